This is an optimization exercise on Yosys and OpenROAD, whose aim is small area, a short achievable clock period and few clock cycles per item, not a production implementation.
RTL that was checked went through simulation tests only; none was proved equivalent to the original.
Runs are listed by start time; runs that overlapped did not see each other's results, and the first one shown may already differ from the original design.
Some runs may be left out. An edit can pass the tests and still lose a function that they never use.
The RTL of runs 2, 9, 10 and 14 was laid out without a check of its function.

--- constraint.sdc ---
create_clock -name core_clock -period 130.0 [get_ports {clk}]
set_input_delay 26.0000 -clock core_clock [delete_from_list [all_inputs] [get_ports {clk}]]
set_output_delay 26.0000 -clock core_clock [all_outputs]
set_load 0.01 [all_outputs]
--- design.v ---
module isEvenNumber(
	output reg result,
	output reg[1:0] stuckState,
	input wire clock,
	input wire reset,
	input wire go_i,
	input wire[31:0] number
);
localparam STATE_Initial = 2'd0,
			  STATE_1 = 2'd1,
			  STATE_2 = 2'd2,
			  STATE_3 = 2'd3;
reg[1:0] currentState;
reg[1:0] nextState;
reg[31:0] number_reg;
always @ (posedge clock) begin
	if (reset)
		currentState <= STATE_Initial;
	else
		currentState <= nextState;
end
always @ (posedge clock) begin
	if (currentState == STATE_Initial && go_i)
		number_reg <= number;
end
always @ (*) begin
	nextState = currentState;
	stuckState = currentState;
	result = 1'b0;
	case (currentState)
		STATE_Initial: begin
			if (go_i)
				nextState = STATE_1;
		end
		STATE_1: begin
			if (number_reg % 2 == 0) 
				nextState = STATE_2;
			else
				nextState = STATE_3;
		end
		STATE_2: begin
			result = 1'b1;
			nextState = STATE_Initial;
		end
		STATE_3: begin
			result = 1'b0;
			nextState = STATE_Initial;
		end
	endcase
end
endmodule
module isFibonacci(
	output reg result,
	output reg[3:0] stuckState,
	input wire clock,
	input wire reset,
	input wire go_i,
	input wire[31:0] number
);
localparam STATE_Initial = 4'd0,
			  STATE_1 = 4'd1,
			  STATE_2 = 4'd2,
			  STATE_3 = 4'd3,
			  STATE_4 = 4'd4,
			  STATE_5 = 4'd5,
			  STATE_6 = 4'd6,
			  STATE_7 = 4'd7,
			  STATE_8 = 4'd8;
reg[3:0] currentState;
reg[3:0] nextState;
reg[32:0] fib1;
reg[32:0] fib2;
reg[32:0] res;
reg[31:0] number_reg;
always @ (posedge clock) begin
	if (reset)
		currentState <= STATE_Initial;
	else
		currentState <= nextState;
end
always @ (posedge clock) begin
	case (currentState)
		STATE_Initial: begin
			if (go_i)
				number_reg <= number;
		end
		STATE_1: begin
			fib1 <= {33{1'b1}};
			fib2 <= 33'd1;
			res <= 33'd0;
		end
		STATE_3: begin
			res <= fib1 + fib2;
		end
		STATE_4: begin
			fib1 <= fib2;
		end
		STATE_5: begin
			fib2 <= res;
		end
		default: ;
	endcase
end
always @ (*) begin
	nextState = currentState;
	stuckState = currentState;
	result = 1'b0;
	case (currentState)
		STATE_Initial: begin
			if (go_i)
				nextState = STATE_1;
		end
		STATE_1: begin
			nextState = STATE_2;
		end
		STATE_2: begin
			nextState = STATE_3;
		end
		STATE_3: begin
			nextState = STATE_4;
		end
		STATE_4: begin
			nextState = STATE_5;
		end
		STATE_5: begin
			nextState = STATE_6;
		end
		STATE_6: begin
			if (res == {1'b0, number_reg})
				nextState = STATE_7;
			else if (res > {1'b0, number_reg})
				nextState = STATE_8;
			else
				nextState = STATE_2;
		end
		STATE_7: begin
			result = 1'b1;
			nextState = STATE_Initial;
		end
		STATE_8: begin
			result = 1'b0;
			nextState = STATE_Initial;
		end
		default: ;
	endcase
end
endmodule
module isPalindrome(
	output reg result,
	output reg[3:0] stuckState,
	input wire clock,
	input wire reset,
	input wire go_i,
	input wire[31:0] number
);
localparam STATE_Initial = 4'd0,
			  STATE_1 = 4'd1,
			  STATE_2 = 4'd2,
			  STATE_3 = 4'd3,
			  STATE_4 = 4'd4,
			  STATE_5 = 4'd5,
			  STATE_6 = 4'd6,
			  STATE_7 = 4'd7,
			  STATE_8 = 4'd8,	
			  STATE_9 = 4'd9;
reg[3:0] currentState;
reg[3:0] nextState;
reg[31:0] divisor;
wire[31:0] leading;
wire[31:0] trailing;
reg[31:0] number_reg;
assign leading = number_reg / divisor;
assign trailing = number_reg % 10;
always @ (posedge clock) begin
	if (reset)
		currentState <= STATE_Initial;
	else
		currentState <= nextState;
end
always @ (posedge clock) begin
	case (currentState)
		STATE_Initial: begin
			if (go_i)
				number_reg <= number;
		end
		STATE_1: begin
			divisor <= 1;
		end
		STATE_3: begin
			divisor <= divisor * 10;
		end
		STATE_7: begin
			number_reg <= (number_reg % divisor) / 10;
		end
		STATE_8: begin
			divisor <= divisor / 100;
		end
		default: ;
	endcase
end
always @ (*) begin
	nextState = currentState;
	stuckState = currentState;
	result = 1'b0;
	case (currentState)
		STATE_Initial: begin
			if (go_i)
				nextState = STATE_1;
		end
		STATE_1: begin
			nextState = STATE_2;
		end
		STATE_2: begin
			if (leading >= 10)
				nextState = STATE_3;
			else
				nextState = STATE_4;
		end
		STATE_3: begin
			nextState = STATE_2;
		end
		STATE_4: begin
			if (number_reg != 0)
				nextState = STATE_5;
			else
				nextState = STATE_9;
		end
		STATE_5: begin
			if (leading != trailing)
				nextState = STATE_6;
			else
				nextState = STATE_7;
		end
		STATE_6: begin
			result = 0;
			nextState = STATE_Initial;
		end
		STATE_7: begin
			nextState = STATE_8;
		end
		STATE_8: begin
			nextState = STATE_4;
		end
		STATE_9: begin
			result = 1;
			nextState = STATE_Initial;
		end
		default: ;
	endcase
end
endmodule
module numberAnalyzer(isEven, isFibonacci, isPalindrome, stuckStateEven, stuckStateFibonacci, stuckStatePalindrome, inp, reset, go_i, clk);
	output isEven;
	output isFibonacci;
	output isPalindrome;
	output[1:0] stuckStateEven;
	output[3:0] stuckStateFibonacci;
	output[3:0] stuckStatePalindrome;
	input[31:0] inp;
	input reset;
	input go_i;
	input clk;
	wire[1:0] stuckStateEven;
	wire[3:0] stuckStateFibonacci;
	wire[3:0] stuckStatePalindrome;
	isEvenNumber ien(isEven, stuckStateEven, clk, reset, go_i, inp);
	isFibonacci  ifn(isFibonacci, stuckStateFibonacci, clk, reset, go_i, inp);
	isPalindrome ipn(isPalindrome, stuckStatePalindrome, clk, reset, go_i, inp);
endmodule
--- config.mk ---
export PLATFORM = sky130hd
export DESIGN_NAME = numberAnalyzer
export DESIGN_NICKNAME = numberAnalyzer
export VERILOG_FILES = /design/flow/design.v
export SDC_FILE = /design/flow/constraint.sdc
export NUM_CORES = 4
export LEC_CHECK = 0
export CAP_MARGIN = 20
export CORE_MARGIN = 2
export CORE_UTILIZATION = 40
export PLACE_DENSITY = 0.6
export SLEW_MARGIN = 20
--- run.sh ---
#!/bin/bash
# synth_recipe.tcl (not shown) runs the flow's synth.tcl, then flattens the netlist and writes it again
# the make line also repeats each setting of config.mk as NAME=value (left out here)
make -C /OpenROAD-flow-scripts/flow DESIGN_CONFIG=/design/flow/config.mk WORK_HOME=/design/flow/orfs CLKGATE_MAP_FILE= SYNTH_SCRIPT=/design/flow/synth_recipe.tcl finish
==> impl_metrics.csv, run 1 <==
group,metric,value,unit
cts,ctsHoldBuffers,0,
worst_setup_path,timing.critical_path.slowest_cell_delay,0.92,ns
worst_setup_path,rr_startpoint,"ipn.divisor[20]",
worst_setup_path,worst_setup_path_start_kind,"flop",
synthesis,synth.lib_cells_used.distinct,188,
drt,firstDrtPassIters,6,
floorplan,dieWidth,374,um
worst_setup_path,critPathMaxFanout,48,
synthesis,ffs_latches_synth,206,
drt,detailedRoute.firstIterationViolations,5466,
sta,timing_hold_violations_final,0,
global_route,global_route.overflow_total,0,
sta,final_min_period_over_clock_period,0.799,
drt,aggregate_routed_wire_length,193000,um
cells_and_area,final_layout_size_suffix_gt1_frac,0.0914,
synthesis,synthesized_nets,8024,
synthesis,synth-edff-count,196,
synthesis,ys_top_cells_by_count,"sky130_fd_sc_hd__nor2_1 (676), sky130_fd_sc_hd__nand2_1 (656), sky130_fd_sc_hd__ha_1 (652)",
global_route,number_of_global_route_vias_before_repair,52623,
global_route,largest_net_degree_at_the_start_of_global_routing,65,
hold_path,holdCritPathClass,"reg2reg",
sta,max-slew-margin-rel,0.204,
synthesis,synthTopCellsByArea,"sky130_fd_sc_hd__ha_1 (15%), sky130_fd_sc_hd__edfxtp_1 (11%), sky130_fd_sc_hd__a21oi_1 (4.9%), sky130_fd_sc_hd__nor2_1 (4.6%), sky130_fd_sc_hd__nand2_1 (4.5%)",
sta,fin_skew,0.0256,ns
drt,wl_per_cell,21.5,um
hold_path,whs_endpoint,"ien.currentState[1]",
outcome,status,"complete, no violations",
synthesis,post_synth.cell_area_avg,7.45,um2
sta,period_minus_slack,103.83,ns
floorplan,placement_rows,135,
synthesis,most_frequent_cell_after_synthesis,"sky130_fd_sc_hd__nor2_1",
cells_and_area,reg_top3,"ifn.fib1: 33 flops, ifn.fib2: 33 flops, ifn.res: 33 flops",
placement,numPortBuffers,47,
hold_path,hold_path_startpoint,"ien.currentState[1]",
sta,final_max_slew_viol_count,0,
worst_setup_path,worst-r2r-cell-count,404,
cts,root_cell_of_the_clock_tree,"sky130_fd_sc_hd__clkbuf_16",
cts,num_cts_buffers,25,
cts,clock_tree_from_tritoncts,"built",
synthesis,synth_top_flop_cell,"sky130_fd_sc_hd__edfxtp_1",
job,max_cap_violations,0,
synthesis,ys_seq_area_frac,0.111,
synthesis,share_of_the_synthesized_area_in_the_top_cell_type,0.149,
drt,vias,56920,
sta,fmax_achieved,9.63,MHz
hold_path,min_path_cells,1,
worst_setup_path,end_kind,"flop",
cells_and_area,post_layout_net_count,7875,
worst_setup_path,regToRegSetupSlack,26.17,ns
sta,fin_tns_setup,0,ns
drt,antenna_left,0,
floorplan,chipHeight,374,um
sta,rsz0062_at_grt,"no",
sta,worst_pin_slew,1.16,ns
cts,numClockSinks,206,
floorplan,initial_core_util,0.403,
cts,cts_repair_resize_count,0,
sta,setup-violations-final,0,
worst_setup_path,cp.arrival,104.18,ns
placement,routabilityCongestion,0.975,
drt,remaining_drc_errors,0,
global_route,globalRouteTotalUtil,0.264,
worst_setup_path,criticalPathCategory,"reg2reg",
worst_setup_path,cp_data_required_time,130.35,ns
cts,worst_skew_pair.late_latency,0.61,ns
worst_setup_path,reg2reg_to,"ipn.number_reg[0]",
cells_and_area,area_growth,4.69,%
cts,cts_setup_buffers,0,
synthesis,async_flop_share,0,
synthesis,netlist_area,54600,um2
synthesis,yosysTopAreaCell,"sky130_fd_sc_hd__ha_1",
placement,hpwlAfterDp,151000,um
floorplan,die_area,140000,um2
synthesis,synthesized_instance_count,7334,
drt,detail_route.vias_per_cell,6.34,
synthesis,yosysWarnings,3,
worst_setup_path,critical-path-slowest-cell,"sky130_fd_sc_hd__a41o_1",
worst_setup_path,crit_path_frequent_cell,"sky130_fd_sc_hd__o21a_1",
cts,cts_max_path_buffers,3,
cells_and_area,final_core_utilization,0.422,
global_route,grt_antenna_before_repair,5,
cts,cts.clk_slew.worst_paths,0.07,ns
floorplan,core,135000,um2
cts,cts-htree-levels,1,
global_route,grt_pass1_wl,300000,um
floorplan,io_pins,48,
## final cells by class
type	count	area [um2]
fillers	13835	78300
multi-input cells	6504	45700
clock inverters	15	156
clock buffers	28	637
repair buffers	150	1240
flip-flops and latches	206	6090
well taps	1781	2230
inverters	298	1120
diodes	2	5.00
## per-layer routing
layer | wire, um | global-route usage | vias to the layer above | share of wire
met1 | 86300 | 0.363 | 26854 | 0.45
met5 | 14 | 0 | - | 0.000072
met2 | 85400 | 0.422 | 2116 | 0.44
met3 | 13400 | 0.0281 | 393 | 0.069
met4 | 8240 | 0.101 | 2 | 0.043
li1 | - | - | 27555 | -
## through the flow
| step | setup WS, ns | instances | cell area [um2] | hold WS, ns |
|---|---|---|---|---|
| after floorplan | 35.86 | 7334 | 54600 | 0.504 |
| after global placement | 30.88 | 8936 | 56300 | 0.493 |
| after detailed placement | 28.43 | 8937 | 56400 | 0.503 |
| after CTS | 28.03 | 8980 | 57200 | 0.512 |
| after global routing | 17.23 | 8982 | 57200 | 0.538 |
| final | 26.17 | 8984 | 57200 | 0.513 |
## worst max-delay path by stage
stage,start,end,slack (ns),cells after the start
after floorplan,ipn.divisor[29],ipn.number_reg[0],35.86,442
after global placement,ipn.divisor[14],ipn.number_reg[0],30.88,401
after detailed placement,ipn.divisor[20],ipn.number_reg[0],28.43,400
after CTS,ipn.divisor[20],ipn.number_reg[0],28.03,400
after global routing,ipn.divisor[20],ipn.number_reg[0],17.23,401
final,ipn.divisor[20],ipn.number_reg[0],26.17,404
## kinds of logic (layout without fill, tap and decap cells)
group,count (synthesis),count (layout),synth area share
DFF,206,206,0.111
AOI/OAI and AO/OA,2617,2617,0.342
and+or+nand+nor,2661,2661,0.241
buffers and inverters,624,491,0.0550
muxes,179,179,0.0357
adders and majority gates,669,669,0.153
other,0,2,0
xor gates and xnor gates,378,378,0.0618
## worst max-delay path, delay by kind of cell (launching register included)
family          cells  cell delay, ns
simple gates       60           15.15
flops               1            0.69
xor+xnor            1            0.22
buf+inv            17            4.51
fa+ha+maj          32            9.32
compound gates    281           69.07
mux                13            4.34
## cells in the final DEF, fill, tap and decap left out, types with 24 or more instances in the layout
cell type,count
sky130_fd_sc_hd__o21a_1,261
sky130_fd_sc_hd__a221oi_1,29
sky130_fd_sc_hd__o31ai_1,98
sky130_fd_sc_hd__a21o_1,206
sky130_fd_sc_hd__o21ai_1,52
sky130_fd_sc_hd__o22ai_1,44
sky130_fd_sc_hd__o21ai_0,438
sky130_fd_sc_hd__and2_1,68
sky130_fd_sc_hd__o2111ai_1,28
sky130_fd_sc_hd__o21bai_1,71
sky130_fd_sc_hd__nor2b_1,77
sky130_fd_sc_hd__edfxtp_1,196
sky130_fd_sc_hd__o211ai_1,77
sky130_fd_sc_hd__nand4_1,91
sky130_fd_sc_hd__o211a_1,24
sky130_fd_sc_hd__nand2b_1,109
sky130_fd_sc_hd__inv_1,281
sky130_fd_sc_hd__nor2_1,670
sky130_fd_sc_hd__xor2_1,117
sky130_fd_sc_hd__nor4_1,55
sky130_fd_sc_hd__nand3_1,193
sky130_fd_sc_hd__nor3_1,302
sky130_fd_sc_hd__or2_2,48
sky130_fd_sc_hd__buf_4,100
sky130_fd_sc_hd__nand2_1,655
sky130_fd_sc_hd__a21boi_0,35
sky130_fd_sc_hd__a211o_1,25
sky130_fd_sc_hd__clkbuf_16,25
sky130_fd_sc_hd__or3_1,82
sky130_fd_sc_hd__mux2_2,88
sky130_fd_sc_hd__ha_1,652
sky130_fd_sc_hd__clkdlybuf4s50_1,47
sky130_fd_sc_hd__and3_1,91
sky130_fd_sc_hd__a211oi_1,71
sky130_fd_sc_hd__a31oi_1,99
sky130_fd_sc_hd__a21oi_1,538
sky130_fd_sc_hd__xnor2_1,252
sky130_fd_sc_hd__mux2i_1,81
Testbench counts, summed over its fixed seeds: cycles 254,525, items 2,400.
Power of run 1 is not shown: default switching activity piles up to over one toggle a cycle in this logic, so the estimate is an artifact.
==> run 2, diff against run 1 <==
==> design.v (replaced) <==
module isEvenNumber(
	output wire result,
	input wire[31:0] number
);
assign result = ~number[0];
endmodule
module isFibonacci(
	output wire result,
	input wire[31:0] number
);
function fib_member(input [31:0] n);
	reg [33:0] a, b, t;
	integer i;
	begin
		fib_member = 1'b0;
		a = 34'd0;
		b = 34'd1;
		for (i = 0; i < 48; i = i + 1) begin
			if ({2'b00, n} == a)
				fib_member = 1'b1;
			t = a + b;
			a = b;
			b = t;
		end
	end
endfunction
assign result = fib_member(number);
endmodule
module isPalindrome(
	output wire result,
	input wire[31:0] number
);
function pal(input [31:0] n);
	reg [71:0] s;
	reg [39:0] d;
	reg sym;
	integer i, j, k;
	begin
		s = {40'd0, n};
		for (i = 0; i < 32; i = i + 1) begin
			for (j = 0; j < 10; j = j + 1)
				if (s[32 + 4 * j +: 4] >= 4'd5)
					s[32 + 4 * j +: 4] = s[32 + 4 * j +: 4] + 4'd3;
			s = s << 1;
		end
		d = s[71:32];
		pal = 1'b1;  
		for (k = 2; k <= 10; k = k + 1) begin
			sym = 1'b1;
			for (i = 0; i < k / 2; i = i + 1)
				if (d[4 * i +: 4] != d[4 * (k - 1 - i) +: 4])
					sym = 1'b0;
			if (d[4 * (k - 1) +: 4] != 4'd0)
				pal = sym;
		end
	end
endfunction
assign result = pal(number);
endmodule
module numberAnalyzer(isEven, isFibonacci, isPalindrome, stuckStateEven, stuckStateFibonacci, stuckStatePalindrome, inp, reset, go_i, clk);
	output isEven;
	output isFibonacci;
	output isPalindrome;
	output[1:0] stuckStateEven;
	output[3:0] stuckStateFibonacci;
	output[3:0] stuckStatePalindrome;
	input[31:0] inp;
	input reset;
	input go_i;
	input clk;
	wire even_w, fib_w, pal_w;
	isEvenNumber ien(even_w, inp);
	isFibonacci  ifn(fib_w, inp);
	isPalindrome ipn(pal_w, inp);
	reg done;
	reg even_r, fib_r, pal_r;
	always @(posedge clk) begin
		done <= ~reset & ~done & go_i;
		even_r <= even_w;
		fib_r <= fib_w;
		pal_r <= pal_w;
	end
	assign isEven = done & even_r;
	assign isFibonacci = done & fib_r;
	assign isPalindrome = done & pal_r;
	assign stuckStateEven = {done, done & ~even_r};
	assign stuckStateFibonacci = {done & ~fib_r, {3{done & fib_r}}};
	assign stuckStatePalindrome = {done & pal_r, {2{done & ~pal_r}}, done & pal_r};
endmodule
==> impl_metrics.csv, run 2 <==
group,metric,value,unit
outcome,status,"complete, no violations",
drt,detail_route.vias_per_cell,6.20,
drt,met2_length,34800,um
cells_and_area,area_growth,4.33,%
floorplan,io_pins,48,
synthesis,yosysWarnings,3,
worst_setup_path,cp_data_required_time,130.16,ns
worst_setup_path,crit_path_frequent_cell,"sky130_fd_sc_hd__ha_1",
worst_setup_path,critPathMaxFanout,12,
floorplan,placement_rows,95,
drt,wl_per_cell,16.5,um
synthesis,post_synth.cell_area_avg,6.83,um2
cells_and_area,final_layout_size_suffix_gt1_frac,0.0916,
cts,cts_setup_buffers,0,
synthesis,ys_top_cells_by_count,"sky130_fd_sc_hd__nor2_1 (382), sky130_fd_sc_hd__nand2_1 (280), sky130_fd_sc_hd__inv_1 (269)",
sta,timing_hold_violations_final,0,
cts,cts.clk_slew.worst_paths,0.04,ns
drt,detailedRoute.firstIterationViolations,2348,
synthesis,synth-edff-count,0,
synthesis,synth_xor_area_frac,0.0653,
floorplan,initial_core_util,0.403,
sta,final_critical_path_setup_slack,66.71,ns
cts,cts_max_path_buffers,2,
hold_path,holdCritPathClass,"reg2reg",
cells_and_area,final_common_cell,"sky130_fd_sc_hd__nor2_1",
cts,clock_tree_from_tritoncts,"built",
floorplan,die_area,69700,um2
sta,setup-violations-final,0,
sta,period_minus_slack,63.29,ns
sta,fin_tns_setup,0,ns
synthesis,compound_cell_area_share_of_the_yosys_netlist,0.367,
sta,rsz0062_at_grt,"no",
worst_setup_path,critical-path-slowest-cell,"sky130_fd_sc_hd__a311oi_1",
cts,root_cell_of_the_clock_tree,"sky130_fd_sc_hd__clkbuf_16",
floorplan,core,67000,um2
sta,fin_skew,0,ns
global_route,global_route.overflow_total,0,
global_route,number_of_global_route_vias_before_repair,26866,
placement,dpl_worst_slack,66.91,ns
sta,minimum_hold_slack,0.530,ns
synthesis,synth.lib_cells_used.distinct,154,
global_route,globalRouteTotalUtil,0.217,
worst_setup_path,worst_setup_path_start_kind,"input port",
synthesis,synthesized_nets,4221,
cts,numClockSinks,4,
cts,ctsHoldBuffers,0,
sta,final_min_period_over_clock_period,0.487,
synthesis,netlist_area,27000,um2
global_route,grt_antenna_before_repair,5,
worst_setup_path,end_kind,"flop",
synthesis,post_synth_fa_ha_maj_area_fraction,0.105,
job,max_cap_violations,0,
cells_and_area,layout_common_cells,"sky130_fd_sc_hd__nor2_1 (382), sky130_fd_sc_hd__nand2_1 (280), sky130_fd_sc_hd__inv_1 (269)",
synthesis,yosysTopAreaCell,"sky130_fd_sc_hd__ha_1",
drt,aggregate_routed_wire_length,79000,um
synthesis,yosys.area_share.simple,0.297,
cells_and_area,post_layout_net_count,4162,
synthesis,async_flop_share,0,
sta,final_max_slew_viol_count,0,
drt,remaining_drc_errors,0,
cts,cts-htree-levels,1,
placement,routabilityCongestion,0.948,
synthesis,synth_top_flop_cell,"sky130_fd_sc_hd__dfxtp_1",
floorplan,dieWidth,264,um
sta,fmax_achieved,15.8,MHz
drt,vias,29608,
synthesis,synth_mux_area_frac,0.0935,
drt,wl_met1,39000,um
global_route,grt_pass1_wl,133000,um
synthesis,synthTopCellsByArea,"sky130_fd_sc_hd__ha_1 (11%), sky130_fd_sc_hd__nor2_1 (5.3%), sky130_fd_sc_hd__mux2i_1 (4.6%), sky130_fd_sc_hd__a21oi_1 (4.0%), sky130_fd_sc_hd__nand2_1 (3.9%)",
worst_setup_path,timing.critical_path.slowest_cell_delay,0.80,ns
synthesis,synth_top_family_by_area,"compound AO/OA/AOI/OAI gates",
synthesis,ffs_latches_synth,4,
worst_setup_path,criticalPathCategory,"in2reg",
cts,cts_repair_resize_count,0,
cts,num_cts_buffers,3,
worst_setup_path,cp.arrival,63.45,ns
sta,worst_pin_slew,0.993,ns
synthesis,share_of_the_synthesized_area_in_the_top_cell_type,0.105,
drt,firstDrtPassIters,7,
drt,met3_wl_post_dr,4470,um
drt,routed.top_layer,"met5",
sta,max-slew-margin-rel,0.319,
floorplan,chipHeight,264,um
drt,antenna_left,0,
placement,numPortBuffers,47,
global_route,largest_net_degree_at_the_start_of_global_routing,30,
synthesis,synthesized_instance_count,3958,
cts,worst_skew_pair.late_latency,0.23,ns
synthesis,most_frequent_cell_after_synthesis,"sky130_fd_sc_hd__nor2_1",
placement,hpwlAfterDp,63700,um
cells_and_area,final_core_utilization,0.421,
synthesis,ys_seq_area_frac,0.00296,
## run 2: cell type report
type                    instances  area [um2]
fillers                      7191       38800
multi-input cells            3511       25100
inverters                     306        1150
well taps                     873        1090
repair buffers                 73         666
flip-flops and latches          4        80.1
clock buffers                   3        75.1
diodes                          4        10.0
## run 2: per-layer routing
metal,up-vias,track usage
met5,-,0
met4,2,0.0197
met3,84,0.0232
met2,789,0.360
met1,13730,0.311
li1,15003,-
## run 2: cell families (layout without fill, tap and decap cells)
family | count (synthesis) | count (layout)
AO/OA/AOI/OAI | 1318 | 1318
XOR/XNOR | 173 | 173
multiplexers | 227 | 227
adder cells (fa/ha/maj) | 228 | 228
AND/OR/NAND/NOR | 1565 | 1565
other | 0 | 4
flip-flops | 4 | 4
buffers and inverters | 443 | 382
## run 2: critical path, delay by kind of cell
kind	cells	cell delay, ns
AOI/OAI and AO/OA	37	10.36
xor gates and xnor gates	16	4.47
adders and majority gates	27	5.85
buffers and inverters	27	3.15
muxes	2	1.03
and+or+nand+nor	63	12.54
## run 2: worst paths after layout
path | cells past startpoint | start | endpoint | slack, ns
worst min register to register | 1 | done | done | 0.53
worst max-delay path | 172 | inp[30] | pal_r | 66.71
worst min-delay path | 1 | done | done | 0.53
worst max register to register | 1 | done | done | 129.39
## run 2: metrics by stage
step / instances / instance area (um2)
after CTS: 4770 / 28200
after global placement: 4767 / 28100
after global routing: 4770 / 28200
after detailed placement: 4767 / 28100
final: 4774 / 28200
after floorplan: 3958 / 27000
Power of run 2 is left out for the same reason.
==> run 3, diff against run 2 <==
==> design.v (replaced) <==
module isEvenNumber(
	output wire result,
	input wire lsb
);
	assign result = ~lsb;
endmodule
module isFibonacci(
	output wire result,
	input wire [31:0] number
);
	function fib_member(input [31:0] n);
		reg [33:0] a, b, t;
		integer i;
		begin
			fib_member = 1'b0;
			a = 34'd0;
			b = 34'd1;
			for (i = 0; i < 48; i = i + 1) begin
				if ({2'b00, n} == a)
					fib_member = 1'b1;
				t = a + b;
				a = b;
				b = t;
			end
		end
	endfunction
	assign result = fib_member(number);
endmodule
module add3(input wire [3:0] a, output wire [3:0] o);
	wire g = a[3] | a[2] & (a[1] | a[0]);
	assign o[3] = g;
	assign o[2] = ~g & a[2] | a[3] & a[0];
	assign o[1] = a[1] ^ (g & ~a[0]);
	assign o[0] = a[0] ^ g;
endmodule
module palFront(
	output wire [36:0] state,
	input wire [31:0] number
);
	wire [3:0] f1_v;
	add3 f1_u(.a({1'b0, number[31], number[30], number[29]}), .o(f1_v));
	wire [3:0] f5_v;
	add3 f5_u(.a({f1_v[2], f1_v[1], f1_v[0], number[28]}), .o(f5_v));
	wire [3:0] f9_v;
	add3 f9_u(.a({f5_v[2], f5_v[1], f5_v[0], number[27]}), .o(f9_v));
	wire [3:0] f13_v;
	add3 f13_u(.a({f9_v[2], f9_v[1], f9_v[0], number[26]}), .o(f13_v));
	wire [3:0] f17_v;
	add3 f17_u(.a({1'b0, f1_v[3], f5_v[3], f9_v[3]}), .o(f17_v));
	wire [3:0] f21_v;
	add3 f21_u(.a({f13_v[2], f13_v[1], f13_v[0], number[25]}), .o(f21_v));
	wire [3:0] f25_v;
	add3 f25_u(.a({f17_v[2], f17_v[1], f17_v[0], f13_v[3]}), .o(f25_v));
	wire [3:0] f29_v;
	add3 f29_u(.a({f21_v[2], f21_v[1], f21_v[0], number[24]}), .o(f29_v));
	wire [3:0] f33_v;
	add3 f33_u(.a({f25_v[2], f25_v[1], f25_v[0], f21_v[3]}), .o(f33_v));
	wire [3:0] f37_v;
	add3 f37_u(.a({f29_v[2], f29_v[1], f29_v[0], number[23]}), .o(f37_v));
	wire [3:0] f41_v;
	add3 f41_u(.a({f33_v[2], f33_v[1], f33_v[0], f29_v[3]}), .o(f41_v));
	wire [3:0] f45_v;
	add3 f45_u(.a({1'b0, f17_v[3], f25_v[3], f33_v[3]}), .o(f45_v));
	wire [3:0] f49_v;
	add3 f49_u(.a({f37_v[2], f37_v[1], f37_v[0], number[22]}), .o(f49_v));
	wire [3:0] f53_v;
	add3 f53_u(.a({f41_v[2], f41_v[1], f41_v[0], f37_v[3]}), .o(f53_v));
	wire [3:0] f57_v;
	add3 f57_u(.a({f45_v[2], f45_v[1], f45_v[0], f41_v[3]}), .o(f57_v));
	wire [3:0] f61_v;
	add3 f61_u(.a({f49_v[2], f49_v[1], f49_v[0], number[21]}), .o(f61_v));
	wire [3:0] f65_v;
	add3 f65_u(.a({f53_v[2], f53_v[1], f53_v[0], f49_v[3]}), .o(f65_v));
	wire [3:0] f69_v;
	add3 f69_u(.a({f57_v[2], f57_v[1], f57_v[0], f53_v[3]}), .o(f69_v));
	wire [3:0] f73_v;
	add3 f73_u(.a({f61_v[2], f61_v[1], f61_v[0], number[20]}), .o(f73_v));
	wire [3:0] f77_v;
	add3 f77_u(.a({f65_v[2], f65_v[1], f65_v[0], f61_v[3]}), .o(f77_v));
	wire [3:0] f81_v;
	add3 f81_u(.a({f69_v[2], f69_v[1], f69_v[0], f65_v[3]}), .o(f81_v));
	wire [3:0] f85_v;
	add3 f85_u(.a({f73_v[2], f73_v[1], f73_v[0], number[19]}), .o(f85_v));
	wire [3:0] f89_v;
	add3 f89_u(.a({f77_v[2], f77_v[1], f77_v[0], f73_v[3]}), .o(f89_v));
	wire [3:0] f93_v;
	add3 f93_u(.a({f81_v[2], f81_v[1], f81_v[0], f77_v[3]}), .o(f93_v));
	wire [3:0] f97_v;
	add3 f97_u(.a({f45_v[3], f57_v[3], f69_v[3], f81_v[3]}), .o(f97_v));
	wire [3:0] f101_v;
	add3 f101_u(.a({f85_v[2], f85_v[1], f85_v[0], number[18]}), .o(f101_v));
	wire [3:0] f105_v;
	add3 f105_u(.a({f89_v[2], f89_v[1], f89_v[0], f85_v[3]}), .o(f105_v));
	wire [3:0] f109_v;
	add3 f109_u(.a({f93_v[2], f93_v[1], f93_v[0], f89_v[3]}), .o(f109_v));
	wire [3:0] f113_v;
	add3 f113_u(.a({f97_v[2], f97_v[1], f97_v[0], f93_v[3]}), .o(f113_v));
	wire [3:0] f117_v;
	add3 f117_u(.a({f101_v[2], f101_v[1], f101_v[0], number[17]}), .o(f117_v));
	wire [3:0] f121_v;
	add3 f121_u(.a({f105_v[2], f105_v[1], f105_v[0], f101_v[3]}), .o(f121_v));
	wire [3:0] f125_v;
	add3 f125_u(.a({f109_v[2], f109_v[1], f109_v[0], f105_v[3]}), .o(f125_v));
	wire [3:0] f129_v;
	add3 f129_u(.a({f113_v[2], f113_v[1], f113_v[0], f109_v[3]}), .o(f129_v));
	wire [3:0] f133_v;
	add3 f133_u(.a({f117_v[2], f117_v[1], f117_v[0], number[16]}), .o(f133_v));
	wire [3:0] f137_v;
	add3 f137_u(.a({f121_v[2], f121_v[1], f121_v[0], f117_v[3]}), .o(f137_v));
	wire [3:0] f141_v;
	add3 f141_u(.a({f125_v[2], f125_v[1], f125_v[0], f121_v[3]}), .o(f141_v));
	wire [3:0] f145_v;
	add3 f145_u(.a({f129_v[2], f129_v[1], f129_v[0], f125_v[3]}), .o(f145_v));
	wire [3:0] f149_v;
	add3 f149_u(.a({1'b0, f97_v[3], f113_v[3], f129_v[3]}), .o(f149_v));
	wire [3:0] f153_v;
	add3 f153_u(.a({f133_v[2], f133_v[1], f133_v[0], number[15]}), .o(f153_v));
	wire [3:0] f157_v;
	add3 f157_u(.a({f137_v[2], f137_v[1], f137_v[0], f133_v[3]}), .o(f157_v));
	wire [3:0] f161_v;
	add3 f161_u(.a({f141_v[2], f141_v[1], f141_v[0], f137_v[3]}), .o(f161_v));
	wire [3:0] f165_v;
	add3 f165_u(.a({f145_v[2], f145_v[1], f145_v[0], f141_v[3]}), .o(f165_v));
	wire [3:0] f169_v;
	add3 f169_u(.a({f149_v[2], f149_v[1], f149_v[0], f145_v[3]}), .o(f169_v));
	wire [3:0] f173_v;
	add3 f173_u(.a({f153_v[2], f153_v[1], f153_v[0], number[14]}), .o(f173_v));
	wire [3:0] f177_v;
	add3 f177_u(.a({f157_v[2], f157_v[1], f157_v[0], f153_v[3]}), .o(f177_v));
	wire [3:0] f181_v;
	add3 f181_u(.a({f161_v[2], f161_v[1], f161_v[0], f157_v[3]}), .o(f181_v));
	wire [3:0] f185_v;
	add3 f185_u(.a({f165_v[2], f165_v[1], f165_v[0], f161_v[3]}), .o(f185_v));
	wire [3:0] f189_v;
	add3 f189_u(.a({f169_v[2], f169_v[1], f169_v[0], f165_v[3]}), .o(f189_v));
	wire [3:0] f193_v;
	add3 f193_u(.a({f173_v[2], f173_v[1], f173_v[0], number[13]}), .o(f193_v));
	wire [3:0] f197_v;
	add3 f197_u(.a({f177_v[2], f177_v[1], f177_v[0], f173_v[3]}), .o(f197_v));
	wire [3:0] f201_v;
	add3 f201_u(.a({f181_v[2], f181_v[1], f181_v[0], f177_v[3]}), .o(f201_v));
	wire [3:0] f205_v;
	add3 f205_u(.a({f185_v[2], f185_v[1], f185_v[0], f181_v[3]}), .o(f205_v));
	wire [3:0] f209_v;
	add3 f209_u(.a({f189_v[2], f189_v[1], f189_v[0], f185_v[3]}), .o(f209_v));
	wire [3:0] f213_v;
	add3 f213_u(.a({1'b0, f149_v[3], f169_v[3], f189_v[3]}), .o(f213_v));
	assign state = {f213_v[3], f213_v[2], f213_v[1], f213_v[0], f209_v[3], f209_v[2], f209_v[1], f209_v[0], f205_v[3], f205_v[2], f205_v[1], f205_v[0], f201_v[3], f201_v[2], f201_v[1], f201_v[0], f197_v[3], f197_v[2], f197_v[1], f197_v[0], f193_v[3], f193_v[2], f193_v[1], f193_v[0], number[12], number[11], number[10], number[9], number[8], number[7], number[6], number[5], number[4], number[3], number[2], number[1], number[0]};
endmodule
module palBack(
	output wire result,
	input wire [36:0] state
);
	wire [39:0] d;
	wire [3:0] b1_v;
	add3 b1_u(.a({state[15], state[14], state[13], state[12]}), .o(b1_v));
	wire [3:0] b5_v;
	add3 b5_u(.a({state[19], state[18], state[17], state[16]}), .o(b5_v));
	wire [3:0] b9_v;
	add3 b9_u(.a({state[23], state[22], state[21], state[20]}), .o(b9_v));
	wire [3:0] b13_v;
	add3 b13_u(.a({state[27], state[26], state[25], state[24]}), .o(b13_v));
	wire [3:0] b17_v;
	add3 b17_u(.a({state[31], state[30], state[29], state[28]}), .o(b17_v));
	wire [3:0] b21_v;
	add3 b21_u(.a({state[35], state[34], state[33], state[32]}), .o(b21_v));
	wire [3:0] b25_v;
	add3 b25_u(.a({b1_v[2], b1_v[1], b1_v[0], state[11]}), .o(b25_v));
	wire [3:0] b29_v;
	add3 b29_u(.a({b5_v[2], b5_v[1], b5_v[0], b1_v[3]}), .o(b29_v));
	wire [3:0] b33_v;
	add3 b33_u(.a({b9_v[2], b9_v[1], b9_v[0], b5_v[3]}), .o(b33_v));
	wire [3:0] b37_v;
	add3 b37_u(.a({b13_v[2], b13_v[1], b13_v[0], b9_v[3]}), .o(b37_v));
	wire [3:0] b41_v;
	add3 b41_u(.a({b17_v[2], b17_v[1], b17_v[0], b13_v[3]}), .o(b41_v));
	wire [3:0] b45_v;
	add3 b45_u(.a({b21_v[2], b21_v[1], b21_v[0], b17_v[3]}), .o(b45_v));
	wire [3:0] b49_v;
	add3 b49_u(.a({b25_v[2], b25_v[1], b25_v[0], state[10]}), .o(b49_v));
	wire [3:0] b53_v;
	add3 b53_u(.a({b29_v[2], b29_v[1], b29_v[0], b25_v[3]}), .o(b53_v));
	wire [3:0] b57_v;
	add3 b57_u(.a({b33_v[2], b33_v[1], b33_v[0], b29_v[3]}), .o(b57_v));
	wire [3:0] b61_v;
	add3 b61_u(.a({b37_v[2], b37_v[1], b37_v[0], b33_v[3]}), .o(b61_v));
	wire [3:0] b65_v;
	add3 b65_u(.a({b41_v[2], b41_v[1], b41_v[0], b37_v[3]}), .o(b65_v));
	wire [3:0] b69_v;
	add3 b69_u(.a({b45_v[2], b45_v[1], b45_v[0], b41_v[3]}), .o(b69_v));
	wire [3:0] b73_v;
	add3 b73_u(.a({b49_v[2], b49_v[1], b49_v[0], state[9]}), .o(b73_v));
	wire [3:0] b77_v;
	add3 b77_u(.a({b53_v[2], b53_v[1], b53_v[0], b49_v[3]}), .o(b77_v));
	wire [3:0] b81_v;
	add3 b81_u(.a({b57_v[2], b57_v[1], b57_v[0], b53_v[3]}), .o(b81_v));
	wire [3:0] b85_v;
	add3 b85_u(.a({b61_v[2], b61_v[1], b61_v[0], b57_v[3]}), .o(b85_v));
	wire [3:0] b89_v;
	add3 b89_u(.a({b65_v[2], b65_v[1], b65_v[0], b61_v[3]}), .o(b89_v));
	wire [3:0] b93_v;
	add3 b93_u(.a({b69_v[2], b69_v[1], b69_v[0], b65_v[3]}), .o(b93_v));
	wire [3:0] b97_v;
	add3 b97_u(.a({state[36], b21_v[3], b45_v[3], b69_v[3]}), .o(b97_v));
	wire [3:0] b101_v;
	add3 b101_u(.a({b73_v[2], b73_v[1], b73_v[0], state[8]}), .o(b101_v));
	wire [3:0] b105_v;
	add3 b105_u(.a({b77_v[2], b77_v[1], b77_v[0], b73_v[3]}), .o(b105_v));
	wire [3:0] b109_v;
	add3 b109_u(.a({b81_v[2], b81_v[1], b81_v[0], b77_v[3]}), .o(b109_v));
	wire [3:0] b113_v;
	add3 b113_u(.a({b85_v[2], b85_v[1], b85_v[0], b81_v[3]}), .o(b113_v));
	wire [3:0] b117_v;
	add3 b117_u(.a({b89_v[2], b89_v[1], b89_v[0], b85_v[3]}), .o(b117_v));
	wire [3:0] b121_v;
	add3 b121_u(.a({b93_v[2], b93_v[1], b93_v[0], b89_v[3]}), .o(b121_v));
	wire [3:0] b125_v;
	add3 b125_u(.a({b97_v[2], b97_v[1], b97_v[0], b93_v[3]}), .o(b125_v));
	wire [3:0] b129_v;
	add3 b129_u(.a({b101_v[2], b101_v[1], b101_v[0], state[7]}), .o(b129_v));
	wire [3:0] b133_v;
	add3 b133_u(.a({b105_v[2], b105_v[1], b105_v[0], b101_v[3]}), .o(b133_v));
	wire [3:0] b137_v;
	add3 b137_u(.a({b109_v[2], b109_v[1], b109_v[0], b105_v[3]}), .o(b137_v));
	wire [3:0] b141_v;
	add3 b141_u(.a({b113_v[2], b113_v[1], b113_v[0], b109_v[3]}), .o(b141_v));
	wire [3:0] b145_v;
	add3 b145_u(.a({b117_v[2], b117_v[1], b117_v[0], b113_v[3]}), .o(b145_v));
	wire [3:0] b149_v;
	add3 b149_u(.a({b121_v[2], b121_v[1], b121_v[0], b117_v[3]}), .o(b149_v));
	wire [3:0] b153_v;
	add3 b153_u(.a({b125_v[2], b125_v[1], b125_v[0], b121_v[3]}), .o(b153_v));
	wire [3:0] b157_v;
	add3 b157_u(.a({b129_v[2], b129_v[1], b129_v[0], state[6]}), .o(b157_v));
	wire [3:0] b161_v;
	add3 b161_u(.a({b133_v[2], b133_v[1], b133_v[0], b129_v[3]}), .o(b161_v));
	wire [3:0] b165_v;
	add3 b165_u(.a({b137_v[2], b137_v[1], b137_v[0], b133_v[3]}), .o(b165_v));
	wire [3:0] b169_v;
	add3 b169_u(.a({b141_v[2], b141_v[1], b141_v[0], b137_v[3]}), .o(b169_v));
	wire [3:0] b173_v;
	add3 b173_u(.a({b145_v[2], b145_v[1], b145_v[0], b141_v[3]}), .o(b173_v));
	wire [3:0] b177_v;
	add3 b177_u(.a({b149_v[2], b149_v[1], b149_v[0], b145_v[3]}), .o(b177_v));
	wire [3:0] b181_v;
	add3 b181_u(.a({b153_v[2], b153_v[1], b153_v[0], b149_v[3]}), .o(b181_v));
	wire [3:0] b185_v;
	add3 b185_u(.a({1'b0, b97_v[3], b125_v[3], b153_v[3]}), .o(b185_v));
	wire [3:0] b189_v;
	add3 b189_u(.a({b157_v[2], b157_v[1], b157_v[0], state[5]}), .o(b189_v));
	wire [3:0] b193_v;
	add3 b193_u(.a({b161_v[2], b161_v[1], b161_v[0], b157_v[3]}), .o(b193_v));
	wire [3:0] b197_v;
	add3 b197_u(.a({b165_v[2], b165_v[1], b165_v[0], b161_v[3]}), .o(b197_v));
	wire [3:0] b201_v;
	add3 b201_u(.a({b169_v[2], b169_v[1], b169_v[0], b165_v[3]}), .o(b201_v));
	wire [3:0] b205_v;
	add3 b205_u(.a({b173_v[2], b173_v[1], b173_v[0], b169_v[3]}), .o(b205_v));
	wire [3:0] b209_v;
	add3 b209_u(.a({b177_v[2], b177_v[1], b177_v[0], b173_v[3]}), .o(b209_v));
	wire [3:0] b213_v;
	add3 b213_u(.a({b181_v[2], b181_v[1], b181_v[0], b177_v[3]}), .o(b213_v));
	wire [3:0] b217_v;
	add3 b217_u(.a({b185_v[2], b185_v[1], b185_v[0], b181_v[3]}), .o(b217_v));
	wire [3:0] b221_v;
	add3 b221_u(.a({b189_v[2], b189_v[1], b189_v[0], state[4]}), .o(b221_v));
	wire [3:0] b225_v;
	add3 b225_u(.a({b193_v[2], b193_v[1], b193_v[0], b189_v[3]}), .o(b225_v));
	wire [3:0] b229_v;
	add3 b229_u(.a({b197_v[2], b197_v[1], b197_v[0], b193_v[3]}), .o(b229_v));
	wire [3:0] b233_v;
	add3 b233_u(.a({b201_v[2], b201_v[1], b201_v[0], b197_v[3]}), .o(b233_v));
	wire [3:0] b237_v;
	add3 b237_u(.a({b205_v[2], b205_v[1], b205_v[0], b201_v[3]}), .o(b237_v));
	wire [3:0] b241_v;
	add3 b241_u(.a({b209_v[2], b209_v[1], b209_v[0], b205_v[3]}), .o(b241_v));
	wire [3:0] b245_v;
	add3 b245_u(.a({b213_v[2], b213_v[1], b213_v[0], b209_v[3]}), .o(b245_v));
	wire [3:0] b249_v;
	add3 b249_u(.a({b217_v[2], b217_v[1], b217_v[0], b213_v[3]}), .o(b249_v));
	wire [3:0] b253_v;
	add3 b253_u(.a({b221_v[2], b221_v[1], b221_v[0], state[3]}), .o(b253_v));
	wire [3:0] b257_v;
	add3 b257_u(.a({b225_v[2], b225_v[1], b225_v[0], b221_v[3]}), .o(b257_v));
	wire [3:0] b261_v;
	add3 b261_u(.a({b229_v[2], b229_v[1], b229_v[0], b225_v[3]}), .o(b261_v));
	wire [3:0] b265_v;
	add3 b265_u(.a({b233_v[2], b233_v[1], b233_v[0], b229_v[3]}), .o(b265_v));
	wire [3:0] b269_v;
	add3 b269_u(.a({b237_v[2], b237_v[1], b237_v[0], b233_v[3]}), .o(b269_v));
	wire [3:0] b273_v;
	add3 b273_u(.a({b241_v[2], b241_v[1], b241_v[0], b237_v[3]}), .o(b273_v));
	wire [3:0] b277_v;
	add3 b277_u(.a({b245_v[2], b245_v[1], b245_v[0], b241_v[3]}), .o(b277_v));
	wire [3:0] b281_v;
	add3 b281_u(.a({b249_v[2], b249_v[1], b249_v[0], b245_v[3]}), .o(b281_v));
	wire [3:0] b285_v;
	add3 b285_u(.a({1'b0, b185_v[3], b217_v[3], b249_v[3]}), .o(b285_v));
	wire [3:0] b289_v;
	add3 b289_u(.a({b253_v[2], b253_v[1], b253_v[0], state[2]}), .o(b289_v));
	wire [3:0] b293_v;
	add3 b293_u(.a({b257_v[2], b257_v[1], b257_v[0], b253_v[3]}), .o(b293_v));
	wire [3:0] b297_v;
	add3 b297_u(.a({b261_v[2], b261_v[1], b261_v[0], b257_v[3]}), .o(b297_v));
	wire [3:0] b301_v;
	add3 b301_u(.a({b265_v[2], b265_v[1], b265_v[0], b261_v[3]}), .o(b301_v));
	wire [3:0] b305_v;
	add3 b305_u(.a({b269_v[2], b269_v[1], b269_v[0], b265_v[3]}), .o(b305_v));
	wire [3:0] b309_v;
	add3 b309_u(.a({b273_v[2], b273_v[1], b273_v[0], b269_v[3]}), .o(b309_v));
	wire [3:0] b313_v;
	add3 b313_u(.a({b277_v[2], b277_v[1], b277_v[0], b273_v[3]}), .o(b313_v));
	wire [3:0] b317_v;
	add3 b317_u(.a({b281_v[2], b281_v[1], b281_v[0], b277_v[3]}), .o(b317_v));
	wire [3:0] b321_v;
	add3 b321_u(.a({b285_v[2], b285_v[1], b285_v[0], b281_v[3]}), .o(b321_v));
	wire [3:0] b325_v;
	add3 b325_u(.a({b289_v[2], b289_v[1], b289_v[0], state[1]}), .o(b325_v));
	wire [3:0] b329_v;
	add3 b329_u(.a({b293_v[2], b293_v[1], b293_v[0], b289_v[3]}), .o(b329_v));
	wire [3:0] b333_v;
	add3 b333_u(.a({b297_v[2], b297_v[1], b297_v[0], b293_v[3]}), .o(b333_v));
	wire [3:0] b337_v;
	add3 b337_u(.a({b301_v[2], b301_v[1], b301_v[0], b297_v[3]}), .o(b337_v));
	wire [3:0] b341_v;
	add3 b341_u(.a({b305_v[2], b305_v[1], b305_v[0], b301_v[3]}), .o(b341_v));
	wire [3:0] b345_v;
	add3 b345_u(.a({b309_v[2], b309_v[1], b309_v[0], b305_v[3]}), .o(b345_v));
	wire [3:0] b349_v;
	add3 b349_u(.a({b313_v[2], b313_v[1], b313_v[0], b309_v[3]}), .o(b349_v));
	wire [3:0] b353_v;
	add3 b353_u(.a({b317_v[2], b317_v[1], b317_v[0], b313_v[3]}), .o(b353_v));
	wire [3:0] b357_v;
	add3 b357_u(.a({b321_v[2], b321_v[1], b321_v[0], b317_v[3]}), .o(b357_v));
	assign d = {1'b0, b285_v[3], b321_v[3], b357_v[3], b357_v[2], b357_v[1], b357_v[0], b353_v[3], b353_v[2], b353_v[1], b353_v[0], b349_v[3], b349_v[2], b349_v[1], b349_v[0], b345_v[3], b345_v[2], b345_v[1], b345_v[0], b341_v[3], b341_v[2], b341_v[1], b341_v[0], b337_v[3], b337_v[2], b337_v[1], b337_v[0], b333_v[3], b333_v[2], b333_v[1], b333_v[0], b329_v[3], b329_v[2], b329_v[1], b329_v[0], b325_v[3], b325_v[2], b325_v[1], b325_v[0], state[0]};
	function pal(input [39:0] d);
		reg sym;
		integer i, k;
		begin
			pal = 1'b1;
			for (k = 2; k <= 10; k = k + 1) begin
				sym = 1'b1;
				for (i = 0; i < k / 2; i = i + 1)
					if (d[4 * i +: 4] != d[4 * (k - 1 - i) +: 4])
						sym = 1'b0;
				if (d[4 * (k - 1) +: 4] != 4'd0)
					pal = sym;
			end
		end
	endfunction
	assign result = pal(d);
endmodule
module numberAnalyzer(isEven, isFibonacci, isPalindrome, stuckStateEven, stuckStateFibonacci, stuckStatePalindrome, inp, reset, go_i, clk);
	output isEven;
	output isFibonacci;
	output isPalindrome;
	output[1:0] stuckStateEven;
	output[3:0] stuckStateFibonacci;
	output[3:0] stuckStatePalindrome;
	input[31:0] inp;
	input reset;
	input go_i;
	input clk;
	wire fib_w;
	wire [36:0] pal_w;
	isFibonacci ifn(fib_w, inp);
	palFront pf(pal_w, inp);
	reg done;
	reg fib_r;
	reg [36:0] pal_s;
	always @(posedge clk) begin
		done <= ~reset & ~done & go_i;
		fib_r <= fib_w;
		pal_s <= pal_w;
	end
	wire even_r, pal_r;
	isEvenNumber ien(even_r, pal_s[0]);
	palBack pb(pal_r, pal_s);
	assign isEven = done & even_r;
	assign isFibonacci = done & fib_r;
	assign isPalindrome = done & pal_r;
	assign stuckStateEven = {done, done & ~even_r};
	assign stuckStateFibonacci = {done & ~fib_r, {3{done & fib_r}}};
	assign stuckStatePalindrome = {done & pal_r, {2{done & ~pal_r}}, done & pal_r};
endmodule
==> flow/run.sh (new file) <==
#!/bin/bash
# Own layout flow: the standard synthesis, then the combinational logic is
# mapped again with an area-oriented ABC script (flip-flops are kept as the
# standard synthesis made them: same instances, names and cells), then the standard flow's
# standard layout from that netlist.  Each tool's output goes to a log here.
set -euo pipefail
W=$PWD
F=$W/flow
P=${FLOW_PLATFORM:-sky130hd}
R=$W/orfs/results/$P/numberAnalyzer/base
LOGS=$W/orfs/logs/$P/numberAnalyzer/base
YOSYS=${YOSYS_EXE:-$FLOW_HOME/../tools/install/yosys/bin/yosys}
[[ -x $YOSYS ]] || YOSYS=yosys

# 1. standard synthesis
bash standard.sh synth > $W/flow_synth.log 2>&1

# 2. re-map the combinational logic
cp $R/1_2_yosys.v $W/standard_1_2_yosys.v
printf 'set_driving_cell sky130_fd_sc_hd__buf_1\nset_load 5\n' > $W/remap.constr
export REMAP_IN=$W/standard_1_2_yosys.v
export REMAP_OUT=$W/remap_1_2_yosys.v
export REMAP_LIB=$FLOW_HOME/platforms/$P/lib/sky130_fd_sc_hd__tt_025C_1v80.lib
export REMAP_ABC=$F/area.abc
export REMAP_CONSTR=$W/remap.constr
export REMAP_TOP=$FLOW_TOP
export REMAP_DONTUSE="$(grep -o -- '-dont_use [^ ]*' $LOGS/1_2_yosys.log | sed 's/-dont_use //' | sort -u | tr '\n' ' ')"
$YOSYS -c $F/remap.tcl > $W/flow_remap.log 2>&1
cp $REMAP_OUT $R/1_2_yosys.v
rm -f $R/1_synth.odb $R/1_synth.sdc

# 3. standard layout from the re-mapped netlist
bash standard.sh > $W/flow_layout.log 2>&1
==> flow/area.abc (new file) <==
strash
dch -f
map -a
mfs -a
strash
dch -f
map -a
topo
stime -c
==> flow/remap.tcl (new file) <==
# Re-map the combinational logic of a synthesized netlist with an area-oriented ABC script.
# Flip-flop instances are kept as they are (same names and cell types).
# env: REMAP_IN, REMAP_OUT, REMAP_LIB, REMAP_ABC (script), REMAP_DONTUSE (list), REMAP_TOP
yosys -import
set lib $::env(REMAP_LIB)
read_liberty -ignore_miss_func $lib
# sequential cells stay as instances
read_verilog -defer $::env(REMAP_IN)
hierarchy -top $::env(REMAP_TOP)
setattr -mod -set keep_hierarchy 1 {=t:$_*FF*} %m
flatten
opt_clean -purge
set du {}
foreach c $::env(REMAP_DONTUSE) { lappend du -dont_use $c }
abc -script $::env(REMAP_ABC) -liberty $lib {*}$du -constr $::env(REMAP_CONSTR)
opt_clean -purge
setundef -zero
splitnets
opt_clean -purge
# nets named after the flattened cells' pins
yosys rename -hide w:*.*
hilomap -singleton -hicell sky130_fd_sc_hd__conb_1 HI -locell sky130_fd_sc_hd__conb_1 LO
insbuf -buf sky130_fd_sc_hd__buf_4 A X
opt_clean -purge
select -module $::env(REMAP_TOP)
tee -o $::env(REMAP_OUT).stat stat -liberty $lib
write_verilog -noattr -nohex -nodec -selected $::env(REMAP_OUT)
==> standard.sh (new file) <==
#!/bin/bash
# synth_recipe.tcl (not shown) runs the flow's synth.tcl, then flattens the netlist and writes it again
# the make line also repeats each setting of config.mk as NAME=value (left out here)
make -C /OpenROAD-flow-scripts/flow DESIGN_CONFIG=/design/flow/config.mk WORK_HOME=/design/flow/orfs CLKGATE_MAP_FILE= SYNTH_SCRIPT=/design/flow/synth_recipe.tcl "${@:-finish}"
removed: run.sh
==> impl_metrics.csv, run 3 <==
group,metric,value,unit
outcome,status,"complete, no violations",
cts,cts_setup_buffers,0,
sta,worst_pin_slew,0.874,ns
global_route,global_route.overflow_total,0,
synthesis,yosysWarnings,3,
floorplan,initial_core_util,0.406,
cells_and_area,top_register_by_number_of_flip_flops,"pal_s",
cells_and_area,reg_top3,"pal_s: 37 flops, done: 1 flops, fib_r: 1 flops",
cts,numClockSinks,39,
worst_setup_path,criticalPathCategory,"reg2out",
worst_setup_path,critPathMaxFanout,9,
sta,setup-violations-final,0,
sta,fin_skew,0,ns
synthesis,netlist_area,10200,um2
floorplan,dieWidth,164,um
sta,fin_tns_setup,0,ns
sta,final_max_slew_viol_count,0,
cts,worst_skew_pair.late_latency,0.28,ns
drt,detail_route.vias_per_cell,5.31,
placement,routabilityCongestion,0.963,
cts,root_cell_of_the_clock_tree,"sky130_fd_sc_hd__clkbuf_16",
cells_and_area,layout_common_cells,"sky130_fd_sc_hd__nor2_1 (471), sky130_fd_sc_hd__clkinv_1 (430), sky130_fd_sc_hd__nand2_1 (389)",
cells_and_area,final_layout_size_suffix_gt1_frac,0.0186,
cts,clock_tree_from_tritoncts,"built",
floorplan,core,25100,um2
drt,wl_per_cell,13.0,um
cts,cts.clk_slew.worst_paths,0.06,ns
placement,hpwlAfterDp,26800,um
sta,final_critical_path_setup_slack,90.97,ns
worst_setup_path,cp_data_required_time,104.00,ns
cts,cts_max_path_buffers,2,
cells_and_area,n_antenna_cell,0,
worst_setup_path,timing.critical_path.slowest_cell_delay,0.67,ns
worst_setup_path,end_kind,"output pin",
cells_and_area,post_layout_net_count,2135,
global_route,globalRouteTotalUtil,0.236,
global_route,number_of_global_route_vias_before_repair,11712,
drt,vias,12903,
floorplan,die_area,26800,um2
floorplan,io_pins,48,
hold_path,holdCritPathClass,"reg2reg",
global_route,grt_pass1_wl,53100,um
worst_setup_path,critical-path-slowest-cell,"sky130_fd_sc_hd__nor2_1",
cells_and_area,area_growth,10.1,%
synthesis,post_synth.cell_area_avg,4.98,um2
cts,cts_repair_resize_count,0,
synthesis,synthesized_instance_count,2049,
worst_setup_path,cp.arrival,13.03,ns
sta,max-slew-margin-rel,0.415,
job,max_cap_violations,0,
cts,cts-htree-levels,2,
cells_and_area,final_core_utilization,0.448,
cells_and_area,final_common_cell,"sky130_fd_sc_hd__nor2_1",
drt,antenna_left,0,
sta,timing_hold_violations_final,0,
sta,final_min_period_over_clock_period,0.300,
cells_and_area,largest_register_ff_count,37,
floorplan,chipHeight,164,um
drt,remaining_drc_errors,0,
sta,rsz0062_at_grt,"no",
global_route,largest_net_degree_at_the_start_of_global_routing,15,
drt,detailedRoute.firstIterationViolations,798,
floorplan,placement_rows,58,
placement,numPortBuffers,47,
sta,period_minus_slack,39.03,ns
sta,fmax_achieved,25.6,MHz
global_route,grt_antenna_before_repair,0,
synthesis,synthesized_nets,2084,
cts,num_cts_buffers,5,
drt,firstDrtPassIters,6,
worst_setup_path,worst_setup_path_start_kind,"flop",
placement,dpl_worst_slack,90.78,ns
cts,ctsHoldBuffers,0,
drt,aggregate_routed_wire_length,31700,um
==> run 3: final cells by class <==
cell class	count	area, um2
sequential	39	781
fill	2854	13900
timing repair buffer	51	500
inverter	430	1610
clock inverter	3	46.3
clock buffer	5	125
multi-input combinational	1573	7760
tap	330	413
==> run 3: through the flow <==
step                      hold slack (ns)  cell area, um2  cells
final                               0.616           11200   2431
after CTS                           0.626           11200   2431
after global placement              0.599           11100   2423
after global routing                0.673           11200   2431
after floorplan                     0.534           10200   2049
after detailed placement            0.608           11100   2423
==> run 3: path summary, 6_finish.rpt <==
path	start	end	slack, ns	cells after the start
setup / recovery	pal_s[13]	stuckStatePalindrome[2]	90.97	82
hold / removal	done	done	0.62	3
setup reg to reg	done	done	129.22	3
hold reg to reg	done	done	0.62	3
==> run 3: metal layers <==
| layer | GRT usage | share of wire |
|---|---|---|
| met4 | 0.113 | 0.047 |
| met5 | 0 | 0 |
| met1 | 0.281 | 0.45 |
| met2 | 0.427 | 0.47 |
| met3 | 0.0164 | 0.039 |
==> run 3: critical path: cells and delay by family (launching register included) <==
family | cells | cell delay [ns]
XOR/XNOR | 2 | 0.44
flip-flops | 1 | 0.34
AO/OA/AOI/OAI | 19 | 3.92
buffers and inverters | 21 | 3.07
AND/OR/NAND/NOR | 40 | 4.96
Testbench counts for the RTL of run 3, summed over its fixed seeds: cycles 4,800, items 2,400.
Power of run 3 is left out for the same reason.
==> run 4, diff against run 3 <==
--- a/flow/run.sh
+++ b/flow/run.sh
@@ -30,4 +30,4 @@
 rm -f $R/1_synth.odb $R/1_synth.sdc
 
 # 3. standard layout from the re-mapped netlist
-bash standard.sh > $W/flow_layout.log 2>&1
+bash standard.sh BUFFER_PORTS_ARGS="-buffer_cell sky130_fd_sc_hd__buf_1" > $W/flow_layout.log 2>&1
==> flow/area.abc (replaced) <==
strash
dc2
dch -f
amap -m
topo
stime -c
--- a/config.mk
+++ b/config.mk
@@ -7,6 +7,6 @@
 export LEC_CHECK = 0
 export CAP_MARGIN = 20
 export CORE_MARGIN = 2
-export CORE_UTILIZATION = 40
-export PLACE_DENSITY = 0.6
+export CORE_UTILIZATION = 60
+export PLACE_DENSITY = 0.75
 export SLEW_MARGIN = 20
==> impl_metrics.csv, run 4 <==
group,metric,value,unit
cells_and_area,area_growth,6.08,%
synthesis,post_synth.cell_area_avg,5.21,um2
cts,clock_tree_from_tritoncts,"built",
worst_setup_path,cp_data_required_time,104.00,ns
global_route,number_of_global_route_vias_before_repair,10924,
synthesis,yosysWarnings,3,
cts,cts.clk_slew.worst_paths,0.07,ns
floorplan,initial_core_util,0.605,
synthesis,synthesized_instance_count,1745,
sta,final_max_slew_viol_count,0,
hold_path,holdCritPathClass,"reg2reg",
drt,antenna_left,0,
worst_setup_path,timing.critical_path.slowest_cell_delay,0.74,ns
worst_setup_path,crit_path_frequent_cell,"sky130_fd_sc_hd__nor2_1",
sta,final_critical_path_setup_slack,87.90,ns
floorplan,io_pins,48,
global_route,largest_net_degree_at_the_start_of_global_routing,15,
worst_setup_path,critPathMaxFanout,7,
cells_and_area,top_register_by_number_of_flip_flops,"pal_s",
placement,numPortBuffers,47,
sta,setup-violations-final,0,
placement,dpl_worst_slack,88.59,ns
global_route,grt_antenna_before_repair,0,
cells_and_area,final_common_cell,"sky130_fd_sc_hd__nor2_1",
sta,worst_pin_slew,1.15,ns
synthesis,synthesized_nets,1780,
worst_setup_path,cp.arrival,16.10,ns
sta,fin_skew,0,ns
cts,root_cell_of_the_clock_tree,"sky130_fd_sc_hd__clkbuf_16",
drt,detailedRoute.firstIterationViolations,1463,
outcome,status,"complete, no violations",
sta,fin_tns_setup,0,ns
worst_setup_path,critical-path-slowest-cell,"sky130_fd_sc_hd__a21oi_1",
placement,routabilityCongestion,1.11,
cells_and_area,n_antenna_cell,0,
cells_and_area,post-route-cell-area,9650,um2
cells_and_area,layout_common_cells,"sky130_fd_sc_hd__nor2_1 (385), sky130_fd_sc_hd__clkinv_1 (275), sky130_fd_sc_hd__o21ai_0 (219)",
cells_and_area,largest_register_ff_count,37,
sta,period_minus_slack,42.10,ns
cts,ctsHoldBuffers,0,
cts,num_cts_buffers,5,
floorplan,placement_rows,45,
placement,placedInstanceArea,9500,um2
floorplan,chipHeight,127,um
placement,placed_cells,1979,
cells_and_area,final_layout_size_suffix_gt1_frac,0.00778,
worst_setup_path,worst_setup_path_start_kind,"flop",
cts,cts-htree-levels,2,
job,max_cap_violations,0,
worst_setup_path,criticalPathCategory,"reg2out",
cts,cts_setup_buffers,0,
worst_setup_path,end_kind,"output pin",
floorplan,die_area,16200,um2
cts,cts_repair_resize_count,0,
drt,aggregate_routed_wire_length,30300,um
cts,cts_max_path_buffers,2,
sta,final_min_period_over_clock_period,0.324,
cts,worst_skew_pair.late_latency,0.30,ns
synthesis,netlist_area,9100,um2
drt,vias,12765,
floorplan,core,15000,um2
cells_and_area,post_layout_net_count,1833,
drt,firstDrtPassIters,6,
cells_and_area,reg_top3,"pal_s: 37 flops, done: 1 flops, fib_r: 1 flops",
sta,timing_hold_violations_final,0,
hold_path,min_path_cells,3,
floorplan,dieWidth,127,um
placement,hpwlAfterDp,24400,um
sta,rsz0062_at_grt,"no",
cts,numClockSinks,39,
global_route,globalRouteTotalUtil,0.357,
sta,max-slew-margin-rel,0.233,
global_route,grt_pass1_wl,49200,um
sta,fmax_achieved,23.8,MHz
drt,wl_per_cell,15.3,um
worst_setup_path,worst-r2r-cell-count,3,
global_route,global_route.overflow_total,0,
drt,remaining_drc_errors,0,
cells_and_area,post_layout_instance_count_excluding_filler_cells,1987,
drt,detail_route.vias_per_cell,6.42,
[run 4: path summary, 6_finish.rpt]
kind | to | from | slack [ns]
worst max-delay path | stuckStatePalindrome[3] | pal_s[25] | 87.90
worst min-delay path | done | done | 0.76
worst max register to register | done | done | 128.96
worst min register to register | done | done | 0.76
[run 4: critical path, delay by kind of cell (launching register included)]
family                 cells  cell delay, ns
AOI/OAI and AO/OA         26            7.84
buffers and inverters     14            2.90
DFF                        1            0.34
and+or+nand+nor           35            4.71
[run 4: final cells by class]
class                   instances  area (um2)
well taps                     188         235
clock buffers                   5         125
fillers                      1426        5380
multi-input cells            1424        7230
flip-flops and latches         39         781
repair buffers                 53         221
inverters                     275        1030
clock inverters                 3        23.8
[run 4: layer usage]
| layer | wire, um | global-route usage |
|---|---|---|
| met4 | 832 | 0.111 |
| met5 | 0 | 0 |
| met2 | 13500 | 0.600 |
| met3 | 2760 | 0.0791 |
| met1 | 13200 | 0.456 |
[run 4: stage by stage]
stage,hold WS [ns],util
after CTS,0.769,0.642
final,0.762,0.642
after detailed placement,0.754,0.632
after floorplan,0.534,-
after global placement,0.749,0.632
after global routing,0.820,0.642
Power of run 4 is left out for the same reason.
==> run 5, diff against run 4 <==
--- a/design.v
+++ b/design.v
@@ -145,7 +145,19 @@
 	add3 f209_u(.a({f189_v[2], f189_v[1], f189_v[0], f185_v[3]}), .o(f209_v));
 	wire [3:0] f213_v;
 	add3 f213_u(.a({1'b0, f149_v[3], f169_v[3], f189_v[3]}), .o(f213_v));
-	assign state = {f213_v[3], f213_v[2], f213_v[1], f213_v[0], f209_v[3], f209_v[2], f209_v[1], f209_v[0], f205_v[3], f205_v[2], f205_v[1], f205_v[0], f201_v[3], f201_v[2], f201_v[1], f201_v[0], f197_v[3], f197_v[2], f197_v[1], f197_v[0], f193_v[3], f193_v[2], f193_v[1], f193_v[0], number[12], number[11], number[10], number[9], number[8], number[7], number[6], number[5], number[4], number[3], number[2], number[1], number[0]};
+	wire [3:0] f217_v;
+	add3 f217_u(.a({f193_v[2], f193_v[1], f193_v[0], number[12]}), .o(f217_v));
+	wire [3:0] f221_v;
+	add3 f221_u(.a({f197_v[2], f197_v[1], f197_v[0], f193_v[3]}), .o(f221_v));
+	wire [3:0] f225_v;
+	add3 f225_u(.a({f201_v[2], f201_v[1], f201_v[0], f197_v[3]}), .o(f225_v));
+	wire [3:0] f229_v;
+	add3 f229_u(.a({f205_v[2], f205_v[1], f205_v[0], f201_v[3]}), .o(f229_v));
+	wire [3:0] f233_v;
+	add3 f233_u(.a({f209_v[2], f209_v[1], f209_v[0], f205_v[3]}), .o(f233_v));
+	wire [3:0] f237_v;
+	add3 f237_u(.a({f213_v[2], f213_v[1], f213_v[0], f209_v[3]}), .o(f237_v));
+	assign state = {f213_v[3], f237_v[3], f237_v[2], f237_v[1], f237_v[0], f233_v[3], f233_v[2], f233_v[1], f233_v[0], f229_v[3], f229_v[2], f229_v[1], f229_v[0], f225_v[3], f225_v[2], f225_v[1], f225_v[0], f221_v[3], f221_v[2], f221_v[1], f221_v[0], f217_v[3], f217_v[2], f217_v[1], f217_v[0], number[11], number[10], number[9], number[8], number[7], number[6], number[5], number[4], number[3], number[2], number[1], number[0]};
 endmodule
 module palBack(
 	output wire result,
@@ -153,19 +165,19 @@
 );
 	wire [39:0] d;
 	wire [3:0] b1_v;
-	add3 b1_u(.a({state[15], state[14], state[13], state[12]}), .o(b1_v));
+	add3 b1_u(.a({state[14], state[13], state[12], state[11]}), .o(b1_v));
 	wire [3:0] b5_v;
-	add3 b5_u(.a({state[19], state[18], state[17], state[16]}), .o(b5_v));
+	add3 b5_u(.a({state[18], state[17], state[16], state[15]}), .o(b5_v));
 	wire [3:0] b9_v;
-	add3 b9_u(.a({state[23], state[22], state[21], state[20]}), .o(b9_v));
+	add3 b9_u(.a({state[22], state[21], state[20], state[19]}), .o(b9_v));
 	wire [3:0] b13_v;
-	add3 b13_u(.a({state[27], state[26], state[25], state[24]}), .o(b13_v));
+	add3 b13_u(.a({state[26], state[25], state[24], state[23]}), .o(b13_v));
 	wire [3:0] b17_v;
-	add3 b17_u(.a({state[31], state[30], state[29], state[28]}), .o(b17_v));
+	add3 b17_u(.a({state[30], state[29], state[28], state[27]}), .o(b17_v));
 	wire [3:0] b21_v;
-	add3 b21_u(.a({state[35], state[34], state[33], state[32]}), .o(b21_v));
+	add3 b21_u(.a({state[34], state[33], state[32], state[31]}), .o(b21_v));
 	wire [3:0] b25_v;
-	add3 b25_u(.a({b1_v[2], b1_v[1], b1_v[0], state[11]}), .o(b25_v));
+	add3 b25_u(.a({b1_v[2], b1_v[1], b1_v[0], state[10]}), .o(b25_v));
 	wire [3:0] b29_v;
 	add3 b29_u(.a({b5_v[2], b5_v[1], b5_v[0], b1_v[3]}), .o(b29_v));
 	wire [3:0] b33_v;
@@ -177,7 +189,7 @@
 	wire [3:0] b45_v;
 	add3 b45_u(.a({b21_v[2], b21_v[1], b21_v[0], b17_v[3]}), .o(b45_v));
 	wire [3:0] b49_v;
-	add3 b49_u(.a({b25_v[2], b25_v[1], b25_v[0], state[10]}), .o(b49_v));
+	add3 b49_u(.a({b25_v[2], b25_v[1], b25_v[0], state[9]}), .o(b49_v));
 	wire [3:0] b53_v;
 	add3 b53_u(.a({b29_v[2], b29_v[1], b29_v[0], b25_v[3]}), .o(b53_v));
 	wire [3:0] b57_v;
@@ -189,23 +201,23 @@
 	wire [3:0] b69_v;
 	add3 b69_u(.a({b45_v[2], b45_v[1], b45_v[0], b41_v[3]}), .o(b69_v));
 	wire [3:0] b73_v;
-	add3 b73_u(.a({b49_v[2], b49_v[1], b49_v[0], state[9]}), .o(b73_v));
+	add3 b73_u(.a({state[36], state[35], b21_v[3], b45_v[3]}), .o(b73_v));
 	wire [3:0] b77_v;
-	add3 b77_u(.a({b53_v[2], b53_v[1], b53_v[0], b49_v[3]}), .o(b77_v));
+	add3 b77_u(.a({b49_v[2], b49_v[1], b49_v[0], state[8]}), .o(b77_v));
 	wire [3:0] b81_v;
-	add3 b81_u(.a({b57_v[2], b57_v[1], b57_v[0], b53_v[3]}), .o(b81_v));
+	add3 b81_u(.a({b53_v[2], b53_v[1], b53_v[0], b49_v[3]}), .o(b81_v));
 	wire [3:0] b85_v;
-	add3 b85_u(.a({b61_v[2], b61_v[1], b61_v[0], b57_v[3]}), .o(b85_v));
+	add3 b85_u(.a({b57_v[2], b57_v[1], b57_v[0], b53_v[3]}), .o(b85_v));
 	wire [3:0] b89_v;
-	add3 b89_u(.a({b65_v[2], b65_v[1], b65_v[0], b61_v[3]}), .o(b89_v));
+	add3 b89_u(.a({b61_v[2], b61_v[1], b61_v[0], b57_v[3]}), .o(b89_v));
 	wire [3:0] b93_v;
-	add3 b93_u(.a({b69_v[2], b69_v[1], b69_v[0], b65_v[3]}), .o(b93_v));
+	add3 b93_u(.a({b65_v[2], b65_v[1], b65_v[0], b61_v[3]}), .o(b93_v));
 	wire [3:0] b97_v;
-	add3 b97_u(.a({state[36], b21_v[3], b45_v[3], b69_v[3]}), .o(b97_v));
+	add3 b97_u(.a({b69_v[2], b69_v[1], b69_v[0], b65_v[3]}), .o(b97_v));
 	wire [3:0] b101_v;
-	add3 b101_u(.a({b73_v[2], b73_v[1], b73_v[0], state[8]}), .o(b101_v));
+	add3 b101_u(.a({b73_v[2], b73_v[1], b73_v[0], b69_v[3]}), .o(b101_v));
 	wire [3:0] b105_v;
-	add3 b105_u(.a({b77_v[2], b77_v[1], b77_v[0], b73_v[3]}), .o(b105_v));
+	add3 b105_u(.a({b77_v[2], b77_v[1], b77_v[0], state[7]}), .o(b105_v));
 	wire [3:0] b109_v;
 	add3 b109_u(.a({b81_v[2], b81_v[1], b81_v[0], b77_v[3]}), .o(b109_v));
 	wire [3:0] b113_v;
@@ -217,9 +229,9 @@
 	wire [3:0] b125_v;
 	add3 b125_u(.a({b97_v[2], b97_v[1], b97_v[0], b93_v[3]}), .o(b125_v));
 	wire [3:0] b129_v;
-	add3 b129_u(.a({b101_v[2], b101_v[1], b101_v[0], state[7]}), .o(b129_v));
+	add3 b129_u(.a({b101_v[2], b101_v[1], b101_v[0], b97_v[3]}), .o(b129_v));
 	wire [3:0] b133_v;
-	add3 b133_u(.a({b105_v[2], b105_v[1], b105_v[0], b101_v[3]}), .o(b133_v));
+	add3 b133_u(.a({b105_v[2], b105_v[1], b105_v[0], state[6]}), .o(b133_v));
 	wire [3:0] b137_v;
 	add3 b137_u(.a({b109_v[2], b109_v[1], b109_v[0], b105_v[3]}), .o(b137_v));
 	wire [3:0] b141_v;
@@ -231,27 +243,27 @@
 	wire [3:0] b153_v;
 	add3 b153_u(.a({b125_v[2], b125_v[1], b125_v[0], b121_v[3]}), .o(b153_v));
 	wire [3:0] b157_v;
-	add3 b157_u(.a({b129_v[2], b129_v[1], b129_v[0], state[6]}), .o(b157_v));
+	add3 b157_u(.a({b129_v[2], b129_v[1], b129_v[0], b125_v[3]}), .o(b157_v));
 	wire [3:0] b161_v;
-	add3 b161_u(.a({b133_v[2], b133_v[1], b133_v[0], b129_v[3]}), .o(b161_v));
+	add3 b161_u(.a({1'b0, b73_v[3], b101_v[3], b129_v[3]}), .o(b161_v));
 	wire [3:0] b165_v;
-	add3 b165_u(.a({b137_v[2], b137_v[1], b137_v[0], b133_v[3]}), .o(b165_v));
+	add3 b165_u(.a({b133_v[2], b133_v[1], b133_v[0], state[5]}), .o(b165_v));
 	wire [3:0] b169_v;
-	add3 b169_u(.a({b141_v[2], b141_v[1], b141_v[0], b137_v[3]}), .o(b169_v));
+	add3 b169_u(.a({b137_v[2], b137_v[1], b137_v[0], b133_v[3]}), .o(b169_v));
 	wire [3:0] b173_v;
-	add3 b173_u(.a({b145_v[2], b145_v[1], b145_v[0], b141_v[3]}), .o(b173_v));
+	add3 b173_u(.a({b141_v[2], b141_v[1], b141_v[0], b137_v[3]}), .o(b173_v));
 	wire [3:0] b177_v;
-	add3 b177_u(.a({b149_v[2], b149_v[1], b149_v[0], b145_v[3]}), .o(b177_v));
+	add3 b177_u(.a({b145_v[2], b145_v[1], b145_v[0], b141_v[3]}), .o(b177_v));
 	wire [3:0] b181_v;
-	add3 b181_u(.a({b153_v[2], b153_v[1], b153_v[0], b149_v[3]}), .o(b181_v));
+	add3 b181_u(.a({b149_v[2], b149_v[1], b149_v[0], b145_v[3]}), .o(b181_v));
 	wire [3:0] b185_v;
-	add3 b185_u(.a({1'b0, b97_v[3], b125_v[3], b153_v[3]}), .o(b185_v));
+	add3 b185_u(.a({b153_v[2], b153_v[1], b153_v[0], b149_v[3]}), .o(b185_v));
 	wire [3:0] b189_v;
-	add3 b189_u(.a({b157_v[2], b157_v[1], b157_v[0], state[5]}), .o(b189_v));
+	add3 b189_u(.a({b157_v[2], b157_v[1], b157_v[0], b153_v[3]}), .o(b189_v));
 	wire [3:0] b193_v;
 	add3 b193_u(.a({b161_v[2], b161_v[1], b161_v[0], b157_v[3]}), .o(b193_v));
 	wire [3:0] b197_v;
-	add3 b197_u(.a({b165_v[2], b165_v[1], b165_v[0], b161_v[3]}), .o(b197_v));
+	add3 b197_u(.a({b165_v[2], b165_v[1], b165_v[0], state[4]}), .o(b197_v));
 	wire [3:0] b201_v;
 	add3 b201_u(.a({b169_v[2], b169_v[1], b169_v[0], b165_v[3]}), .o(b201_v));
 	wire [3:0] b205_v;
@@ -263,11 +275,11 @@
 	wire [3:0] b217_v;
 	add3 b217_u(.a({b185_v[2], b185_v[1], b185_v[0], b181_v[3]}), .o(b217_v));
 	wire [3:0] b221_v;
-	add3 b221_u(.a({b189_v[2], b189_v[1], b189_v[0], state[4]}), .o(b221_v));
+	add3 b221_u(.a({b189_v[2], b189_v[1], b189_v[0], b185_v[3]}), .o(b221_v));
 	wire [3:0] b225_v;
 	add3 b225_u(.a({b193_v[2], b193_v[1], b193_v[0], b189_v[3]}), .o(b225_v));
 	wire [3:0] b229_v;
-	add3 b229_u(.a({b197_v[2], b197_v[1], b197_v[0], b193_v[3]}), .o(b229_v));
+	add3 b229_u(.a({b197_v[2], b197_v[1], b197_v[0], state[3]}), .o(b229_v));
 	wire [3:0] b233_v;
 	add3 b233_u(.a({b201_v[2], b201_v[1], b201_v[0], b197_v[3]}), .o(b233_v));
 	wire [3:0] b237_v;
@@ -279,31 +291,31 @@
 	wire [3:0] b249_v;
 	add3 b249_u(.a({b217_v[2], b217_v[1], b217_v[0], b213_v[3]}), .o(b249_v));
 	wire [3:0] b253_v;
-	add3 b253_u(.a({b221_v[2], b221_v[1], b221_v[0], state[3]}), .o(b253_v));
+	add3 b253_u(.a({b221_v[2], b221_v[1], b221_v[0], b217_v[3]}), .o(b253_v));
 	wire [3:0] b257_v;
 	add3 b257_u(.a({b225_v[2], b225_v[1], b225_v[0], b221_v[3]}), .o(b257_v));
 	wire [3:0] b261_v;
-	add3 b261_u(.a({b229_v[2], b229_v[1], b229_v[0], b225_v[3]}), .o(b261_v));
+	add3 b261_u(.a({1'b0, b161_v[3], b193_v[3], b225_v[3]}), .o(b261_v));
 	wire [3:0] b265_v;
-	add3 b265_u(.a({b233_v[2], b233_v[1], b233_v[0], b229_v[3]}), .o(b265_v));
+	add3 b265_u(.a({b229_v[2], b229_v[1], b229_v[0], state[2]}), .o(b265_v));
 	wire [3:0] b269_v;
-	add3 b269_u(.a({b237_v[2], b237_v[1], b237_v[0], b233_v[3]}), .o(b269_v));
+	add3 b269_u(.a({b233_v[2], b233_v[1], b233_v[0], b229_v[3]}), .o(b269_v));
 	wire [3:0] b273_v;
-	add3 b273_u(.a({b241_v[2], b241_v[1], b241_v[0], b237_v[3]}), .o(b273_v));
+	add3 b273_u(.a({b237_v[2], b237_v[1], b237_v[0], b233_v[3]}), .o(b273_v));
 	wire [3:0] b277_v;
-	add3 b277_u(.a({b245_v[2], b245_v[1], b245_v[0], b241_v[3]}), .o(b277_v));
+	add3 b277_u(.a({b241_v[2], b241_v[1], b241_v[0], b237_v[3]}), .o(b277_v));
 	wire [3:0] b281_v;
-	add3 b281_u(.a({b249_v[2], b249_v[1], b249_v[0], b245_v[3]}), .o(b281_v));
+	add3 b281_u(.a({b245_v[2], b245_v[1], b245_v[0], b241_v[3]}), .o(b281_v));
 	wire [3:0] b285_v;
-	add3 b285_u(.a({1'b0, b185_v[3], b217_v[3], b249_v[3]}), .o(b285_v));
+	add3 b285_u(.a({b249_v[2], b249_v[1], b249_v[0], b245_v[3]}), .o(b285_v));
 	wire [3:0] b289_v;
-	add3 b289_u(.a({b253_v[2], b253_v[1], b253_v[0], state[2]}), .o(b289_v));
+	add3 b289_u(.a({b253_v[2], b253_v[1], b253_v[0], b249_v[3]}), .o(b289_v));
 	wire [3:0] b293_v;
 	add3 b293_u(.a({b257_v[2], b257_v[1], b257_v[0], b253_v[3]}), .o(b293_v));
 	wire [3:0] b297_v;
 	add3 b297_u(.a({b261_v[2], b261_v[1], b261_v[0], b257_v[3]}), .o(b297_v));
 	wire [3:0] b301_v;
-	add3 b301_u(.a({b265_v[2], b265_v[1], b265_v[0], b261_v[3]}), .o(b301_v));
+	add3 b301_u(.a({b265_v[2], b265_v[1], b265_v[0], state[1]}), .o(b301_v));
 	wire [3:0] b305_v;
 	add3 b305_u(.a({b269_v[2], b269_v[1], b269_v[0], b265_v[3]}), .o(b305_v));
 	wire [3:0] b309_v;
@@ -315,24 +327,12 @@
 	wire [3:0] b321_v;
 	add3 b321_u(.a({b285_v[2], b285_v[1], b285_v[0], b281_v[3]}), .o(b321_v));
 	wire [3:0] b325_v;
-	add3 b325_u(.a({b289_v[2], b289_v[1], b289_v[0], state[1]}), .o(b325_v));
+	add3 b325_u(.a({b289_v[2], b289_v[1], b289_v[0], b285_v[3]}), .o(b325_v));
 	wire [3:0] b329_v;
 	add3 b329_u(.a({b293_v[2], b293_v[1], b293_v[0], b289_v[3]}), .o(b329_v));
 	wire [3:0] b333_v;
 	add3 b333_u(.a({b297_v[2], b297_v[1], b297_v[0], b293_v[3]}), .o(b333_v));
-	wire [3:0] b337_v;
-	add3 b337_u(.a({b301_v[2], b301_v[1], b301_v[0], b297_v[3]}), .o(b337_v));
-	wire [3:0] b341_v;
-	add3 b341_u(.a({b305_v[2], b305_v[1], b305_v[0], b301_v[3]}), .o(b341_v));
-	wire [3:0] b345_v;
-	add3 b345_u(.a({b309_v[2], b309_v[1], b309_v[0], b305_v[3]}), .o(b345_v));
-	wire [3:0] b349_v;
-	add3 b349_u(.a({b313_v[2], b313_v[1], b313_v[0], b309_v[3]}), .o(b349_v));
-	wire [3:0] b353_v;
-	add3 b353_u(.a({b317_v[2], b317_v[1], b317_v[0], b313_v[3]}), .o(b353_v));
-	wire [3:0] b357_v;
-	add3 b357_u(.a({b321_v[2], b321_v[1], b321_v[0], b317_v[3]}), .o(b357_v));
-	assign d = {1'b0, b285_v[3], b321_v[3], b357_v[3], b357_v[2], b357_v[1], b357_v[0], b353_v[3], b353_v[2], b353_v[1], b353_v[0], b349_v[3], b349_v[2], b349_v[1], b349_v[0], b345_v[3], b345_v[2], b345_v[1], b345_v[0], b341_v[3], b341_v[2], b341_v[1], b341_v[0], b337_v[3], b337_v[2], b337_v[1], b337_v[0], b333_v[3], b333_v[2], b333_v[1], b333_v[0], b329_v[3], b329_v[2], b329_v[1], b329_v[0], b325_v[3], b325_v[2], b325_v[1], b325_v[0], state[0]};
+	assign d = {1'b0, b261_v[3], b297_v[3], b333_v[3], b333_v[2], b333_v[1], b333_v[0], b329_v[3], b329_v[2], b329_v[1], b329_v[0], b325_v[3], b325_v[2], b325_v[1], b325_v[0], b321_v[3], b321_v[2], b321_v[1], b321_v[0], b317_v[3], b317_v[2], b317_v[1], b317_v[0], b313_v[3], b313_v[2], b313_v[1], b313_v[0], b309_v[3], b309_v[2], b309_v[1], b309_v[0], b305_v[3], b305_v[2], b305_v[1], b305_v[0], b301_v[3], b301_v[2], b301_v[1], b301_v[0], state[0]};
 	function pal(input [39:0] d);
 		reg sym;
 		integer i, k;
--- a/flow/run.sh
+++ b/flow/run.sh
@@ -30,4 +30,4 @@
 rm -f $R/1_synth.odb $R/1_synth.sdc
 
 # 3. standard layout from the re-mapped netlist
-bash standard.sh BUFFER_PORTS_ARGS="-buffer_cell sky130_fd_sc_hd__buf_1" > $W/flow_layout.log 2>&1
+bash standard.sh BUFFER_PORTS_ARGS="-buffer_cell sky130_fd_sc_hd__buf_1" SETUP_SLACK_MARGIN=91.5 > $W/flow_layout.log 2>&1
--- a/config.mk
+++ b/config.mk
@@ -7,6 +7,7 @@
 export LEC_CHECK = 0
 export CAP_MARGIN = 20
 export CORE_MARGIN = 2
-export CORE_UTILIZATION = 60
-export PLACE_DENSITY = 0.75
+export CORE_UTILIZATION = 70
+export CTS_BUF_LIST = sky130_fd_sc_hd__clkbuf_4
+export PLACE_DENSITY = 0.8
 export SLEW_MARGIN = 20
==> impl_metrics.csv, run 5 <==
group,metric,value,unit
outcome,status,"stopped before the end",
outcome,stop_stage,"5_1_grt",
outcome,error,"[ERROR GRT-0232] Routing congestion too high. Check the congestion heatmap in the GUI.",
sta,worst_path_end_type,"register data pin",
floorplan,dieWidth,118,um
cts,root_cell_of_the_clock_tree,"sky130_fd_sc_hd__clkbuf_4",
sta,grt-worst-endpoint,"pal_s[21]$_DFF_P_/D",
floorplan,placement_rows,41,
placement,hpwlAfterDp,23700,um
synthesis,netlist_area,9150,um2
synthesis,synthesized_nets,1802,
placement,numPortBuffers,47,
floorplan,initial_core_util,0.722,
cts,num_cts_buffers,5,
placement,routabilityCongestion,1.09,
floorplan,chipHeight,118,um
global_route,global_route.overflow_total,76,
floorplan,io_pins,48,
synthesis,post_synth.cell_area_avg,5.18,um2
synthesis,synthesized_instance_count,1767,
global_route,largest_net_degree_at_the_start_of_global_routing,15,
placement,dpl_worst_slack,88.70,ns
cts,cts_max_path_buffers,2,
synthesis,yosysWarnings,3,
global_route,globalRouteTotalUtil,0.725,
cts,cts-htree-levels,2,
-- run 5: how the worst min path moves through the flow --
stage           end  depth (start not counted)  slack [ns]
2_1_floorplan  done                          3        0.53
3_3_place_gp   done                          3        0.63
3_5_place_dp   done                          3        0.66
4_1_cts        done                          3        0.69
-- run 5: timing repair --
item | in CTS
pin swaps | 3
endpoints found under the setup margin | 29
hold endpoints to repair | 0
cloned | 0
gates resized for setup | 167
buffers inserted | 6
hold buffers | 0
-- run 5: stage by stage --
| step | area, um2 | std cells |
|---|---|---|
| 2_1_floorplan | 9150 | 1767 |
| 3_3_place_gp | 9570 | 1989 |
| 3_5_place_dp | 9570 | 1989 |
| 4_1_cts | 9990 | 2003 |
-- run 5: layer usage --
layer,GRT overflow,global-route usage
met4,26,0.766
met2,47,0.941
met5,0,0.0993
met3,1,0.525
met1,2,0.705
Testbench counts for the RTL of run 5, summed over its fixed seeds: cycles 4,800, items 2,400.
==> run 6, diff against run 5 <==
--- a/flow/run.sh
+++ b/flow/run.sh
@@ -30,4 +30,4 @@
 rm -f $R/1_synth.odb $R/1_synth.sdc
 
 # 3. standard layout from the re-mapped netlist
-bash standard.sh BUFFER_PORTS_ARGS="-buffer_cell sky130_fd_sc_hd__buf_1" SETUP_SLACK_MARGIN=91.5 > $W/flow_layout.log 2>&1
+bash standard.sh BUFFER_PORTS_ARGS="-buffer_cell sky130_fd_sc_hd__buf_1" SETUP_SLACK_MARGIN=90 > $W/flow_layout.log 2>&1
==> flow/area.abc (replaced) <==
strash
&get -n
&deepsyn -J 10 -T 600
&put
dch -f
amap -m
topo
stime -c
--- a/config.mk
+++ b/config.mk
@@ -7,7 +7,7 @@
 export LEC_CHECK = 0
 export CAP_MARGIN = 20
 export CORE_MARGIN = 2
-export CORE_UTILIZATION = 70
-export CTS_BUF_LIST = sky130_fd_sc_hd__clkbuf_4
-export PLACE_DENSITY = 0.8
+export CORE_UTILIZATION = 60
+export CTS_BUF_LIST = sky130_fd_sc_hd__clkbuf_8
+export PLACE_DENSITY = 0.75
 export SLEW_MARGIN = 20
==> impl_metrics.csv, run 6 <==
group,metric,value,unit
hold_path,holdCritPathClass,"reg2reg",
cells_and_area,area_growth,14.7,%
cts,clock_tree_from_tritoncts,"built",
cells_and_area,top_register_by_number_of_flip_flops,"pal_s",
cells_and_area,fillCellCount,1161,
worst_setup_path,cp_data_required_time,130.26,ns
sta,fmax_achieved,24.7,MHz
job,max_cap_violations,0,
drt,remaining_drc_errors,0,
cts,num_cts_buffers,5,
cts,cts.clk_slew.worst_paths,0.09,ns
cells_and_area,largest_register_ff_count,37,
global_route,grt_antenna_before_repair,0,
drt,wl_per_cell,19.0,um
outcome,status,"complete, no violations",
placement,numPortBuffers,47,
cts,numClockSinks,39,
sta,final_max_slew_viol_count,0,
cts,cts-htree-levels,2,
cts,cts_max_path_buffers,2,
sta,worst_pin_slew,1.12,ns
floorplan,chipHeight,125,um
sta,fin_skew,0,ns
worst_setup_path,timing.critical_path.slowest_cell_delay,0.36,ns
cells_and_area,final_layout_size_suffix_gt1_frac,0.0969,
synthesis,post_synth.cell_area_avg,5.37,um2
cells_and_area,post_layout_net_count,1758,
drt,detailedRoute.firstIterationViolations,2315,
sta,setup-violations-final,0,
synthesis,synthesized_nets,1682,
floorplan,die_area,15700,um2
floorplan,placement_rows,44,
cells_and_area,layout_common_cells,"sky130_fd_sc_hd__nor2_1 (299), sky130_fd_sc_hd__clkinv_1 (268), sky130_fd_sc_hd__nand2_1 (149)",
drt,antenna_left,0,
global_route,number_of_global_route_vias_before_repair,11217,
drt,aggregate_routed_wire_length,36300,um
worst_setup_path,worst_setup_path_start_kind,"input port",
placement,hpwlAfterDp,25100,um
global_route,globalRouteTotalUtil,0.389,
global_route,grt_pass1_wl,52500,um
sta,fin_tns_setup,0,ns
placement,routabilityCongestion,1.03,
floorplan,core,14500,um2
worst_setup_path,cp.arrival,40.71,ns
cts,worst_skew_pair.late_latency,0.33,ns
cells_and_area,n_antenna_cell,0,
worst_setup_path,end_kind,"flop",
synthesis,yosysWarnings,3,
cells_and_area,reg_top3,"pal_s: 37 flops, done: 1 flops, fib_r: 1 flops",
drt,firstDrtPassIters,9,
cells_and_area,final_common_cell,"sky130_fd_sc_hd__nor2_1",
sta,timing_hold_violations_final,0,
synthesis,netlist_area,8850,um2
cts,root_cell_of_the_clock_tree,"sky130_fd_sc_hd__clkbuf_8",
worst_setup_path,crit_path_frequent_cell,"sky130_fd_sc_hd__nor2_1",
sta,max-slew-margin-rel,0.244,
drt,detail_route.vias_per_cell,7.13,
cells_and_area,final_core_utilization,0.701,
global_route,global_route.overflow_total,0,
sta,period_minus_slack,40.45,ns
worst_setup_path,critical-path-slowest-cell,"sky130_fd_sc_hd__or3_1",
worst_setup_path,criticalPathCategory,"in2reg",
synthesis,synthesized_instance_count,1647,
sta,final_min_period_over_clock_period,0.311,
floorplan,dieWidth,125,um
global_route,largest_net_degree_at_the_start_of_global_routing,14,
sta,rsz0062_at_grt,"yes",
floorplan,initial_core_util,0.611,
drt,vias,13595,
floorplan,io_pins,48,
worst_setup_path,critPathMaxFanout,7,
run 6: layout make-up:
| type | instances | area [um2] | share of cell area |
|---|---|---|---|
| tap | 184 | 230 | 0.0227 |
| timing repair buffer | 76 | 399 | 0.0393 |
| sequential | 39 | 781 | 0.0769 |
| clock inverter | 3 | 43.8 | 0.00431 |
| inverter | 288 | 1100 | 0.109 |
| multi-input combinational | 1313 | 7520 | 0.741 |
| clock buffer | 5 | 68.8 | 0.00678 |
run 6: what timing repair did:
action / CTS / global route
gates resized for setup: 53 / 171
pin swaps: 0 / 12
setup buffers: 0 / 16
hold buffers: 0 / 0
hold endpoints to repair: 0 / 0
setup endpoints to repair: 29 / 29
run 6: stage by stage:
stage                     hold WS, ns  worst slack, ns  area [um2]  cells
after global routing            0.702            88.64       10200   1908
final                           0.610            89.55       10200   1908
after floorplan                 0.534            90.71        8850   1647
after CTS                       0.608            89.93        9490   1892
after global placement          0.570            87.95        9300   1884
after detailed placement        0.588            87.18        9300   1884
run 6: path summary, 6_finish.rpt:
kind | from | to | slack [ns] | depth (start not counted)
hold reg to reg | done | done | 0.61 | 3
hold / removal | done | done | 0.61 | 3
setup / recovery | inp[28] | pal_s[16] | 89.55 | 87
setup reg to reg | done | done | 129.24 | 3
run 6: critical path: cells and delay by family:
kind,cells,cell delay [ns]
AO/OA/AOI/OAI,33,6.25
AND/OR/NAND/NOR,36,5.92
buffers and inverters,18,2.51
run 6: layer usage:
metal | GRT usage | vias up | share of wire
met5 | 0 | - | 0
met4 | 0.142 | 0 | 0.057
li1 | - | 6207 | -
met1 | 0.512 | 5983 | 0.39
met3 | 0.0736 | 294 | 0.12
met2 | 0.635 | 1111 | 0.44
Power of run 6 is left out for the same reason.
==> run 7, diff against run 6 <==
--- a/flow/run.sh
+++ b/flow/run.sh
@@ -30,4 +30,4 @@
 rm -f $R/1_synth.odb $R/1_synth.sdc
 
 # 3. standard layout from the re-mapped netlist
-bash standard.sh BUFFER_PORTS_ARGS="-buffer_cell sky130_fd_sc_hd__buf_1" SETUP_SLACK_MARGIN=90 > $W/flow_layout.log 2>&1
+bash standard.sh BUFFER_PORTS_ARGS="-buffer_cell sky130_fd_sc_hd__buf_1" SETUP_SLACK_MARGIN=89 > $W/flow_layout.log 2>&1
--- a/config.mk
+++ b/config.mk
@@ -8,6 +8,5 @@
 export CAP_MARGIN = 20
 export CORE_MARGIN = 2
 export CORE_UTILIZATION = 60
-export CTS_BUF_LIST = sky130_fd_sc_hd__clkbuf_8
 export PLACE_DENSITY = 0.75
 export SLEW_MARGIN = 20
==> impl_metrics.csv, run 7 <==
group,metric,value,unit
outcome,status,"complete, no violations",
placement,numPortBuffers,47,
cts,clock_tree_from_tritoncts,"built",
drt,antenna_left,0,
worst_setup_path,end_kind,"flop",
worst_setup_path,reg2reg_to,"done",
worst_setup_path,timing.critical_path.slowest_cell_delay,0.32,ns
drt,aggregate_routed_wire_length,34300,um
cts,worst_skew_pair.late_latency,0.30,ns
cells_and_area,post_layout_instance_count_excluding_filler_cells,1897,
worst_setup_path,worst-r2r-cell-count,3,
drt,wl_per_cell,18.1,um
cells_and_area,n_antenna_cell,0,
hold_path,min_path_cells,3,
cts,root_cell_of_the_clock_tree,"sky130_fd_sc_hd__clkbuf_16",
placement,placed_cells,1884,
cells_and_area,area_growth,11.3,%
worst_setup_path,cp.arrival,40.78,ns
global_route,largest_net_degree_at_the_start_of_global_routing,14,
drt,detail_route.vias_per_cell,6.98,
cts,cts.clk_slew.worst_paths,0.06,ns
cts,numClockSinks,39,
floorplan,io_pins,48,
sta,worst_pin_slew,1.12,ns
cells_and_area,final_layout_size_suffix_gt1_frac,0.0595,
sta,setup-violations-final,0,
global_route,number_of_global_route_vias_before_repair,11228,
global_route,grt_antenna_before_repair,0,
synthesis,post_synth.cell_area_avg,5.37,um2
cts,ctsHoldBuffers,0,
placement,routabilityCongestion,1.03,
global_route,global_route.overflow_total,0,
job,max_cap_violations,0,
sta,fin_skew,0,ns
worst_setup_path,regToRegSetupSlack,129.24,ns
floorplan,die_area,15700,um2
floorplan,initial_core_util,0.611,
hold_path,whs_endpoint,"done",
floorplan,dieWidth,125,um
global_route,grt_pass1_wl,52300,um
synthesis,synthesized_instance_count,1647,
worst_setup_path,rr_startpoint,"done",
worst_setup_path,critPathMaxFanout,8,
sta,final_min_period_over_clock_period,0.312,
floorplan,core,14500,um2
drt,vias,13243,
drt,remaining_drc_errors,0,
synthesis,yosysWarnings,3,
worst_setup_path,crit_path_frequent_cell,"sky130_fd_sc_hd__nor2_1",
synthesis,synthesized_nets,1682,
cts,cts_max_path_buffers,2,
drt,firstDrtPassIters,8,
hold_path,holdCritPathClass,"reg2reg",
sta,max-slew-margin-rel,0.248,
sta,timing_hold_violations_final,0,
floorplan,placement_rows,44,
floorplan,chipHeight,125,um
synthesis,netlist_area,8850,um2
global_route,globalRouteTotalUtil,0.390,
worst_setup_path,cp_data_required_time,130.16,ns
cells_and_area,final_common_cell,"sky130_fd_sc_hd__nor2_1",
worst_setup_path,worst_setup_path_start_kind,"input port",
cells_and_area,fillCellCount,1227,
cells_and_area,reg_top3,"pal_s: 37 flops, done: 1 flops, fib_r: 1 flops",
worst_setup_path,criticalPathCategory,"in2reg",
sta,final_max_slew_viol_count,0,
sta,rsz0062_at_grt,"no",
cells_and_area,largest_register_ff_count,37,
sta,fin_tns_setup,0,ns
worst_setup_path,critical-path-slowest-cell,"sky130_fd_sc_hd__a21oi_1",
sta,period_minus_slack,40.62,ns
sta,fmax_achieved,24.6,MHz
cts,cts-htree-levels,2,
cells_and_area,post_layout_net_count,1747,
cells_and_area,top_register_by_number_of_flip_flops,"pal_s",
cts,num_cts_buffers,5,
placement,hpwlAfterDp,25100,um
drt,detailedRoute.firstIterationViolations,2012,
hold_path,hold_path_startpoint,"done",
cells_and_area,layout_common_cells,"sky130_fd_sc_hd__nor2_1 (302), sky130_fd_sc_hd__clkinv_1 (277), sky130_fd_sc_hd__nand2_1 (150)",
-- run 7: cell count changes in the layout (fill, tap and decap cells not counted), sizes merged --
| cell | change |
|---|---|
| buf | -9 |
| clkinv | +9 |
| inv | -8 |
| clkbuf | -2 |
| clkinvlp | -1 |
-- run 7: how the worst max path moves through the flow --
stage,to,startpoint
after floorplan,pal_s[16],inp[31]
after global placement,pal_s[16],inp[28]
after detailed placement,pal_s[16],inp[28]
after CTS,pal_s[16],inp[31]
after global routing,pal_s[21],inp[31]
final,pal_s[21],inp[31]
-- run 7: worst max-delay path, delay by kind of cell --
family | cells | cell delay, ns
AND/OR/NAND/NOR | 37 | 5.40
AO/OA/AOI/OAI | 33 | 6.33
buffers and inverters | 20 | 3.03
-- run 7: area by class of cell --
cell class	count	area (um2)	area share
tap	184	230	0.0234
inverter	288	1100	0.111
sequential	39	781	0.0792
clock buffer	5	125	0.0127
timing repair buffer	65	314	0.0319
clock inverter	3	43.8	0.00445
multi-input combinational	1313	7260	0.737
-- run 7: stage by stage --
stage | hold slack (ns) | instance area (um2) | worst slack [ns] | utilization
after floorplan | 0.534 | 8850 | 90.71 | -
after global placement | 0.570 | 9300 | 87.95 | 0.642
after detailed placement | 0.588 | 9300 | 87.18 | 0.642
after CTS | 0.602 | 9480 | 89.04 | 0.655
after global routing | 0.695 | 9850 | 88.22 | 0.680
final | 0.605 | 9850 | 89.38 | 0.680
-- run 7: repair_timing --
action | in CTS | in global routing
setup endpoints to repair | 20 | 29
gates resized for setup | 21 | 111
buffers inserted | 0 | 5
pin swaps | 0 | 5
-- run 7: metal layers --
layer | vias up | GRT usage | share of wire
li1 | 6178 | - | -
met1 | 5854 | 0.510 | 0.40
met2 | 976 | 0.628 | 0.44
met3 | 235 | 0.0749 | 0.11
met4 | 0 | 0.162 | 0.047
met5 | - | 0 | 0
Power of run 7 is left out for the same reason.
==> run 8, diff against run 7 <==
--- a/flow/run.sh
+++ b/flow/run.sh
@@ -30,4 +30,4 @@
 rm -f $R/1_synth.odb $R/1_synth.sdc
 
 # 3. standard layout from the re-mapped netlist
-bash standard.sh BUFFER_PORTS_ARGS="-buffer_cell sky130_fd_sc_hd__buf_1" SETUP_SLACK_MARGIN=89 > $W/flow_layout.log 2>&1
+bash standard.sh BUFFER_PORTS_ARGS="-buffer_cell sky130_fd_sc_hd__buf_1" SETUP_SLACK_MARGIN=90 > $W/flow_layout.log 2>&1
==> flow/area.abc (replaced) <==
strash
dc2
dch -f
amap -m
topo
stime -c
==> impl_metrics.csv, run 8 <==
group,metric,value,unit
global_route,number_of_global_route_vias_before_repair,11078,
sta,worst_pin_slew,0.943,ns
worst_setup_path,timing.critical_path.slowest_cell_delay,0.53,ns
synthesis,synthesized_nets,1802,
job,max_cap_violations,0,
cts,worst_skew_pair.late_latency,0.29,ns
drt,wl_per_cell,14.9,um
global_route,largest_net_degree_at_the_start_of_global_routing,14,
worst_setup_path,cp_data_required_time,104.00,ns
sta,max-slew-margin-rel,0.365,
sta,timing_hold_violations_final,0,
global_route,global_route.overflow_total,0,
worst_setup_path,critical-path-slowest-cell,"sky130_fd_sc_hd__a22oi_2",
floorplan,chipHeight,128,um
cts,cts_max_path_buffers,2,
worst_setup_path,critPathMaxFanout,10,
cts,root_cell_of_the_clock_tree,"sky130_fd_sc_hd__clkbuf_16",
floorplan,dieWidth,128,um
worst_setup_path,criticalPathCategory,"reg2out",
cts,num_cts_buffers,5,
placement,dpl_worst_slack,88.35,ns
cells_and_area,post_layout_net_count,1866,
sta,rsz0062_at_grt,"no",
synthesis,post_synth.cell_area_avg,5.18,um2
sta,fin_tns_setup,0,ns
cells_and_area,final_layout_size_suffix_gt1_frac,0.0633,
cts,numClockSinks,39,
cells_and_area,top_register_by_number_of_flip_flops,"pal_s",
worst_setup_path,path_delay_family,"compound AO/OA/AOI/OAI gates",
global_route,grt_antenna_before_repair,0,
cts,cts-htree-levels,2,
cells_and_area,reg_top3,"pal_s: 37 flops, done: 1 flops, fib_r: 1 flops",
drt,vias,12939,
drt,firstDrtPassIters,8,
floorplan,die_area,16300,um2
drt,detailedRoute.firstIterationViolations,1264,
drt,detail_route.vias_per_cell,6.41,
worst_setup_path,end_kind,"output pin",
placement,placed_cells,2006,
floorplan,initial_core_util,0.609,
cells_and_area,post_layout_instance_count_excluding_filler_cells,2020,
cts,clock_tree_from_tritoncts,"built",
drt,remaining_drc_errors,0,
sta,period_minus_slack,38.64,ns
synthesis,netlist_area,9150,um2
sta,final_max_slew_viol_count,0,
floorplan,core,15000,um2
global_route,grt_pass1_wl,49300,um
outcome,status,"complete, no violations",
worst_setup_path,cp.arrival,12.64,ns
sta,setup-violations-final,0,
worst_setup_path,crit_path_frequent_cell,"sky130_fd_sc_hd__nor2_1",
placement,numPortBuffers,47,
global_route,globalRouteTotalUtil,0.354,
cells_and_area,final_common_cell,"sky130_fd_sc_hd__nor2_1",
cells_and_area,largest_register_ff_count,37,
placement,routabilityCongestion,1.08,
placement,hpwlAfterDp,23400,um
worst_setup_path,worst_setup_path_start_kind,"flop",
drt,antenna_left,0,
floorplan,placement_rows,45,
cells_and_area,layout_common_cells,"sky130_fd_sc_hd__nor2_1 (393), sky130_fd_sc_hd__clkinv_1 (267), sky130_fd_sc_hd__nand2_1 (190)",
cells_and_area,n_antenna_cell,0,
sta,final_critical_path_setup_slack,91.36,ns
sta,minimum_hold_slack,0.713,ns
sta,fmax_achieved,25.9,MHz
hold_path,holdCritPathClass,"reg2reg",
synthesis,synthesized_instance_count,1767,
cts,cts.clk_slew.worst_paths,0.06,ns
worst_setup_path,crit_buf_inv,19,
cells_and_area,area_growth,11.3,%
floorplan,io_pins,48,
sta,final_min_period_over_clock_period,0.297,
synthesis,yosysWarnings,3,
cells_and_area,fillCellCount,1457,
drt,aggregate_routed_wire_length,30000,um
sta,fin_skew,0,ns
run 8: tightest hold or removal path, cell delays in order, from the launching register on:
cell	delay, ns
sky130_fd_sc_hd__dfxtp_1	0.32
sky130_fd_sc_hd__clkinv_1	0.18
sky130_fd_sc_hd__nand2_1	0.07
sky130_fd_sc_hd__nor2_1	0.10
run 8: worst paths after layout:
check             from                       to  slack, ns  cells after the start
max reg2reg       done                     done     129.10                      3
min reg2reg       done                     done       0.71                      3
max          pal_s[15]  stuckStatePalindrome[3]      91.36                     76
min               done                     done       0.71                      3
run 8: timing repair:
action                     in CTS  in global routing
setup endpoints to repair      26                 29
gates resized for setup        34                159
hold buffers                    0                  0
setup buffers                   0                  6
pin swaps                       0                  4
run 8: metrics by stage:
stage	cell area, um2	utilization
global placement	9590	0.638
detailed placement	9590	0.638
CTS	9790	0.651
global route	10200	0.677
floorplan	9150	-
finish	10200	0.677
run 8: layer usage:
metal | GRT usage | vias up | routed length [um] | part of all wire
met3 | 0.0574 | 127 | 2260 | 0.075
met2 | 0.609 | 577 | 13900 | 0.46
met1 | 0.447 | 5691 | 12700 | 0.42
met4 | 0.125 | 0 | 1090 | 0.036
li1 | - | 6544 | - | -
met5 | 0 | - | 0 | 0
run 8: layout make-up:
class                   instances  area (um2)  share of cell area
clock buffers                   5         125              0.0123
clock inverters                 3        43.8             0.00430
inverters                     278        1060               0.104
multi-input cells            1443        7630               0.750
flip-flops and latches         39         781              0.0767
well taps                     188         235              0.0231
repair buffers                 64         304              0.0299
Power of run 8 is left out for the same reason.
==> run 9, diff against run 8 <==
==> design.v (replaced) <==
module isEvenNumber(
	output wire result,
	input wire lsb
);
	assign result = ~lsb;
endmodule
module isFibonacci(
	output wire result,
	input wire [31:0] number
);
	function fib_member(input [31:0] n);
		reg [33:0] a, b, t;
		integer i;
		begin
			fib_member = 1'b0;
			a = 34'd0;
			b = 34'd1;
			for (i = 0; i < 48; i = i + 1) begin
				if ({2'b00, n} == a)
					fib_member = 1'b1;
				t = a + b;
				a = b;
				b = t;
			end
		end
	endfunction
	assign result = fib_member(number);
endmodule
module qstep(input wire p, input wire [4:0] q, output wire [4:0] m, output wire c);
	assign m[0] = q[0] & ~p | q[2] & p;
	assign m[1] = q[0] & p | q[3] & ~p;
	assign m[2] = q[1] & ~p | q[3] & p;
	assign m[3] = q[1] & p | q[4] & ~p;
	assign m[4] = q[2] & ~p | q[4] & p;
	assign c = q[3] | q[4] | q[2] & p;
endmodule
module palFront(
	output wire [44:0] state,
	input wire [31:0] number
);
	wire [4:0] f1_m;
	wire f1_c;
	qstep f1(.p(1'b0), .q({1'b0, 1'b0, 1'b0, 1'b0, 1'b1}), .m(f1_m), .c(f1_c));
	wire [4:0] f2_m;
	wire f2_c;
	qstep f2(.p(number[31]), .q({1'b0, 1'b0, 1'b0, 1'b0, f1_m[0]}), .m(f2_m), .c(f2_c));
	wire [4:0] f3_m;
	wire f3_c;
	qstep f3(.p(number[30]), .q({1'b0, 1'b0, 1'b0, f2_m[1], f2_m[0]}), .m(f3_m), .c(f3_c));
	wire [4:0] f4_m;
	wire f4_c;
	qstep f4(.p(number[29]), .q({1'b0, f3_m[3], f3_m[2], f3_m[1], f3_m[0]}), .m(f4_m), .c(f4_c));
	wire [4:0] f5_m;
	wire f5_c;
	qstep f5(.p(1'b0), .q({1'b0, 1'b0, 1'b0, 1'b0, 1'b1}), .m(f5_m), .c(f5_c));
	wire [4:0] f6_m;
	wire f6_c;
	qstep f6(.p(number[28]), .q({f4_m[4], f4_m[3], f4_m[2], f4_m[1], f4_m[0]}), .m(f6_m), .c(f6_c));
	wire [4:0] f7_m;
	wire f7_c;
	qstep f7(.p(f4_c), .q({1'b0, 1'b0, 1'b0, 1'b0, f5_m[0]}), .m(f7_m), .c(f7_c));
	wire [4:0] f8_m;
	wire f8_c;
	qstep f8(.p(number[27]), .q({f6_m[4], f6_m[3], f6_m[2], f6_m[1], f6_m[0]}), .m(f8_m), .c(f8_c));
	wire [4:0] f9_m;
	wire f9_c;
	qstep f9(.p(f6_c), .q({1'b0, 1'b0, 1'b0, f7_m[1], f7_m[0]}), .m(f9_m), .c(f9_c));
	wire [4:0] f10_m;
	wire f10_c;
	qstep f10(.p(number[26]), .q({f8_m[4], f8_m[3], f8_m[2], f8_m[1], f8_m[0]}), .m(f10_m), .c(f10_c));
	wire [4:0] f11_m;
	wire f11_c;
	qstep f11(.p(f8_c), .q({1'b0, f9_m[3], f9_m[2], f9_m[1], f9_m[0]}), .m(f11_m), .c(f11_c));
	wire [4:0] f12_m;
	wire f12_c;
	qstep f12(.p(1'b0), .q({1'b0, 1'b0, 1'b0, 1'b0, 1'b1}), .m(f12_m), .c(f12_c));
	wire [4:0] f13_m;
	wire f13_c;
	qstep f13(.p(number[25]), .q({f10_m[4], f10_m[3], f10_m[2], f10_m[1], f10_m[0]}), .m(f13_m), .c(f13_c));
	wire [4:0] f14_m;
	wire f14_c;
	qstep f14(.p(f10_c), .q({f11_m[4], f11_m[3], f11_m[2], f11_m[1], f11_m[0]}), .m(f14_m), .c(f14_c));
	wire [4:0] f15_m;
	wire f15_c;
	qstep f15(.p(f11_c), .q({1'b0, 1'b0, 1'b0, 1'b0, f12_m[0]}), .m(f15_m), .c(f15_c));
	wire [4:0] f16_m;
	wire f16_c;
	qstep f16(.p(number[24]), .q({f13_m[4], f13_m[3], f13_m[2], f13_m[1], f13_m[0]}), .m(f16_m), .c(f16_c));
	wire [4:0] f17_m;
	wire f17_c;
	qstep f17(.p(f13_c), .q({f14_m[4], f14_m[3], f14_m[2], f14_m[1], f14_m[0]}), .m(f17_m), .c(f17_c));
	wire [4:0] f18_m;
	wire f18_c;
	qstep f18(.p(f14_c), .q({1'b0, 1'b0, 1'b0, f15_m[1], f15_m[0]}), .m(f18_m), .c(f18_c));
	wire [4:0] f19_m;
	wire f19_c;
	qstep f19(.p(number[23]), .q({f16_m[4], f16_m[3], f16_m[2], f16_m[1], f16_m[0]}), .m(f19_m), .c(f19_c));
	wire [4:0] f20_m;
	wire f20_c;
	qstep f20(.p(f16_c), .q({f17_m[4], f17_m[3], f17_m[2], f17_m[1], f17_m[0]}), .m(f20_m), .c(f20_c));
	wire [4:0] f21_m;
	wire f21_c;
	qstep f21(.p(f17_c), .q({1'b0, 1'b0, f18_m[2], f18_m[1], f18_m[0]}), .m(f21_m), .c(f21_c));
	wire [4:0] f22_m;
	wire f22_c;
	qstep f22(.p(1'b0), .q({1'b0, 1'b0, 1'b0, 1'b0, 1'b1}), .m(f22_m), .c(f22_c));
	wire [4:0] f23_m;
	wire f23_c;
	qstep f23(.p(number[22]), .q({f19_m[4], f19_m[3], f19_m[2], f19_m[1], f19_m[0]}), .m(f23_m), .c(f23_c));
	wire [4:0] f24_m;
	wire f24_c;
	qstep f24(.p(f19_c), .q({f20_m[4], f20_m[3], f20_m[2], f20_m[1], f20_m[0]}), .m(f24_m), .c(f24_c));
	wire [4:0] f25_m;
	wire f25_c;
	qstep f25(.p(f20_c), .q({f21_m[4], f21_m[3], f21_m[2], f21_m[1], f21_m[0]}), .m(f25_m), .c(f25_c));
	wire [4:0] f26_m;
	wire f26_c;
	qstep f26(.p(f21_c), .q({1'b0, 1'b0, 1'b0, 1'b0, f22_m[0]}), .m(f26_m), .c(f26_c));
	wire [4:0] f27_m;
	wire f27_c;
	qstep f27(.p(number[21]), .q({f23_m[4], f23_m[3], f23_m[2], f23_m[1], f23_m[0]}), .m(f27_m), .c(f27_c));
	wire [4:0] f28_m;
	wire f28_c;
	qstep f28(.p(f23_c), .q({f24_m[4], f24_m[3], f24_m[2], f24_m[1], f24_m[0]}), .m(f28_m), .c(f28_c));
	wire [4:0] f29_m;
	wire f29_c;
	qstep f29(.p(f24_c), .q({f25_m[4], f25_m[3], f25_m[2], f25_m[1], f25_m[0]}), .m(f29_m), .c(f29_c));
	wire [4:0] f30_m;
	wire f30_c;
	qstep f30(.p(f25_c), .q({1'b0, 1'b0, 1'b0, f26_m[1], f26_m[0]}), .m(f30_m), .c(f30_c));
	wire [4:0] f31_m;
	wire f31_c;
	qstep f31(.p(number[20]), .q({f27_m[4], f27_m[3], f27_m[2], f27_m[1], f27_m[0]}), .m(f31_m), .c(f31_c));
	wire [4:0] f32_m;
	wire f32_c;
	qstep f32(.p(f27_c), .q({f28_m[4], f28_m[3], f28_m[2], f28_m[1], f28_m[0]}), .m(f32_m), .c(f32_c));
	wire [4:0] f33_m;
	wire f33_c;
	qstep f33(.p(f28_c), .q({f29_m[4], f29_m[3], f29_m[2], f29_m[1], f29_m[0]}), .m(f33_m), .c(f33_c));
	wire [4:0] f34_m;
	wire f34_c;
	qstep f34(.p(f29_c), .q({1'b0, 1'b0, f30_m[2], f30_m[1], f30_m[0]}), .m(f34_m), .c(f34_c));
	wire [4:0] f35_m;
	wire f35_c;
	qstep f35(.p(number[19]), .q({f31_m[4], f31_m[3], f31_m[2], f31_m[1], f31_m[0]}), .m(f35_m), .c(f35_c));
	wire [4:0] f36_m;
	wire f36_c;
	qstep f36(.p(f31_c), .q({f32_m[4], f32_m[3], f32_m[2], f32_m[1], f32_m[0]}), .m(f36_m), .c(f36_c));
	wire [4:0] f37_m;
	wire f37_c;
	qstep f37(.p(f32_c), .q({f33_m[4], f33_m[3], f33_m[2], f33_m[1], f33_m[0]}), .m(f37_m), .c(f37_c));
	wire [4:0] f38_m;
	wire f38_c;
	qstep f38(.p(f33_c), .q({f34_m[4], f34_m[3], f34_m[2], f34_m[1], f34_m[0]}), .m(f38_m), .c(f38_c));
	wire [4:0] f39_m;
	wire f39_c;
	qstep f39(.p(1'b0), .q({1'b0, 1'b0, 1'b0, 1'b0, 1'b1}), .m(f39_m), .c(f39_c));
	wire [4:0] f40_m;
	wire f40_c;
	qstep f40(.p(number[18]), .q({f35_m[4], f35_m[3], f35_m[2], f35_m[1], f35_m[0]}), .m(f40_m), .c(f40_c));
	wire [4:0] f41_m;
	wire f41_c;
	qstep f41(.p(f35_c), .q({f36_m[4], f36_m[3], f36_m[2], f36_m[1], f36_m[0]}), .m(f41_m), .c(f41_c));
	wire [4:0] f42_m;
	wire f42_c;
	qstep f42(.p(f36_c), .q({f37_m[4], f37_m[3], f37_m[2], f37_m[1], f37_m[0]}), .m(f42_m), .c(f42_c));
	wire [4:0] f43_m;
	wire f43_c;
	qstep f43(.p(f37_c), .q({f38_m[4], f38_m[3], f38_m[2], f38_m[1], f38_m[0]}), .m(f43_m), .c(f43_c));
	wire [4:0] f44_m;
	wire f44_c;
	qstep f44(.p(f38_c), .q({1'b0, 1'b0, 1'b0, 1'b0, f39_m[0]}), .m(f44_m), .c(f44_c));
	wire [4:0] f45_m;
	wire f45_c;
	qstep f45(.p(number[17]), .q({f40_m[4], f40_m[3], f40_m[2], f40_m[1], f40_m[0]}), .m(f45_m), .c(f45_c));
	wire [4:0] f46_m;
	wire f46_c;
	qstep f46(.p(f40_c), .q({f41_m[4], f41_m[3], f41_m[2], f41_m[1], f41_m[0]}), .m(f46_m), .c(f46_c));
	wire [4:0] f47_m;
	wire f47_c;
	qstep f47(.p(f41_c), .q({f42_m[4], f42_m[3], f42_m[2], f42_m[1], f42_m[0]}), .m(f47_m), .c(f47_c));
	wire [4:0] f48_m;
	wire f48_c;
	qstep f48(.p(f42_c), .q({f43_m[4], f43_m[3], f43_m[2], f43_m[1], f43_m[0]}), .m(f48_m), .c(f48_c));
	wire [4:0] f49_m;
	wire f49_c;
	qstep f49(.p(f43_c), .q({1'b0, 1'b0, 1'b0, f44_m[1], f44_m[0]}), .m(f49_m), .c(f49_c));
	assign state = {f49_m[3], f49_m[2], f49_m[1], f49_m[0], f48_c, f48_m[4], f48_m[3], f48_m[2], f48_m[1], f48_m[0], f47_c, f47_m[4], f47_m[3], f47_m[2], f47_m[1], f47_m[0], f46_c, f46_m[4], f46_m[3], f46_m[2], f46_m[1], f46_m[0], f45_c, f45_m[4], f45_m[3], f45_m[2], f45_m[1], f45_m[0], number[16], number[15], number[14], number[13], number[12], number[11], number[10], number[9], number[8], number[7], number[6], number[5], number[4], number[3], number[2], number[1], number[0]};
endmodule
module palBack(
	output wire result,
	input wire [44:0] state
);
	wire [4:0] b1_m;
	wire b1_c;
	qstep b1(.p(state[16]), .q({state[21], state[20], state[19], state[18], state[17]}), .m(b1_m), .c(b1_c));
	wire [4:0] b2_m;
	wire b2_c;
	qstep b2(.p(state[22]), .q({state[27], state[26], state[25], state[24], state[23]}), .m(b2_m), .c(b2_c));
	wire [4:0] b3_m;
	wire b3_c;
	qstep b3(.p(state[28]), .q({state[33], state[32], state[31], state[30], state[29]}), .m(b3_m), .c(b3_c));
	wire [4:0] b4_m;
	wire b4_c;
	qstep b4(.p(state[34]), .q({state[39], state[38], state[37], state[36], state[35]}), .m(b4_m), .c(b4_c));
	wire [4:0] b5_m;
	wire b5_c;
	qstep b5(.p(state[40]), .q({1'b0, state[44], state[43], state[42], state[41]}), .m(b5_m), .c(b5_c));
	wire [4:0] b6_m;
	wire b6_c;
	qstep b6(.p(1'b0), .q({1'b0, 1'b0, 1'b0, 1'b0, 1'b1}), .m(b6_m), .c(b6_c));
	wire [4:0] b7_m;
	wire b7_c;
	qstep b7(.p(state[15]), .q({b1_m[4], b1_m[3], b1_m[2], b1_m[1], b1_m[0]}), .m(b7_m), .c(b7_c));
	wire [4:0] b8_m;
	wire b8_c;
	qstep b8(.p(b1_c), .q({b2_m[4], b2_m[3], b2_m[2], b2_m[1], b2_m[0]}), .m(b8_m), .c(b8_c));
	wire [4:0] b9_m;
	wire b9_c;
	qstep b9(.p(b2_c), .q({b3_m[4], b3_m[3], b3_m[2], b3_m[1], b3_m[0]}), .m(b9_m), .c(b9_c));
	wire [4:0] b10_m;
	wire b10_c;
	qstep b10(.p(b3_c), .q({b4_m[4], b4_m[3], b4_m[2], b4_m[1], b4_m[0]}), .m(b10_m), .c(b10_c));
	wire [4:0] b11_m;
	wire b11_c;
	qstep b11(.p(b4_c), .q({b5_m[4], b5_m[3], b5_m[2], b5_m[1], b5_m[0]}), .m(b11_m), .c(b11_c));
	wire [4:0] b12_m;
	wire b12_c;
	qstep b12(.p(b5_c), .q({1'b0, 1'b0, 1'b0, 1'b0, b6_m[0]}), .m(b12_m), .c(b12_c));
	wire [4:0] b13_m;
	wire b13_c;
	qstep b13(.p(state[14]), .q({b7_m[4], b7_m[3], b7_m[2], b7_m[1], b7_m[0]}), .m(b13_m), .c(b13_c));
	wire [4:0] b14_m;
	wire b14_c;
	qstep b14(.p(b7_c), .q({b8_m[4], b8_m[3], b8_m[2], b8_m[1], b8_m[0]}), .m(b14_m), .c(b14_c));
	wire [4:0] b15_m;
	wire b15_c;
	qstep b15(.p(b8_c), .q({b9_m[4], b9_m[3], b9_m[2], b9_m[1], b9_m[0]}), .m(b15_m), .c(b15_c));
	wire [4:0] b16_m;
	wire b16_c;
	qstep b16(.p(b9_c), .q({b10_m[4], b10_m[3], b10_m[2], b10_m[1], b10_m[0]}), .m(b16_m), .c(b16_c));
	wire [4:0] b17_m;
	wire b17_c;
	qstep b17(.p(b10_c), .q({b11_m[4], b11_m[3], b11_m[2], b11_m[1], b11_m[0]}), .m(b17_m), .c(b17_c));
	wire [4:0] b18_m;
	wire b18_c;
	qstep b18(.p(b11_c), .q({1'b0, 1'b0, 1'b0, b12_m[1], b12_m[0]}), .m(b18_m), .c(b18_c));
	wire [4:0] b19_m;
	wire b19_c;
	qstep b19(.p(state[13]), .q({b13_m[4], b13_m[3], b13_m[2], b13_m[1], b13_m[0]}), .m(b19_m), .c(b19_c));
	wire [4:0] b20_m;
	wire b20_c;
	qstep b20(.p(b13_c), .q({b14_m[4], b14_m[3], b14_m[2], b14_m[1], b14_m[0]}), .m(b20_m), .c(b20_c));
	wire [4:0] b21_m;
	wire b21_c;
	qstep b21(.p(b14_c), .q({b15_m[4], b15_m[3], b15_m[2], b15_m[1], b15_m[0]}), .m(b21_m), .c(b21_c));
	wire [4:0] b22_m;
	wire b22_c;
	qstep b22(.p(b15_c), .q({b16_m[4], b16_m[3], b16_m[2], b16_m[1], b16_m[0]}), .m(b22_m), .c(b22_c));
	wire [4:0] b23_m;
	wire b23_c;
	qstep b23(.p(b16_c), .q({b17_m[4], b17_m[3], b17_m[2], b17_m[1], b17_m[0]}), .m(b23_m), .c(b23_c));
	wire [4:0] b24_m;
	wire b24_c;
	qstep b24(.p(b17_c), .q({1'b0, 1'b0, b18_m[2], b18_m[1], b18_m[0]}), .m(b24_m), .c(b24_c));
	wire [4:0] b25_m;
	wire b25_c;
	qstep b25(.p(1'b0), .q({1'b0, 1'b0, 1'b0, 1'b0, 1'b1}), .m(b25_m), .c(b25_c));
	wire [4:0] b26_m;
	wire b26_c;
	qstep b26(.p(state[12]), .q({b19_m[4], b19_m[3], b19_m[2], b19_m[1], b19_m[0]}), .m(b26_m), .c(b26_c));
	wire [4:0] b27_m;
	wire b27_c;
	qstep b27(.p(b19_c), .q({b20_m[4], b20_m[3], b20_m[2], b20_m[1], b20_m[0]}), .m(b27_m), .c(b27_c));
	wire [4:0] b28_m;
	wire b28_c;
	qstep b28(.p(b20_c), .q({b21_m[4], b21_m[3], b21_m[2], b21_m[1], b21_m[0]}), .m(b28_m), .c(b28_c));
	wire [4:0] b29_m;
	wire b29_c;
	qstep b29(.p(b21_c), .q({b22_m[4], b22_m[3], b22_m[2], b22_m[1], b22_m[0]}), .m(b29_m), .c(b29_c));
	wire [4:0] b30_m;
	wire b30_c;
	qstep b30(.p(b22_c), .q({b23_m[4], b23_m[3], b23_m[2], b23_m[1], b23_m[0]}), .m(b30_m), .c(b30_c));
	wire [4:0] b31_m;
	wire b31_c;
	qstep b31(.p(b23_c), .q({b24_m[4], b24_m[3], b24_m[2], b24_m[1], b24_m[0]}), .m(b31_m), .c(b31_c));
	wire [4:0] b32_m;
	wire b32_c;
	qstep b32(.p(b24_c), .q({1'b0, 1'b0, 1'b0, 1'b0, b25_m[0]}), .m(b32_m), .c(b32_c));
	wire [4:0] b33_m;
	wire b33_c;
	qstep b33(.p(state[11]), .q({b26_m[4], b26_m[3], b26_m[2], b26_m[1], b26_m[0]}), .m(b33_m), .c(b33_c));
	wire [4:0] b34_m;
	wire b34_c;
	qstep b34(.p(b26_c), .q({b27_m[4], b27_m[3], b27_m[2], b27_m[1], b27_m[0]}), .m(b34_m), .c(b34_c));
	wire [4:0] b35_m;
	wire b35_c;
	qstep b35(.p(b27_c), .q({b28_m[4], b28_m[3], b28_m[2], b28_m[1], b28_m[0]}), .m(b35_m), .c(b35_c));
	wire [4:0] b36_m;
	wire b36_c;
	qstep b36(.p(b28_c), .q({b29_m[4], b29_m[3], b29_m[2], b29_m[1], b29_m[0]}), .m(b36_m), .c(b36_c));
	wire [4:0] b37_m;
	wire b37_c;
	qstep b37(.p(b29_c), .q({b30_m[4], b30_m[3], b30_m[2], b30_m[1], b30_m[0]}), .m(b37_m), .c(b37_c));
	wire [4:0] b38_m;
	wire b38_c;
	qstep b38(.p(b30_c), .q({b31_m[4], b31_m[3], b31_m[2], b31_m[1], b31_m[0]}), .m(b38_m), .c(b38_c));
	wire [4:0] b39_m;
	wire b39_c;
	qstep b39(.p(b31_c), .q({1'b0, 1'b0, 1'b0, b32_m[1], b32_m[0]}), .m(b39_m), .c(b39_c));
	wire [4:0] b40_m;
	wire b40_c;
	qstep b40(.p(state[10]), .q({b33_m[4], b33_m[3], b33_m[2], b33_m[1], b33_m[0]}), .m(b40_m), .c(b40_c));
	wire [4:0] b41_m;
	wire b41_c;
	qstep b41(.p(b33_c), .q({b34_m[4], b34_m[3], b34_m[2], b34_m[1], b34_m[0]}), .m(b41_m), .c(b41_c));
	wire [4:0] b42_m;
	wire b42_c;
	qstep b42(.p(b34_c), .q({b35_m[4], b35_m[3], b35_m[2], b35_m[1], b35_m[0]}), .m(b42_m), .c(b42_c));
	wire [4:0] b43_m;
	wire b43_c;
	qstep b43(.p(b35_c), .q({b36_m[4], b36_m[3], b36_m[2], b36_m[1], b36_m[0]}), .m(b43_m), .c(b43_c));
	wire [4:0] b44_m;
	wire b44_c;
	qstep b44(.p(b36_c), .q({b37_m[4], b37_m[3], b37_m[2], b37_m[1], b37_m[0]}), .m(b44_m), .c(b44_c));
	wire [4:0] b45_m;
	wire b45_c;
	qstep b45(.p(b37_c), .q({b38_m[4], b38_m[3], b38_m[2], b38_m[1], b38_m[0]}), .m(b45_m), .c(b45_c));
	wire [4:0] b46_m;
	wire b46_c;
	qstep b46(.p(b38_c), .q({1'b0, 1'b0, b39_m[2], b39_m[1], b39_m[0]}), .m(b46_m), .c(b46_c));
	wire [4:0] b47_m;
	wire b47_c;
	qstep b47(.p(state[9]), .q({b40_m[4], b40_m[3], b40_m[2], b40_m[1], b40_m[0]}), .m(b47_m), .c(b47_c));
	wire [4:0] b48_m;
	wire b48_c;
	qstep b48(.p(b40_c), .q({b41_m[4], b41_m[3], b41_m[2], b41_m[1], b41_m[0]}), .m(b48_m), .c(b48_c));
	wire [4:0] b49_m;
	wire b49_c;
	qstep b49(.p(b41_c), .q({b42_m[4], b42_m[3], b42_m[2], b42_m[1], b42_m[0]}), .m(b49_m), .c(b49_c));
	wire [4:0] b50_m;
	wire b50_c;
	qstep b50(.p(b42_c), .q({b43_m[4], b43_m[3], b43_m[2], b43_m[1], b43_m[0]}), .m(b50_m), .c(b50_c));
	wire [4:0] b51_m;
	wire b51_c;
	qstep b51(.p(b43_c), .q({b44_m[4], b44_m[3], b44_m[2], b44_m[1], b44_m[0]}), .m(b51_m), .c(b51_c));
	wire [4:0] b52_m;
	wire b52_c;
	qstep b52(.p(b44_c), .q({b45_m[4], b45_m[3], b45_m[2], b45_m[1], b45_m[0]}), .m(b52_m), .c(b52_c));
	wire [4:0] b53_m;
	wire b53_c;
	qstep b53(.p(b45_c), .q({b46_m[4], b46_m[3], b46_m[2], b46_m[1], b46_m[0]}), .m(b53_m), .c(b53_c));
	wire [4:0] b54_m;
	wire b54_c;
	qstep b54(.p(1'b0), .q({1'b0, 1'b0, 1'b0, 1'b0, 1'b1}), .m(b54_m), .c(b54_c));
	wire [4:0] b55_m;
	wire b55_c;
	qstep b55(.p(state[8]), .q({b47_m[4], b47_m[3], b47_m[2], b47_m[1], b47_m[0]}), .m(b55_m), .c(b55_c));
	wire [4:0] b56_m;
	wire b56_c;
	qstep b56(.p(b47_c), .q({b48_m[4], b48_m[3], b48_m[2], b48_m[1], b48_m[0]}), .m(b56_m), .c(b56_c));
	wire [4:0] b57_m;
	wire b57_c;
	qstep b57(.p(b48_c), .q({b49_m[4], b49_m[3], b49_m[2], b49_m[1], b49_m[0]}), .m(b57_m), .c(b57_c));
	wire [4:0] b58_m;
	wire b58_c;
	qstep b58(.p(b49_c), .q({b50_m[4], b50_m[3], b50_m[2], b50_m[1], b50_m[0]}), .m(b58_m), .c(b58_c));
	wire [4:0] b59_m;
	wire b59_c;
	qstep b59(.p(b50_c), .q({b51_m[4], b51_m[3], b51_m[2], b51_m[1], b51_m[0]}), .m(b59_m), .c(b59_c));
	wire [4:0] b60_m;
	wire b60_c;
	qstep b60(.p(b51_c), .q({b52_m[4], b52_m[3], b52_m[2], b52_m[1], b52_m[0]}), .m(b60_m), .c(b60_c));
	wire [4:0] b61_m;
	wire b61_c;
	qstep b61(.p(b52_c), .q({b53_m[4], b53_m[3], b53_m[2], b53_m[1], b53_m[0]}), .m(b61_m), .c(b61_c));
	wire [4:0] b62_m;
	wire b62_c;
	qstep b62(.p(b53_c), .q({1'b0, 1'b0, 1'b0, 1'b0, b54_m[0]}), .m(b62_m), .c(b62_c));
	wire [4:0] b63_m;
	wire b63_c;
	qstep b63(.p(state[7]), .q({b55_m[4], b55_m[3], b55_m[2], b55_m[1], b55_m[0]}), .m(b63_m), .c(b63_c));
	wire [4:0] b64_m;
	wire b64_c;
	qstep b64(.p(b55_c), .q({b56_m[4], b56_m[3], b56_m[2], b56_m[1], b56_m[0]}), .m(b64_m), .c(b64_c));
	wire [4:0] b65_m;
	wire b65_c;
	qstep b65(.p(b56_c), .q({b57_m[4], b57_m[3], b57_m[2], b57_m[1], b57_m[0]}), .m(b65_m), .c(b65_c));
	wire [4:0] b66_m;
	wire b66_c;
	qstep b66(.p(b57_c), .q({b58_m[4], b58_m[3], b58_m[2], b58_m[1], b58_m[0]}), .m(b66_m), .c(b66_c));
	wire [4:0] b67_m;
	wire b67_c;
	qstep b67(.p(b58_c), .q({b59_m[4], b59_m[3], b59_m[2], b59_m[1], b59_m[0]}), .m(b67_m), .c(b67_c));
	wire [4:0] b68_m;
	wire b68_c;
	qstep b68(.p(b59_c), .q({b60_m[4], b60_m[3], b60_m[2], b60_m[1], b60_m[0]}), .m(b68_m), .c(b68_c));
	wire [4:0] b69_m;
	wire b69_c;
	qstep b69(.p(b60_c), .q({b61_m[4], b61_m[3], b61_m[2], b61_m[1], b61_m[0]}), .m(b69_m), .c(b69_c));
	wire [4:0] b70_m;
	wire b70_c;
	qstep b70(.p(b61_c), .q({1'b0, 1'b0, 1'b0, b62_m[1], b62_m[0]}), .m(b70_m), .c(b70_c));
	wire [4:0] b71_m;
	wire b71_c;
	qstep b71(.p(state[6]), .q({b63_m[4], b63_m[3], b63_m[2], b63_m[1], b63_m[0]}), .m(b71_m), .c(b71_c));
	wire [4:0] b72_m;
	wire b72_c;
	qstep b72(.p(b63_c), .q({b64_m[4], b64_m[3], b64_m[2], b64_m[1], b64_m[0]}), .m(b72_m), .c(b72_c));
	wire [4:0] b73_m;
	wire b73_c;
	qstep b73(.p(b64_c), .q({b65_m[4], b65_m[3], b65_m[2], b65_m[1], b65_m[0]}), .m(b73_m), .c(b73_c));
	wire [4:0] b74_m;
	wire b74_c;
	qstep b74(.p(b65_c), .q({b66_m[4], b66_m[3], b66_m[2], b66_m[1], b66_m[0]}), .m(b74_m), .c(b74_c));
	wire [4:0] b75_m;
	wire b75_c;
	qstep b75(.p(b66_c), .q({b67_m[4], b67_m[3], b67_m[2], b67_m[1], b67_m[0]}), .m(b75_m), .c(b75_c));
	wire [4:0] b76_m;
	wire b76_c;
	qstep b76(.p(b67_c), .q({b68_m[4], b68_m[3], b68_m[2], b68_m[1], b68_m[0]}), .m(b76_m), .c(b76_c));
	wire [4:0] b77_m;
	wire b77_c;
	qstep b77(.p(b68_c), .q({b69_m[4], b69_m[3], b69_m[2], b69_m[1], b69_m[0]}), .m(b77_m), .c(b77_c));
	wire [4:0] b78_m;
	wire b78_c;
	qstep b78(.p(b69_c), .q({1'b0, b70_m[3], b70_m[2], b70_m[1], b70_m[0]}), .m(b78_m), .c(b78_c));
	wire [4:0] b79_m;
	wire b79_c;
	qstep b79(.p(1'b0), .q({1'b0, 1'b0, 1'b0, 1'b0, 1'b1}), .m(b79_m), .c(b79_c));
	wire [4:0] b80_m;
	wire b80_c;
	qstep b80(.p(state[5]), .q({b71_m[4], b71_m[3], b71_m[2], b71_m[1], b71_m[0]}), .m(b80_m), .c(b80_c));
	wire [4:0] b81_m;
	wire b81_c;
	qstep b81(.p(b71_c), .q({b72_m[4], b72_m[3], b72_m[2], b72_m[1], b72_m[0]}), .m(b81_m), .c(b81_c));
	wire [4:0] b82_m;
	wire b82_c;
	qstep b82(.p(b72_c), .q({b73_m[4], b73_m[3], b73_m[2], b73_m[1], b73_m[0]}), .m(b82_m), .c(b82_c));
	wire [4:0] b83_m;
	wire b83_c;
	qstep b83(.p(b73_c), .q({b74_m[4], b74_m[3], b74_m[2], b74_m[1], b74_m[0]}), .m(b83_m), .c(b83_c));
	wire [4:0] b84_m;
	wire b84_c;
	qstep b84(.p(b74_c), .q({b75_m[4], b75_m[3], b75_m[2], b75_m[1], b75_m[0]}), .m(b84_m), .c(b84_c));
	wire [4:0] b85_m;
	wire b85_c;
	qstep b85(.p(b75_c), .q({b76_m[4], b76_m[3], b76_m[2], b76_m[1], b76_m[0]}), .m(b85_m), .c(b85_c));
	wire [4:0] b86_m;
	wire b86_c;
	qstep b86(.p(b76_c), .q({b77_m[4], b77_m[3], b77_m[2], b77_m[1], b77_m[0]}), .m(b86_m), .c(b86_c));
	wire [4:0] b87_m;
	wire b87_c;
	qstep b87(.p(b77_c), .q({b78_m[4], b78_m[3], b78_m[2], b78_m[1], b78_m[0]}), .m(b87_m), .c(b87_c));
	wire [4:0] b88_m;
	wire b88_c;
	qstep b88(.p(b78_c), .q({1'b0, 1'b0, 1'b0, 1'b0, b79_m[0]}), .m(b88_m), .c(b88_c));
	wire [4:0] b89_m;
	wire b89_c;
	qstep b89(.p(state[4]), .q({b80_m[4], b80_m[3], b80_m[2], b80_m[1], b80_m[0]}), .m(b89_m), .c(b89_c));
	wire [4:0] b90_m;
	wire b90_c;
	qstep b90(.p(b80_c), .q({b81_m[4], b81_m[3], b81_m[2], b81_m[1], b81_m[0]}), .m(b90_m), .c(b90_c));
	wire [4:0] b91_m;
	wire b91_c;
	qstep b91(.p(b81_c), .q({b82_m[4], b82_m[3], b82_m[2], b82_m[1], b82_m[0]}), .m(b91_m), .c(b91_c));
	wire [4:0] b92_m;
	wire b92_c;
	qstep b92(.p(b82_c), .q({b83_m[4], b83_m[3], b83_m[2], b83_m[1], b83_m[0]}), .m(b92_m), .c(b92_c));
	wire [4:0] b93_m;
	wire b93_c;
	qstep b93(.p(b83_c), .q({b84_m[4], b84_m[3], b84_m[2], b84_m[1], b84_m[0]}), .m(b93_m), .c(b93_c));
	wire [4:0] b94_m;
	wire b94_c;
	qstep b94(.p(b84_c), .q({b85_m[4], b85_m[3], b85_m[2], b85_m[1], b85_m[0]}), .m(b94_m), .c(b94_c));
	wire [4:0] b95_m;
	wire b95_c;
	qstep b95(.p(b85_c), .q({b86_m[4], b86_m[3], b86_m[2], b86_m[1], b86_m[0]}), .m(b95_m), .c(b95_c));
	wire [4:0] b96_m;
	wire b96_c;
	qstep b96(.p(b86_c), .q({b87_m[4], b87_m[3], b87_m[2], b87_m[1], b87_m[0]}), .m(b96_m), .c(b96_c));
	wire [4:0] b97_m;
	wire b97_c;
	qstep b97(.p(b87_c), .q({1'b0, 1'b0, 1'b0, b88_m[1], b88_m[0]}), .m(b97_m), .c(b97_c));
	wire [4:0] b98_m;
	wire b98_c;
	qstep b98(.p(state[3]), .q({b89_m[4], b89_m[3], b89_m[2], b89_m[1], b89_m[0]}), .m(b98_m), .c(b98_c));
	wire [4:0] b99_m;
	wire b99_c;
	qstep b99(.p(b89_c), .q({b90_m[4], b90_m[3], b90_m[2], b90_m[1], b90_m[0]}), .m(b99_m), .c(b99_c));
	wire [4:0] b100_m;
	wire b100_c;
	qstep b100(.p(b90_c), .q({b91_m[4], b91_m[3], b91_m[2], b91_m[1], b91_m[0]}), .m(b100_m), .c(b100_c));
	wire [4:0] b101_m;
	wire b101_c;
	qstep b101(.p(b91_c), .q({b92_m[4], b92_m[3], b92_m[2], b92_m[1], b92_m[0]}), .m(b101_m), .c(b101_c));
	wire [4:0] b102_m;
	wire b102_c;
	qstep b102(.p(b92_c), .q({b93_m[4], b93_m[3], b93_m[2], b93_m[1], b93_m[0]}), .m(b102_m), .c(b102_c));
	wire [4:0] b103_m;
	wire b103_c;
	qstep b103(.p(b93_c), .q({b94_m[4], b94_m[3], b94_m[2], b94_m[1], b94_m[0]}), .m(b103_m), .c(b103_c));
	wire [4:0] b104_m;
	wire b104_c;
	qstep b104(.p(b94_c), .q({b95_m[4], b95_m[3], b95_m[2], b95_m[1], b95_m[0]}), .m(b104_m), .c(b104_c));
	wire [4:0] b105_m;
	wire b105_c;
	qstep b105(.p(b95_c), .q({b96_m[4], b96_m[3], b96_m[2], b96_m[1], b96_m[0]}), .m(b105_m), .c(b105_c));
	wire [4:0] b106_m;
	wire b106_c;
	qstep b106(.p(b96_c), .q({1'b0, 1'b0, b97_m[2], b97_m[1], b97_m[0]}), .m(b106_m), .c(b106_c));
	wire [4:0] b107_m;
	wire b107_c;
	qstep b107(.p(1'b0), .q({1'b0, 1'b0, 1'b0, 1'b0, 1'b1}), .m(b107_m), .c(b107_c));
	wire [4:0] b108_m;
	wire b108_c;
	qstep b108(.p(state[2]), .q({b98_m[4], b98_m[3], b98_m[2], b98_m[1], b98_m[0]}), .m(b108_m), .c(b108_c));
	wire [4:0] b109_m;
	wire b109_c;
	qstep b109(.p(b98_c), .q({b99_m[4], b99_m[3], b99_m[2], b99_m[1], b99_m[0]}), .m(b109_m), .c(b109_c));
	wire [4:0] b110_m;
	wire b110_c;
	qstep b110(.p(b99_c), .q({b100_m[4], b100_m[3], b100_m[2], b100_m[1], b100_m[0]}), .m(b110_m), .c(b110_c));
	wire [4:0] b111_m;
	wire b111_c;
	qstep b111(.p(b100_c), .q({b101_m[4], b101_m[3], b101_m[2], b101_m[1], b101_m[0]}), .m(b111_m), .c(b111_c));
	wire [4:0] b112_m;
	wire b112_c;
	qstep b112(.p(b101_c), .q({b102_m[4], b102_m[3], b102_m[2], b102_m[1], b102_m[0]}), .m(b112_m), .c(b112_c));
	wire [4:0] b113_m;
	wire b113_c;
	qstep b113(.p(b102_c), .q({b103_m[4], b103_m[3], b103_m[2], b103_m[1], b103_m[0]}), .m(b113_m), .c(b113_c));
	wire [4:0] b114_m;
	wire b114_c;
	qstep b114(.p(b103_c), .q({b104_m[4], b104_m[3], b104_m[2], b104_m[1], b104_m[0]}), .m(b114_m), .c(b114_c));
	wire [4:0] b115_m;
	wire b115_c;
	qstep b115(.p(b104_c), .q({b105_m[4], b105_m[3], b105_m[2], b105_m[1], b105_m[0]}), .m(b115_m), .c(b115_c));
	wire [4:0] b116_m;
	wire b116_c;
	qstep b116(.p(b105_c), .q({b106_m[4], b106_m[3], b106_m[2], b106_m[1], b106_m[0]}), .m(b116_m), .c(b116_c));
	wire [4:0] b117_m;
	wire b117_c;
	qstep b117(.p(b106_c), .q({1'b0, 1'b0, 1'b0, 1'b0, b107_m[0]}), .m(b117_m), .c(b117_c));
	wire [4:0] b118_m;
	wire b118_c;
	qstep b118(.p(state[1]), .q({b108_m[4], b108_m[3], b108_m[2], b108_m[1], b108_m[0]}), .m(b118_m), .c(b118_c));
	wire [4:0] b119_m;
	wire b119_c;
	qstep b119(.p(b108_c), .q({b109_m[4], b109_m[3], b109_m[2], b109_m[1], b109_m[0]}), .m(b119_m), .c(b119_c));
	wire [4:0] b120_m;
	wire b120_c;
	qstep b120(.p(b109_c), .q({b110_m[4], b110_m[3], b110_m[2], b110_m[1], b110_m[0]}), .m(b120_m), .c(b120_c));
	wire [4:0] b121_m;
	wire b121_c;
	qstep b121(.p(b110_c), .q({b111_m[4], b111_m[3], b111_m[2], b111_m[1], b111_m[0]}), .m(b121_m), .c(b121_c));
	wire [4:0] b122_m;
	wire b122_c;
	qstep b122(.p(b111_c), .q({b112_m[4], b112_m[3], b112_m[2], b112_m[1], b112_m[0]}), .m(b122_m), .c(b122_c));
	wire [4:0] b123_m;
	wire b123_c;
	qstep b123(.p(b112_c), .q({b113_m[4], b113_m[3], b113_m[2], b113_m[1], b113_m[0]}), .m(b123_m), .c(b123_c));
	wire [4:0] b124_m;
	wire b124_c;
	qstep b124(.p(b113_c), .q({b114_m[4], b114_m[3], b114_m[2], b114_m[1], b114_m[0]}), .m(b124_m), .c(b124_c));
	wire [4:0] b125_m;
	wire b125_c;
	qstep b125(.p(b114_c), .q({b115_m[4], b115_m[3], b115_m[2], b115_m[1], b115_m[0]}), .m(b125_m), .c(b125_c));
	wire [4:0] b126_m;
	wire b126_c;
	qstep b126(.p(b115_c), .q({b116_m[4], b116_m[3], b116_m[2], b116_m[1], b116_m[0]}), .m(b126_m), .c(b126_c));
	wire [4:0] b127_m;
	wire b127_c;
	qstep b127(.p(b116_c), .q({1'b0, 1'b0, 1'b0, b117_m[1], b117_m[0]}), .m(b127_m), .c(b127_c));
	wire [9:0] z;
	assign z[0] = ~state[0] & b118_m[0];
	assign z[1] = ~b118_c & b119_m[0];
	assign z[2] = ~b119_c & b120_m[0];
	assign z[3] = ~b120_c & b121_m[0];
	assign z[4] = ~b121_c & b122_m[0];
	assign z[5] = ~b122_c & b123_m[0];
	assign z[6] = ~b123_c & b124_m[0];
	assign z[7] = ~b124_c & b125_m[0];
	assign z[8] = ~b125_c & b126_m[0];
	assign z[9] = ~b126_c & b127_m[0];
	wire [10:2] s;
	assign s[2] = ((state[0] ~^ b118_c) & (b118_m[0] & b119_m[0] | b118_m[1] & b119_m[1] | b118_m[2] & b119_m[2] | b118_m[3] & b119_m[3] | b118_m[4] & b119_m[4]));
	assign s[3] = ((state[0] ~^ b119_c) & (b118_m[0] & b120_m[0] | b118_m[1] & b120_m[1] | b118_m[2] & b120_m[2] | b118_m[3] & b120_m[3] | b118_m[4] & b120_m[4]));
	assign s[4] = ((state[0] ~^ b120_c) & (b118_m[0] & b121_m[0] | b118_m[1] & b121_m[1] | b118_m[2] & b121_m[2] | b118_m[3] & b121_m[3] | b118_m[4] & b121_m[4])) & ((b118_c ~^ b119_c) & (b119_m[0] & b120_m[0] | b119_m[1] & b120_m[1] | b119_m[2] & b120_m[2] | b119_m[3] & b120_m[3] | b119_m[4] & b120_m[4]));
	assign s[5] = ((state[0] ~^ b121_c) & (b118_m[0] & b122_m[0] | b118_m[1] & b122_m[1] | b118_m[2] & b122_m[2] | b118_m[3] & b122_m[3] | b118_m[4] & b122_m[4])) & ((b118_c ~^ b120_c) & (b119_m[0] & b121_m[0] | b119_m[1] & b121_m[1] | b119_m[2] & b121_m[2] | b119_m[3] & b121_m[3] | b119_m[4] & b121_m[4]));
	assign s[6] = ((state[0] ~^ b122_c) & (b118_m[0] & b123_m[0] | b118_m[1] & b123_m[1] | b118_m[2] & b123_m[2] | b118_m[3] & b123_m[3] | b118_m[4] & b123_m[4])) & ((b118_c ~^ b121_c) & (b119_m[0] & b122_m[0] | b119_m[1] & b122_m[1] | b119_m[2] & b122_m[2] | b119_m[3] & b122_m[3] | b119_m[4] & b122_m[4])) & ((b119_c ~^ b120_c) & (b120_m[0] & b121_m[0] | b120_m[1] & b121_m[1] | b120_m[2] & b121_m[2] | b120_m[3] & b121_m[3] | b120_m[4] & b121_m[4]));
	assign s[7] = ((state[0] ~^ b123_c) & (b118_m[0] & b124_m[0] | b118_m[1] & b124_m[1] | b118_m[2] & b124_m[2] | b118_m[3] & b124_m[3] | b118_m[4] & b124_m[4])) & ((b118_c ~^ b122_c) & (b119_m[0] & b123_m[0] | b119_m[1] & b123_m[1] | b119_m[2] & b123_m[2] | b119_m[3] & b123_m[3] | b119_m[4] & b123_m[4])) & ((b119_c ~^ b121_c) & (b120_m[0] & b122_m[0] | b120_m[1] & b122_m[1] | b120_m[2] & b122_m[2] | b120_m[3] & b122_m[3] | b120_m[4] & b122_m[4]));
	assign s[8] = ((state[0] ~^ b124_c) & (b118_m[0] & b125_m[0] | b118_m[1] & b125_m[1] | b118_m[2] & b125_m[2] | b118_m[3] & b125_m[3] | b118_m[4] & b125_m[4])) & ((b118_c ~^ b123_c) & (b119_m[0] & b124_m[0] | b119_m[1] & b124_m[1] | b119_m[2] & b124_m[2] | b119_m[3] & b124_m[3] | b119_m[4] & b124_m[4])) & ((b119_c ~^ b122_c) & (b120_m[0] & b123_m[0] | b120_m[1] & b123_m[1] | b120_m[2] & b123_m[2] | b120_m[3] & b123_m[3] | b120_m[4] & b123_m[4])) & ((b120_c ~^ b121_c) & (b121_m[0] & b122_m[0] | b121_m[1] & b122_m[1] | b121_m[2] & b122_m[2] | b121_m[3] & b122_m[3] | b121_m[4] & b122_m[4]));
	assign s[9] = ((state[0] ~^ b125_c) & (b118_m[0] & b126_m[0] | b118_m[1] & b126_m[1] | b118_m[2] & b126_m[2] | b118_m[3] & b126_m[3] | b118_m[4] & b126_m[4])) & ((b118_c ~^ b124_c) & (b119_m[0] & b125_m[0] | b119_m[1] & b125_m[1] | b119_m[2] & b125_m[2] | b119_m[3] & b125_m[3] | b119_m[4] & b125_m[4])) & ((b119_c ~^ b123_c) & (b120_m[0] & b124_m[0] | b120_m[1] & b124_m[1] | b120_m[2] & b124_m[2] | b120_m[3] & b124_m[3] | b120_m[4] & b124_m[4])) & ((b120_c ~^ b122_c) & (b121_m[0] & b123_m[0] | b121_m[1] & b123_m[1] | b121_m[2] & b123_m[2] | b121_m[3] & b123_m[3] | b121_m[4] & b123_m[4]));
	assign s[10] = ((state[0] ~^ b126_c) & (b118_m[0] & b127_m[0] | b118_m[1] & b127_m[1] | b118_m[2] & b127_m[2])) & ((b118_c ~^ b125_c) & (b119_m[0] & b126_m[0] | b119_m[1] & b126_m[1] | b119_m[2] & b126_m[2] | b119_m[3] & b126_m[3] | b119_m[4] & b126_m[4])) & ((b119_c ~^ b124_c) & (b120_m[0] & b125_m[0] | b120_m[1] & b125_m[1] | b120_m[2] & b125_m[2] | b120_m[3] & b125_m[3] | b120_m[4] & b125_m[4])) & ((b120_c ~^ b123_c) & (b121_m[0] & b124_m[0] | b121_m[1] & b124_m[1] | b121_m[2] & b124_m[2] | b121_m[3] & b124_m[3] | b121_m[4] & b124_m[4])) & ((b121_c ~^ b122_c) & (b122_m[0] & b123_m[0] | b122_m[1] & b123_m[1] | b122_m[2] & b123_m[2] | b122_m[3] & b123_m[3] | b122_m[4] & b123_m[4]));
	function pal(input [9:0] z, input [10:2] s);
		integer k;
		begin
			pal = 1'b1;
			for (k = 2; k <= 10; k = k + 1)
				if (!z[k - 1])
					pal = s[k];
		end
	endfunction
	assign result = pal(z, s);
endmodule
module numberAnalyzer(isEven, isFibonacci, isPalindrome, stuckStateEven, stuckStateFibonacci, stuckStatePalindrome, inp, reset, go_i, clk);
	output isEven;
	output isFibonacci;
	output isPalindrome;
	output[1:0] stuckStateEven;
	output[3:0] stuckStateFibonacci;
	output[3:0] stuckStatePalindrome;
	input[31:0] inp;
	input reset;
	input go_i;
	input clk;
	wire fib_w;
	wire [44:0] pal_w;
	isFibonacci ifn(fib_w, inp);
	palFront pf(pal_w, inp);
	reg done;
	reg fib_r;
	reg [44:0] pal_s;
	always @(posedge clk) begin
		done <= ~reset & ~done & go_i;
		fib_r <= fib_w;
		pal_s <= pal_w;
	end
	wire even_r, pal_r;
	isEvenNumber ien(even_r, pal_s[0]);
	palBack pb(pal_r, pal_s);
	assign isEven = done & even_r;
	assign isFibonacci = done & fib_r;
	assign isPalindrome = done & pal_r;
	assign stuckStateEven = {done, done & ~even_r};
	assign stuckStateFibonacci = {done & ~fib_r, {3{done & fib_r}}};
	assign stuckStatePalindrome = {done & pal_r, {2{done & ~pal_r}}, done & pal_r};
endmodule
==> impl_metrics.csv, run 9 <==
group,metric,value,unit
global_route,globalRouteTotalUtil,0.378,
cts,clock_tree_from_tritoncts,"built",
worst_setup_path,timing.critical_path.slowest_cell_delay,0.81,ns
global_route,global_route.overflow_total,0,
floorplan,core,21100,um2
sta,final_min_period_over_clock_period,0.295,
worst_setup_path,regToRegSetupSlack,129.06,ns
hold_path,whs_endpoint,"done",
sta,fmax_achieved,26.0,MHz
cells_and_area,post_layout_net_count,2427,
placement,placed_cells,2660,
cts,num_cts_buffers,5,
placement,hpwlAfterDp,35000,um
cells_and_area,post_layout_instance_count_excluding_filler_cells,2668,
sta,final_max_slew_viol_count,0,
cells_and_area,final_common_cell,"sky130_fd_sc_hd__nor2_1",
floorplan,die_area,22800,um2
outcome,status,"complete, no violations",
drt,remaining_drc_errors,0,
cells_and_area,n_antenna_cell,0,
worst_setup_path,rr_startpoint,"done",
synthesis,synthesized_instance_count,2332,
cells_and_area,final_layout_size_suffix_gt1_frac,0.0130,
job,max_cap_violations,0,
cells_and_area,layout_common_cells,"sky130_fd_sc_hd__nor2_1 (493), sky130_fd_sc_hd__o22ai_1 (400), sky130_fd_sc_hd__clkinv_1 (315)",
cells_and_area,fillCellCount,1971,
cells_and_area,area_of_the_multi_input_gates,10800,um2
global_route,grt_pass1_wl,73900,um
worst_setup_path,critical-path-slowest-cell,"sky130_fd_sc_hd__a211oi_1",
synthesis,synthesized_nets,2367,
sta,fin_tns_setup,0,ns
sta,rsz0062_at_grt,"no",
cts,cts.clk_slew.worst_paths,0.07,ns
global_route,grt_util_met3,0.0684,
cts,numClockSinks,47,
drt,antenna_left,0,
global_route,grt_antenna_before_repair,0,
drt,vias,19040,
cells_and_area,top_register_by_number_of_flip_flops,"pal_s",
cells_and_area,reg_top3,"pal_s: 45 flops, done: 1 flops, fib_r: 1 flops",
worst_setup_path,end_kind,"output pin",
worst_setup_path,crit_path_frequent_cell,"sky130_fd_sc_hd__nor2_1",
drt,detail_route.vias_per_cell,7.14,
global_route,number_of_global_route_vias_before_repair,15890,
cts,root_cell_of_the_clock_tree,"sky130_fd_sc_hd__clkbuf_16",
drt,aggregate_routed_wire_length,45100,um
worst_setup_path,worst_setup_path_start_kind,"flop",
worst_setup_path,cp_data_required_time,104.00,ns
placement,routabilityCongestion,1.08,
drt,wl_per_cell,16.9,um
hold_path,min_path_cells,3,
global_route,grt_busiest_layer,"met2",
floorplan,placement_rows,53,
placement,numPortBuffers,47,
cells_and_area,largest_register_ff_count,45,
sta,worst_pin_slew,1.11,ns
sta,period_minus_slack,38.39,ns
worst_setup_path,worst-r2r-cell-count,3,
worst_setup_path,critPathMaxFanout,11,
cts,cts_max_path_buffers,2,
synthesis,netlist_area,13000,um2
cts,worst_skew_pair.late_latency,0.29,ns
sta,max-slew-margin-rel,0.259,
hold_path,holdCritPathClass,"reg2reg",
worst_setup_path,reg2reg_to,"done",
floorplan,chipHeight,151,um
worst_setup_path,criticalPathCategory,"reg2out",
hold_path,hold_path_startpoint,"done",
drt,firstDrtPassIters,9,
floorplan,io_pins,48,
worst_setup_path,cp.arrival,12.39,ns
global_route,largest_net_degree_at_the_start_of_global_routing,16,
global_route,global_routing_usage_on_met2,0.615,
cells_and_area,area_growth,6.09,%
cells_and_area,seqCellArea,941,um2
sta,setup-violations-final,0,
drt,detailedRoute.firstIterationViolations,2621,
synthesis,post_synth.cell_area_avg,5.55,um2
synthesis,yosysWarnings,3,
cts,cts-htree-levels,2,
cts,cts_setup_buffers,0,
worst_setup_path,timing.critical_path.from,"pal_s[13]",
sta,timing_hold_violations_final,0,
floorplan,initial_core_util,0.614,
global_route,met1_usage,0.506,
floorplan,dieWidth,151,um
sta,fin_skew,0,ns
-- run 9: through the flow --
step	utilization	cell area, um2	hold slack [ns]	worst slack (ns)
2_1_floorplan	-	13000	0.538	92.46
3_3_place_gp	0.641	13500	0.668	92.03
3_5_place_dp	0.641	13500	0.688	91.27
4_1_cts	0.649	13700	0.704	90.87
5_1_grt	0.652	13700	0.720	90.00
6_report	0.652	13700	0.702	91.61
-- run 9: how the worst max path moves through the flow --
stage / endpoint / cells past startpoint
finish: stuckStatePalindrome[0] / 44
global route: stuckStatePalindrome[0] / 49
CTS: stuckStatePalindrome[2] / 49
detailed placement: stuckStatePalindrome[2] / 49
global placement: stuckStatePalindrome[1] / 49
floorplan: stuckStatePalindrome[0] / 44
-- run 9: what timing repair did --
item | 4_1_cts | 5_1_grt
setup endpoints to repair | 0 | 5
hold buffers | 0 | 0
resized for setup | 0 | 6
-- run 9: area by class of cell --
class | count | share of cell area
multi-input combinational | 1963 | 0.788
inverter | 315 | 0.0861
sequential | 47 | 0.0685
tap | 275 | 0.0250
timing repair buffer | 60 | 0.0199
clock buffer | 5 | 0.00911
clock inverter | 3 | 0.00319
-- run 9: per-layer routing --
metal  vias to the layer above  routed length [um]  share of wire
met1                      8408               18800           0.42
met2                      1269               20100           0.45
met5                         -                   0              0
met3                       179                4620           0.10
met4                         0                1590          0.035
li1                       9184                   -              -
-- run 9: worst max-delay path, delay by kind of cell (launching register included) --
kind | cells | cell delay [ns]
compound gates | 16 | 5.32
simple gates | 20 | 4.08
buf+inv | 8 | 2.27
flops | 1 | 0.41
Power of run 9 is left out for the same reason.
==> run 10, diff against run 9 <==
==> flow/run.sh (replaced) <==
#!/bin/bash
# Own layout flow: the standard synthesis with an area-oriented ABC script
# (a copy of ORFS's scripts whose ABC script is flow/area.abc; every other
# synthesis step, and so every register and its name, is as standard), then the
# combinational logic is mapped once more with the same script (flip-flops kept
# as they are: same instances, names and cells), then the standard layout
# from that netlist with 1x port buffers and a setup repair margin.  Each tool's
# output goes to a log of its own here.
set -euo pipefail
W=$PWD
F=$W/flow
P=${FLOW_PLATFORM:-sky130hd}
R=$W/orfs/results/$P/numberAnalyzer/base
LOGS=$W/orfs/logs/$P/numberAnalyzer/base
YOSYS=${YOSYS_EXE:-$FLOW_HOME/../tools/install/yosys/bin/yosys}
[[ -x $YOSYS ]] || YOSYS=yosys

# 1. standard synthesis, ABC script replaced
rm -rf $W/scripts_area
cp -r $FLOW_HOME/scripts $W/scripts_area
cp $F/area.abc $W/scripts_area/abc_speed.script
cp $F/area.abc $W/scripts_area/abc_area.script
bash standard.sh SCRIPTS_DIR=$W/scripts_area synth > $W/flow_synth.log 2>&1

# 2. re-map the combinational logic
cp $R/1_2_yosys.v $W/synth_1_2_yosys.v
printf 'set_driving_cell sky130_fd_sc_hd__buf_1\nset_load 5\n' > $W/remap.constr
export REMAP_IN=$W/synth_1_2_yosys.v
export REMAP_OUT=$W/remap_1_2_yosys.v
export REMAP_LIB=$FLOW_HOME/platforms/$P/lib/sky130_fd_sc_hd__tt_025C_1v80.lib
export REMAP_ABC=$F/area.abc
export REMAP_CONSTR=$W/remap.constr
export REMAP_TOP=$FLOW_TOP
export REMAP_DONTUSE="$(grep -o -- '-dont_use [^ ]*' $LOGS/1_2_yosys.log | sed 's/-dont_use //' | sort -u | tr '\n' ' ')"
$YOSYS -c $F/remap.tcl > $W/flow_remap.log 2>&1
cp $REMAP_OUT $R/1_2_yosys.v
rm -f $R/1_synth.odb $R/1_synth.sdc

# 3. standard layout from the re-mapped netlist
bash standard.sh BUFFER_PORTS_ARGS="-buffer_cell sky130_fd_sc_hd__buf_1" SETUP_SLACK_MARGIN=90 > $W/flow_layout.log 2>&1
==> impl_metrics.csv, run 10 <==
group,metric,value,unit
sta,max-slew-margin-rel,0.200,
cts,cts-htree-levels,2,
sta,final_critical_path_setup_slack,93.24,ns
sta,final_min_period_over_clock_period,0.283,
cells_and_area,post_layout_net_count,2047,
sta,worst_pin_slew,1.19,ns
sta,rsz0062_at_grt,"no",
synthesis,synthesized_nets,1999,
sta,final_max_slew_viol_count,0,
cts,clock_tree_from_tritoncts,"built",
cells_and_area,largest_register_ff_count,45,
floorplan,core,17200,um2
sta,timing_hold_violations_final,0,
cts,cts_repair_resize_count,0,
job,max_cap_violations,0,
cells_and_area,final_layout_size_suffix_gt1_frac,0.00497,
placement,numPortBuffers,47,
drt,vias,14876,
worst_setup_path,crit_path_frequent_cell,"sky130_fd_sc_hd__clkinv_1",
global_route,number_of_global_route_vias_before_repair,12808,
worst_setup_path,criticalPathCategory,"reg2out",
drt,firstDrtPassIters,9,
floorplan,dieWidth,136,um
hold_path,holdCritPathClass,"reg2reg",
cts,cts_setup_buffers,0,
worst_setup_path,critPathMaxFanout,7,
drt,antenna_left,0,
cells_and_area,layout_common_cells,"sky130_fd_sc_hd__nor2_1 (474), sky130_fd_sc_hd__o22ai_1 (393), sky130_fd_sc_hd__clkinv_1 (258)",
cells_and_area,n_antenna_cell,0,
drt,detail_route.vias_per_cell,6.65,
placement,hpwlAfterDp,26800,um
hold_path,hold_path_startpoint,"done",
worst_setup_path,worst_setup_path_start_kind,"flop",
worst_setup_path,crit_cells,36,
global_route,largest_net_degree_at_the_start_of_global_routing,18,
synthesis,yosysWarnings,3,
cells_and_area,top_register_by_number_of_flip_flops,"pal_s",
worst_setup_path,critical-path-slowest-cell,"sky130_fd_sc_hd__nor3_1",
floorplan,placement_rows,48,
synthesis,synthesized_instance_count,1964,
global_route,global_route.overflow_total,0,
cells_and_area,area_growth,5.43,%
sta,fmax_achieved,27.2,MHz
cells_and_area,reg_top3,"pal_s: 45 flops, done: 1 flops, fib_r: 1 flops",
worst_setup_path,timing.critical_path.slowest_cell_delay,0.58,ns
worst_setup_path,timing.critical_path.from,"pal_s[16]",
cts,ctsHoldBuffers,0,
sta,fin_tns_setup,0,ns
cts,root_cell_of_the_clock_tree,"sky130_fd_sc_hd__clkbuf_16",
drt,detailedRoute.firstIterationViolations,1269,
drt,aggregate_routed_wire_length,33000,um
worst_setup_path,cp_data_required_time,104.00,ns
placement,dpl_worst_slack,93.88,ns
cts,cts_max_path_buffers,2,
worst_setup_path,end_kind,"output pin",
synthesis,netlist_area,10500,um2
sta,fin_skew,0,ns
cells_and_area,fillCellCount,1657,
drt,wl_per_cell,14.8,um
worst_setup_path,rr_startpoint,"done",
worst_setup_path,crit_buf_inv,10,
sta,setup-violations-final,0,
cells_and_area,final_common_cell,"sky130_fd_sc_hd__nor2_1",
placement,routabilityCongestion,1.05,
cts,worst_skew_pair.late_latency,0.30,ns
worst_setup_path,cp.arrival,10.76,ns
global_route,grt_antenna_before_repair,0,
global_route,globalRouteTotalUtil,0.344,
cts,cts.clk_slew.worst_paths,0.06,ns
floorplan,initial_core_util,0.611,
cts,numClockSinks,47,
outcome,status,"complete, no violations",
floorplan,chipHeight,136,um
drt,remaining_drc_errors,0,
worst_setup_path,path_delay_family,"simple AND/OR/NAND/NOR gates",
global_route,grt_pass1_wl,54300,um
synthesis,post_synth.cell_area_avg,5.35,um2
worst_setup_path,worst-r2r-cell-count,3,
floorplan,die_area,18600,um2
hold_path,min_path_cells,3,
sta,period_minus_slack,36.76,ns
cts,num_cts_buffers,5,
floorplan,io_pins,48,
## run 10: area by class of cell
cell class / instances / area [um2] / area share
well taps: 225 / 282 / 0.0254
multi-input cells: 1652 / 8540 / 0.772
clock buffers: 5 / 125 / 0.0113
clock inverters: 3 / 27.5 / 0.00249
inverters: 258 / 968 / 0.0875
flip-flops and latches: 47 / 941 / 0.0850
repair buffers: 48 / 184 / 0.0166
## run 10: worst paths after layout
check             slack (ns)      endpoint
setup / recovery       93.24  isPalindrome
hold / removal          0.67          done
setup reg to reg      129.12          done
hold reg to reg         0.67          done
## run 10: worst register-to-register path, cell delays in order (launching register included)
cell,delay [ns]
sky130_fd_sc_hd__dfxtp_1,0.33
sky130_fd_sc_hd__clkinv_1,0.26
sky130_fd_sc_hd__nand2_1,0.16
sky130_fd_sc_hd__nor2_1,0.04
## run 10: through the flow
step	cell area [um2]	util	hold slack, ns	cells
6_report	11100	0.644	0.670	2238
5_1_grt	11100	0.644	0.722	2238
4_1_cts	11100	0.644	0.660	2238
3_5_place_dp	10900	0.635	0.642	2230
3_3_place_gp	10900	0.635	0.618	2230
2_1_floorplan	10500	-	0.539	1964
## run 10: routing by layer
metal  wire length, um  GRT usage
met3              2150     0.0354
met5                 0          0
met2             15700      0.633
met1             13900      0.407
met4              1230      0.131
Power of run 10 is left out for the same reason.
==> run 11, diff against run 10 <==
==> design.v (replaced) <==
module isEvenNumber(
	output wire result,
	input wire lsb
);
	assign result = ~lsb;
endmodule
module isFibonacci(
	output wire result,
	input wire [31:0] number
);
	function fib_member(input [31:0] n);
		reg [33:0] a, b, t;
		integer i;
		begin
			fib_member = 1'b0;
			a = 34'd0;
			b = 34'd1;
			for (i = 0; i < 48; i = i + 1) begin
				if ({2'b00, n} == a)
					fib_member = 1'b1;
				t = a + b;
				a = b;
				b = t;
			end
		end
	endfunction
	assign result = fib_member(number);
endmodule
module qstep(input wire p, input wire [4:0] q, output wire [4:0] m, output wire c);
	assign m[0] = q[0] & ~p | q[2] & p;
	assign m[1] = q[0] & p | q[3] & ~p;
	assign m[2] = q[1] & ~p | q[3] & p;
	assign m[3] = q[1] & p | q[4] & ~p;
	assign m[4] = q[2] & ~p | q[4] & p;
	assign c = q[3] | q[4] | q[2] & p;
endmodule
module palFront(
	output wire [49:0] state,
	input wire [31:0] number
);
	wire [4:0] f1_m;
	wire f1_c;
	qstep f1(.p(1'b0), .q({1'b0, 1'b0, 1'b0, 1'b0, 1'b1}), .m(f1_m), .c(f1_c));
	wire [4:0] f2_m;
	wire f2_c;
	qstep f2(.p(number[31]), .q({1'b0, 1'b0, 1'b0, 1'b0, f1_m[0]}), .m(f2_m), .c(f2_c));
	wire [4:0] f3_m;
	wire f3_c;
	qstep f3(.p(number[30]), .q({1'b0, 1'b0, 1'b0, f2_m[1], f2_m[0]}), .m(f3_m), .c(f3_c));
	wire [4:0] f4_m;
	wire f4_c;
	qstep f4(.p(number[29]), .q({1'b0, f3_m[3], f3_m[2], f3_m[1], f3_m[0]}), .m(f4_m), .c(f4_c));
	wire [4:0] f5_m;
	wire f5_c;
	qstep f5(.p(1'b0), .q({1'b0, 1'b0, 1'b0, 1'b0, 1'b1}), .m(f5_m), .c(f5_c));
	wire [4:0] f6_m;
	wire f6_c;
	qstep f6(.p(number[28]), .q({f4_m[4], f4_m[3], f4_m[2], f4_m[1], f4_m[0]}), .m(f6_m), .c(f6_c));
	wire [4:0] f7_m;
	wire f7_c;
	qstep f7(.p(f4_c), .q({1'b0, 1'b0, 1'b0, 1'b0, f5_m[0]}), .m(f7_m), .c(f7_c));
	wire [4:0] f8_m;
	wire f8_c;
	qstep f8(.p(number[27]), .q({f6_m[4], f6_m[3], f6_m[2], f6_m[1], f6_m[0]}), .m(f8_m), .c(f8_c));
	wire [4:0] f9_m;
	wire f9_c;
	qstep f9(.p(f6_c), .q({1'b0, 1'b0, 1'b0, f7_m[1], f7_m[0]}), .m(f9_m), .c(f9_c));
	wire [4:0] f10_m;
	wire f10_c;
	qstep f10(.p(number[26]), .q({f8_m[4], f8_m[3], f8_m[2], f8_m[1], f8_m[0]}), .m(f10_m), .c(f10_c));
	wire [4:0] f11_m;
	wire f11_c;
	qstep f11(.p(f8_c), .q({1'b0, f9_m[3], f9_m[2], f9_m[1], f9_m[0]}), .m(f11_m), .c(f11_c));
	wire [4:0] f12_m;
	wire f12_c;
	qstep f12(.p(1'b0), .q({1'b0, 1'b0, 1'b0, 1'b0, 1'b1}), .m(f12_m), .c(f12_c));
	wire [4:0] f13_m;
	wire f13_c;
	qstep f13(.p(number[25]), .q({f10_m[4], f10_m[3], f10_m[2], f10_m[1], f10_m[0]}), .m(f13_m), .c(f13_c));
	wire [4:0] f14_m;
	wire f14_c;
	qstep f14(.p(f10_c), .q({f11_m[4], f11_m[3], f11_m[2], f11_m[1], f11_m[0]}), .m(f14_m), .c(f14_c));
	wire [4:0] f15_m;
	wire f15_c;
	qstep f15(.p(f11_c), .q({1'b0, 1'b0, 1'b0, 1'b0, f12_m[0]}), .m(f15_m), .c(f15_c));
	wire [4:0] f16_m;
	wire f16_c;
	qstep f16(.p(number[24]), .q({f13_m[4], f13_m[3], f13_m[2], f13_m[1], f13_m[0]}), .m(f16_m), .c(f16_c));
	wire [4:0] f17_m;
	wire f17_c;
	qstep f17(.p(f13_c), .q({f14_m[4], f14_m[3], f14_m[2], f14_m[1], f14_m[0]}), .m(f17_m), .c(f17_c));
	wire [4:0] f18_m;
	wire f18_c;
	qstep f18(.p(f14_c), .q({1'b0, 1'b0, 1'b0, f15_m[1], f15_m[0]}), .m(f18_m), .c(f18_c));
	wire [4:0] f19_m;
	wire f19_c;
	qstep f19(.p(number[23]), .q({f16_m[4], f16_m[3], f16_m[2], f16_m[1], f16_m[0]}), .m(f19_m), .c(f19_c));
	wire [4:0] f20_m;
	wire f20_c;
	qstep f20(.p(f16_c), .q({f17_m[4], f17_m[3], f17_m[2], f17_m[1], f17_m[0]}), .m(f20_m), .c(f20_c));
	wire [4:0] f21_m;
	wire f21_c;
	qstep f21(.p(f17_c), .q({1'b0, 1'b0, f18_m[2], f18_m[1], f18_m[0]}), .m(f21_m), .c(f21_c));
	wire [4:0] f22_m;
	wire f22_c;
	qstep f22(.p(1'b0), .q({1'b0, 1'b0, 1'b0, 1'b0, 1'b1}), .m(f22_m), .c(f22_c));
	wire [4:0] f23_m;
	wire f23_c;
	qstep f23(.p(number[22]), .q({f19_m[4], f19_m[3], f19_m[2], f19_m[1], f19_m[0]}), .m(f23_m), .c(f23_c));
	wire [4:0] f24_m;
	wire f24_c;
	qstep f24(.p(f19_c), .q({f20_m[4], f20_m[3], f20_m[2], f20_m[1], f20_m[0]}), .m(f24_m), .c(f24_c));
	wire [4:0] f25_m;
	wire f25_c;
	qstep f25(.p(f20_c), .q({f21_m[4], f21_m[3], f21_m[2], f21_m[1], f21_m[0]}), .m(f25_m), .c(f25_c));
	wire [4:0] f26_m;
	wire f26_c;
	qstep f26(.p(f21_c), .q({1'b0, 1'b0, 1'b0, 1'b0, f22_m[0]}), .m(f26_m), .c(f26_c));
	wire [4:0] f27_m;
	wire f27_c;
	qstep f27(.p(number[21]), .q({f23_m[4], f23_m[3], f23_m[2], f23_m[1], f23_m[0]}), .m(f27_m), .c(f27_c));
	wire [4:0] f28_m;
	wire f28_c;
	qstep f28(.p(f23_c), .q({f24_m[4], f24_m[3], f24_m[2], f24_m[1], f24_m[0]}), .m(f28_m), .c(f28_c));
	wire [4:0] f29_m;
	wire f29_c;
	qstep f29(.p(f24_c), .q({f25_m[4], f25_m[3], f25_m[2], f25_m[1], f25_m[0]}), .m(f29_m), .c(f29_c));
	wire [4:0] f30_m;
	wire f30_c;
	qstep f30(.p(f25_c), .q({1'b0, 1'b0, 1'b0, f26_m[1], f26_m[0]}), .m(f30_m), .c(f30_c));
	wire [4:0] f31_m;
	wire f31_c;
	qstep f31(.p(number[20]), .q({f27_m[4], f27_m[3], f27_m[2], f27_m[1], f27_m[0]}), .m(f31_m), .c(f31_c));
	wire [4:0] f32_m;
	wire f32_c;
	qstep f32(.p(f27_c), .q({f28_m[4], f28_m[3], f28_m[2], f28_m[1], f28_m[0]}), .m(f32_m), .c(f32_c));
	wire [4:0] f33_m;
	wire f33_c;
	qstep f33(.p(f28_c), .q({f29_m[4], f29_m[3], f29_m[2], f29_m[1], f29_m[0]}), .m(f33_m), .c(f33_c));
	wire [4:0] f34_m;
	wire f34_c;
	qstep f34(.p(f29_c), .q({1'b0, 1'b0, f30_m[2], f30_m[1], f30_m[0]}), .m(f34_m), .c(f34_c));
	wire [4:0] f35_m;
	wire f35_c;
	qstep f35(.p(number[19]), .q({f31_m[4], f31_m[3], f31_m[2], f31_m[1], f31_m[0]}), .m(f35_m), .c(f35_c));
	wire [4:0] f36_m;
	wire f36_c;
	qstep f36(.p(f31_c), .q({f32_m[4], f32_m[3], f32_m[2], f32_m[1], f32_m[0]}), .m(f36_m), .c(f36_c));
	wire [4:0] f37_m;
	wire f37_c;
	qstep f37(.p(f32_c), .q({f33_m[4], f33_m[3], f33_m[2], f33_m[1], f33_m[0]}), .m(f37_m), .c(f37_c));
	wire [4:0] f38_m;
	wire f38_c;
	qstep f38(.p(f33_c), .q({f34_m[4], f34_m[3], f34_m[2], f34_m[1], f34_m[0]}), .m(f38_m), .c(f38_c));
	wire [4:0] f39_m;
	wire f39_c;
	qstep f39(.p(1'b0), .q({1'b0, 1'b0, 1'b0, 1'b0, 1'b1}), .m(f39_m), .c(f39_c));
	wire [4:0] f40_m;
	wire f40_c;
	qstep f40(.p(number[18]), .q({f35_m[4], f35_m[3], f35_m[2], f35_m[1], f35_m[0]}), .m(f40_m), .c(f40_c));
	wire [4:0] f41_m;
	wire f41_c;
	qstep f41(.p(f35_c), .q({f36_m[4], f36_m[3], f36_m[2], f36_m[1], f36_m[0]}), .m(f41_m), .c(f41_c));
	wire [4:0] f42_m;
	wire f42_c;
	qstep f42(.p(f36_c), .q({f37_m[4], f37_m[3], f37_m[2], f37_m[1], f37_m[0]}), .m(f42_m), .c(f42_c));
	wire [4:0] f43_m;
	wire f43_c;
	qstep f43(.p(f37_c), .q({f38_m[4], f38_m[3], f38_m[2], f38_m[1], f38_m[0]}), .m(f43_m), .c(f43_c));
	wire [4:0] f44_m;
	wire f44_c;
	qstep f44(.p(f38_c), .q({1'b0, 1'b0, 1'b0, 1'b0, f39_m[0]}), .m(f44_m), .c(f44_c));
	wire [4:0] f45_m;
	wire f45_c;
	qstep f45(.p(number[17]), .q({f40_m[4], f40_m[3], f40_m[2], f40_m[1], f40_m[0]}), .m(f45_m), .c(f45_c));
	wire [4:0] f46_m;
	wire f46_c;
	qstep f46(.p(f40_c), .q({f41_m[4], f41_m[3], f41_m[2], f41_m[1], f41_m[0]}), .m(f46_m), .c(f46_c));
	wire [4:0] f47_m;
	wire f47_c;
	qstep f47(.p(f41_c), .q({f42_m[4], f42_m[3], f42_m[2], f42_m[1], f42_m[0]}), .m(f47_m), .c(f47_c));
	wire [4:0] f48_m;
	wire f48_c;
	qstep f48(.p(f42_c), .q({f43_m[4], f43_m[3], f43_m[2], f43_m[1], f43_m[0]}), .m(f48_m), .c(f48_c));
	wire [4:0] f49_m;
	wire f49_c;
	qstep f49(.p(f43_c), .q({1'b0, 1'b0, 1'b0, f44_m[1], f44_m[0]}), .m(f49_m), .c(f49_c));
	wire [4:0] f50_m;
	wire f50_c;
	qstep f50(.p(number[16]), .q({f45_m[4], f45_m[3], f45_m[2], f45_m[1], f45_m[0]}), .m(f50_m), .c(f50_c));
	wire [4:0] f51_m;
	wire f51_c;
	qstep f51(.p(f45_c), .q({f46_m[4], f46_m[3], f46_m[2], f46_m[1], f46_m[0]}), .m(f51_m), .c(f51_c));
	wire [4:0] f52_m;
	wire f52_c;
	qstep f52(.p(f46_c), .q({f47_m[4], f47_m[3], f47_m[2], f47_m[1], f47_m[0]}), .m(f52_m), .c(f52_c));
	wire [4:0] f53_m;
	wire f53_c;
	qstep f53(.p(f47_c), .q({f48_m[4], f48_m[3], f48_m[2], f48_m[1], f48_m[0]}), .m(f53_m), .c(f53_c));
	wire [4:0] f54_m;
	wire f54_c;
	qstep f54(.p(f48_c), .q({1'b0, f49_m[3], f49_m[2], f49_m[1], f49_m[0]}), .m(f54_m), .c(f54_c));
	wire [4:0] f55_m;
	wire f55_c;
	qstep f55(.p(1'b0), .q({1'b0, 1'b0, 1'b0, 1'b0, 1'b1}), .m(f55_m), .c(f55_c));
	wire [4:0] f56_m;
	wire f56_c;
	qstep f56(.p(number[15]), .q({f50_m[4], f50_m[3], f50_m[2], f50_m[1], f50_m[0]}), .m(f56_m), .c(f56_c));
	wire [4:0] f57_m;
	wire f57_c;
	qstep f57(.p(f50_c), .q({f51_m[4], f51_m[3], f51_m[2], f51_m[1], f51_m[0]}), .m(f57_m), .c(f57_c));
	wire [4:0] f58_m;
	wire f58_c;
	qstep f58(.p(f51_c), .q({f52_m[4], f52_m[3], f52_m[2], f52_m[1], f52_m[0]}), .m(f58_m), .c(f58_c));
	wire [4:0] f59_m;
	wire f59_c;
	qstep f59(.p(f52_c), .q({f53_m[4], f53_m[3], f53_m[2], f53_m[1], f53_m[0]}), .m(f59_m), .c(f59_c));
	wire [4:0] f60_m;
	wire f60_c;
	qstep f60(.p(f53_c), .q({f54_m[4], f54_m[3], f54_m[2], f54_m[1], f54_m[0]}), .m(f60_m), .c(f60_c));
	wire [4:0] f61_m;
	wire f61_c;
	qstep f61(.p(f54_c), .q({1'b0, 1'b0, 1'b0, 1'b0, f55_m[0]}), .m(f61_m), .c(f61_c));
	wire [4:0] f62_m;
	wire f62_c;
	qstep f62(.p(number[14]), .q({f56_m[4], f56_m[3], f56_m[2], f56_m[1], f56_m[0]}), .m(f62_m), .c(f62_c));
	wire [4:0] f63_m;
	wire f63_c;
	qstep f63(.p(f56_c), .q({f57_m[4], f57_m[3], f57_m[2], f57_m[1], f57_m[0]}), .m(f63_m), .c(f63_c));
	wire [4:0] f64_m;
	wire f64_c;
	qstep f64(.p(f57_c), .q({f58_m[4], f58_m[3], f58_m[2], f58_m[1], f58_m[0]}), .m(f64_m), .c(f64_c));
	wire [4:0] f65_m;
	wire f65_c;
	qstep f65(.p(f58_c), .q({f59_m[4], f59_m[3], f59_m[2], f59_m[1], f59_m[0]}), .m(f65_m), .c(f65_c));
	wire [4:0] f66_m;
	wire f66_c;
	qstep f66(.p(f59_c), .q({f60_m[4], f60_m[3], f60_m[2], f60_m[1], f60_m[0]}), .m(f66_m), .c(f66_c));
	wire [4:0] f67_m;
	wire f67_c;
	qstep f67(.p(f60_c), .q({1'b0, 1'b0, 1'b0, f61_m[1], f61_m[0]}), .m(f67_m), .c(f67_c));
	wire [4:0] f68_m;
	wire f68_c;
	qstep f68(.p(number[13]), .q({f62_m[4], f62_m[3], f62_m[2], f62_m[1], f62_m[0]}), .m(f68_m), .c(f68_c));
	wire [4:0] f69_m;
	wire f69_c;
	qstep f69(.p(f62_c), .q({f63_m[4], f63_m[3], f63_m[2], f63_m[1], f63_m[0]}), .m(f69_m), .c(f69_c));
	wire [4:0] f70_m;
	wire f70_c;
	qstep f70(.p(f63_c), .q({f64_m[4], f64_m[3], f64_m[2], f64_m[1], f64_m[0]}), .m(f70_m), .c(f70_c));
	wire [4:0] f71_m;
	wire f71_c;
	qstep f71(.p(f64_c), .q({f65_m[4], f65_m[3], f65_m[2], f65_m[1], f65_m[0]}), .m(f71_m), .c(f71_c));
	wire [4:0] f72_m;
	wire f72_c;
	qstep f72(.p(f65_c), .q({f66_m[4], f66_m[3], f66_m[2], f66_m[1], f66_m[0]}), .m(f72_m), .c(f72_c));
	wire [4:0] f73_m;
	wire f73_c;
	qstep f73(.p(f66_c), .q({1'b0, 1'b0, f67_m[2], f67_m[1], f67_m[0]}), .m(f73_m), .c(f73_c));
	wire [4:0] f74_m;
	wire f74_c;
	qstep f74(.p(1'b0), .q({1'b0, 1'b0, 1'b0, 1'b0, 1'b1}), .m(f74_m), .c(f74_c));
	wire [4:0] f75_m;
	wire f75_c;
	qstep f75(.p(number[12]), .q({f68_m[4], f68_m[3], f68_m[2], f68_m[1], f68_m[0]}), .m(f75_m), .c(f75_c));
	wire [4:0] f76_m;
	wire f76_c;
	qstep f76(.p(f68_c), .q({f69_m[4], f69_m[3], f69_m[2], f69_m[1], f69_m[0]}), .m(f76_m), .c(f76_c));
	wire [4:0] f77_m;
	wire f77_c;
	qstep f77(.p(f69_c), .q({f70_m[4], f70_m[3], f70_m[2], f70_m[1], f70_m[0]}), .m(f77_m), .c(f77_c));
	wire [4:0] f78_m;
	wire f78_c;
	qstep f78(.p(f70_c), .q({f71_m[4], f71_m[3], f71_m[2], f71_m[1], f71_m[0]}), .m(f78_m), .c(f78_c));
	wire [4:0] f79_m;
	wire f79_c;
	qstep f79(.p(f71_c), .q({f72_m[4], f72_m[3], f72_m[2], f72_m[1], f72_m[0]}), .m(f79_m), .c(f79_c));
	wire [4:0] f80_m;
	wire f80_c;
	qstep f80(.p(f72_c), .q({f73_m[4], f73_m[3], f73_m[2], f73_m[1], f73_m[0]}), .m(f80_m), .c(f80_c));
	wire [4:0] f81_m;
	wire f81_c;
	qstep f81(.p(f73_c), .q({1'b0, 1'b0, 1'b0, 1'b0, f74_m[0]}), .m(f81_m), .c(f81_c));
	assign state = {f81_m[1], f81_m[0], f80_c, f80_m[4], f80_m[3], f80_m[2], f80_m[1], f80_m[0], f79_c, f79_m[4], f79_m[3], f79_m[2], f79_m[1], f79_m[0], f78_c, f78_m[4], f78_m[3], f78_m[2], f78_m[1], f78_m[0], f77_c, f77_m[4], f77_m[3], f77_m[2], f77_m[1], f77_m[0], f76_c, f76_m[4], f76_m[3], f76_m[2], f76_m[1], f76_m[0], f75_c, f75_m[4], f75_m[3], f75_m[2], f75_m[1], f75_m[0], number[11], number[10], number[9], number[8], number[7], number[6], number[5], number[4], number[3], number[2], number[1], number[0]};
endmodule
module palBack(
	output wire result,
	input wire [49:0] state
);
	wire [4:0] b1_m;
	wire b1_c;
	qstep b1(.p(state[11]), .q({state[16], state[15], state[14], state[13], state[12]}), .m(b1_m), .c(b1_c));
	wire [4:0] b2_m;
	wire b2_c;
	qstep b2(.p(state[17]), .q({state[22], state[21], state[20], state[19], state[18]}), .m(b2_m), .c(b2_c));
	wire [4:0] b3_m;
	wire b3_c;
	qstep b3(.p(state[23]), .q({state[28], state[27], state[26], state[25], state[24]}), .m(b3_m), .c(b3_c));
	wire [4:0] b4_m;
	wire b4_c;
	qstep b4(.p(state[29]), .q({state[34], state[33], state[32], state[31], state[30]}), .m(b4_m), .c(b4_c));
	wire [4:0] b5_m;
	wire b5_c;
	qstep b5(.p(state[35]), .q({state[40], state[39], state[38], state[37], state[36]}), .m(b5_m), .c(b5_c));
	wire [4:0] b6_m;
	wire b6_c;
	qstep b6(.p(state[41]), .q({state[46], state[45], state[44], state[43], state[42]}), .m(b6_m), .c(b6_c));
	wire [4:0] b7_m;
	wire b7_c;
	qstep b7(.p(state[47]), .q({1'b0, 1'b0, 1'b0, state[49], state[48]}), .m(b7_m), .c(b7_c));
	wire [4:0] b8_m;
	wire b8_c;
	qstep b8(.p(state[10]), .q({b1_m[4], b1_m[3], b1_m[2], b1_m[1], b1_m[0]}), .m(b8_m), .c(b8_c));
	wire [4:0] b9_m;
	wire b9_c;
	qstep b9(.p(b1_c), .q({b2_m[4], b2_m[3], b2_m[2], b2_m[1], b2_m[0]}), .m(b9_m), .c(b9_c));
	wire [4:0] b10_m;
	wire b10_c;
	qstep b10(.p(b2_c), .q({b3_m[4], b3_m[3], b3_m[2], b3_m[1], b3_m[0]}), .m(b10_m), .c(b10_c));
	wire [4:0] b11_m;
	wire b11_c;
	qstep b11(.p(b3_c), .q({b4_m[4], b4_m[3], b4_m[2], b4_m[1], b4_m[0]}), .m(b11_m), .c(b11_c));
	wire [4:0] b12_m;
	wire b12_c;
	qstep b12(.p(b4_c), .q({b5_m[4], b5_m[3], b5_m[2], b5_m[1], b5_m[0]}), .m(b12_m), .c(b12_c));
	wire [4:0] b13_m;
	wire b13_c;
	qstep b13(.p(b5_c), .q({b6_m[4], b6_m[3], b6_m[2], b6_m[1], b6_m[0]}), .m(b13_m), .c(b13_c));
	wire [4:0] b14_m;
	wire b14_c;
	qstep b14(.p(b6_c), .q({1'b0, 1'b0, b7_m[2], b7_m[1], b7_m[0]}), .m(b14_m), .c(b14_c));
	wire [4:0] b15_m;
	wire b15_c;
	qstep b15(.p(state[9]), .q({b8_m[4], b8_m[3], b8_m[2], b8_m[1], b8_m[0]}), .m(b15_m), .c(b15_c));
	wire [4:0] b16_m;
	wire b16_c;
	qstep b16(.p(b8_c), .q({b9_m[4], b9_m[3], b9_m[2], b9_m[1], b9_m[0]}), .m(b16_m), .c(b16_c));
	wire [4:0] b17_m;
	wire b17_c;
	qstep b17(.p(b9_c), .q({b10_m[4], b10_m[3], b10_m[2], b10_m[1], b10_m[0]}), .m(b17_m), .c(b17_c));
	wire [4:0] b18_m;
	wire b18_c;
	qstep b18(.p(b10_c), .q({b11_m[4], b11_m[3], b11_m[2], b11_m[1], b11_m[0]}), .m(b18_m), .c(b18_c));
	wire [4:0] b19_m;
	wire b19_c;
	qstep b19(.p(b11_c), .q({b12_m[4], b12_m[3], b12_m[2], b12_m[1], b12_m[0]}), .m(b19_m), .c(b19_c));
	wire [4:0] b20_m;
	wire b20_c;
	qstep b20(.p(b12_c), .q({b13_m[4], b13_m[3], b13_m[2], b13_m[1], b13_m[0]}), .m(b20_m), .c(b20_c));
	wire [4:0] b21_m;
	wire b21_c;
	qstep b21(.p(b13_c), .q({b14_m[4], b14_m[3], b14_m[2], b14_m[1], b14_m[0]}), .m(b21_m), .c(b21_c));
	wire [4:0] b22_m;
	wire b22_c;
	qstep b22(.p(1'b0), .q({1'b0, 1'b0, 1'b0, 1'b0, 1'b1}), .m(b22_m), .c(b22_c));
	wire [4:0] b23_m;
	wire b23_c;
	qstep b23(.p(state[8]), .q({b15_m[4], b15_m[3], b15_m[2], b15_m[1], b15_m[0]}), .m(b23_m), .c(b23_c));
	wire [4:0] b24_m;
	wire b24_c;
	qstep b24(.p(b15_c), .q({b16_m[4], b16_m[3], b16_m[2], b16_m[1], b16_m[0]}), .m(b24_m), .c(b24_c));
	wire [4:0] b25_m;
	wire b25_c;
	qstep b25(.p(b16_c), .q({b17_m[4], b17_m[3], b17_m[2], b17_m[1], b17_m[0]}), .m(b25_m), .c(b25_c));
	wire [4:0] b26_m;
	wire b26_c;
	qstep b26(.p(b17_c), .q({b18_m[4], b18_m[3], b18_m[2], b18_m[1], b18_m[0]}), .m(b26_m), .c(b26_c));
	wire [4:0] b27_m;
	wire b27_c;
	qstep b27(.p(b18_c), .q({b19_m[4], b19_m[3], b19_m[2], b19_m[1], b19_m[0]}), .m(b27_m), .c(b27_c));
	wire [4:0] b28_m;
	wire b28_c;
	qstep b28(.p(b19_c), .q({b20_m[4], b20_m[3], b20_m[2], b20_m[1], b20_m[0]}), .m(b28_m), .c(b28_c));
	wire [4:0] b29_m;
	wire b29_c;
	qstep b29(.p(b20_c), .q({b21_m[4], b21_m[3], b21_m[2], b21_m[1], b21_m[0]}), .m(b29_m), .c(b29_c));
	wire [4:0] b30_m;
	wire b30_c;
	qstep b30(.p(b21_c), .q({1'b0, 1'b0, 1'b0, 1'b0, b22_m[0]}), .m(b30_m), .c(b30_c));
	wire [4:0] b31_m;
	wire b31_c;
	qstep b31(.p(state[7]), .q({b23_m[4], b23_m[3], b23_m[2], b23_m[1], b23_m[0]}), .m(b31_m), .c(b31_c));
	wire [4:0] b32_m;
	wire b32_c;
	qstep b32(.p(b23_c), .q({b24_m[4], b24_m[3], b24_m[2], b24_m[1], b24_m[0]}), .m(b32_m), .c(b32_c));
	wire [4:0] b33_m;
	wire b33_c;
	qstep b33(.p(b24_c), .q({b25_m[4], b25_m[3], b25_m[2], b25_m[1], b25_m[0]}), .m(b33_m), .c(b33_c));
	wire [4:0] b34_m;
	wire b34_c;
	qstep b34(.p(b25_c), .q({b26_m[4], b26_m[3], b26_m[2], b26_m[1], b26_m[0]}), .m(b34_m), .c(b34_c));
	wire [4:0] b35_m;
	wire b35_c;
	qstep b35(.p(b26_c), .q({b27_m[4], b27_m[3], b27_m[2], b27_m[1], b27_m[0]}), .m(b35_m), .c(b35_c));
	wire [4:0] b36_m;
	wire b36_c;
	qstep b36(.p(b27_c), .q({b28_m[4], b28_m[3], b28_m[2], b28_m[1], b28_m[0]}), .m(b36_m), .c(b36_c));
	wire [4:0] b37_m;
	wire b37_c;
	qstep b37(.p(b28_c), .q({b29_m[4], b29_m[3], b29_m[2], b29_m[1], b29_m[0]}), .m(b37_m), .c(b37_c));
	wire [4:0] b38_m;
	wire b38_c;
	qstep b38(.p(b29_c), .q({1'b0, 1'b0, 1'b0, b30_m[1], b30_m[0]}), .m(b38_m), .c(b38_c));
	wire [4:0] b39_m;
	wire b39_c;
	qstep b39(.p(state[6]), .q({b31_m[4], b31_m[3], b31_m[2], b31_m[1], b31_m[0]}), .m(b39_m), .c(b39_c));
	wire [4:0] b40_m;
	wire b40_c;
	qstep b40(.p(b31_c), .q({b32_m[4], b32_m[3], b32_m[2], b32_m[1], b32_m[0]}), .m(b40_m), .c(b40_c));
	wire [4:0] b41_m;
	wire b41_c;
	qstep b41(.p(b32_c), .q({b33_m[4], b33_m[3], b33_m[2], b33_m[1], b33_m[0]}), .m(b41_m), .c(b41_c));
	wire [4:0] b42_m;
	wire b42_c;
	qstep b42(.p(b33_c), .q({b34_m[4], b34_m[3], b34_m[2], b34_m[1], b34_m[0]}), .m(b42_m), .c(b42_c));
	wire [4:0] b43_m;
	wire b43_c;
	qstep b43(.p(b34_c), .q({b35_m[4], b35_m[3], b35_m[2], b35_m[1], b35_m[0]}), .m(b43_m), .c(b43_c));
	wire [4:0] b44_m;
	wire b44_c;
	qstep b44(.p(b35_c), .q({b36_m[4], b36_m[3], b36_m[2], b36_m[1], b36_m[0]}), .m(b44_m), .c(b44_c));
	wire [4:0] b45_m;
	wire b45_c;
	qstep b45(.p(b36_c), .q({b37_m[4], b37_m[3], b37_m[2], b37_m[1], b37_m[0]}), .m(b45_m), .c(b45_c));
	wire [4:0] b46_m;
	wire b46_c;
	qstep b46(.p(b37_c), .q({1'b0, b38_m[3], b38_m[2], b38_m[1], b38_m[0]}), .m(b46_m), .c(b46_c));
	wire [4:0] b47_m;
	wire b47_c;
	qstep b47(.p(1'b0), .q({1'b0, 1'b0, 1'b0, 1'b0, 1'b1}), .m(b47_m), .c(b47_c));
	wire [4:0] b48_m;
	wire b48_c;
	qstep b48(.p(state[5]), .q({b39_m[4], b39_m[3], b39_m[2], b39_m[1], b39_m[0]}), .m(b48_m), .c(b48_c));
	wire [4:0] b49_m;
	wire b49_c;
	qstep b49(.p(b39_c), .q({b40_m[4], b40_m[3], b40_m[2], b40_m[1], b40_m[0]}), .m(b49_m), .c(b49_c));
	wire [4:0] b50_m;
	wire b50_c;
	qstep b50(.p(b40_c), .q({b41_m[4], b41_m[3], b41_m[2], b41_m[1], b41_m[0]}), .m(b50_m), .c(b50_c));
	wire [4:0] b51_m;
	wire b51_c;
	qstep b51(.p(b41_c), .q({b42_m[4], b42_m[3], b42_m[2], b42_m[1], b42_m[0]}), .m(b51_m), .c(b51_c));
	wire [4:0] b52_m;
	wire b52_c;
	qstep b52(.p(b42_c), .q({b43_m[4], b43_m[3], b43_m[2], b43_m[1], b43_m[0]}), .m(b52_m), .c(b52_c));
	wire [4:0] b53_m;
	wire b53_c;
	qstep b53(.p(b43_c), .q({b44_m[4], b44_m[3], b44_m[2], b44_m[1], b44_m[0]}), .m(b53_m), .c(b53_c));
	wire [4:0] b54_m;
	wire b54_c;
	qstep b54(.p(b44_c), .q({b45_m[4], b45_m[3], b45_m[2], b45_m[1], b45_m[0]}), .m(b54_m), .c(b54_c));
	wire [4:0] b55_m;
	wire b55_c;
	qstep b55(.p(b45_c), .q({b46_m[4], b46_m[3], b46_m[2], b46_m[1], b46_m[0]}), .m(b55_m), .c(b55_c));
	wire [4:0] b56_m;
	wire b56_c;
	qstep b56(.p(b46_c), .q({1'b0, 1'b0, 1'b0, 1'b0, b47_m[0]}), .m(b56_m), .c(b56_c));
	wire [4:0] b57_m;
	wire b57_c;
	qstep b57(.p(state[4]), .q({b48_m[4], b48_m[3], b48_m[2], b48_m[1], b48_m[0]}), .m(b57_m), .c(b57_c));
	wire [4:0] b58_m;
	wire b58_c;
	qstep b58(.p(b48_c), .q({b49_m[4], b49_m[3], b49_m[2], b49_m[1], b49_m[0]}), .m(b58_m), .c(b58_c));
	wire [4:0] b59_m;
	wire b59_c;
	qstep b59(.p(b49_c), .q({b50_m[4], b50_m[3], b50_m[2], b50_m[1], b50_m[0]}), .m(b59_m), .c(b59_c));
	wire [4:0] b60_m;
	wire b60_c;
	qstep b60(.p(b50_c), .q({b51_m[4], b51_m[3], b51_m[2], b51_m[1], b51_m[0]}), .m(b60_m), .c(b60_c));
	wire [4:0] b61_m;
	wire b61_c;
	qstep b61(.p(b51_c), .q({b52_m[4], b52_m[3], b52_m[2], b52_m[1], b52_m[0]}), .m(b61_m), .c(b61_c));
	wire [4:0] b62_m;
	wire b62_c;
	qstep b62(.p(b52_c), .q({b53_m[4], b53_m[3], b53_m[2], b53_m[1], b53_m[0]}), .m(b62_m), .c(b62_c));
	wire [4:0] b63_m;
	wire b63_c;
	qstep b63(.p(b53_c), .q({b54_m[4], b54_m[3], b54_m[2], b54_m[1], b54_m[0]}), .m(b63_m), .c(b63_c));
	wire [4:0] b64_m;
	wire b64_c;
	qstep b64(.p(b54_c), .q({b55_m[4], b55_m[3], b55_m[2], b55_m[1], b55_m[0]}), .m(b64_m), .c(b64_c));
	wire [4:0] b65_m;
	wire b65_c;
	qstep b65(.p(b55_c), .q({1'b0, 1'b0, 1'b0, b56_m[1], b56_m[0]}), .m(b65_m), .c(b65_c));
	wire [4:0] b66_m;
	wire b66_c;
	qstep b66(.p(state[3]), .q({b57_m[4], b57_m[3], b57_m[2], b57_m[1], b57_m[0]}), .m(b66_m), .c(b66_c));
	wire [4:0] b67_m;
	wire b67_c;
	qstep b67(.p(b57_c), .q({b58_m[4], b58_m[3], b58_m[2], b58_m[1], b58_m[0]}), .m(b67_m), .c(b67_c));
	wire [4:0] b68_m;
	wire b68_c;
	qstep b68(.p(b58_c), .q({b59_m[4], b59_m[3], b59_m[2], b59_m[1], b59_m[0]}), .m(b68_m), .c(b68_c));
	wire [4:0] b69_m;
	wire b69_c;
	qstep b69(.p(b59_c), .q({b60_m[4], b60_m[3], b60_m[2], b60_m[1], b60_m[0]}), .m(b69_m), .c(b69_c));
	wire [4:0] b70_m;
	wire b70_c;
	qstep b70(.p(b60_c), .q({b61_m[4], b61_m[3], b61_m[2], b61_m[1], b61_m[0]}), .m(b70_m), .c(b70_c));
	wire [4:0] b71_m;
	wire b71_c;
	qstep b71(.p(b61_c), .q({b62_m[4], b62_m[3], b62_m[2], b62_m[1], b62_m[0]}), .m(b71_m), .c(b71_c));
	wire [4:0] b72_m;
	wire b72_c;
	qstep b72(.p(b62_c), .q({b63_m[4], b63_m[3], b63_m[2], b63_m[1], b63_m[0]}), .m(b72_m), .c(b72_c));
	wire [4:0] b73_m;
	wire b73_c;
	qstep b73(.p(b63_c), .q({b64_m[4], b64_m[3], b64_m[2], b64_m[1], b64_m[0]}), .m(b73_m), .c(b73_c));
	wire [4:0] b74_m;
	wire b74_c;
	qstep b74(.p(b64_c), .q({1'b0, 1'b0, b65_m[2], b65_m[1], b65_m[0]}), .m(b74_m), .c(b74_c));
	wire [4:0] b75_m;
	wire b75_c;
	qstep b75(.p(1'b0), .q({1'b0, 1'b0, 1'b0, 1'b0, 1'b1}), .m(b75_m), .c(b75_c));
	wire [4:0] b76_m;
	wire b76_c;
	qstep b76(.p(state[2]), .q({b66_m[4], b66_m[3], b66_m[2], b66_m[1], b66_m[0]}), .m(b76_m), .c(b76_c));
	wire [4:0] b77_m;
	wire b77_c;
	qstep b77(.p(b66_c), .q({b67_m[4], b67_m[3], b67_m[2], b67_m[1], b67_m[0]}), .m(b77_m), .c(b77_c));
	wire [4:0] b78_m;
	wire b78_c;
	qstep b78(.p(b67_c), .q({b68_m[4], b68_m[3], b68_m[2], b68_m[1], b68_m[0]}), .m(b78_m), .c(b78_c));
	wire [4:0] b79_m;
	wire b79_c;
	qstep b79(.p(b68_c), .q({b69_m[4], b69_m[3], b69_m[2], b69_m[1], b69_m[0]}), .m(b79_m), .c(b79_c));
	wire [4:0] b80_m;
	wire b80_c;
	qstep b80(.p(b69_c), .q({b70_m[4], b70_m[3], b70_m[2], b70_m[1], b70_m[0]}), .m(b80_m), .c(b80_c));
	wire [4:0] b81_m;
	wire b81_c;
	qstep b81(.p(b70_c), .q({b71_m[4], b71_m[3], b71_m[2], b71_m[1], b71_m[0]}), .m(b81_m), .c(b81_c));
	wire [4:0] b82_m;
	wire b82_c;
	qstep b82(.p(b71_c), .q({b72_m[4], b72_m[3], b72_m[2], b72_m[1], b72_m[0]}), .m(b82_m), .c(b82_c));
	wire [4:0] b83_m;
	wire b83_c;
	qstep b83(.p(b72_c), .q({b73_m[4], b73_m[3], b73_m[2], b73_m[1], b73_m[0]}), .m(b83_m), .c(b83_c));
	wire [4:0] b84_m;
	wire b84_c;
	qstep b84(.p(b73_c), .q({b74_m[4], b74_m[3], b74_m[2], b74_m[1], b74_m[0]}), .m(b84_m), .c(b84_c));
	wire [4:0] b85_m;
	wire b85_c;
	qstep b85(.p(b74_c), .q({1'b0, 1'b0, 1'b0, 1'b0, b75_m[0]}), .m(b85_m), .c(b85_c));
	wire [4:0] b86_m;
	wire b86_c;
	qstep b86(.p(state[1]), .q({b76_m[4], b76_m[3], b76_m[2], b76_m[1], b76_m[0]}), .m(b86_m), .c(b86_c));
	wire [4:0] b87_m;
	wire b87_c;
	qstep b87(.p(b76_c), .q({b77_m[4], b77_m[3], b77_m[2], b77_m[1], b77_m[0]}), .m(b87_m), .c(b87_c));
	wire [4:0] b88_m;
	wire b88_c;
	qstep b88(.p(b77_c), .q({b78_m[4], b78_m[3], b78_m[2], b78_m[1], b78_m[0]}), .m(b88_m), .c(b88_c));
	wire [4:0] b89_m;
	wire b89_c;
	qstep b89(.p(b78_c), .q({b79_m[4], b79_m[3], b79_m[2], b79_m[1], b79_m[0]}), .m(b89_m), .c(b89_c));
	wire [4:0] b90_m;
	wire b90_c;
	qstep b90(.p(b79_c), .q({b80_m[4], b80_m[3], b80_m[2], b80_m[1], b80_m[0]}), .m(b90_m), .c(b90_c));
	wire [4:0] b91_m;
	wire b91_c;
	qstep b91(.p(b80_c), .q({b81_m[4], b81_m[3], b81_m[2], b81_m[1], b81_m[0]}), .m(b91_m), .c(b91_c));
	wire [4:0] b92_m;
	wire b92_c;
	qstep b92(.p(b81_c), .q({b82_m[4], b82_m[3], b82_m[2], b82_m[1], b82_m[0]}), .m(b92_m), .c(b92_c));
	wire [4:0] b93_m;
	wire b93_c;
	qstep b93(.p(b82_c), .q({b83_m[4], b83_m[3], b83_m[2], b83_m[1], b83_m[0]}), .m(b93_m), .c(b93_c));
	wire [4:0] b94_m;
	wire b94_c;
	qstep b94(.p(b83_c), .q({b84_m[4], b84_m[3], b84_m[2], b84_m[1], b84_m[0]}), .m(b94_m), .c(b94_c));
	wire [4:0] b95_m;
	wire b95_c;
	qstep b95(.p(b84_c), .q({1'b0, 1'b0, 1'b0, b85_m[1], b85_m[0]}), .m(b95_m), .c(b95_c));
	wire [9:0] z;
	assign z[0] = ~state[0] & b86_m[0];
	assign z[1] = ~b86_c & b87_m[0];
	assign z[2] = ~b87_c & b88_m[0];
	assign z[3] = ~b88_c & b89_m[0];
	assign z[4] = ~b89_c & b90_m[0];
	assign z[5] = ~b90_c & b91_m[0];
	assign z[6] = ~b91_c & b92_m[0];
	assign z[7] = ~b92_c & b93_m[0];
	assign z[8] = ~b93_c & b94_m[0];
	assign z[9] = ~b94_c & b95_m[0];
	wire [10:2] s;
	assign s[2] = ((state[0] ~^ b86_c) & (b86_m[0] & b87_m[0] | b86_m[1] & b87_m[1] | b86_m[2] & b87_m[2] | b86_m[3] & b87_m[3] | b86_m[4] & b87_m[4]));
	assign s[3] = ((state[0] ~^ b87_c) & (b86_m[0] & b88_m[0] | b86_m[1] & b88_m[1] | b86_m[2] & b88_m[2] | b86_m[3] & b88_m[3] | b86_m[4] & b88_m[4]));
	assign s[4] = ((state[0] ~^ b88_c) & (b86_m[0] & b89_m[0] | b86_m[1] & b89_m[1] | b86_m[2] & b89_m[2] | b86_m[3] & b89_m[3] | b86_m[4] & b89_m[4])) & ((b86_c ~^ b87_c) & (b87_m[0] & b88_m[0] | b87_m[1] & b88_m[1] | b87_m[2] & b88_m[2] | b87_m[3] & b88_m[3] | b87_m[4] & b88_m[4]));
	assign s[5] = ((state[0] ~^ b89_c) & (b86_m[0] & b90_m[0] | b86_m[1] & b90_m[1] | b86_m[2] & b90_m[2] | b86_m[3] & b90_m[3] | b86_m[4] & b90_m[4])) & ((b86_c ~^ b88_c) & (b87_m[0] & b89_m[0] | b87_m[1] & b89_m[1] | b87_m[2] & b89_m[2] | b87_m[3] & b89_m[3] | b87_m[4] & b89_m[4]));
	assign s[6] = ((state[0] ~^ b90_c) & (b86_m[0] & b91_m[0] | b86_m[1] & b91_m[1] | b86_m[2] & b91_m[2] | b86_m[3] & b91_m[3] | b86_m[4] & b91_m[4])) & ((b86_c ~^ b89_c) & (b87_m[0] & b90_m[0] | b87_m[1] & b90_m[1] | b87_m[2] & b90_m[2] | b87_m[3] & b90_m[3] | b87_m[4] & b90_m[4])) & ((b87_c ~^ b88_c) & (b88_m[0] & b89_m[0] | b88_m[1] & b89_m[1] | b88_m[2] & b89_m[2] | b88_m[3] & b89_m[3] | b88_m[4] & b89_m[4]));
	assign s[7] = ((state[0] ~^ b91_c) & (b86_m[0] & b92_m[0] | b86_m[1] & b92_m[1] | b86_m[2] & b92_m[2] | b86_m[3] & b92_m[3] | b86_m[4] & b92_m[4])) & ((b86_c ~^ b90_c) & (b87_m[0] & b91_m[0] | b87_m[1] & b91_m[1] | b87_m[2] & b91_m[2] | b87_m[3] & b91_m[3] | b87_m[4] & b91_m[4])) & ((b87_c ~^ b89_c) & (b88_m[0] & b90_m[0] | b88_m[1] & b90_m[1] | b88_m[2] & b90_m[2] | b88_m[3] & b90_m[3] | b88_m[4] & b90_m[4]));
	assign s[8] = ((state[0] ~^ b92_c) & (b86_m[0] & b93_m[0] | b86_m[1] & b93_m[1] | b86_m[2] & b93_m[2] | b86_m[3] & b93_m[3] | b86_m[4] & b93_m[4])) & ((b86_c ~^ b91_c) & (b87_m[0] & b92_m[0] | b87_m[1] & b92_m[1] | b87_m[2] & b92_m[2] | b87_m[3] & b92_m[3] | b87_m[4] & b92_m[4])) & ((b87_c ~^ b90_c) & (b88_m[0] & b91_m[0] | b88_m[1] & b91_m[1] | b88_m[2] & b91_m[2] | b88_m[3] & b91_m[3] | b88_m[4] & b91_m[4])) & ((b88_c ~^ b89_c) & (b89_m[0] & b90_m[0] | b89_m[1] & b90_m[1] | b89_m[2] & b90_m[2] | b89_m[3] & b90_m[3] | b89_m[4] & b90_m[4]));
	assign s[9] = ((state[0] ~^ b93_c) & (b86_m[0] & b94_m[0] | b86_m[1] & b94_m[1] | b86_m[2] & b94_m[2] | b86_m[3] & b94_m[3] | b86_m[4] & b94_m[4])) & ((b86_c ~^ b92_c) & (b87_m[0] & b93_m[0] | b87_m[1] & b93_m[1] | b87_m[2] & b93_m[2] | b87_m[3] & b93_m[3] | b87_m[4] & b93_m[4])) & ((b87_c ~^ b91_c) & (b88_m[0] & b92_m[0] | b88_m[1] & b92_m[1] | b88_m[2] & b92_m[2] | b88_m[3] & b92_m[3] | b88_m[4] & b92_m[4])) & ((b88_c ~^ b90_c) & (b89_m[0] & b91_m[0] | b89_m[1] & b91_m[1] | b89_m[2] & b91_m[2] | b89_m[3] & b91_m[3] | b89_m[4] & b91_m[4]));
	assign s[10] = ((state[0] ~^ b94_c) & (b86_m[0] & b95_m[0] | b86_m[1] & b95_m[1] | b86_m[2] & b95_m[2])) & ((b86_c ~^ b93_c) & (b87_m[0] & b94_m[0] | b87_m[1] & b94_m[1] | b87_m[2] & b94_m[2] | b87_m[3] & b94_m[3] | b87_m[4] & b94_m[4])) & ((b87_c ~^ b92_c) & (b88_m[0] & b93_m[0] | b88_m[1] & b93_m[1] | b88_m[2] & b93_m[2] | b88_m[3] & b93_m[3] | b88_m[4] & b93_m[4])) & ((b88_c ~^ b91_c) & (b89_m[0] & b92_m[0] | b89_m[1] & b92_m[1] | b89_m[2] & b92_m[2] | b89_m[3] & b92_m[3] | b89_m[4] & b92_m[4])) & ((b89_c ~^ b90_c) & (b90_m[0] & b91_m[0] | b90_m[1] & b91_m[1] | b90_m[2] & b91_m[2] | b90_m[3] & b91_m[3] | b90_m[4] & b91_m[4]));
	function pal(input [9:0] z, input [10:2] s);
		integer k;
		begin
			pal = 1'b1;
			for (k = 2; k <= 10; k = k + 1)
				if (!z[k - 1])
					pal = s[k];
		end
	endfunction
	assign result = pal(z, s);
endmodule
module numberAnalyzer(isEven, isFibonacci, isPalindrome, stuckStateEven, stuckStateFibonacci, stuckStatePalindrome, inp, reset, go_i, clk);
	output isEven;
	output isFibonacci;
	output isPalindrome;
	output[1:0] stuckStateEven;
	output[3:0] stuckStateFibonacci;
	output[3:0] stuckStatePalindrome;
	input[31:0] inp;
	input reset;
	input go_i;
	input clk;
	wire fib_w;
	wire [49:0] pal_w;
	isFibonacci ifn(fib_w, inp);
	palFront pf(pal_w, inp);
	reg done;
	reg fib_r;
	reg [49:0] pal_s;
	always @(posedge clk) begin
		done <= ~reset & ~done & go_i;
		fib_r <= fib_w;
		pal_s <= pal_w;
	end
	wire even_r, pal_r;
	isEvenNumber ien(even_r, pal_s[0]);
	palBack pb(pal_r, pal_s);
	assign isEven = done & even_r;
	assign isFibonacci = done & fib_r;
	assign isPalindrome = done & pal_r;
	assign stuckStateEven = {done, done & ~even_r};
	assign stuckStateFibonacci = {done & ~fib_r, {3{done & fib_r}}};
	assign stuckStatePalindrome = {done & pal_r, {2{done & ~pal_r}}, done & pal_r};
endmodule
==> impl_metrics.csv, run 11 <==
group,metric,value,unit
sta,rsz0062_at_grt,"no",
cts,clock_tree_from_tritoncts,"built",
sta,final_min_period_over_clock_period,0.269,
cells_and_area,layout_common_cells,"sky130_fd_sc_hd__nor2_1 (459), sky130_fd_sc_hd__o22ai_1 (401), sky130_fd_sc_hd__clkinv_1 (260)",
placement,numPortBuffers,47,
worst_setup_path,reg2reg_to,"done",
hold_path,hold_path_startpoint,"done",
cells_and_area,area_growth,5.73,%
cells_and_area,post_layout_net_count,2039,
floorplan,placement_rows,48,
worst_setup_path,crit_path_frequent_cell,"sky130_fd_sc_hd__nor2_1",
hold_path,whs_endpoint,"done",
cts,cts_max_path_buffers,2,
drt,detailedRoute.firstIterationViolations,1363,
global_route,globalRouteTotalUtil,0.361,
sta,fin_tns_setup,0,ns
sta,final_max_slew_viol_count,0,
outcome,status,"complete, no violations",
cts,ctsHoldBuffers,0,
drt,antenna_left,0,
sta,setup-violations-final,0,
worst_setup_path,end_kind,"output pin",
cells_and_area,reg_top3,"pal_s: 50 flops, done: 1 flops, fib_r: 1 flops",
floorplan,dieWidth,137,um
global_route,global_route.overflow_total,0,
cts,worst_skew_pair.late_latency,0.29,ns
drt,vias,14958,
cells_and_area,post_layout_instance_count_excluding_filler_cells,2230,
worst_setup_path,rr_startpoint,"done",
drt,aggregate_routed_wire_length,34800,um
cells_and_area,post-route-cell-area,11200,um2
drt,detail_route.vias_per_cell,6.71,
job,max_cap_violations,0,
worst_setup_path,timing.critical_path.slowest_cell_delay,0.64,ns
synthesis,yosysWarnings,3,
cells_and_area,fillCellCount,1640,
floorplan,io_pins,48,
worst_setup_path,critPathMaxFanout,7,
cts,root_cell_of_the_clock_tree,"sky130_fd_sc_hd__clkbuf_16",
worst_setup_path,criticalPathCategory,"reg2out",
placement,placed_cells,2221,
drt,remaining_drc_errors,0,
synthesis,synthesized_nets,1989,
worst_setup_path,worst-r2r-cell-count,3,
worst_setup_path,regToRegSetupSlack,129.05,ns
cts,num_cts_buffers,5,
floorplan,initial_core_util,0.613,
worst_setup_path,cp_data_required_time,104.00,ns
hold_path,holdCritPathClass,"reg2reg",
global_route,largest_net_degree_at_the_start_of_global_routing,18,
floorplan,die_area,18700,um2
sta,fin_skew,0,ns
cells_and_area,largest_register_ff_count,50,
worst_setup_path,worst_setup_path_start_kind,"flop",
hold_path,min_path_cells,3,
sta,worst_pin_slew,1.18,ns
worst_setup_path,critical-path-slowest-cell,"sky130_fd_sc_hd__a211oi_1",
global_route,grt_antenna_before_repair,0,
floorplan,core,17200,um2
placement,hpwlAfterDp,27200,um
cts,cts.clk_slew.worst_paths,0.07,ns
drt,firstDrtPassIters,9,
cts,cts-htree-levels,2,
cts,cts_setup_buffers,0,
cells_and_area,final_common_cell,"sky130_fd_sc_hd__nor2_1",
sta,fmax_achieved,28.6,MHz
cts,numClockSinks,52,
global_route,grt_pass1_wl,57100,um
worst_setup_path,cp.arrival,8.96,ns
synthesis,netlist_area,10600,um2
global_route,number_of_global_route_vias_before_repair,12987,
cells_and_area,final_layout_size_suffix_gt1_frac,0.00599,
floorplan,chipHeight,137,um
sta,max-slew-margin-rel,0.215,
sta,timing_hold_violations_final,0,
cells_and_area,top_register_by_number_of_flip_flops,"pal_s",
placement,routabilityCongestion,1.11,
cells_and_area,n_antenna_cell,0,
synthesis,post_synth.cell_area_avg,5.41,um2
sta,period_minus_slack,34.96,ns
synthesis,synthesized_instance_count,1954,
cts,cts_repair_resize_count,0,
placement,placedInstanceArea,11000,um2
drt,wl_per_cell,15.6,um
## run 11: how the worst max path moves through the flow
stage          startpoint                       to  slack, ns  depth (start not counted)
2_1_floorplan   pal_s[11]  stuckStatePalindrome[0]      96.67                         31
3_3_place_gp    pal_s[11]             isPalindrome      95.83                         30
3_5_place_dp    pal_s[11]  stuckStatePalindrome[0]      95.52                         30
4_1_cts         pal_s[11]  stuckStatePalindrome[0]      95.16                         30
5_1_grt         pal_s[11]             isPalindrome      93.89                         30
6_report        pal_s[11]  stuckStatePalindrome[0]      95.04                         30
## run 11: worst max-delay path, delay by kind of cell, from the launching register on
kind / cells / cell delay, ns
AO/OA/AOI/OAI: 10 / 2.85
buffers and inverters: 5 / 1.29
flip-flops: 1 / 0.37
AND/OR/NAND/NOR: 15 / 4.15
## run 11: stage by stage
stage          hold WS, ns  setup slack, ns   util
2_1_floorplan        0.538            96.67      -
6_report             0.714            95.04  0.648
3_3_place_gp         0.702            95.83  0.637
5_1_grt              0.760            93.89  0.648
4_1_cts              0.728            95.16  0.647
3_5_place_dp         0.712            95.52  0.637
## run 11: area by class of cell
type,instances,area (um2),area share
inverter,260,976,0.0874
timing repair buffer,50,199,0.0178
multi-input combinational,1635,8500,0.761
tap,225,282,0.0252
clock buffer,5,125,0.0112
sequential,52,1040,0.0932
clock inverter,3,46.3,0.00415
## run 11: routing by layer
layer	global-route usage	routed length, um	up-vias
met4	0.178	1710	0
met3	0.0507	2480	163
met5	0	0	-
met1	0.417	14100	6606
li1	-	-	7487
met2	0.648	16400	702
Testbench counts for the RTL of run 11, summed over its fixed seeds: cycles 4,800, items 2,400.
Power of run 11 is left out for the same reason.
==> run 12, diff against run 11 <==
--- a/flow/run.sh
+++ b/flow/run.sh
@@ -37,4 +37,4 @@
 rm -f $R/1_synth.odb $R/1_synth.sdc
 
 # 3. standard layout from the re-mapped netlist
-bash standard.sh BUFFER_PORTS_ARGS="-buffer_cell sky130_fd_sc_hd__buf_1" SETUP_SLACK_MARGIN=90 > $W/flow_layout.log 2>&1
+bash standard.sh BUFFER_PORTS_ARGS="-buffer_cell sky130_fd_sc_hd__buf_1" SETUP_SLACK_MARGIN=96 > $W/flow_layout.log 2>&1
==> impl_metrics.csv, run 12 <==
group,metric,value,unit
outcome,status,"complete, no violations",
sta,worst_pin_slew,1.25,ns
placement,placed_cells,2221,
hold_path,hold_path_startpoint,"done",
worst_setup_path,crit_path_frequent_cell,"sky130_fd_sc_hd__clkinv_1",
global_route,number_of_global_route_vias_before_repair,13087,
sta,final_min_period_over_clock_period,0.258,
floorplan,chipHeight,137,um
global_route,grt_antenna_before_repair,0,
cells_and_area,n_antenna_cell,0,
placement,numPortBuffers,47,
cells_and_area,post_layout_net_count,2049,
sta,final_max_slew_viol_count,0,
worst_setup_path,critical-path-slowest-cell,"sky130_fd_sc_hd__dfxtp_1",
worst_setup_path,crit_buf_inv,9,
hold_path,holdCritPathClass,"reg2reg",
sta,timing_hold_violations_final,0,
synthesis,post_synth.cell_area_avg,5.41,um2
floorplan,initial_core_util,0.613,
drt,detail_route.vias_per_cell,6.81,
worst_setup_path,cp.arrival,7.54,ns
worst_setup_path,critPathMaxFanout,6,
synthesis,yosysWarnings,3,
sta,setup-violations-final,0,
sta,fin_tns_setup,0,ns
sta,rsz0062_at_grt,"yes",
drt,antenna_left,0,
worst_setup_path,timing.critical_path.slowest_cell_delay,0.43,ns
sta,max-slew-margin-rel,0.167,
cells_and_area,final_common_cell,"sky130_fd_sc_hd__nor2_1",
cts,cts_max_path_buffers,2,
drt,detailedRoute.firstIterationViolations,1548,
global_route,grt_util_met3,0.0544,
global_route,grt_pass1_wl,57600,um
cells_and_area,final_layout_size_suffix_gt1_frac,0.0630,
worst_setup_path,worst_setup_path_start_kind,"flop",
global_route,global_routing_usage_on_met2,0.654,
synthesis,synthesized_nets,1989,
worst_setup_path,path_delay_family,"compound AO/OA/AOI/OAI gates",
sta,fmax_achieved,29.8,MHz
cells_and_area,top_register_by_number_of_flip_flops,"pal_s",
synthesis,netlist_area,10600,um2
drt,aggregate_routed_wire_length,36200,um
cts,numClockSinks,52,
worst_setup_path,end_kind,"output pin",
placement,hpwlAfterDp,27200,um
placement,routabilityCongestion,1.11,
cts,cts.clk_slew.worst_paths,0.07,ns
cts,root_cell_of_the_clock_tree,"sky130_fd_sc_hd__clkbuf_16",
sta,period_minus_slack,33.54,ns
cells_and_area,fillCellCount,1527,
global_route,met1_usage,0.420,
cells_and_area,layout_common_cells,"sky130_fd_sc_hd__nor2_1 (455), sky130_fd_sc_hd__o22ai_1 (386), sky130_fd_sc_hd__clkinv_1 (249)",
floorplan,dieWidth,137,um
drt,vias,15249,
global_route,globalRouteTotalUtil,0.365,
worst_setup_path,rr_startpoint,"done",
sta,fin_skew,0,ns
cells_and_area,post_layout_instance_count_excluding_filler_cells,2240,
cts,worst_skew_pair.late_latency,0.29,ns
cts,num_cts_buffers,5,
worst_setup_path,timing.critical_path.from,"pal_s[17]",
global_route,grt_busiest_layer,"met2",
global_route,global_route.overflow_total,0,
floorplan,io_pins,48,
drt,firstDrtPassIters,7,
cells_and_area,area_growth,12.2,%
worst_setup_path,criticalPathCategory,"reg2out",
floorplan,core,17200,um2
floorplan,die_area,18700,um2
cells_and_area,reg_top3,"pal_s: 50 flops, done: 1 flops, fib_r: 1 flops",
cells_and_area,largest_register_ff_count,50,
cts,clock_tree_from_tritoncts,"built",
cts,cts-htree-levels,2,
job,max_cap_violations,0,
global_route,largest_net_degree_at_the_start_of_global_routing,18,
drt,remaining_drc_errors,0,
worst_setup_path,cp_data_required_time,104.00,ns
synthesis,synthesized_instance_count,1954,
drt,wl_per_cell,16.1,um
floorplan,placement_rows,48,
run 12: metrics by stage:
step,cell area (um2),setup slack [ns],hold WS [ns],util
after floorplan,10600,96.67,0.538,-
after global placement,11000,95.83,0.702,0.637
after detailed placement,11000,95.52,0.712,0.637
after CTS,11300,96.02,0.728,0.653
after global routing,11900,95.85,0.760,0.688
final,11900,96.46,0.719,0.688
run 12: final timing paths:
check / end / slack [ns] / cells after the start
setup / recovery: stuckStatePalindrome[0] / 96.46 / 36
hold / removal: done / 0.72 / 3
hold reg to reg: done / 0.72 / 3
setup reg to reg: done / 129.04 / 3
run 12: final cells by class:
cell class	count	area, um2	share of cell area
tap	225	282	0.0238
clock buffer	5	125	0.0106
inverter	260	980	0.0827
timing repair buffer	60	274	0.0231
clock inverter	3	46.3	0.00391
sequential	52	1040	0.0878
multi-input combinational	1635	9100	0.768
run 12: worst reg2reg max path, cell delays in order, from the launching register on:
cell and delay, ns:
sky130_fd_sc_hd__dfxtp_1 0.33, sky130_fd_sc_hd__clkinv_1 0.31, sky130_fd_sc_hd__nand2_1 0.17, sky130_fd_sc_hd__nor2_1 0.05
run 12: what timing repair did:
action	in CTS	in global routing
resized for setup	24	118
endpoints found under the setup margin	5	18
endpoints found under the hold margin	0	0
hold buffers	0	0
buffers inserted	0	10
pin swaps	0	9
gates cloned	0	0
run 12: per-layer routing:
layer  wire length (um)  vias to the layer above
met1              14400                     6810
met2              17500                      756
li1                   -                     7486
met3               2480                      197
met4               1780                        0
met5                  0                        -
Power of run 12 is left out for the same reason.
==> run 13, diff against run 12 <==
--- a/flow/run.sh
+++ b/flow/run.sh
@@ -2,7 +2,7 @@
 # Own layout flow: the standard synthesis with an area-oriented ABC script
 # (a copy of ORFS's scripts whose ABC script is flow/area.abc; every other
 # synthesis step, and so every register and its name, is as standard), then the
-# combinational logic is mapped once more with the same script (flip-flops kept
+# combinational logic is mapped once more with flow/remap.abc (flip-flops kept
 # as they are: same instances, names and cells), then the standard layout
 # from that netlist with 1x port buffers and a setup repair margin.  Each tool's
 # output goes to a log of its own here.
@@ -28,7 +28,7 @@
 export REMAP_IN=$W/synth_1_2_yosys.v
 export REMAP_OUT=$W/remap_1_2_yosys.v
 export REMAP_LIB=$FLOW_HOME/platforms/$P/lib/sky130_fd_sc_hd__tt_025C_1v80.lib
-export REMAP_ABC=$F/area.abc
+export REMAP_ABC=$F/remap.abc
 export REMAP_CONSTR=$W/remap.constr
 export REMAP_TOP=$FLOW_TOP
 export REMAP_DONTUSE="$(grep -o -- '-dont_use [^ ]*' $LOGS/1_2_yosys.log | sed 's/-dont_use //' | sort -u | tr '\n' ' ')"
@@ -37,4 +37,4 @@
 rm -f $R/1_synth.odb $R/1_synth.sdc
 
 # 3. standard layout from the re-mapped netlist
-bash standard.sh BUFFER_PORTS_ARGS="-buffer_cell sky130_fd_sc_hd__buf_1" SETUP_SLACK_MARGIN=96 > $W/flow_layout.log 2>&1
+bash standard.sh BUFFER_PORTS_ARGS="-buffer_cell sky130_fd_sc_hd__buf_1" SETUP_SLACK_MARGIN=90 > $W/flow_layout.log 2>&1
==> flow/remap.abc (new file) <==
strash
&get -n
&dch -f
&if -K 4 -a
&mfs
&st
&put
dch -f
amap -m
topo
stime -c
==> impl_metrics.csv, run 13 <==
group,metric,value,unit
outcome,status,"complete, no violations",
cells_and_area,reg_top3,"pal_s: 50 flops, done: 1 flops, fib_r: 1 flops",
cts,cts-htree-levels,2,
drt,antenna_left,0,
cells_and_area,largest_register_ff_count,50,
cts,cts.clk_slew.worst_paths,0.07,ns
sta,fin_skew,0,ns
sta,final_max_slew_viol_count,0,
placement,numPortBuffers,47,
worst_setup_path,crit_cells,32,
worst_setup_path,cp.arrival,8.37,ns
worst_setup_path,critical-path-slowest-cell,"sky130_fd_sc_hd__nor3_1",
cts,numClockSinks,52,
worst_setup_path,crit_path_frequent_cell,"sky130_fd_sc_hd__o22ai_1",
drt,detail_route.vias_per_cell,7.21,
synthesis,netlist_area,9910,um2
cts,cts_setup_buffers,0,
worst_setup_path,cp_data_required_time,104.00,ns
sta,minimum_hold_slack,0.617,ns
floorplan,core,16000,um2
sta,period_minus_slack,34.37,ns
worst_setup_path,end_kind,"output pin",
global_route,grt_antenna_before_repair,1,
cells_and_area,post_layout_net_count,1742,
floorplan,chipHeight,133,um
cells_and_area,layout_common_cells,"sky130_fd_sc_hd__o22ai_1 (569), sky130_fd_sc_hd__clkinv_1 (205), sky130_fd_sc_hd__nor2_1 (199)",
worst_setup_path,critical_path.endpoint,"stuckStatePalindrome[0]",
floorplan,placement_rows,46,
cells_and_area,final_layout_size_suffix_gt1_frac,0.00527,
worst_setup_path,critPathMaxFanout,7,
placement,routabilityCongestion,1.01,
synthesis,synthesized_instance_count,1659,
synthesis,post_synth.cell_area_avg,5.98,um2
floorplan,io_pins,48,
job,max_cap_violations,0,
floorplan,initial_core_util,0.620,
sta,worst_pin_slew,1.17,ns
global_route,globalRouteTotalUtil,0.343,
worst_setup_path,criticalPathCategory,"reg2out",
placement,dpl_worst_slack,96.01,ns
sta,max-slew-margin-rel,0.212,
worst_setup_path,worst_setup_path_start_kind,"flop",
drt,detailedRoute.firstIterationViolations,1323,
worst_setup_path,crit_buf_inv,5,
worst_setup_path,rr_startpoint,"done",
sta,timing_hold_violations_final,0,
drt,remaining_drc_errors,0,
cts,worst_skew_pair.late_latency,0.30,ns
drt,firstDrtPassIters,7,
sta,rsz0062_at_grt,"no",
drt,aggregate_routed_wire_length,32200,um
worst_setup_path,regToRegSetupSlack,129.22,ns
synthesis,synthesized_nets,1694,
drt,wl_per_cell,16.7,um
sta,setup-violations-final,0,
cells_and_area,top_register_by_number_of_flip_flops,"pal_s",
global_route,grt_pass1_wl,52300,um
sta,final_min_period_over_clock_period,0.264,
worst_setup_path,reg2reg_to,"done",
sta,fmax_achieved,29.1,MHz
placement,hpwlAfterDp,25900,um
cells_and_area,area_growth,5.62,%
sta,final_critical_path_setup_slack,95.63,ns
global_route,largest_net_degree_at_the_start_of_global_routing,19,
cts,cts_max_path_buffers,2,
cts,cts_repair_resize_count,0,
worst_setup_path,timing.critical_path.from,"pal_s[11]",
cts,root_cell_of_the_clock_tree,"sky130_fd_sc_hd__clkbuf_16",
drt,vias,13879,
sta,fin_tns_setup,0,ns
cts,num_cts_buffers,5,
cts,ctsHoldBuffers,0,
worst_setup_path,timing.critical_path.slowest_cell_delay,0.60,ns
floorplan,dieWidth,133,um
hold_path,holdCritPathClass,"reg2reg",
global_route,number_of_global_route_vias_before_repair,11761,
synthesis,yosysWarnings,3,
worst_setup_path,path_delay_family,"compound AO/OA/AOI/OAI gates",
floorplan,die_area,17600,um2
cts,clock_tree_from_tritoncts,"built",
worst_setup_path,worst-r2r-cell-count,3,
global_route,global_route.overflow_total,0,
cells_and_area,final_common_cell,"sky130_fd_sc_hd__o22ai_1",
-- run 13: how the worst min path moves through the flow --
stage,start,end,slack [ns],cells after the start
after detailed placement,done,done,0.61,3
final,done,done,0.62,3
after floorplan,done,done,0.54,3
after global placement,done,done,0.60,3
after global routing,done,done,0.65,3
after CTS,done,done,0.62,3
-- run 13: tightest hold or removal path, delay by kind of cell (launching register included) --
kind	cells	cell delay [ns]
flops	1	0.31
simple gates	2	0.14
buf+inv	1	0.13
-- run 13: through the flow --
stage / util / std cells / cell area (um2)
CTS: 0.654 / 1924 / 10500
detailed placement: 0.645 / 1916 / 10300
finish: 0.654 / 1925 / 10500
floorplan: - / 1659 / 9910
global route: 0.654 / 1925 / 10500
global placement: 0.645 / 1916 / 10300
-- run 13: layout make-up --
cell class | count | area [um2]
clock inverters | 3 | 27.5
flip-flops and latches | 52 | 1040
multi-input cells | 1395 | 8050
diodes | 1 | 2.50
repair buffers | 48 | 184
fillers | 1514 | 5530
clock buffers | 5 | 125
inverters | 205 | 769
well taps | 216 | 270
-- run 13: layer usage --
metal / vias to the layer above / track usage / wire (um)
met4: 0 / 0.115 / 1100
met5: - / 0 / 0
met2: 631 / 0.588 / 14600
met3: 115 / 0.0667 / 2790
met1: 6171 / 0.430 / 13700
li1: 6962 / - / -
Power of run 13 is left out for the same reason.
==> run 14, diff against run 13 <==
==> design.v (replaced) <==
module isEvenNumber(
	output wire result,
	input wire lsb
);
	assign result = ~lsb;
endmodule
module isFibonacci(
	output wire result,
	input wire [31:0] number
);
	function fib_member(input [31:0] n);
		reg [33:0] a, b, t;
		integer i;
		begin
			fib_member = 1'b0;
			a = 34'd0;
			b = 34'd1;
			for (i = 0; i < 48; i = i + 1) begin
				if ({2'b00, n} == a)
					fib_member = 1'b1;
				t = a + b;
				a = b;
				b = t;
			end
		end
	endfunction
	assign result = fib_member(number);
endmodule
module qstep(input wire p, input wire [4:0] q, output wire [4:0] m, output wire c);
	assign m[0] = q[0] & ~p | q[2] & p;
	assign m[1] = q[0] & p | q[3] & ~p;
	assign m[2] = q[1] & ~p | q[3] & p;
	assign m[3] = q[1] & p | q[4] & ~p;
	assign m[4] = q[2] & ~p | q[4] & p;
	assign c = q[3] | q[4] | q[2] & p;
endmodule
module palFront(
	output wire [37:0] state,
	input wire [31:0] number
);
	wire [4:0] f1_m;
	wire f1_c;
	qstep f1(.p(1'b0), .q({1'b0, 1'b0, 1'b0, 1'b0, 1'b1}), .m(f1_m), .c(f1_c));
	wire [4:0] f2_m;
	wire f2_c;
	qstep f2(.p(number[31]), .q({1'b0, 1'b0, 1'b0, 1'b0, f1_m[0]}), .m(f2_m), .c(f2_c));
	wire [4:0] f3_m;
	wire f3_c;
	qstep f3(.p(number[30]), .q({1'b0, 1'b0, 1'b0, f2_m[1], f2_m[0]}), .m(f3_m), .c(f3_c));
	wire [4:0] f4_m;
	wire f4_c;
	qstep f4(.p(number[29]), .q({1'b0, f3_m[3], f3_m[2], f3_m[1], f3_m[0]}), .m(f4_m), .c(f4_c));
	wire [4:0] f5_m;
	wire f5_c;
	qstep f5(.p(1'b0), .q({1'b0, 1'b0, 1'b0, 1'b0, 1'b1}), .m(f5_m), .c(f5_c));
	wire [4:0] f6_m;
	wire f6_c;
	qstep f6(.p(number[28]), .q({f4_m[4], f4_m[3], f4_m[2], f4_m[1], f4_m[0]}), .m(f6_m), .c(f6_c));
	wire [4:0] f7_m;
	wire f7_c;
	qstep f7(.p(f4_c), .q({1'b0, 1'b0, 1'b0, 1'b0, f5_m[0]}), .m(f7_m), .c(f7_c));
	wire [4:0] f8_m;
	wire f8_c;
	qstep f8(.p(number[27]), .q({f6_m[4], f6_m[3], f6_m[2], f6_m[1], f6_m[0]}), .m(f8_m), .c(f8_c));
	wire [4:0] f9_m;
	wire f9_c;
	qstep f9(.p(f6_c), .q({1'b0, 1'b0, 1'b0, f7_m[1], f7_m[0]}), .m(f9_m), .c(f9_c));
	wire [4:0] f10_m;
	wire f10_c;
	qstep f10(.p(number[26]), .q({f8_m[4], f8_m[3], f8_m[2], f8_m[1], f8_m[0]}), .m(f10_m), .c(f10_c));
	wire [4:0] f11_m;
	wire f11_c;
	qstep f11(.p(f8_c), .q({1'b0, f9_m[3], f9_m[2], f9_m[1], f9_m[0]}), .m(f11_m), .c(f11_c));
	wire [4:0] f12_m;
	wire f12_c;
	qstep f12(.p(1'b0), .q({1'b0, 1'b0, 1'b0, 1'b0, 1'b1}), .m(f12_m), .c(f12_c));
	wire [4:0] f13_m;
	wire f13_c;
	qstep f13(.p(number[25]), .q({f10_m[4], f10_m[3], f10_m[2], f10_m[1], f10_m[0]}), .m(f13_m), .c(f13_c));
	wire [4:0] f14_m;
	wire f14_c;
	qstep f14(.p(f10_c), .q({f11_m[4], f11_m[3], f11_m[2], f11_m[1], f11_m[0]}), .m(f14_m), .c(f14_c));
	wire [4:0] f15_m;
	wire f15_c;
	qstep f15(.p(f11_c), .q({1'b0, 1'b0, 1'b0, 1'b0, f12_m[0]}), .m(f15_m), .c(f15_c));
	wire [4:0] f16_m;
	wire f16_c;
	qstep f16(.p(number[24]), .q({f13_m[4], f13_m[3], f13_m[2], f13_m[1], f13_m[0]}), .m(f16_m), .c(f16_c));
	wire [4:0] f17_m;
	wire f17_c;
	qstep f17(.p(f13_c), .q({f14_m[4], f14_m[3], f14_m[2], f14_m[1], f14_m[0]}), .m(f17_m), .c(f17_c));
	wire [4:0] f18_m;
	wire f18_c;
	qstep f18(.p(f14_c), .q({1'b0, 1'b0, 1'b0, f15_m[1], f15_m[0]}), .m(f18_m), .c(f18_c));
	wire [4:0] f19_m;
	wire f19_c;
	qstep f19(.p(number[23]), .q({f16_m[4], f16_m[3], f16_m[2], f16_m[1], f16_m[0]}), .m(f19_m), .c(f19_c));
	wire [4:0] f20_m;
	wire f20_c;
	qstep f20(.p(f16_c), .q({f17_m[4], f17_m[3], f17_m[2], f17_m[1], f17_m[0]}), .m(f20_m), .c(f20_c));
	wire [4:0] f21_m;
	wire f21_c;
	qstep f21(.p(f17_c), .q({1'b0, 1'b0, f18_m[2], f18_m[1], f18_m[0]}), .m(f21_m), .c(f21_c));
	wire [4:0] f22_m;
	wire f22_c;
	qstep f22(.p(1'b0), .q({1'b0, 1'b0, 1'b0, 1'b0, 1'b1}), .m(f22_m), .c(f22_c));
	wire [4:0] f23_m;
	wire f23_c;
	qstep f23(.p(number[22]), .q({f19_m[4], f19_m[3], f19_m[2], f19_m[1], f19_m[0]}), .m(f23_m), .c(f23_c));
	wire [4:0] f24_m;
	wire f24_c;
	qstep f24(.p(f19_c), .q({f20_m[4], f20_m[3], f20_m[2], f20_m[1], f20_m[0]}), .m(f24_m), .c(f24_c));
	wire [4:0] f25_m;
	wire f25_c;
	qstep f25(.p(f20_c), .q({f21_m[4], f21_m[3], f21_m[2], f21_m[1], f21_m[0]}), .m(f25_m), .c(f25_c));
	wire [4:0] f26_m;
	wire f26_c;
	qstep f26(.p(f21_c), .q({1'b0, 1'b0, 1'b0, 1'b0, f22_m[0]}), .m(f26_m), .c(f26_c));
	wire [4:0] f27_m;
	wire f27_c;
	qstep f27(.p(number[21]), .q({f23_m[4], f23_m[3], f23_m[2], f23_m[1], f23_m[0]}), .m(f27_m), .c(f27_c));
	wire [4:0] f28_m;
	wire f28_c;
	qstep f28(.p(f23_c), .q({f24_m[4], f24_m[3], f24_m[2], f24_m[1], f24_m[0]}), .m(f28_m), .c(f28_c));
	wire [4:0] f29_m;
	wire f29_c;
	qstep f29(.p(f24_c), .q({f25_m[4], f25_m[3], f25_m[2], f25_m[1], f25_m[0]}), .m(f29_m), .c(f29_c));
	wire [4:0] f30_m;
	wire f30_c;
	qstep f30(.p(f25_c), .q({1'b0, 1'b0, 1'b0, f26_m[1], f26_m[0]}), .m(f30_m), .c(f30_c));
	wire [4:0] f31_m;
	wire f31_c;
	qstep f31(.p(number[20]), .q({f27_m[4], f27_m[3], f27_m[2], f27_m[1], f27_m[0]}), .m(f31_m), .c(f31_c));
	wire [4:0] f32_m;
	wire f32_c;
	qstep f32(.p(f27_c), .q({f28_m[4], f28_m[3], f28_m[2], f28_m[1], f28_m[0]}), .m(f32_m), .c(f32_c));
	wire [4:0] f33_m;
	wire f33_c;
	qstep f33(.p(f28_c), .q({f29_m[4], f29_m[3], f29_m[2], f29_m[1], f29_m[0]}), .m(f33_m), .c(f33_c));
	wire [4:0] f34_m;
	wire f34_c;
	qstep f34(.p(f29_c), .q({1'b0, 1'b0, f30_m[2], f30_m[1], f30_m[0]}), .m(f34_m), .c(f34_c));
	wire [4:0] f35_m;
	wire f35_c;
	qstep f35(.p(number[19]), .q({f31_m[4], f31_m[3], f31_m[2], f31_m[1], f31_m[0]}), .m(f35_m), .c(f35_c));
	wire [4:0] f36_m;
	wire f36_c;
	qstep f36(.p(f31_c), .q({f32_m[4], f32_m[3], f32_m[2], f32_m[1], f32_m[0]}), .m(f36_m), .c(f36_c));
	wire [4:0] f37_m;
	wire f37_c;
	qstep f37(.p(f32_c), .q({f33_m[4], f33_m[3], f33_m[2], f33_m[1], f33_m[0]}), .m(f37_m), .c(f37_c));
	wire [4:0] f38_m;
	wire f38_c;
	qstep f38(.p(f33_c), .q({f34_m[4], f34_m[3], f34_m[2], f34_m[1], f34_m[0]}), .m(f38_m), .c(f38_c));
	wire [4:0] f39_m;
	wire f39_c;
	qstep f39(.p(1'b0), .q({1'b0, 1'b0, 1'b0, 1'b0, 1'b1}), .m(f39_m), .c(f39_c));
	wire [4:0] f40_m;
	wire f40_c;
	qstep f40(.p(number[18]), .q({f35_m[4], f35_m[3], f35_m[2], f35_m[1], f35_m[0]}), .m(f40_m), .c(f40_c));
	wire [4:0] f41_m;
	wire f41_c;
	qstep f41(.p(f35_c), .q({f36_m[4], f36_m[3], f36_m[2], f36_m[1], f36_m[0]}), .m(f41_m), .c(f41_c));
	wire [4:0] f42_m;
	wire f42_c;
	qstep f42(.p(f36_c), .q({f37_m[4], f37_m[3], f37_m[2], f37_m[1], f37_m[0]}), .m(f42_m), .c(f42_c));
	wire [4:0] f43_m;
	wire f43_c;
	qstep f43(.p(f37_c), .q({f38_m[4], f38_m[3], f38_m[2], f38_m[1], f38_m[0]}), .m(f43_m), .c(f43_c));
	wire [4:0] f44_m;
	wire f44_c;
	qstep f44(.p(f38_c), .q({1'b0, 1'b0, 1'b0, 1'b0, f39_m[0]}), .m(f44_m), .c(f44_c));
	wire [4:0] f45_m;
	wire f45_c;
	qstep f45(.p(number[17]), .q({f40_m[4], f40_m[3], f40_m[2], f40_m[1], f40_m[0]}), .m(f45_m), .c(f45_c));
	wire [4:0] f46_m;
	wire f46_c;
	qstep f46(.p(f40_c), .q({f41_m[4], f41_m[3], f41_m[2], f41_m[1], f41_m[0]}), .m(f46_m), .c(f46_c));
	wire [4:0] f47_m;
	wire f47_c;
	qstep f47(.p(f41_c), .q({f42_m[4], f42_m[3], f42_m[2], f42_m[1], f42_m[0]}), .m(f47_m), .c(f47_c));
	wire [4:0] f48_m;
	wire f48_c;
	qstep f48(.p(f42_c), .q({f43_m[4], f43_m[3], f43_m[2], f43_m[1], f43_m[0]}), .m(f48_m), .c(f48_c));
	wire [4:0] f49_m;
	wire f49_c;
	qstep f49(.p(f43_c), .q({1'b0, 1'b0, 1'b0, f44_m[1], f44_m[0]}), .m(f49_m), .c(f49_c));
	wire [4:0] f50_m;
	wire f50_c;
	qstep f50(.p(number[16]), .q({f45_m[4], f45_m[3], f45_m[2], f45_m[1], f45_m[0]}), .m(f50_m), .c(f50_c));
	wire [4:0] f51_m;
	wire f51_c;
	qstep f51(.p(f45_c), .q({f46_m[4], f46_m[3], f46_m[2], f46_m[1], f46_m[0]}), .m(f51_m), .c(f51_c));
	wire [4:0] f52_m;
	wire f52_c;
	qstep f52(.p(f46_c), .q({f47_m[4], f47_m[3], f47_m[2], f47_m[1], f47_m[0]}), .m(f52_m), .c(f52_c));
	wire [4:0] f53_m;
	wire f53_c;
	qstep f53(.p(f47_c), .q({f48_m[4], f48_m[3], f48_m[2], f48_m[1], f48_m[0]}), .m(f53_m), .c(f53_c));
	wire [4:0] f54_m;
	wire f54_c;
	qstep f54(.p(f48_c), .q({1'b0, f49_m[3], f49_m[2], f49_m[1], f49_m[0]}), .m(f54_m), .c(f54_c));
	wire [4:0] f55_m;
	wire f55_c;
	qstep f55(.p(1'b0), .q({1'b0, 1'b0, 1'b0, 1'b0, 1'b1}), .m(f55_m), .c(f55_c));
	wire [4:0] f56_m;
	wire f56_c;
	qstep f56(.p(number[15]), .q({f50_m[4], f50_m[3], f50_m[2], f50_m[1], f50_m[0]}), .m(f56_m), .c(f56_c));
	wire [4:0] f57_m;
	wire f57_c;
	qstep f57(.p(f50_c), .q({f51_m[4], f51_m[3], f51_m[2], f51_m[1], f51_m[0]}), .m(f57_m), .c(f57_c));
	wire [4:0] f58_m;
	wire f58_c;
	qstep f58(.p(f51_c), .q({f52_m[4], f52_m[3], f52_m[2], f52_m[1], f52_m[0]}), .m(f58_m), .c(f58_c));
	wire [4:0] f59_m;
	wire f59_c;
	qstep f59(.p(f52_c), .q({f53_m[4], f53_m[3], f53_m[2], f53_m[1], f53_m[0]}), .m(f59_m), .c(f59_c));
	wire [4:0] f60_m;
	wire f60_c;
	qstep f60(.p(f53_c), .q({f54_m[4], f54_m[3], f54_m[2], f54_m[1], f54_m[0]}), .m(f60_m), .c(f60_c));
	wire [4:0] f61_m;
	wire f61_c;
	qstep f61(.p(f54_c), .q({1'b0, 1'b0, 1'b0, 1'b0, f55_m[0]}), .m(f61_m), .c(f61_c));
	wire [4:0] f62_m;
	wire f62_c;
	qstep f62(.p(number[14]), .q({f56_m[4], f56_m[3], f56_m[2], f56_m[1], f56_m[0]}), .m(f62_m), .c(f62_c));
	wire [4:0] f63_m;
	wire f63_c;
	qstep f63(.p(f56_c), .q({f57_m[4], f57_m[3], f57_m[2], f57_m[1], f57_m[0]}), .m(f63_m), .c(f63_c));
	wire [4:0] f64_m;
	wire f64_c;
	qstep f64(.p(f57_c), .q({f58_m[4], f58_m[3], f58_m[2], f58_m[1], f58_m[0]}), .m(f64_m), .c(f64_c));
	wire [4:0] f65_m;
	wire f65_c;
	qstep f65(.p(f58_c), .q({f59_m[4], f59_m[3], f59_m[2], f59_m[1], f59_m[0]}), .m(f65_m), .c(f65_c));
	wire [4:0] f66_m;
	wire f66_c;
	qstep f66(.p(f59_c), .q({f60_m[4], f60_m[3], f60_m[2], f60_m[1], f60_m[0]}), .m(f66_m), .c(f66_c));
	wire [4:0] f67_m;
	wire f67_c;
	qstep f67(.p(f60_c), .q({1'b0, 1'b0, 1'b0, f61_m[1], f61_m[0]}), .m(f67_m), .c(f67_c));
	wire [4:0] f68_m;
	wire f68_c;
	qstep f68(.p(number[13]), .q({f62_m[4], f62_m[3], f62_m[2], f62_m[1], f62_m[0]}), .m(f68_m), .c(f68_c));
	wire [4:0] f69_m;
	wire f69_c;
	qstep f69(.p(f62_c), .q({f63_m[4], f63_m[3], f63_m[2], f63_m[1], f63_m[0]}), .m(f69_m), .c(f69_c));
	wire [4:0] f70_m;
	wire f70_c;
	qstep f70(.p(f63_c), .q({f64_m[4], f64_m[3], f64_m[2], f64_m[1], f64_m[0]}), .m(f70_m), .c(f70_c));
	wire [4:0] f71_m;
	wire f71_c;
	qstep f71(.p(f64_c), .q({f65_m[4], f65_m[3], f65_m[2], f65_m[1], f65_m[0]}), .m(f71_m), .c(f71_c));
	wire [4:0] f72_m;
	wire f72_c;
	qstep f72(.p(f65_c), .q({f66_m[4], f66_m[3], f66_m[2], f66_m[1], f66_m[0]}), .m(f72_m), .c(f72_c));
	wire [4:0] f73_m;
	wire f73_c;
	qstep f73(.p(f66_c), .q({1'b0, 1'b0, f67_m[2], f67_m[1], f67_m[0]}), .m(f73_m), .c(f73_c));
	wire [4:0] f74_m;
	wire f74_c;
	qstep f74(.p(1'b0), .q({1'b0, 1'b0, 1'b0, 1'b0, 1'b1}), .m(f74_m), .c(f74_c));
	wire [4:0] f75_m;
	wire f75_c;
	qstep f75(.p(number[12]), .q({f68_m[4], f68_m[3], f68_m[2], f68_m[1], f68_m[0]}), .m(f75_m), .c(f75_c));
	wire [4:0] f76_m;
	wire f76_c;
	qstep f76(.p(f68_c), .q({f69_m[4], f69_m[3], f69_m[2], f69_m[1], f69_m[0]}), .m(f76_m), .c(f76_c));
	wire [4:0] f77_m;
	wire f77_c;
	qstep f77(.p(f69_c), .q({f70_m[4], f70_m[3], f70_m[2], f70_m[1], f70_m[0]}), .m(f77_m), .c(f77_c));
	wire [4:0] f78_m;
	wire f78_c;
	qstep f78(.p(f70_c), .q({f71_m[4], f71_m[3], f71_m[2], f71_m[1], f71_m[0]}), .m(f78_m), .c(f78_c));
	wire [4:0] f79_m;
	wire f79_c;
	qstep f79(.p(f71_c), .q({f72_m[4], f72_m[3], f72_m[2], f72_m[1], f72_m[0]}), .m(f79_m), .c(f79_c));
	wire [4:0] f80_m;
	wire f80_c;
	qstep f80(.p(f72_c), .q({f73_m[4], f73_m[3], f73_m[2], f73_m[1], f73_m[0]}), .m(f80_m), .c(f80_c));
	wire [4:0] f81_m;
	wire f81_c;
	qstep f81(.p(f73_c), .q({1'b0, 1'b0, 1'b0, 1'b0, f74_m[0]}), .m(f81_m), .c(f81_c));
	wire f82 = f75_m[1] | f75_m[3];
	wire f83 = f75_m[2] | f75_m[3];
	wire f84 = f76_m[1] | f76_m[3];
	wire f85 = f76_m[2] | f76_m[3];
	wire f86 = f77_m[1] | f77_m[3];
	wire f87 = f77_m[2] | f77_m[3];
	wire f88 = f78_m[1] | f78_m[3];
	wire f89 = f78_m[2] | f78_m[3];
	wire f90 = f79_m[1] | f79_m[3];
	wire f91 = f79_m[2] | f79_m[3];
	wire f92 = f80_m[1] | f80_m[3];
	wire f93 = f80_m[2] | f80_m[3];
	assign state = {f81_m[1], f81_m[0], f80_c, f80_m[4], f93, f92, f79_c, f79_m[4], f91, f90, f78_c, f78_m[4], f89, f88, f77_c, f77_m[4], f87, f86, f76_c, f76_m[4], f85, f84, f75_c, f75_m[4], f83, f82, number[11], number[10], number[9], number[8], number[7], number[6], number[5], number[4], number[3], number[2], number[1], number[0]};
endmodule
module palBack(
	output wire result,
	input wire [37:0] state
);
	wire b1 = ~(state[12] | state[13] | state[14]);
	wire b2 = state[12] & ~state[13];
	wire b3 = state[13] & ~state[12];
	wire b4 = state[13] & state[12];
	wire b5 = ~(state[16] | state[17] | state[18]);
	wire b6 = state[16] & ~state[17];
	wire b7 = state[17] & ~state[16];
	wire b8 = state[17] & state[16];
	wire b9 = ~(state[20] | state[21] | state[22]);
	wire b10 = state[20] & ~state[21];
	wire b11 = state[21] & ~state[20];
	wire b12 = state[21] & state[20];
	wire b13 = ~(state[24] | state[25] | state[26]);
	wire b14 = state[24] & ~state[25];
	wire b15 = state[25] & ~state[24];
	wire b16 = state[25] & state[24];
	wire b17 = ~(state[28] | state[29] | state[30]);
	wire b18 = state[28] & ~state[29];
	wire b19 = state[29] & ~state[28];
	wire b20 = state[29] & state[28];
	wire b21 = ~(state[32] | state[33] | state[34]);
	wire b22 = state[32] & ~state[33];
	wire b23 = state[33] & ~state[32];
	wire b24 = state[33] & state[32];
	wire [4:0] b25_m;
	wire b25_c;
	qstep b25(.p(state[11]), .q({state[14], b4, b3, b2, b1}), .m(b25_m), .c(b25_c));
	wire [4:0] b26_m;
	wire b26_c;
	qstep b26(.p(state[15]), .q({state[18], b8, b7, b6, b5}), .m(b26_m), .c(b26_c));
	wire [4:0] b27_m;
	wire b27_c;
	qstep b27(.p(state[19]), .q({state[22], b12, b11, b10, b9}), .m(b27_m), .c(b27_c));
	wire [4:0] b28_m;
	wire b28_c;
	qstep b28(.p(state[23]), .q({state[26], b16, b15, b14, b13}), .m(b28_m), .c(b28_c));
	wire [4:0] b29_m;
	wire b29_c;
	qstep b29(.p(state[27]), .q({state[30], b20, b19, b18, b17}), .m(b29_m), .c(b29_c));
	wire [4:0] b30_m;
	wire b30_c;
	qstep b30(.p(state[31]), .q({state[34], b24, b23, b22, b21}), .m(b30_m), .c(b30_c));
	wire [4:0] b31_m;
	wire b31_c;
	qstep b31(.p(state[35]), .q({1'b0, 1'b0, 1'b0, state[37], state[36]}), .m(b31_m), .c(b31_c));
	wire [4:0] b32_m;
	wire b32_c;
	qstep b32(.p(state[10]), .q({b25_m[4], b25_m[3], b25_m[2], b25_m[1], b25_m[0]}), .m(b32_m), .c(b32_c));
	wire [4:0] b33_m;
	wire b33_c;
	qstep b33(.p(b25_c), .q({b26_m[4], b26_m[3], b26_m[2], b26_m[1], b26_m[0]}), .m(b33_m), .c(b33_c));
	wire [4:0] b34_m;
	wire b34_c;
	qstep b34(.p(b26_c), .q({b27_m[4], b27_m[3], b27_m[2], b27_m[1], b27_m[0]}), .m(b34_m), .c(b34_c));
	wire [4:0] b35_m;
	wire b35_c;
	qstep b35(.p(b27_c), .q({b28_m[4], b28_m[3], b28_m[2], b28_m[1], b28_m[0]}), .m(b35_m), .c(b35_c));
	wire [4:0] b36_m;
	wire b36_c;
	qstep b36(.p(b28_c), .q({b29_m[4], b29_m[3], b29_m[2], b29_m[1], b29_m[0]}), .m(b36_m), .c(b36_c));
	wire [4:0] b37_m;
	wire b37_c;
	qstep b37(.p(b29_c), .q({b30_m[4], b30_m[3], b30_m[2], b30_m[1], b30_m[0]}), .m(b37_m), .c(b37_c));
	wire [4:0] b38_m;
	wire b38_c;
	qstep b38(.p(b30_c), .q({1'b0, 1'b0, b31_m[2], b31_m[1], b31_m[0]}), .m(b38_m), .c(b38_c));
	wire [4:0] b39_m;
	wire b39_c;
	qstep b39(.p(state[9]), .q({b32_m[4], b32_m[3], b32_m[2], b32_m[1], b32_m[0]}), .m(b39_m), .c(b39_c));
	wire [4:0] b40_m;
	wire b40_c;
	qstep b40(.p(b32_c), .q({b33_m[4], b33_m[3], b33_m[2], b33_m[1], b33_m[0]}), .m(b40_m), .c(b40_c));
	wire [4:0] b41_m;
	wire b41_c;
	qstep b41(.p(b33_c), .q({b34_m[4], b34_m[3], b34_m[2], b34_m[1], b34_m[0]}), .m(b41_m), .c(b41_c));
	wire [4:0] b42_m;
	wire b42_c;
	qstep b42(.p(b34_c), .q({b35_m[4], b35_m[3], b35_m[2], b35_m[1], b35_m[0]}), .m(b42_m), .c(b42_c));
	wire [4:0] b43_m;
	wire b43_c;
	qstep b43(.p(b35_c), .q({b36_m[4], b36_m[3], b36_m[2], b36_m[1], b36_m[0]}), .m(b43_m), .c(b43_c));
	wire [4:0] b44_m;
	wire b44_c;
	qstep b44(.p(b36_c), .q({b37_m[4], b37_m[3], b37_m[2], b37_m[1], b37_m[0]}), .m(b44_m), .c(b44_c));
	wire [4:0] b45_m;
	wire b45_c;
	qstep b45(.p(b37_c), .q({b38_m[4], b38_m[3], b38_m[2], b38_m[1], b38_m[0]}), .m(b45_m), .c(b45_c));
	wire [4:0] b46_m;
	wire b46_c;
	qstep b46(.p(1'b0), .q({1'b0, 1'b0, 1'b0, 1'b0, 1'b1}), .m(b46_m), .c(b46_c));
	wire [4:0] b47_m;
	wire b47_c;
	qstep b47(.p(state[8]), .q({b39_m[4], b39_m[3], b39_m[2], b39_m[1], b39_m[0]}), .m(b47_m), .c(b47_c));
	wire [4:0] b48_m;
	wire b48_c;
	qstep b48(.p(b39_c), .q({b40_m[4], b40_m[3], b40_m[2], b40_m[1], b40_m[0]}), .m(b48_m), .c(b48_c));
	wire [4:0] b49_m;
	wire b49_c;
	qstep b49(.p(b40_c), .q({b41_m[4], b41_m[3], b41_m[2], b41_m[1], b41_m[0]}), .m(b49_m), .c(b49_c));
	wire [4:0] b50_m;
	wire b50_c;
	qstep b50(.p(b41_c), .q({b42_m[4], b42_m[3], b42_m[2], b42_m[1], b42_m[0]}), .m(b50_m), .c(b50_c));
	wire [4:0] b51_m;
	wire b51_c;
	qstep b51(.p(b42_c), .q({b43_m[4], b43_m[3], b43_m[2], b43_m[1], b43_m[0]}), .m(b51_m), .c(b51_c));
	wire [4:0] b52_m;
	wire b52_c;
	qstep b52(.p(b43_c), .q({b44_m[4], b44_m[3], b44_m[2], b44_m[1], b44_m[0]}), .m(b52_m), .c(b52_c));
	wire [4:0] b53_m;
	wire b53_c;
	qstep b53(.p(b44_c), .q({b45_m[4], b45_m[3], b45_m[2], b45_m[1], b45_m[0]}), .m(b53_m), .c(b53_c));
	wire [4:0] b54_m;
	wire b54_c;
	qstep b54(.p(b45_c), .q({1'b0, 1'b0, 1'b0, 1'b0, b46_m[0]}), .m(b54_m), .c(b54_c));
	wire [4:0] b55_m;
	wire b55_c;
	qstep b55(.p(state[7]), .q({b47_m[4], b47_m[3], b47_m[2], b47_m[1], b47_m[0]}), .m(b55_m), .c(b55_c));
	wire [4:0] b56_m;
	wire b56_c;
	qstep b56(.p(b47_c), .q({b48_m[4], b48_m[3], b48_m[2], b48_m[1], b48_m[0]}), .m(b56_m), .c(b56_c));
	wire [4:0] b57_m;
	wire b57_c;
	qstep b57(.p(b48_c), .q({b49_m[4], b49_m[3], b49_m[2], b49_m[1], b49_m[0]}), .m(b57_m), .c(b57_c));
	wire [4:0] b58_m;
	wire b58_c;
	qstep b58(.p(b49_c), .q({b50_m[4], b50_m[3], b50_m[2], b50_m[1], b50_m[0]}), .m(b58_m), .c(b58_c));
	wire [4:0] b59_m;
	wire b59_c;
	qstep b59(.p(b50_c), .q({b51_m[4], b51_m[3], b51_m[2], b51_m[1], b51_m[0]}), .m(b59_m), .c(b59_c));
	wire [4:0] b60_m;
	wire b60_c;
	qstep b60(.p(b51_c), .q({b52_m[4], b52_m[3], b52_m[2], b52_m[1], b52_m[0]}), .m(b60_m), .c(b60_c));
	wire [4:0] b61_m;
	wire b61_c;
	qstep b61(.p(b52_c), .q({b53_m[4], b53_m[3], b53_m[2], b53_m[1], b53_m[0]}), .m(b61_m), .c(b61_c));
	wire [4:0] b62_m;
	wire b62_c;
	qstep b62(.p(b53_c), .q({1'b0, 1'b0, 1'b0, b54_m[1], b54_m[0]}), .m(b62_m), .c(b62_c));
	wire [4:0] b63_m;
	wire b63_c;
	qstep b63(.p(state[6]), .q({b55_m[4], b55_m[3], b55_m[2], b55_m[1], b55_m[0]}), .m(b63_m), .c(b63_c));
	wire [4:0] b64_m;
	wire b64_c;
	qstep b64(.p(b55_c), .q({b56_m[4], b56_m[3], b56_m[2], b56_m[1], b56_m[0]}), .m(b64_m), .c(b64_c));
	wire [4:0] b65_m;
	wire b65_c;
	qstep b65(.p(b56_c), .q({b57_m[4], b57_m[3], b57_m[2], b57_m[1], b57_m[0]}), .m(b65_m), .c(b65_c));
	wire [4:0] b66_m;
	wire b66_c;
	qstep b66(.p(b57_c), .q({b58_m[4], b58_m[3], b58_m[2], b58_m[1], b58_m[0]}), .m(b66_m), .c(b66_c));
	wire [4:0] b67_m;
	wire b67_c;
	qstep b67(.p(b58_c), .q({b59_m[4], b59_m[3], b59_m[2], b59_m[1], b59_m[0]}), .m(b67_m), .c(b67_c));
	wire [4:0] b68_m;
	wire b68_c;
	qstep b68(.p(b59_c), .q({b60_m[4], b60_m[3], b60_m[2], b60_m[1], b60_m[0]}), .m(b68_m), .c(b68_c));
	wire [4:0] b69_m;
	wire b69_c;
	qstep b69(.p(b60_c), .q({b61_m[4], b61_m[3], b61_m[2], b61_m[1], b61_m[0]}), .m(b69_m), .c(b69_c));
	wire [4:0] b70_m;
	wire b70_c;
	qstep b70(.p(b61_c), .q({1'b0, b62_m[3], b62_m[2], b62_m[1], b62_m[0]}), .m(b70_m), .c(b70_c));
	wire [4:0] b71_m;
	wire b71_c;
	qstep b71(.p(1'b0), .q({1'b0, 1'b0, 1'b0, 1'b0, 1'b1}), .m(b71_m), .c(b71_c));
	wire [4:0] b72_m;
	wire b72_c;
	qstep b72(.p(state[5]), .q({b63_m[4], b63_m[3], b63_m[2], b63_m[1], b63_m[0]}), .m(b72_m), .c(b72_c));
	wire [4:0] b73_m;
	wire b73_c;
	qstep b73(.p(b63_c), .q({b64_m[4], b64_m[3], b64_m[2], b64_m[1], b64_m[0]}), .m(b73_m), .c(b73_c));
	wire [4:0] b74_m;
	wire b74_c;
	qstep b74(.p(b64_c), .q({b65_m[4], b65_m[3], b65_m[2], b65_m[1], b65_m[0]}), .m(b74_m), .c(b74_c));
	wire [4:0] b75_m;
	wire b75_c;
	qstep b75(.p(b65_c), .q({b66_m[4], b66_m[3], b66_m[2], b66_m[1], b66_m[0]}), .m(b75_m), .c(b75_c));
	wire [4:0] b76_m;
	wire b76_c;
	qstep b76(.p(b66_c), .q({b67_m[4], b67_m[3], b67_m[2], b67_m[1], b67_m[0]}), .m(b76_m), .c(b76_c));
	wire [4:0] b77_m;
	wire b77_c;
	qstep b77(.p(b67_c), .q({b68_m[4], b68_m[3], b68_m[2], b68_m[1], b68_m[0]}), .m(b77_m), .c(b77_c));
	wire [4:0] b78_m;
	wire b78_c;
	qstep b78(.p(b68_c), .q({b69_m[4], b69_m[3], b69_m[2], b69_m[1], b69_m[0]}), .m(b78_m), .c(b78_c));
	wire [4:0] b79_m;
	wire b79_c;
	qstep b79(.p(b69_c), .q({b70_m[4], b70_m[3], b70_m[2], b70_m[1], b70_m[0]}), .m(b79_m), .c(b79_c));
	wire [4:0] b80_m;
	wire b80_c;
	qstep b80(.p(b70_c), .q({1'b0, 1'b0, 1'b0, 1'b0, b71_m[0]}), .m(b80_m), .c(b80_c));
	wire [4:0] b81_m;
	wire b81_c;
	qstep b81(.p(state[4]), .q({b72_m[4], b72_m[3], b72_m[2], b72_m[1], b72_m[0]}), .m(b81_m), .c(b81_c));
	wire [4:0] b82_m;
	wire b82_c;
	qstep b82(.p(b72_c), .q({b73_m[4], b73_m[3], b73_m[2], b73_m[1], b73_m[0]}), .m(b82_m), .c(b82_c));
	wire [4:0] b83_m;
	wire b83_c;
	qstep b83(.p(b73_c), .q({b74_m[4], b74_m[3], b74_m[2], b74_m[1], b74_m[0]}), .m(b83_m), .c(b83_c));
	wire [4:0] b84_m;
	wire b84_c;
	qstep b84(.p(b74_c), .q({b75_m[4], b75_m[3], b75_m[2], b75_m[1], b75_m[0]}), .m(b84_m), .c(b84_c));
	wire [4:0] b85_m;
	wire b85_c;
	qstep b85(.p(b75_c), .q({b76_m[4], b76_m[3], b76_m[2], b76_m[1], b76_m[0]}), .m(b85_m), .c(b85_c));
	wire [4:0] b86_m;
	wire b86_c;
	qstep b86(.p(b76_c), .q({b77_m[4], b77_m[3], b77_m[2], b77_m[1], b77_m[0]}), .m(b86_m), .c(b86_c));
	wire [4:0] b87_m;
	wire b87_c;
	qstep b87(.p(b77_c), .q({b78_m[4], b78_m[3], b78_m[2], b78_m[1], b78_m[0]}), .m(b87_m), .c(b87_c));
	wire [4:0] b88_m;
	wire b88_c;
	qstep b88(.p(b78_c), .q({b79_m[4], b79_m[3], b79_m[2], b79_m[1], b79_m[0]}), .m(b88_m), .c(b88_c));
	wire [4:0] b89_m;
	wire b89_c;
	qstep b89(.p(b79_c), .q({1'b0, 1'b0, 1'b0, b80_m[1], b80_m[0]}), .m(b89_m), .c(b89_c));
	wire [4:0] b90_m;
	wire b90_c;
	qstep b90(.p(state[3]), .q({b81_m[4], b81_m[3], b81_m[2], b81_m[1], b81_m[0]}), .m(b90_m), .c(b90_c));
	wire [4:0] b91_m;
	wire b91_c;
	qstep b91(.p(b81_c), .q({b82_m[4], b82_m[3], b82_m[2], b82_m[1], b82_m[0]}), .m(b91_m), .c(b91_c));
	wire [4:0] b92_m;
	wire b92_c;
	qstep b92(.p(b82_c), .q({b83_m[4], b83_m[3], b83_m[2], b83_m[1], b83_m[0]}), .m(b92_m), .c(b92_c));
	wire [4:0] b93_m;
	wire b93_c;
	qstep b93(.p(b83_c), .q({b84_m[4], b84_m[3], b84_m[2], b84_m[1], b84_m[0]}), .m(b93_m), .c(b93_c));
	wire [4:0] b94_m;
	wire b94_c;
	qstep b94(.p(b84_c), .q({b85_m[4], b85_m[3], b85_m[2], b85_m[1], b85_m[0]}), .m(b94_m), .c(b94_c));
	wire [4:0] b95_m;
	wire b95_c;
	qstep b95(.p(b85_c), .q({b86_m[4], b86_m[3], b86_m[2], b86_m[1], b86_m[0]}), .m(b95_m), .c(b95_c));
	wire [4:0] b96_m;
	wire b96_c;
	qstep b96(.p(b86_c), .q({b87_m[4], b87_m[3], b87_m[2], b87_m[1], b87_m[0]}), .m(b96_m), .c(b96_c));
	wire [4:0] b97_m;
	wire b97_c;
	qstep b97(.p(b87_c), .q({b88_m[4], b88_m[3], b88_m[2], b88_m[1], b88_m[0]}), .m(b97_m), .c(b97_c));
	wire [4:0] b98_m;
	wire b98_c;
	qstep b98(.p(b88_c), .q({1'b0, 1'b0, b89_m[2], b89_m[1], b89_m[0]}), .m(b98_m), .c(b98_c));
	wire [4:0] b99_m;
	wire b99_c;
	qstep b99(.p(1'b0), .q({1'b0, 1'b0, 1'b0, 1'b0, 1'b1}), .m(b99_m), .c(b99_c));
	wire [4:0] b100_m;
	wire b100_c;
	qstep b100(.p(state[2]), .q({b90_m[4], b90_m[3], b90_m[2], b90_m[1], b90_m[0]}), .m(b100_m), .c(b100_c));
	wire [4:0] b101_m;
	wire b101_c;
	qstep b101(.p(b90_c), .q({b91_m[4], b91_m[3], b91_m[2], b91_m[1], b91_m[0]}), .m(b101_m), .c(b101_c));
	wire [4:0] b102_m;
	wire b102_c;
	qstep b102(.p(b91_c), .q({b92_m[4], b92_m[3], b92_m[2], b92_m[1], b92_m[0]}), .m(b102_m), .c(b102_c));
	wire [4:0] b103_m;
	wire b103_c;
	qstep b103(.p(b92_c), .q({b93_m[4], b93_m[3], b93_m[2], b93_m[1], b93_m[0]}), .m(b103_m), .c(b103_c));
	wire [4:0] b104_m;
	wire b104_c;
	qstep b104(.p(b93_c), .q({b94_m[4], b94_m[3], b94_m[2], b94_m[1], b94_m[0]}), .m(b104_m), .c(b104_c));
	wire [4:0] b105_m;
	wire b105_c;
	qstep b105(.p(b94_c), .q({b95_m[4], b95_m[3], b95_m[2], b95_m[1], b95_m[0]}), .m(b105_m), .c(b105_c));
	wire [4:0] b106_m;
	wire b106_c;
	qstep b106(.p(b95_c), .q({b96_m[4], b96_m[3], b96_m[2], b96_m[1], b96_m[0]}), .m(b106_m), .c(b106_c));
	wire [4:0] b107_m;
	wire b107_c;
	qstep b107(.p(b96_c), .q({b97_m[4], b97_m[3], b97_m[2], b97_m[1], b97_m[0]}), .m(b107_m), .c(b107_c));
	wire [4:0] b108_m;
	wire b108_c;
	qstep b108(.p(b97_c), .q({b98_m[4], b98_m[3], b98_m[2], b98_m[1], b98_m[0]}), .m(b108_m), .c(b108_c));
	wire [4:0] b109_m;
	wire b109_c;
	qstep b109(.p(b98_c), .q({1'b0, 1'b0, 1'b0, 1'b0, b99_m[0]}), .m(b109_m), .c(b109_c));
	wire [4:0] b110_m;
	wire b110_c;
	qstep b110(.p(state[1]), .q({b100_m[4], b100_m[3], b100_m[2], b100_m[1], b100_m[0]}), .m(b110_m), .c(b110_c));
	wire [4:0] b111_m;
	wire b111_c;
	qstep b111(.p(b100_c), .q({b101_m[4], b101_m[3], b101_m[2], b101_m[1], b101_m[0]}), .m(b111_m), .c(b111_c));
	wire [4:0] b112_m;
	wire b112_c;
	qstep b112(.p(b101_c), .q({b102_m[4], b102_m[3], b102_m[2], b102_m[1], b102_m[0]}), .m(b112_m), .c(b112_c));
	wire [4:0] b113_m;
	wire b113_c;
	qstep b113(.p(b102_c), .q({b103_m[4], b103_m[3], b103_m[2], b103_m[1], b103_m[0]}), .m(b113_m), .c(b113_c));
	wire [4:0] b114_m;
	wire b114_c;
	qstep b114(.p(b103_c), .q({b104_m[4], b104_m[3], b104_m[2], b104_m[1], b104_m[0]}), .m(b114_m), .c(b114_c));
	wire [4:0] b115_m;
	wire b115_c;
	qstep b115(.p(b104_c), .q({b105_m[4], b105_m[3], b105_m[2], b105_m[1], b105_m[0]}), .m(b115_m), .c(b115_c));
	wire [4:0] b116_m;
	wire b116_c;
	qstep b116(.p(b105_c), .q({b106_m[4], b106_m[3], b106_m[2], b106_m[1], b106_m[0]}), .m(b116_m), .c(b116_c));
	wire [4:0] b117_m;
	wire b117_c;
	qstep b117(.p(b106_c), .q({b107_m[4], b107_m[3], b107_m[2], b107_m[1], b107_m[0]}), .m(b117_m), .c(b117_c));
	wire [4:0] b118_m;
	wire b118_c;
	qstep b118(.p(b107_c), .q({b108_m[4], b108_m[3], b108_m[2], b108_m[1], b108_m[0]}), .m(b118_m), .c(b118_c));
	wire [4:0] b119_m;
	wire b119_c;
	qstep b119(.p(b108_c), .q({1'b0, 1'b0, 1'b0, b109_m[1], b109_m[0]}), .m(b119_m), .c(b119_c));
	wire [9:0] z;
	assign z[0] = ~state[0] & b110_m[0];
	assign z[1] = ~b110_c & b111_m[0];
	assign z[2] = ~b111_c & b112_m[0];
	assign z[3] = ~b112_c & b113_m[0];
	assign z[4] = ~b113_c & b114_m[0];
	assign z[5] = ~b114_c & b115_m[0];
	assign z[6] = ~b115_c & b116_m[0];
	assign z[7] = ~b116_c & b117_m[0];
	assign z[8] = ~b117_c & b118_m[0];
	assign z[9] = ~b118_c & b119_m[0];
	wire [10:2] s;
	assign s[2] = ((state[0] ~^ b110_c) & (b110_m[0] & b111_m[0] | b110_m[1] & b111_m[1] | b110_m[2] & b111_m[2] | b110_m[3] & b111_m[3] | b110_m[4] & b111_m[4]));
	assign s[3] = ((state[0] ~^ b111_c) & (b110_m[0] & b112_m[0] | b110_m[1] & b112_m[1] | b110_m[2] & b112_m[2] | b110_m[3] & b112_m[3] | b110_m[4] & b112_m[4]));
	assign s[4] = ((state[0] ~^ b112_c) & (b110_m[0] & b113_m[0] | b110_m[1] & b113_m[1] | b110_m[2] & b113_m[2] | b110_m[3] & b113_m[3] | b110_m[4] & b113_m[4])) & ((b110_c ~^ b111_c) & (b111_m[0] & b112_m[0] | b111_m[1] & b112_m[1] | b111_m[2] & b112_m[2] | b111_m[3] & b112_m[3] | b111_m[4] & b112_m[4]));
	assign s[5] = ((state[0] ~^ b113_c) & (b110_m[0] & b114_m[0] | b110_m[1] & b114_m[1] | b110_m[2] & b114_m[2] | b110_m[3] & b114_m[3] | b110_m[4] & b114_m[4])) & ((b110_c ~^ b112_c) & (b111_m[0] & b113_m[0] | b111_m[1] & b113_m[1] | b111_m[2] & b113_m[2] | b111_m[3] & b113_m[3] | b111_m[4] & b113_m[4]));
	assign s[6] = ((state[0] ~^ b114_c) & (b110_m[0] & b115_m[0] | b110_m[1] & b115_m[1] | b110_m[2] & b115_m[2] | b110_m[3] & b115_m[3] | b110_m[4] & b115_m[4])) & ((b110_c ~^ b113_c) & (b111_m[0] & b114_m[0] | b111_m[1] & b114_m[1] | b111_m[2] & b114_m[2] | b111_m[3] & b114_m[3] | b111_m[4] & b114_m[4])) & ((b111_c ~^ b112_c) & (b112_m[0] & b113_m[0] | b112_m[1] & b113_m[1] | b112_m[2] & b113_m[2] | b112_m[3] & b113_m[3] | b112_m[4] & b113_m[4]));
	assign s[7] = ((state[0] ~^ b115_c) & (b110_m[0] & b116_m[0] | b110_m[1] & b116_m[1] | b110_m[2] & b116_m[2] | b110_m[3] & b116_m[3] | b110_m[4] & b116_m[4])) & ((b110_c ~^ b114_c) & (b111_m[0] & b115_m[0] | b111_m[1] & b115_m[1] | b111_m[2] & b115_m[2] | b111_m[3] & b115_m[3] | b111_m[4] & b115_m[4])) & ((b111_c ~^ b113_c) & (b112_m[0] & b114_m[0] | b112_m[1] & b114_m[1] | b112_m[2] & b114_m[2] | b112_m[3] & b114_m[3] | b112_m[4] & b114_m[4]));
	assign s[8] = ((state[0] ~^ b116_c) & (b110_m[0] & b117_m[0] | b110_m[1] & b117_m[1] | b110_m[2] & b117_m[2] | b110_m[3] & b117_m[3] | b110_m[4] & b117_m[4])) & ((b110_c ~^ b115_c) & (b111_m[0] & b116_m[0] | b111_m[1] & b116_m[1] | b111_m[2] & b116_m[2] | b111_m[3] & b116_m[3] | b111_m[4] & b116_m[4])) & ((b111_c ~^ b114_c) & (b112_m[0] & b115_m[0] | b112_m[1] & b115_m[1] | b112_m[2] & b115_m[2] | b112_m[3] & b115_m[3] | b112_m[4] & b115_m[4])) & ((b112_c ~^ b113_c) & (b113_m[0] & b114_m[0] | b113_m[1] & b114_m[1] | b113_m[2] & b114_m[2] | b113_m[3] & b114_m[3] | b113_m[4] & b114_m[4]));
	assign s[9] = ((state[0] ~^ b117_c) & (b110_m[0] & b118_m[0] | b110_m[1] & b118_m[1] | b110_m[2] & b118_m[2] | b110_m[3] & b118_m[3] | b110_m[4] & b118_m[4])) & ((b110_c ~^ b116_c) & (b111_m[0] & b117_m[0] | b111_m[1] & b117_m[1] | b111_m[2] & b117_m[2] | b111_m[3] & b117_m[3] | b111_m[4] & b117_m[4])) & ((b111_c ~^ b115_c) & (b112_m[0] & b116_m[0] | b112_m[1] & b116_m[1] | b112_m[2] & b116_m[2] | b112_m[3] & b116_m[3] | b112_m[4] & b116_m[4])) & ((b112_c ~^ b114_c) & (b113_m[0] & b115_m[0] | b113_m[1] & b115_m[1] | b113_m[2] & b115_m[2] | b113_m[3] & b115_m[3] | b113_m[4] & b115_m[4]));
	assign s[10] = ((state[0] ~^ b118_c) & (b110_m[0] & b119_m[0] | b110_m[1] & b119_m[1] | b110_m[2] & b119_m[2])) & ((b110_c ~^ b117_c) & (b111_m[0] & b118_m[0] | b111_m[1] & b118_m[1] | b111_m[2] & b118_m[2] | b111_m[3] & b118_m[3] | b111_m[4] & b118_m[4])) & ((b111_c ~^ b116_c) & (b112_m[0] & b117_m[0] | b112_m[1] & b117_m[1] | b112_m[2] & b117_m[2] | b112_m[3] & b117_m[3] | b112_m[4] & b117_m[4])) & ((b112_c ~^ b115_c) & (b113_m[0] & b116_m[0] | b113_m[1] & b116_m[1] | b113_m[2] & b116_m[2] | b113_m[3] & b116_m[3] | b113_m[4] & b116_m[4])) & ((b113_c ~^ b114_c) & (b114_m[0] & b115_m[0] | b114_m[1] & b115_m[1] | b114_m[2] & b115_m[2] | b114_m[3] & b115_m[3] | b114_m[4] & b115_m[4]));
	function pal(input [9:0] z, input [10:2] s);
		integer k;
		begin
			pal = 1'b1;
			for (k = 2; k <= 10; k = k + 1)
				if (!z[k - 1])
					pal = s[k];
		end
	endfunction
	assign result = pal(z, s);
endmodule
module numberAnalyzer(isEven, isFibonacci, isPalindrome, stuckStateEven, stuckStateFibonacci, stuckStatePalindrome, inp, reset, go_i, clk);
	output isEven;
	output isFibonacci;
	output isPalindrome;
	output[1:0] stuckStateEven;
	output[3:0] stuckStateFibonacci;
	output[3:0] stuckStatePalindrome;
	input[31:0] inp;
	input reset;
	input go_i;
	input clk;
	wire fib_w;
	wire [37:0] pal_w;
	isFibonacci ifn(fib_w, inp);
	palFront pf(pal_w, inp);
	reg done;
	reg fib_r;
	reg [37:0] pal_s;
	always @(posedge clk) begin
		done <= ~reset & ~done & go_i;
		fib_r <= fib_w;
		pal_s <= pal_w;
	end
	wire even_r, pal_r;
	isEvenNumber ien(even_r, pal_s[0]);
	palBack pb(pal_r, pal_s);
	assign isEven = done & even_r;
	assign isFibonacci = done & fib_r;
	assign isPalindrome = done & pal_r;
	assign stuckStateEven = {done, done & ~even_r};
	assign stuckStateFibonacci = {done & ~fib_r, {3{done & fib_r}}};
	assign stuckStatePalindrome = {done & pal_r, {2{done & ~pal_r}}, done & pal_r};
endmodule
==> impl_metrics.csv, run 14 <==
group,metric,value,unit
cells_and_area,largest_register_ff_count,38,
drt,detail_route.vias_per_cell,6.97,
sta,period_minus_slack,34.52,ns
cells_and_area,post_layout_net_count,1819,
cts,numClockSinks,40,
drt,vias,13947,
synthesis,netlist_area,9850,um2
job,max_cap_violations,0,
synthesis,synthesized_instance_count,1735,
synthesis,post_synth.cell_area_avg,5.68,um2
floorplan,initial_core_util,0.618,
floorplan,chipHeight,132,um
synthesis,synthesized_nets,1770,
cts,root_cell_of_the_clock_tree,"sky130_fd_sc_hd__clkbuf_16",
sta,setup-violations-final,0,
floorplan,io_pins,48,
drt,wl_per_cell,15.4,um
cts,ctsHoldBuffers,0,
floorplan,placement_rows,46,
cts,cts.clk_slew.worst_paths,0.06,ns
sta,fin_tns_setup,0,ns
cts,worst_skew_pair.late_latency,0.29,ns
worst_setup_path,cp.arrival,8.52,ns
global_route,globalRouteTotalUtil,0.333,
sta,timing_hold_violations_final,0,
hold_path,holdCritPathClass,"reg2reg",
global_route,global_route.overflow_total,0,
cts,cts_repair_resize_count,0,
floorplan,core,15900,um2
cts,cts_max_path_buffers,2,
cts,cts-htree-levels,2,
placement,routabilityCongestion,1.10,
cells_and_area,final_layout_size_suffix_gt1_frac,0.00560,
drt,antenna_left,0,
placement,hpwlAfterDp,24500,um
outcome,status,"complete, no violations",
drt,remaining_drc_errors,0,
worst_setup_path,cp_data_required_time,104.00,ns
drt,firstDrtPassIters,6,
global_route,grt_pass1_wl,51400,um
sta,fin_skew,0,ns
drt,detailedRoute.firstIterationViolations,1324,
sta,fmax_achieved,29.0,MHz
cts,cts_setup_buffers,0,
global_route,largest_net_degree_at_the_start_of_global_routing,15,
global_route,number_of_global_route_vias_before_repair,11861,
cts,clock_tree_from_tritoncts,"built",
cells_and_area,n_antenna_cell,0,
floorplan,die_area,17500,um2
cells_and_area,final_common_cell,"sky130_fd_sc_hd__o22ai_1",
sta,worst_pin_slew,1.07,ns
cts,num_cts_buffers,5,
worst_setup_path,worst_setup_path_start_kind,"flop",
sta,final_max_slew_viol_count,0,
placement,numPortBuffers,47,
drt,aggregate_routed_wire_length,30700,um
floorplan,dieWidth,132,um
sta,rsz0062_at_grt,"no",
cells_and_area,area_growth,5.90,%
global_route,grt_antenna_before_repair,0,
cells_and_area,layout_common_cells,"sky130_fd_sc_hd__o22ai_1 (518), sky130_fd_sc_hd__nor2_1 (279), sky130_fd_sc_hd__clkinv_1 (222)",
sta,max-slew-margin-rel,0.285,
synthesis,yosysWarnings,3,
worst_setup_path,criticalPathCategory,"reg2out",
cells_and_area,top_register_by_number_of_flip_flops,"pal_s",
worst_setup_path,critPathMaxFanout,8,
worst_setup_path,end_kind,"output pin",
cells_and_area,reg_top3,"pal_s: 38 flops, done: 1 flops, fib_r: 1 flops",
sta,final_min_period_over_clock_period,0.266,
run 14: changes by cell type in the layout (fill, tap and decap cells not counted), moves of 8 or more:
cell and change:
sky130_fd_sc_hd__nand2_1 +28, sky130_fd_sc_hd__nor4_1 +10, sky130_fd_sc_hd__clkinv_1 +17, sky130_fd_sc_hd__a22oi_1 -8, sky130_fd_sc_hd__nor2_1 +80, sky130_fd_sc_hd__dfxtp_1 -12
sky130_fd_sc_hd__o211ai_1 -12, sky130_fd_sc_hd__or3_1 +17, sky130_fd_sc_hd__nor2b_1 -11, sky130_fd_sc_hd__o21ai_0 +16, sky130_fd_sc_hd__o22ai_1 -51
run 14: per-layer routing:
metal / share of wire / track usage / up-vias / routed length (um)
met5: 0 / 0 / - / 0
met3: 0.083 / 0.0496 / 97 / 2550
li1: - / - / 7035 / -
met4: 0.029 / 0.0864 / 0 / 884
met2: 0.46 / 0.585 / 623 / 14200
met1: 0.43 / 0.425 / 6192 / 13100
run 14: stage by stage:
step	hold slack (ns)	setup slack, ns	utilization	instance area (um2)	std cells
final	0.697	95.48	0.654	10400	2001
after global routing	0.735	94.62	0.654	10400	2001
after detailed placement	0.658	95.96	0.643	10300	1993
after floorplan	0.539	96.76	-	9850	1735
after CTS	0.675	95.56	0.654	10400	2001
after global placement	0.643	96.41	0.643	10300	1993
run 14: critical path: stages, from the launching register on:
cell and delay, ns:
sky130_fd_sc_hd__dfxtp_1 0.35, sky130_fd_sc_hd__o32ai_1 0.61, sky130_fd_sc_hd__clkinv_1 0.28, sky130_fd_sc_hd__o22a_1 0.30, sky130_fd_sc_hd__a211oi_1 0.71, sky130_fd_sc_hd__o22ai_1 0.28, sky130_fd_sc_hd__o22ai_1 0.31, sky130_fd_sc_hd__o22ai_1 0.16
sky130_fd_sc_hd__a211oi_1 0.59, sky130_fd_sc_hd__clkinv_1 0.30, sky130_fd_sc_hd__a211oi_1 0.61, sky130_fd_sc_hd__clkinv_1 0.32, sky130_fd_sc_hd__a211oi_1 0.59, sky130_fd_sc_hd__or2_0 0.21, sky130_fd_sc_hd__nand3_1 0.20, sky130_fd_sc_hd__a22oi_1 0.48
sky130_fd_sc_hd__nor2_1 0.11, sky130_fd_sc_hd__or4_1 0.54, sky130_fd_sc_hd__nor4_1 0.29, sky130_fd_sc_hd__nor2_1 0.08, sky130_fd_sc_hd__nor3_1 0.15, sky130_fd_sc_hd__a31oi_1 0.06, sky130_fd_sc_hd__nor3_1 0.15, sky130_fd_sc_hd__nor2_1 0.07
sky130_fd_sc_hd__nor3_1 0.28, sky130_fd_sc_hd__buf_1 0.20
run 14: final timing paths:
| path | startpoint | to | slack [ns] | cells past startpoint |
|---|---|---|---|---|
| min reg2reg | done | done | 0.70 | 3 |
| max | pal_s[12] | isPalindrome | 95.48 | 25 |
| min | done | done | 0.70 | 3 |
| max reg2reg | done | done | 129.08 | 3 |
run 14: area by class of cell:
class | count | area, um2
Multi-Input combinational cell | 1466 | 8160
Sequential cell | 40 | 801
Tap cell | 216 | 270
Clock buffer | 5 | 125
Fill cell | 1537 | 5520
Inverter | 222 | 833
Clock inverter | 3 | 46.3
Timing Repair Buffer | 49 | 191
Power of run 14 is left out for the same reason.
==> run 15, diff against run 14 <==
==> design.v: back to that of run 11 <==
--- a/config.mk
+++ b/config.mk
@@ -8,5 +8,8 @@
 export CAP_MARGIN = 20
 export CORE_MARGIN = 2
 export CORE_UTILIZATION = 60
+export CTS_BUF_LIST = sky130_fd_sc_hd__clkbuf_8
+export CTS_CLUSTER_DIAMETER = 200
+export CTS_CLUSTER_SIZE = 50
 export PLACE_DENSITY = 0.75
 export SLEW_MARGIN = 20
==> impl_metrics.csv, run 15 <==
group,metric,value,unit
placement,numPortBuffers,47,
cts,ctsHoldBuffers,0,
worst_setup_path,worst_setup_path_start_kind,"flop",
worst_setup_path,criticalPathCategory,"reg2out",
drt,detailedRoute.firstIterationViolations,1291,
cts,cts-htree-levels,2,
cells_and_area,final_common_cell,"sky130_fd_sc_hd__o22ai_1",
drt,met2_length,14700,um
worst_setup_path,cp_data_required_time,104.00,ns
cells_and_area,layout_common_cells,"sky130_fd_sc_hd__o22ai_1 (569), sky130_fd_sc_hd__clkinv_1 (205), sky130_fd_sc_hd__nor2_1 (199)",
floorplan,initial_core_util,0.620,
cts,cts_max_path_buffers,2,
drt,remaining_drc_errors,0,
placement,dpl_worst_slack,96.01,ns
synthesis,post_synth.cell_area_avg,5.98,um2
global_route,grt_pass1_wl,52100,um
sta,fin_tns_setup,0,ns
synthesis,synthesized_nets,1694,
cts,cts.clk_slew.worst_paths,0.10,ns
sta,final_max_slew_viol_count,0,
sta,final_min_period_over_clock_period,0.265,
global_route,global_route.overflow_total,0,
sta,period_minus_slack,34.43,ns
outcome,status,"complete, no violations",
drt,vias,13840,
cells_and_area,largest_register_ff_count,50,
global_route,number_of_global_route_vias_before_repair,11765,
cells_and_area,final_layout_size_suffix_gt1_frac,0.00527,
hold_path,min_path_cells,3,
placement,routabilityCongestion,1.01,
floorplan,die_area,17600,um2
global_route,largest_net_degree_at_the_start_of_global_routing,19,
sta,max-slew-margin-rel,0.231,
cts,numClockSinks,52,
sta,rsz0062_at_grt,"no",
floorplan,placement_rows,46,
cells_and_area,top_register_by_number_of_flip_flops,"pal_s",
cts,worst_skew_pair.late_latency,0.32,ns
drt,detail_route.vias_per_cell,7.19,
worst_setup_path,end_kind,"output pin",
drt,firstDrtPassIters,7,
cts,root_cell_of_the_clock_tree,"sky130_fd_sc_hd__clkbuf_8",
worst_setup_path,critPathMaxFanout,7,
cts,num_cts_buffers,5,
global_route,grt_antenna_before_repair,1,
hold_path,holdCritPathClass,"reg2reg",
drt,met3_wl_post_dr,2830,um
global_route,globalRouteTotalUtil,0.342,
floorplan,dieWidth,133,um
cells_and_area,post_layout_net_count,1742,
sta,minimum_hold_slack,0.624,ns
worst_setup_path,worst-r2r-cell-count,3,
drt,aggregate_routed_wire_length,32100,um
drt,wl_met1,13500,um
sta,setup-violations-final,0,
worst_setup_path,cp.arrival,8.43,ns
drt,antenna_left,0,
synthesis,synthesized_instance_count,1659,
placement,hpwlAfterDp,25900,um
sta,worst_pin_slew,1.14,ns
cells_and_area,reg_top3,"pal_s: 50 flops, done: 1 flops, fib_r: 1 flops",
cts,cts_setup_buffers,0,
floorplan,chipHeight,133,um
cells_and_area,area_growth,5.05,%
floorplan,io_pins,48,
cts,clock_tree_from_tritoncts,"built",
sta,final_critical_path_setup_slack,95.57,ns
job,max_cap_violations,0,
drt,routed.top_layer,"met4",
synthesis,netlist_area,9910,um2
sta,fin_skew,0,ns
synthesis,yosysWarnings,3,
cts,cts_repair_resize_count,0,
floorplan,core,16000,um2
sta,timing_hold_violations_final,0,
drt,wl_per_cell,16.7,um
sta,fmax_achieved,29.0,MHz
[run 15: worst paths after layout]
check                  from                      end  slack [ns]
setup / recovery  pal_s[11]  stuckStatePalindrome[0]       95.57
hold / removal         done                     done        0.62
setup reg to reg       done                     done      129.22
hold reg to reg        done                     done        0.62
[run 15: critical path: stages, from the launching register on]
cell and delay (ns):
sky130_fd_sc_hd__dfxtp_1 0.37, sky130_fd_sc_hd__a211oi_1 0.56, sky130_fd_sc_hd__o22ai_1 0.25, sky130_fd_sc_hd__a211oi_1 0.66
sky130_fd_sc_hd__nor2_1 0.15, sky130_fd_sc_hd__nor2_1 0.33, sky130_fd_sc_hd__clkinv_1 0.23, sky130_fd_sc_hd__a211oi_1 0.62
sky130_fd_sc_hd__clkinv_1 0.29, sky130_fd_sc_hd__o22ai_1 0.27, sky130_fd_sc_hd__o22ai_1 0.15, sky130_fd_sc_hd__o211ai_1 0.47
sky130_fd_sc_hd__clkinv_1 0.26, sky130_fd_sc_hd__o22ai_1 0.30, sky130_fd_sc_hd__o22ai_1 0.17, sky130_fd_sc_hd__a211oi_1 0.70
sky130_fd_sc_hd__clkinv_1 0.33, sky130_fd_sc_hd__or4_1 0.57, sky130_fd_sc_hd__o21a_1 0.12, sky130_fd_sc_hd__nor3_1 0.12
sky130_fd_sc_hd__a31oi_1 0.06, sky130_fd_sc_hd__nor3_1 0.16, sky130_fd_sc_hd__a31oi_1 0.06, sky130_fd_sc_hd__and2_0 0.17
sky130_fd_sc_hd__nor2b_1 0.32, sky130_fd_sc_hd__nor2b_1 0.24, sky130_fd_sc_hd__buf_1 0.17
[run 15: per-layer routing]
| metal | global-route usage | vias up |
|---|---|---|
| met4 | 0.115 | 0 |
| met5 | 0 | - |
| met3 | 0.0663 | 111 |
| met2 | 0.586 | 649 |
| met1 | 0.428 | 6124 |
| li1 | - | 6956 |
[run 15: final cells by class]
| cell class | count | area (um2) |
|---|---|---|
| Sequential cell | 52 | 1040 |
| Antenna cell | 1 | 2.50 |
| Multi-Input combinational cell | 1395 | 8050 |
| Clock buffer | 5 | 68.8 |
| Timing Repair Buffer | 48 | 184 |
| Inverter | 205 | 769 |
| Tap cell | 216 | 270 |
| Fill cell | 1525 | 5590 |
| Clock inverter | 3 | 27.5 |
[run 15: metrics by stage]
stage | util | instances | cell area, um2
final | 0.651 | 1925 | 10400
after global routing | 0.651 | 1925 | 10400
after CTS | 0.651 | 1924 | 10400
after detailed placement | 0.645 | 1916 | 10300
after global placement | 0.645 | 1916 | 10300
after floorplan | - | 1659 | 9910
Testbench counts for the RTL of run 15, summed over its fixed seeds: cycles 4,800, items 2,400.
Power of run 15 is left out for the same reason.
==> run 16, diff against run 15 <==
--- a/config.mk
+++ b/config.mk
@@ -9,7 +9,5 @@
 export CORE_MARGIN = 2
 export CORE_UTILIZATION = 60
 export CTS_BUF_LIST = sky130_fd_sc_hd__clkbuf_8
-export CTS_CLUSTER_DIAMETER = 200
-export CTS_CLUSTER_SIZE = 50
 export PLACE_DENSITY = 0.75
 export SLEW_MARGIN = 20
==> impl_metrics.csv, run 16 <==
group,metric,value,unit
outcome,status,"complete, no violations",
drt,wl_per_cell,16.7,um
cells_and_area,post_layout_net_count,1742,
cts,num_cts_buffers,5,
cells_and_area,final_core_utilization,0.651,
cts,root_cell_of_the_clock_tree,"sky130_fd_sc_hd__clkbuf_8",
synthesis,post_synth.cell_area_avg,5.98,um2
cts,worst_skew_pair.late_latency,0.32,ns
drt,detailedRoute.firstIterationViolations,1291,
global_route,globalRouteTotalUtil,0.342,
cells_and_area,final_layout_size_suffix_gt1_frac,0.00527,
sta,timing_hold_violations_final,0,
drt,routed.top_layer,"met4",
drt,antenna_left,0,
synthesis,yosysWarnings,3,
floorplan,core,16000,um2
cells_and_area,area_growth,5.05,%
cts,numClockSinks,52,
sta,rsz0062_at_grt,"no",
cts,clock_tree_from_tritoncts,"built",
sta,max-slew-margin-rel,0.231,
sta,worst_pin_slew,1.14,ns
cells_and_area,post-route-cell-area,10400,um2
worst_setup_path,critPathMaxFanout,7,
cts,cts.clk_slew.worst_paths,0.10,ns
cts,cts_max_path_buffers,2,
cells_and_area,reg_top3,"pal_s: 50 flops, done: 1 flops, fib_r: 1 flops",
floorplan,io_pins,48,
drt,aggregate_routed_wire_length,32100,um
drt,remaining_drc_errors,0,
worst_setup_path,worst_setup_path_start_kind,"flop",
worst_setup_path,end_kind,"output pin",
worst_setup_path,cp.arrival,8.43,ns
drt,wl_met1,13500,um
worst_setup_path,cp_data_required_time,104.00,ns
sta,final_min_period_over_clock_period,0.265,
cts,ctsHoldBuffers,0,
drt,vias,13840,
sta,period_minus_slack,34.43,ns
cells_and_area,layout_common_cells,"sky130_fd_sc_hd__o22ai_1 (569), sky130_fd_sc_hd__clkinv_1 (205), sky130_fd_sc_hd__nor2_1 (199)",
global_route,grt_pass1_wl,52100,um
sta,fmax_achieved,29.0,MHz
global_route,largest_net_degree_at_the_start_of_global_routing,19,
job,max_cap_violations,0,
global_route,number_of_global_route_vias_before_repair,11765,
drt,met3_wl_post_dr,2830,um
cts,cts_repair_resize_count,0,
sta,final_max_slew_viol_count,0,
floorplan,die_area,17600,um2
sta,setup-violations-final,0,
global_route,global_route.overflow_total,0,
synthesis,synthesized_nets,1694,
placement,routabilityCongestion,1.01,
floorplan,initial_core_util,0.620,
placement,placedInstanceArea,10300,um2
drt,detail_route.vias_per_cell,7.19,
placement,numPortBuffers,47,
synthesis,netlist_area,9910,um2
sta,fin_skew,0,ns
cells_and_area,largest_register_ff_count,50,
floorplan,placement_rows,46,
cts,cts-htree-levels,2,
drt,met2_length,14700,um
placement,hpwlAfterDp,25900,um
sta,final_critical_path_setup_slack,95.57,ns
worst_setup_path,criticalPathCategory,"reg2out",
cells_and_area,top_register_by_number_of_flip_flops,"pal_s",
floorplan,dieWidth,133,um
cts,cts_setup_buffers,0,
synthesis,synthesized_instance_count,1659,
floorplan,chipHeight,133,um
drt,firstDrtPassIters,7,
placement,dpl_worst_slack,96.01,ns
sta,fin_tns_setup,0,ns
global_route,grt_antenna_before_repair,1,
hold_path,holdCritPathClass,"reg2reg",
cells_and_area,final_common_cell,"sky130_fd_sc_hd__o22ai_1",
-- run 16: cell counts in the layout (fill, tap and decap cells not counted) --
No cell type changed its count.
-- run 16: cell type report --
| class | instances | area (um2) |
|---|---|---|
| sequential | 52 | 1040 |
| timing repair buffer | 48 | 184 |
| inverter | 205 | 769 |
| tap | 216 | 270 |
| fill | 1525 | 5590 |
| antenna | 1 | 2.50 |
| clock buffer | 5 | 68.8 |
| multi-input combinational | 1395 | 8050 |
| clock inverter | 3 | 27.5 |
-- run 16: through the flow --
step,cells,hold WS (ns)
3_5_place_dp,1916,0.606
4_1_cts,1924,0.630
5_1_grt,1925,0.663
6_report,1925,0.624
2_1_floorplan,1659,0.538
3_3_place_gp,1916,0.598
-- run 16: worst paths after layout --
kind,from,endpoint,slack [ns],cells past startpoint
worst max-delay path,pal_s[11],stuckStatePalindrome[0],95.57,26
worst min-delay path,done,done,0.62,3
worst max register to register,done,done,129.22,3
worst min register to register,done,done,0.62,3
-- run 16: worst max-delay path: stages, from the launching register on --
cell and delay (ns):
sky130_fd_sc_hd__dfxtp_1 0.37, sky130_fd_sc_hd__a211oi_1 0.56, sky130_fd_sc_hd__o22ai_1 0.25, sky130_fd_sc_hd__a211oi_1 0.66, sky130_fd_sc_hd__nor2_1 0.15, sky130_fd_sc_hd__nor2_1 0.33, sky130_fd_sc_hd__clkinv_1 0.23, sky130_fd_sc_hd__a211oi_1 0.62
sky130_fd_sc_hd__clkinv_1 0.29, sky130_fd_sc_hd__o22ai_1 0.27, sky130_fd_sc_hd__o22ai_1 0.15, sky130_fd_sc_hd__o211ai_1 0.47, sky130_fd_sc_hd__clkinv_1 0.26, sky130_fd_sc_hd__o22ai_1 0.30, sky130_fd_sc_hd__o22ai_1 0.17, sky130_fd_sc_hd__a211oi_1 0.70
sky130_fd_sc_hd__clkinv_1 0.33, sky130_fd_sc_hd__or4_1 0.57, sky130_fd_sc_hd__o21a_1 0.12, sky130_fd_sc_hd__nor3_1 0.12, sky130_fd_sc_hd__a31oi_1 0.06, sky130_fd_sc_hd__nor3_1 0.16, sky130_fd_sc_hd__a31oi_1 0.06, sky130_fd_sc_hd__and2_0 0.17
sky130_fd_sc_hd__nor2b_1 0.32, sky130_fd_sc_hd__nor2b_1 0.24, sky130_fd_sc_hd__buf_1 0.17
-- run 16: layer usage --
metal / vias to the layer above / global-route usage
met2: 649 / 0.586
met3: 111 / 0.0663
met1: 6124 / 0.428
met4: 0 / 0.115
li1: 6956 / -
met5: - / 0
Power of run 16 is left out for the same reason.
==> run 17, diff against run 16 <==
--- a/config.mk
+++ b/config.mk
@@ -7,7 +7,7 @@
 export LEC_CHECK = 0
 export CAP_MARGIN = 20
 export CORE_MARGIN = 2
-export CORE_UTILIZATION = 60
+export CORE_UTILIZATION = 65
 export CTS_BUF_LIST = sky130_fd_sc_hd__clkbuf_8
-export PLACE_DENSITY = 0.75
+export PLACE_DENSITY = 0.8
 export SLEW_MARGIN = 20
==> impl_metrics.csv, run 17 <==
group,metric,value,unit
outcome,status,"complete, no violations",
hold_path,holdCritPathClass,"reg2reg",
cells_and_area,top_register_by_number_of_flip_flops,"pal_s",
cells_and_area,layout_common_cells,"sky130_fd_sc_hd__o22ai_1 (569), sky130_fd_sc_hd__clkinv_1 (205), sky130_fd_sc_hd__nor2_1 (199)",
job,max_cap_violations,0,
global_route,grt_antenna_before_repair,0,
drt,detail_route.vias_per_cell,7.41,
placement,numPortBuffers,47,
cts,cts-htree-levels,2,
placement,routabilityCongestion,1.09,
worst_setup_path,criticalPathCategory,"reg2out",
cells_and_area,post_layout_instance_count_excluding_filler_cells,1896,
worst_setup_path,critPathMaxFanout,7,
worst_setup_path,worst_setup_path_start_kind,"flop",
synthesis,post_synth.cell_area_avg,5.98,um2
floorplan,io_pins,48,
drt,detailedRoute.firstIterationViolations,1458,
drt,wl_per_cell,17.0,um
drt,vias,14055,
cts,cts_max_path_buffers,2,
cts,cts_setup_buffers,0,
sta,rsz0062_at_grt,"no",
cts,clock_tree_from_tritoncts,"built",
floorplan,chipHeight,128,um
cells_and_area,final_layout_size_suffix_gt1_frac,0.00527,
drt,remaining_drc_errors,0,
cts,numClockSinks,52,
synthesis,synthesized_instance_count,1659,
worst_setup_path,timing.critical_path.slowest_cell_delay,0.70,ns
synthesis,yosysWarnings,3,
floorplan,initial_core_util,0.660,
sta,timing_hold_violations_final,0,
sta,max-slew-margin-rel,0.210,
sta,fin_skew,0,ns
cts,root_cell_of_the_clock_tree,"sky130_fd_sc_hd__clkbuf_8",
sta,final_max_slew_viol_count,0,
worst_setup_path,crit_path_frequent_cell,"sky130_fd_sc_hd__o22ai_1",
drt,antenna_left,0,
drt,aggregate_routed_wire_length,32300,um
cts,ctsHoldBuffers,0,
cells_and_area,reg_top3,"pal_s: 50 flops, done: 1 flops, fib_r: 1 flops",
placement,placedInstanceArea,10300,um2
sta,fmax_achieved,28.9,MHz
placement,hpwlAfterDp,25200,um
placement,dpl_worst_slack,96.02,ns
sta,worst_pin_slew,1.17,ns
drt,firstDrtPassIters,6,
floorplan,placement_rows,45,
worst_setup_path,cp.arrival,8.63,ns
global_route,number_of_global_route_vias_before_repair,12000,
floorplan,core,15000,um2
sta,period_minus_slack,34.63,ns
sta,setup-violations-final,0,
placement,placed_cells,1888,
global_route,global_route.overflow_total,0,
worst_setup_path,cp_data_required_time,104.00,ns
sta,final_critical_path_setup_slack,95.37,ns
cells_and_area,area_growth,4.64,%
worst_setup_path,critical-path-slowest-cell,"sky130_fd_sc_hd__nor3_1",
cts,worst_skew_pair.late_latency,0.31,ns
cts,cts_repair_resize_count,0,
sta,fin_tns_setup,0,ns
floorplan,die_area,16300,um2
floorplan,dieWidth,128,um
cells_and_area,post-route-cell-area,10400,um2
global_route,globalRouteTotalUtil,0.371,
cells_and_area,n_antenna_cell,0,
cells_and_area,final_common_cell,"sky130_fd_sc_hd__o22ai_1",
cells_and_area,post_layout_net_count,1742,
worst_setup_path,end_kind,"output pin",
synthesis,synthesized_nets,1694,
global_route,largest_net_degree_at_the_start_of_global_routing,19,
cells_and_area,largest_register_ff_count,50,
cts,num_cts_buffers,5,
global_route,grt_pass1_wl,52000,um
cts,cts.clk_slew.worst_paths,0.09,ns
sta,final_min_period_over_clock_period,0.266,
synthesis,netlist_area,9910,um2
==> run 17: cell types whose count changed in the layout (fill, tap and decap cells not counted) <==
| cell | previous run | this run |
|---|---|---|
| sky130_fd_sc_hd__inv_8 | 1 | 0 |
| sky130_fd_sc_hd__diode_2 | 1 | 0 |
| sky130_fd_sc_hd__clkinv_4 | 1 | 0 |
| sky130_fd_sc_hd__o21ai_1 | 1 | 0 |
| sky130_fd_sc_hd__o21ai_0 | 48 | 49 |
| sky130_fd_sc_hd__inv_6 | 0 | 2 |
==> run 17: final timing paths <==
kind	start	end	slack (ns)	cells past startpoint
setup reg to reg	done	done	129.22	3
setup / recovery	pal_s[11]	stuckStatePalindrome[3]	95.37	32
hold / removal	done	done	0.63	3
hold reg to reg	done	done	0.63	3
==> run 17: cell type report <==
class	instances	area, um2
clock buffer	5	68.8
clock inverter	3	25.0
fill	1359	4660
inverter	205	769
multi-input combinational	1395	8050
sequential	52	1040
tap	188	235
timing repair buffer	48	184
==> run 17: per-layer routing <==
metal	global-route usage	part of all wire	routed length, um	up-vias
met2	0.690	0.48	15500	758
met1	0.434	0.41	13100	6220
met4	0.148	0.039	1270	0
met3	0.0415	0.072	2340	151
li1	-	-	-	6926
met5	0	0	0	-
==> run 17: metrics by stage <==
| step | hold WS, ns | util |
|---|---|---|
| CTS | 0.624 | 0.690 |
| detailed placement | 0.601 | 0.684 |
| global placement | 0.589 | 0.684 |
| floorplan | 0.538 | - |
| global route | 0.663 | 0.690 |
| finish | 0.634 | 0.690 |
==> run 17: worst max-delay path: cells and delay by family (launching register included) <==
kind	cells	cell delay [ns]
flops	1	0.46
simple gates	12	3.17
buf+inv	5	1.10
compound gates	15	3.58
Power of run 17 is left out for the same reason.

what the ideal ports hide:
The flow's constraints put no driver on any port. The routed layouts listed below were extracted and timed again, unchanged, in two steps. Step 1, drivers: a clkbuf_16 drives clk and a buf_2 each remaining input, both assumed. Step 2 adds t to the input delays and takes it off the output delays; t is the mean of the earliest and latest rising clock arrival at the registers after step 1. Input paths then give back, and output paths get back, about the clock's delay inside the block. Three values: ideal ports, drivers, drivers and shift; two values: the first two.
run	t (ns)	setup WS [ns]	clock arrival spread, ns	pins driven straight from the clock port
run 1	0.665	26.170 / 26.170 / 26.170	0.028 / 0.027	1
run 2	0.263	66.712 / 66.673 / 66.410	0.004 / 0.004	1
run 3	0.322	90.974 / 90.932 / 90.736	0.006 / 0.006	1
run 4	0.335	87.898 / 87.856 / 88.191	0.014 / 0.015	1
run 6	0.366	89.554 / 89.573 / 89.207	0.022 / 0.022	1
run 7	0.349	89.379 / 89.399 / 89.051	0.014 / 0.015	1
run 8	0.332	91.364 / 91.324 / 91.314	0.007 / 0.007	1
run 9	0.337	91.610 / 91.564 / 91.901	0.008 / 0.008	1
run 10	0.337	93.235 / 93.195 / 93.532	0.012 / 0.012	1
run 11	0.325	95.043 / 95.007 / 95.331	0.005 / 0.005	1
run 12	0.326	96.460 / 96.423 / 96.481	0.005 / 0.005	1
run 13	0.342	95.627 / 95.583 / 95.705	0.005 / 0.005	1
run 14	0.332	95.483 / 95.438 / 95.769	0.009 / 0.009	1
run 15	0.357	95.567 / 95.528 / 95.763	0.005 / 0.004	1
run 16	0.357	95.567 / 95.528 / 95.763	0.005 / 0.004	1
run 17	0.351	95.372 / 95.335 / 95.686	0.012 / 0.011	1
After both steps every run listed still meets setup and hold. For run 6, which loses most, drivers alone change the setup slack by +0.019 ns; drivers and shift together by -0.347 ns.
